From an optimization exercise on the open Yosys and OpenROAD flow, aimed at small area and a short achievable clock period; shortcuts taken in it are not production practice.
Where RTL was checked, it was by simulation tests only, not by an equivalence proof against the original.
Runs are listed by start time; runs that overlapped did not see each other's results, and the first one shown may already differ from the original design.
Not every run is shown, and edits may drop behaviour that the tests do not exercise.
No functional check of the RTL was part of runs 2, 3, 5, 7, 9, 15, 17 to 21, 33, 34, 41, 43 and 45 to 47.
In runs 16 to 22 and 24 to 49 the design's own scripts or RTL, not TritonCTS, make the clock network.
The clock input has no modelled driver; a real chip could not lean on it and would need a root buffer or a full tree.
No activity file was given, so power comes from the tool's default toggle rates.

File: design/flow/config.mk
export PLATFORM = sky130hd
export DESIGN_NAME = adder_top
export DESIGN_NICKNAME = adder_top
export VERILOG_FILES = /design/flow/design.v
export SDC_FILE = /design/flow/constraint.sdc
export NUM_CORES = 4
export LEC_CHECK = 0
export ABC_CLOCK_PERIOD_IN_PS = 2500
export CAP_MARGIN = 20
export CORE_MARGIN = 2
export CORE_UTILIZATION = 40
export PLACE_DENSITY = 0.6
export SETUP_SLACK_MARGIN = 0.6
export SLEW_MARGIN = 20
File: design/flow/constraint.sdc
create_clock -name core_clock -period 3.1 [get_ports {clk}]
set_input_delay 0.6200 -clock core_clock [delete_from_list [all_inputs] [get_ports {clk}]]
set_output_delay 0.6200 -clock core_clock [all_outputs]
set_load 0.01 [all_outputs]
File: design/flow/design.v
module adder_top (
    input         clk,
    input  [63:0] a,
    input  [63:0] b,
    input         cin,
    output [63:0] sum,
    output        cout
);
    reg [63:0] a_q, b_q;
    reg        cin_q;
    reg [63:0] sum_q;
    reg        cout_q;
    wire [63:0] s;
    wire        c;
    Adder #(.WIDTH(64)) u_adder (
        .io_a   (a_q),
        .io_b   (b_q),
        .io_cin (cin_q),
        .io_sum (s),
        .io_cout(c)
    );
    always @(posedge clk) begin
        a_q    <= a;
        b_q    <= b;
        cin_q  <= cin;
        sum_q  <= s;
        cout_q <= c;
    end
    assign sum  = sum_q;
    assign cout = cout_q;
endmodule

module Adder #(
    parameter WIDTH = 64
) (
    input  [WIDTH-1:0] io_a,
    input  [WIDTH-1:0] io_b,
    input              io_cin,
    output [WIDTH-1:0] io_sum,
    output             io_cout
);
assign {io_cout, io_sum}  = io_a + io_b + io_cin;
endmodule
File: design/flow/run.sh
#!/bin/bash
# synth_recipe.tcl (not shown) runs the flow's synth.tcl, then flattens the netlist and writes it again
# the make line also repeats each setting of config.mk as NAME=value (left out here)
make -C /OpenROAD-flow-scripts/flow DESIGN_CONFIG=/design/flow/config.mk WORK_HOME=/design/flow/orfs CLKGATE_MAP_FILE= SYNTH_SCRIPT=/design/flow/synth_recipe.tcl finish
==> out/metrics.csv, run 1 <==
metric;value;unit
initial antenna violation count;1;
Post-Layout Cell Count;1281;
xor and xnor fraction of the mapped netlist area;6.43;%
GRT met1 Usage;28.4;%
row cnt;51;
critical-path cell list;fa_2 -> fa_2 -> a21oi_2 -> nand4b_1 -> a21oi_2 -> o211ai_2 -> a211oi_4 -> o41ai_4 -> buf_4 -> o41ai_4 -> buf_6 -> a21oi_4 -> xnor2_1;
compound-cell area share of the yosys netlist;18.5;%
DR iter-0 viols;384;
simple-gate portion of the synthesized area;13.2;%
Final Hold Fails;0;
sequential share of power;42.5;%
Post-layout nets;1197;
Critical Path RT;3.43;ns
largest cells by area after synthesis;dfxtp_1, ha_1, a21oi_1;
CTS root buf;clkbuf_16;
clk sinks;194;
ANT nets after route;0;
Die Ht;145;microns
clk_skew;0.0132;ns
WL per Instance;16.4;microns
met3 Resource Use GR;4.74;%
DP Area;0.0101;sq mm
gr ovfl total;0;
peak supply drop;369;uV
die area;0.0209;sq mm
vias per cell;4.96;
DR vias;6355;
Cell Pwr Density;593;mW/mm^2
post-synthesis cell type count;68;
critical path class;flip-flop to flip-flop;
adder-cell area share of the yosys netlist;10.5;%
Max-slew headroom;48.9;%
number of synthesized flops with an enable pin;0;
first-pass GRT wire length;32500;microns
power share of the combinational group;25.9;%
clock tree buffer depth;2;
multiplexer share of the synthesized area;0.253;%
RSZ-0062 raised after global routing;yes;
switching pwr;1.99;mW
Total Routing Usage GR;20.3;%
Pre-antenna DRT Iters;5;
cell total after placement;1222;
final period utilization;92.4;%
minimum clock period;2.86;ns
CP endpoint kind;flip-flop;
CP max FO;4;
max-cap viol count;0;
Slew Limit Fails;0;
Residual DRC;0;
area of the multi-input gates;0.00436;sq mm
PnR worst setup slack;0.235;ns
Worst path max stage delay;0.40;ns
WHS Path Cells;1;
H-tree depth;4;
Mean Syn Cell Area;10.1;sq um
GR peak layer;met2;
fill count;1708;
Synth-to-Final Area Change;44.6;%
total wire length;21000;microns
main combinational cell family by area after synthesis;compound AO/OA/AOI/OAI gates;
FF-to-FF path depth;13;
status;no timing/DRC/antenna violations;
syn nets;974;
commonest non-fill, non-tap cell in the layout;clkdlybuf4s50_1;
Gate Count Post-Synth;779;
slowest CP cell;fa_2;
#FFs+latches synth;194;
# port buffers;194;
internal cell power;4.78;mW
Seq/Total Area, Yosys;49.2;%
post-route cell area;0.0114;sq mm
highest clock rate;349;MHz
area leader, netlist;dfxtp_1;
FF/Latch Area;0.00389;sq mm
Core Area;0.0194;sq mm
Critical Path AT;3.19;ns
num ports;195;
clock power share;31.6;%
latest clock arrival within the worst-skew pair;0.44;ns
Critical R2R Launch;a_q[0];
Hold Startpoint;cin_q;
layout cells sized above 1;15.8;%
largest net degree at the start of global routing;20;
vias in the first global route;6246;
dpl ws;0.0733;ns
met2 Use GR;31.0;%
# setup viols final;0;
worst slew pin tran;0.759;ns
Initial Utilization;40.7;%
Final TNS setup;0;ns
area of the mapped netlist;0.00790;sq mm
die width;145;microns
P_leak;4.66;nW
Hold Crit Class;flip-flop to flip-flop;
Synth Flop Type;dfxtp_1;
Total Power;6.77;mW
Sw Share;29.4;%
Critical Path Start;a_q[0];
total of warnings raised by yosys;1;
hold_buf cts;0;
GP Congestion;0.823;
Reg clk slew, reported paths;0.08;ns
hpwl dp;16400;microns
most frequent cells in the layout;clkdlybuf4s50_1, dfxtp_1, a21oi_1;
CTS tree;done;
Critical Path Start Type;flip-flop;
Yosys top cell area share;49.2;%
asr flop ratio synth;0;%
CTS buffer count;17;
[kinds of logic (layout without fill, tap and decap cells)]
kind of cell               after synthesis  in the layout
and+or+nand+nor                        210            210
other                                    0              1
xor gates and xnor gates                58             58
muxes                                    2              2
AOI/OAI and AO/OA                      216            216
DFF                                    194            194
adders and majority gates               65             65
buffers and inverters                   34            270
[flip-flops by register name (all words and copies together) (netlist names)]
| name | cells |
|---|---|
| a_q | 64 |
| b_q | 64 |
| cin_q | 1 |
| cout_q | 1 |
| sum_q | 64 |
[cell usage after synthesis (3+ instances only)]
cell	instances
o21ai_0	30
xor2_1	23
o21bai_1	14
nor2b_1	6
a21o_1	33
nor3b_1	4
inv_1	11
clkbuf_1	13
nand2_1	61
nand2b_1	8
xnor2_1	35
nor4_1	5
nor3_1	14
or3_1	4
and2_1	7
dfxtp_1	194
o21ai_1	8
buf_2	6
nand4_1	18
nand4b_1	3
a21oi_2	7
a31oi_1	5
nor2_1	52
o31ai_1	4
a21oi_1	78
ha_1	63
a211oi_1	3
and3_1	6
o21a_1	5
nand3_1	13
[through the flow]
step                      utilization, %  hold WS [ns]
after global placement              52.2         0.523
final                               58.9         0.545
after global routing                58.9         0.554
after floorplan                        -         0.516
after detailed placement            52.2         0.544
after CTS                           57.3         0.548
[final timing paths]
kind / to / slack, ns
hold / removal: sum_q[0] / 0.54
hold reg to reg: sum_q[0] / 0.54
setup / recovery: sum_q[60] / 0.24
setup reg to reg: sum_q[60] / 0.24
[power groups by stage]
stage | registers, mW | clock network (mW) | logic (mW)
floorplan | 3.01 | 0 | 0.721
global placement | 2.93 | 0 | 1.59
detailed placement | 2.93 | 0 | 1.58
CTS | 2.88 | 2.19 | 1.68
global route | 2.90 | 2.28 | 1.89
finish | 2.88 | 2.14 | 1.75
[area by class of cell]
cell class                 count  area share [%]
inverter                      11           0.361
antenna                        1          0.0219
tap                          265            2.90
clock inverter                14            1.26
timing repair buffer         227            19.5
multi-input combinational    551            38.2
sequential                   194            34.0
clock buffer                  18            3.76
[critical path: cells and delay by family (launching register included)]
family          cells  cell delay (ns)
compound gates      7             1.06
xor+xnor            1             0.08
fa+ha+maj           2             0.76
buf+inv             2             0.35
flops               1             0.33
simple gates        1             0.16
[layer usage]
metal	wire, microns	vias to the layer above
li1	-	3222
met1	10200	2958
met2	9370	157
met3	1170	18
met4	289	0
met5	0	-
[what timing repair did]
| action | 4_1_cts | 5_1_grt |
|---|---|---|
| setup buffers | 17 | 9 |
| hold endpoints to repair | 0 | 0 |
| endpoints found under the setup margin | 35 | 46 |
| pin swaps | 41 | 27 |
| resized for setup | 63 | 46 |
==> run 2, diff against run 1 <==
--- a/design/flow/design.v
+++ b/design/flow/design.v
@@ -39,5 +39,187 @@
     output [WIDTH-1:0] io_sum,
     output             io_cout
 );
-assign {io_cout, io_sum}  = io_a + io_b + io_cin;
+wire [WIDTH-1:0] p0 = io_a ^ io_b;
+wire [WIDTH-1:0] g0 = io_a & io_b;
+wire gc0 = g0[0] | (p0[0] & io_cin);
+wire g1_1 = g0[1] | (p0[1] & gc0);
+wire g1_3 = g0[3] | (p0[3] & g0[2]);
+wire p1_3 = p0[3] & p0[2];
+wire g1_5 = g0[5] | (p0[5] & g0[4]);
+wire p1_5 = p0[5] & p0[4];
+wire g1_7 = g0[7] | (p0[7] & g0[6]);
+wire p1_7 = p0[7] & p0[6];
+wire g1_9 = g0[9] | (p0[9] & g0[8]);
+wire p1_9 = p0[9] & p0[8];
+wire g1_11 = g0[11] | (p0[11] & g0[10]);
+wire p1_11 = p0[11] & p0[10];
+wire g1_13 = g0[13] | (p0[13] & g0[12]);
+wire p1_13 = p0[13] & p0[12];
+wire g1_15 = g0[15] | (p0[15] & g0[14]);
+wire p1_15 = p0[15] & p0[14];
+wire g1_17 = g0[17] | (p0[17] & g0[16]);
+wire p1_17 = p0[17] & p0[16];
+wire g1_19 = g0[19] | (p0[19] & g0[18]);
+wire p1_19 = p0[19] & p0[18];
+wire g1_21 = g0[21] | (p0[21] & g0[20]);
+wire p1_21 = p0[21] & p0[20];
+wire g1_23 = g0[23] | (p0[23] & g0[22]);
+wire p1_23 = p0[23] & p0[22];
+wire g1_25 = g0[25] | (p0[25] & g0[24]);
+wire p1_25 = p0[25] & p0[24];
+wire g1_27 = g0[27] | (p0[27] & g0[26]);
+wire p1_27 = p0[27] & p0[26];
+wire g1_29 = g0[29] | (p0[29] & g0[28]);
+wire p1_29 = p0[29] & p0[28];
+wire g1_31 = g0[31] | (p0[31] & g0[30]);
+wire p1_31 = p0[31] & p0[30];
+wire g1_33 = g0[33] | (p0[33] & g0[32]);
+wire p1_33 = p0[33] & p0[32];
+wire g1_35 = g0[35] | (p0[35] & g0[34]);
+wire p1_35 = p0[35] & p0[34];
+wire g1_37 = g0[37] | (p0[37] & g0[36]);
+wire p1_37 = p0[37] & p0[36];
+wire g1_39 = g0[39] | (p0[39] & g0[38]);
+wire p1_39 = p0[39] & p0[38];
+wire g1_41 = g0[41] | (p0[41] & g0[40]);
+wire p1_41 = p0[41] & p0[40];
+wire g1_43 = g0[43] | (p0[43] & g0[42]);
+wire p1_43 = p0[43] & p0[42];
+wire g1_45 = g0[45] | (p0[45] & g0[44]);
+wire p1_45 = p0[45] & p0[44];
+wire g1_47 = g0[47] | (p0[47] & g0[46]);
+wire p1_47 = p0[47] & p0[46];
+wire g1_49 = g0[49] | (p0[49] & g0[48]);
+wire p1_49 = p0[49] & p0[48];
+wire g1_51 = g0[51] | (p0[51] & g0[50]);
+wire p1_51 = p0[51] & p0[50];
+wire g1_53 = g0[53] | (p0[53] & g0[52]);
+wire p1_53 = p0[53] & p0[52];
+wire g1_55 = g0[55] | (p0[55] & g0[54]);
+wire p1_55 = p0[55] & p0[54];
+wire g1_57 = g0[57] | (p0[57] & g0[56]);
+wire p1_57 = p0[57] & p0[56];
+wire g1_59 = g0[59] | (p0[59] & g0[58]);
+wire p1_59 = p0[59] & p0[58];
+wire g1_61 = g0[61] | (p0[61] & g0[60]);
+wire p1_61 = p0[61] & p0[60];
+wire g1_63 = g0[63] | (p0[63] & g0[62]);
+wire p1_63 = p0[63] & p0[62];
+wire g2_3 = g1_3 | (p1_3 & g1_1);
+wire g2_7 = g1_7 | (p1_7 & g1_5);
+wire p2_7 = p1_7 & p1_5;
+wire g2_11 = g1_11 | (p1_11 & g1_9);
+wire p2_11 = p1_11 & p1_9;
+wire g2_15 = g1_15 | (p1_15 & g1_13);
+wire p2_15 = p1_15 & p1_13;
+wire g2_19 = g1_19 | (p1_19 & g1_17);
+wire p2_19 = p1_19 & p1_17;
+wire g2_23 = g1_23 | (p1_23 & g1_21);
+wire p2_23 = p1_23 & p1_21;
+wire g2_27 = g1_27 | (p1_27 & g1_25);
+wire p2_27 = p1_27 & p1_25;
+wire g2_31 = g1_31 | (p1_31 & g1_29);
+wire p2_31 = p1_31 & p1_29;
+wire g2_35 = g1_35 | (p1_35 & g1_33);
+wire p2_35 = p1_35 & p1_33;
+wire g2_39 = g1_39 | (p1_39 & g1_37);
+wire p2_39 = p1_39 & p1_37;
+wire g2_43 = g1_43 | (p1_43 & g1_41);
+wire p2_43 = p1_43 & p1_41;
+wire g2_47 = g1_47 | (p1_47 & g1_45);
+wire p2_47 = p1_47 & p1_45;
+wire g2_51 = g1_51 | (p1_51 & g1_49);
+wire p2_51 = p1_51 & p1_49;
+wire g2_55 = g1_55 | (p1_55 & g1_53);
+wire p2_55 = p1_55 & p1_53;
+wire g2_59 = g1_59 | (p1_59 & g1_57);
+wire p2_59 = p1_59 & p1_57;
+wire g2_63 = g1_63 | (p1_63 & g1_61);
+wire p2_63 = p1_63 & p1_61;
+wire g3_7 = g2_7 | (p2_7 & g2_3);
+wire g3_15 = g2_15 | (p2_15 & g2_11);
+wire p3_15 = p2_15 & p2_11;
+wire g3_23 = g2_23 | (p2_23 & g2_19);
+wire p3_23 = p2_23 & p2_19;
+wire g3_31 = g2_31 | (p2_31 & g2_27);
+wire p3_31 = p2_31 & p2_27;
+wire g3_39 = g2_39 | (p2_39 & g2_35);
+wire p3_39 = p2_39 & p2_35;
+wire g3_47 = g2_47 | (p2_47 & g2_43);
+wire p3_47 = p2_47 & p2_43;
+wire g3_55 = g2_55 | (p2_55 & g2_51);
+wire p3_55 = p2_55 & p2_51;
+wire g3_63 = g2_63 | (p2_63 & g2_59);
+wire p3_63 = p2_63 & p2_59;
+wire g4_15 = g3_15 | (p3_15 & g3_7);
+wire g4_31 = g3_31 | (p3_31 & g3_23);
+wire p4_31 = p3_31 & p3_23;
+wire g4_47 = g3_47 | (p3_47 & g3_39);
+wire p4_47 = p3_47 & p3_39;
+wire g4_63 = g3_63 | (p3_63 & g3_55);
+wire p4_63 = p3_63 & p3_55;
+wire g5_31 = g4_31 | (p4_31 & g4_15);
+wire g5_63 = g4_63 | (p4_63 & g4_47);
+wire p5_63 = p4_63 & p4_47;
+wire g6_63 = g5_63 | (p5_63 & g5_31);
+wire g7_47 = g4_47 | (p4_47 & g5_31);
+wire g8_23 = g3_23 | (p3_23 & g4_15);
+wire g8_39 = g3_39 | (p3_39 & g5_31);
+wire g8_55 = g3_55 | (p3_55 & g7_47);
+wire g9_11 = g2_11 | (p2_11 & g3_7);
+wire g9_19 = g2_19 | (p2_19 & g4_15);
+wire g9_27 = g2_27 | (p2_27 & g8_23);
+wire g9_35 = g2_35 | (p2_35 & g5_31);
+wire g9_43 = g2_43 | (p2_43 & g8_39);
+wire g9_51 = g2_51 | (p2_51 & g7_47);
+wire g9_59 = g2_59 | (p2_59 & g8_55);
+wire g10_5 = g1_5 | (p1_5 & g2_3);
+wire g10_9 = g1_9 | (p1_9 & g3_7);
+wire g10_13 = g1_13 | (p1_13 & g9_11);
+wire g10_17 = g1_17 | (p1_17 & g4_15);
+wire g10_21 = g1_21 | (p1_21 & g9_19);
+wire g10_25 = g1_25 | (p1_25 & g8_23);
+wire g10_29 = g1_29 | (p1_29 & g9_27);
+wire g10_33 = g1_33 | (p1_33 & g5_31);
+wire g10_37 = g1_37 | (p1_37 & g9_35);
+wire g10_41 = g1_41 | (p1_41 & g8_39);
+wire g10_45 = g1_45 | (p1_45 & g9_43);
+wire g10_49 = g1_49 | (p1_49 & g7_47);
+wire g10_53 = g1_53 | (p1_53 & g9_51);
+wire g10_57 = g1_57 | (p1_57 & g8_55);
+wire g10_61 = g1_61 | (p1_61 & g9_59);
+wire g11_2 = g0[2] | (p0[2] & g1_1);
+wire g11_4 = g0[4] | (p0[4] & g2_3);
+wire g11_6 = g0[6] | (p0[6] & g10_5);
+wire g11_8 = g0[8] | (p0[8] & g3_7);
+wire g11_10 = g0[10] | (p0[10] & g10_9);
+wire g11_12 = g0[12] | (p0[12] & g9_11);
+wire g11_14 = g0[14] | (p0[14] & g10_13);
+wire g11_16 = g0[16] | (p0[16] & g4_15);
+wire g11_18 = g0[18] | (p0[18] & g10_17);
+wire g11_20 = g0[20] | (p0[20] & g9_19);
+wire g11_22 = g0[22] | (p0[22] & g10_21);
+wire g11_24 = g0[24] | (p0[24] & g8_23);
+wire g11_26 = g0[26] | (p0[26] & g10_25);
+wire g11_28 = g0[28] | (p0[28] & g9_27);
+wire g11_30 = g0[30] | (p0[30] & g10_29);
+wire g11_32 = g0[32] | (p0[32] & g5_31);
+wire g11_34 = g0[34] | (p0[34] & g10_33);
+wire g11_36 = g0[36] | (p0[36] & g9_35);
+wire g11_38 = g0[38] | (p0[38] & g10_37);
+wire g11_40 = g0[40] | (p0[40] & g8_39);
+wire g11_42 = g0[42] | (p0[42] & g10_41);
+wire g11_44 = g0[44] | (p0[44] & g9_43);
+wire g11_46 = g0[46] | (p0[46] & g10_45);
+wire g11_48 = g0[48] | (p0[48] & g7_47);
+wire g11_50 = g0[50] | (p0[50] & g10_49);
+wire g11_52 = g0[52] | (p0[52] & g9_51);
+wire g11_54 = g0[54] | (p0[54] & g10_53);
+wire g11_56 = g0[56] | (p0[56] & g8_55);
+wire g11_58 = g0[58] | (p0[58] & g10_57);
+wire g11_60 = g0[60] | (p0[60] & g9_59);
+wire g11_62 = g0[62] | (p0[62] & g10_61);
+wire [WIDTH:0] c = {g6_63, g11_62, g10_61, g11_60, g9_59, g11_58, g10_57, g11_56, g8_55, g11_54, g10_53, g11_52, g9_51, g11_50, g10_49, g11_48, g7_47, g11_46, g10_45, g11_44, g9_43, g11_42, g10_41, g11_40, g8_39, g11_38, g10_37, g11_36, g9_35, g11_34, g10_33, g11_32, g5_31, g11_30, g10_29, g11_28, g9_27, g11_26, g10_25, g11_24, g8_23, g11_22, g10_21, g11_20, g9_19, g11_18, g10_17, g11_16, g4_15, g11_14, g10_13, g11_12, g9_11, g11_10, g10_9, g11_8, g3_7, g11_6, g10_5, g11_4, g2_3, g11_2, g1_1, gc0, io_cin};
+assign io_sum = p0 ^ c[WIDTH-1:0];
+assign io_cout = c[WIDTH];
 endmodule
==> design/flow/config.mk (replaced) <==
export PLATFORM = sky130hd
export DESIGN_NAME = adder_top
export DESIGN_NICKNAME = adder_top
export VERILOG_FILES = /design/flow/design.v
export SDC_FILE = /design/flow/constraint.sdc
export NUM_CORES = 4
export LEC_CHECK = 0
export ABC_CLOCK_PERIOD_IN_PS = 1500
export CAP_MARGIN = 20
export CORE_MARGIN = 2
export CORE_UTILIZATION = 40
export PLACE_DENSITY = 0.6
export SETUP_SLACK_MARGIN = 1.0
export SLEW_MARGIN = 20
==> run 2 against run 1 <==
Against the previous run: now fails the layout checks on setup timing; first-iteration DRC count fell by 60%; flip-flop and latch count unchanged; cell area shrank 14%; clock power barely moved; setup slack worse by 0.34 ns; power fell by 7.5%.
==> out/metrics.csv, run 2 <==
metric;value;unit
status;complete, but fails checks;
SO Faults;setup timing;
peak supply drop;545;uV
commonest non-fill, non-tap cell in the layout;clkdlybuf4s50_1;
Final Hold Fails;0;
largest cells by area after synthesis;dfxtp_1, ha_1, fa_1;
Crit Reg-Reg Endpoint;sum_q[43];
Antenna Cells;0;
multiplexer share of the synthesized area;0;%
Hold EP;sum_q[44];
registers with the most flip-flops;a_q: 64 flops, b_q: 64 flops, sum_q: 64 flops;
Hold WS;0.552;ns
H-tree depth;4;
clk sinks;194;
Die Ht;133;microns
area of the mapped netlist;0.00663;sq mm
clock tree buffer depth;2;
Core Area;0.0164;sq mm
Cell Pwr Density;634;mW/mm^2
DR iter-0 viols;155;
Synth-to-Final Area Change;49.0;%
gr ovfl total;0;
Initial Utilization;40.4;%
Total Routing Usage GR;15.8;%
area leader, netlist;dfxtp_1;
Hold Crit Class;flip-flop to flip-flop;
initial antenna violation count;0;
Worst path max stage delay;0.37;ns
critical-path cell list;inv_2 -> fa_2 -> inv_2 -> fa_2 -> a211oi_2 -> o211ai_1 -> nand4b_1 -> a311oi_2 -> buf_4 -> o211ai_4 -> o21ai_1 -> buf_4 -> a21o_1 -> a21o_1 -> fa_1 -> xor2_1;
Slew Limit Fails;0;
Yosys top cell area share;58.6;%
Post-layout nets;967;
Gate Count Post-Synth;497;
first-pass GRT wire length;21900;microns
layout cells sized above 1;14.8;%
PnR worst setup slack;-0.108;ns
Reg2Reg Setup Slack;-0.11;ns
# setup viols final;10;
num ports;195;
largest net degree at the start of global routing;18;
total wire length;13400;microns
RSZ-0062 raised after global routing;yes;
Critical R2R Launch;a_q[0];
FF-to-FF path depth;16;
CP endpoint kind;flip-flop;
Critical Path AT;3.52;ns
Critical Path Start Type;flip-flop;
total of warnings raised by yosys;1;
latest clock arrival within the worst-skew pair;0.43;ns
main combinational cell family by area after synthesis;adder cells;
#FFs+latches synth;194;
Final Core Density;60.2;%
Pre-antenna DRT Iters;4;
Critical Path RT;3.42;ns
Mean Syn Cell Area;13.3;sq um
highest clock rate;312;MHz
Worst Path Buf+Inv;4;
# port buffers;194;
CP max FO;3;
Hold Startpoint;b_q[44];
ANT nets after route;0;
WL per Instance;13.7;microns
worst slew pin tran;0.580;ns
clk_skew;0.0121;ns
simple-gate portion of the synthesized area;4.29;%
P_leak;4.31;nW
die area;0.0176;sq mm
CTS root buf;clkbuf_16;
row cnt;47;
minimum clock period;3.21;ns
most frequent cells in the layout;clkdlybuf4s50_1, dfxtp_1, ha_1;
Reg clk slew, reported paths;0.07;ns
CTS buffer count;17;
compound-cell area share of the yosys netlist;9.06;%
DR vias;4356;
number of synthesized flops with an enable pin;0;
most common cell in the synthesized netlist;dfxtp_1;
vias per cell;4.47;
post-synthesis cell type count;40;
max-cap viol count;0;
die width;133;microns
critical path class;flip-flop to flip-flop;
Seq/Total Area, Yosys;58.6;%
final period utilization;103;%
hpwl dp;10400;microns
hold_buf cts;0;
GP Congestion;0.784;
vias in the first global route;4680;
Top Family by Delay on Critical Path;compound AO/OA/AOI/OAI gates;
Max-slew headroom;61.1;%
asr flop ratio synth;0;%
Synth Flop Type;dfxtp_1;
Residual DRC;0;
dpl ws;-0.235;ns
xor and xnor fraction of the mapped netlist area;4.10;%
Synth top cells by count;dfxtp_1, ha_1, inv_1, fa_1, a21o_1;
syn nets;722;
CTS tree;done;
slowest CP cell;fa_1;
WHS Path Cells;1;
adder-cell area share of the yosys netlist;21.7;%
==> run 2: area by class of cell <==
type	count	area (sq um)
clock buffer	18	429
tap	220	275
fill	1305	6540
inverter	40	150
multi-input combinational	263	2750
sequential	194	3880
timing repair buffer	226	2220
clock inverter	14	159
==> run 2: how the worst max path moves through the flow <==
stage	start	end	cells past startpoint	slack (ns)
finish	a_q[0]	sum_q[43]	16	-0.11
global route	a_q[0]	sum_q[39]	16	-0.30
CTS	a_q[0]	sum_q[43]	16	-0.12
detailed placement	a_q[0]	sum_q[62]	14	-0.23
global placement	a_q[0]	sum_q[62]	14	-0.16
floorplan	a_q[0]	sum_q[39]	15	0.11
==> run 2: cell families (layout without fill, tap and decap cells) <==
group / Yosys count / count (layout)
compound gates: 86 / 86
xor+xnor: 31 / 31
fa+ha+maj: 95 / 95
buf+inv: 40 / 298
flops: 194 / 194
simple gates: 51 / 51
==> run 2: repair_timing <==
action                     in CTS  in global routing
pin swaps                      23                 17
setup endpoints to repair      59                 60
setup buffers                   9                  5
resized for setup              28                 15
==> run 2: worst reg2reg max path: stages, from the launching register on <==
cell,delay [ns]
dfxtp_2,0.32
inv_2,0.05
fa_2,0.19
inv_2,0.04
fa_2,0.34
a211oi_2,0.21
o211ai_1,0.17
nand4b_1,0.15
a311oi_2,0.10
buf_4,0.17
o211ai_4,0.19
o21ai_1,0.12
buf_4,0.16
a21o_1,0.16
a21o_1,0.18
fa_1,0.37
xor2_1,0.17
==> run 2: through the flow <==
step | total power, mW | setup TNS (ns) | instances | instance area, sq um
floorplan | 3.40 | 0 | 497 | 6670
global placement | 4.08 | -0.955 | 929 | 9020
detailed placement | 4.10 | -2.52 | 929 | 9020
CTS | 6.32 | -0.889 | 970 | 9770
global route | 6.57 | -5.34 | 975 | 9870
finish | 6.26 | -0.485 | 975 | 9870
==> run 2: report_power, final <==
| group | total [mW] | internal, mW | switching, mW | leakage (nW) |
|---|---|---|---|---|
| logic | 1.23 | 0.745 | 0.488 | 2.40 |
| registers | 2.88 | 2.77 | 0.103 | 1.64 |
| clock network | 2.15 | 1.20 | 0.956 | 0.272 |
| total | 6.26 | 4.72 | 1.55 | 4.31 |
==> run 2: routing by layer <==
layer	vias to the layer above	GRT usage [%]	wire length, microns
li1	2175	-	-
met1	2042	18.3	5520
met2	120	26.3	6550
met3	19	6.36	1020
met4	0	6.39	287
met5	-	0	0
## Run 3: large edit since run 2, in outline
design/flow/design.v: 225 -> 369 lines; modules unchanged: 1
  Adder: edited, 193 -> 337 lines, not shown
==> run 3 against run 2 <==
Against the previous run: now clean on timing, DRC and antenna; largest power group unchanged; non-clock buffer count down 6; count of clock-buffer cells in the layout up 3; final cell count up 6.8%.
==> out/metrics.csv, run 3 <==
metric;value;unit
met2 Use GR;29.3;%
status;no timing/DRC/antenna violations;
worst slew pin tran;0.508;ns
Final Hold Fails;0;
max-cap viol count;0;
vias per cell;4.72;
Gate Count Post-Synth;575;
H-tree depth;4;
CP max FO;3;
num ports;195;
# port buffers;194;
Critical Path AT;3.07;ns
Pre-antenna DRT Iters;4;
Sw Share;24.9;%
critical path class;flip-flop to flip-flop;
DR vias;4913;
largest net degree at the start of global routing;17;
Total Routing Usage GR;17.4;%
CTS tree;done;
met1 wire length;7100;microns
Post-layout nets;1009;
registers with the most flip-flops;a_q: 64 flops, b_q: 64 flops, sum_q: 64 flops;
RSZ-0062 raised after global routing;yes;
post-synthesis cell type count;63;
final period utilization;88.8;%
Final Core Density;61.3;%
met3 Resource Use GR;4.35;%
Initial Utilization;41.0;%
die area;0.0181;sq mm
Crit Reg-Reg Endpoint;sum_q[35];
switching pwr;1.59;mW
hpwl dp;11700;microns
DR iter-0 viols;191;
Critical Path RT;3.41;ns
hold_buf cts;0;
total wire length;15800;microns
latest clock arrival within the worst-skew pair;0.43;ns
highest clock rate;363;MHz
CTS root buf;clkbuf_16;
Hold Crit Class;flip-flop to flip-flop;
most frequent cells in the layout;clkdlybuf4s50_1, dfxtp_1, ha_1;
largest cells by area after synthesis;dfxtp_1, ha_1, xnor2_1;
met2 routed WL;7700;microns
Core Area;0.0166;sq mm
Seq/Total Area, Yosys;57.1;%
Yosys top cell area share;57.1;%
met3 wire length;741;microns
Final TNS setup;0;ns
Hold Startpoint;b_q[63];
GR peak layer;met2;
Max-slew headroom;66.1;%
Cell Pwr Density;629;mW/mm^2
die width;134;microns
total of warnings raised by yosys;1;
first-pass GRT wire length;24400;microns
Die Ht;134;microns
Hold EP;cout_q;
internal cell power;4.80;mW
commonest non-fill, non-tap cell in the layout;clkdlybuf4s50_1;
WHS Path Cells;2;
layout cells sized above 1;15.8;%
CP endpoint kind;flip-flop;
Reg2Reg Setup Slack;0.35;ns
Slew Limit Fails;0;
clock power share;33.5;%
GRT met1 Usage;22.0;%
area leader, netlist;dfxtp_1;
Synth top cells by count;dfxtp_1, ha_1, a21oi_1, xnor2_1, nand2_1;
ANT nets after route;0;
P_leak;4.23;nW
peak supply drop;417;uV
sequential share of power;45.0;%
FF-to-FF path depth;15;
CTS buffer count;17;
initial antenna violation count;0;
Reg clk slew, reported paths;0.06;ns
Critical Path Start Type;flip-flop;
number of synthesized flops with an enable pin;0;
gr ovfl total;0;
area of the mapped netlist;0.00681;sq mm
vias in the first global route;4931;
Mean Syn Cell Area;11.8;sq um
clock tree buffer depth;2;
#FFs+latches synth;194;
row cnt;47;
most common cell in the synthesized netlist;dfxtp_1;
WL per Instance;15.1;microns
Synth Flop Type;dfxtp_1;
clk sinks;194;
Residual DRC;0;
asr flop ratio synth;0;%
# setup viols final;0;
Antenna Cells;0;
clk_skew;0.00693;ns
minimum clock period;2.75;ns
Critical R2R Launch;cin_q;
GP Congestion;0.763;
power share of the combinational group;21.5;%
Synth-to-Final Area Change;49.3;%
syn nets;774;
uppermost routed layer;met4;
run 3: cell count changes after synthesis, sizes merged, moves of 13 or more:
cell	previous run	this run
nand2	13	26
a21o	26	12
inv	40	24
a21oi	21	38
nor2	6	19
xnor2	9	29
fa	33	7
run 3: through the flow:
step / instance area [sq um] / hold WS (ns) / power [mW] / std cells / setup WS, ns
after floorplan: 6880 / 0.514 / 3.52 / 575 / 0.563
after global placement: 9080 / 0.526 / 4.19 / 986 / 0.190
after detailed placement: 9080 / 0.540 / 4.20 / 986 / 0.0792
after CTS: 9910 / 0.553 / 6.41 / 1031 / 0.312
after global routing: 10200 / 0.592 / 6.68 / 1041 / 0.205
final: 10200 / 0.553 / 6.39 / 1041 / 0.348
run 3: power groups by stage:
stage | Clock (mW) | Sequential [mW] | Combinational (mW)
4_1_cts | 2.20 | 2.88 | 1.33
3_3_place_gp | 0 | 2.93 | 1.26
5_1_grt | 2.29 | 2.90 | 1.49
2_1_floorplan | 0 | 3.00 | 0.517
6_report | 2.14 | 2.87 | 1.38
3_5_place_dp | 0 | 2.93 | 1.27
run 3: layout make-up:
cell class	instances	area (sq um)
Timing Repair Buffer	220	2190
Fill cell	1398	6420
Clock buffer	21	470
Multi-Input combinational cell	353	3150
Inverter	24	90.1
Clock inverter	9	108
Tap cell	220	275
Sequential cell	194	3890
run 3: kinds of logic after synthesis:
kind of cell / Yosys count / share of synthesized area, %
flip-flops: 194 / 57.1
AO/OA/AOI/OAI: 122 / 12.4
AND/OR/NAND/NOR: 112 / 9.03
buffers and inverters: 28 / 1.56
multiplexers: 1 / 0.147
adder cells (fa/ha/maj): 69 / 13.5
XOR/XNOR: 49 / 6.31
run 3: worst max-delay path by stage:
| stage | end | slack (ns) | cells past startpoint | from |
|---|---|---|---|---|
| 2_1_floorplan | sum_q[47] | 0.56 | 12 | a_q[0] |
| 3_3_place_gp | sum_q[51] | 0.19 | 12 | a_q[0] |
| 3_5_place_dp | sum_q[51] | 0.08 | 12 | a_q[0] |
| 4_1_cts | sum_q[58] | 0.31 | 9 | a_q[37] |
| 5_1_grt | sum_q[61] | 0.21 | 14 | cin_q |
| 6_report | sum_q[35] | 0.35 | 15 | cin_q |
run 3: critical path: stages (launching register included):
cell and delay, ns:
dfxtp_2 0.33, inv_2 0.04, fa_2 0.37, inv_2 0.06
fa_2 0.23, a211oi_4 0.07, o211ai_2 0.25, nand3_4 0.13
buf_4 0.16, buf_6 0.12, o21ai_4 0.16, o21bai_4 0.10
buf_6 0.12, o211ai_1 0.22, a31oi_1 0.15, xnor2_1 0.14
run 3: repair_timing:
item                       in CTS  in global routing
setup endpoints to repair      56                 58
resized for setup              34                 39
buffers inserted               15                 10
hold endpoints to repair        0                  0
pin swaps                      27                 33
==> run 4, diff against run 3 <==
==> design/flow/design.v (replaced) <==
module adder_top (
    input         clk,
    input  [63:0] a,
    input  [63:0] b,
    input         cin,
    output [63:0] sum,
    output        cout
);
    reg [63:0] a_q, b_q;
    reg        cin_q;
    reg [63:0] sum_q;
    reg        cout_q;
    wire [63:0] s;
    wire        c;
    Adder #(.WIDTH(64)) u_adder (
        .io_a   (a_q),
        .io_b   (b_q),
        .io_cin (cin_q),
        .io_sum (s),
        .io_cout(c)
    );
    always @(posedge clk) begin
        a_q    <= a;
        b_q    <= b;
        cin_q  <= cin;
        sum_q  <= s;
        cout_q <= c;
    end
    assign sum  = sum_q;
    assign cout = cout_q;
endmodule

module Adder #(
    parameter WIDTH = 64
) (
    input  [WIDTH-1:0] io_a,
    input  [WIDTH-1:0] io_b,
    input              io_cin,
    output [WIDTH-1:0] io_sum,
    output             io_cout
);
assign {io_cout, io_sum}  = io_a + io_b + io_cin;
endmodule
==> design/flow/config.mk (replaced) <==
export PLATFORM = sky130hd
export DESIGN_NAME = adder_top
export DESIGN_NICKNAME = adder_top
export VERILOG_FILES = /design/flow/design.v
export SDC_FILE = /design/flow/constraint.sdc
export NUM_CORES = 4
export LEC_CHECK = 0
export ABC_CLOCK_PERIOD_IN_PS = 1000
export CAP_MARGIN = 20
export CORE_MARGIN = 2
export CORE_UTILIZATION = 40
export PLACE_DENSITY = 0.6
export SETUP_SLACK_MARGIN = 1.1
export SLEW_MARGIN = 20
==> run 4 against run 3 <==
Against the previous run: synthesized area increased by 16%; clock skew is essentially flat; power rose by 7.8%; final cell count up 25%; synthesized cell count is 35% higher; combinational power rose by 32%; core utilization is 1.1 points lower; still clean; first-iteration DRC count is 140% higher.
==> out/metrics.csv, run 4 <==
metric;value;unit
num ports;195;
dpl ws;0.158;ns
Total Power;6.89;mW
total wire length;21600;microns
gr ovfl total;0;
CTS root buf;clkbuf_16;
Seq/Total Area, Yosys;49.2;%
latest clock arrival within the worst-skew pair;0.44;ns
worst slew pin tran;0.565;ns
most frequent cells in the layout;dfxtp_1, clkdlybuf4s50_1, a21oi_1;
DR iter-0 viols;457;
Initial Utilization;40.7;%
critical-path cell list;fa_2 -> fa_2 -> a21oi_2 -> nand4b_1 -> a21oi_2 -> o211ai_2 -> a211oi_4 -> o41ai_4 -> buf_4 -> o21ai_4 -> a21oi_2 -> xnor2_1;
minimum clock period;2.86;ns
clk sinks;194;
status;no timing/DRC/antenna violations;
Max-slew headroom;62.0;%
area of the multi-input gates;0.00442;sq mm
total of warnings raised by yosys;1;
# setup viols final;0;
PnR worst setup slack;0.243;ns
Pre-antenna DRT Iters;5;
clock tree buffer depth;2;
CTS tree;done;
critical path class;flip-flop to flip-flop;
Reg clk slew, reported paths;0.07;ns
FF/Latch Area;0.00388;sq mm
Antenna Cells;0;
# port buffers;194;
layout cells sized above 1;18.3;%
Crit Reg-Reg Endpoint;sum_q[44];
multiplexer share of the synthesized area;0.253;%
Critical R2R Launch;cin_q;
FF-to-FF path depth;12;
Critical Path Start Type;flip-flop;
hold_buf cts;0;
hpwl dp;16200;microns
final period utilization;92.2;%
compound-cell area share of the yosys netlist;18.5;%
area leader, netlist;dfxtp_1;
#FFs+latches synth;194;
Synth top cells by count;dfxtp_1, a21oi_1, ha_1, nand2_1, nor2_1;
largest net degree at the start of global routing;18;
asr flop ratio synth;0;%
Worst Path Buf+Inv;1;
Reg2Reg Setup Slack;0.24;ns
Final Hold Fails;0;
CTS buffer count;17;
Post-layout nets;1216;
CP max FO;3;
Critical Path AT;3.22;ns
fill count;1689;
registers with the most flip-flops;a_q: 64 flops, b_q: 64 flops, sum_q: 64 flops;
Hold Crit Class;flip-flop to flip-flop;
post-synthesis cell type count;68;
largest cells by area after synthesis;dfxtp_1, ha_1, a21oi_1;
simple-gate portion of the synthesized area;13.2;%
RSZ-0062 raised after global routing;yes;
Critical Path RT;3.47;ns
Residual DRC;0;
Final TNS setup;0;ns
first-pass GRT wire length;32600;microns
ANT nets after route;0;
Slew Limit Fails;0;
vias per cell;5.06;
die area;0.0209;sq mm
vias in the first global route;6318;
Top Family by Delay on Critical Path;compound AO/OA/AOI/OAI gates;
Critical Path Start;cin_q;
initial antenna violation count;0;
main combinational cell family by area after synthesis;compound AO/OA/AOI/OAI gates;
Worst path max stage delay;0.39;ns
GP Congestion;0.875;
area of the mapped netlist;0.00790;sq mm
die width;145;microns
Total Routing Usage GR;20.4;%
xor and xnor fraction of the mapped netlist area;6.43;%
Synth Flop Type;dfxtp_1;
Gate Count Post-Synth;779;
P_leak;4.81;nW
number of synthesized flops with an enable pin;0;
Mean Syn Cell Area;10.1;sq um
Crit. path cell count;12;
Cell Pwr Density;590;mW/mm^2
H-tree depth;4;
CP endpoint kind;flip-flop;
highest clock rate;350;MHz
Synth-to-Final Area Change;47.9;%
max-cap viol count;0;
most common cell in the synthesized netlist;dfxtp_1;
WL per Instance;16.6;microns
syn nets;974;
CP most frequent cell;a21oi_2;
DR vias;6574;
Die Ht;145;microns
CP Capture Point;sum_q[44];
peak supply drop;380;uV
row cnt;51;
clk_skew;0.00678;ns
slowest CP cell;fa_2;
adder-cell area share of the yosys netlist;10.5;%
Core Area;0.0194;sq mm
Yosys top cell area share;49.2;%
run 4: worst min path at each step:
stage	cells past startpoint	end	slack (ns)	from
final	1	sum_q[0]	0.54	a_q[0]
after global routing	1	sum_q[0]	0.56	cin_q
after CTS	1	sum_q[0]	0.54	a_q[0]
after detailed placement	1	sum_q[0]	0.53	cin_q
after global placement	1	sum_q[0]	0.52	cin_q
after floorplan	1	sum_q[0]	0.52	cin_q
run 4: layout make-up:
cell class | count | share of cell area (%)
timing repair buffer | 246 | 20.7
inverter | 11 | 0.354
multi-input combinational | 551 | 37.9
tap | 265 | 2.84
clock buffer | 17 | 3.64
clock inverter | 14 | 1.33
sequential | 194 | 33.3
run 4: routing by layer:
metal | GRT usage, % | routed length (microns) | up-vias
met5 | 0 | 0 | -
met4 | 6.90 | 342 | 0
met2 | 32.2 | 10200 | 190
li1 | - | - | 3273
met3 | 4.17 | 1150 | 26
met1 | 27.8 | 9920 | 3085
run 4: power breakdown:
part | total (mW) | internal, mW | switching, mW
logic | 1.82 | 0.975 | 0.848
registers | 2.88 | 2.78 | 0.102
clock network | 2.19 | 1.20 | 0.990
total | 6.89 | 4.95 | 1.94
run 4: cells by family after synthesis:
kind of cell,Yosys count
compound gates,216
xor+xnor,58
fa+ha+maj,65
buf+inv,34
flops,194
mux,2
simple gates,210
run 4: repair_timing:
action | CTS | global route
pin swaps | 28 | 35
endpoints found under the hold margin | 0 | 0
setup buffers | 26 | 17
resized for setup | 34 | 84
setup endpoints to repair | 53 | 61
run 4: through the flow:
stage / hold WS, ns / area, sq um / cells / utilization, %
finish: 0.540 / 11700 / 1298 / 60.2
global route: 0.564 / 11700 / 1298 / 60.2
detailed placement: 0.526 / 10200 / 1224 / 52.7
CTS: 0.540 / 11200 / 1281 / 57.5
floorplan: 0.516 / 8000 / 779 / -
global placement: 0.521 / 10200 / 1224 / 52.7
## Run 5: large edit since run 4, in outline
design/flow/design.v: 43 -> 1015 lines; modules unchanged: 1
  Adder: edited, 11 -> 956 lines, not shown
  AdderPgN: new, 4 lines, not shown
  AdderXor: new, 3 lines
  AdderXnor: new, 3 lines
  AdderBlackP: new, 4 lines, not shown
  AdderGreyP: new, 3 lines
  AdderBlackN: new, 4 lines, not shown
  AdderGreyN: new, 3 lines, not shown
  AdderInv: new, 3 lines
==> module AdderXor as of run 5 <==
module AdderXor (input a, input b, output y);
  assign y = a ^ b;
endmodule
==> module AdderXnor as of run 5 <==
module AdderXnor (input a, input b, output y);
  assign y = ~(a ^ b);
endmodule
==> module AdderGreyP as of run 5 <==
module AdderGreyP (input gi, input pi, input gj, output gn);
  assign gn = ~(gi | (pi & gj));
endmodule
==> module AdderInv as of run 5 <==
module AdderInv (input a, output y);
  assign y = ~a;
endmodule
--- a/design/flow/config.mk
+++ b/design/flow/config.mk
@@ -5,10 +5,11 @@
 export SDC_FILE = /design/flow/constraint.sdc
 export NUM_CORES = 4
 export LEC_CHECK = 0
-export ABC_CLOCK_PERIOD_IN_PS = 1000
+export ABC_CLOCK_PERIOD_IN_PS = 1500
 export CAP_MARGIN = 20
 export CORE_MARGIN = 2
 export CORE_UTILIZATION = 40
 export PLACE_DENSITY = 0.6
 export SETUP_SLACK_MARGIN = 1.1
 export SLEW_MARGIN = 20
+export SYNTH_HIERARCHICAL = 1
==> run 5 against run 4 <==
Against the previous run: setup slack improved by 0.89 ns; clock power barely moved; power rose by 5.0%; sequential power is 2% higher; die area is 18% higher; critical endpoint is now sum[15]; highest routed layer unchanged; synthesized cell count grew 36%; synthesized area up 18%; largest power group unchanged; maximum frequency increased by 45%.
==> out/metrics.csv, run 5 <==
metric;value;unit
area of the mapped netlist;0.00933;sq mm
Gate Count Post-Synth;1058;
most frequent cells in the layout;dfxtp_1, clkdlybuf4s50_1, nand2_1;
RSZ-0062 raised after global routing;yes;
peak supply drop;339;uV
Critical Path RT;2.48;ns
area leader, netlist;dfxtp_1;
compound-cell area share of the yosys netlist;29.9;%
# setup viols final;0;
first-pass GRT wire length;42500;microns
commonest non-fill, non-tap cell in the layout;dfxtp_1;
DP Area;0.0117;sq mm
Cell Pwr Density;570;mW/mm^2
initial antenna violation count;0;
Worst path max stage delay;0.60;ns
Top Family by Delay on Critical Path;buffers and inverters;
clock power share;30.1;%
highest clock rate;508;MHz
row cnt;55;
Antenna Cells;0;
FF-to-FF path depth;7;
H-tree depth;4;
Worst Path Buf+Inv;1;
switching pwr;2.41;mW
simple-gate portion of the synthesized area;15.8;%
#FFs+latches synth;194;
critical path class;flip-flop to primary output;
syn nets;1188;
number of synthesized flops with an enable pin;0;
multiplexer share of the synthesized area;0;%
Pre-antenna DRT Iters;5;
post-route cell area;0.0127;sq mm
Hold Startpoint;cin_q;
sequential share of power;40.8;%
hold_buf cts;0;
post-synthesis cell type count;9;
Hold Crit Class;flip-flop to flip-flop;
Synth-to-Final Area Change;36.2;%
Sw Share;33.4;%
Critical Path AT;1.35;ns
Max-slew headroom;64.5;%
CTS root buf;clkbuf_16;
Initial Utilization;40.9;%
Critical Path Start;sum_q[15];
clk_skew;0.0139;ns
hpwl dp;24800;microns
Slew Limit Fails;0;
power share of the combinational group;29.1;%
GP Congestion;0.967;
internal cell power;4.82;mW
Critical Path Start Type;flip-flop;
Reg2Reg Setup Slack;1.14;ns
CP Capture Point;sum[15];
Hold WS;0.547;ns
vias per cell;4.78;
Die Ht;157;microns
Synth top cells by count;nor2_1, dfxtp_1, nand2_1, a21oi_2, o21ai_2;
asr flop ratio synth;0;%
Reg clk slew, reported paths;0.08;ns
P_leak;4.64;nW
Crit. path cell count;1;
CTS tree;done;
Yosys top cell area share;41.6;%
Mean Syn Cell Area;8.82;sq um
latest clock arrival within the worst-skew pair;0.44;ns
Final TNS setup;0;ns
Core Area;0.0228;sq mm
layout cells sized above 1;34.8;%
# port buffers;194;
Critical R2R Launch;b_q[13];
most common cell in the synthesized netlist;nor2_1;
DR vias;7664;
Total Routing Usage GR;23.6;%
Seq/Total Area, Yosys;41.6;%
Residual DRC;0;
adder-cell area share of the yosys netlist;0;%
die area;0.0246;sq mm
Synth Flop Type;dfxtp_1;
CP max FO;1;
vias in the first global route;7691;
Crit Reg-Reg Endpoint;sum_q[20];
gr ovfl total;0;
Final Hold Fails;0;
clock tree buffer depth;2;
CP endpoint kind;primary output;
xor and xnor fraction of the mapped netlist area;12.0;%
DR iter-0 viols;271;
final period utilization;63.5;%
largest cells by area after synthesis;dfxtp_1, a21oi_2, o21ai_2;
critical-path cell list;clkdlybuf4s50_1;
minimum clock period;1.97;ns
die width;157;microns
PnR worst setup slack;1.13;ns
dpl ws;0.553;ns
num ports;195;
status;no timing/DRC/antenna violations;
Final Core Density;55.8;%
clk sinks;194;
WL per Instance;18.0;microns
fill count;2125;
registers with the most flip-flops;a_q: 64 flops, b_q: 64 flops, sum_q: 64 flops;
slowest CP cell;clkdlybuf4s50_1;
CTS buffer count;17;
total of warnings raised by yosys;7;
max-cap viol count;0;
Post-layout nets;1407;
total wire length;28900;microns
ANT nets after route;0;
largest net degree at the start of global routing;20;
main combinational cell family by area after synthesis;compound AO/OA/AOI/OAI gates;
worst slew pin tran;0.529;ns
## run 5: cell count changes in the layout (fill, tap and decap cells not counted), moves of 59 or more
cell     previous run  this run
nor2_1             48       138
nand2_1            56       169
o21ai_2             4       161
nor2_2              3        78
xor2_1             22        85
a21oi_1            59         0
a21oi_2            20       145
## run 5: repair_timing
action                                  CTS  global route
buffers inserted                          3             3
pin swaps                                 4             6
endpoints found under the setup margin   41            39
gates resized for setup                  35            92
cloned                                    0             0
## run 5: logic make-up (layout without fill, tap and decap cells)
| kind of cell | after synthesis | after routing |
|---|---|---|
| DFF | 194 | 194 |
| AOI/OAI and AO/OA | 328 | 328 |
| and+or+nand+nor | 392 | 392 |
| xor gates and xnor gates | 128 | 128 |
| buffers and inverters | 16 | 247 |
## run 5: per-layer routing
metal | GRT usage [%] | up-vias | share of wire (%) | wire length, microns
li1 | - | 3983 | - | -
met1 | 29.2 | 3436 | 45 | 12900
met2 | 41.5 | 198 | 48 | 13800
met3 | 3.54 | 47 | 4.0 | 1160
met4 | 8.87 | 0 | 3.6 | 1040
met5 | 0 | - | 0 | 0
## run 5: layout make-up
type | instances | area [sq um] | area share [%]
Multi-Input combinational cell | 848 | 5800 | 45.6
Sequential cell | 194 | 3890 | 30.6
Timing Repair Buffer | 200 | 1990 | 15.6
Clock buffer | 18 | 439 | 3.46
Tap cell | 313 | 392 | 3.08
Clock inverter | 13 | 144 | 1.13
Inverter | 16 | 60.1 | 0.473
## run 5: worst min-delay path by stage
| stage | cells after the start | to |
|---|---|---|
| after floorplan | 1 | sum_q[0] |
| after global placement | 2 | sum_q[29] |
| after detailed placement | 1 | sum_q[0] |
| after CTS | 1 | sum_q[0] |
| after global routing | 1 | sum_q[0] |
| final | 1 | sum_q[0] |
## run 5: power groups by stage
stage                     logic (mW)  clock network, mW  registers [mW]
after floorplan                0.997                  0            3.08
after global placement          2.04                  0            3.00
after detailed placement        2.02                  0            3.00
after CTS                       2.06               2.23            2.95
after global routing            2.25               2.33            2.98
final                           2.11               2.18            2.95
## run 5: stage by stage
step / power, mW / instances
floorplan: 4.07 / 1058
global placement: 5.03 / 1565
detailed placement: 5.02 / 1565
CTS: 7.24 / 1599
global route: 7.57 / 1602
finish: 7.24 / 1602
## run 5: Yosys stat by module (local to each module, per instance), a selection
module	times used	cells	cell area, sq um	flip-flops and latches
AdderXor	86	1	8.76	0
AdderGreyN	22	1	5.00	0
AdderBlackN	153	2	12.5	0
adder_top	1	194	3880	194
AdderInv	16	1	3.75	0
AdderXnor	42	1	8.76	0
AdderPgN	64	2	7.51	0
AdderGreyP	42	1	8.76	0
AdderBlackP	111	2	12.5	0
--- run 6: outline of the changes from run 5 ---
design/flow/design.v: 1015 -> 747 lines; modules unchanged: 9
  Adder: edited, 956 -> 688 lines, not shown
==> run 6 against run 5 <==
Against the previous run: core utilization increased by 3.2 points; register-to-register slack better by 0.04 ns; sequential power about the same; clock power shrank 4%; sequential share of layout area up 4.7 points; synthesized cell count decreased by 25%; critical endpoint is now sum[5]; largest cell class unchanged; highest routed layer unchanged.
==> out/metrics.csv, run 6 <==
metric;value;unit
asr flop ratio synth;0;%
most frequent cells in the layout;dfxtp_1, clkdlybuf4s50_1, nand2_1, xor2_1, o21ai_2;
ANT nets after route;0;
vias in the first global route;5685;
largest net degree at the start of global routing;17;
largest cells by area after synthesis;dfxtp_1, xor2_1, a21oi_2;
Critical Path RT;2.48;ns
Worst Path Buf+Inv;1;
GP Congestion;0.911;
CP max FO;1;
die area;0.0200;sq mm
most common cell in the synthesized netlist;dfxtp_1;
initial antenna violation count;0;
RSZ-0062 raised after global routing;yes;
Post-Layout Cell Count;1265;
post-synthesis cell type count;9;
Reg clk slew, reported paths;0.07;ns
total wire length;18700;microns
DR iter-0 viols;165;
# port buffers;194;
CP endpoint kind;primary output;
CTS tree;done;
num ports;195;
Initial Utilization;40.6;%
latest clock arrival within the worst-skew pair;0.43;ns
Hold WS;0.452;ns
Final TNS setup;0;ns
DR vias;5818;
status;no timing/DRC/antenna violations;
total of warnings raised by yosys;7;
clk sinks;194;
Final Hold Fails;0;
fill count;1668;
Synth top cells by count;dfxtp_1, nor2_1, nand2_1, xor2_1;
first-pass GRT wire length;28000;microns
clock tree buffer depth;2;
Synth-to-Final Area Change;45.4;%
gr ovfl total;0;
Critical Path AT;1.32;ns
Max-slew headroom;81.8;%
row cnt;50;
hpwl dp;14800;microns
die width;141;microns
Total Routing Usage GR;18.3;%
Critical Path Start Type;flip-flop;
Hold Crit Class;flip-flop to flip-flop;
area leader, netlist;dfxtp_1;
syn nets;919;
#FFs+latches synth;194;
area of the mapped netlist;0.00756;sq mm
P_leak;4.23;nW
Core Area;0.0186;sq mm
clk_skew;0.00939;ns
layout cells sized above 1;28.9;%
final period utilization;62.6;%
number of synthesized flops with an enable pin;0;
hold_buf cts;0;
peak supply drop;383;uV
Pre-antenna DRT Iters;4;
Top Family by Delay on Critical Path;buffers and inverters;
registers with the most flip-flops;a_q: 64 flops, b_q: 64 flops, sum_q: 64 flops;
Yosys top cell area share;51.4;%
Total Power;6.64;mW
cell total after placement;1217;
slowest CP cell;clkdlybuf4s50_1;
WL per Instance;14.8;microns
max-cap viol count;0;
highest clock rate;515;MHz
minimum clock period;1.94;ns
CTS root buf;clkbuf_16;
Residual DRC;0;
worst slew pin tran;0.272;ns
Slew Limit Fails;0;
Synth Flop Type;dfxtp_1;
CTS buffer count;17;
Final Core Density;59.0;%
Mean Syn Cell Area;9.58;sq um
Die Ht;141;microns
Antenna Cells;0;
Post-layout nets;1149;
critical-path cell list;clkdlybuf4s50_1;
Worst path max stage delay;0.54;ns
vias per cell;4.60;
# setup viols final;0;
Seq/Total Area, Yosys;51.4;%
H-tree depth;4;
critical path class;flip-flop to primary output;
Cell Pwr Density;604;mW/mm^2
Gate Count Post-Synth;789;
run 6: cell count changes after synthesis, moves of 57 or more:
cell | previous run | this run
a21oi_2 | 153 | 75
nor2_1 | 217 | 139
o21ai_2 | 153 | 75
nand2_1 | 175 | 118
run 6: worst paths after layout:
check | startpoint | end | slack, ns | cells after the start
max reg2reg | b_q[17] | sum_q[61] | 1.18 | 9
min reg2reg | cin_q | sum_q[0] | 0.45 | 1
min | cin_q | sum_q[0] | 0.45 | 1
max | sum_q[5] | sum[5] | 1.16 | 1
run 6: layout make-up:
class                      count  area [sq um]  area share, %
multi-input combinational    578          4130           37.5
sequential                   194          3880           35.3
timing repair buffer         211          2070           18.8
clock buffer                  23           478           4.35
tap                          234           293           2.66
clock inverter                 8          80.1          0.728
inverter                      17          63.8          0.580
run 6: kinds of logic (layout without fill, tap and decap cells):
kind of cell	after synthesis	count (layout)	share of synthesized area, %
AND/OR/NAND/NOR	257	257	12.8
buffers and inverters	17	259	0.844
XOR/XNOR	128	128	14.8
AO/OA/AOI/OAI	193	193	20.2
flip-flops	194	194	51.4
run 6: routing by layer:
layer / track usage (%) / vias up / wire length [microns]
met2: 32.8 / 137 / 9440
li1: - / 3051 / -
met3: 4.72 / 25 / 909
met5: 0 / - / 0
met1: 21.1 / 2605 / 8060
met4: 6.26 / 0 / 322
run 6: timing repair:
action | 4_1_cts | 5_1_grt
endpoints found under the setup margin | 36 | 37
resized for setup | 39 | 101
buffers inserted | 3 | 14
pin swaps | 4 | 24
run 6: per-stage QoR:
stage / cell area (sq um) / setup WS (ns)
finish: 11000 / 1.16
global route: 11000 / 1.06
CTS: 10600 / 1.08
detailed placement: 9800 / 0.625
global placement: 9800 / 0.643
floorplan: 7570 / 1.22
run 6: power breakdown:
group,internal [mW],switching [mW]
sequential,2.79,0.140
clock,1.17,0.928
combinational,0.830,0.791
total,4.79,1.86
run 6: Yosys stat by module, one instance, submodules excluded, a selection:
| module | flip-flops and latches | cell area [sq um] | cells | copies in the design |
|---|---|---|---|---|
| AdderBlackN | 0 | 12.5 | 2 | 75 |
| AdderBlackP | 0 | 12.5 | 2 | 54 |
| AdderGreyN | 0 | 5.00 | 1 | 43 |
| AdderGreyP | 0 | 8.76 | 1 | 21 |
| AdderInv | 0 | 3.75 | 1 | 17 |
| AdderPgN | 0 | 7.51 | 2 | 64 |
| AdderXnor | 0 | 8.76 | 1 | 21 |
| AdderXor | 0 | 8.76 | 1 | 107 |
| adder_top | 194 | 3880 | 194 | 1 |
==> run 7, diff against run 6 <==
==> design/flow/design.v: back to that of run 5 <==
==> design/flow/flow/run.sh (new file) <==
#!/bin/bash
# Layout: the standard ORFS flow, with the input and output ports buffered
# by a plain buffer (buf_2) instead of the cell buffer_ports picks on its own.
set -euo pipefail
bash standard.sh BUFFER_PORTS_ARGS="-buffer_cell sky130_fd_sc_hd__buf_2" finish > flow_make.log 2>&1
==> design/flow/standard.sh (new file) <==
#!/bin/bash
# synth_recipe.tcl (not shown) runs the flow's synth.tcl, then flattens the netlist and writes it again
# the make line also repeats each setting of config.mk as NAME=value (left out here)
make -C /OpenROAD-flow-scripts/flow DESIGN_CONFIG=/design/flow/config.mk WORK_HOME=/design/flow/orfs CLKGATE_MAP_FILE= SYNTH_SCRIPT=/design/flow/synth_recipe.tcl "${@:-finish}"
==> design/flow/config.mk (replaced) <==
export PLATFORM = sky130hd
export DESIGN_NAME = adder_top
export DESIGN_NICKNAME = adder_top
export VERILOG_FILES = /design/flow/design.v
export SDC_FILE = /design/flow/constraint.sdc
export NUM_CORES = 4
export LEC_CHECK = 0
export ABC_CLOCK_PERIOD_IN_PS = 1000
export CAP_MARGIN = 20
export CORE_MARGIN = 2
export CORE_UTILIZATION = 40
export PLACE_DENSITY = 0.6
export SETUP_SLACK_MARGIN = 1.6
export SLEW_MARGIN = 20
export SYNTH_HIERARCHICAL = 1
removed: design/flow/run.sh
==> run 7 against run 6 <==
Against the previous run: cell area grew 27%; first-iteration DRC count grew 90%; sequential power grew 3%; largest power group unchanged.
==> out/metrics.csv, run 7 <==
metric;value;unit
GP Congestion;0.920;
max-cap viol count;0;
WL per Instance;17.9;microns
layout cells sized above 1;71.1;%
minimum clock period;1.85;ns
Gate Count Post-Synth;1058;
vias per cell;4.93;
Yosys top cell area share;41.6;%
clk_skew;0.0143;ns
ANT nets after route;0;
simple-gate portion of the synthesized area;15.8;%
hpwl dp;23300;microns
xor and xnor fraction of the mapped netlist area;12.0;%
latest clock arrival within the worst-skew pair;0.44;ns
die area;0.0246;sq mm
Critical Path AT;2.22;ns
clk sinks;194;
hold_buf cts;0;
gr ovfl total;0;
area of the mapped netlist;0.00933;sq mm
Worst Path Buf+Inv;1;
Final TNS setup;0;ns
first-pass GRT wire length;43700;microns
number of synthesized flops with an enable pin;0;
fill count;1930;
Residual DRC;0;
Final Core Density;61.4;%
Synth-to-Final Area Change;49.9;%
commonest non-fill, non-tap cell in the layout;buf_2;
Critical Path RT;3.47;ns
#FFs+latches synth;194;
Mean Syn Cell Area;8.82;sq um
critical path class;flip-flop to flip-flop;
DP Area;0.0109;sq mm
registers with the most flip-flops;a_q: 64 flops, b_q: 64 flops, sum_q: 64 flops;
multiplexer share of the synthesized area;0;%
# setup viols final;0;
Reg clk slew, reported paths;0.08;ns
total wire length;29500;microns
Hold Crit Class;primary input to flip-flop;
CTS tree;done;
peak supply drop;422;uV
Die Ht;157;microns
RSZ-0062 raised after global routing;yes;
highest clock rate;541;MHz
total of warnings raised by yosys;7;
H-tree depth;4;
syn nets;1188;
post-route cell area;0.0140;sq mm
clock tree buffer depth;2;
Pre-antenna DRT Iters;4;
critical-path cell list;nor2_4 -> o21ai_4 -> a21oi_4 -> o21ai_4 -> a21oi_4 -> inv_1 -> a21oi_2 -> xor2_1;
Synth Flop Type;dfxtp_1;
P_leak;5.14;nW
largest cells by area after synthesis;dfxtp_1, a21oi_2, o21ai_2;
row cnt;55;
main combinational cell family by area after synthesis;compound AO/OA/AOI/OAI gates;
die width;157;microns
Slew Limit Fails;0;
Post-layout nets;1447;
Initial Utilization;40.9;%
most common cell in the synthesized netlist;nor2_1;
asr flop ratio synth;0;%
Max-slew headroom;62.9;%
CTS root buf;clkbuf_16;
post-synthesis cell type count;9;
largest net degree at the start of global routing;19;
Antenna Cells;0;
vias in the first global route;8279;
Total Power;7.59;mW
# port buffers;194;
CTS buffer count;17;
num ports;195;
adder-cell area share of the yosys netlist;0;%
slowest CP cell;dfxtp_4;
CP max FO;3;
Synth top cells by count;nor2_1, dfxtp_1, nand2_1, a21oi_2, o21ai_2;
Cell Pwr Density;543;mW/mm^2
dpl ws;0.989;ns
compound-cell area share of the yosys netlist;29.9;%
worst slew pin tran;0.553;ns
Seq/Total Area, Yosys;41.6;%
final period utilization;59.6;%
Core Area;0.0228;sq mm
Final Hold Fails;0;
PnR worst setup slack;1.25;ns
Worst path max stage delay;0.36;ns
Total Routing Usage GR;23.8;%
area leader, netlist;dfxtp_1;
DR iter-0 viols;313;
CP endpoint kind;flip-flop;
DR vias;8098;
most frequent cells in the layout;buf_2, o21ai_2, nand2_1;
Top Family by Delay on Critical Path;compound AO/OA/AOI/OAI gates;
status;no timing/DRC/antenna violations;
Critical Path Start Type;flip-flop;
initial antenna violation count;0;
## run 7: kinds of logic after synthesis
kind of cell,count (synthesis)
xor gates and xnor gates,128
DFF,194
AOI/OAI and AO/OA,328
and+or+nand+nor,392
buffers and inverters,16
## run 7: timing repair
action                                  4_1_cts  5_1_grt
buffers inserted                             36       10
endpoints found under the setup margin      106      118
pin swaps                                    90       47
gates resized for setup                     370      162
## run 7: per-module statistics from Yosys, one instance, submodules excluded, a selection
module | flip-flops and latches | area (sq um) | cells | times used
AdderBlackN | 0 | 12.5 | 2 | 153
AdderGreyN | 0 | 5.00 | 1 | 22
AdderGreyP | 0 | 8.76 | 1 | 42
AdderXor | 0 | 8.76 | 1 | 86
AdderInv | 0 | 3.75 | 1 | 16
AdderPgN | 0 | 7.51 | 2 | 64
adder_top | 194 | 3880 | 194 | 1
AdderXnor | 0 | 8.76 | 1 | 42
AdderBlackP | 0 | 12.5 | 2 | 111
## run 7: worst paths after layout
| kind | startpoint | endpoint | slack, ns | depth (start not counted) |
|---|---|---|---|---|
| worst max-delay path | a_q[6] | sum_q[41] | 1.25 | 8 |
| worst min-delay path | a[28] | a_q[28] | 0.27 | 1 |
| worst max register to register | a_q[6] | sum_q[41] | 1.25 | 8 |
| worst min register to register | a_q[25] | sum_q[25] | 0.59 | 2 |
## run 7: per-stage QoR
stage | cells | hold slack, ns
global placement | 1565 | 0.518
finish | 1643 | 0.269
detailed placement | 1565 | 0.515
global route | 1643 | 0.254
floorplan | 1058 | 0.488
CTS | 1633 | 0.254
## run 7: report_power, final
group	total [mW]	internal (mW)	switching [mW]
combinational	2.36	0.973	1.38
clock	2.22	1.18	1.03
sequential	3.02	2.82	0.195
## run 7: per-layer routing
metal  share of wire, %  routed length [microns]  global-route usage (%)
met1                 42                    12400                    28.2
met2                 50                    14700                    42.9
met3                4.0                     1170                    3.52
met4                4.0                     1170                    10.0
met5                  0                        0                       0
## run 7: cell type report
cell class | count | area, sq um | area share (%)
multi-input combinational | 848 | 7360 | 52.6
inverter | 16 | 65.1 | 0.465
sequential | 194 | 4030 | 28.8
clock inverter | 13 | 139 | 0.994
tap | 313 | 392 | 2.80
clock buffer | 19 | 454 | 3.25
timing repair buffer | 240 | 1540 | 11.0
==> run 8, diff against run 7 <==
==> design/flow/design.v: back to that of run 6 <==
==> run 8 against run 7 <==
Against the previous run: still clean on timing, DRC and antenna; power is 9.7% lower; setup slack better by 0.012 ns; final cell count is 21% lower; synthesized cell count is 25% lower; clock power is 4% lower; combinational power is 27% lower; register-to-register slack hardly changed; maximum frequency is 0.63% higher; non-clock buffer count stayed put; sequential share of layout area is 6.0 points higher.
==> out/metrics.csv, run 8 <==
metric;value;unit
registers with the most flip-flops;a_q: 64 flops, b_q: 64 flops, sum_q: 64 flops;
initial antenna violation count;0;
WL per Instance;14.7;microns
CP endpoint kind;flip-flop;
clk_skew;0.0139;ns
row cnt;50;
fill count;1559;
die area;0.0200;sq mm
Critical Path AT;2.15;ns
Synth Flop Type;dfxtp_1;
peak supply drop;434;uV
Hold Crit Class;primary input to flip-flop;
first-pass GRT wire length;29100;microns
Seq/Total Area, Yosys;51.4;%
critical-path cell list;nor2_4 -> nor2_4 -> a21oi_4 -> o21ai_4 -> a21oi_4 -> o21ai_4 -> a21oi_4 -> o21ai_2 -> xor2_1;
Yosys top cell area share;51.4;%
internal cell power;4.89;mW
CP max FO;4;
hpwl dp;14400;microns
Gate Count Post-Synth;789;
Final Hold Fails;0;
Worst path max stage delay;0.36;ns
largest cells by area after synthesis;dfxtp_1, xor2_1, a21oi_2;
post-synthesis cell type count;9;
GR peak layer;met2;
clock tree buffer depth;2;
clk sinks;194;
H-tree depth;4;
gr ovfl total;0;
GP Congestion;0.826;
CTS root buf;clkbuf_16;
clock power share;31.1;%
met3 Resource Use GR;4.79;%
#FFs+latches synth;194;
die width;141;microns
most common cell in the synthesized netlist;dfxtp_1;
Worst Path Buf+Inv;0;
highest clock rate;545;MHz
asr flop ratio synth;0;%
vias in the first global route;5985;
CP most frequent cell;a21oi_4;
area leader, netlist;dfxtp_1;
Residual DRC;0;
status;no timing/DRC/antenna violations;
total of warnings raised by yosys;7;
Post-layout nets;1178;
PnR worst setup slack;1.26;ns
worst slew pin tran;0.371;ns
max-cap viol count;0;
Hold WS;0.289;ns
slowest CP cell;dfxtp_4;
Critical Path Start Type;flip-flop;
largest net degree at the start of global routing;17;
Final TNS setup;0;ns
CTS buffer count;17;
Slew Limit Fails;0;
# setup viols final;0;
Max-slew headroom;75.2;%
Antenna Cells;0;
Sw Share;28.6;%
Total Routing Usage GR;18.8;%
most frequent cells in the layout;buf_2, xor2_1, dfxtp_2;
vias per cell;4.63;
DR vias;5981;
Cell Pwr Density;591;mW/mm^2
Synth top cells by count;dfxtp_1, nor2_1, nand2_1, xor2_1;
layout cells sized above 1;67.1;%
CTS tree;done;
P_leak;4.65;nW
area of the mapped netlist;0.00756;sq mm
latest clock arrival within the worst-skew pair;0.43;ns
Pre-antenna DRT Iters;4;
hold_buf cts;0;
Top Family by Delay on Critical Path;compound AO/OA/AOI/OAI gates;
minimum clock period;1.84;ns
commonest non-fill, non-tap cell in the layout;buf_2;
RSZ-0062 raised after global routing;yes;
Core Area;0.0186;sq mm
power share of the combinational group;25.1;%
switching pwr;1.96;mW
ANT nets after route;0;
GRT met1 Usage;22.3;%
number of synthesized flops with an enable pin;0;
syn nets;919;
DR iter-0 viols;151;
sequential share of power;43.9;%
Die Ht;141;microns
Initial Utilization;40.6;%
met2 Use GR;33.2;%
final period utilization;59.2;%
# port buffers;194;
Reg clk slew, reported paths;0.06;ns
Mean Syn Cell Area;9.58;sq um
Final Core Density;62.2;%
total wire length;19000;microns
Synth-to-Final Area Change;53.3;%
critical path class;flip-flop to flip-flop;
dpl ws;1.07;ns
Critical Path RT;3.41;ns
num ports;195;
[run 8: stage by stage]
step	cell area [sq um]	cells	power, mW
5_1_grt	11600	1292	7.17
3_5_place_dp	9240	1217	4.25
3_3_place_gp	9240	1217	4.26
4_1_cts	10800	1278	6.65
6_report	11600	1292	6.85
2_1_floorplan	7980	789	3.79
[run 8: worst paths after layout]
path	start	endpoint	slack (ns)	cells past startpoint
worst max register to register	b_q[4]	sum_q[62]	1.26	9
worst min register to register	b_q[63]	cout_q	0.48	2
worst max-delay path	b_q[4]	sum_q[62]	1.26	9
worst min-delay path	b[31]	b_q[31]	0.29	1
[run 8: area by class of cell]
type	instances	area (sq um)	area share, %
Tap cell	234	293	2.53
Clock buffer	24	492	4.24
Timing Repair Buffer	240	1590	13.8
Inverter	17	63.8	0.551
Multi-Input combinational cell	578	5040	43.5
Sequential cell	194	4030	34.8
Clock inverter	5	77.6	0.669
[run 8: per-layer routing]
layer	share of wire [%]	routed length, microns
met1	43	8120
met2	51	9690
met3	4.6	865
met4	1.5	285
met5	0	0
[run 8: timing repair]
action                     CTS  global route
gates cloned                 0             0
setup endpoints to repair   79           113
buffers inserted            32            14
pin swaps                   83            39
gates resized for setup    209           159
[run 8: power by group through the flow]
stage                     combinational (mW)  clock (mW)  sequential [mW]
final                                   1.72        2.13             3.01
after global placement                  1.27           0             2.99
after floorplan                        0.705           0             3.08
after global routing                    1.84        2.29             3.04
after CTS                               1.50        2.18             2.97
after detailed placement                1.26           0             2.99
[run 8: per-module statistics from Yosys, one instance, submodules excluded, excerpt]
| module | cell area (sq um) | flops+latches |
|---|---|---|
| AdderBlackN | 12.5 | 0 |
| AdderBlackP | 12.5 | 0 |
| AdderGreyN | 5.00 | 0 |
| AdderGreyP | 8.76 | 0 |
| AdderInv | 3.75 | 0 |
| AdderPgN | 7.51 | 0 |
| AdderXnor | 8.76 | 0 |
| AdderXor | 8.76 | 0 |
| adder_top | 3880 | 194 |
[run 8: logic make-up (layout without fill, tap and decap cells)]
logic type	after synthesis	in the layout	synth area share (%)
xor gates and xnor gates	128	128	14.8
and+or+nand+nor	257	257	12.8
buffers and inverters	17	286	0.844
DFF	194	194	51.4
AOI/OAI and AO/OA	193	193	20.2
==> run 9, diff against run 8 <==
==> design/flow/design.v: back to that of run 5 <==
--- a/design/flow/config.mk
+++ b/design/flow/config.mk
@@ -8,8 +8,8 @@
 export ABC_CLOCK_PERIOD_IN_PS = 1000
 export CAP_MARGIN = 20
 export CORE_MARGIN = 2
-export CORE_UTILIZATION = 40
-export PLACE_DENSITY = 0.6
-export SETUP_SLACK_MARGIN = 1.6
+export CORE_UTILIZATION = 65
+export PLACE_DENSITY = 0.85
+export SETUP_SLACK_MARGIN = 1.4
 export SLEW_MARGIN = 20
 export SYNTH_HIERARCHICAL = 1
==> run 9 against run 8 <==
Against the previous run: the run now fails in 5_1_grt; synthesized area is 23% higher; synthesized cell count increased by 34%.
==> out/metrics.csv, run 9 <==
metric;value;unit
Error;[ERROR GRT-0232] Routing congestion too high. Check the congestion heatmap in the GUI.;
CTS root buf;clkbuf_16;
H-tree depth;4;
clk sinks;194;
clock tree buffer depth;2;
Gate Count Post-Synth;1058;
# port buffers;194;
Synth top cells by count;nor2_1, dfxtp_1, nand2_1, a21oi_2, o21ai_2;
syn nets;1188;
worst_ep grt;sum_q[42]$_DFF_P_/D;
gr ovfl total;1644;
GP Congestion;1.04;
Yosys top cell area share;41.6;%
CTS buffer count;17;
stage reached;5_1_grt;
Seq/Total Area, Yosys;41.6;%
Die Ht;124;microns
#FFs+latches synth;194;
Mean Syn Cell Area;8.82;sq um
row cnt;43;
area leader, netlist;dfxtp_1;
Synth Flop Type;dfxtp_1;
largest net degree at the start of global routing;19;
hpwl dp;22400;microns
most common cell in the synthesized netlist;nor2_1;
die width;124;microns
asr flop ratio synth;0;%
post-synthesis cell type count;9;
DP Area;0.0106;sq mm
Total Routing Usage GR;97.4;%
total of warnings raised by yosys;7;
hold_buf cts;0;
worst endpoint type;register input;
number of synthesized flops with an enable pin;0;
Initial Utilization;66.9;%
num ports;195;
dpl ws;0.794;ns
status;stopped before the end;
area of the mapped netlist;0.00933;sq mm
largest cells by area after synthesis;dfxtp_1, a21oi_2, o21ai_2;
==> run 9: cell families after synthesis <==
| kind of cell | count (synthesis) | share of synthesized area, % |
|---|---|---|
| compound gates | 328 | 29.9 |
| xor+xnor | 128 | 12.0 |
| buf+inv | 16 | 0.644 |
| flops | 194 | 41.6 |
| simple gates | 392 | 15.8 |
==> run 9: stage by stage <==
step,util (%),cells
2_1_floorplan,-,1058
3_3_place_gp,75.7,1432
4_1_cts,90.4,1492
3_5_place_dp,75.7,1432
==> run 9: worst max-delay path by stage <==
stage,from,end,slack (ns)
after floorplan,a_q[0],sum_q[62],1.39
after global placement,b_q[1],sum_q[62],0.76
after detailed placement,b_q[1],sum_q[62],0.79
after CTS,a_q[3],sum_q[46],1.32
==> run 9: timing repair <==
action,in CTS
endpoints found under the hold margin,0
endpoints found under the setup margin,54
pin swaps,71
gates resized for setup,368
buffers inserted,28
==> run 9: Yosys stat by module, one instance, submodules excluded, a selection <==
module / cells / flops+latches
adder_top: 194 / 194
AdderBlackN: 2 / 0
AdderBlackP: 2 / 0
AdderGreyP: 1 / 0
AdderXnor: 1 / 0
AdderXor: 1 / 0
AdderPgN: 2 / 0
AdderGreyN: 1 / 0
AdderInv: 1 / 0
==> run 9: routing by layer <==
metal / GRT overflow / GRT usage, %
met2: 1330 / 143
met4: 291 / 114
met1: 15 / 81.9
met3: 8 / 61.6
met5: 0 / 10.1
==> run 9: power groups by stage <==
stage | clock network, mW | registers [mW] | logic [mW]
2_1_floorplan | 0 | 3.08 | 1.00
3_3_place_gp | 0 | 2.98 | 1.67
3_5_place_dp | 0 | 2.99 | 1.69
4_1_cts | 2.16 | 2.98 | 2.00
==> run 10, diff against run 9 <==
==> design/flow/design.v: back to that of run 6 <==
==> run 10 against run 9 <==
Against the previous run: the flow again stops in 5_1_grt; synthesized area down 19%; synthesized cell count down 25%.
==> out/metrics.csv, run 10 <==
metric;value;unit
hpwl dp;13500;microns
Synth top cells by count;dfxtp_1, nor2_1, nand2_1, xor2_1;
worst endpoint type;register input;
clock tree buffer depth;2;
asr flop ratio synth;0;%
post-synthesis cell type count;9;
largest cells by area after synthesis;dfxtp_1, xor2_1, a21oi_2;
syn nets;919;
worst_ep grt;sum_q[50]$_DFF_P_/D;
GP Congestion;0.924;
area of the mapped netlist;0.00756;sq mm
Mean Syn Cell Area;9.58;sq um
#FFs+latches synth;194;
area leader, netlist;dfxtp_1;
Gate Count Post-Synth;789;
CTS buffer count;17;
Initial Utilization;66.5;%
Die Ht;112;microns
largest net degree at the start of global routing;17;
most common cell in the synthesized netlist;dfxtp_1;
total of warnings raised by yosys;7;
number of synthesized flops with an enable pin;0;
initial antenna violation count;1;
hold_buf cts;0;
gr ovfl total;925;
num ports;195;
status;stopped before the end;
Synth Flop Type;dfxtp_1;
Total Routing Usage GR;91.7;%
Yosys top cell area share;51.4;%
stage reached;5_1_grt;
H-tree depth;4;
Seq/Total Area, Yosys;51.4;%
die width;112;microns
# port buffers;194;
DP Area;0.00876;sq mm
Error;[ERROR GRT-0232] Routing congestion too high. Check the congestion heatmap in the GUI.;
clk sinks;194;
row cnt;39;
CTS root buf;clkbuf_16;
run 10: changes by cell type after synthesis, sizes merged:
| cell | before | now |
|---|---|---|
| a21oi | 153 | 75 |
| inv | 16 | 17 |
| nand2 | 175 | 118 |
| nor2 | 217 | 139 |
| o21ai | 175 | 118 |
| xnor2 | 42 | 21 |
| xor2 | 86 | 107 |
run 10: through the flow:
| step | setup WS, ns | power (mW) | cells | hold WS (ns) |
|---|---|---|---|---|
| after floorplan | 1.38 | 3.72 | 789 | 0.431 |
| after global placement | 1.01 | 4.14 | 1126 | 0.440 |
| after detailed placement | 0.966 | 4.17 | 1126 | 0.444 |
| after CTS | 1.26 | 6.36 | 1175 | 0.265 |
run 10: worst min-delay path by stage:
stage / start / end / slack, ns / cells past startpoint
detailed placement: cin_q / sum_q[0] / 0.44 / 1
floorplan: cin_q / sum_q[0] / 0.43 / 1
global placement: cin_q / sum_q[0] / 0.44 / 1
CTS: b[33] / b_q[33] / 0.26 / 1
run 10: per-module statistics from Yosys (local to each module, per instance), a selection:
module / copies in the design / area [sq um] / cells
AdderBlackN: 75 / 12.5 / 2
AdderBlackP: 54 / 12.5 / 2
AdderGreyN: 43 / 5.00 / 1
AdderGreyP: 21 / 8.76 / 1
AdderInv: 17 / 3.75 / 1
AdderPgN: 64 / 7.51 / 2
AdderXnor: 21 / 8.76 / 1
AdderXor: 107 / 8.76 / 1
adder_top: 1 / 3880 / 194
run 10: what timing repair did:
item	CTS
endpoints found under the setup margin	52
pin swaps	59
gates resized for setup	168
setup buffers	18
run 10: logic make-up after synthesis:
kind of cell / synth area share (%)
buf+inv: 0.844
compound gates: 20.2
simple gates: 12.8
xor+xnor: 14.8
flops: 51.4
run 10: power groups by stage:
stage	Sequential [mW]	Clock [mW]	Combinational (mW)
detailed placement	2.97	0	1.19
floorplan	3.07	0	0.652
CTS	2.94	2.08	1.34
global placement	2.97	0	1.17
run 10: per-layer routing:
layer,track usage [%],overflow
met5,6.67,0
met2,126,727
met1,84.3,8
met3,59.2,11
met4,105,179
==> run 11, diff against run 10 <==
--- a/design/flow/config.mk
+++ b/design/flow/config.mk
@@ -8,8 +8,8 @@
 export ABC_CLOCK_PERIOD_IN_PS = 1000
 export CAP_MARGIN = 20
 export CORE_MARGIN = 2
-export CORE_UTILIZATION = 65
-export PLACE_DENSITY = 0.85
+export CORE_UTILIZATION = 50
+export PLACE_DENSITY = 0.7
 export SETUP_SLACK_MARGIN = 1.4
 export SLEW_MARGIN = 20
 export SYNTH_HIERARCHICAL = 1
==> run 11 against run 10 <==
Against the previous run: the run now finishes clean; synthesized cell count is the same; synthesized area is the same.
==> out/metrics.csv, run 11 <==
metric;value;unit
status;no timing/DRC/antenna violations;
Residual DRC;0;
Cell Pwr Density;594;mW/mm^2
Comb power;1.70;mW
peak supply drop;839;uV
Clock net power;2.19;mW
die area;0.0161;sq mm
num ports;195;
layout cells sized above 1;66.8;%
Sw Share;32.0;%
vias per cell;5.18;
clock tree buffer depth;2;
hpwl dp;13300;microns
largest cells by area after synthesis;dfxtp_1, xor2_1, a21oi_2;
DR iter-0 viols;327;
Final TNS setup;0;ns
Synth Flop Type;dfxtp_1;
power share of the combinational group;24.8;%
number of synthesized flops with an enable pin;0;
area of the mapped netlist;0.00756;sq mm
Final Hold Fails;0;
most common cell in the synthesized netlist;dfxtp_1;
#FFs+latches synth;194;
sequential share of power;43.2;%
Pre-antenna DRT Iters;4;
P_leak;4.68;nW
CTS tree;done;
PnR worst setup slack;1.09;ns
Synth top cells by count;dfxtp_1, nor2_1, nand2_1, xor2_1;
WL per Instance;17.9;microns
gr ovfl total;0;
CTS root buf;clkbuf_16;
die width;127;microns
post-synthesis cell type count;9;
syn nets;919;
CP endpoint kind;flip-flop;
Core Area;0.0146;sq mm
DR vias;6502;
Critical Path RT;3.42;ns
top power group;registers;
switching pwr;2.19;mW
critical path class;flip-flop to flip-flop;
internal cell power;4.65;mW
ANT nets after route;0;
CTS buffer count;17;
asr flop ratio synth;0;%
final period utilization;64.8;%
Synth-to-Final Area Change;52.4;%
Initial Utilization;51.6;%
clk_skew;0.00817;ns
Reg clk slew, reported paths;0.08;ns
Gate Count Post-Synth;789;
Critical Path Start Type;flip-flop;
Seq/Total Area, Yosys;51.4;%
Die Ht;127;microns
total wire length;22400;microns
first-pass GRT wire length;28500;microns
# setup viols final;0;
hold_buf cts;0;
# port buffers;194;
H-tree depth;4;
Hold Crit Class;primary input to flip-flop;
worst slew pin tran;0.291;ns
Critical Path AT;2.33;ns
area leader, netlist;dfxtp_1;
post-route cell area;0.0115;sq mm
Slew Limit Fails;0;
initial antenna violation count;0;
dpl ws;0.925;ns
Max-slew headroom;80.5;%
Total Routing Usage GR;22.8;%
clock power share;32.0;%
vias in the first global route;6066;
row cnt;44;
minimum clock period;2.01;ns
GP Congestion;0.906;
highest clock rate;498;MHz
RSZ-0062 raised after global routing;yes;
DP Area;0.00881;sq mm
Antenna Cells;0;
max-cap viol count;0;
clk sinks;194;
largest net degree at the start of global routing;20;
registers with the most flip-flops;a_q: 64 flops, b_q: 64 flops, sum_q: 64 flops;
CP max FO;3;
commonest non-fill, non-tap cell in the layout;buf_2;
most frequent cells in the layout;buf_2, dfxtp_1, xor2_1;
Post-layout nets;1189;
total of warnings raised by yosys;7;
Mean Syn Cell Area;9.58;sq um
Seq power;2.96;mW
latest clock arrival within the worst-skew pair;0.45;ns
Yosys top cell area share;51.4;%
[run 11: final cells by class]
type	instances	area (sq um)
clock buffers	17	425
clock inverters	15	165
fillers	888	3120
inverters	17	63.8
multi-input cells	578	5170
flip-flops and latches	194	4020
well taps	184	230
repair buffers	251	1450
[run 11: Yosys stat by module, one instance, submodules excluded, a selection]
| module | flip-flops and latches | copies in the design | cell area [sq um] | cells inside |
|---|---|---|---|---|
| AdderPgN | 0 | 64 | 7.51 | 2 |
| AdderBlackP | 0 | 54 | 12.5 | 2 |
| AdderGreyP | 0 | 21 | 8.76 | 1 |
| AdderXnor | 0 | 21 | 8.76 | 1 |
| AdderGreyN | 0 | 43 | 5.00 | 1 |
| AdderBlackN | 0 | 75 | 12.5 | 2 |
| adder_top | 194 | 1 | 3880 | 194 |
| AdderInv | 0 | 17 | 3.75 | 1 |
| AdderXor | 0 | 107 | 8.76 | 1 |
[run 11: worst paths after layout]
kind,from,end,slack (ns),cells after the start
setup / recovery,b_q[5],sum_q[60],1.09,9
hold / removal,b[3],b_q[3],0.27,1
setup reg to reg,b_q[5],sum_q[60],1.09,9
hold reg to reg,cin_q,sum_q[0],0.46,1
[run 11: stage by stage]
stage | util (%) | total power, mW | instances | hold slack, ns
floorplan | - | 3.72 | 789 | 0.431
global placement | 60.2 | 4.16 | 1167 | 0.438
detailed placement | 60.2 | 4.16 | 1167 | 0.453
CTS | 71.8 | 6.57 | 1229 | 0.256
global route | 78.7 | 7.13 | 1256 | 0.246
finish | 78.7 | 6.84 | 1256 | 0.267
[run 11: routing by layer]
| metal | vias to the layer above | global-route usage [%] | share of wire (%) |
|---|---|---|---|
| met1 | 3047 | 25.6 | 37 |
| met3 | 77 | 5.07 | 4.5 |
| met4 | 0 | 8.34 | 4.8 |
| met2 | 238 | 42.3 | 53 |
| li1 | 3140 | - | - |
| met5 | - | 0 | 0 |
[run 11: kinds of logic (layout without fill, tap and decap cells)]
kind of cell	Yosys count	in the layout	synth area share, %
buffers and inverters	17	300	0.844
AO/OA/AOI/OAI	193	193	20.2
AND/OR/NAND/NOR	257	257	12.8
flip-flops	194	194	51.4
XOR/XNOR	128	128	14.8
[run 11: what timing repair did]
action,in CTS,in global routing
setup endpoints to repair,54,55
buffers inserted,30,27
endpoints found under the hold margin,0,0
pin swaps,82,124
gates resized for setup,243,224
[run 11: worst max-delay path, cell delays in order (launching register included)]
cell and delay (ns):
dfxtp_4 0.37, nor2_2 0.23, nor2_4 0.12, a21oi_4 0.26
o21ai_4 0.13, a21oi_4 0.23, o21ai_4 0.11, a21oi_4 0.20
o21ai_2 0.07, xor2_1 0.16
==> run 12, diff against run 11 <==
==> design/flow/config.mk (replaced) <==
export PLATFORM = sky130hd
export DESIGN_NAME = adder_top
export DESIGN_NICKNAME = adder_top
export VERILOG_FILES = /design/flow/design.v
export SDC_FILE = /design/flow/constraint.sdc
export NUM_CORES = 4
export LEC_CHECK = 0
export ABC_CLOCK_PERIOD_IN_PS = 1500
export CAP_MARGIN = 20
export CORE_MARGIN = 2
export CORE_UTILIZATION = 40
export PLACE_DENSITY = 0.6
export SETUP_SLACK_MARGIN = 1.1
export SLEW_MARGIN = 20
export SYNTH_HIERARCHICAL = 1
==> run 12 against run 11 <==
Against the previous run: clock power is 2% higher; largest cell class unchanged; non-clock buffer count is 48 lower; sequential share of layout area is 3.7 points higher; still clean; flip-flop and latch count stayed put; register-to-register slack better by 0.07 ns; highest routed layer unchanged; via count is 11% lower; cell area is 13% lower; largest power group unchanged; maximum frequency is 3.4% higher.
==> out/metrics.csv, run 12 <==
metric;value;unit
status;no timing/DRC/antenna violations;
Antenna Cells;0;
clock tree buffer depth;2;
#FFs+latches synth;194;
syn nets;919;
DR vias;5816;
Cell Pwr Density;645;mW/mm^2
Critical Path RT;3.46;ns
uppermost routed layer;met4;
worst slew pin tran;0.302;ns
Worst Path Buf+Inv;1;
Hold EP;b_q[24];
Hold Crit Class;primary input to flip-flop;
Max-slew headroom;79.9;%
GP Congestion;0.922;
RSZ-0062 raised after global routing;yes;
initial antenna violation count;0;
Die Ht;141;microns
number of synthesized flops with an enable pin;0;
gr ovfl total;0;
vias in the first global route;5647;
commonest non-fill, non-tap cell in the layout;buf_2;
Initial Utilization;40.6;%
most frequent cells in the layout;buf_2, dfxtp_1, xor2_1;
Synth top cells by count;dfxtp_1, nor2_1, nand2_1, xor2_1;
met3 wire length;899;microns
Hold WS;0.279;ns
latest clock arrival within the worst-skew pair;0.44;ns
Seq/Total Area, Yosys;51.4;%
CTS tree;done;
vias per cell;4.62;
Final Core Density;54.0;%
Total Routing Usage GR;17.8;%
total of warnings raised by yosys;7;
met2 routed WL;9010;microns
Gate Count Post-Synth;789;
critical-path cell list;nor2_2 -> nor2_2 -> nand2_2 -> o21ai_4 -> inv_1 -> o21ai_4 -> a21oi_4 -> o21ai_1 -> xor2_1;
largest cells by area after synthesis;dfxtp_1, xor2_1, a21oi_2;
Worst path max stage delay;0.39;ns
Core Area;0.0186;sq mm
area of the mapped netlist;0.00756;sq mm
Yosys top cell area share;51.4;%
CTS buffer count;17;
clk sinks;194;
highest clock rate;515;MHz
largest net degree at the start of global routing;17;
H-tree depth;4;
WL per Instance;14.2;microns
Residual DRC;0;
CTS root buf;clkbuf_16;
row cnt;50;
CP endpoint kind;flip-flop;
FF-to-FF path depth;9;
# port buffers;194;
Slew Limit Fails;0;
die area;0.0200;sq mm
Reg2Reg Setup Slack;1.16;ns
peak supply drop;501;uV
Synth-to-Final Area Change;33.2;%
Critical Path Start Type;flip-flop;
post-synthesis cell type count;9;
first-pass GRT wire length;27000;microns
layout cells sized above 1;47.1;%
met1 wire length;7560;microns
final period utilization;62.7;%
Final Hold Fails;0;
slowest CP cell;dfxtp_1;
area of the multi-input gates;0.00419;sq mm
asr flop ratio synth;0;%
num ports;195;
FF/Latch Area;0.00389;sq mm
ANT nets after route;0;
minimum clock period;1.94;ns
fill count;1696;
clk_skew;0.00986;ns
Post-layout nets;1141;
Final TNS setup;0;ns
Critical R2R Launch;b_q[6];
Hold Startpoint;b[24];
total wire length;17900;microns
Top Family by Delay on Critical Path;compound AO/OA/AOI/OAI gates;
CP max FO;4;
hpwl dp;14200;microns
die width;141;microns
Reg clk slew, reported paths;0.07;ns
P_leak;4.23;nW
WHS Path Cells;1;
DR iter-0 viols;237;
Pre-antenna DRT Iters;5;
Mean Syn Cell Area;9.58;sq um
area leader, netlist;dfxtp_1;
most common cell in the synthesized netlist;dfxtp_1;
Crit Reg-Reg Endpoint;sum_q[56];
Synth Flop Type;dfxtp_1;
critical path class;flip-flop to flip-flop;
max-cap viol count;0;
# setup viols final;0;
Critical Path AT;2.30;ns
registers with the most flip-flops;a_q: 64 flops, b_q: 64 flops, sum_q: 64 flops;
## run 12: cell counts after synthesis
No cell type changed its count.
## run 12: how the worst max path moves through the flow
| stage | start | end | cells after the start |
|---|---|---|---|
| 6_report | b_q[6] | sum_q[56] | 9 |
| 2_1_floorplan | b_q[0] | sum_q[62] | 9 |
| 3_5_place_dp | b_q[0] | sum_q[56] | 9 |
| 4_1_cts | b_q[54] | sum_q[56] | 9 |
| 5_1_grt | b_q[20] | sum_q[54] | 9 |
| 3_3_place_gp | b_q[0] | sum_q[56] | 9 |
## run 12: timing repair
action | in CTS | in global routing
setup buffers | 4 | 5
setup endpoints to repair | 35 | 33
resized for setup | 35 | 111
hold buffers | 0 | 0
pin swaps | 4 | 16
## run 12: metal layers
metal | up-vias | GRT usage [%]
li1 | 3040 | -
met1 | 2592 | 20.1
met2 | 152 | 31.8
met3 | 32 | 5.20
met4 | 0 | 6.53
met5 | - | 0
## run 12: through the flow
step	total power [mW]	instances	instance area [sq um]	setup slack, ns
2_1_floorplan	3.71	789	7570	1.22
3_3_place_gp	4.17	1217	8830	0.715
3_5_place_dp	4.17	1217	8830	0.601
4_1_cts	6.46	1253	9610	1.08
5_1_grt	6.82	1258	10100	1.03
6_report	6.50	1258	10100	1.16
## run 12: cells by family (layout without fill, tap and decap cells)
family,after synthesis,in the layout,share of synthesized area (%)
XOR/XNOR,128,128,14.8
AND/OR/NAND/NOR,257,257,12.8
buffers and inverters,17,252,0.844
AO/OA/AOI/OAI,193,193,20.2
flip-flops,194,194,51.4
## run 12: area by class of cell
type,count,area share [%]
clock inverter,12,1.58
multi-input combinational,578,41.6
inverter,17,0.633
timing repair buffer,203,10.3
clock buffer,20,4.43
tap,234,2.91
sequential,194,38.6
## run 12: worst register-to-register path, stage by stage, from the launching register on
cell and delay, ns:
dfxtp_1 0.39, nor2_2 0.08, nor2_2 0.24, nand2_2 0.14, o21ai_4 0.24, inv_1 0.12
o21ai_4 0.24, a21oi_4 0.11, o21ai_1 0.16, xor2_1 0.17
## run 12: power breakdown
group	switching (mW)	internal (mW)	leakage (nW)	total, mW
logic	0.795	0.544	2.30	1.34
clock network	0.942	1.29	0.290	2.24
registers	0.134	2.79	1.64	2.92
total	1.87	4.63	4.23	6.50
## run 12: Yosys stat by module, one instance, submodules excluded, a selection
module       cells inside  times used  flip-flops and latches
adder_top             194           1                     194
AdderGreyN              1          43                       0
AdderGreyP              1          21                       0
AdderPgN                2          64                       0
AdderXnor               1          21                       0
AdderBlackP             2          54                       0
==> run 13, diff against run 12 <==
==> design/flow/flow/run.sh (replaced) <==
#!/bin/bash
# Layout: the standard ORFS flow, with the input and output ports buffered
# by a plain buffer (buf_1) instead of the cell buffer_ports picks on its own.
set -euo pipefail
bash standard.sh BUFFER_PORTS_ARGS="-buffer_cell sky130_fd_sc_hd__buf_1" finish > flow_make.log 2>&1
--- a/design/flow/config.mk
+++ b/design/flow/config.mk
@@ -9,6 +9,7 @@
 export CAP_MARGIN = 20
 export CORE_MARGIN = 2
 export CORE_UTILIZATION = 40
+export CTS_BUF_LIST = sky130_fd_sc_hd__clkbuf_8
 export PLACE_DENSITY = 0.6
 export SETUP_SLACK_MARGIN = 1.1
 export SLEW_MARGIN = 20
==> run 13 against run 12 <==
Against the previous run: final cell count is 0.56% higher; wire length shrank 0.79%; clock power shrank 23%; first-iteration DRC count down 23%; non-clock buffer count is 7 higher; critical path type unchanged; largest cell class unchanged.
==> out/metrics.csv, run 13 <==
metric;value;unit
largest net degree at the start of global routing;18;
DR vias;5774;
# port buffers;194;
RSZ-0062 raised after global routing;yes;
registers with the most flip-flops;a_q: 64 flops, b_q: 64 flops, sum_q: 64 flops;
sequential share of power;49.3;%
met3 wire length;832;microns
WL per Instance;14.1;microns
Reg2Reg Setup Slack;1.15;ns
total wire length;17800;microns
# setup viols final;0;
#FFs+latches synth;194;
Hold Crit Class;primary input to flip-flop;
most common cell in the synthesized netlist;dfxtp_1;
Critical Path AT;2.30;ns
post-route cell area;0.00966;sq mm
met1 wire length;7450;microns
die area;0.0200;sq mm
CP max FO;3;
uppermost routed layer;met4;
clk sinks;194;
Synth Flop Type;dfxtp_1;
Initial Utilization;40.6;%
clk_skew;0.0159;ns
ANT nets after route;0;
vias in the first global route;5667;
Residual DRC;0;
clock power share;29.2;%
num ports;195;
DR iter-0 viols;183;
row cnt;50;
area of the mapped netlist;0.00756;sq mm
post-synthesis cell type count;9;
initial antenna violation count;0;
most frequent cells in the layout;buf_1, dfxtp_1, xor2_1;
CTS buffer count;17;
status;no timing/DRC/antenna violations;
Synth-to-Final Area Change;27.7;%
GP Congestion;0.909;
met2 routed WL;9060;microns
area leader, netlist;dfxtp_1;
Seq/Total Area, Yosys;51.4;%
gr ovfl total;0;
Post-layout nets;1148;
power share of the combinational group;21.4;%
clock tree buffer depth;2;
hpwl dp;14000;microns
die width;141;microns
critical path class;flip-flop to flip-flop;
final period utilization;62.9;%
vias per cell;4.56;
Max-slew headroom;81.3;%
highest clock rate;513;MHz
CTS tree;done;
max-cap viol count;0;
FF/Latch Area;0.00389;sq mm
Mean Syn Cell Area;9.58;sq um
Pre-antenna DRT Iters;5;
total of warnings raised by yosys;7;
Die Ht;141;microns
Core Area;0.0186;sq mm
largest cells by area after synthesis;dfxtp_1, xor2_1, a21oi_2;
Total Routing Usage GR;17.7;%
Final TNS setup;0;ns
asr flop ratio synth;0;%
CTS root buf;clkbuf_8;
Final Hold Fails;0;
DP Area;0.00859;sq mm
peak supply drop;422;uV
Gate Count Post-Synth;789;
Critical Path Start Type;flip-flop;
internal cell power;4.09;mW
Critical Path RT;3.45;ns
Slew Limit Fails;0;
number of synthesized flops with an enable pin;0;
worst slew pin tran;0.279;ns
H-tree depth;4;
Antenna Cells;0;
Cell Pwr Density;614;mW/mm^2
minimum clock period;1.95;ns
Sw Share;31.0;%
Synth top cells by count;dfxtp_1, nor2_1, nand2_1, xor2_1;
layout cells sized above 1;29.3;%
P_leak;3.64;nW
syn nets;919;
CP endpoint kind;flip-flop;
fill count;1744;
switching pwr;1.84;mW
commonest non-fill, non-tap cell in the layout;buf_1;
Reg clk slew, reported paths;0.10;ns
latest clock arrival within the worst-skew pair;0.47;ns
Yosys top cell area share;51.4;%
first-pass GRT wire length;26900;microns
area of the multi-input gates;0.00414;sq mm
[run 13: per-stage QoR]
step	instances	worst slack, ns	hold slack, ns	util [%]	power [mW]
final	1265	1.15	0.231	51.8	5.93
after CTS	1253	1.06	0.187	49.2	5.88
after detailed placement	1217	0.682	0.450	46.1	4.10
after global routing	1265	1.04	0.193	51.8	6.24
after floorplan	789	1.22	0.431	-	3.71
after global placement	1217	0.746	0.440	46.1	4.09
[run 13: final timing paths]
check                           startpoint        end  depth (start not counted)
worst max-delay path                b_q[3]  sum_q[50]                          9
worst min-delay path                 a[31]    a_q[31]                          1
worst max register to register      b_q[3]  sum_q[50]                          9
worst min register to register       cin_q   sum_q[0]                          1
[run 13: final cells by class]
cell class	count	area share [%]
Inverter	17	0.661
Tap cell	234	3.03
Clock inverter	11	1.44
Clock buffer	21	2.99
Multi-Input combinational cell	578	42.9
Sequential cell	194	40.2
Timing Repair Buffer	210	8.78
[run 13: layer usage]
metal | GRT usage [%] | vias to the layer above
li1 | - | 3042
met5 | 0 | -
met3 | 4.42 | 27
met1 | 19.9 | 2563
met4 | 6.84 | 0
met2 | 32.1 | 142
[run 13: timing repair]
item / 4_1_cts / 5_1_grt
setup buffers: 4 / 12
hold buffers: 0 / 0
resized for setup: 28 / 114
cloned: 0 / 0
pin swaps: 4 / 18
endpoints found under the hold margin: 0 / 0
endpoints found under the setup margin: 34 / 41
[run 13: per-module statistics from Yosys, one instance, submodules excluded, excerpt]
| module | flip-flops and latches | area [sq um] |
|---|---|---|
| AdderBlackN | 0 | 12.5 |
| AdderXor | 0 | 8.76 |
| AdderPgN | 0 | 7.51 |
| AdderXnor | 0 | 8.76 |
| AdderGreyP | 0 | 8.76 |
| AdderGreyN | 0 | 5.00 |
| AdderBlackP | 0 | 12.5 |
| AdderInv | 0 | 3.75 |
| adder_top | 194 | 3880 |
[run 13: critical path: stages, from the launching register on]
cell     delay, ns
dfxtp_1       0.34
nor2_1        0.24
nor2_4        0.07
a21oi_2       0.22
o21ai_2       0.13
a21oi_2       0.25
o21ai_4       0.12
a21oi_4       0.21
o21ai_1       0.11
xor2_1        0.16
[run 13: cell families (layout without fill, tap and decap cells)]
group	count (synthesis)	after routing	synth area share, %
AOI/OAI and AO/OA	193	193	20.2
xor gates and xnor gates	128	128	14.8
and+or+nand+nor	257	257	12.8
DFF	194	194	51.4
buffers and inverters	17	259	0.844
[run 13: power groups by stage]
stage	clock [mW]	sequential, mW	combinational [mW]
after detailed placement	0	2.98	1.12
after global placement	0	2.98	1.12
final	1.73	2.93	1.27
after global routing	1.89	2.96	1.38
after CTS	1.79	2.92	1.17
after floorplan	0	3.07	0.640
==> run 14, diff against run 13 <==
==> design/flow/flow/run.sh (replaced) <==
#!/bin/bash
# Layout: the standard ORFS flow with two changes:
#  - the input and output ports are buffered by buf_1 (buffer_ports -buffer_cell)
#  - after clock tree synthesis, flow/skew.tcl gives the result registers a
#    later clock (useful skew on the register-to-register adder path); timing
#    repair then runs after global routing, with the skew in place.
set -euo pipefail
here=$(pwd)
bash standard.sh \
  BUFFER_PORTS_ARGS="-buffer_cell sky130_fd_sc_hd__buf_1" \
  SKIP_CTS_REPAIR_TIMING=1 \
  POST_CTS_TCL="$here/flow/skew.tcl" \
  finish > flow_make.log 2>&1
==> design/flow/flow/skew.tcl (new file) <==
# POST_CTS hook: give the result registers (sum_q, cout_q) a later clock than
# the operand registers, so the adder path between them gets more of the
# cycle.  Every result register's clock pin is moved from its leaf clock net
# onto a new net driven by a delay buffer hung on that same leaf net.
set skew_cell sky130_fd_sc_hd__clkbuf_4
set block [ord::get_db_block]
set master [[ord::get_db] findMaster $skew_cell]
if { $master == "NULL" } { error "no master $skew_cell" }
set groups [dict create]
foreach inst [$block getInsts] {
  set n [$inst getName]
  if { [string match "sum_q*" $n] || [string match "cout_q*" $n] } {
    set it [$inst findITerm CLK]
    set net [$it getNet]
    dict lappend groups [$net getName] $it
  }
}
set k 0
foreach netname [dict keys $groups] {
  set net [$block findNet $netname]
  set iterms [dict get $groups $netname]
  set newnet [odb::dbNet_create $block "clk_late_$k"]
  $newnet setSigType CLOCK
  set buf [odb::dbInst_create $block $master "clk_late_buf_$k"]
  set sx 0
  set sy 0
  foreach it $iterms {
    set b [[$it getInst] getBBox]
    set sx [expr { $sx + ([$b xMin] + [$b xMax]) / 2 }]
    set sy [expr { $sy + ([$b yMin] + [$b yMax]) / 2 }]
    $it disconnect
    $it connect $newnet
  }
  set n [llength $iterms]
  $buf setLocation [expr { $sx / $n }] [expr { $sy / $n }]
  $buf setPlacementStatus PLACED
  foreach it [$buf getITerms] {
    set mt [$it getMTerm]
    if { [$mt getSigType] == "POWER" || [$mt getSigType] == "GROUND" } { continue }
    if { [$mt getIoType] == "INPUT" } { $it connect $net }
    if { [$mt getIoType] == "OUTPUT" } { $it connect $newnet }
  }
  puts "skew: $netname -> clk_late_$k ($n result registers)"
  incr k
}
global_connect
detailed_placement
check_placement -verbose
estimate_parasitics -placement
report_clock_skew
report_checks -path_delay max -digits 3
report_checks -path_delay max -to [all_outputs] -digits 3
report_worst_slack -max
report_worst_slack -min
--- a/design/flow/config.mk
+++ b/design/flow/config.mk
@@ -11,6 +11,6 @@
 export CORE_UTILIZATION = 40
 export CTS_BUF_LIST = sky130_fd_sc_hd__clkbuf_8
 export PLACE_DENSITY = 0.6
-export SETUP_SLACK_MARGIN = 1.1
+export SETUP_SLACK_MARGIN = 1.3
 export SLEW_MARGIN = 20
 export SYNTH_HIERARCHICAL = 1
==> run 14 against run 13 <==
Against the previous run: still clean; sequential share of layout area shrank 1.2 points; maximum frequency grew 10%; register-to-register slack gained 0.18 ns; combinational power is essentially flat; power grew 7.4%; core utilization grew 1.7 points; global-route usage shrank 0.066 points; sequential power is essentially flat; critical path type unchanged; largest cell class unchanged.
==> out/metrics.csv, run 14 <==
metric;value;unit
Gate Count Post-Synth;789;
asr flop ratio synth;0;%
FF/Latch Area;0.00389;sq mm
highest clock rate;567;MHz
fill count;1746;
Final Hold Fails;0;
CP max FO;3;
Hold Crit Class;primary input to flip-flop;
latest clock arrival within the worst-skew pair;0.61;ns
first-pass GRT wire length;27000;microns
Final Core Density;53.6;%
commonest non-fill, non-tap cell in the layout;buf_1;
Max-slew headroom;81.6;%
gr ovfl total;0;
Hold WS;0.251;ns
area of the multi-input gates;0.00432;sq mm
Worst path max stage delay;0.36;ns
status;no timing/DRC/antenna violations;
Critical Path Start Type;flip-flop;
multiplexer share of the synthesized area;0;%
syn nets;919;
Die Ht;141;microns
# setup viols final;0;
CTS tree;done;
Total Routing Usage GR;17.6;%
Core Area;0.0186;sq mm
worst slew pin tran;0.277;ns
hpwl dp;14100;microns
Post-layout nets;1164;
largest net degree at the start of global routing;17;
layout cells sized above 1;32.0;%
adder-cell area share of the yosys netlist;0;%
clk sinks;194;
Mean Syn Cell Area;9.58;sq um
most common cell in the synthesized netlist;dfxtp_1;
slowest CP cell;dfxtp_1;
most frequent cells in the layout;buf_1, dfxtp_1, xor2_1;
Reg clk slew, reported paths;0.08;ns
xor and xnor fraction of the mapped netlist area;14.8;%
largest cells by area after synthesis;dfxtp_1, xor2_1, a21oi_2;
area leader, netlist;dfxtp_1;
total of warnings raised by yosys;7;
post-synthesis cell type count;9;
vias per cell;4.63;
vias in the first global route;5677;
Yosys top cell area share;51.4;%
area of the mapped netlist;0.00756;sq mm
# port buffers;194;
peak supply drop;291;uV
DR vias;5924;
minimum clock period;1.77;ns
Cell Pwr Density;638;mW/mm^2
Final TNS setup;0;ns
registers with the most flip-flops;a_q: 64 flops, b_q: 64 flops, sum_q: 64 flops;
row cnt;50;
die width;141;microns
max-cap viol count;0;
compound-cell area share of the yosys netlist;20.2;%
initial antenna violation count;0;
Seq/Total Area, Yosys;51.4;%
P_leak;3.75;nW
critical-path cell list;nor2_4 -> o21ai_4 -> a21oi_2 -> o21ai_2 -> a21oi_2 -> o21ai_2 -> a21oi_2 -> o21ai_1 -> xor2_1;
CP most frequent cell;a21oi_2;
critical path class;flip-flop to flip-flop;
die area;0.0200;sq mm
Critical Path RT;3.59;ns
#FFs+latches synth;194;
Pre-antenna DRT Iters;7;
Synth Flop Type;dfxtp_1;
simple-gate portion of the synthesized area;12.8;%
ANT nets after route;0;
number of synthesized flops with an enable pin;0;
RSZ-0062 raised after global routing;yes;
Critical Path AT;2.26;ns
CP endpoint kind;flip-flop;
Antenna Cells;0;
Initial Utilization;40.6;%
Synth top cells by count;dfxtp_1, nor2_1, nand2_1, xor2_1;
clk_skew;0.179;ns
WL per Instance;14.0;microns
Synth-to-Final Area Change;32.0;%
main combinational cell family by area after synthesis;compound AO/OA/AOI/OAI gates;
DR iter-0 viols;145;
num ports;195;
total wire length;18000;microns
final period utilization;56.9;%
Slew Limit Fails;0;
GP Congestion;0.871;
Residual DRC;0;
run 14: metal layers:
metal  GRT usage, %  routed length [microns]
met5              0                        0
met4           5.16                      304
met3           4.32                      827
met2           31.5                     8990
met1           20.9                     7850
run 14: path summary, 6_finish.rpt:
path                             start        end  slack [ns]  cells after the start
worst min-delay path              b[1]     b_q[1]        0.25                      1
worst max register to register  b_q[4]  sum_q[52]        1.33                      9
worst max-delay path            b_q[4]  sum_q[52]        1.33                      9
worst min register to register   cin_q   sum_q[0]        0.31                      1
run 14: area by class of cell, clock buffers not listed:
class	count	area share (%)
Timing Repair Buffer	210	8.51
Multi-Input combinational cell	578	43.3
Tap cell	234	2.93
Sequential cell	194	39.0
Clock inverter	9	1.55
Buffer	16	1.20
Inverter	17	0.639
run 14: per-stage QoR:
stage	worst slack, ns	power [mW]	instances	instance area (sq um)
after global placement	0.720	4.10	1217	8590
after floorplan	1.30	3.71	789	7570
after detailed placement	0.764	4.10	1217	8590
after global routing	1.25	6.69	1279	9980
final	1.33	6.37	1279	9980
run 14: critical path, delay by kind of cell (launching register included):
kind	cells	cell delay, ns
simple gates	1	0.18
compound gates	7	1.09
xor+xnor	1	0.17
flops	1	0.36
run 14: power by group:
group | total, mW | internal [mW] | switching (mW)
Clock | 2.14 | 1.19 | 0.949
Sequential | 2.94 | 2.79 | 0.148
Combinational | 1.29 | 0.494 | 0.800
Total | 6.37 | 4.47 | 1.90
run 14: logic make-up after synthesis:
logic type | count (synthesis)
AO/OA/AOI/OAI | 193
XOR/XNOR | 128
buffers and inverters | 17
flip-flops | 194
AND/OR/NAND/NOR | 257
run 14: per-module statistics from Yosys, one instance, submodules excluded, excerpt:
module	cell area, sq um	copies in the design	cells
AdderXnor	8.76	21	1
AdderBlackP	12.5	54	2
AdderPgN	7.51	64	2
AdderXor	8.76	107	1
AdderBlackN	12.5	75	2
AdderInv	3.75	17	1
AdderGreyP	8.76	21	1
AdderGreyN	5.00	43	1
--- run 15: outline of the changes from run 14 ---
design/flow/design.v: 747 -> 750 lines; modules unchanged: 8
  Adder: edited, 688 -> 688 lines, not shown
  AdderHalf: new, 3 lines
  AdderHalfN: new, 3 lines
  removed: AdderXnor
==> module AdderHalf as of run 15 <==
module AdderHalf (input gn, input pn, output x);
  assign x = gn & ~pn;
endmodule
==> module AdderHalfN as of run 15 <==
module AdderHalfN (input gn, input pn, output xn);
  assign xn = ~(gn & ~pn);
endmodule
new, not shown: design/flow/flow/clocktree.tcl
removed: design/flow/flow/skew.tcl
==> design/flow/flow/run.sh (replaced) <==
#!/bin/bash
# Layout: the standard ORFS flow (standard.sh) with two changes:
#  - the input and output ports are buffered by buf_1 (buffer_ports -buffer_cell);
#  - after clock tree synthesis, flow/clocktree.tcl replaces the clock tree with
#    a shallow one: the clock port drives four buffers; three drive the operand
#    registers, the fourth drives the leaf buffers of the result registers.
#    Timing repair then runs after global routing, on the new tree.
# make's full output goes to flow_make.log; each ORFS step logs to orfs/logs/.
set -euo pipefail
here=$(pwd)
bash standard.sh \
  BUFFER_PORTS_ARGS="-buffer_cell sky130_fd_sc_hd__buf_1" \
  SKIP_CTS_REPAIR_TIMING=1 \
  POST_CTS_TCL="$here/flow/clocktree.tcl" \
  finish > flow_make.log 2>&1
--- a/design/flow/config.mk
+++ b/design/flow/config.mk
@@ -9,8 +9,7 @@
 export CAP_MARGIN = 20
 export CORE_MARGIN = 2
 export CORE_UTILIZATION = 40
-export CTS_BUF_LIST = sky130_fd_sc_hd__clkbuf_8
 export PLACE_DENSITY = 0.6
-export SETUP_SLACK_MARGIN = 1.3
+export SETUP_SLACK_MARGIN = 1.5
 export SLEW_MARGIN = 20
 export SYNTH_HIERARCHICAL = 1
==> run 15 against run 14 <==
Against the previous run: the flow now stops in 4_1_cts; synthesized area is 2.2% higher; synthesized cell count unchanged.
==> out/metrics.csv, run 15 <==
metric;value;unit
clk sinks;194;
area of the mapped netlist;0.00772;sq mm
Seq/Total Area, Yosys;50.3;%
area leader, netlist;dfxtp_1;
Mean Syn Cell Area;9.79;sq um
status;stopped before the end;
DP Area;0.00904;sq mm
Error;"Error: cts.tcl, 90 can't read ""db"": no such variable";
Synth top cells by count;dfxtp_1, nor2_1, nand2_1, a21oi_2, o21ai_2;
asr flop ratio synth;0;%
post-synthesis cell type count;10;
Gate Count Post-Synth;789;
row cnt;50;
syn nets;919;
Die Ht;143;microns
stage reached;4_1_cts;
num ports;195;
Synth Flop Type;dfxtp_1;
dpl ws;0.919;ns
total of warnings raised by yosys;7;
hpwl dp;14100;microns
GP Congestion;0.843;
Initial Utilization;41.0;%
#FFs+latches synth;194;
number of synthesized flops with an enable pin;0;
cell total after placement;1243;
# port buffers;194;
Yosys top cell area share;50.3;%
most common cell in the synthesized netlist;dfxtp_1;
largest cells by area after synthesis;dfxtp_1, a21oi_2, o21ai_2;
die width;143;microns
run 15: cell types whose count changed after synthesis, sizes merged:
cell,previous run,this run
xnor2,21,0
xor2,107,64
nand2b,0,21
nor2b,0,43
run 15: power groups by stage:
stage / clock network (mW) / registers, mW / logic, mW
global placement: 0 / 2.94 / 1.15
floorplan: 0 / 3.01 / 0.710
detailed placement: 0 / 2.94 / 1.15
run 15: how the worst max path moves through the flow:
stage | start | end | slack, ns
3_5_place_dp | b_q[12] | sum_q[52] | 0.92
2_1_floorplan | b_q[6] | sum_q[52] | 1.41
3_3_place_gp | b_q[12] | sum_q[52] | 0.93
run 15: per-stage QoR:
stage	hold WS, ns	total power, mW
after detailed placement	0.441	4.09
after global placement	0.442	4.09
after floorplan	0.431	3.72
run 15: cells by family after synthesis:
kind of cell,Yosys count,share of synthesized area [%]
compound gates,193,19.8
xor+xnor,64,7.26
buf+inv,17,0.826
flops,194,50.3
simple gates,321,21.8
run 15: modules after synthesis (local to each module, per instance), excerpt:
module,times used,area [sq um],cells inside
AdderBlackP,54,12.5,2
AdderBlackN,75,12.5,2
AdderXor,64,8.76,1
AdderHalf,43,13.8,1
AdderHalfN,21,6.26,1
AdderGreyP,21,8.76,1
adder_top,1,3880,194
AdderInv,17,3.75,1
AdderGreyN,43,5.00,1
==> run 16, diff against run 15 <==
==> design/flow/design.v: back to that of run 6 <==
==> design/flow/flow/run.sh (replaced) <==
#!/bin/bash
# Layout: the standard ORFS flow (standard.sh) with two changes:
#  - the input and output ports are buffered by buf_1 (buffer_ports -buffer_cell);
#  - after clock tree synthesis, flow/clocktree.tcl replaces the clock tree with
#    a two-level one (see its header); timing repair then runs after global
#    routing, on the new tree.
# make's full output goes to flow_make.log; each ORFS step logs to orfs/logs/.
set -euo pipefail
here=$(pwd)
bash standard.sh \
  BUFFER_PORTS_ARGS="-buffer_cell sky130_fd_sc_hd__buf_1" \
  SKIP_CTS_REPAIR_TIMING=1 \
  POST_CTS_TCL="$here/flow/clocktree.tcl" \
  finish > flow_make.log 2>&1
--- a/design/flow/flow/clocktree.tcl
+++ b/design/flow/flow/clocktree.tcl
@@ -3,10 +3,22 @@
   return $default
 }
 set in_roots   [ct_env CT_IN_ROOTS 3]
+set in_leaves  [ct_env CT_IN_LEAVES 9]
 set in_cell    [ct_env CT_IN_CELL sky130_fd_sc_hd__clkbuf_16]
+set in_leaf_cell [ct_env CT_IN_LEAF_CELL sky130_fd_sc_hd__clkbuf_16]
 set mid_cell   [ct_env CT_MID_CELL sky130_fd_sc_hd__clkbuf_8]
-set out_leaves [ct_env CT_OUT_LEAVES 2]
+set out_leaves [ct_env CT_OUT_LEAVES 4]
 set out_cell   [ct_env CT_OUT_CELL sky130_fd_sc_hd__clkbuf_16]
+
+# signal (or clock) input and output pins, leaving out the supply pins
+proc ct_in { it } {
+  set mt [$it getMTerm]
+  return [expr { [$mt getSigType] in {SIGNAL CLOCK} && [$mt getIoType] eq "INPUT" }]
+}
+proc ct_out { it } {
+  set mt [$it getMTerm]
+  return [expr { [$mt getSigType] in {SIGNAL CLOCK} && [$mt getIoType] eq "OUTPUT" }]
+}
 
 set db [ord::get_db]
 set block [ord::get_db_block]
@@ -22,7 +34,7 @@
   set net [lindex $todo 0]
   set todo [lrange $todo 1 end]
   foreach it [$net getITerms] {
-    if { ![$it isInputSignal] } { continue }
+    if { ![ct_in $it] } { continue }
     set inst [$it getInst]
     set m [[$inst getMaster] getName]
     if { [string match "*df*" $m] } {
@@ -35,7 +47,7 @@
     if { [lsearch -exact $old_insts $inst] >= 0 } { continue }
     lappend old_insts $inst
     foreach ot [$inst getITerms] {
-      if { [$ot isOutputSignal] && [$ot getNet] ne "NULL" } {
+      if { [ct_out $ot] && [$ot getNet] ne "NULL" } {
         if { [string match "*inv*" $m] && [llength [[$ot getNet] getITerms]] > 1 } {
           error "inverter [$inst getName] drives a clock net"
         }
@@ -119,23 +131,25 @@
   return $groups
 }
 
-set ct_count 0
+set ::ct_count 0
 # a buffer of master cell driving a new net, placed at (x, y), input on net in_net
 proc ct_buffer { cell in_net x y } {
-  global db block ct_count
+  set db [ord::get_db]
+  set block [ord::get_db_block]
   set master [$db findMaster $cell]
   if { $master eq "NULL" } { error "no cell $cell" }
-  set inst [odb::dbInst_create $block $master "clktree_buf_$ct_count"]
-  set net [odb::dbNet_create $block "clktree_net_$ct_count"]
-  incr ct_count
+  set inst [odb::dbInst_create $block $master "clktree_buf_$::ct_count"]
+  set ::ct_last_inst $inst
+  set net [odb::dbNet_create $block "clktree_net_$::ct_count"]
+  incr ::ct_count
   $net setSigType CLOCK
   set w [$master getWidth]
   set h [$master getHeight]
   $inst setLocation [expr { int($x - $w / 2) }] [expr { int($y - $h / 2) }]
   $inst setPlacementStatus PLACED
   foreach it [$inst getITerms] {
-    if { [$it isInputSignal] } { $it connect $in_net }
-    if { [$it isOutputSignal] } { $it connect $net }
+    if { [ct_in $it] } { $it connect $in_net }
+    if { [ct_out $it] } { $it connect $net }
   }
   return $net
 }
@@ -161,22 +175,42 @@
   }
 }
 
-foreach g [ct_cluster $in_sinks $in_roots] {
-  lassign [ct_centroid $g] x y
-  set net [ct_buffer $in_cell $clk_net $x $y]
-  foreach it $g { $it connect $net }
-  puts "clocktree: $in_cell at ([expr {$x/1000.0}], [expr {$y/1000.0}]) drives [llength $g] operand registers"
-}
-set out_groups [ct_cluster $out_sinks $out_leaves]
-lassign [ct_centroid $out_sinks] x y
-set mid_net [ct_buffer $mid_cell $clk_net $x $y]
-puts "clocktree: $mid_cell at ([expr {$x/1000.0}], [expr {$y/1000.0}]) drives $out_leaves leaf buffers"
-foreach g $out_groups {
-  lassign [ct_centroid $g] x y
-  set net [ct_buffer $out_cell $mid_net $x $y]
-  foreach it $g { $it connect $net }
-  puts "clocktree: $out_cell at ([expr {$x/1000.0}], [expr {$y/1000.0}]) drives [llength $g] result registers"
-}
+# leaf buffers on clusters of registers; their input pins, clustered again, go
+# to the root buffers.  Returns the leaf buffers' input pins.
+proc ct_leaves { regs nleaves cell what } {
+  set pins {}
+  foreach g [ct_cluster $regs $nleaves] {
+    lassign [ct_centroid $g] x y
+    set net [odb::dbNet_create [ord::get_db_block] "clktree_tmp_$::ct_count"]
+    set leafnet [ct_buffer $cell $net $x $y]
+    foreach it $g { $it connect $leafnet }
+    set inst $::ct_last_inst
+    foreach it [$inst getITerms] {
+      if { [ct_in $it] } { lappend pins $it }
+    }
+    puts "clocktree: $cell at ([expr {$x/1000.0}], [expr {$y/1000.0}]) drives [llength $g] $what registers"
+  }
+  return $pins
+}
+proc ct_drive { pins cell in_net } {
+  lassign [ct_centroid $pins] x y
+  set net [ct_buffer $cell $in_net $x $y]
+  foreach it $pins {
+    set old [$it getNet]
+    $it disconnect
+    if { $old ne "NULL" && [llength [$old getITerms]] == 0 } { odb::dbNet_destroy $old }
+    $it connect $net
+  }
+  puts "clocktree: $cell at ([expr {$x/1000.0}], [expr {$y/1000.0}]) drives [llength $pins] buffers"
+  return $net
+}
+
+set in_leaf_pins [ct_leaves $in_sinks $in_leaves $in_leaf_cell operand]
+foreach g [ct_cluster $in_leaf_pins $in_roots] {
+  ct_drive $g $in_cell $clk_net
+}
+set out_leaf_pins [ct_leaves $out_sinks $out_leaves $out_cell result]
+ct_drive $out_leaf_pins $mid_cell $clk_net
 
 global_connect
 detailed_placement
==> run 16 against run 15 <==
Against the previous run: now clean on timing, DRC and antenna; synthesized area is 2.1% lower; synthesized cell count unchanged.
==> out/metrics.csv, run 16 <==
metric;value;unit
#FFs+latches synth;194;
Critical Path RT;3.34;ns
Initial Utilization;40.6;%
number of synthesized flops with an enable pin;0;
most common cell in the synthesized netlist;dfxtp_1;
clk_skew;0.102;ns
Synth-to-Final Area Change;44.6;%
gr ovfl total;0;
Antenna Cells;0;
Post-Layout Cell Count;1269;
critical path class;flip-flop to flip-flop;
vias per cell;4.69;
cell total after placement;1217;
GP Congestion;0.849;
Max-slew headroom;81.0;%
syn nets;919;
total wire length;19100;microns
post-route cell area;0.0109;sq mm
final period utilization;57.5;%
initial antenna violation count;0;
Total Routing Usage GR;17.3;%
Core Area;0.0186;sq mm
largest cells by area after synthesis;dfxtp_1, xor2_1, a21oi_2;
commonest non-fill, non-tap cell in the layout;buf_1;
num ports;195;
Residual DRC;0;
largest net degree at the start of global routing;18;
PnR worst setup slack;1.32;ns
highest clock rate;561;MHz
Final TNS setup;0;ns
Yosys top cell area share;51.4;%
asr flop ratio synth;0;%
DR vias;5947;
layout cells sized above 1;42.2;%
Cell Pwr Density;575;mW/mm^2
registers with the most flip-flops;a_q: 64 flops, b_q: 64 flops, sum_q: 64 flops;
Synth Flop Type;dfxtp_1;
minimum clock period;1.78;ns
Gate Count Post-Synth;789;
Critical Path Start Type;flip-flop;
Final Hold Fails;0;
die area;0.0200;sq mm
dpl ws;1.05;ns
Slew Limit Fails;0;
row cnt;50;
max-cap viol count;0;
area leader, netlist;dfxtp_1;
Reg clk slew, reported paths;0.09;ns
Critical Path AT;2.02;ns
first-pass GRT wire length;26900;microns
DR iter-0 viols;106;
RSZ-0062 raised after global routing;yes;
Seq/Total Area, Yosys;51.4;%
P_leak;3.96;nW
DP Area;0.00878;sq mm
Pre-antenna DRT Iters;4;
# setup viols final;0;
clk sinks;194;
worst slew pin tran;0.285;ns
Die Ht;141;microns
Mean Syn Cell Area;9.58;sq um
Synth top cells by count;dfxtp_1, nor2_1, nand2_1, xor2_1;
WL per Instance;15.1;microns
Hold Crit Class;flip-flop to flip-flop;
Hold WS;0.335;ns
latest clock arrival within the worst-skew pair;0.37;ns
post-synthesis cell type count;9;
most frequent cells in the layout;buf_1, dfxtp_1, xor2_1;
hpwl dp;13700;microns
total of warnings raised by yosys;7;
ANT nets after route;0;
CP max FO;3;
# port buffers;194;
CP endpoint kind;flip-flop;
peak supply drop;440;uV
die width;141;microns
vias in the first global route;5542;
status;no timing/DRC/antenna violations;
area of the mapped netlist;0.00756;sq mm
Post-layout nets;1167;
run 16: changes by cell type after synthesis, sizes merged:
cell,change
nor2b,-43
xnor2,+21
xor2,+43
nand2b,-21
run 16: layout make-up:
type,instances,area (sq um)
Tap cell,234,293
Buffer,17,414
Multi-Input combinational cell,578,5120
Timing Repair Buffer,229,1040
Inverter,17,68.8
Fill cell,1604,7710
Sequential cell,194,3990
run 16: cells by family after synthesis:
family          share of synthesized area (%)
simple gates                             12.8
xor+xnor                                 14.8
buf+inv                                 0.844
compound gates                           20.2
flops                                    51.4
run 16: path summary, 6_finish.rpt:
kind,startpoint,to,slack [ns],cells after the start
setup / recovery,a_q[14],sum_q[58],1.32,9
hold / removal,cin_q,sum_q[0],0.33,1
setup reg to reg,a_q[14],sum_q[58],1.32,9
hold reg to reg,cin_q,sum_q[0],0.33,1
run 16: modules after synthesis (local to each module, per instance), a selection:
module / copies in the design / cells inside / flip-flops and latches / cell area [sq um]
AdderGreyN: 43 / 1 / 0 / 5.00
AdderXnor: 21 / 1 / 0 / 8.76
AdderBlackP: 54 / 2 / 0 / 12.5
AdderBlackN: 75 / 2 / 0 / 12.5
adder_top: 1 / 194 / 194 / 3880
AdderXor: 107 / 1 / 0 / 8.76
AdderPgN: 64 / 2 / 0 / 7.51
AdderInv: 17 / 1 / 0 / 3.75
run 16: where the power goes:
group	switching, mW	internal, mW
clock	0.862	0.947
combinational	0.912	0.606
sequential	0.168	2.79
run 16: through the flow:
stage	power (mW)	utilization, %
final	6.29	58.7
after global routing	6.60	58.7
after detailed placement	4.14	47.1
after global placement	4.13	47.1
after floorplan	3.75	-
run 16: critical path, stage by stage (launching register included):
cell     delay [ns]
dfxtp_4        0.36
nor2_4         0.17
o21ai_4        0.11
a21oi_4        0.24
o21ai_4        0.12
a21oi_4        0.22
o21ai_4        0.11
a21oi_4        0.21
o21ai_2        0.08
xor2_1         0.14
run 16: metal layers:
layer	vias up	share of wire, %	wire (microns)	track usage [%]
met5	-	0	0	0
met4	0	3.1	587	6.21
met1	2698	40	7710	20.7
met3	38	4.8	915	3.34
met2	135	52	9890	30.8
li1	3076	-	-	-
==> run 17, diff against run 16 <==
==> design/flow/design.v: back to that of run 15 <==
==> run 17 against run 16 <==
Against the previous run: largest cell class unchanged; synthesized cell count did not move; power fell by 1.7%; sequential power fell by 2%; flip-flop and latch count did not move; final cell count rose by 2.6%; setup slack got worse by 0.00079 ns; highest routed layer unchanged; still clean; critical path depth did not move.
==> out/metrics.csv, run 17 <==
metric;value;unit
status;no timing/DRC/antenna violations;
layout cells sized above 1;43.5;%
P_leak;4.22;nW
largest cells by area after synthesis;dfxtp_1, a21oi_2, o21ai_2;
Gate Count Post-Synth;789;
Hold EP;sum_q[0];
critical path class;flip-flop to flip-flop;
FF-to-FF path depth;9;
CP endpoint kind;flip-flop;
highest clock rate;561;MHz
die width;143;microns
worst slew pin tran;0.375;ns
post-synthesis cell type count;10;
max-cap viol count;0;
WHS Path Cells;1;
# setup viols final;0;
latest clock arrival within the worst-skew pair;0.37;ns
area of the mapped netlist;0.00772;sq mm
area leader, netlist;dfxtp_1;
Final Core Density;58.1;%
clk_skew;0.102;ns
Core Area;0.0188;sq mm
Pre-antenna DRT Iters;4;
registers with the most flip-flops;a_q: 64 flops, b_q: 64 flops, sum_q: 64 flops;
Residual DRC;0;
slowest CP cell;dfxtp_2;
syn nets;919;
Synth top cells by count;dfxtp_1, nor2_1, nand2_1, a21oi_2, o21ai_2;
Critical Path RT;3.35;ns
num ports;195;
Crit Reg-Reg Endpoint;sum_q[50];
Die Ht;143;microns
met2 Use GR;29.5;%
largest net degree at the start of global routing;18;
Hold Startpoint;cin_q;
Hold Crit Class;flip-flop to flip-flop;
total wire length;19000;microns
Reg clk slew, reported paths;0.08;ns
gr ovfl total;0;
area of the multi-input gates;0.00515;sq mm
Initial Utilization;41.0;%
Critical Path Start Type;flip-flop;
met3 Resource Use GR;3.35;%
peak supply drop;440;uV
Reg2Reg Setup Slack;1.32;ns
DR vias;5968;
critical-path cell list;nor2_4 -> o21ai_4 -> a21oi_4 -> o21ai_4 -> a21oi_4 -> o21ai_4 -> a21oi_4 -> o21ai_2 -> xor2_1;
Mean Syn Cell Area;9.79;sq um
Max-slew headroom;74.9;%
die area;0.0204;sq mm
commonest non-fill, non-tap cell in the layout;buf_1;
ANT nets after route;0;
Antenna Cells;0;
WL per Instance;14.6;microns
fill count;1656;
Critical Path AT;2.03;ns
FF/Latch Area;0.00391;sq mm
asr flop ratio synth;0;%
row cnt;50;
initial antenna violation count;0;
DR iter-0 viols;186;
Worst path max stage delay;0.34;ns
# port buffers;194;
Worst Path Buf+Inv;0;
#FFs+latches synth;194;
Post-Layout Cell Count;1302;
GP Congestion;0.843;
GRT met1 Usage;20.8;%
Total Routing Usage GR;16.8;%
number of synthesized flops with an enable pin;0;
cell total after placement;1243;
Cell Pwr Density;564;mW/mm^2
Synth Flop Type;dfxtp_1;
minimum clock period;1.78;ns
most frequent cells in the layout;buf_1, dfxtp_1, nand2_1;
Seq/Total Area, Yosys;50.3;%
final period utilization;57.5;%
GR peak layer;met2;
Top Family by Delay on Critical Path;compound AO/OA/AOI/OAI gates;
vias per cell;4.58;
vias in the first global route;5529;
hpwl dp;14100;microns
Final Hold Fails;0;
Synth-to-Final Area Change;41.7;%
first-pass GRT wire length;26900;microns
Critical R2R Launch;a_q[14];
CP max FO;3;
total of warnings raised by yosys;7;
Post-layout nets;1174;
most common cell in the synthesized netlist;dfxtp_1;
Final TNS setup;0;ns
Slew Limit Fails;0;
clk sinks;194;
Yosys top cell area share;50.3;%
RSZ-0062 raised after global routing;yes;
run 17: cell types whose count changed after synthesis:
| cell | before | now |
|---|---|---|
| nand2b_1 | 0 | 21 |
| nor2b_4 | 0 | 43 |
| xnor2_1 | 21 | 0 |
| xor2_1 | 107 | 64 |
run 17: stage by stage:
| step | area, sq um | hold slack [ns] | total power [mW] | worst slack, ns |
|---|---|---|---|---|
| floorplan | 7990 | 0.431 | 3.72 | 1.41 |
| global placement | 9040 | 0.442 | 4.09 | 0.926 |
| detailed placement | 9040 | 0.441 | 4.09 | 0.919 |
| global route | 10900 | 0.363 | 6.48 | 1.23 |
| finish | 10900 | 0.355 | 6.18 | 1.32 |
run 17: worst max-delay path by stage:
stage | from | endpoint | slack [ns] | cells past startpoint
floorplan | b_q[6] | sum_q[52] | 1.41 | 9
global placement | b_q[12] | sum_q[52] | 0.93 | 9
detailed placement | b_q[12] | sum_q[52] | 0.92 | 9
global route | a_q[6] | sum_q[50] | 1.23 | 9
finish | a_q[14] | sum_q[50] | 1.32 | 9
run 17: per-layer routing:
| metal | part of all wire (%) | vias to the layer above |
|---|---|---|
| li1 | - | 3095 |
| met1 | 42 | 2710 |
| met2 | 51 | 134 |
| met3 | 5.0 | 29 |
| met4 | 2.1 | 0 |
| met5 | 0 | - |
run 17: modules after synthesis (local to each module, per instance), excerpt:
module / cells / flops+latches / area (sq um)
AdderHalf: 1 / 0 / 13.8
AdderBlackN: 2 / 0 / 12.5
adder_top: 194 / 194 / 3880
AdderBlackP: 2 / 0 / 12.5
AdderGreyP: 1 / 0 / 8.76
AdderGreyN: 1 / 0 / 5.00
AdderInv: 1 / 0 / 3.75
AdderXor: 1 / 0 / 8.76
AdderHalfN: 1 / 0 / 6.26
AdderPgN: 2 / 0 / 7.51
run 17: area by class of cell:
cell class / count / share of cell area, %
multi-input cells: 578 / 47.0
repair buffers: 236 / 9.89
inverters: 17 / 0.606
plain buffers: 17 / 3.78
flip-flops and latches: 194 / 35.7
well taps: 260 / 2.97
run 17: kinds of logic (layout without fill, tap and decap cells):
logic type	count (synthesis)	in the layout	synth area share, %
buffers and inverters	17	270	0.826
AND/OR/NAND/NOR	321	321	21.8
AO/OA/AOI/OAI	193	193	19.8
flip-flops	194	194	50.3
XOR/XNOR	64	64	7.26
run 17: power breakdown:
| group | internal (mW) | total, mW | switching (mW) |
|---|---|---|---|
| Clock | 0.946 | 1.80 | 0.854 |
| Combinational | 0.598 | 1.47 | 0.877 |
| Sequential | 2.77 | 2.91 | 0.135 |
| Total | 4.31 | 6.18 | 1.87 |
==> run 18, diff against run 17 <==
--- a/design/flow/config.mk
+++ b/design/flow/config.mk
@@ -8,8 +8,8 @@
 export ABC_CLOCK_PERIOD_IN_PS = 1500
 export CAP_MARGIN = 20
 export CORE_MARGIN = 2
-export CORE_UTILIZATION = 40
-export PLACE_DENSITY = 0.6
-export SETUP_SLACK_MARGIN = 1.5
+export CORE_UTILIZATION = 55
+export PLACE_DENSITY = 0.8
+export SETUP_SLACK_MARGIN = 1.4
 export SLEW_MARGIN = 20
 export SYNTH_HIERARCHICAL = 1
==> run 18 against run 17 <==
Against the previous run: register-to-register slack got worse by 0.09 ns; combinational power barely moved; global-route usage rose by 5.8 points; flip-flop and latch count did not move; maximum frequency fell by 4.9%; critical path depth did not move; synthesized area did not move; cell area fell by 2.5%; sequential share of layout area rose by 0.96 points; first-iteration DRC count rose by 19%; worst hold slack improved by 0.0080 ns; critical path type unchanged.
==> out/metrics.csv, run 18 <==
metric;value;unit
Residual DRC;0;
largest net degree at the start of global routing;18;
CP most frequent cell;nor2_4;
Cell Pwr Density;578;mW/mm^2
most frequent cells in the layout;buf_1, dfxtp_1, nand2_1;
die area;0.0150;sq mm
Total Routing Usage GR;22.6;%
Synth-to-Final Area Change;38.2;%
FF-to-FF path depth;9;
# setup viols final;0;
hpwl dp;13100;microns
P_leak;4.16;nW
Reg clk slew, reported paths;0.08;ns
RSZ-0062 raised after global routing;yes;
post-route cell area;0.0107;sq mm
Post-Layout Cell Count;1221;
Slew Limit Fails;0;
slowest CP cell;dfxtp_1;
Hold WS;0.363;ns
clk_skew;0.103;ns
dpl ws;0.931;ns
# port buffers;194;
total wire length;20500;microns
Synth Flop Type;dfxtp_1;
Top Family by Delay on Critical Path;simple AND/OR/NAND/NOR gates;
clk sinks;194;
Critical Path Start Type;flip-flop;
Post-layout nets;1173;
Final Hold Fails;0;
area leader, netlist;dfxtp_1;
max-cap viol count;0;
Final Core Density;77.5;%
highest clock rate;533;MHz
Hold Crit Class;flip-flop to flip-flop;
Critical Path Start;a_q[18];
Mean Syn Cell Area;9.79;sq um
Yosys top cell area share;50.3;%
vias in the first global route;5810;
Pre-antenna DRT Iters;5;
minimum clock period;1.88;ns
Seq/Total Area, Yosys;50.3;%
Gate Count Post-Synth;789;
layout cells sized above 1;43.0;%
die width;123;microns
registers with the most flip-flops;a_q: 64 flops, b_q: 64 flops, sum_q: 64 flops;
cell total after placement;1163;
initial antenna violation count;0;
first-pass GRT wire length;26400;microns
ANT nets after route;0;
worst slew pin tran;0.396;ns
vias per cell;5.18;
Worst Path Buf+Inv;1;
Crit. path cell count;9;
Antenna Cells;0;
syn nets;919;
peak supply drop;671;uV
num ports;195;
area of the mapped netlist;0.00772;sq mm
Max-slew headroom;73.5;%
Worst path max stage delay;0.39;ns
Critical Path AT;2.16;ns
Critical Path RT;3.38;ns
CP endpoint kind;flip-flop;
DR iter-0 viols;222;
Synth top cells by count;dfxtp_1, nor2_1, nand2_1, a21oi_2, o21ai_2;
critical-path cell list;nor2_4 -> nor2_4 -> nand2_2 -> nor2_4 -> nand2_1 -> o21ai_4 -> inv_1 -> o21ai_1 -> xor2_1;
row cnt;43;
critical path class;flip-flop to flip-flop;
WHS Path Cells;1;
latest clock arrival within the worst-skew pair;0.37;ns
#FFs+latches synth;194;
Die Ht;123;microns
CP max FO;3;
Critical R2R Launch;a_q[18];
Final TNS setup;0;ns
Core Area;0.0138;sq mm
post-synthesis cell type count;10;
GP Congestion;0.886;
PnR worst setup slack;1.22;ns
DR vias;6330;
Total Power;6.17;mW
status;no timing/DRC/antenna violations;
largest cells by area after synthesis;dfxtp_1, a21oi_2, o21ai_2;
Hold Startpoint;cin_q;
commonest non-fill, non-tap cell in the layout;buf_1;
total of warnings raised by yosys;7;
WL per Instance;16.8;microns
final period utilization;60.5;%
gr ovfl total;0;
most common cell in the synthesized netlist;dfxtp_1;
fill count;859;
number of synthesized flops with an enable pin;0;
asr flop ratio synth;0;%
DP Area;0.00881;sq mm
Initial Utilization;56.1;%
run 18: cell count changes in the layout (fill, tap and decap cells not counted), sizes merged:
cell	change
buf	-1
run 18: power by group:
part           internal [mW]  switching [mW]  total [mW]
logic                  0.579           0.883        1.46
clock network          0.946           0.850        1.80
registers               2.77           0.140        2.91
total                   4.30            1.87        6.17
run 18: final timing paths:
check	slack, ns	end
max	1.22	sum_q[20]
min	0.36	sum_q[0]
max reg2reg	1.22	sum_q[20]
min reg2reg	0.36	sum_q[0]
run 18: logic make-up after synthesis:
| group | share of synthesized area [%] |
|---|---|
| compound gates | 19.8 |
| xor+xnor | 7.26 |
| flops | 50.3 |
| buf+inv | 0.826 |
| simple gates | 21.8 |
run 18: cell type report:
| cell class | count | area [sq um] | share of cell area (%) |
|---|---|---|---|
| inverters | 17 | 63.8 | 0.598 |
| plain buffers | 17 | 414 | 3.88 |
| flip-flops and latches | 194 | 3920 | 36.7 |
| repair buffers | 235 | 1050 | 9.88 |
| multi-input cells | 578 | 5000 | 46.8 |
| well taps | 180 | 225 | 2.11 |
run 18: worst reg2reg max path: stages, from the launching register on:
cell and delay, ns:
dfxtp_1 0.39, nor2_4 0.08, nor2_4 0.22, nand2_2 0.15, nor2_4 0.14, nand2_1 0.14
o21ai_4 0.29, inv_1 0.10, o21ai_1 0.18, xor2_1 0.19
run 18: per-module statistics from Yosys (local to each module, per instance), a selection:
| module | times used | flops+latches | cell area (sq um) | cells inside |
|---|---|---|---|---|
| adder_top | 1 | 194 | 3880 | 194 |
| AdderHalf | 43 | 0 | 13.8 | 1 |
| AdderBlackN | 75 | 0 | 12.5 | 2 |
| AdderBlackP | 54 | 0 | 12.5 | 2 |
| AdderGreyP | 21 | 0 | 8.76 | 1 |
| AdderXor | 64 | 0 | 8.76 | 1 |
| AdderPgN | 64 | 0 | 7.51 | 2 |
| AdderHalfN | 21 | 0 | 6.26 | 1 |
| AdderGreyN | 43 | 0 | 5.00 | 1 |
| AdderInv | 17 | 0 | 3.75 | 1 |
run 18: routing by layer:
layer / part of all wire (%) / GRT usage [%] / routed length, microns
met5: 0 / 0 / 0
met2: 53 / 41.5 / 10800
met1: 37 / 25.7 / 7660
met4: 3.8 / 8.91 / 779
met3: 5.8 / 4.28 / 1180
==> run 19, diff against run 18 <==
--- a/design/flow/config.mk
+++ b/design/flow/config.mk
@@ -8,8 +8,8 @@
 export ABC_CLOCK_PERIOD_IN_PS = 1500
 export CAP_MARGIN = 20
 export CORE_MARGIN = 2
-export CORE_UTILIZATION = 55
-export PLACE_DENSITY = 0.8
+export CORE_UTILIZATION = 40
+export PLACE_DENSITY = 0.85
 export SETUP_SLACK_MARGIN = 1.4
 export SLEW_MARGIN = 20
 export SYNTH_HIERARCHICAL = 1
==> run 19 against run 18 <==
Against the previous run: power is 0.51% lower; critical path depth stayed put; global-route usage is 4.8 points lower; worst hold slack worse by 0.014 ns; die area is 36% higher; wire length is 0.95% lower; combinational power hardly changed; largest cell class unchanged.
==> out/metrics.csv, run 19 <==
metric;value;unit
status;no timing/DRC/antenna violations;
met1 wire length;8170;microns
met3 wire length;1100;microns
WHS Path Cells;1;
Slew Limit Fails;0;
Crit Reg-Reg Endpoint;sum_q[56];
GP Congestion;0.861;
Hold Startpoint;cin_q;
critical path class;flip-flop to flip-flop;
ANT nets after route;0;
area of the mapped netlist;0.00772;sq mm
critical-path cell list;nor2_4 -> o21ai_4 -> a21oi_2 -> o21ai_2 -> a21oi_2 -> o21ai_4 -> a21oi_4 -> o21ai_2 -> xor2_1;
largest net degree at the start of global routing;18;
syn nets;919;
Reg2Reg Setup Slack;1.29;ns
Residual DRC;0;
P_leak;4.15;nW
Synth-to-Final Area Change;38.7;%
Mean Syn Cell Area;9.79;sq um
Final Hold Fails;0;
DR vias;6150;
Post-layout nets;1170;
vias in the first global route;5760;
Synth top cells by count;dfxtp_1, nor2_1, nand2_1, a21oi_2, o21ai_2;
CP max FO;3;
largest cells by area after synthesis;dfxtp_1, a21oi_2, o21ai_2;
peak supply drop;539;uV
Critical Path RT;3.35;ns
FF-to-FF path depth;9;
die area;0.0204;sq mm
uppermost routed layer;met4;
slowest CP cell;dfxtp_2;
num ports;195;
clk_skew;0.0940;ns
Cell Pwr Density;573;mW/mm^2
Max-slew headroom;75.0;%
Hold Crit Class;flip-flop to flip-flop;
DR iter-0 viols;211;
total of warnings raised by yosys;7;
worst slew pin tran;0.373;ns
# port buffers;194;
#FFs+latches synth;194;
Seq/Total Area, Yosys;50.3;%
latest clock arrival within the worst-skew pair;0.36;ns
minimum clock period;1.81;ns
commonest non-fill, non-tap cell in the layout;buf_1;
vias per cell;4.74;
post-synthesis cell type count;10;
met2 routed WL;10400;microns
Worst path max stage delay;0.33;ns
Post-Layout Cell Count;1298;
clk sinks;194;
Gate Count Post-Synth;789;
Die Ht;143;microns
Critical Path AT;2.06;ns
RSZ-0062 raised after global routing;yes;
Critical Path Start Type;flip-flop;
asr flop ratio synth;0;%
Reg clk slew, reported paths;0.08;ns
total wire length;20300;microns
CP endpoint kind;flip-flop;
layout cells sized above 1;43.6;%
number of synthesized flops with an enable pin;0;
initial antenna violation count;0;
Initial Utilization;41.0;%
area leader, netlist;dfxtp_1;
highest clock rate;554;MHz
WL per Instance;15.6;microns
final period utilization;58.3;%
# setup viols final;0;
registers with the most flip-flops;a_q: 64 flops, b_q: 64 flops, sum_q: 64 flops;
Total Routing Usage GR;17.8;%
cell total after placement;1243;
Critical R2R Launch;a_q[12];
Core Area;0.0188;sq mm
most frequent cells in the layout;buf_1, dfxtp_1, nand2_1;
Antenna Cells;0;
Yosys top cell area share;50.3;%
gr ovfl total;0;
max-cap viol count;0;
row cnt;50;
fill count;1537;
die width;143;microns
hpwl dp;14700;microns
most common cell in the synthesized netlist;dfxtp_1;
first-pass GRT wire length;28000;microns
Synth Flop Type;dfxtp_1;
Hold EP;sum_q[0];
Pre-antenna DRT Iters;4;
Final TNS setup;0;ns
run 19: cell counts after synthesis:
Identical to the previous run, type by type.
run 19: report_power, final:
group / switching [mW] / total, mW / internal, mW / leakage (nW)
combinational: 0.873 / 1.44 / 0.568 / 2.31
clock: 0.846 / 1.79 / 0.946 / 0.204
sequential: 0.134 / 2.90 / 2.77 / 1.64
total: 1.85 / 6.14 / 4.28 / 4.15
run 19: critical path: cells and delay by family, from the launching register on:
kind | cells | cell delay, ns
AOI/OAI and AO/OA | 7 | 1.10
xor gates and xnor gates | 1 | 0.14
DFF | 1 | 0.33
and+or+nand+nor | 1 | 0.21
run 19: cell families after synthesis:
| kind of cell | share of synthesized area, % |
|---|---|
| xor gates and xnor gates | 7.26 |
| and+or+nand+nor | 21.8 |
| AOI/OAI and AO/OA | 19.8 |
| DFF | 50.3 |
| buffers and inverters | 0.826 |
run 19: worst max path at each step:
| stage | slack (ns) | start | end | cells after the start |
|---|---|---|---|---|
| 6_report | 1.29 | a_q[12] | sum_q[56] | 9 |
| 5_1_grt | 1.21 | a_q[18] | sum_q[61] | 9 |
| 3_5_place_dp | 0.85 | a_q[14] | sum_q[50] | 9 |
| 3_3_place_gp | 0.88 | b_q[14] | sum_q[50] | 9 |
| 2_1_floorplan | 1.37 | a_q[0] | sum_q[62] | 9 |
run 19: modules after synthesis, one instance, submodules excluded, a selection:
module	cells inside	area, sq um
AdderHalf	1	13.8
AdderGreyN	1	5.00
AdderBlackP	2	12.5
AdderInv	1	3.75
AdderHalfN	1	6.26
AdderGreyP	1	8.76
AdderPgN	2	7.51
adder_top	194	3880
AdderBlackN	2	12.5
AdderXor	1	8.76
run 19: per-stage QoR:
| step | hold WS, ns | power [mW] | worst slack, ns | util [%] | cell area [sq um] |
|---|---|---|---|---|---|
| floorplan | 0.431 | 3.70 | 1.37 | - | 7860 |
| global route | 0.355 | 6.42 | 1.21 | 56.9 | 10700 |
| global placement | 0.449 | 4.06 | 0.877 | 47.3 | 8910 |
| detailed placement | 0.452 | 4.08 | 0.849 | 47.3 | 8910 |
| finish | 0.349 | 6.14 | 1.29 | 56.9 | 10700 |
run 19: per-layer routing:
layer  up-vias  global-route usage, %
met5         -                      0
li1       3085                      -
met2       185                   32.5
met4         0                   5.16
met1      2836                   20.8
met3        44                   3.89
run 19: cell type report:
type	instances	area [sq um]	area share, %
multi-input combinational	578	4960	46.3
sequential	194	3920	36.6
timing repair buffer	232	1020	9.53
buffer	17	414	3.87
tap	260	325	3.04
inverter	17	66.3	0.619
==> run 20, diff against run 19 <==
==> design/flow/flow/run.sh (replaced) <==
#!/bin/bash
# Layout: the standard ORFS flow (standard.sh) with three changes:
#  - flow/pins.tcl places the ports as a bit-sliced datapath (operands on the
#    bottom edge, results on the top edge, both in bit order);
#  - the input and output ports are buffered by buf_1 (buffer_ports -buffer_cell);
#  - after clock tree synthesis, flow/clocktree.tcl replaces the clock tree with
#    a two-level one (see its header); timing repair then runs after global
#    routing, on the new tree.
# make's full output goes to flow_make.log; each ORFS step logs to orfs/logs/.
set -euo pipefail
here=$(pwd)
bash standard.sh \
  BUFFER_PORTS_ARGS="-buffer_cell sky130_fd_sc_hd__buf_1" \
  PRE_IO_PLACEMENT_TCL="$here/flow/pins.tcl" \
  SKIP_CTS_REPAIR_TIMING=1 \
  POST_CTS_TCL="$here/flow/clocktree.tcl" \
  finish > flow_make.log 2>&1
==> design/flow/flow/pins.tcl (new file) <==
# PRE_IO_PLACEMENT hook: lay the ports out as a bit-sliced datapath.  The die
# width is cut into 66 equal slots; slot 0 holds cin, slot i+1 holds a[i] and
# b[i] on the bottom edge and sum[i] on the top edge, slot 65 holds cout on
# the top edge.  The clock goes on the left edge.  place_pins then picks the
# exact legal positions inside each slot.
set die [[ord::get_db_block] getDieArea]
set x0 [expr { [$die xMin] / 1000.0 + 3.0 }]
set x1 [expr { [$die xMax] / 1000.0 - 3.0 }]
set step [expr { ($x1 - $x0) / 66.0 }]
proc pins_slot { x0 step k } {
  set a [expr { $x0 + $k * $step }]
  return [format "%.3f-%.3f" $a [expr { $a + $step }]]
}
set_io_pin_constraint -pin_names {cin} -region bottom:[pins_slot $x0 $step 0]
for { set i 0 } { $i < 64 } { incr i } {
  set r [pins_slot $x0 $step [expr { $i + 1 }]]
  set_io_pin_constraint -pin_names [list "a\[$i\]" "b\[$i\]"] -region bottom:$r
  set_io_pin_constraint -pin_names [list "sum\[$i\]"] -region top:$r
}
set_io_pin_constraint -pin_names {cout} -region top:[pins_slot $x0 $step 65]
set_io_pin_constraint -pin_names {clk} -region left:*
--- a/design/flow/config.mk
+++ b/design/flow/config.mk
@@ -9,7 +9,7 @@
 export CAP_MARGIN = 20
 export CORE_MARGIN = 2
 export CORE_UTILIZATION = 40
-export PLACE_DENSITY = 0.85
+export PLACE_DENSITY = 0.6
 export SETUP_SLACK_MARGIN = 1.4
 export SLEW_MARGIN = 20
 export SYNTH_HIERARCHICAL = 1
==> run 20 against run 19 <==
Against the previous run: power is 3.0% higher; flip-flop and latch count unchanged; wire length up 32%; synthesized cell count unchanged; sequential share of layout area shrank 1.6 points; via count increased by 2.4%; critical path type unchanged; largest power group unchanged.
==> out/metrics.csv, run 20 <==
metric;value;unit
Synth top cells by count;dfxtp_1, nor2_1, nand2_1, a21oi_2, o21ai_2;
most common cell in the synthesized netlist;dfxtp_1;
Crit Reg-Reg Endpoint;sum_q[28];
Initial Utilization;41.0;%
peak supply drop;473;uV
Critical Path AT;2.15;ns
post-route cell area;0.0113;sq mm
# port buffers;194;
Reg clk slew, reported paths;0.06;ns
largest net degree at the start of global routing;18;
Antenna Cells;0;
Die Ht;143;microns
num ports;195;
power share of the combinational group;26.4;%
latest clock arrival within the worst-skew pair;0.33;ns
WHS Path Cells;1;
#FFs+latches synth;194;
post-synthesis cell type count;10;
vias per cell;4.85;
Seq/Total Area, Yosys;50.3;%
CP max FO;3;
critical-path cell list;nor2_4 -> nor2_4 -> nand2_4 -> nor2_4 -> nand2_1 -> o21ai_4 -> inv_1 -> o21ai_2 -> xor2_2;
Critical Path Start Type;flip-flop;
largest cells by area after synthesis;dfxtp_1, a21oi_2, o21ai_2;
area of the mapped netlist;0.00772;sq mm
sequential share of power;46.2;%
most frequent cells in the layout;buf_1, dfxtp_1, nor2_4;
Sw Share;31.3;%
Pre-antenna DRT Iters;4;
Max-slew headroom;73.3;%
minimum clock period;1.91;ns
Final TNS setup;0;ns
Worst path max stage delay;0.35;ns
Mean Syn Cell Area;9.79;sq um
status;no timing/DRC/antenna violations;
first-pass GRT wire length;36000;microns
Synth Flop Type;dfxtp_1;
Reg2Reg Setup Slack;1.19;ns
clk sinks;194;
Total Routing Usage GR;25.2;%
die area;0.0204;sq mm
ANT nets after route;0;
hpwl dp;21900;microns
final period utilization;61.7;%
switching pwr;1.98;mW
Core Area;0.0188;sq mm
area leader, netlist;dfxtp_1;
# setup viols final;0;
number of synthesized flops with an enable pin;0;
total of warnings raised by yosys;7;
slowest CP cell;dfxtp_2;
die width;143;microns
max-cap viol count;0;
GP Congestion;0.942;
CP most frequent cell;nor2_4;
dpl ws;0.795;ns
DR vias;6299;
Hold Startpoint;b[38];
Residual DRC;0;
Synth-to-Final Area Change;46.1;%
asr flop ratio synth;0;%
RSZ-0062 raised after global routing;yes;
Hold Crit Class;primary input to flip-flop;
internal cell power;4.34;mW
CP endpoint kind;flip-flop;
PnR worst setup slack;1.19;ns
Final Hold Fails;0;
DP Area;0.00891;sq mm
Hold WS;0.424;ns
clk_skew;0.0662;ns
Yosys top cell area share;50.3;%
Gate Count Post-Synth;789;
Slew Limit Fails;0;
DR iter-0 viols;154;
syn nets;919;
Critical Path RT;3.33;ns
total wire length;26800;microns
gr ovfl total;0;
worst slew pin tran;0.399;ns
vias in the first global route;6526;
row cnt;50;
commonest non-fill, non-tap cell in the layout;buf_1;
FF-to-FF path depth;9;
initial antenna violation count;0;
Cell Pwr Density;560;mW/mm^2
registers with the most flip-flops;a_q: 64 flops, b_q: 64 flops, sum_q: 64 flops;
critical path class;flip-flop to flip-flop;
Hold EP;b_q[38];
highest clock rate;523;MHz
P_leak;4.30;nW
WL per Instance;20.7;microns
clock power share;27.4;%
layout cells sized above 1;49.9;%
Post-layout nets;1171;
Critical R2R Launch;b_q[17];
## run 20: layout make-up
type / instances / area, sq um
fillers: 1625 / 7540
multi-input cells: 578 / 5490
flip-flops and latches: 194 / 3950
repair buffers: 233 / 1040
plain buffers: 17 / 414
well taps: 260 / 325
inverters: 17 / 66.3
## run 20: logic make-up (layout without fill, tap and decap cells)
kind of cell,after synthesis,in the layout,synth area share [%]
AO/OA/AOI/OAI,193,193,19.8
XOR/XNOR,64,64,7.26
buffers and inverters,17,267,0.826
flip-flops,194,194,50.3
AND/OR/NAND/NOR,321,321,21.8
## run 20: stage by stage
stage | total power, mW | instances | utilization, %
2_1_floorplan | 3.70 | 789 | -
5_1_grt | 6.60 | 1299 | 59.9
3_3_place_gp | 4.22 | 1243 | 47.3
6_report | 6.32 | 1299 | 59.9
3_5_place_dp | 4.21 | 1243 | 47.3
## run 20: worst max path at each step
stage / depth (start not counted) / start / slack, ns / end
6_report: 9 / b_q[17] / 1.19 / sum_q[28]
5_1_grt: 9 / a_q[5] / 1.16 / sum_q[24]
3_5_place_dp: 9 / cin_q / 0.80 / sum_q[62]
3_3_place_gp: 9 / b_q[2] / 0.79 / sum_q[32]
2_1_floorplan: 9 / a_q[0] / 1.37 / sum_q[62]
## run 20: layer usage
metal / vias to the layer above / routed length [microns] / track usage [%]
met4: 0 / 1580 / 12.6
met5: - / 0 / 0
met1: 3044 / 7320 / 18.2
met2: 122 / 17200 / 58.2
met3: 74 / 770 / 3.89
li1: 3059 / - / -
## run 20: worst max-delay path, delay by kind of cell (launching register included)
kind                   cells  cell delay [ns]
AO/OA/AOI/OAI              2             0.42
AND/OR/NAND/NOR            5             0.74
XOR/XNOR                   1             0.22
buffers and inverters      1             0.12
flip-flops                 1             0.35
## run 20: power by group through the flow
stage	Sequential, mW	Clock, mW	Combinational (mW)
finish	2.92	1.73	1.67
global route	2.95	1.88	1.77
detailed placement	2.95	0	1.26
global placement	2.95	0	1.27
floorplan	3.01	0	0.694
## run 20: modules after synthesis, one instance, submodules excluded, excerpt
module	cell area [sq um]	flops+latches	cells inside	times used
adder_top	3880	194	194	1
AdderHalf	13.8	0	1	43
AdderXor	8.76	0	1	64
AdderPgN	7.51	0	2	64
AdderHalfN	6.26	0	1	21
AdderGreyN	5.00	0	1	43
AdderInv	3.75	0	1	17
==> run 21, diff against run 20 <==
--- a/design/flow/config.mk
+++ b/design/flow/config.mk
@@ -7,6 +7,7 @@
 export LEC_CHECK = 0
 export ABC_CLOCK_PERIOD_IN_PS = 1500
 export CAP_MARGIN = 20
+export CORE_ASPECT_RATIO = 0.5
 export CORE_MARGIN = 2
 export CORE_UTILIZATION = 40
 export PLACE_DENSITY = 0.6
==> run 21 against run 20 <==
Against the previous run: via count is 0.94% lower; critical path type unchanged; power is 1.3% lower; still clean on timing, DRC and antenna; largest power group unchanged; wire length is 12% lower.
==> out/metrics.csv, run 21 <==
metric;value;unit
Critical Path Start Type;flip-flop;
Mean Syn Cell Area;9.79;sq um
vias in the first global route;6212;
CP endpoint kind;flip-flop;
Critical Path RT;3.35;ns
Reg2Reg Setup Slack;1.17;ns
Hold Crit Class;primary input to flip-flop;
CP most frequent cell;o21ai_4;
total wire length;23600;microns
dpl ws;0.609;ns
Post-Layout Cell Count;1305;
P_leak;4.27;nW
hpwl dp;18900;microns
post-synthesis cell type count;10;
RSZ-0062 raised after global routing;yes;
slowest CP cell;dfxtp_2;
Core Area;0.0187;sq mm
latest clock arrival within the worst-skew pair;0.34;ns
area of the mapped netlist;0.00772;sq mm
cell total after placement;1242;
area leader, netlist;dfxtp_1;
commonest non-fill, non-tap cell in the layout;buf_1;
clk sinks;194;
Slew Limit Fails;0;
Worst path max stage delay;0.36;ns
Synth Flop Type;dfxtp_1;
Yosys top cell area share;50.3;%
CP max FO;5;
largest net degree at the start of global routing;18;
Critical Path AT;2.19;ns
max-cap viol count;0;
Final TNS setup;0;ns
#FFs+latches synth;194;
# port buffers;194;
Total Power;6.24;mW
DR iter-0 viols;197;
largest cells by area after synthesis;dfxtp_1, a21oi_2, o21ai_2;
Residual DRC;0;
Reg clk slew, reported paths;0.07;ns
Total Routing Usage GR;21.9;%
Die Ht;102;microns
PnR worst setup slack;1.17;ns
worst slew pin tran;0.396;ns
registers with the most flip-flops;a_q: 64 flops, b_q: 64 flops, sum_q: 64 flops;
initial antenna violation count;0;
WL per Instance;18.1;microns
most common cell in the synthesized netlist;dfxtp_1;
Seq/Total Area, Yosys;50.3;%
row cnt;35;
Cell Pwr Density;559;mW/mm^2
final period utilization;62.4;%
ANT nets after route;0;
syn nets;919;
Final Core Density;59.8;%
Final Hold Fails;0;
vias per cell;4.78;
GP Congestion;0.905;
die area;0.0205;sq mm
Post-layout nets;1178;
asr flop ratio synth;0;%
Synth-to-Final Area Change;44.4;%
critical-path cell list;nor2_4 -> o21ai_4 -> a21oi_4 -> o21ai_4 -> a21oi_4 -> o21ai_4 -> inv_1 -> o21ai_2 -> xor2_2;
Synth top cells by count;dfxtp_1, nor2_1, nand2_1, a21oi_2, o21ai_2;
minimum clock period;1.93;ns
# setup viols final;0;
Max-slew headroom;73.5;%
gr ovfl total;0;
total of warnings raised by yosys;7;
Gate Count Post-Synth;789;
highest clock rate;517;MHz
critical path class;flip-flop to flip-flop;
die width;201;microns
most frequent cells in the layout;buf_1, dfxtp_1, nand2_1;
fill count;1683;
Pre-antenna DRT Iters;4;
Initial Utilization;41.4;%
peak supply drop;370;uV
layout cells sized above 1;48.7;%
clk_skew;0.0756;ns
DR vias;6240;
number of synthesized flops with an enable pin;0;
Antenna Cells;0;
status;no timing/DRC/antenna violations;
first-pass GRT wire length;32800;microns
num ports;195;
==> run 21: cell counts after synthesis <==
Identical to the previous run, type by type.
==> run 21: final timing paths <==
| check | endpoint | startpoint | cells after the start |
|---|---|---|---|
| setup / recovery | sum_q[32] | a_q[0] | 9 |
| hold / removal | a_q[56] | a[56] | 1 |
| setup reg to reg | sum_q[32] | a_q[0] | 9 |
| hold reg to reg | sum_q[0] | cin_q | 1 |
==> run 21: logic make-up after synthesis <==
kind of cell | synth area share, %
xor gates and xnor gates | 7.26
buffers and inverters | 0.826
AOI/OAI and AO/OA | 19.8
DFF | 50.3
and+or+nand+nor | 21.8
==> run 21: Yosys stat by module (local to each module, per instance), excerpt <==
module / copies in the design / flops+latches
AdderPgN: 64 / 0
AdderXor: 64 / 0
AdderHalf: 43 / 0
AdderBlackN: 75 / 0
AdderBlackP: 54 / 0
AdderGreyN: 43 / 0
==> run 21: worst max-delay path, delay by kind of cell, from the launching register on <==
| kind | cells | cell delay, ns |
|---|---|---|
| AND/OR/NAND/NOR | 1 | 0.05 |
| flip-flops | 1 | 0.36 |
| XOR/XNOR | 1 | 0.21 |
| buffers and inverters | 1 | 0.10 |
| AO/OA/AOI/OAI | 6 | 1.17 |
==> run 21: routing by layer <==
layer / vias to the layer above / global-route usage [%] / wire length, microns
met5: - / 0 / 0
met4: 0 / 6.32 / 514
met3: 26 / 3.44 / 784
met2: 61 / 48.6 / 14100
met1: 3070 / 21.0 / 8210
li1: 3083 / - / -
==> run 21: layout make-up <==
type	instances	area [sq um]	share of cell area, %
buffer	17	414	3.71
inverter	17	71.3	0.639
multi-input combinational	578	5280	47.4
sequential	194	3940	35.3
tap	259	324	2.91
timing repair buffer	240	1120	10.1
==> run 21: per-stage QoR <==
step | hold slack (ns) | cell area [sq um]
after floorplan | 0.431 | 7860
after global placement | 0.508 | 8910
after detailed placement | 0.507 | 8910
after global routing | 0.409 | 11200
final | 0.420 | 11200
==> run 21: where the power goes <==
group / switching (mW) / internal (mW)
logic: 0.982 / 0.631
registers: 0.131 / 2.77
clock network: 0.777 / 0.944
## Run 22: large edit since run 21, in outline
design/flow/design.v: 750 -> 778 lines; modules unchanged: 10
  Adder: edited, 688 -> 716 lines, not shown
removed: design/flow/flow/pins.tcl
==> design/flow/flow/run.sh (replaced) <==
#!/bin/bash
# Layout: the standard ORFS flow (standard.sh) with two changes:
#  - the input and output ports are buffered by buf_1 (buffer_ports -buffer_cell);
#  - after clock tree synthesis, flow/clocktree.tcl replaces the clock tree with
#    a two-level one (see its header); timing repair then runs after global
#    routing, on the new tree.
# make's full output goes to flow_make.log; each ORFS step logs to orfs/logs/.
set -euo pipefail
here=$(pwd)
bash standard.sh \
  BUFFER_PORTS_ARGS="-buffer_cell sky130_fd_sc_hd__buf_1" \
  SKIP_CTS_REPAIR_TIMING=1 \
  POST_CTS_TCL="$here/flow/clocktree.tcl" \
  finish > flow_make.log 2>&1
==> design/flow/config.mk (replaced) <==
export PLATFORM = sky130hd
export DESIGN_NAME = adder_top
export DESIGN_NICKNAME = adder_top
export VERILOG_FILES = /design/flow/design.v
export SDC_FILE = /design/flow/constraint.sdc
export NUM_CORES = 4
export LEC_CHECK = 0
export ABC_AREA = 1
export ABC_CLOCK_PERIOD_IN_PS = 1500
export CAP_MARGIN = 20
export CORE_MARGIN = 2
export CORE_UTILIZATION = 40
export PLACE_DENSITY = 0.6
export SETUP_SLACK_MARGIN = 1.3
export SLEW_MARGIN = 20
export SYNTH_HIERARCHICAL = 1
==> run 22 against run 21 <==
Against the previous run: final cell count grew 25%; clock power grew 5%; critical path depth grew 1; still clean; power shrank 3.6%; global-route usage shrank 4.6 points; sequential power shrank 2%; sequential share of layout area grew 0.21 points; worst hold slack lost 0.048 ns; critical endpoint is now sum_q[48].
==> out/metrics.csv, run 22 <==
metric;value;unit
Die Ht;148;microns
# setup viols final;0;
Critical Path AT;2.07;ns
most common cell in the synthesized netlist;nand2_1;
worst slew pin tran;0.343;ns
Post-Layout Cell Count;1626;
Reg clk slew, reported paths;0.08;ns
final period utilization;58.0;%
clk sinks;194;
Hold Crit Class;flip-flop to flip-flop;
fill count;1924;
RSZ-0062 raised after global routing;yes;
Mean Syn Cell Area;7.39;sq um
vias per cell;4.41;
CP endpoint kind;flip-flop;
commonest non-fill, non-tap cell in the layout;nand2_1;
most frequent cells in the layout;nand2_1, inv_1, buf_1;
gr ovfl total;0;
total wire length;20300;microns
hpwl dp;15600;microns
registers with the most flip-flops;a_q: 64 flops, b_q: 64 flops, sum_q: 64 flops;
Antenna Cells;0;
largest net degree at the start of global routing;18;
Final Hold Fails;0;
WL per Instance;12.5;microns
Cell Pwr Density;549;mW/mm^2
Hold WS;0.372;ns
num ports;195;
Core Area;0.0203;sq mm
critical path class;flip-flop to flip-flop;
Final TNS setup;0;ns
#FFs+latches synth;194;
power share of the combinational group;23.1;%
total of warnings raised by yosys;7;
Initial Utilization;40.9;%
Pre-antenna DRT Iters;5;
clock power share;29.9;%
GP Congestion;0.860;
dpl ws;0.835;ns
CP max FO;7;
Synth top cells by count;nand2_1, inv_1, dfxtp_1, nor2_1, a21oi_2;
P_leak;5.10;nW
DR iter-0 viols;206;
vias in the first global route;6446;
highest clock rate;556;MHz
Synth-to-Final Area Change;32.0;%
Max-slew headroom;77.1;%
row cnt;52;
Synth Flop Type;dfxtp_1;
PnR worst setup slack;1.30;ns
latest clock arrival within the worst-skew pair;0.37;ns
largest cells by area after synthesis;dfxtp_1, nand2_1, inv_1;
layout cells sized above 1;29.4;%
Critical Path RT;3.37;ns
minimum clock period;1.80;ns
Residual DRC;0;
Yosys top cell area share;46.8;%
syn nets;1253;
peak supply drop;477;uV
die area;0.0219;sq mm
Slew Limit Fails;0;
DR vias;7174;
Critical Path Start Type;flip-flop;
area leader, netlist;dfxtp_1;
Sw Share;30.7;%
die width;148;microns
switching pwr;1.85;mW
number of synthesized flops with an enable pin;0;
internal cell power;4.17;mW
max-cap viol count;0;
Reg2Reg Setup Slack;1.30;ns
first-pass GRT wire length;30200;microns
asr flop ratio synth;0;%
area of the mapped netlist;0.00830;sq mm
cell total after placement;1587;
Post-layout nets;1488;
# port buffers;194;
initial antenna violation count;0;
clk_skew;0.0968;ns
sequential share of power;47.0;%
post-synthesis cell type count;8;
Seq/Total Area, Yosys;46.8;%
Total Routing Usage GR;17.3;%
ANT nets after route;0;
Gate Count Post-Synth;1123;
status;no timing/DRC/antenna violations;
## run 22: per-module statistics from Yosys, one instance, submodules excluded, excerpt
| module | cells | flip-flops and latches | copies in the design |
|---|---|---|---|
| AdderGreyP | 1 | 0 | 32 |
| AdderXor | 5 | 0 | 64 |
| AdderHalf | 2 | 0 | 32 |
| AdderPgN | 2 | 0 | 64 |
| AdderBlackN | 2 | 0 | 75 |
| AdderInv | 1 | 0 | 31 |
| AdderHalfN | 2 | 0 | 32 |
| AdderBlackP | 2 | 0 | 54 |
| adder_top | 194 | 194 | 1 |
| AdderGreyN | 1 | 0 | 32 |
## run 22: critical path, cell delays in order, from the launching register on
cell     delay, ns
dfxtp_2       0.34
nor2_4        0.13
o21ai_4       0.13
a21oi_4       0.30
o21ai_4       0.13
a21oi_4       0.27
inv_2         0.08
a21oi_4       0.22
o21ai_2       0.08
nand2_1       0.06
nand2_1       0.06
## run 22: worst paths after layout
path              depth (start not counted)  startpoint         to
setup reg to reg                         10      a_q[0]  sum_q[48]
hold reg to reg                           2       cin_q   sum_q[0]
hold / removal                            2       cin_q   sum_q[0]
setup / recovery                         10      a_q[0]  sum_q[48]
## run 22: power groups by stage
| stage | logic, mW | clock network [mW] | registers [mW] |
|---|---|---|---|
| final | 1.39 | 1.80 | 2.83 |
| after global placement | 1.13 | 0 | 2.87 |
| after floorplan | 0.735 | 0 | 2.92 |
| after global routing | 1.54 | 1.96 | 2.85 |
| after detailed placement | 1.15 | 0 | 2.87 |
## run 22: per-layer routing
metal	up-vias	wire length, microns	share of wire [%]	GRT usage [%]
met1	3161	8750	43	21.3
met3	24	891	4.4	2.90
met2	143	10200	50	31.5
met5	-	0	0	0
met4	0	395	2.0	4.52
li1	3846	-	-	-
## run 22: kinds of logic (layout without fill, tap and decap cells)
logic type	count (synthesis)	in the layout	synth area share, %
DFF	194	194	46.8
AOI/OAI and AO/OA	193	193	18.9
and+or+nand+nor	513	513	24.2
buffers and inverters	223	456	10.1
## run 22: layout make-up
class	count	area, sq um	area share [%]
timing repair buffer	216	897	8.19
inverter	223	837	7.64
sequential	194	3890	35.5
multi-input combinational	706	4570	41.8
tap	270	338	3.09
buffer	17	414	3.78
## run 22: metrics by stage
step	instance area [sq um]	util, %	power, mW
2_1_floorplan	8330	-	3.66
3_3_place_gp	9400	46.3	4.00
3_5_place_dp	9400	46.3	4.01
5_1_grt	10900	53.9	6.34
6_report	10900	53.9	6.01
==> run 23, diff against run 22 <==
==> design/flow/flow/run.sh (replaced) <==
#!/bin/bash
# Layout: the standard ORFS flow with two changes:
#  - the input and output ports are buffered by buf_1 (buffer_ports -buffer_cell)
#  - after clock tree synthesis, flow/skew.tcl gives the result registers a
#    later clock (useful skew on the register-to-register adder path); timing
#    repair then runs after global routing, with the skew in place.
set -euo pipefail
here=$(pwd)
bash standard.sh \
  BUFFER_PORTS_ARGS="-buffer_cell sky130_fd_sc_hd__buf_1" \
  SKIP_CTS_REPAIR_TIMING=1 \
  POST_CTS_TCL="$here/flow/skew.tcl" \
  finish > flow_make.log 2>&1
==> design/flow/flow/skew.tcl (new file) <==
# POST_CTS hook: give the result registers (sum_q, cout_q) a later clock than
# the operand registers, so the adder path between them gets more of the
# cycle.  Every result register's clock pin is moved from its leaf clock net
# onto a new net driven by a delay buffer hung on that same leaf net.
set skew_cell sky130_fd_sc_hd__clkbuf_4
set block [ord::get_db_block]
set master [[ord::get_db] findMaster $skew_cell]
if { $master == "NULL" } { error "no master $skew_cell" }
set groups [dict create]
foreach inst [$block getInsts] {
  set n [$inst getName]
  if { [string match "sum_q*" $n] || [string match "cout_q*" $n] } {
    set it [$inst findITerm CLK]
    set net [$it getNet]
    dict lappend groups [$net getName] $it
  }
}
set k 0
foreach netname [dict keys $groups] {
  set net [$block findNet $netname]
  set iterms [dict get $groups $netname]
  set newnet [odb::dbNet_create $block "clk_late_$k"]
  $newnet setSigType CLOCK
  set buf [odb::dbInst_create $block $master "clk_late_buf_$k"]
  set sx 0
  set sy 0
  foreach it $iterms {
    set b [[$it getInst] getBBox]
    set sx [expr { $sx + ([$b xMin] + [$b xMax]) / 2 }]
    set sy [expr { $sy + ([$b yMin] + [$b yMax]) / 2 }]
    $it disconnect
    $it connect $newnet
  }
  set n [llength $iterms]
  $buf setLocation [expr { $sx / $n }] [expr { $sy / $n }]
  $buf setPlacementStatus PLACED
  foreach it [$buf getITerms] {
    set mt [$it getMTerm]
    if { [$mt getSigType] == "POWER" || [$mt getSigType] == "GROUND" } { continue }
    if { [$mt getIoType] == "INPUT" } { $it connect $net }
    if { [$mt getIoType] == "OUTPUT" } { $it connect $newnet }
  }
  puts "skew: $netname -> clk_late_$k ($n result registers)"
  incr k
}
global_connect
detailed_placement
check_placement -verbose
estimate_parasitics -placement
report_clock_skew
report_checks -path_delay max -digits 3
report_checks -path_delay max -to [all_outputs] -digits 3
report_worst_slack -max
report_worst_slack -min
--- a/design/flow/config.mk
+++ b/design/flow/config.mk
@@ -10,6 +10,7 @@
 export CAP_MARGIN = 20
 export CORE_MARGIN = 2
 export CORE_UTILIZATION = 40
+export CTS_BUF_LIST = sky130_fd_sc_hd__clkbuf_8
 export PLACE_DENSITY = 0.6
 export SETUP_SLACK_MARGIN = 1.3
 export SLEW_MARGIN = 20
removed: design/flow/flow/clocktree.tcl
==> run 23 against run 22 <==
Against the previous run: still clean on timing, DRC and antenna; wire length decreased by 0.15%; worst hold slack got worse by 0.14 ns; core utilization about the same; critical path depth increased by 1; sequential share of layout area increased by 0.065 points; flip-flop and latch count unchanged; via count increased by 0.35%; synthesized cell count unchanged; sequential power about the same; final cell count increased by 1.8%; maximum frequency increased by 2.6%; highest routed layer unchanged.
==> out/metrics.csv, run 23 <==
metric;value;unit
registers with the most flip-flops;a_q: 64 flops, b_q: 64 flops, sum_q: 64 flops;
Seq/Total Area, Yosys;46.8;%
highest clock rate;570;MHz
Final Hold Fails;0;
number of synthesized flops with an enable pin;0;
max-cap viol count;0;
hpwl dp;15600;microns
largest cells by area after synthesis;dfxtp_1, nand2_1, inv_1;
CP max FO;3;
Pre-antenna DRT Iters;5;
Residual DRC;0;
Max-slew headroom;77.1;%
gr ovfl total;0;
post-synthesis cell type count;8;
vias per cell;4.35;
CP endpoint kind;flip-flop;
# port buffers;194;
layout cells sized above 1;30.8;%
die area;0.0219;sq mm
# setup viols final;0;
Reg clk slew, reported paths;0.09;ns
vias in the first global route;6510;
latest clock arrival within the worst-skew pair;0.63;ns
Synth top cells by count;nand2_1, inv_1, dfxtp_1, nor2_1, a21oi_2;
area leader, netlist;dfxtp_1;
Cell Pwr Density;578;mW/mm^2
area of the mapped netlist;0.00830;sq mm
commonest non-fill, non-tap cell in the layout;nand2_1;
ANT nets after route;0;
final period utilization;56.6;%
most frequent cells in the layout;nand2_1, inv_1, buf_1;
Yosys top cell area share;46.8;%
worst slew pin tran;0.343;ns
clock power share;33.8;%
GP Congestion;0.860;
DR vias;7199;
row cnt;52;
Gate Count Post-Synth;1123;
total of warnings raised by yosys;7;
clk_skew;0.186;ns
Synth Flop Type;dfxtp_1;
Post-layout nets;1503;
Antenna Cells;0;
internal cell power;4.34;mW
Critical Path AT;2.28;ns
Critical Path Start Type;flip-flop;
total wire length;20200;microns
DP Area;0.00940;sq mm
switching pwr;1.99;mW
dpl ws;0.835;ns
sequential share of power;44.7;%
Initial Utilization;40.9;%
Final TNS setup;0;ns
syn nets;1253;
post-route cell area;0.0110;sq mm
first-pass GRT wire length;30300;microns
#FFs+latches synth;194;
DR iter-0 viols;214;
Hold Crit Class;primary input to flip-flop;
largest net degree at the start of global routing;17;
CTS tree;done;
peak supply drop;309;uV
Mean Syn Cell Area;7.39;sq um
Slew Limit Fails;0;
clk sinks;194;
Core Area;0.0203;sq mm
power share of the combinational group;21.5;%
P_leak;5.19;nW
die width;148;microns
asr flop ratio synth;0;%
Hold WS;0.234;ns
WL per Instance;12.2;microns
num ports;195;
most common cell in the synthesized netlist;nand2_1;
initial antenna violation count;0;
minimum clock period;1.75;ns
Critical Path RT;3.63;ns
Total Routing Usage GR;17.8;%
critical path class;flip-flop to flip-flop;
Sw Share;31.4;%
Die Ht;148;microns
status;no timing/DRC/antenna violations;
RSZ-0062 raised after global routing;yes;
Synth-to-Final Area Change;32.0;%
PnR worst setup slack;1.35;ns
run 23: cell counts after synthesis:
No cell type changed its count.
run 23: logic make-up (layout without fill, tap and decap cells):
| group | Yosys count | after routing | share of synthesized area [%] |
|---|---|---|---|
| AOI/OAI and AO/OA | 193 | 193 | 18.9 |
| and+or+nand+nor | 513 | 513 | 24.2 |
| DFF | 194 | 194 | 46.8 |
| buffers and inverters | 223 | 486 | 10.1 |
run 23: power by group through the flow:
stage / Clock, mW / Combinational [mW] / Sequential [mW]
finish: 2.14 / 1.36 / 2.83
global route: 2.32 / 1.51 / 2.85
detailed placement: 0 / 1.15 / 2.87
global placement: 0 / 1.13 / 2.87
floorplan: 0 / 0.735 / 2.92
run 23: per-module statistics from Yosys (local to each module, per instance), a selection:
module / cells inside / flops+latches / copies in the design / area (sq um)
AdderPgN: 2 / 0 / 64 / 7.51
AdderBlackN: 2 / 0 / 75 / 12.5
AdderInv: 1 / 0 / 31 / 3.75
AdderGreyP: 1 / 0 / 32 / 8.76
AdderHalfN: 2 / 0 / 32 / 7.51
adder_top: 194 / 194 / 1 / 3880
AdderGreyN: 1 / 0 / 32 / 5.00
AdderHalf: 2 / 0 / 32 / 10.0
run 23: per-stage QoR:
stage                     util, %  total power [mW]  instances
after floorplan                 -              3.66       1123
after global routing         53.9              6.68       1656
final                        53.9              6.33       1656
after global placement       46.3              4.00       1587
after detailed placement     46.3              4.01       1587
run 23: cell type report, clock buffers not listed:
class / instances / area, sq um
Fill cell: 1957 / 9350
Multi-Input combinational cell: 706 / 4410
Sequential cell: 194 / 3900
Timing Repair Buffer: 215 / 907
Inverter: 223 / 837
Tap cell: 270 / 338
Clock inverter: 15 / 204
Buffer: 16 / 120
run 23: layer usage:
layer / vias up / share of wire [%] / global-route usage [%]
met1: 3178 / 44 / 21.5
met2: 117 / 51 / 31.9
met4: 0 / 0.81 / 4.76
met3: 10 / 3.4 / 3.92
met5: - / 0 / 0
li1: 3894 / - / -
run 23: path summary, 6_finish.rpt:
| check | start | to | slack [ns] | depth (start not counted) |
|---|---|---|---|---|
| hold / removal | b[32] | b_q[32] | 0.23 | 1 |
| setup reg to reg | b_q[6] | sum_q[18] | 1.35 | 11 |
| hold reg to reg | cin_q | sum_q[0] | 0.31 | 2 |
| setup / recovery | b_q[6] | sum_q[18] | 1.35 | 11 |
run 23: worst max-delay path: stages, from the launching register on:
cell and delay, ns:
dfxtp_1 0.34, nor2_4 0.19, o21ai_4 0.09, a21oi_2 0.25, o21ai_4 0.11, a21oi_2 0.26
o21ai_4 0.11, buf_4 0.17, a21oi_2 0.15, inv_1 0.05, nand2_1 0.05, nand2_1 0.05
==> run 24, diff against run 23 <==
==> design/flow/flow/run.sh (replaced) <==
#!/bin/bash
# Layout: the standard ORFS flow (standard.sh) with two changes:
#  - the input and output ports are buffered by buf_1 (buffer_ports -buffer_cell);
#  - after clock tree synthesis, flow/clocktree.tcl replaces the clock tree with
#    a two-level one (see its header); timing repair then runs after global
#    routing, on the new tree.
# make's full output goes to flow_make.log; each ORFS step logs to orfs/logs/.
set -euo pipefail
here=$(pwd)
# clock tree cells (read by flow/clocktree.tcl)
export CT_IN_ROOTS=3 CT_IN_LEAVES=9 CT_OUT_LEAVES=4
export CT_IN_CELL=sky130_fd_sc_hd__clkbuf_16
export CT_IN_LEAF_CELL=sky130_fd_sc_hd__clkbuf_8
export CT_MID_CELL=sky130_fd_sc_hd__clkbuf_2
export CT_OUT_CELL=sky130_fd_sc_hd__clkbuf_8
bash standard.sh \
  BUFFER_PORTS_ARGS="-buffer_cell sky130_fd_sc_hd__buf_1" \
  SKIP_CTS_REPAIR_TIMING=1 \
  POST_CTS_TCL="$here/flow/clocktree.tcl" \
  finish > flow_make.log 2>&1
==> design/flow/flow/clocktree.tcl: back to that of run 16 <==
--- a/design/flow/config.mk
+++ b/design/flow/config.mk
@@ -5,12 +5,10 @@
 export SDC_FILE = /design/flow/constraint.sdc
 export NUM_CORES = 4
 export LEC_CHECK = 0
-export ABC_AREA = 1
 export ABC_CLOCK_PERIOD_IN_PS = 1500
 export CAP_MARGIN = 20
 export CORE_MARGIN = 2
 export CORE_UTILIZATION = 40
-export CTS_BUF_LIST = sky130_fd_sc_hd__clkbuf_8
 export PLACE_DENSITY = 0.6
 export SETUP_SLACK_MARGIN = 1.3
 export SLEW_MARGIN = 20
removed: design/flow/flow/skew.tcl
==> run 24 against run 23 <==
Against the previous run: power fell by 14%; critical path depth fell by 10; synthesized area is 6.8% lower; worst hold slack got worse by 0.067 ns; sequential power up 1%; clock skew up 0.090 ns; sequential share of layout area is 5.4 points higher; core utilization decreased by 3.6 points; highest routed layer unchanged; cell area decreased by 13%; maximum frequency up 2.6%; final cell count decreased by 22%; flip-flop and latch count did not move.
==> out/metrics.csv, run 24 <==
metric;value;unit
layout cells sized above 1;29.2;%
CP endpoint kind;primary output;
registers with the most flip-flops;a_q: 64 flops, b_q: 64 flops, sum_q: 64 flops;
ANT nets after route;0;
Gate Count Post-Synth;803;
final period utilization;55.1;%
area of the multi-input gates;0.00410;sq mm
Top Family by Delay on Critical Path;flip-flops;
total wire length;17500;microns
Initial Utilization;41.1;%
GP Congestion;0.862;
simple-gate portion of the synthesized area;20.8;%
RSZ-0062 raised after global routing;yes;
Total Routing Usage GR;16.6;%
Critical Path Start Type;flip-flop;
minimum clock period;1.71;ns
post-synthesis cell type count;10;
Hold WS;0.167;ns
compound-cell area share of the yosys netlist;20.3;%
WHS Path Cells;1;
status;no timing/DRC/antenna violations;
initial antenna violation count;1;
critical path class;flip-flop to primary output;
Seq/Total Area, Yosys;50.2;%
DR vias;5760;
total of warnings raised by yosys;7;
vias in the first global route;5474;
FF-to-FF path depth;9;
Final Core Density;50.3;%
multiplexer share of the synthesized area;0;%
highest clock rate;585;MHz
fill count;1806;
Worst Path Buf+Inv;1;
num ports;195;
syn nets;933;
largest net degree at the start of global routing;18;
P_leak;3.81;nW
row cnt;50;
# port buffers;194;
Synth-to-Final Area Change;22.5;%
most frequent cells in the layout;dfxtp_1, buf_1, nand2_1;
most common cell in the synthesized netlist;dfxtp_1;
peak supply drop;418;uV
Slew Limit Fails;0;
clk_skew;0.276;ns
latest clock arrival within the worst-skew pair;0.55;ns
#FFs+latches synth;194;
Pre-antenna DRT Iters;4;
die width;143;microns
vias per cell;4.49;
Worst path max stage delay;0.37;ns
Final Hold Fails;0;
hpwl dp;13900;microns
Critical Path AT;1.09;ns
WL per Instance;13.7;microns
number of synthesized flops with an enable pin;0;
Yosys top cell area share;50.2;%
Reg clk slew, reported paths;0.12;ns
Residual DRC;0;
CP max FO;1;
xor and xnor fraction of the mapped netlist area;7.25;%
# setup viols final;0;
clk sinks;194;
Core Area;0.0188;sq mm
Final TNS setup;0;ns
first-pass GRT wire length;26200;microns
Cell Pwr Density;572;mW/mm^2
asr flop ratio synth;0;%
gr ovfl total;0;
Post-layout nets;1155;
Die Ht;143;microns
area leader, netlist;dfxtp_1;
Synth Flop Type;dfxtp_1;
Hold Crit Class;flip-flop to flip-flop;
Critical Path RT;2.48;ns
DR iter-0 viols;174;
critical-path cell list;buf_1;
main combinational cell family by area after synthesis;simple AND/OR/NAND/NOR gates;
worst slew pin tran;0.380;ns
die area;0.0205;sq mm
Max-slew headroom;74.6;%
max-cap viol count;0;
largest cells by area after synthesis;dfxtp_1, a21oi_2, o21ai_2;
adder-cell area share of the yosys netlist;0;%
FF/Latch Area;0.00388;sq mm
area of the mapped netlist;0.00774;sq mm
Synth top cells by count;dfxtp_1, nor2_1, nand2_1, a21oi_2, o21ai_2;
Mean Syn Cell Area;9.63;sq um
Crit. path cell count;1;
slowest CP cell;dfxtp_1;
==> run 24: changes by cell type in the layout (fill, tap and decap cells not counted), moves of 24 or more <==
cell / before / now
nor2b_4: 0 / 32
inv_1: 221 / 31
xor2_1: 0 / 64
nor2_4: 38 / 5
nand2b_1: 0 / 32
nand2_2: 24 / 0
nor2_2: 97 / 64
nand2_1: 317 / 118
nor2_1: 36 / 70
==> run 24: Yosys stat by module, one instance, submodules excluded, a selection <==
module | flops+latches | copies in the design | cell area, sq um | cells
adder_top | 194 | 1 | 3880 | 194
AdderHalf | 0 | 32 | 13.8 | 1
AdderInv | 0 | 31 | 3.75 | 1
AdderHalfN | 0 | 32 | 6.26 | 1
AdderBlackP | 0 | 54 | 12.5 | 2
AdderGreyN | 0 | 32 | 5.00 | 1
==> run 24: final timing paths <==
path                             endpoint  slack [ns]      start
worst max-delay path              sum[14]        1.39  sum_q[14]
worst min register to register   sum_q[0]        0.17      cin_q
worst min-delay path             sum_q[0]        0.17      cin_q
worst max register to register  sum_q[46]        1.39    b_q[34]
==> run 24: layer usage <==
metal  part of all wire, %  track usage, %  up-vias  routed length (microns)
met5                     0               0        -                        0
met4                   3.0            6.31        0                      526
met3                   5.0            3.35       36                      872
met2                    50            29.5      139                     8720
met1                    42            19.5     2535                     7420
li1                      -               -     3050                        -
==> run 24: kinds of logic after synthesis <==
group | count (synthesis)
simple gates | 321
buf+inv | 31
flops | 194
xor+xnor | 64
compound gates | 193
==> run 24: metrics by stage <==
step	cell area (sq um)	instances	power (mW)	worst slack (ns)
finish	9480	1284	5.42	1.39
detailed placement	8830	1257	4.05	0.833
global route	9480	1284	5.71	1.27
global placement	8830	1257	4.04	0.868
floorplan	7780	803	3.68	1.29
==> run 24: power breakdown <==
part           internal, mW  switching [mW]  leakage [nW]
logic                 0.454           0.745          2.04
clock network         0.559           0.794         0.135
registers              2.76           0.109          1.64
==> run 24: layout make-up <==
type / count / area share, %
multi-input cells: 578 / 43.2
diodes: 1 / 0.0264
well taps: 260 / 3.43
repair buffers: 203 / 8.40
flip-flops and latches: 194 / 41.0
plain buffers: 17 / 2.73
inverters: 31 / 1.23
==> run 25, diff against run 24 <==
==> design/flow/flow/run.sh (replaced) <==
#!/bin/bash
# Layout: the standard ORFS flow (standard.sh) with these changes:
#  - the input and output ports are buffered by buf_1 (buffer_ports -buffer_cell),
#    and after clock tree synthesis flow/outbuf.tcl makes the output ones stronger;
#  - after clock tree synthesis, flow/clocktree.tcl replaces the clock tree with
#    a two-level one (see its header); timing repair then runs after global
#    routing, on the new tree.
# make's full output goes to flow_make.log; each ORFS step logs to orfs/logs/.
set -euo pipefail
here=$(pwd)
# clock tree cells (read by flow/clocktree.tcl)
export CT_IN_ROOTS=3 CT_IN_LEAVES=9 CT_OUT_LEAVES=4
export CT_IN_CELL=sky130_fd_sc_hd__clkbuf_16
export CT_IN_LEAF_CELL=sky130_fd_sc_hd__clkbuf_8
export CT_MID_CELL=sky130_fd_sc_hd__clkbuf_2
export CT_OUT_CELL=sky130_fd_sc_hd__clkbuf_16
# output port buffer (read by flow/outbuf.tcl)
export OUT_PORT_BUF=sky130_fd_sc_hd__buf_2
bash standard.sh \
  BUFFER_PORTS_ARGS="-buffer_cell sky130_fd_sc_hd__buf_1" \
  SKIP_CTS_REPAIR_TIMING=1 \
  POST_CTS_TCL="$here/flow/post_cts.tcl" \
  finish > flow_make.log 2>&1
==> design/flow/flow/outbuf.tcl (new file) <==
# Give the output ports a stronger buffer than the one buffer_ports put on
# every port (OUT_PORT_BUF, default buf_2): the path from the result
# registers to the outputs is one of the critical ones.
set ob_cell [expr { [info exists ::env(OUT_PORT_BUF)] ? $::env(OUT_PORT_BUF) : "sky130_fd_sc_hd__buf_2" }]
set ob_master [[ord::get_db] findMaster $ob_cell]
if { $ob_master eq "NULL" } { error "no cell $ob_cell" }
set ob_count 0
foreach bt [[ord::get_db_block] getBTerms] {
  if { [$bt getIoType] ne "OUTPUT" } { continue }
  set net [$bt getNet]
  foreach it [$net getITerms] {
    if { [[$it getMTerm] getIoType] ne "OUTPUT" } { continue }
    set inst [$it getInst]
    if { [string match "sky130_fd_sc_hd__buf_*" [[$inst getMaster] getName]] } {
      $inst swapMaster $ob_master
      incr ob_count
    }
  }
}
puts "outbuf: $ob_count output port buffers are now $ob_cell"
==> design/flow/flow/post_cts.tcl (new file) <==
# POST_CTS hook: stronger output port buffers, then the clock tree.
set post_cts_dir [file dirname [info script]]
source [file join $post_cts_dir outbuf.tcl]
source [file join $post_cts_dir clocktree.tcl]
==> run 25 against run 24 <==
Against the previous run: wire length is 0.80% lower; setup slack gained 0.0040 ns; critical endpoint is now sum_q[54]; register-to-register slack is essentially flat; via count is 0.61% lower; final cell count about the same; clock power up 9%; still clean on timing, DRC and antenna; largest cell class unchanged; global-route usage shrank 0.057 points; sequential share of layout area is 0.41 points lower; first-iteration DRC count rose by 17%.
==> out/metrics.csv, run 25 <==
metric;value;unit
status;no timing/DRC/antenna violations;
Core Area;0.0188;sq mm
Critical Path RT;3.55;ns
Pre-antenna DRT Iters;4;
clk sinks;194;
clk_skew;0.296;ns
layout cells sized above 1;34.9;%
gr ovfl total;0;
Synth Flop Type;dfxtp_1;
initial antenna violation count;0;
Post-layout nets;1155;
most common cell in the synthesized netlist;dfxtp_1;
DR iter-0 viols;203;
Die Ht;143;microns
most frequent cells in the layout;dfxtp_1, buf_1, nand2_1;
hpwl dp;13900;microns
DP Area;0.00883;sq mm
Cell Pwr Density;582;mW/mm^2
die area;0.0205;sq mm
GRT met1 Usage;19.4;%
Gate Count Post-Synth;803;
WL per Instance;13.6;microns
largest net degree at the start of global routing;18;
Total Routing Usage GR;16.5;%
post-route cell area;0.00957;sq mm
#FFs+latches synth;194;
Crit Reg-Reg Endpoint;sum_q[54];
Mean Syn Cell Area;9.63;sq um
CP max FO;3;
post-synthesis cell type count;10;
number of synthesized flops with an enable pin;0;
Critical Path AT;2.15;ns
Post-Layout Cell Count;1283;
max-cap viol count;0;
cell total after placement;1257;
# port buffers;194;
registers with the most flip-flops;a_q: 64 flops, b_q: 64 flops, sum_q: 64 flops;
dpl ws;0.833;ns
final period utilization;55.0;%
die width;143;microns
ANT nets after route;0;
latest clock arrival within the worst-skew pair;0.56;ns
Synth top cells by count;dfxtp_1, nor2_1, nand2_1, a21oi_2, o21ai_2;
first-pass GRT wire length;26100;microns
# setup viols final;0;
Antenna Cells;0;
CP endpoint kind;flip-flop;
worst slew pin tran;0.382;ns
RSZ-0062 raised after global routing;yes;
minimum clock period;1.70;ns
Residual DRC;0;
Critical Path Start Type;flip-flop;
PnR worst setup slack;1.40;ns
vias in the first global route;5474;
peak supply drop;419;uV
Hold EP;sum_q[0];
Seq/Total Area, Yosys;50.2;%
Critical R2R Launch;b_q[12];
GR peak layer;met2;
Hold WS;0.157;ns
met2 Use GR;29.5;%
total of warnings raised by yosys;7;
WHS Path Cells;1;
commonest non-fill, non-tap cell in the layout;dfxtp_1;
Hold Crit Class;flip-flop to flip-flop;
Synth-to-Final Area Change;23.8;%
Hold Startpoint;cin_q;
Final TNS setup;0;ns
Reg clk slew, reported paths;0.08;ns
DR vias;5725;
Slew Limit Fails;0;
Final Hold Fails;0;
row cnt;50;
met3 Resource Use GR;3.32;%
Initial Utilization;41.1;%
P_leak;4.01;nW
largest cells by area after synthesis;dfxtp_1, a21oi_2, o21ai_2;
num ports;195;
syn nets;933;
asr flop ratio synth;0;%
Yosys top cell area share;50.2;%
highest clock rate;587;MHz
GP Congestion;0.862;
vias per cell;4.46;
critical path class;flip-flop to flip-flop;
area of the mapped netlist;0.00774;sq mm
FF-to-FF path depth;9;
Max-slew headroom;74.4;%
area leader, netlist;dfxtp_1;
total wire length;17400;microns
Reg2Reg Setup Slack;1.40;ns
run 25: cells by family after synthesis:
family | share of synthesized area (%)
AO/OA/AOI/OAI | 20.3
XOR/XNOR | 7.25
buffers and inverters | 1.50
flip-flops | 50.2
AND/OR/NAND/NOR | 20.8
run 25: modules after synthesis, one instance, submodules excluded, a selection:
module       cells inside  copies in the design  area (sq um)
adder_top             194                     1          3880
AdderBlackN             2                    75          12.5
AdderBlackP             2                    54          12.5
AdderGreyP              1                    32          8.76
AdderXor                1                    64          8.76
AdderPgN                2                    64          7.51
AdderHalfN              1                    32          6.26
AdderGreyN              1                    32          5.00
run 25: layout make-up:
cell class	count	area, sq um
plain buffers	17	304
fillers	1802	9260
inverters	31	116
multi-input cells	578	4070
flip-flops and latches	194	3880
well taps	260	325
repair buffers	203	877
run 25: worst max path at each step:
stage               startpoint   endpoint  slack (ns)  cells past startpoint
finish                 b_q[12]  sum_q[54]        1.40                      9
detailed placement       cin_q  sum_q[54]        0.83                      9
floorplan                cin_q  sum_q[54]        1.29                      9
global route           b_q[50]  sum_q[54]        1.27                      9
global placement         cin_q  sum_q[54]        0.87                      9
run 25: where the power goes:
| group | switching (mW) | leakage (nW) | internal [mW] |
|---|---|---|---|
| clock | 0.799 | 0.155 | 0.668 |
| sequential | 0.102 | 1.64 | 2.76 |
| combinational | 0.741 | 2.22 | 0.500 |
| total | 1.64 | 4.01 | 3.93 |
run 25: layer usage:
metal / routed length [microns] / part of all wire (%)
met1: 7360 / 42
met2: 8640 / 50
met3: 900 / 5.2
met4: 499 / 2.9
met5: 0 / 0
run 25: worst max-delay path, stage by stage (launching register included):
cell and delay (ns):
dfxtp_1 0.33, nor2_2 0.22, nor2_2 0.10, a21oi_2 0.21, o21ai_2 0.12, a21oi_2 0.23, o21ai_4 0.12, a21oi_2 0.26
o21ai_1 0.12, xor2_1 0.17
run 25: through the flow:
step	total power, mW	utilization, %
final	5.57	50.8
after global placement	4.04	46.9
after global routing	5.86	50.8
after detailed placement	4.05	46.9
after floorplan	3.68	-
==> run 26, diff against run 25 <==
--- a/design/flow/config.mk
+++ b/design/flow/config.mk
@@ -10,6 +10,6 @@
 export CORE_MARGIN = 2
 export CORE_UTILIZATION = 40
 export PLACE_DENSITY = 0.6
-export SETUP_SLACK_MARGIN = 1.3
+export SETUP_SLACK_MARGIN = 1.2
 export SLEW_MARGIN = 20
 export SYNTH_HIERARCHICAL = 1
==> run 26 against run 25 <==
Against the previous run: final cell count fell by 0.16%; cell area fell by 2.2%; maximum frequency fell by 7.1%; sequential power barely moved; sequential share of layout area rose by 0.92 points; synthesized area did not move; synthesized cell count did not move; clock skew rose by 0.0019 ns; global-route usage rose by 0.65 points; setup slack got worse by 0.13 ns; still clean; critical path type unchanged; register-to-register slack got worse by 0.13 ns; highest routed layer unchanged.
==> out/metrics.csv, run 26 <==
metric;value;unit
# port buffers;194;
Hold WS;0.170;ns
Total Routing Usage GR;17.1;%
first-pass GRT wire length;27100;microns
xor and xnor fraction of the mapped netlist area;7.25;%
Max-slew headroom;74.0;%
worst slew pin tran;0.388;ns
CP most frequent cell;a21oi_2;
ANT nets after route;0;
initial antenna violation count;1;
# setup viols final;0;
area of the mapped netlist;0.00774;sq mm
Initial Utilization;41.1;%
asr flop ratio synth;0;%
Post-layout nets;1152;
most common cell in the synthesized netlist;dfxtp_1;
latest clock arrival within the worst-skew pair;0.58;ns
Synth Flop Type;dfxtp_1;
simple-gate portion of the synthesized area;20.8;%
Worst path max stage delay;0.32;ns
Reg clk slew, reported paths;0.09;ns
clk_skew;0.298;ns
clk sinks;194;
total wire length;17800;microns
max-cap viol count;0;
CP Capture Point;sum_q[54];
Residual DRC;0;
final period utilization;59.2;%
largest cells by area after synthesis;dfxtp_1, a21oi_2, o21ai_2;
gr ovfl total;0;
Critical Path Start;b_q[12];
Die Ht;143;microns
DR iter-0 viols;188;
status;no timing/DRC/antenna violations;
highest clock rate;545;MHz
vias in the first global route;5601;
die width;143;microns
registers with the most flip-flops;a_q: 64 flops, b_q: 64 flops, sum_q: 64 flops;
Mean Syn Cell Area;9.63;sq um
FF-to-FF path depth;9;
critical-path cell list;nor2_1 -> nor2_1 -> a21oi_2 -> o21ai_2 -> a21oi_2 -> o21ai_2 -> a21oi_2 -> o21ai_1 -> xor2_1;
GP Congestion;0.837;
Core Area;0.0188;sq mm
Cell Pwr Density;592;mW/mm^2
Worst Path Buf+Inv;0;
WL per Instance;13.9;microns
number of synthesized flops with an enable pin;0;
peak supply drop;377;uV
critical path class;flip-flop to flip-flop;
Critical Path RT;3.57;ns
area leader, netlist;dfxtp_1;
minimum clock period;1.83;ns
vias per cell;4.47;
compound-cell area share of the yosys netlist;20.3;%
syn nets;933;
die area;0.0205;sq mm
Seq/Total Area, Yosys;50.2;%
Hold Crit Class;flip-flop to flip-flop;
DR vias;5726;
layout cells sized above 1;30.1;%
Slew Limit Fails;0;
Crit Reg-Reg Endpoint;sum_q[54];
total of warnings raised by yosys;7;
main combinational cell family by area after synthesis;simple AND/OR/NAND/NOR gates;
commonest non-fill, non-tap cell in the layout;dfxtp_1;
Pre-antenna DRT Iters;4;
Critical Path AT;2.30;ns
Reg2Reg Setup Slack;1.27;ns
CP endpoint kind;flip-flop;
CP max FO;3;
multiplexer share of the synthesized area;0;%
RSZ-0062 raised after global routing;yes;
hpwl dp;14300;microns
Final Hold Fails;0;
Critical Path Start Type;flip-flop;
slowest CP cell;dfxtp_1;
Top Family by Delay on Critical Path;compound AO/OA/AOI/OAI gates;
P_leak;3.98;nW
adder-cell area share of the yosys netlist;0;%
Critical R2R Launch;b_q[12];
Yosys top cell area share;50.2;%
most frequent cells in the layout;dfxtp_1, buf_1, nor2_1;
#FFs+latches synth;194;
Crit. path cell count;9;
Gate Count Post-Synth;803;
Synth top cells by count;dfxtp_1, nor2_1, nand2_1, a21oi_2, o21ai_2;
num ports;195;
post-synthesis cell type count;10;
Synth-to-Final Area Change;21.0;%
row cnt;50;
Final TNS setup;0;ns
largest net degree at the start of global routing;18;
run 26: metrics by stage:
stage | area (sq um) | utilization (%) | cells | power (mW) | worst slack, ns
after floorplan | 7750 | - | 803 | 3.67 | 1.20
after global placement | 8800 | 46.8 | 1257 | 4.04 | 0.673
after detailed placement | 8800 | 46.8 | 1257 | 4.04 | 0.623
after global routing | 9360 | 49.7 | 1281 | 5.85 | 1.16
final | 9360 | 49.7 | 1281 | 5.54 | 1.27
run 26: Yosys stat by module, one instance, submodules excluded, excerpt:
module	times used	cells inside
adder_top	1	194
AdderHalf	32	1
AdderBlackN	75	2
AdderBlackP	54	2
AdderGreyP	32	1
AdderXor	64	1
AdderPgN	64	2
AdderHalfN	32	1
AdderGreyN	32	1
AdderInv	31	1
run 26: logic make-up (layout without fill, tap and decap cells):
group / Yosys count / in the layout
buffers and inverters: 31 / 248
other: 0 / 1
xor gates and xnor gates: 64 / 64
and+or+nand+nor: 321 / 321
AOI/OAI and AO/OA: 193 / 193
DFF: 194 / 194
run 26: routing by layer:
layer | GRT usage (%) | wire length, microns | vias to the layer above
li1 | - | - | 3046
met1 | 20.4 | 7660 | 2530
met2 | 31.4 | 8950 | 128
met3 | 3.59 | 880 | 22
met4 | 4.38 | 319 | 0
met5 | 0 | 0 | -
run 26: cell type report:
class | count | area (sq um)
Fill cell | 1799 | 9470
Sequential cell | 194 | 3880
Multi-Input combinational cell | 578 | 3870
Timing Repair Buffer | 200 | 855
Tap cell | 260 | 325
Buffer | 17 | 304
Inverter | 31 | 116
Antenna cell | 1 | 2.50
run 26: worst min-delay path by stage:
| stage | from | end | slack, ns | cells after the start |
|---|---|---|---|---|
| 6_report | cin_q | sum_q[0] | 0.17 | 1 |
| 5_1_grt | cin_q | sum_q[0] | 0.18 | 1 |
| 3_5_place_dp | cin_q | sum_q[0] | 0.45 | 1 |
| 3_3_place_gp | cin_q | sum_q[0] | 0.44 | 1 |
| 2_1_floorplan | cin_q | sum_q[0] | 0.43 | 1 |
run 26: where the power goes:
group	switching (mW)	internal (mW)	leakage (nW)	total [mW]
combinational	0.727	0.478	2.19	1.21
clock	0.819	0.668	0.155	1.49
sequential	0.0895	2.76	1.64	2.85
total	1.64	3.91	3.98	5.54
==> run 27, diff against run 26 <==
==> design/flow/config.mk (replaced) <==
export PLATFORM = sky130hd
export DESIGN_NAME = adder_top
export DESIGN_NICKNAME = adder_top
export VERILOG_FILES = /design/flow/design.v
export SDC_FILE = /design/flow/constraint.sdc
export NUM_CORES = 4
export LEC_CHECK = 0
export ABC_CLOCK_PERIOD_IN_PS = 100000
export CAP_MARGIN = 20
export CORE_MARGIN = 2
export CORE_UTILIZATION = 40
export PLACE_DENSITY = 0.6
export SETUP_SLACK_MARGIN = 1.3
export SLEW_MARGIN = 20
export SYNTH_HIERARCHICAL = 1
==> run 27 against run 26 <==
Against the previous run: largest cell class is now multi-input gates; combinational power is essentially flat; cell area grew 2.3%; first-iteration DRC count grew 8.0%.
==> out/metrics.csv, run 27 <==
metric;value;unit
number of synthesized flops with an enable pin;0;
Worst path max stage delay;0.33;ns
Pre-antenna DRT Iters;4;
#FFs+latches synth;194;
area of the mapped netlist;0.00774;sq mm
final period utilization;55.0;%
commonest non-fill, non-tap cell in the layout;dfxtp_1;
post-route cell area;0.00957;sq mm
Initial Utilization;41.1;%
Slew Limit Fails;0;
max-cap viol count;0;
registers with the most flip-flops;a_q: 64 flops, b_q: 64 flops, sum_q: 64 flops;
Critical Path Start Type;flip-flop;
Yosys top cell area share;50.2;%
latest clock arrival within the worst-skew pair;0.56;ns
total wire length;17400;microns
worst slew pin tran;0.382;ns
# setup viols final;0;
num ports;195;
Critical Path Start;b_q[12];
most frequent cells in the layout;dfxtp_1, buf_1, nand2_1;
P_leak;4.01;nW
DR iter-0 viols;203;
die area;0.0205;sq mm
gr ovfl total;0;
Total Routing Usage GR;16.5;%
critical-path cell list;nor2_2 -> nor2_2 -> a21oi_2 -> o21ai_2 -> a21oi_2 -> o21ai_4 -> a21oi_2 -> o21ai_1 -> xor2_1;
slowest CP cell;dfxtp_1;
area leader, netlist;dfxtp_1;
DR vias;5725;
layout cells sized above 1;34.9;%
Residual DRC;0;
clk_skew;0.296;ns
total of warnings raised by yosys;7;
Post-Layout Cell Count;1283;
Core Area;0.0188;sq mm
die width;143;microns
largest net degree at the start of global routing;18;
CP max FO;3;
GP Congestion;0.862;
vias in the first global route;5474;
minimum clock period;1.70;ns
Post-layout nets;1155;
Reg clk slew, reported paths;0.08;ns
DP Area;0.00883;sq mm
CP endpoint kind;flip-flop;
largest cells by area after synthesis;dfxtp_1, a21oi_2, o21ai_2;
Final Hold Fails;0;
hpwl dp;13900;microns
initial antenna violation count;0;
WL per Instance;13.6;microns
Worst Path Buf+Inv;0;
Critical Path AT;2.15;ns
row cnt;50;
cell total after placement;1257;
Synth-to-Final Area Change;23.8;%
Top Family by Delay on Critical Path;compound AO/OA/AOI/OAI gates;
Critical Path RT;3.55;ns
CP most frequent cell;a21oi_2;
Total Power;5.57;mW
clk sinks;194;
first-pass GRT wire length;26100;microns
ANT nets after route;0;
asr flop ratio synth;0;%
Max-slew headroom;74.4;%
critical path class;flip-flop to flip-flop;
Die Ht;143;microns
Final Core Density;50.8;%
dpl ws;0.833;ns
Synth Flop Type;dfxtp_1;
Synth top cells by count;dfxtp_1, nor2_1, nand2_1, a21oi_2, o21ai_2;
RSZ-0062 raised after global routing;yes;
Cell Pwr Density;582;mW/mm^2
Hold Crit Class;flip-flop to flip-flop;
syn nets;933;
Critical R2R Launch;b_q[12];
fill count;1802;
peak supply drop;419;uV
Final TNS setup;0;ns
# port buffers;194;
Seq/Total Area, Yosys;50.2;%
status;no timing/DRC/antenna violations;
highest clock rate;587;MHz
post-synthesis cell type count;10;
Mean Syn Cell Area;9.63;sq um
vias per cell;4.46;
Hold WS;0.157;ns
Antenna Cells;0;
most common cell in the synthesized netlist;dfxtp_1;
PnR worst setup slack;1.40;ns
Hold Startpoint;cin_q;
Gate Count Post-Synth;803;
[run 27: changes by cell type in the layout (fill, tap and decap cells not counted), sizes merged]
cell	before	now
diode	1	0
buf	200	203
[run 27: cell families after synthesis]
group           synth area share [%]
simple gates                    20.8
xor+xnor                        7.25
buf+inv                         1.50
flops                           50.2
compound gates                  20.3
[run 27: worst reg2reg max path, stage by stage (launching register included)]
cell and delay, ns:
dfxtp_1 0.33, nor2_2 0.22, nor2_2 0.10, a21oi_2 0.21, o21ai_2 0.12, a21oi_2 0.23
o21ai_4 0.12, a21oi_2 0.26, o21ai_1 0.13, xor2_1 0.17
[run 27: cell type report]
type	count	area (sq um)	share of cell area, %
Buffer	17	304	3.18
Inverter	31	116	1.22
Multi-Input combinational cell	578	4070	42.5
Sequential cell	194	3880	40.6
Tap cell	260	325	3.40
Timing Repair Buffer	203	877	9.16
[run 27: path summary, 6_finish.rpt]
kind                    end  cells after the start  slack, ns
setup / recovery  sum_q[54]                      9       1.40
hold / removal     sum_q[0]                      1       0.16
setup reg to reg  sum_q[54]                      9       1.40
hold reg to reg    sum_q[0]                      1       0.16
[run 27: report_power, final]
group	internal, mW	switching, mW
clock network	0.668	0.799
logic	0.500	0.741
registers	2.76	0.102
total	3.93	1.64
[run 27: per-module statistics from Yosys, one instance, submodules excluded, a selection]
| module | cells | flops+latches |
|---|---|---|
| AdderBlackN | 2 | 0 |
| AdderBlackP | 2 | 0 |
| AdderPgN | 2 | 0 |
| AdderHalfN | 1 | 0 |
| AdderGreyN | 1 | 0 |
| AdderHalf | 1 | 0 |
| AdderGreyP | 1 | 0 |
| adder_top | 194 | 194 |
| AdderInv | 1 | 0 |
| AdderXor | 1 | 0 |
[run 27: metal layers]
layer / wire, microns / GRT usage, %
met4: 499 / 6.10
met5: 0 / 0
met3: 900 / 3.32
met1: 7360 / 19.4
met2: 8640 / 29.5
==> run 28, diff against run 27 <==
==> design/flow/config.mk (replaced) <==
export PLATFORM = sky130hd
export DESIGN_NAME = adder_top
export DESIGN_NICKNAME = adder_top
export VERILOG_FILES = /design/flow/design.v
export SDC_FILE = /design/flow/constraint.sdc
export NUM_CORES = 4
export LEC_CHECK = 0
export ABC_CLOCK_PERIOD_IN_PS = 1500
export CAP_MARGIN = 20
export CORE_MARGIN = 2
export CORE_UTILIZATION = 40
export PLACE_DENSITY = 0.6
export SETUP_SLACK_MARGIN = 1.4
export SLEW_MARGIN = 20
export SYNTH_HIERARCHICAL = 1
==> run 28 against run 27 <==
Against the previous run: still clean on timing, DRC and antenna; worst hold slack gained 0.038 ns; maximum frequency up 1.4%; final cell count up 0.47%; clock power barely moved; synthesized cell count unchanged; synthesized area unchanged; clock skew up 0.0013 ns; power increased by 2.3%; largest power group unchanged.
==> out/metrics.csv, run 28 <==
metric;value;unit
latest clock arrival within the worst-skew pair;0.56;ns
number of synthesized flops with an enable pin;0;
post-synthesis cell type count;10;
num ports;195;
WHS Path Cells;1;
Mean Syn Cell Area;9.63;sq um
Synth top cells by count;dfxtp_1, nor2_1, nand2_1, a21oi_2, o21ai_2;
clk sinks;194;
fill count;1779;
GP Congestion;0.898;
gr ovfl total;0;
CP endpoint kind;flip-flop;
FF-to-FF path depth;9;
row cnt;50;
area leader, netlist;dfxtp_1;
Reg2Reg Setup Slack;1.42;ns
area of the mapped netlist;0.00774;sq mm
Yosys top cell area share;50.2;%
Pre-antenna DRT Iters;4;
largest cells by area after synthesis;dfxtp_1, a21oi_2, o21ai_2;
# port buffers;194;
Post-layout nets;1161;
DR vias;5827;
syn nets;933;
Reg clk slew, reported paths;0.12;ns
Critical Path RT;3.54;ns
WL per Instance;14.2;microns
Hold Crit Class;flip-flop to flip-flop;
area of the multi-input gates;0.00439;sq mm
peak supply drop;376;uV
Critical Path AT;2.12;ns
# setup viols final;0;
FF/Latch Area;0.00390;sq mm
Residual DRC;0;
Final Hold Fails;0;
#FFs+latches synth;194;
max-cap viol count;0;
Antenna Cells;0;
status;no timing/DRC/antenna violations;
clk_skew;0.297;ns
most common cell in the synthesized netlist;dfxtp_1;
highest clock rate;595;MHz
total wire length;18300;microns
ANT nets after route;0;
DR iter-0 viols;163;
RSZ-0062 raised after global routing;yes;
die width;143;microns
Initial Utilization;41.1;%
Max-slew headroom;74.9;%
commonest non-fill, non-tap cell in the layout;dfxtp_1;
minimum clock period;1.68;ns
Critical Path Start Type;flip-flop;
Cell Pwr Density;573;mW/mm^2
die area;0.0205;sq mm
most frequent cells in the layout;dfxtp_1, buf_1, nand2_1;
initial antenna violation count;1;
Synth Flop Type;dfxtp_1;
Total Routing Usage GR;17.3;%
total of warnings raised by yosys;7;
Seq/Total Area, Yosys;50.2;%
hpwl dp;14100;microns
dpl ws;0.962;ns
worst slew pin tran;0.375;ns
final period utilization;54.2;%
Synth-to-Final Area Change;28.7;%
largest net degree at the start of global routing;18;
vias in the first global route;5661;
P_leak;4.08;nW
Die Ht;143;microns
PnR worst setup slack;1.42;ns
vias per cell;4.52;
Core Area;0.0188;sq mm
layout cells sized above 1;40.6;%
CP max FO;3;
Final TNS setup;0;ns
Slew Limit Fails;0;
registers with the most flip-flops;a_q: 64 flops, b_q: 64 flops, sum_q: 64 flops;
critical path class;flip-flop to flip-flop;
first-pass GRT wire length;27500;microns
asr flop ratio synth;0;%
Gate Count Post-Synth;803;
## run 28: cell count changes in the layout (fill, tap and decap cells not counted), sizes merged
cell / previous run / this run
buf: 203 / 209
## run 28: layout make-up
class / instances / area share (%)
plain buffers: 17 / 3.05
well taps: 260 / 3.27
flip-flops and latches: 194 / 39.2
multi-input cells: 578 / 44.1
inverters: 31 / 1.17
repair buffers: 209 / 9.26
## run 28: kinds of logic (layout without fill, tap and decap cells)
| kind of cell | count (synthesis) | after routing | share of synthesized area [%] |
|---|---|---|---|
| AND/OR/NAND/NOR | 321 | 321 | 20.8 |
| buffers and inverters | 31 | 257 | 1.50 |
| AO/OA/AOI/OAI | 193 | 193 | 20.3 |
| flip-flops | 194 | 194 | 50.2 |
| XOR/XNOR | 64 | 64 | 7.25 |
## run 28: metal layers
metal / routed length (microns) / track usage (%) / vias up
met5: 0 / 0 / -
met4: 318 / 4.38 / 0
met3: 980 / 3.42 / 23
met2: 9260 / 31.7 / 131
met1: 7780 / 20.6 / 2614
li1: - / - / 3059
## run 28: report_power, final
part | internal (mW) | switching (mW) | leakage, nW
clock network | 0.669 | 0.835 | 0.155
registers | 2.77 | 0.112 | 1.64
logic | 0.537 | 0.782 | 2.29
total | 3.98 | 1.73 | 4.08
## run 28: critical path: stages (launching register included)
cell and delay, ns:
dfxtp_1 0.34, nor2_2 0.19, o21ai_2 0.11, a21oi_2 0.22, o21ai_2 0.13, a21oi_2 0.25
o21ai_4 0.11, a21oi_4 0.20, o21ai_1 0.11, xor2_1 0.17
## run 28: stage by stage
step	power (mW)	cell area (sq um)	hold slack, ns	utilization (%)	instances
detailed placement	4.08	8920	0.452	47.4	1257
global route	6.01	9960	0.201	52.9	1289
global placement	4.08	8920	0.444	47.4	1257
finish	5.70	9960	0.195	52.9	1289
floorplan	3.70	7870	0.431	-	803
## run 28: worst paths after layout
| path | from | to |
|---|---|---|
| setup / recovery | b_q[8] | sum_q[52] |
| setup reg to reg | b_q[8] | sum_q[52] |
| hold reg to reg | cin_q | sum_q[0] |
| hold / removal | cin_q | sum_q[0] |
## run 28: modules after synthesis (local to each module, per instance), a selection
module       area [sq um]  copies in the design  flip-flops and latches  cells
AdderHalfN           6.26                    32                       0      1
AdderBlackP          12.5                    54                       0      2
AdderInv             3.75                    31                       0      1
AdderGreyN           5.00                    32                       0      1
AdderBlackN          12.5                    75                       0      2
AdderPgN             7.51                    64                       0      2
AdderGreyP           8.76                    32                       0      1
AdderXor             8.76                    64                       0      1
==> run 29: too many edits to list; what changed since run 28 <==
design/flow/design.v: 778 -> 814 lines; modules unchanged: 10
  Adder: edited, 716 -> 752 lines, not shown
--- a/design/flow/config.mk
+++ b/design/flow/config.mk
@@ -10,6 +10,6 @@
 export CORE_MARGIN = 2
 export CORE_UTILIZATION = 40
 export PLACE_DENSITY = 0.6
-export SETUP_SLACK_MARGIN = 1.4
+export SETUP_SLACK_MARGIN = 1.3
 export SLEW_MARGIN = 20
 export SYNTH_HIERARCHICAL = 1
==> run 29 against run 28 <==
Against the previous run: maximum frequency fell by 1.5%; die area fell by 1.8%; first-iteration DRC count fell by 45%; largest cell class is now registers.
==> out/metrics.csv, run 29 <==
metric;value;unit
Initial Utilization;40.7;%
multiplexer share of the synthesized area;0;%
area leader, netlist;dfxtp_1;
peak supply drop;457;uV
slowest CP cell;dfxtp_1;
Worst Path Buf+Inv;0;
Synth-to-Final Area Change;23.0;%
vias in the first global route;5313;
post-synthesis cell type count;10;
Mean Syn Cell Area;9.56;sq um
hpwl dp;12400;microns
clk sinks;194;
Final Hold Fails;0;
Hold Crit Class;flip-flop to flip-flop;
number of synthesized flops with an enable pin;0;
vias per cell;4.35;
met2 routed WL;7620;microns
simple-gate portion of the synthesized area;20.4;%
clk_skew;0.280;ns
Max-slew headroom;72.9;%
Critical Path RT;3.55;ns
die width;142;microns
met1 wire length;6920;microns
WL per Instance;12.7;microns
largest net degree at the start of global routing;18;
minimum clock period;1.71;ns
Core Area;0.0186;sq mm
row cnt;50;
worst slew pin tran;0.404;ns
Residual DRC;0;
layout cells sized above 1;30.0;%
Cell Pwr Density;586;mW/mm^2
Worst path max stage delay;0.33;ns
GP Congestion;0.773;
adder-cell area share of the yosys netlist;0;%
met3 wire length;886;microns
total wire length;15800;microns
num ports;195;
Total Routing Usage GR;15.7;%
RSZ-0062 raised after global routing;no;
Hold WS;0.327;ns
total of warnings raised by yosys;7;
area of the mapped netlist;0.00759;sq mm
CP endpoint kind;flip-flop;
first-pass GRT wire length;25000;microns
FF-to-FF path depth;9;
Post-Layout Cell Count;1248;
gr ovfl total;0;
P_leak;4.21;nW
Slew Limit Fails;0;
Post-layout nets;1145;
die area;0.0201;sq mm
asr flop ratio synth;0;%
Yosys top cell area share;51.2;%
main combinational cell family by area after synthesis;simple AND/OR/NAND/NOR gates;
Synth Flop Type;dfxtp_1;
highest clock rate;586;MHz
Top Family by Delay on Critical Path;compound AO/OA/AOI/OAI gates;
#FFs+latches synth;194;
Reg clk slew, reported paths;0.08;ns
initial antenna violation count;1;
most common cell in the synthesized netlist;dfxtp_1;
Pre-antenna DRT Iters;4;
final period utilization;55.0;%
latest clock arrival within the worst-skew pair;0.55;ns
Critical Path AT;2.15;ns
# setup viols final;0;
WHS Path Cells;3;
DR vias;5427;
critical-path cell list;nor2_1 -> o21ai_2 -> a21oi_2 -> o21ai_2 -> a21oi_2 -> o21ai_2 -> a21oi_2 -> o21ai_1 -> xor2_1;
commonest non-fill, non-tap cell in the layout;dfxtp_1;
# port buffers;194;
Gate Count Post-Synth;794;
DR iter-0 viols;90;
ANT nets after route;0;
Crit. path cell count;9;
critical path class;flip-flop to flip-flop;
largest cells by area after synthesis;dfxtp_1, a21oi_2, xor2_1;
Synth top cells by count;dfxtp_1, nor2_1, nand2_1, inv_1, a21oi_2;
Seq/Total Area, Yosys;51.2;%
syn nets;924;
Die Ht;142;microns
Final TNS setup;0;ns
Critical Path Start Type;flip-flop;
cell total after placement;1222;
max-cap viol count;0;
uppermost routed layer;met4;
Reg2Reg Setup Slack;1.39;ns
xor and xnor fraction of the mapped netlist area;7.39;%
registers with the most flip-flops;a_q: 64 flops, b_q: 64 flops, sum_q: 64 flops;
status;no timing/DRC/antenna violations;
CP max FO;4;
compound-cell area share of the yosys netlist;17.3;%
most frequent cells in the layout;dfxtp_1, buf_1, nand2_1;
## run 29: cell types whose count changed in the layout (fill, tap and decap cells not counted), moves of 13 or more
cell     change
nor2_1      +35
nor2_4      -22
o21ai_2     -18
o21ai_1     +13
inv_1       +47
nor2_2      -32
## run 29: path summary, 6_finish.rpt
path,from,endpoint
worst max-delay path,b_q[5],sum_q[35]
worst min-delay path,b_q[29],sum_q[29]
worst max register to register,b_q[5],sum_q[35]
worst min register to register,b_q[29],sum_q[29]
## run 29: layout make-up
type	count	area, sq um
Antenna cell	1	2.50
Buffer	17	304
Fill cell	1741	9310
Inverter	76	285
Multi-Input combinational cell	524	3700
Sequential cell	194	3880
Tap cell	234	293
Timing Repair Buffer	202	870
## run 29: per-module statistics from Yosys (local to each module, per instance), a selection
module	flip-flops and latches	cells inside	area (sq um)
AdderHalfN	0	1	6.26
AdderGreyN	0	1	5.00
AdderPgN	0	2	7.51
AdderHalf	0	1	13.8
AdderBlackN	0	2	12.5
AdderInv	0	1	3.75
AdderXor	0	1	8.76
## run 29: logic make-up after synthesis
logic type | after synthesis
xor+xnor | 64
compound gates | 166
buf+inv | 76
simple gates | 294
flops | 194
## run 29: worst min-delay path: cells and delay by family, from the launching register on
family,cells,cell delay (ns)
simple gates,2,0.17
xor+xnor,1,0.06
flops,1,0.33
## run 29: stage by stage
stage	util [%]	total power [mW]	instance area, sq um	setup WS [ns]
final	50.1	5.47	9340	1.39
after global routing	50.1	5.79	9340	1.30
after detailed placement	46.8	3.97	8730	0.925
after global placement	46.8	3.96	8730	0.946
after floorplan	-	3.63	7700	1.30
## run 29: per-layer routing
layer / GRT usage, % / vias up
met4: 5.32 / 0
met1: 18.7 / 2337
met3: 3.64 / 22
met2: 27.7 / 132
met5: 0 / -
li1: - / 2936
## run 29: power breakdown
group          internal (mW)  switching [mW]
combinational          0.476           0.655
clock                  0.668           0.810
sequential              2.76           0.100
==> run 30, diff against run 29 <==
==> design/flow/design.v: back to that of run 22 <==
--- a/design/flow/flow/run.sh
+++ b/design/flow/flow/run.sh
@@ -1,5 +1,7 @@
 #!/bin/bash
 # Layout: the standard ORFS flow (standard.sh) with these changes:
+#  - after floorplanning, flow/downsize.tcl sets every logic gate to its
+#    smallest drive strength (timing repair later upsizes what it needs);
 #  - the input and output ports are buffered by buf_1 (buffer_ports -buffer_cell),
 #    and after clock tree synthesis flow/outbuf.tcl makes the output ones stronger;
 #  - after clock tree synthesis, flow/clocktree.tcl replaces the clock tree with
@@ -18,6 +20,7 @@
 export OUT_PORT_BUF=sky130_fd_sc_hd__buf_2
 bash standard.sh \
   BUFFER_PORTS_ARGS="-buffer_cell sky130_fd_sc_hd__buf_1" \
+  POST_FLOORPLAN_TCL="$here/flow/downsize.tcl" \
   SKIP_CTS_REPAIR_TIMING=1 \
   POST_CTS_TCL="$here/flow/post_cts.tcl" \
   finish > flow_make.log 2>&1
==> design/flow/flow/downsize.tcl (new file) <==
# POST_FLOORPLAN hook: synthesis maps each small helper module of the adder
# once, at whatever drive strength ABC picks, and every instance inherits it.
# Start all logic gates from the smallest drive strength of their kind
# instead; timing repair after placement and routing upsizes the ones on
# critical paths.  Registers and tie cells are left alone.
set db [ord::get_db]
set ds_count 0
foreach inst [[ord::get_db_block] getInsts] {
  set m [[$inst getMaster] getName]
  if { ![regexp {^(sky130_fd_sc_hd__(?:a21oi|o21ai|nand2|nor2|nand2b|nor2b|xor2|xnor2|inv|and2|or2|a21o|o21a|a21boi|o21bai))_([0-9]+)$} $m -> base size] } { continue }
  if { $size == 1 } { continue }
  set small [$db findMaster "${base}_1"]
  if { $small eq "NULL" } { continue }
  $inst swapMaster $small
  incr ds_count
}
puts "downsize: $ds_count logic gates set to drive strength 1"
==> run 30 against run 29 <==
Against the previous run: combinational power down 4%; sequential share of layout area up 2.7 points; wire length grew 15%; cell area fell by 6.1%; synthesized area is 1.9% higher; setup slack lost 0.093 ns; synthesized cell count rose by 1.1%; maximum frequency decreased by 5.2%; first-iteration DRC count rose to 3.2 times the previous value; clock power about the same; flip-flop and latch count unchanged; die area grew 1.9%; critical endpoint is now sum_q[60].
==> out/metrics.csv, run 30 <==
metric;value;unit
# setup viols final;0;
Final Hold Fails;0;
Critical Path Start Type;flip-flop;
Critical Path Start;b_q[0];
Hold Crit Class;flip-flop to flip-flop;
Reg2Reg Setup Slack;1.30;ns
area leader, netlist;dfxtp_1;
critical path class;flip-flop to flip-flop;
post-route cell area;0.00877;sq mm
Synth-to-Final Area Change;13.3;%
final period utilization;58.1;%
syn nets;933;
post-synthesis cell type count;10;
Seq/Total Area, Yosys;50.2;%
vias per cell;4.55;
Critical Path RT;3.54;ns
num ports;195;
Critical R2R Launch;b_q[0];
layout cells sized above 1;17.6;%
# port buffers;194;
area of the mapped netlist;0.00774;sq mm
total wire length;18300;microns
Cell Pwr Density;618;mW/mm^2
initial antenna violation count;1;
most frequent cells in the layout;dfxtp_1, buf_1, nand2_1;
Final Core Density;46.6;%
ANT nets after route;0;
Reg clk slew, reported paths;0.09;ns
CP most frequent cell;a21oi_2;
CP max FO;6;
P_leak;3.64;nW
gr ovfl total;0;
highest clock rate;556;MHz
clk sinks;194;
max-cap viol count;0;
worst slew pin tran;0.359;ns
Synth Flop Type;dfxtp_1;
RSZ-0062 raised after global routing;yes;
Mean Syn Cell Area;9.63;sq um
slowest CP cell;dfxtp_1;
DP Area;0.00795;sq mm
status;no timing/DRC/antenna violations;
Total Routing Usage GR;16.9;%
hpwl dp;14100;microns
Crit Reg-Reg Endpoint;sum_q[60];
registers with the most flip-flops;a_q: 64 flops, b_q: 64 flops, sum_q: 64 flops;
WL per Instance;14.2;microns
die area;0.0205;sq mm
CP endpoint kind;flip-flop;
Die Ht;143;microns
peak supply drop;383;uV
cell total after placement;1258;
Slew Limit Fails;0;
critical-path cell list;nor2_1 -> o21ai_4 -> a21oi_4 -> inv_1 -> a21oi_2 -> o21ai_2 -> a21oi_2 -> o21ai_1 -> xor2_1;
commonest non-fill, non-tap cell in the layout;dfxtp_1;
most common cell in the synthesized netlist;dfxtp_1;
Total Power;5.41;mW
DR vias;5840;
largest cells by area after synthesis;dfxtp_1, a21oi_2, o21ai_2;
row cnt;50;
DR iter-0 viols;285;
Final TNS setup;0;ns
minimum clock period;1.80;ns
Critical Path AT;2.24;ns
vias in the first global route;5511;
dpl ws;0.510;ns
die width;143;microns
largest net degree at the start of global routing;18;
CP Capture Point;sum_q[60];
Hold WS;0.183;ns
Max-slew headroom;76.1;%
number of synthesized flops with an enable pin;0;
Post-layout nets;1154;
FF-to-FF path depth;9;
first-pass GRT wire length;26700;microns
Pre-antenna DRT Iters;4;
Worst path max stage delay;0.32;ns
Residual DRC;0;
Post-Layout Cell Count;1283;
#FFs+latches synth;194;
Gate Count Post-Synth;803;
Yosys top cell area share;50.2;%
latest clock arrival within the worst-skew pair;0.56;ns
PnR worst setup slack;1.30;ns
Synth top cells by count;dfxtp_1, nor2_1, nand2_1, a21oi_2, o21ai_2;
clk_skew;0.288;ns
asr flop ratio synth;0;%
total of warnings raised by yosys;7;
Initial Utilization;41.1;%
GP Congestion;0.946;
Core Area;0.0188;sq mm
[run 30: cell count changes after synthesis, sizes merged]
| cell | change |
|---|---|
| o21ai | +13 |
| nor2 | +19 |
| inv | -45 |
| nor2b | -6 |
| a21oi | +14 |
| nand2b | +6 |
| nand2 | +8 |
[run 30: logic make-up after synthesis]
logic type,after synthesis,share of synthesized area [%]
xor+xnor,64,7.25
compound gates,193,20.3
simple gates,321,20.8
flops,194,50.2
buf+inv,31,1.50
[run 30: power by group]
group / leakage, nW / switching, mW / internal, mW
clock: 0.155 / 0.799 / 0.668
sequential: 1.64 / 0.0972 / 2.76
combinational: 1.85 / 0.667 / 0.421
total: 3.64 / 1.56 / 3.85
[run 30: layer usage]
metal	share of wire, %	vias up	GRT usage [%]
met2	46	158	27.8
li1	-	3041	-
met5	0	-	0
met1	45	2611	21.9
met3	6.4	30	3.66
met4	2.2	0	5.52
[run 30: worst min path at each step]
| stage | start | slack, ns | end | depth (start not counted) |
|---|---|---|---|---|
| after global routing | cin_q | 0.20 | sum_q[0] | 1 |
| after detailed placement | cin_q | 0.45 | sum_q[0] | 1 |
| after floorplan | cin_q | 0.43 | sum_q[0] | 1 |
| final | cin_q | 0.18 | sum_q[0] | 1 |
| after global placement | cin_q | 0.44 | sum_q[0] | 1 |
[run 30: final cells by class]
class / count / area, sq um
fill: 1928 / 10100
sequential: 194 / 3880
multi-input combinational: 578 / 3270
timing repair buffer: 202 / 870
tap: 260 / 325
buffer: 17 / 304
inverter: 31 / 116
antenna: 1 / 2.50
[run 30: modules after synthesis (local to each module, per instance), excerpt]
module | cells inside | copies in the design
AdderBlackN | 2 | 75
AdderBlackP | 2 | 54
AdderGreyP | 1 | 32
AdderHalf | 1 | 32
AdderInv | 1 | 31
AdderXor | 1 | 64
adder_top | 194 | 1
[run 30: worst max-delay path: cells and delay by family (launching register included)]
| family | cells | cell delay [ns] |
|---|---|---|
| AO/OA/AOI/OAI | 6 | 1.12 |
| flip-flops | 1 | 0.32 |
| AND/OR/NAND/NOR | 1 | 0.25 |
| XOR/XNOR | 1 | 0.17 |
| buffers and inverters | 1 | 0.11 |
==> run 31, diff against run 30 <==
==> design/flow/design.v: back to that of run 29 <==
==> run 31 against run 30 <==
Against the previous run: critical path depth increased by 2; core utilization decreased by 0.48 points; combinational power is 9.6% lower; sequential share of layout area grew 0.94 points; setup slack better by 0.072 ns; register-to-register slack improved by 0.07 ns; critical endpoint is now sum_q[61]; highest routed layer unchanged.
==> out/metrics.csv, run 31 <==
metric;value;unit
largest net degree at the start of global routing;18;
Final Hold Fails;0;
asr flop ratio synth;0;%
registers with the most flip-flops;a_q: 64 flops, b_q: 64 flops, sum_q: 64 flops;
clk_skew;0.278;ns
multiplexer share of the synthesized area;0;%
clk sinks;194;
Synth Flop Type;dfxtp_1;
power share of the combinational group;18.4;%
Gate Count Post-Synth;794;
Post-layout nets;1149;
first-pass GRT wire length;23700;microns
xor and xnor fraction of the mapped netlist area;7.39;%
most frequent cells in the layout;dfxtp_1, buf_1, nand2_1;
CP endpoint kind;flip-flop;
minimum clock period;1.73;ns
largest cells by area after synthesis;dfxtp_1, a21oi_2, xor2_1;
Hold Startpoint;cin_q;
internal cell power;3.84;mW
vias per cell;4.43;
met3 Resource Use GR;3.71;%
Core Area;0.0186;sq mm
Yosys top cell area share;51.2;%
simple-gate portion of the synthesized area;20.4;%
Reg clk slew, reported paths;0.09;ns
ANT nets after route;0;
# setup viols final;0;
most common cell in the synthesized netlist;dfxtp_1;
final period utilization;55.7;%
initial antenna violation count;0;
total wire length;15900;microns
Mean Syn Cell Area;9.56;sq um
Cell Pwr Density;622;mW/mm^2
total of warnings raised by yosys;7;
DR iter-0 viols;154;
switching pwr;1.50;mW
Hold Crit Class;flip-flop to flip-flop;
#FFs+latches synth;194;
Synth top cells by count;dfxtp_1, nor2_1, nand2_1, inv_1, a21oi_2;
Critical Path Start Type;flip-flop;
WL per Instance;12.7;microns
commonest non-fill, non-tap cell in the layout;dfxtp_1;
Critical Path AT;2.17;ns
peak supply drop;320;uV
layout cells sized above 1;15.4;%
GRT met1 Usage;18.3;%
Critical R2R Launch;a_q[1];
number of synthesized flops with an enable pin;0;
latest clock arrival within the worst-skew pair;0.56;ns
Total Power;5.34;mW
compound-cell area share of the yosys netlist;17.3;%
main combinational cell family by area after synthesis;simple AND/OR/NAND/NOR gates;
Slew Limit Fails;0;
clock power share;28.1;%
GR peak layer;met2;
P_leak;3.83;nW
highest clock rate;579;MHz
FF-to-FF path depth;11;
CP max FO;5;
sequential share of power;53.5;%
worst slew pin tran;0.352;ns
Critical Path RT;3.55;ns
row cnt;50;
Antenna Cells;0;
PnR worst setup slack;1.37;ns
area leader, netlist;dfxtp_1;
RSZ-0062 raised after global routing;yes;
Final Core Density;46.1;%
vias in the first global route;5070;
Critical Path Start;a_q[1];
Seq/Total Area, Yosys;51.2;%
Crit Reg-Reg Endpoint;sum_q[61];
Pre-antenna DRT Iters;6;
gr ovfl total;0;
status;no timing/DRC/antenna violations;
DR vias;5536;
CP Capture Point;sum_q[61];
num ports;195;
hpwl dp;11900;microns
syn nets;924;
adder-cell area share of the yosys netlist;0;%
Residual DRC;0;
post-synthesis cell type count;10;
die area;0.0201;sq mm
max-cap viol count;0;
Hold WS;0.273;ns
Initial Utilization;40.7;%
Synth-to-Final Area Change;13.2;%
GP Congestion;0.801;
# port buffers;194;
Final TNS setup;0;ns
Total Routing Usage GR;15.1;%
Reg2Reg Setup Slack;1.37;ns
Max-slew headroom;76.6;%
area of the mapped netlist;0.00759;sq mm
met2 Use GR;25.4;%
dpl ws;0.598;ns
die width;142;microns
Die Ht;142;microns
critical path class;flip-flop to flip-flop;
Sw Share;28.1;%
-- run 31: kinds of logic (layout without fill, tap and decap cells) --
logic type      after synthesis  count (layout)
compound gates              166             166
buf+inv                      76             299
flops                       194             194
simple gates                294             294
xor+xnor                     64              64
-- run 31: cell type report --
type	instances	area, sq um
tap	234	293
buffer	17	304
inverter	76	285
multi-input combinational	524	2920
timing repair buffer	206	900
sequential	194	3890
fill	1866	10100
-- run 31: worst min path at each step --
| stage | depth (start not counted) | to | slack, ns |
|---|---|---|---|
| finish | 1 | sum_q[0] | 0.27 |
| global route | 1 | sum_q[0] | 0.26 |
| detailed placement | 3 | sum_q[21] | 0.56 |
| global placement | 1 | sum_q[0] | 0.55 |
| floorplan | 1 | sum_q[0] | 0.55 |
-- run 31: power groups by stage --
stage                     logic (mW)  clock network [mW]  registers, mW
after global placement         0.857                   0           2.91
after floorplan                0.631                   0           3.00
after global routing            1.09                1.66           2.88
final                          0.985                1.50           2.86
after detailed placement       0.860                   0           2.92
-- run 31: through the flow --
| stage | area [sq um] | instances |
|---|---|---|
| after floorplan | 7700 | 794 |
| after global placement | 7880 | 1226 |
| after detailed placement | 7880 | 1226 |
| after global routing | 8590 | 1251 |
| final | 8590 | 1251 |
-- run 31: Yosys stat by module (local to each module, per instance), excerpt --
| module | flops+latches | cells | copies in the design | cell area, sq um |
|---|---|---|---|---|
| AdderHalf | 0 | 1 | 38 | 13.8 |
| AdderHalfN | 0 | 1 | 26 | 6.26 |
| AdderPgN | 0 | 2 | 64 | 7.51 |
| AdderGreyP | 0 | 1 | 26 | 8.76 |
| AdderBlackN | 0 | 2 | 56 | 12.5 |
| AdderGreyN | 0 | 1 | 38 | 5.00 |
| AdderXor | 0 | 1 | 64 | 8.76 |
| AdderInv | 0 | 1 | 76 | 3.75 |
| adder_top | 194 | 194 | 1 | 3880 |
| AdderBlackP | 0 | 2 | 46 | 12.5 |
-- run 31: layer usage --
metal  vias up  part of all wire (%)
met2       149                    47
met4         0                   3.7
li1       2950                     -
met1      2404                    43
met5         -                     0
met3        33                   6.3
-- run 31: worst max-delay path, stage by stage (launching register included) --
cell and delay [ns]:
dfxtp_2 0.33, nor2_2 0.14, o21ai_1 0.12, a21oi_2 0.24, o21ai_4 0.12, a21oi_2 0.14
buf_4 0.13, o21ai_1 0.05, buf_4 0.16, a21oi_4 0.20, o21ai_1 0.10, xor2_1 0.17
==> run 32, diff against run 31 <==
--- a/design/flow/config.mk
+++ b/design/flow/config.mk
@@ -10,6 +10,6 @@
 export CORE_MARGIN = 2
 export CORE_UTILIZATION = 40
 export PLACE_DENSITY = 0.6
-export SETUP_SLACK_MARGIN = 1.3
+export SETUP_SLACK_MARGIN = 1.5
 export SLEW_MARGIN = 20
 export SYNTH_HIERARCHICAL = 1
==> run 32 against run 31 <==
Against the previous run: via count is 0.70% higher; synthesized cell count unchanged; die area stayed put; flip-flop and latch count stayed put; final cell count is 0.24% higher; maximum frequency rose by 6.3%; clock skew shrank 0.014 ns; cell area increased by 9.3%; clock power hardly changed; sequential share of layout area is 3.2 points lower; wire length grew 2.5%; highest routed layer unchanged.
==> out/metrics.csv, run 32 <==
metric;value;unit
status;no timing/DRC/antenna violations;
post-synthesis cell type count;10;
clk sinks;194;
critical path class;flip-flop to flip-flop;
latest clock arrival within the worst-skew pair;0.54;ns
highest clock rate;616;MHz
most frequent cells in the layout;dfxtp_1, buf_1, nand2_1;
number of synthesized flops with an enable pin;0;
Critical Path RT;3.52;ns
layout cells sized above 1;30.1;%
Critical Path Start Type;flip-flop;
registers with the most flip-flops;a_q: 64 flops, b_q: 64 flops, sum_q: 64 flops;
initial antenna violation count;1;
# port buffers;194;
Critical R2R Launch;b_q[5];
area of the mapped netlist;0.00759;sq mm
worst slew pin tran;0.332;ns
Synth top cells by count;dfxtp_1, nor2_1, nand2_1, inv_1, a21oi_2;
Total Routing Usage GR;15.3;%
row cnt;50;
die area;0.0201;sq mm
max-cap viol count;0;
die width;142;microns
CP max FO;4;
Final Hold Fails;0;
most common cell in the synthesized netlist;dfxtp_1;
area leader, netlist;dfxtp_1;
CP endpoint kind;flip-flop;
Hold Crit Class;flip-flop to flip-flop;
peak supply drop;367;uV
DP Area;0.00786;sq mm
vias in the first global route;5162;
Initial Utilization;40.7;%
Pre-antenna DRT Iters;5;
Slew Limit Fails;0;
Core Area;0.0186;sq mm
Synth-to-Final Area Change;23.7;%
Post-layout nets;1151;
P_leak;4.00;nW
RSZ-0062 raised after global routing;yes;
clk_skew;0.264;ns
GP Congestion;0.822;
WL per Instance;13.0;microns
Die Ht;142;microns
vias per cell;4.45;
Cell Pwr Density;598;mW/mm^2
Critical Path Start;b_q[5];
Mean Syn Cell Area;9.56;sq um
ANT nets after route;0;
gr ovfl total;0;
Hold Startpoint;cin_q;
num ports;195;
commonest non-fill, non-tap cell in the layout;dfxtp_1;
largest net degree at the start of global routing;18;
asr flop ratio synth;0;%
post-route cell area;0.00939;sq mm
syn nets;924;
Seq/Total Area, Yosys;51.2;%
total wire length;16300;microns
total of warnings raised by yosys;7;
#FFs+latches synth;194;
DR vias;5575;
Yosys top cell area share;51.2;%
Residual DRC;0;
hpwl dp;11900;microns
largest cells by area after synthesis;dfxtp_1, a21oi_2, xor2_1;
Reg clk slew, reported paths;0.09;ns
Critical Path AT;2.05;ns
Final TNS setup;0;ns
first-pass GRT wire length;24400;microns
final period utilization;52.4;%
# setup viols final;0;
minimum clock period;1.62;ns
Max-slew headroom;77.9;%
DR iter-0 viols;158;
Gate Count Post-Synth;794;
Synth Flop Type;dfxtp_1;
-- run 32: changes by cell type in the layout (fill, tap and decap cells not counted), sizes merged --
| cell | before | now |
|---|---|---|
| buf | 206 | 208 |
| diode | 0 | 1 |
-- run 32: stage by stage --
step                      total power [mW]  std cells  worst slack (ns)  util [%]  hold WS, ns
after global placement                3.76       1223             0.586      42.1        0.540
after floorplan                       3.64        794              1.30         -        0.548
after detailed placement              3.77       1223             0.508      42.1        0.544
after global routing                  5.91       1254              1.41      50.4        0.268
final                                 5.61       1254              1.48      50.4        0.271
-- run 32: layer usage --
| layer | GRT usage [%] | share of wire [%] | up-vias |
|---|---|---|---|
| met5 | 0 | 0 | - |
| met4 | 5.53 | 2.2 | 0 |
| met3 | 3.75 | 6.1 | 22 |
| met2 | 26.8 | 50 | 138 |
| met1 | 18.3 | 42 | 2466 |
| li1 | - | - | 2949 |
-- run 32: path summary, 6_finish.rpt --
check         endpoint  slack, ns  cells past startpoint
max          sum_q[19]       1.48                      9
min           sum_q[0]       0.27                      1
max reg2reg  sum_q[19]       1.48                      9
min reg2reg   sum_q[0]       0.27                      1
-- run 32: power breakdown --
| part | switching (mW) | internal, mW | leakage, nW |
|---|---|---|---|
| clock network | 0.811 | 0.668 | 0.155 |
| logic | 0.632 | 0.579 | 2.21 |
| registers | 0.133 | 2.79 | 1.64 |
| total | 1.58 | 4.04 | 4.00 |
-- run 32: Yosys stat by module (local to each module, per instance), a selection --
module	area, sq um	flip-flops and latches	copies in the design	cells inside
AdderBlackP	12.5	0	46	2
AdderHalf	13.8	0	38	1
AdderInv	3.75	0	76	1
AdderPgN	7.51	0	64	2
AdderGreyP	8.76	0	26	1
AdderBlackN	12.5	0	56	2
AdderGreyN	5.00	0	38	1
AdderHalfN	6.26	0	26	1
AdderXor	8.76	0	64	1
adder_top	3880	194	1	194
-- run 32: layout make-up --
class	count	area (sq um)
diodes	1	2.50
repair buffers	208	1190
multi-input cells	524	3360
fillers	1791	9250
inverters	76	285
well taps	234	293
flip-flops and latches	194	3950
plain buffers	17	304
-- run 32: critical path: stages, from the launching register on --
cell and delay (ns):
dfxtp_1 0.38, nor2_4 0.05, nor2_1 0.23, nand2_2 0.14
nor2_2 0.20, nand2_1 0.14, o21ai_4 0.21, buf_4 0.16
a21oi_1 0.08, xor2_1 0.16
-- run 32: logic make-up after synthesis --
kind of cell,after synthesis,share of synthesized area [%]
AND/OR/NAND/NOR,294,20.4
flip-flops,194,51.2
AO/OA/AOI/OAI,166,17.3
buffers and inverters,76,3.76
XOR/XNOR,64,7.39
--- run 33: outline of the changes from run 32 ---
design/flow/design.v: 814 -> 880 lines; modules unchanged: 10
  Adder: edited, 752 -> 818 lines, not shown
--- a/design/flow/config.mk
+++ b/design/flow/config.mk
@@ -10,6 +10,6 @@
 export CORE_MARGIN = 2
 export CORE_UTILIZATION = 40
 export PLACE_DENSITY = 0.6
-export SETUP_SLACK_MARGIN = 1.5
+export SETUP_SLACK_MARGIN = 1.4
 export SLEW_MARGIN = 20
 export SYNTH_HIERARCHICAL = 1
==> run 33 against run 32 <==
Against the previous run: still clean; final cell count increased by 6.1%; wire length is 3.9% lower; combinational power down 11%; flip-flop and latch count did not move; worst hold slack improved by 0.030 ns; register-to-register slack got worse by 0.02 ns; critical path depth grew 1; clock power about the same; critical path type unchanged; largest cell class unchanged; highest routed layer unchanged.
==> out/metrics.csv, run 33 <==
metric;value;unit
Initial Utilization;40.4;%
ANT nets after route;0;
final period utilization;53.0;%
power share of the combinational group;19.9;%
CP most frequent cell;o21ai_1;
most frequent cells in the layout;dfxtp_1, buf_1, inv_1;
CP endpoint kind;flip-flop;
layout cells sized above 1;21.5;%
internal cell power;3.90;mW
Core Area;0.0193;sq mm
Synth-to-Final Area Change;17.4;%
Pre-antenna DRT Iters;4;
Hold WS;0.301;ns
simple-gate portion of the synthesized area;20.5;%
WL per Instance;11.8;microns
minimum clock period;1.64;ns
number of synthesized flops with an enable pin;0;
adder-cell area share of the yosys netlist;0;%
Final Core Density;47.4;%
peak supply drop;407;uV
Post-layout nets;1197;
compound-cell area share of the yosys netlist;17.5;%
Synth top cells by count;dfxtp_1, nor2_1, nand2_1, inv_1, o21ai_2;
commonest non-fill, non-tap cell in the layout;dfxtp_1;
met1 wire length;6700;microns
clk_skew;0.274;ns
# port buffers;194;
row cnt;51;
Total Routing Usage GR;14.4;%
latest clock arrival within the worst-skew pair;0.55;ns
vias in the first global route;5214;
Yosys top cell area share;49.9;%
fill count;1899;
Residual DRC;0;
clock power share;27.6;%
first-pass GRT wire length;23700;microns
P_leak;4.06;nW
Antenna Cells;0;
multiplexer share of the synthesized area;0;%
CP max FO;8;
clk sinks;194;
max-cap viol count;0;
Final Hold Fails;0;
Die Ht;144;microns
Seq/Total Area, Yosys;49.9;%
#FFs+latches synth;194;
DR iter-0 viols;117;
met2 routed WL;7720;microns
die area;0.0206;sq mm
Final TNS setup;0;ns
xor and xnor fraction of the mapped netlist area;7.20;%
most common cell in the synthesized netlist;dfxtp_1;
Hold Crit Class;flip-flop to flip-flop;
Worst Path Buf+Inv;1;
slowest CP cell;dfxtp_1;
hpwl dp;11500;microns
Sw Share;28.5;%
total of warnings raised by yosys;7;
highest clock rate;609;MHz
# setup viols final;0;
Reg clk slew, reported paths;0.09;ns
Mean Syn Cell Area;9.34;sq um
die width;144;microns
syn nets;964;
met3 wire length;834;microns
total wire length;15700;microns
sequential share of power;52.6;%
critical-path cell list;nor2_2 -> o21ai_1 -> a21oi_1 -> o21ai_4 -> a21oi_4 -> o21ai_1 -> a21oi_2 -> buf_6 -> o21ai_2 -> xor2_1;
Critical Path Start Type;flip-flop;
Max-slew headroom;74.3;%
Critical Path AT;2.08;ns
area of the multi-input gates;0.00321;sq mm
RSZ-0062 raised after global routing;yes;
largest net degree at the start of global routing;18;
Synth Flop Type;dfxtp_1;
initial antenna violation count;0;
vias per cell;4.31;
Cell Pwr Density;597;mW/mm^2
num ports;195;
worst slew pin tran;0.386;ns
area leader, netlist;dfxtp_1;
registers with the most flip-flops;a_q: 64 flops, b_q: 64 flops, sum_q: 64 flops;
status;no timing/DRC/antenna violations;
Top Family by Delay on Critical Path;compound AO/OA/AOI/OAI gates;
DR vias;5737;
main combinational cell family by area after synthesis;simple AND/OR/NAND/NOR gates;
gr ovfl total;0;
largest cells by area after synthesis;dfxtp_1, o21ai_2, nor2b_4;
switching pwr;1.55;mW
Critical Path RT;3.53;ns
post-synthesis cell type count;10;
FF/Latch Area;0.00390;sq mm
GP Congestion;0.803;
area of the mapped netlist;0.00779;sq mm
uppermost routed layer;met4;
Gate Count Post-Synth;834;
Slew Limit Fails;0;
Worst path max stage delay;0.33;ns
critical path class;flip-flop to flip-flop;
asr flop ratio synth;0;%
==> run 33: cell count changes after synthesis <==
cell,change
o21ai_1,+3
nand2_1,-6
o21ai_2,+13
nor2_1,+13
inv_1,+26
a21oi_2,-9
nor2b_4,+3
nand2b_1,-3
==> run 33: cell families after synthesis <==
group / Yosys count
AND/OR/NAND/NOR: 301
flip-flops: 194
AO/OA/AOI/OAI: 173
buffers and inverters: 102
XOR/XNOR: 64
==> run 33: routing by layer <==
metal / GRT usage (%) / vias up
met1: 17.3 / 2527
met2: 25.2 / 123
met5: 0 / -
met3: 3.20 / 24
met4: 5.01 / 0
li1: - / 3063
==> run 33: layout make-up <==
type,count,share of cell area (%)
multi-input combinational,538,35.1
buffer,17,3.33
sequential,194,42.7
inverter,102,4.19
timing repair buffer,214,11.0
tap,265,3.63
==> run 33: path summary, 6_finish.rpt <==
check                           startpoint  cells after the start   endpoint  slack (ns)
worst min-delay path               b_q[21]                      3  sum_q[21]        0.30
worst max-delay path               b_q[37]                     10  sum_q[41]        1.46
worst min register to register     b_q[21]                      3  sum_q[21]        0.30
worst max register to register     b_q[37]                     10  sum_q[41]        1.46
==> run 33: metrics by stage <==
step | setup slack, ns | area (sq um) | std cells | power (mW)
6_report | 1.46 | 9140 | 1330 | 5.46
5_1_grt | 1.33 | 9140 | 1330 | 5.77
2_1_floorplan | 1.18 | 7940 | 834 | 3.67
3_5_place_dp | 0.553 | 8090 | 1299 | 3.80
3_3_place_gp | 0.629 | 8090 | 1299 | 3.79
==> run 33: worst reg2reg max path, delay by kind of cell, from the launching register on <==
| family | cells | cell delay [ns] |
|---|---|---|
| xor+xnor | 1 | 0.16 |
| simple gates | 1 | 0.16 |
| buf+inv | 1 | 0.17 |
| compound gates | 7 | 0.98 |
| flops | 1 | 0.33 |
==> run 33: power groups by stage <==
| stage | Clock [mW] | Sequential [mW] | Combinational [mW] |
|---|---|---|---|
| 2_1_floorplan | 0 | 3.00 | 0.670 |
| 5_1_grt | 1.66 | 2.90 | 1.20 |
| 6_report | 1.50 | 2.87 | 1.08 |
| 3_3_place_gp | 0 | 2.91 | 0.879 |
| 3_5_place_dp | 0 | 2.91 | 0.889 |
==> run 33: per-module statistics from Yosys (local to each module, per instance), a selection <==
| module | cells | copies in the design | flops+latches |
|---|---|---|---|
| adder_top | 194 | 1 | 194 |
| AdderHalf | 1 | 41 | 0 |
| AdderBlackN | 2 | 69 | 0 |
| AdderBlackP | 2 | 40 | 0 |
| AdderGreyP | 1 | 23 | 0 |
| AdderXor | 1 | 64 | 0 |
| AdderPgN | 2 | 64 | 0 |
| AdderHalfN | 1 | 23 | 0 |
| AdderGreyN | 1 | 41 | 0 |
| AdderInv | 1 | 102 | 0 |
--- run 34: outline of the changes from run 33 ---
design/flow/design.v: 880 -> 784 lines; modules unchanged: 10
  Adder: edited, 818 -> 722 lines, not shown
==> run 34 against run 33 <==
Against the previous run: register-to-register slack got worse by 0.03 ns; cell area rose by 1.2%; worst hold slack got worse by 0.012 ns; flip-flop and latch count stayed put; global-route usage increased by 2.4 points; sequential share of layout area fell by 0.54 points; clock skew is 0.046 ns higher; power grew 2.1%; highest routed layer unchanged.
==> out/metrics.csv, run 34 <==
metric;value;unit
CP endpoint kind;primary output;
Hold WS;0.289;ns
GP Congestion;0.952;
# port buffers;194;
WHS Path Cells;3;
area of the mapped netlist;0.00780;sq mm
RSZ-0062 raised after global routing;yes;
highest clock rate;598;MHz
simple-gate portion of the synthesized area;21.0;%
DR vias;5933;
most common cell in the synthesized netlist;dfxtp_1;
multiplexer share of the synthesized area;0;%
WL per Instance;14.1;microns
Post-layout nets;1175;
DR iter-0 viols;304;
Worst Path Buf+Inv;1;
Synth top cells by count;dfxtp_1, nor2_1, nand2_1, a21oi_2, o21ai_2;
vias per cell;4.53;
row cnt;51;
largest net degree at the start of global routing;18;
clk sinks;194;
number of synthesized flops with an enable pin;0;
Top Family by Delay on Critical Path;flip-flops;
initial antenna violation count;1;
Initial Utilization;40.5;%
P_leak;3.75;nW
worst slew pin tran;0.439;ns
compound-cell area share of the yosys netlist;20.7;%
most frequent cells in the layout;dfxtp_1, buf_1, nand2_1;
vias in the first global route;5459;
syn nets;942;
#FFs+latches synth;194;
Final Core Density;48.0;%
Cell Pwr Density;603;mW/mm^2
Synth-to-Final Area Change;18.4;%
area leader, netlist;dfxtp_1;
Mean Syn Cell Area;9.61;sq um
latest clock arrival within the worst-skew pair;0.59;ns
Die Ht;144;microns
final period utilization;54.0;%
Pre-antenna DRT Iters;4;
registers with the most flip-flops;a_q: 64 flops, b_q: 64 flops, sum_q: 64 flops;
max-cap viol count;0;
critical path class;flip-flop to primary output;
xor and xnor fraction of the mapped netlist area;7.18;%
Critical Path Start Type;flip-flop;
Final Hold Fails;0;
ANT nets after route;0;
FF-to-FF path depth;9;
Core Area;0.0193;sq mm
main combinational cell family by area after synthesis;simple AND/OR/NAND/NOR gates;
total of warnings raised by yosys;7;
largest cells by area after synthesis;dfxtp_1, a21oi_2, o21ai_2;
asr flop ratio synth;0;%
minimum clock period;1.67;ns
num ports;195;
layout cells sized above 1;25.2;%
Total Routing Usage GR;16.8;%
Critical Path RT;2.48;ns
slowest CP cell;dfxtp_1;
# setup viols final;0;
clk_skew;0.319;ns
Worst path max stage delay;0.34;ns
gr ovfl total;0;
die width;144;microns
peak supply drop;404;uV
Reg clk slew, reported paths;0.09;ns
total wire length;18500;microns
first-pass GRT wire length;26800;microns
Total Power;5.57;mW
hpwl dp;14000;microns
commonest non-fill, non-tap cell in the layout;dfxtp_1;
status;no timing/DRC/antenna violations;
Residual DRC;0;
adder-cell area share of the yosys netlist;0;%
Crit. path cell count;1;
Critical Path AT;1.05;ns
post-synthesis cell type count;10;
Yosys top cell area share;49.8;%
Slew Limit Fails;0;
Synth Flop Type;dfxtp_1;
Seq/Total Area, Yosys;49.8;%
Max-slew headroom;70.5;%
Final TNS setup;0;ns
critical-path cell list;buf_2;
die area;0.0206;sq mm
CP max FO;1;
Gate Count Post-Synth;812;
Hold Crit Class;flip-flop to flip-flop;
run 34: final timing paths:
path | from | to | slack [ns]
worst max-delay path | sum_q[30] | sum[30] | 1.43
worst min register to register | b_q[38] | sum_q[38] | 0.29
worst max register to register | b_q[13] | sum_q[45] | 1.43
worst min-delay path | b_q[38] | sum_q[38] | 0.29
run 34: modules after synthesis, one instance, submodules excluded, a selection:
| module | flip-flops and latches | cell area [sq um] |
|---|---|---|
| adder_top | 194 | 3880 |
| AdderHalf | 0 | 13.8 |
| AdderBlackN | 0 | 12.5 |
| AdderBlackP | 0 | 12.5 |
| AdderGreyP | 0 | 8.76 |
| AdderXor | 0 | 8.76 |
| AdderPgN | 0 | 7.51 |
| AdderHalfN | 0 | 6.26 |
| AdderGreyN | 0 | 5.00 |
| AdderInv | 0 | 3.75 |
run 34: kinds of logic after synthesis:
family,count (synthesis)
flip-flops,194
AO/OA/AOI/OAI,199
buffers and inverters,28
XOR/XNOR,64
AND/OR/NAND/NOR,327
run 34: layout make-up:
type	instances	area, sq um
fillers	1940	10000
plain buffers	17	304
well taps	265	332
diodes	1	2.50
repair buffers	214	1020
flip-flops and latches	194	3900
inverters	28	105
multi-input cells	590	3580
run 34: where the power goes:
| group | total [mW] | internal (mW) | switching (mW) |
|---|---|---|---|
| Clock | 1.50 | 0.668 | 0.827 |
| Combinational | 1.20 | 0.497 | 0.706 |
| Sequential | 2.88 | 2.77 | 0.106 |
| Total | 5.57 | 3.93 | 1.64 |
run 34: layer usage:
metal / share of wire (%) / global-route usage [%] / wire [microns] / up-vias
met1: 45 / 22.4 / 8250 / 2634
met4: 1.7 / 4.80 / 310 / 0
met5: 0 / 0 / 0 / -
met2: 47 / 27.3 / 8690 / 163
met3: 6.7 / 3.93 / 1230 / 18
li1: - / - / - / 3118
run 34: worst min-delay path, delay by kind of cell, from the launching register on:
kind,cells,cell delay [ns]
flops,1,0.33
simple gates,2,0.17
xor+xnor,1,0.06
run 34: metrics by stage:
stage               cell area (sq um)  std cells  setup slack [ns]
floorplan                        7900        812              1.36
global placement                 7990       1271             0.601
detailed placement               7990       1271             0.540
global route                     9240       1309              1.31
finish                           9240       1309              1.43
==> run 35, diff against run 34 <==
==> design/flow/design.v: back to that of run 29 <==
--- a/design/flow/config.mk
+++ b/design/flow/config.mk
@@ -8,8 +8,8 @@
 export ABC_CLOCK_PERIOD_IN_PS = 1500
 export CAP_MARGIN = 20
 export CORE_MARGIN = 2
-export CORE_UTILIZATION = 40
-export PLACE_DENSITY = 0.6
+export CORE_UTILIZATION = 50
+export PLACE_DENSITY = 0.7
 export SETUP_SLACK_MARGIN = 1.4
 export SLEW_MARGIN = 20
 export SYNTH_HIERARCHICAL = 1
==> run 35 against run 34 <==
Against the previous run: clock power about the same; die area down 22%; sequential power about the same; sequential share of layout area up 1.8 points; synthesized cell count down 2.2%; still clean; critical path type is now flip-flop to flip-flop; first-iteration DRC count down 24%; register-to-register slack worse by 0.07 ns; wire length down 14%; clock skew down 0.050 ns; flip-flop and latch count unchanged.
==> out/metrics.csv, run 35 <==
metric;value;unit
Synth top cells by count;dfxtp_1, nor2_1, nand2_1, inv_1, a21oi_2;
CP endpoint kind;flip-flop;
Critical Path AT;2.16;ns
fill count;1315;
status;no timing/DRC/antenna violations;
Total Routing Usage GR;18.2;%
area of the multi-input gates;0.00319;sq mm
worst slew pin tran;0.332;ns
final period utilization;56.2;%
highest clock rate;574;MHz
Cell Pwr Density;609;mW/mm^2
CP max FO;4;
Slew Limit Fails;0;
Initial Utilization;50.5;%
clk_skew;0.270;ns
hpwl dp;11300;microns
commonest non-fill, non-tap cell in the layout;dfxtp_1;
die area;0.0162;sq mm
largest cells by area after synthesis;dfxtp_1, a21oi_2, xor2_1;
Antenna Cells;0;
vias in the first global route;5161;
syn nets;924;
GP Congestion;0.794;
# setup viols final;0;
Yosys top cell area share;51.2;%
Critical Path Start Type;flip-flop;
critical path class;flip-flop to flip-flop;
Synth Flop Type;dfxtp_1;
first-pass GRT wire length;23500;microns
gr ovfl total;0;
area of the mapped netlist;0.00759;sq mm
Mean Syn Cell Area;9.56;sq um
Max-slew headroom;77.9;%
largest net degree at the start of global routing;18;
initial antenna violation count;0;
post-synthesis cell type count;10;
peak supply drop;398;uV
vias per cell;4.69;
Die Ht;127;microns
DR vias;5664;
P_leak;3.89;nW
Final TNS setup;0;ns
Reg clk slew, reported paths;0.09;ns
dpl ws;0.803;ns
Residual DRC;0;
asr flop ratio synth;0;%
Final Hold Fails;0;
Pre-antenna DRT Iters;4;
DR iter-0 viols;231;
#FFs+latches synth;194;
# port buffers;194;
area leader, netlist;dfxtp_1;
latest clock arrival within the worst-skew pair;0.54;ns
most frequent cells in the layout;dfxtp_1, buf_1, nand2_1;
num ports;195;
PnR worst setup slack;1.36;ns
Hold Crit Class;flip-flop to flip-flop;
Gate Count Post-Synth;794;
layout cells sized above 1;23.1;%
Seq/Total Area, Yosys;51.2;%
number of synthesized flops with an enable pin;0;
most common cell in the synthesized netlist;dfxtp_1;
minimum clock period;1.74;ns
Core Area;0.0150;sq mm
clk sinks;194;
max-cap viol count;0;
total of warnings raised by yosys;7;
WL per Instance;13.2;microns
ANT nets after route;0;
Synth-to-Final Area Change;16.6;%
die width;127;microns
total wire length;15900;microns
registers with the most flip-flops;a_q: 64 flops, b_q: 64 flops, sum_q: 64 flops;
row cnt;45;
RSZ-0062 raised after global routing;yes;
Critical Path RT;3.52;ns
Post-layout nets;1152;
FF/Latch Area;0.00389;sq mm
[run 35: where the power goes]
part           leakage [nW]  switching, mW  total (mW)  internal, mW
registers              1.64          0.102        2.86          2.76
logic                  2.10          0.618        1.06         0.437
clock network         0.155          0.799        1.47         0.668
total                  3.89           1.52        5.39          3.87
[run 35: metal layers]
metal  vias to the layer above  GRT usage (%)  part of all wire (%)
met5                         -              0                     0
met4                         0           7.95                   3.8
met3                        42           4.19                   5.8
met2                       156           32.3                    50
met1                      2509           21.0                    41
li1                       2957              -                     -
[run 35: cells by family (layout without fill, tap and decap cells)]
group           count (synthesis)  in the layout  share of synthesized area [%]
simple gates                  294            294                           20.4
compound gates                166            166                           17.3
buf+inv                        76            302                           3.76
flops                         194            194                           51.2
xor+xnor                       64             64                           7.39
[run 35: modules after synthesis, one instance, submodules excluded, excerpt]
module,flops+latches,times used,cells
adder_top,194,1,194
AdderBlackP,0,46,2
AdderXor,0,64,1
AdderHalfN,0,26,1
AdderGreyN,0,38,1
AdderInv,0,76,1
AdderPgN,0,64,2
AdderHalf,0,38,1
AdderGreyP,0,26,1
AdderBlackN,0,56,2
[run 35: per-stage QoR]
stage / hold WS, ns / cell area (sq um) / utilization (%) / instances / total power, mW
global placement: 0.526 / 7810 / 52.0 / 1179 / 3.76
finish: 0.278 / 8850 / 58.8 / 1208 / 5.39
floorplan: 0.548 / 7740 / - / 794 / 3.63
detailed placement: 0.546 / 7810 / 52.0 / 1179 / 3.76
global route: 0.279 / 8850 / 58.8 / 1208 / 5.66
[run 35: layout make-up]
cell class	instances	share of cell area, %
Sequential cell	194	44.0
Multi-Input combinational cell	524	36.1
Timing Repair Buffer	209	10.6
Buffer	17	3.44
Inverter	76	3.22
Tap cell	188	2.66
[run 35: path summary, 6_finish.rpt]
check | slack (ns) | end | depth (start not counted) | from
max | 1.36 | sum_q[50] | 9 | a_q[5]
min | 0.28 | sum_q[0] | 1 | cin_q
max reg2reg | 1.36 | sum_q[50] | 9 | a_q[5]
min reg2reg | 0.28 | sum_q[0] | 1 | cin_q
[run 35: critical path, stage by stage (launching register included)]
cell     delay, ns
dfxtp_1       0.32
nor2_2        0.17
o21ai_2       0.11
a21oi_2       0.25
o21ai_2       0.11
a21oi_2       0.25
o21ai_4       0.11
a21oi_4       0.28
o21ai_2       0.12
xor2_1        0.17
==> run 36, diff against run 35 <==
--- a/design/flow/config.mk
+++ b/design/flow/config.mk
@@ -8,8 +8,8 @@
 export ABC_CLOCK_PERIOD_IN_PS = 1500
 export CAP_MARGIN = 20
 export CORE_MARGIN = 2
-export CORE_UTILIZATION = 50
-export PLACE_DENSITY = 0.7
+export CORE_UTILIZATION = 40
+export PLACE_DENSITY = 0.6
 export SETUP_SLACK_MARGIN = 1.4
 export SLEW_MARGIN = 20
 export SYNTH_HIERARCHICAL = 1
==> run 36 against run 35 <==
Against the previous run: sequential share of layout area up 0.095 points; wire length increased by 2.6%; worst hold slack better by 0.036 ns; first-iteration DRC count shrank 25%; clock skew rose by 0.014 ns; largest power group unchanged.
==> out/metrics.csv, run 36 <==
metric;value;unit
status;no timing/DRC/antenna violations;
clock power share;28.0;%
highest clock rate;603;MHz
Final Hold Fails;0;
most frequent cells in the layout;dfxtp_1, buf_1, nand2_1;
Critical Path Start Type;flip-flop;
P_leak;3.87;nW
Critical Path AT;1.04;ns
Worst Path Buf+Inv;1;
Die Ht;142;microns
commonest non-fill, non-tap cell in the layout;dfxtp_1;
max-cap viol count;0;
Core Area;0.0186;sq mm
layout cells sized above 1;21.1;%
Total Routing Usage GR;15.5;%
Post-layout nets;1151;
Pre-antenna DRT Iters;5;
slowest CP cell;dfxtp_2;
CP max FO;1;
Gate Count Post-Synth;794;
area of the mapped netlist;0.00759;sq mm
latest clock arrival within the worst-skew pair;0.57;ns
critical path class;flip-flop to primary output;
Residual DRC;0;
hpwl dp;12100;microns
Seq/Total Area, Yosys;51.2;%
Synth Flop Type;dfxtp_1;
Top Family by Delay on Critical Path;flip-flops;
Final TNS setup;0;ns
CP endpoint kind;primary output;
ANT nets after route;0;
Mean Syn Cell Area;9.56;sq um
# setup viols final;0;
die width;142;microns
total of warnings raised by yosys;7;
GP Congestion;0.811;
Synth-to-Final Area Change;16.2;%
largest net degree at the start of global routing;18;
DR vias;5541;
first-pass GRT wire length;24400;microns
num ports;195;
clk_skew;0.284;ns
switching pwr;1.55;mW
Post-Layout Cell Count;1253;
Worst path max stage delay;0.34;ns
critical-path cell list;buf_2;
syn nets;924;
#FFs+latches synth;194;
Slew Limit Fails;0;
final period utilization;53.5;%
Synth top cells by count;dfxtp_1, nor2_1, nand2_1, inv_1, a21oi_2;
# port buffers;194;
internal cell power;3.86;mW
Yosys top cell area share;51.2;%
power share of the combinational group;19.3;%
gr ovfl total;0;
cell total after placement;1225;
RSZ-0062 raised after global routing;yes;
largest cells by area after synthesis;dfxtp_1, a21oi_2, xor2_1;
peak supply drop;353;uV
initial antenna violation count;0;
area leader, netlist;dfxtp_1;
WL per Instance;13.0;microns
Hold Crit Class;flip-flop to flip-flop;
number of synthesized flops with an enable pin;0;
post-synthesis cell type count;10;
registers with the most flip-flops;a_q: 64 flops, b_q: 64 flops, sum_q: 64 flops;
asr flop ratio synth;0;%
most common cell in the synthesized netlist;dfxtp_1;
DR iter-0 viols;174;
Max-slew headroom;76.1;%
Cell Pwr Density;614;mW/mm^2
worst slew pin tran;0.358;ns
vias per cell;4.42;
die area;0.0201;sq mm
minimum clock period;1.66;ns
Critical Path RT;2.48;ns
total wire length;16300;microns
Antenna Cells;0;
Sw Share;28.7;%
vias in the first global route;5079;
Reg clk slew, reported paths;0.09;ns
row cnt;50;
Initial Utilization;40.7;%
sequential share of power;52.7;%
clk sinks;194;
Final Core Density;47.3;%
run 36: cell counts after synthesis:
No cell type changed its count.
run 36: routing by layer:
layer | GRT usage [%] | part of all wire [%] | up-vias
met4 | 6.47 | 3.0 | 0
met2 | 26.2 | 48 | 148
met3 | 3.71 | 6.4 | 28
met1 | 19.1 | 42 | 2408
met5 | 0 | 0 | -
li1 | - | - | 2957
run 36: power by group through the flow:
stage               logic, mW  clock network [mW]  registers (mW)
finish                   1.05                1.51            2.85
global route             1.15                1.67            2.88
detailed placement      0.867                   0            2.91
global placement        0.861                   0            2.91
floorplan               0.633                   0            3.00
run 36: Yosys stat by module (local to each module, per instance), a selection:
module	flops+latches	area (sq um)
AdderHalf	0	13.8
AdderBlackP	0	12.5
AdderPgN	0	7.51
AdderBlackN	0	12.5
adder_top	194	3880
AdderInv	0	3.75
AdderXor	0	8.76
AdderGreyP	0	8.76
AdderGreyN	0	5.00
AdderHalfN	0	6.26
run 36: cell families after synthesis:
logic type	Yosys count	synth area share, %
XOR/XNOR	64	7.39
flip-flops	194	51.2
AO/OA/AOI/OAI	166	17.3
AND/OR/NAND/NOR	294	20.4
buffers and inverters	76	3.76
run 36: path summary, 6_finish.rpt:
path / slack [ns] / startpoint / depth (start not counted) / endpoint
hold / removal: 0.31 / b_q[27] / 3 / sum_q[27]
hold reg to reg: 0.31 / b_q[27] / 3 / sum_q[27]
setup reg to reg: 1.47 / b_q[17] / 10 / sum_q[61]
setup / recovery: 1.44 / cout_q / 1 / cout
run 36: layout make-up:
cell class                 instances  area [sq um]
buffer                            17           304
multi-input combinational        524          3130
fill                            1809          9820
timing repair buffer             208           918
sequential                       194          3890
tap                              234           293
inverter                          76           285
run 36: per-stage QoR:
step                hold WS, ns  power (mW)  instance area (sq um)  setup WS [ns]
floorplan                 0.548        3.63                   7740           1.30
global placement          0.529        3.77                   7870          0.693
detailed placement        0.559        3.77                   7870          0.679
global route              0.336        5.71                   8820           1.32
finish                    0.314        5.41                   8820           1.44
==> run 37, diff against run 36 <==
--- a/design/flow/flow/run.sh
+++ b/design/flow/flow/run.sh
@@ -11,11 +11,11 @@
 set -euo pipefail
 here=$(pwd)
 # clock tree cells (read by flow/clocktree.tcl)
-export CT_IN_ROOTS=3 CT_IN_LEAVES=9 CT_OUT_LEAVES=4
-export CT_IN_CELL=sky130_fd_sc_hd__clkbuf_16
+export CT_IN_ROOTS=3 CT_IN_LEAVES=9 CT_OUT_LEAVES=5
+export CT_IN_CELL=sky130_fd_sc_hd__clkbuf_8
 export CT_IN_LEAF_CELL=sky130_fd_sc_hd__clkbuf_8
 export CT_MID_CELL=sky130_fd_sc_hd__clkbuf_2
-export CT_OUT_CELL=sky130_fd_sc_hd__clkbuf_16
+export CT_OUT_CELL=sky130_fd_sc_hd__clkbuf_8
 # output port buffer (read by flow/outbuf.tcl)
 export OUT_PORT_BUF=sky130_fd_sc_hd__buf_2
 bash standard.sh \
==> run 37 against run 36 <==
Against the previous run: synthesized cell count unchanged; sequential power about the same; combinational power increased by 5%; core utilization increased by 0.70 points; flip-flop and latch count unchanged; wire length increased by 1.7%; critical path type unchanged; largest cell class unchanged; largest power group unchanged.
==> out/metrics.csv, run 37 <==
metric;value;unit
most common cell in the synthesized netlist;dfxtp_1;
DR iter-0 viols;157;
asr flop ratio synth;0;%
registers with the most flip-flops;a_q: 64 flops, b_q: 64 flops, sum_q: 64 flops;
commonest non-fill, non-tap cell in the layout;dfxtp_1;
Critical R2R Launch;b_q[3];
RSZ-0062 raised after global routing;yes;
Core Area;0.0186;sq mm
Post-layout nets;1155;
DP Area;0.00787;sq mm
Critical Path Start;sum_q[20];
peak supply drop;355;uV
status;no timing/DRC/antenna violations;
Seq/Total Area, Yosys;51.2;%
P_leak;3.90;nW
# setup viols final;0;
final period utilization;53.9;%
Synth Flop Type;dfxtp_1;
Max-slew headroom;77.4;%
GP Congestion;0.811;
Hold Startpoint;a_q[22];
Total Routing Usage GR;15.6;%
initial antenna violation count;1;
Residual DRC;0;
post-synthesis cell type count;10;
latest clock arrival within the worst-skew pair;0.58;ns
# port buffers;194;
clk_skew;0.283;ns
critical-path cell list;buf_6;
Total Power;5.32;mW
syn nets;924;
die width;142;microns
Worst path max stage delay;0.36;ns
row cnt;50;
layout cells sized above 1;24.7;%
Worst Path Buf+Inv;1;
slowest CP cell;dfxtp_1;
hpwl dp;12100;microns
Slew Limit Fails;0;
area of the multi-input gates;0.00322;sq mm
clk sinks;194;
area leader, netlist;dfxtp_1;
Final TNS setup;0;ns
Synth-to-Final Area Change;17.9;%
total wire length;16600;microns
vias per cell;4.45;
Pre-antenna DRT Iters;4;
fill count;1823;
CP endpoint kind;primary output;
Synth top cells by count;dfxtp_1, nor2_1, nand2_1, inv_1, a21oi_2;
CP max FO;1;
Mean Syn Cell Area;9.56;sq um
Reg clk slew, reported paths;0.12;ns
gr ovfl total;0;
ANT nets after route;0;
worst slew pin tran;0.340;ns
Gate Count Post-Synth;794;
number of synthesized flops with an enable pin;0;
die area;0.0201;sq mm
#FFs+latches synth;194;
WL per Instance;13.2;microns
largest cells by area after synthesis;dfxtp_1, a21oi_2, xor2_1;
minimum clock period;1.67;ns
Final Hold Fails;0;
num ports;195;
critical path class;flip-flop to primary output;
Critical Path AT;1.05;ns
Critical Path Start Type;flip-flop;
DR vias;5594;
Top Family by Delay on Critical Path;flip-flops;
FF/Latch Area;0.00390;sq mm
largest net degree at the start of global routing;16;
Hold Crit Class;flip-flop to flip-flop;
Initial Utilization;40.7;%
Die Ht;142;microns
max-cap viol count;0;
total of warnings raised by yosys;7;
vias in the first global route;5048;
Cell Pwr Density;595;mW/mm^2
most frequent cells in the layout;dfxtp_1, buf_1, nand2_1;
first-pass GRT wire length;24400;microns
Critical Path RT;2.48;ns
post-route cell area;0.00895;sq mm
area of the mapped netlist;0.00759;sq mm
Yosys top cell area share;51.2;%
highest clock rate;598;MHz
-- run 37: worst paths after layout --
path                                   to  slack (ns)  cells past startpoint
worst max-delay path              sum[20]        1.43                      1
worst min-delay path            sum_q[22]        0.32                      3
worst max register to register  sum_q[51]        1.45                      9
worst min register to register  sum_q[22]        0.32                      3
-- run 37: cells by family (layout without fill, tap and decap cells) --
logic type      Yosys count  in the layout  synth area share [%]
simple gates            294            294                  20.4
flops                   194            194                  51.2
compound gates          166            166                  17.3
buf+inv                  76            305                  3.76
xor+xnor                 64             64                  7.39
other cells               0              1                     0
-- run 37: metrics by stage --
step,hold WS [ns],utilization (%),cells,setup slack (ns)
2_1_floorplan,0.548,-,794,1.30
3_3_place_gp,0.529,42.2,1225,0.693
3_5_place_dp,0.559,42.2,1225,0.679
5_1_grt,0.345,48.0,1258,1.33
6_report,0.320,48.0,1258,1.43
-- run 37: layout make-up --
type	instances	area share, %
timing repair buffer	211	11.3
tap	234	3.27
buffer	18	2.67
inverter	76	3.19
antenna	1	0.0280
multi-input combinational	524	36.0
sequential	194	43.6
-- run 37: where the power goes --
part	internal [mW]	switching, mW
logic	0.472	0.629
clock network	0.503	0.851
registers	2.77	0.101
total	3.74	1.58
-- run 37: worst register-to-register path, delay by kind of cell, from the launching register on --
kind	cells	cell delay (ns)
flops	1	0.33
simple gates	2	0.24
xor+xnor	1	0.17
compound gates	6	1.05
-- run 37: per-module statistics from Yosys (local to each module, per instance), a selection --
module,area [sq um],cells inside,flops+latches,copies in the design
AdderGreyN,5.00,1,0,38
AdderHalf,13.8,1,0,38
AdderInv,3.75,1,0,76
AdderGreyP,8.76,1,0,26
AdderBlackN,12.5,2,0,56
adder_top,3880,194,194,1
AdderBlackP,12.5,2,0,46
AdderXor,8.76,1,0,64
AdderPgN,7.51,2,0,64
AdderHalfN,6.26,1,0,26
-- run 37: per-layer routing --
metal  vias to the layer above  GRT usage, %  wire (microns)
met5                         -             0               0
met4                         0          6.63             575
met3                        36          3.81            1050
met2                       144          26.0            7890
met1                      2443          19.3            7070
li1                       2971             -               -
==> run 38, diff against run 37 <==
--- a/design/flow/flow/run.sh
+++ b/design/flow/flow/run.sh
@@ -6,21 +6,23 @@
 #    and after clock tree synthesis flow/outbuf.tcl makes the output ones stronger;
 #  - after clock tree synthesis, flow/clocktree.tcl replaces the clock tree with
 #    a two-level one (see its header); timing repair then runs after global
-#    routing, on the new tree.
+#    routing, on the new tree, and is followed by power recovery (RECOVER_POWER),
+#    which downsizes gates off the critical paths.
 # make's full output goes to flow_make.log; each ORFS step logs to orfs/logs/.
 set -euo pipefail
 here=$(pwd)
 # clock tree cells (read by flow/clocktree.tcl)
-export CT_IN_ROOTS=3 CT_IN_LEAVES=9 CT_OUT_LEAVES=5
-export CT_IN_CELL=sky130_fd_sc_hd__clkbuf_8
+export CT_IN_ROOTS=3 CT_IN_LEAVES=9 CT_OUT_LEAVES=4
+export CT_IN_CELL=sky130_fd_sc_hd__clkbuf_16
 export CT_IN_LEAF_CELL=sky130_fd_sc_hd__clkbuf_8
 export CT_MID_CELL=sky130_fd_sc_hd__clkbuf_2
-export CT_OUT_CELL=sky130_fd_sc_hd__clkbuf_8
+export CT_OUT_CELL=sky130_fd_sc_hd__clkbuf_16
 # output port buffer (read by flow/outbuf.tcl)
 export OUT_PORT_BUF=sky130_fd_sc_hd__buf_2
 bash standard.sh \
   BUFFER_PORTS_ARGS="-buffer_cell sky130_fd_sc_hd__buf_1" \
   POST_FLOORPLAN_TCL="$here/flow/downsize.tcl" \
   SKIP_CTS_REPAIR_TIMING=1 \
+  RECOVER_POWER=100 \
   POST_CTS_TCL="$here/flow/post_cts.tcl" \
   finish > flow_make.log 2>&1
==> run 38 against run 37 <==
Against the previous run: still clean; sequential power about the same; final cell count down 0.40%; wire length down 1.6%; cell area down 3.9%; synthesized cell count unchanged; clock skew up 0.0018 ns; setup slack worse by 0.52 ns.
==> out/metrics.csv, run 38 <==
metric;value;unit
dpl ws;0.679;ns
Worst path max stage delay;0.69;ns
CP most frequent cell;a21oi_1;
registers with the most flip-flops;a_q: 64 flops, b_q: 64 flops, sum_q: 64 flops;
P_leak;3.65;nW
critical-path cell list;nor2_4 -> nor2_2 -> nand2_2 -> o21ai_2 -> a21oi_1 -> clkbuf_1 -> o21ai_0 -> clkbuf_4 -> a21oi_1 -> xor2_1;
CP Capture Point;sum_q[25];
die area;0.0201;sq mm
slowest CP cell;o21ai_0;
Gate Count Post-Synth;794;
compound-cell area share of the yosys netlist;17.3;%
Synth-to-Final Area Change;13.3;%
vias in the first global route;5079;
Total Power;5.32;mW
Max-slew headroom;45.4;%
Critical Path Start Type;flip-flop;
total of warnings raised by yosys;7;
num ports;195;
asr flop ratio synth;0;%
#FFs+latches synth;194;
Critical R2R Launch;b_q[5];
RSZ-0062 raised after global routing;yes;
Seq/Total Area, Yosys;51.2;%
area of the multi-input gates;0.00301;sq mm
Yosys top cell area share;51.2;%
Hold WS;0.281;ns
WL per Instance;13.0;microns
Synth top cells by count;dfxtp_1, nor2_1, nand2_1, inv_1, a21oi_2;
gr ovfl total;0;
ANT nets after route;0;
adder-cell area share of the yosys netlist;0;%
multiplexer share of the synthesized area;0;%
Synth Flop Type;dfxtp_1;
vias per cell;4.43;
fill count;1879;
FF/Latch Area;0.00389;sq mm
Core Area;0.0186;sq mm
layout cells sized above 1;12.6;%
Final TNS setup;0;ns
most frequent cells in the layout;dfxtp_1, buf_1, nand2_1;
# port buffers;194;
peak supply drop;346;uV
post-synthesis cell type count;10;
CP max FO;6;
row cnt;50;
worst slew pin tran;0.811;ns
Reg clk slew, reported paths;0.09;ns
Hold Crit Class;flip-flop to flip-flop;
DP Area;0.00787;sq mm
minimum clock period;2.19;ns
Critical Path AT;2.65;ns
Final Hold Fails;0;
number of synthesized flops with an enable pin;0;
Critical Path Start;b_q[5];
Reg2Reg Setup Slack;0.91;ns
clk sinks;194;
PnR worst setup slack;0.908;ns
Cell Pwr Density;619;mW/mm^2
status;no timing/DRC/antenna violations;
initial antenna violation count;0;
first-pass GRT wire length;24400;microns
critical path class;flip-flop to flip-flop;
largest net degree at the start of global routing;18;
FF-to-FF path depth;10;
CP endpoint kind;flip-flop;
area of the mapped netlist;0.00759;sq mm
max-cap viol count;0;
Die Ht;142;microns
Initial Utilization;40.7;%
most common cell in the synthesized netlist;dfxtp_1;
post-route cell area;0.00860;sq mm
highest clock rate;456;MHz
Antenna Cells;0;
Residual DRC;0;
Post-layout nets;1151;
DR iter-0 viols;175;
clk_skew;0.285;ns
final period utilization;70.7;%
DR vias;5548;
GP Congestion;0.811;
latest clock arrival within the worst-skew pair;0.57;ns
xor and xnor fraction of the mapped netlist area;7.39;%
simple-gate portion of the synthesized area;20.4;%
area leader, netlist;dfxtp_1;
Critical Path RT;3.56;ns
commonest non-fill, non-tap cell in the layout;dfxtp_1;
Crit Reg-Reg Endpoint;sum_q[25];
die width;142;microns
Slew Limit Fails;0;
Total Routing Usage GR;15.5;%
total wire length;16300;microns
Pre-antenna DRT Iters;6;
# setup viols final;0;
Mean Syn Cell Area;9.56;sq um
main combinational cell family by area after synthesis;simple AND/OR/NAND/NOR gates;
largest cells by area after synthesis;dfxtp_1, a21oi_2, xor2_1;
syn nets;924;
hpwl dp;12100;microns
[run 38: cell count changes in the layout (fill, tap and decap cells not counted), sizes merged]
cell	change
clkdlybuf4s25	+1
clkbuf	+68
buf	-73
diode	-1
[run 38: worst min-delay path by stage]
stage / startpoint / to / depth (start not counted)
after floorplan: cin_q / sum_q[0] / 1
after global placement: cin_q / sum_q[0] / 1
after detailed placement: cin_q / sum_q[0] / 1
after global routing: cin_q / sum_q[0] / 1
final: cin_q / sum_q[0] / 1
[run 38: kinds of logic after synthesis]
family | Yosys count
AOI/OAI and AO/OA | 166
xor gates and xnor gates | 64
buffers and inverters | 76
DFF | 194
and+or+nand+nor | 294
[run 38: modules after synthesis, one instance, submodules excluded, a selection]
| module | cells inside | area, sq um | flip-flops and latches | times used |
|---|---|---|---|---|
| AdderBlackN | 2 | 12.5 | 0 | 56 |
| adder_top | 194 | 3880 | 194 | 1 |
| AdderGreyP | 1 | 8.76 | 0 | 26 |
| AdderInv | 1 | 3.75 | 0 | 76 |
| AdderHalfN | 1 | 6.26 | 0 | 26 |
| AdderGreyN | 1 | 5.00 | 0 | 38 |
| AdderBlackP | 2 | 12.5 | 0 | 46 |
| AdderPgN | 2 | 7.51 | 0 | 64 |
| AdderHalf | 1 | 13.8 | 0 | 38 |
| AdderXor | 1 | 8.76 | 0 | 64 |
[run 38: stage by stage]
step / cells / util, %
finish: 1253 / 46.1
floorplan: 794 / -
global placement: 1225 / 42.2
detailed placement: 1225 / 42.2
global route: 1253 / 46.1
[run 38: per-layer routing]
metal | global-route usage, % | wire, microns | up-vias
met4 | 6.47 | 509 | 0
li1 | - | - | 2952
met2 | 26.2 | 7820 | 147
met5 | 0 | 0 | -
met1 | 19.1 | 6920 | 2421
met3 | 3.71 | 1080 | 28
[run 38: power by group]
part,total (mW),switching (mW),internal [mW]
Clock,1.51,0.842,0.669
Combinational,0.952,0.595,0.357
Sequential,2.86,0.0960,2.76
[run 38: worst max-delay path, delay by kind of cell (launching register included)]
family / cells / cell delay (ns)
AO/OA/AOI/OAI: 4 / 1.01
flip-flops: 1 / 0.38
buffers and inverters: 2 / 0.48
XOR/XNOR: 1 / 0.17
AND/OR/NAND/NOR: 3 / 0.33
[run 38: cell type report]
class / instances / share of cell area (%)
Buffer: 17 / 3.54
Inverter: 76 / 3.32
Multi-Input combinational cell: 524 / 35.0
Sequential cell: 194 / 45.2
Tap cell: 234 / 3.41
Timing Repair Buffer: 208 / 9.56
==> run 39, diff against run 38 <==
--- a/design/flow/flow/run.sh
+++ b/design/flow/flow/run.sh
@@ -6,8 +6,7 @@
 #    and after clock tree synthesis flow/outbuf.tcl makes the output ones stronger;
 #  - after clock tree synthesis, flow/clocktree.tcl replaces the clock tree with
 #    a two-level one (see its header); timing repair then runs after global
-#    routing, on the new tree, and is followed by power recovery (RECOVER_POWER),
-#    which downsizes gates off the critical paths.
+#    routing, on the new tree.
 # make's full output goes to flow_make.log; each ORFS step logs to orfs/logs/.
 set -euo pipefail
 here=$(pwd)
@@ -23,6 +22,5 @@
   BUFFER_PORTS_ARGS="-buffer_cell sky130_fd_sc_hd__buf_1" \
   POST_FLOORPLAN_TCL="$here/flow/downsize.tcl" \
   SKIP_CTS_REPAIR_TIMING=1 \
-  RECOVER_POWER=100 \
   POST_CTS_TCL="$here/flow/post_cts.tcl" \
   finish > flow_make.log 2>&1
--- a/design/flow/config.mk
+++ b/design/flow/config.mk
@@ -10,6 +10,6 @@
 export CORE_MARGIN = 2
 export CORE_UTILIZATION = 40
 export PLACE_DENSITY = 0.6
-export SETUP_SLACK_MARGIN = 1.4
+export SETUP_SLACK_MARGIN = 1.35
 export SLEW_MARGIN = 20
 export SYNTH_HIERARCHICAL = 1
==> run 39 against run 38 <==
Against the previous run: highest routed layer unchanged; largest power group unchanged; global-route usage shrank 0.39 points; clock power is 3% lower; flip-flop and latch count did not move; critical path depth unchanged; power grew 0.48%; critical endpoint is now sum_q[62].
==> out/metrics.csv, run 39 <==
metric;value;unit
most frequent cells in the layout;dfxtp_1, buf_1, nand2_1;
critical path class;flip-flop to flip-flop;
fill count;1813;
Critical Path AT;2.12;ns
Seq/Total Area, Yosys;51.2;%
Mean Syn Cell Area;9.56;sq um
gr ovfl total;0;
die width;142;microns
Yosys top cell area share;51.2;%
Post-layout nets;1153;
post-synthesis cell type count;10;
GP Congestion;0.788;
Cell Pwr Density;614;mW/mm^2
# setup viols final;0;
CP max FO;6;
# port buffers;194;
RSZ-0062 raised after global routing;yes;
vias per cell;4.42;
Critical Path RT;3.53;ns
Total Routing Usage GR;15.1;%
Synth top cells by count;dfxtp_1, nor2_1, nand2_1, inv_1, a21oi_2;
vias in the first global route;5074;
post-route cell area;0.00870;sq mm
CP endpoint kind;flip-flop;
largest net degree at the start of global routing;18;
largest cells by area after synthesis;dfxtp_1, a21oi_2, xor2_1;
clk_skew;0.279;ns
Initial Utilization;40.7;%
Synth-to-Final Area Change;14.7;%
#FFs+latches synth;194;
max-cap viol count;0;
Die Ht;142;microns
most common cell in the synthesized netlist;dfxtp_1;
Pre-antenna DRT Iters;4;
Reg clk slew, reported paths;0.09;ns
syn nets;924;
highest clock rate;594;MHz
asr flop ratio synth;0;%
total of warnings raised by yosys;7;
Total Power;5.35;mW
P_leak;3.87;nW
Gate Count Post-Synth;794;
latest clock arrival within the worst-skew pair;0.54;ns
DR vias;5550;
registers with the most flip-flops;a_q: 64 flops, b_q: 64 flops, sum_q: 64 flops;
Max-slew headroom;77.1;%
Slew Limit Fails;0;
area of the mapped netlist;0.00759;sq mm
layout cells sized above 1;17.8;%
total wire length;15900;microns
worst slew pin tran;0.344;ns
num ports;195;
dpl ws;0.516;ns
PnR worst setup slack;1.42;ns
initial antenna violation count;0;
area leader, netlist;dfxtp_1;
Core Area;0.0186;sq mm
Final TNS setup;0;ns
WL per Instance;12.7;microns
Synth Flop Type;dfxtp_1;
DP Area;0.00786;sq mm
clk sinks;194;
status;no timing/DRC/antenna violations;
first-pass GRT wire length;24000;microns
Antenna Cells;0;
final period utilization;54.3;%
Hold WS;0.317;ns
Post-Layout Cell Count;1255;
Critical Path Start Type;flip-flop;
Final Hold Fails;0;
number of synthesized flops with an enable pin;0;
DR iter-0 viols;168;
Hold Crit Class;flip-flop to flip-flop;
commonest non-fill, non-tap cell in the layout;dfxtp_1;
ANT nets after route;0;
Residual DRC;0;
minimum clock period;1.68;ns
cell total after placement;1224;
Final Core Density;46.7;%
die area;0.0201;sq mm
hpwl dp;12000;microns
row cnt;50;
peak supply drop;359;uV
==> run 39: final timing paths <==
| path | start | to | slack (ns) | cells past startpoint |
|---|---|---|---|---|
| worst max register to register | a_q[1] | sum_q[62] | 1.42 | 10 |
| worst min-delay path | a_q[36] | sum_q[36] | 0.32 | 3 |
| worst max-delay path | a_q[1] | sum_q[62] | 1.42 | 10 |
| worst min register to register | a_q[36] | sum_q[36] | 0.32 | 3 |
==> run 39: cell type report <==
| type | count | area [sq um] | share of cell area (%) |
|---|---|---|---|
| flip-flops and latches | 194 | 3880 | 44.6 |
| multi-input cells | 524 | 3000 | 34.5 |
| repair buffers | 210 | 933 | 10.7 |
| plain buffers | 17 | 304 | 3.49 |
| well taps | 234 | 293 | 3.36 |
| inverters | 76 | 285 | 3.28 |
==> run 39: routing by layer <==
metal | share of wire, % | GRT usage [%] | vias up
li1 | - | - | 2953
met1 | 44 | 18.8 | 2420
met2 | 48 | 26.2 | 152
met3 | 5.8 | 3.58 | 25
met4 | 2.0 | 4.63 | 0
met5 | 0 | 0 | -
==> run 39: logic make-up (layout without fill, tap and decap cells) <==
kind of cell,count (synthesis),after routing,share of synthesized area [%]
xor gates and xnor gates,64,64,7.39
buffers and inverters,76,303,3.76
and+or+nand+nor,294,294,20.4
AOI/OAI and AO/OA,166,166,17.3
DFF,194,194,51.2
==> run 39: worst max-delay path, cell delays in order, from the launching register on <==
cell and delay (ns):
dfxtp_2 0.33, nor2_2 0.15, o21ai_2 0.10, a21oi_2 0.23
o21ai_4 0.10, a21oi_1 0.17, buf_4 0.19, o21ai_4 0.09
a21oi_4 0.23, o21ai_1 0.10, xor2_1 0.14
==> run 39: Yosys stat by module (local to each module, per instance), excerpt <==
module	cells	copies in the design	flops+latches
AdderInv	1	76	0
AdderGreyP	1	26	0
AdderHalfN	1	26	0
AdderBlackN	2	56	0
adder_top	194	1	194
AdderHalf	1	38	0
==> run 39: where the power goes <==
| part | total (mW) | switching, mW | internal, mW |
|---|---|---|---|
| registers | 2.85 | 0.0930 | 2.76 |
| clock network | 1.47 | 0.806 | 0.668 |
| logic | 1.02 | 0.595 | 0.424 |
| total | 5.35 | 1.49 | 3.85 |
==> run 40, diff against run 39 <==
--- a/design/flow/config.mk
+++ b/design/flow/config.mk
@@ -10,6 +10,6 @@
 export CORE_MARGIN = 2
 export CORE_UTILIZATION = 40
 export PLACE_DENSITY = 0.6
-export SETUP_SLACK_MARGIN = 1.35
+export SETUP_SLACK_MARGIN = 1.45
 export SLEW_MARGIN = 20
 export SYNTH_HIERARCHICAL = 1
==> run 40 against run 39 <==
Against the previous run: clock power hardly changed; final cell count is 0.80% higher; combinational power rose by 14%; cell area up 6.8%; core utilization up 3.2 points; die area stayed put; synthesized cell count unchanged; worst hold slack got worse by 0.0092 ns; synthesized area unchanged; wire length is 4.8% higher; flip-flop and latch count did not move; critical path type unchanged; largest power group unchanged.
==> out/metrics.csv, run 40 <==
metric;value;unit
main combinational cell family by area after synthesis;simple AND/OR/NAND/NOR gates;
Max-slew headroom;77.7;%
asr flop ratio synth;0;%
initial antenna violation count;1;
CP max FO;4;
Initial Utilization;40.7;%
compound-cell area share of the yosys netlist;17.3;%
total wire length;16700;microns
Pre-antenna DRT Iters;4;
status;no timing/DRC/antenna violations;
Top Family by Delay on Critical Path;compound AO/OA/AOI/OAI gates;
Post-Layout Cell Count;1265;
Mean Syn Cell Area;9.56;sq um
GP Congestion;0.819;
max-cap viol count;0;
Core Area;0.0186;sq mm
Total Power;5.52;mW
Post-layout nets;1162;
DR vias;5588;
clk_skew;0.271;ns
final period utilization;53.3;%
most common cell in the synthesized netlist;dfxtp_1;
multiplexer share of the synthesized area;0;%
area of the mapped netlist;0.00759;sq mm
RSZ-0062 raised after global routing;yes;
Reg2Reg Setup Slack;1.45;ns
CP endpoint kind;flip-flop;
Synth-to-Final Area Change;22.5;%
largest net degree at the start of global routing;18;
Hold Crit Class;flip-flop to flip-flop;
registers with the most flip-flops;a_q: 64 flops, b_q: 64 flops, sum_q: 64 flops;
Slew Limit Fails;0;
commonest non-fill, non-tap cell in the layout;dfxtp_1;
#FFs+latches synth;194;
# port buffers;194;
clk sinks;194;
FF/Latch Area;0.00391;sq mm
adder-cell area share of the yosys netlist;0;%
Final Hold Fails;0;
critical-path cell list;nor2_4 -> o21ai_4 -> a21oi_4 -> o21ai_4 -> a21oi_2 -> buf_4 -> o21ai_4 -> a21oi_4 -> o21ai_2 -> xor2_1;
slowest CP cell;dfxtp_2;
num ports;195;
Synth Flop Type;dfxtp_1;
Worst Path Buf+Inv;1;
xor and xnor fraction of the mapped netlist area;7.39;%
# setup viols final;0;
layout cells sized above 1;27.9;%
number of synthesized flops with an enable pin;0;
first-pass GRT wire length;24400;microns
area leader, netlist;dfxtp_1;
critical path class;flip-flop to flip-flop;
dpl ws;0.701;ns
vias in the first global route;5099;
ANT nets after route;0;
row cnt;50;
latest clock arrival within the worst-skew pair;0.55;ns
Seq/Total Area, Yosys;51.2;%
Worst path max stage delay;0.34;ns
Critical Path AT;2.08;ns
Reg clk slew, reported paths;0.09;ns
worst slew pin tran;0.334;ns
Final TNS setup;0;ns
cell total after placement;1225;
most frequent cells in the layout;dfxtp_1, buf_1, nand2_1;
hpwl dp;12100;microns
die width;142;microns
Gate Count Post-Synth;794;
simple-gate portion of the synthesized area;20.4;%
Total Routing Usage GR;15.4;%
gr ovfl total;0;
total of warnings raised by yosys;7;
vias per cell;4.42;
Critical Path Start Type;flip-flop;
P_leak;4.00;nW
fill count;1836;
area of the multi-input gates;0.00343;sq mm
Synth top cells by count;dfxtp_1, nor2_1, nand2_1, inv_1, a21oi_2;
largest cells by area after synthesis;dfxtp_1, a21oi_2, xor2_1;
Critical Path RT;3.53;ns
peak supply drop;341;uV
PnR worst setup slack;1.45;ns
Yosys top cell area share;51.2;%
post-synthesis cell type count;10;
highest clock rate;605;MHz
CP most frequent cell;o21ai_4;
WL per Instance;13.2;microns
minimum clock period;1.65;ns
syn nets;924;
DR iter-0 viols;174;
Die Ht;142;microns
Cell Pwr Density;594;mW/mm^2
Residual DRC;0;
die area;0.0201;sq mm
==> run 40: changes by cell type in the layout (fill, tap and decap cells not counted), moves of 5 or more <==
cell / before / now
nor2_1: 89 / 53
nor2_4: 1 / 30
dfxtp_1: 193 / 170
dfxtp_2: 1 / 24
o21ai_1: 73 / 53
o21ai_2: 16 / 33
buf_2: 65 / 55
buf_6: 1 / 11
buf_4: 15 / 24
nand2_1: 106 / 98
a21oi_1: 45 / 38
nor2_2: 30 / 37
nand2_2: 4 / 10
a21oi_4: 5 / 10
==> run 40: power by group <==
part           internal [mW]  switching [mW]  total, mW
Sequential              2.77           0.107       2.88
Combinational          0.499           0.656       1.16
Clock                  0.669           0.818       1.49
Total                   3.94            1.58       5.52
==> run 40: layer usage <==
metal	global-route usage [%]	share of wire [%]
met2	27.8	51
met3	3.10	5.4
met1	18.1	41
met5	0	0
met4	5.79	2.7
==> run 40: cell families after synthesis <==
kind of cell	Yosys count
and+or+nand+nor	294
DFF	194
AOI/OAI and AO/OA	166
xor gates and xnor gates	64
buffers and inverters	76
==> run 40: final timing paths <==
kind | from | endpoint | cells past startpoint
worst max-delay path | a_q[5] | sum_q[58] | 10
worst min-delay path | cin_q | sum_q[0] | 1
worst max register to register | a_q[5] | sum_q[58] | 10
worst min register to register | cin_q | sum_q[0] | 1
==> run 40: Yosys stat by module, one instance, submodules excluded, a selection <==
module / flip-flops and latches / times used / cells / area, sq um
AdderPgN: 0 / 64 / 2 / 7.51
AdderXor: 0 / 64 / 1 / 8.76
AdderGreyP: 0 / 26 / 1 / 8.76
AdderBlackN: 0 / 56 / 2 / 12.5
AdderGreyN: 0 / 38 / 1 / 5.00
AdderBlackP: 0 / 46 / 2 / 12.5
AdderHalf: 0 / 38 / 1 / 13.8
AdderHalfN: 0 / 26 / 1 / 6.26
AdderInv: 0 / 76 / 1 / 3.75
==> run 40: cell type report <==
| class | count | area share [%] |
|---|---|---|
| diodes | 1 | 0.0269 |
| plain buffers | 17 | 3.27 |
| inverters | 76 | 3.10 |
| multi-input cells | 524 | 36.9 |
| flip-flops and latches | 194 | 42.1 |
| well taps | 234 | 3.15 |
| repair buffers | 219 | 11.4 |
==> run 40: metrics by stage <==
step / hold slack, ns / area [sq um] / util, %
finish: 0.307 / 9290 / 49.9
global route: 0.329 / 9290 / 49.9
detailed placement: 0.565 / 7870 / 42.2
global placement: 0.557 / 7870 / 42.2
floorplan: 0.548 / 7750 / -
--- run 41: outline of the changes from run 40 ---
design/flow/design.v: 814 -> 1018 lines; modules unchanged: 10
  Adder: edited, 752 -> 956 lines, not shown
--- a/design/flow/config.mk
+++ b/design/flow/config.mk
@@ -10,6 +10,6 @@
 export CORE_MARGIN = 2
 export CORE_UTILIZATION = 40
 export PLACE_DENSITY = 0.6
-export SETUP_SLACK_MARGIN = 1.45
+export SETUP_SLACK_MARGIN = 1.4
 export SLEW_MARGIN = 20
 export SYNTH_HIERARCHICAL = 1
==> run 41 against run 40 <==
Against the previous run: still clean on timing, DRC and antenna; setup slack got worse by 0.047 ns; critical path depth is 9 lower; register-to-register slack worse by 0.03 ns; synthesized area increased by 23%; critical path type is now flip-flop to primary output; largest cell class is now multi-input gates.
==> out/metrics.csv, run 41 <==
metric;value;unit
status;no timing/DRC/antenna violations;
Crit Reg-Reg Endpoint;sum_q[53];
met2 routed WL;12400;microns
internal cell power;3.98;mW
Critical Path AT;1.08;ns
hpwl dp;22600;microns
#FFs+latches synth;194;
most frequent cells in the layout;dfxtp_1, nand2_1, nor2_1;
FF-to-FF path depth;8;
slowest CP cell;dfxtp_2;
P_leak;4.06;nW
CP max FO;1;
gr ovfl total;0;
Synth-to-Final Area Change;10.4;%
Core Area;0.0228;sq mm
post-route cell area;0.0103;sq mm
num ports;195;
first-pass GRT wire length;40500;microns
CP endpoint kind;primary output;
asr flop ratio synth;0;%
cell total after placement;1565;
Total Power;5.93;mW
CP Capture Point;sum[63];
total wire length;27900;microns
Pre-antenna DRT Iters;5;
final period utilization;54.9;%
Critical Path Start;sum_q[63];
Top Family by Delay on Critical Path;flip-flops;
minimum clock period;1.70;ns
critical-path cell list;buf_6;
Yosys top cell area share;41.6;%
Final Hold Fails;0;
GP Congestion;1.03;
post-synthesis cell type count;10;
WL per Instance;17.5;microns
Sw Share;32.8;%
Residual DRC;0;
Max-slew headroom;71.2;%
Hold Crit Class;flip-flop to flip-flop;
Critical Path RT;2.48;ns
largest cells by area after synthesis;dfxtp_1, a21oi_2, o21ai_2;
row cnt;55;
max-cap viol count;0;
highest clock rate;588;MHz
ANT nets after route;0;
Post-layout nets;1418;
Post-Layout Cell Count;1600;
area of the mapped netlist;0.00933;sq mm
syn nets;1188;
layout cells sized above 1;20.1;%
clock power share;25.5;%
vias in the first global route;7640;
Slew Limit Fails;0;
Mean Syn Cell Area;8.82;sq um
RSZ-0062 raised after global routing;yes;
peak supply drop;331;uV
Crit. path cell count;1;
total of warnings raised by yosys;7;
DP Area;0.00914;sq mm
Worst Path Buf+Inv;1;
clk sinks;194;
die width;157;microns
Synth Flop Type;dfxtp_1;
Critical R2R Launch;cin_q;
commonest non-fill, non-tap cell in the layout;dfxtp_1;
clk_skew;0.321;ns
Critical Path Start Type;flip-flop;
most common cell in the synthesized netlist;nor2_1;
# port buffers;194;
Synth top cells by count;nor2_1, dfxtp_1, nand2_1, a21oi_2, o21ai_2;
# setup viols final;0;
die area;0.0246;sq mm
DR vias;7977;
power share of the combinational group;25.9;%
area leader, netlist;dfxtp_1;
Total Routing Usage GR;21.9;%
initial antenna violation count;1;
Reg clk slew, reported paths;0.10;ns
Cell Pwr Density;575;mW/mm^2
sequential share of power;48.6;%
Gate Count Post-Synth;1058;
switching pwr;1.95;mW
number of synthesized flops with an enable pin;0;
met1 wire length;12400;microns
Initial Utilization;41.0;%
vias per cell;4.99;
Worst path max stage delay;0.38;ns
largest net degree at the start of global routing;18;
Die Ht;157;microns
worst slew pin tran;0.431;ns
registers with the most flip-flops;a_q: 64 flops, b_q: 64 flops, sum_q: 64 flops;
Reg2Reg Setup Slack;1.42;ns
DR iter-0 viols;499;
latest clock arrival within the worst-skew pair;0.59;ns
Final TNS setup;0;ns
Seq/Total Area, Yosys;41.6;%
met3 wire length;2290;microns
critical path class;flip-flop to primary output;
uppermost routed layer;met4;
[run 41: cell count changes after synthesis]
cell,change
inv_1,-60
nor2_1,+97
nand2b_1,+16
o21ai_2,+97
a21oi_2,+81
nand2_1,+65
nor2b_4,-16
o21ai_1,-16
[run 41: routing by layer]
layer  track usage (%)  vias up
met2              35.1      279
met3              5.32       48
li1                  -     3991
met1              29.3     3659
met5                 0        -
met4              6.25        0
[run 41: power groups by stage]
stage	sequential (mW)	clock (mW)	combinational [mW]
after floorplan	3.01	0	1.01
after detailed placement	2.93	0	1.27
final	2.88	1.51	1.54
after global routing	2.91	1.65	1.67
after global placement	2.93	0	1.28
[run 41: worst min path at each step]
stage | startpoint | end | slack (ns) | depth (start not counted)
floorplan | cin_q | sum_q[0] | 0.48 | 1
global placement | cin_q | sum_q[0] | 0.48 | 1
detailed placement | cin_q | sum_q[0] | 0.50 | 1
global route | cin_q | sum_q[0] | 0.34 | 1
finish | b_q[39] | sum_q[39] | 0.28 | 3
[run 41: stage by stage]
step	util (%)	worst slack [ns]	hold WS, ns
global placement	40.1	0.462	0.480
global route	45.2	1.35	0.336
floorplan	-	1.45	0.483
finish	45.2	1.40	0.281
detailed placement	40.1	0.400	0.496
[run 41: final cells by class]
cell class | instances | area, sq um
buffer | 17 | 304
inverter | 16 | 60.1
multi-input combinational | 848 | 4700
sequential | 194 | 3890
fill | 2408 | 12500
timing repair buffer | 211 | 955
antenna | 1 | 2.50
tap | 313 | 392
[run 41: modules after synthesis (local to each module, per instance), excerpt]
module       cell area (sq um)  flops+latches
AdderPgN                  7.51              0
AdderGreyP                8.76              0
AdderBlackN               12.5              0
AdderInv                  3.75              0
AdderHalf                 13.8              0
AdderBlackP               12.5              0
AdderHalfN                6.26              0
AdderXor                  8.76              0
AdderGreyN                5.00              0
adder_top                 3880            194
[run 41: kinds of logic after synthesis]
family                    count (synthesis)  synth area share, %
AOI/OAI and AO/OA                       328                 29.9
xor gates and xnor gates                 64                 6.01
buffers and inverters                    16                0.644
DFF                                     194                 41.6
and+or+nand+nor                         456                 21.8
==> run 42, diff against run 41 <==
==> design/flow/design.v: back to that of run 29 <==
--- a/design/flow/flow/run.sh
+++ b/design/flow/flow/run.sh
@@ -17,7 +17,7 @@
 export CT_MID_CELL=sky130_fd_sc_hd__clkbuf_2
 export CT_OUT_CELL=sky130_fd_sc_hd__clkbuf_16
 # output port buffer (read by flow/outbuf.tcl)
-export OUT_PORT_BUF=sky130_fd_sc_hd__buf_2
+export OUT_PORT_BUF=sky130_fd_sc_hd__buf_1
 bash standard.sh \
   BUFFER_PORTS_ARGS="-buffer_cell sky130_fd_sc_hd__buf_1" \
   POST_FLOORPLAN_TCL="$here/flow/downsize.tcl" \
==> run 42 against run 41 <==
Against the previous run: first-iteration DRC count decreased by 63%; power is 8.7% lower; global-route usage down 6.4 points; core utilization rose by 2.3 points; synthesized area shrank 19%; critical path depth is the same; flip-flop and latch count did not move; synthesized cell count fell by 25%; combinational power fell by 32%; worst hold slack improved by 0.047 ns; die area is 18% lower; critical path type unchanged; largest power group unchanged.
==> out/metrics.csv, run 42 <==
metric;value;unit
Synth-to-Final Area Change;16.7;%
Residual DRC;0;
critical path class;flip-flop to primary output;
P_leak;3.82;nW
Hold WS;0.328;ns
clk sinks;194;
first-pass GRT wire length;24400;microns
Hold Crit Class;flip-flop to flip-flop;
commonest non-fill, non-tap cell in the layout;dfxtp_1;
Gate Count Post-Synth;794;
Post-layout nets;1153;
critical-path cell list;buf_1;
Final TNS setup;0;ns
area of the mapped netlist;0.00759;sq mm
gr ovfl total;0;
Core Area;0.0186;sq mm
peak supply drop;353;uV
number of synthesized flops with an enable pin;0;
#FFs+latches synth;194;
initial antenna violation count;0;
met3 wire length;1020;microns
DP Area;0.00787;sq mm
Final Core Density;47.5;%
most common cell in the synthesized netlist;dfxtp_1;
cell total after placement;1225;
minimum clock period;1.66;ns
largest cells by area after synthesis;dfxtp_1, a21oi_2, xor2_1;
Critical Path Start Type;flip-flop;
Reg clk slew, reported paths;0.09;ns
uppermost routed layer;met4;
Initial Utilization;40.7;%
Die Ht;142;microns
die area;0.0201;sq mm
RSZ-0062 raised after global routing;yes;
Total Power;5.41;mW
final period utilization;53.6;%
Pre-antenna DRT Iters;5;
Slew Limit Fails;0;
Worst path max stage delay;0.33;ns
most frequent cells in the layout;dfxtp_1, buf_1, nand2_1;
CP endpoint kind;primary output;
WL per Instance;13.1;microns
post-route cell area;0.00886;sq mm
die width;142;microns
Synth top cells by count;dfxtp_1, nor2_1, nand2_1, inv_1, a21oi_2;
# port buffers;194;
slowest CP cell;dfxtp_1;
# setup viols final;0;
GP Congestion;0.811;
vias in the first global route;5072;
Worst Path Buf+Inv;1;
post-synthesis cell type count;10;
max-cap viol count;0;
highest clock rate;602;MHz
met1 wire length;6910;microns
Max-slew headroom;76.1;%
Mean Syn Cell Area;9.56;sq um
Yosys top cell area share;51.2;%
Seq/Total Area, Yosys;51.2;%
clk_skew;0.285;ns
num ports;195;
dpl ws;0.679;ns
Critical Path AT;1.04;ns
registers with the most flip-flops;a_q: 64 flops, b_q: 64 flops, sum_q: 64 flops;
row cnt;50;
worst slew pin tran;0.359;ns
Post-Layout Cell Count;1255;
total of warnings raised by yosys;7;
syn nets;924;
area leader, netlist;dfxtp_1;
Synth Flop Type;dfxtp_1;
layout cells sized above 1;19.7;%
hpwl dp;12100;microns
latest clock arrival within the worst-skew pair;0.57;ns
PnR worst setup slack;1.44;ns
largest net degree at the start of global routing;18;
Total Routing Usage GR;15.5;%
met2 routed WL;7980;microns
Critical Path RT;2.48;ns
vias per cell;4.42;
asr flop ratio synth;0;%
Top Family by Delay on Critical Path;flip-flops;
ANT nets after route;0;
Antenna Cells;0;
total wire length;16400;microns
CP max FO;1;
status;no timing/DRC/antenna violations;
DR vias;5549;
DR iter-0 viols;184;
Final Hold Fails;0;
Cell Pwr Density;611;mW/mm^2
run 42: cell count changes after synthesis:
cell      before  now
nor2b_4       22   38
o21ai_2      153   56
nand2_1      175  110
o21ai_1       22   38
inv_1         16   76
a21oi_2      153   72
nand2b_1      42   26
nor2_1       217  120
run 42: worst paths after layout:
check	slack, ns	startpoint	depth (start not counted)	to
min	0.33	b_q[36]	3	sum_q[37]
max reg2reg	1.47	a_q[7]	10	sum_q[59]
min reg2reg	0.33	b_q[36]	3	sum_q[37]
max	1.44	sum_q[1]	1	sum[1]
run 42: final cells by class:
| class | instances | area, sq um |
|---|---|---|
| fill | 1817 | 9790 |
| sequential | 194 | 3890 |
| multi-input combinational | 524 | 3170 |
| timing repair buffer | 210 | 911 |
| buffer | 17 | 304 |
| tap | 234 | 293 |
| inverter | 76 | 285 |
run 42: kinds of logic after synthesis:
logic type      count (synthesis)  synth area share [%]
simple gates                  294                  20.4
buf+inv                        76                  3.76
xor+xnor                       64                  7.39
compound gates                166                  17.3
flops                         194                  51.2
run 42: layer usage:
metal / GRT usage (%) / up-vias
met5: 0 / -
met4: 6.47 / 0
met3: 3.68 / 28
met2: 26.1 / 148
met1: 19.1 / 2413
li1: - / 2960
run 42: power by group:
part           switching, mW  total, mW  internal [mW]
sequential            0.0990       2.86           2.76
clock                  0.843       1.51          0.669
combinational          0.623       1.04          0.416
total                   1.57       5.41           3.85
run 42: per-module statistics from Yosys, one instance, submodules excluded, excerpt:
module,times used,cells
adder_top,1,194
AdderPgN,64,2
AdderHalf,38,1
AdderInv,76,1
AdderGreyN,38,1
AdderBlackP,46,2
AdderGreyP,26,1
AdderBlackN,56,2
AdderXor,64,1
AdderHalfN,26,1
--- run 43: outline of the changes from run 42 ---
design/flow/design.v: 814 -> 802 lines; modules unchanged: 10
  Adder: edited, 752 -> 740 lines, not shown
--- a/design/flow/flow/run.sh
+++ b/design/flow/flow/run.sh
@@ -17,7 +17,7 @@
 export CT_MID_CELL=sky130_fd_sc_hd__clkbuf_2
 export CT_OUT_CELL=sky130_fd_sc_hd__clkbuf_16
 # output port buffer (read by flow/outbuf.tcl)
-export OUT_PORT_BUF=sky130_fd_sc_hd__buf_1
+export OUT_PORT_BUF=sky130_fd_sc_hd__buf_2
 bash standard.sh \
   BUFFER_PORTS_ARGS="-buffer_cell sky130_fd_sc_hd__buf_1" \
   POST_FLOORPLAN_TCL="$here/flow/downsize.tcl" \
==> run 43 against run 42 <==
Against the previous run: power fell by 0.92%; setup slack worse by 0.13 ns; global-route usage is 1.2 points lower; sequential share of layout area increased by 1.4 points; clock power about the same; wire length decreased by 11%; core utilization up 0.28 points; critical path depth up 10; synthesized cell count is 3.4% lower; register-to-register slack worse by 0.16 ns; worst hold slack worse by 0.090 ns; die area down 2.6%; critical path type is now flip-flop to flip-flop.
==> out/metrics.csv, run 43 <==
metric;value;unit
main combinational cell family by area after synthesis;simple AND/OR/NAND/NOR gates;
vias per cell;4.37;
max-cap viol count;0;
cell total after placement;1192;
GP Congestion;0.780;
Mean Syn Cell Area;9.63;sq um
Yosys top cell area share;52.6;%
critical-path cell list;nor2_4 -> o21ai_4 -> a21oi_2 -> o21ai_4 -> a21oi_2 -> buf_6 -> o21ai_4 -> buf_12 -> a21oi_4 -> o21ai_2 -> xor2_1;
gr ovfl total;0;
DR vias;5334;
Critical Path Start Type;flip-flop;
post-synthesis cell type count;10;
Pre-antenna DRT Iters;4;
Post-layout nets;1123;
Hold WS;0.238;ns
DR iter-0 viols;136;
area of the mapped netlist;0.00738;sq mm
total of warnings raised by yosys;7;
Slew Limit Fails;0;
area leader, netlist;dfxtp_1;
layout cells sized above 1;18.5;%
Seq/Total Area, Yosys;52.6;%
ANT nets after route;0;
worst slew pin tran;0.379;ns
minimum clock period;1.79;ns
Synth top cells by count;dfxtp_1, nor2_1, nand2_1, inv_1;
FF/Latch Area;0.00391;sq mm
Synth Flop Type;dfxtp_1;
Post-Layout Cell Count;1221;
clk sinks;194;
compound-cell area share of the yosys netlist;15.3;%
first-pass GRT wire length;22800;microns
CP max FO;7;
highest clock rate;560;MHz
post-route cell area;0.00861;sq mm
Total Routing Usage GR;14.3;%
most frequent cells in the layout;dfxtp_1, buf_1, nand2_1;
registers with the most flip-flops;a_q: 64 flops, b_q: 64 flops, sum_q: 64 flops;
clk_skew;0.273;ns
initial antenna violation count;1;
Cell Pwr Density;623;mW/mm^2
# port buffers;194;
Critical Path AT;2.21;ns
largest net degree at the start of global routing;18;
Residual DRC;0;
xor and xnor fraction of the mapped netlist area;7.59;%
CP most frequent cell;o21ai_4;
Hold Crit Class;flip-flop to flip-flop;
slowest CP cell;dfxtp_2;
fill count;1714;
number of synthesized flops with an enable pin;0;
die area;0.0196;sq mm
commonest non-fill, non-tap cell in the layout;dfxtp_1;
area of the multi-input gates;0.00282;sq mm
row cnt;49;
simple-gate portion of the synthesized area;19.9;%
critical path class;flip-flop to flip-flop;
status;no timing/DRC/antenna violations;
largest cells by area after synthesis;dfxtp_1, a21oi_2, xor2_1;
Reg2Reg Setup Slack;1.31;ns
total wire length;14700;microns
#FFs+latches synth;194;
most common cell in the synthesized netlist;dfxtp_1;
P_leak;3.93;nW
Core Area;0.0180;sq mm
peak supply drop;382;uV
vias in the first global route;5012;
Gate Count Post-Synth;767;
Final Hold Fails;0;
RSZ-0062 raised after global routing;yes;
latest clock arrival within the worst-skew pair;0.55;ns
Reg clk slew, reported paths;0.10;ns
Worst path max stage delay;0.34;ns
Die Ht;140;microns
Critical Path RT;3.53;ns
multiplexer share of the synthesized area;0;%
Final Core Density;47.8;%
Synth-to-Final Area Change;16.7;%
Initial Utilization;41.0;%
final period utilization;57.6;%
adder-cell area share of the yosys netlist;0;%
Final TNS setup;0;ns
num ports;195;
CP endpoint kind;flip-flop;
# setup viols final;0;
WL per Instance;12.0;microns
syn nets;897;
hpwl dp;10400;microns
Max-slew headroom;74.6;%
die width;140;microns
DP Area;0.00774;sq mm
asr flop ratio synth;0;%
## run 43: report_power, final
| group | internal [mW] | leakage (nW) | switching, mW |
|---|---|---|---|
| registers | 2.77 | 1.64 | 0.0910 |
| logic | 0.427 | 2.14 | 0.558 |
| clock network | 0.670 | 0.155 | 0.853 |
## run 43: per-layer routing
layer / share of wire, % / global-route usage (%)
met4: 2.9 / 5.16
met2: 46 / 23.7
met1: 42 / 17.0
met5: 0 / 0
met3: 9.3 / 5.40
## run 43: modules after synthesis, one instance, submodules excluded, excerpt
| module | times used | cells |
|---|---|---|
| AdderBlackN | 43 | 2 |
| AdderBlackP | 38 | 2 |
| AdderGreyN | 38 | 1 |
| AdderGreyP | 26 | 1 |
| AdderHalf | 38 | 1 |
| AdderHalfN | 26 | 1 |
| AdderInv | 91 | 1 |
| AdderPgN | 64 | 2 |
| AdderXor | 64 | 1 |
| adder_top | 1 | 194 |
## run 43: path summary, 6_finish.rpt
path	depth (start not counted)	end	start
setup / recovery	11	sum_q[61]	b_q[1]
hold / removal	1	sum_q[0]	cin_q
setup reg to reg	11	sum_q[61]	b_q[1]
hold reg to reg	1	sum_q[0]	cin_q
## run 43: kinds of logic after synthesis
group	Yosys count
AO/OA/AOI/OAI	145
XOR/XNOR	64
buffers and inverters	91
flip-flops	194
AND/OR/NAND/NOR	273
## run 43: through the flow
stage               setup slack (ns)  power (mW)
floorplan                       1.19        3.57
global placement               0.666        3.71
detailed placement             0.626        3.72
global route                    1.21        5.67
finish                          1.31        5.36
## run 43: area by class of cell
class / count / share of cell area (%)
inverters: 91 / 3.97
multi-input cells: 482 / 32.7
well taps: 229 / 3.33
plain buffers: 17 / 3.53
flip-flops and latches: 194 / 45.4
repair buffers: 207 / 11.1
diodes: 1 / 0.0291
## run 43: worst max-delay path: cells and delay by family, from the launching register on
kind | cells | cell delay (ns)
AO/OA/AOI/OAI | 7 | 0.94
flip-flops | 1 | 0.34
buffers and inverters | 2 | 0.31
AND/OR/NAND/NOR | 1 | 0.17
XOR/XNOR | 1 | 0.15
==> run 44, diff against run 43 <==
==> design/flow/design.v: back to that of run 29 <==
--- a/design/flow/flow/run.sh
+++ b/design/flow/flow/run.sh
@@ -13,7 +13,7 @@
 # clock tree cells (read by flow/clocktree.tcl)
 export CT_IN_ROOTS=3 CT_IN_LEAVES=9 CT_OUT_LEAVES=4
 export CT_IN_CELL=sky130_fd_sc_hd__clkbuf_16
-export CT_IN_LEAF_CELL=sky130_fd_sc_hd__clkbuf_8
+export CT_IN_LEAF_CELL=sky130_fd_sc_hd__clkbuf_16
 export CT_MID_CELL=sky130_fd_sc_hd__clkbuf_2
 export CT_OUT_CELL=sky130_fd_sc_hd__clkbuf_16
 # output port buffer (read by flow/outbuf.tcl)
==> run 44 against run 43 <==
Against the previous run: synthesized area up 2.8%; core utilization down 0.094 points; final cell count rose by 2.4%; largest power group unchanged.
==> out/metrics.csv, run 44 <==
metric;value;unit
vias per cell;4.43;
Post-layout nets;1148;
P_leak;3.90;nW
Worst path max stage delay;0.34;ns
most frequent cells in the layout;dfxtp_1, buf_1, nand2_1;
ANT nets after route;0;
asr flop ratio synth;0;%
first-pass GRT wire length;24500;microns
area of the mapped netlist;0.00759;sq mm
Total Routing Usage GR;15.5;%
Mean Syn Cell Area;9.56;sq um
Hold WS;0.298;ns
GP Congestion;0.811;
DR iter-0 viols;182;
critical-path cell list;buf_2;
Max-slew headroom;76.5;%
worst slew pin tran;0.353;ns
gr ovfl total;0;
vias in the first global route;5086;
registers with the most flip-flops;a_q: 64 flops, b_q: 64 flops, sum_q: 64 flops;
Residual DRC;0;
WL per Instance;13.1;microns
most common cell in the synthesized netlist;dfxtp_1;
# port buffers;194;
die width;142;microns
Initial Utilization;40.7;%
Reg2Reg Setup Slack;1.48;ns
RSZ-0062 raised after global routing;yes;
# setup viols final;0;
Hold Crit Class;flip-flop to flip-flop;
Post-Layout Cell Count;1250;
FF/Latch Area;0.00389;sq mm
Synth top cells by count;dfxtp_1, nor2_1, nand2_1, inv_1, a21oi_2;
Final Hold Fails;0;
area of the multi-input gates;0.00312;sq mm
peak supply drop;461;uV
Slew Limit Fails;0;
Reg clk slew, reported paths;0.09;ns
highest clock rate;606;MHz
status;no timing/DRC/antenna violations;
Final TNS setup;0;ns
Synth-to-Final Area Change;17.1;%
minimum clock period;1.65;ns
Top Family by Delay on Critical Path;flip-flops;
post-synthesis cell type count;10;
Pre-antenna DRT Iters;7;
DP Area;0.00787;sq mm
final period utilization;53.2;%
Die Ht;142;microns
commonest non-fill, non-tap cell in the layout;dfxtp_1;
Critical Path RT;2.48;ns
layout cells sized above 1;20.9;%
cell total after placement;1225;
clk_skew;0.284;ns
latest clock arrival within the worst-skew pair;0.56;ns
Seq/Total Area, Yosys;51.2;%
syn nets;924;
fill count;1796;
slowest CP cell;dfxtp_2;
Antenna Cells;0;
uppermost routed layer;met4;
critical path class;flip-flop to primary output;
met1 wire length;6900;microns
met2 routed WL;7830;microns
Yosys top cell area share;51.2;%
total wire length;16300;microns
largest cells by area after synthesis;dfxtp_1, a21oi_2, xor2_1;
Critical Path AT;1.03;ns
area leader, netlist;dfxtp_1;
met3 wire length;1040;microns
CP max FO;1;
initial antenna violation count;0;
PnR worst setup slack;1.45;ns
Gate Count Post-Synth;794;
Synth Flop Type;dfxtp_1;
die area;0.0201;sq mm
CP endpoint kind;primary output;
total of warnings raised by yosys;7;
max-cap viol count;0;
dpl ws;0.679;ns
#FFs+latches synth;194;
Worst Path Buf+Inv;1;
Cell Pwr Density;639;mW/mm^2
DR vias;5540;
post-route cell area;0.00889;sq mm
Critical Path Start Type;flip-flop;
row cnt;50;
number of synthesized flops with an enable pin;0;
Core Area;0.0186;sq mm
Total Power;5.68;mW
Final Core Density;47.7;%
largest net degree at the start of global routing;18;
hpwl dp;12100;microns
clk sinks;194;
num ports;195;
## run 44: cell count changes after synthesis
| cell | before | now |
|---|---|---|
| nand2_1 | 102 | 110 |
| inv_1 | 91 | 76 |
| a21oi_2 | 64 | 72 |
| o21ai_2 | 43 | 56 |
| nor2_1 | 107 | 120 |
## run 44: cell type report
cell class	instances	share of cell area, %
inverters	76	3.21
repair buffers	205	10.1
flip-flops and latches	194	43.8
plain buffers	17	4.56
multi-input cells	524	35.1
well taps	234	3.29
## run 44: kinds of logic after synthesis
family          share of synthesized area, %
simple gates                            20.4
xor+xnor                                7.39
compound gates                          17.3
flops                                   51.2
buf+inv                                 3.76
## run 44: power by group
part	internal [mW]	total (mW)	switching, mW
clock network	0.920	1.79	0.870
logic	0.422	1.04	0.617
registers	2.76	2.85	0.0900
total	4.11	5.68	1.58
## run 44: modules after synthesis (local to each module, per instance), a selection
module / flops+latches / cells
AdderBlackN: 0 / 2
AdderBlackP: 0 / 2
AdderGreyN: 0 / 1
AdderGreyP: 0 / 1
AdderHalf: 0 / 1
AdderHalfN: 0 / 1
AdderInv: 0 / 1
AdderPgN: 0 / 2
AdderXor: 0 / 1
adder_top: 194 / 194
## run 44: routing by layer
metal	GRT usage, %	up-vias
met1	18.9	2404
met3	3.71	28
li1	-	2957
met2	26.3	151
met5	0	-
met4	6.53	0
## run 44: worst paths after layout
| path | startpoint | end | cells after the start |
|---|---|---|---|
| worst min-delay path | cin_q | sum_q[0] | 1 |
| worst max-delay path | cout_q | cout | 1 |
| worst max register to register | a_q[0] | sum_q[59] | 10 |
| worst min register to register | cin_q | sum_q[0] | 1 |
## Run 45: large edit since run 44, in outline
design/flow/design.v: 814 -> 784 lines; modules unchanged: 10
  Adder: edited, 752 -> 722 lines, not shown
==> run 45 against run 44 <==
Against the previous run: wire length shrank 2.2%; die area shrank 0.72%; sequential power is essentially flat; global-route usage shrank 0.62 points; worst hold slack gained 0.010 ns; final cell count shrank 0.72%; synthesized cell count shrank 1.9%; maximum frequency grew 0.19%; flip-flop and latch count is the same; clock power is essentially flat; combinational power is essentially flat; setup slack gained 0.0032 ns.
==> out/metrics.csv, run 45 <==
metric;value;unit
status;no timing/DRC/antenna violations;
DR iter-0 viols;139;
first-pass GRT wire length;23600;microns
multiplexer share of the synthesized area;0;%
area of the mapped netlist;0.00753;sq mm
Synth Flop Type;dfxtp_1;
compound-cell area share of the yosys netlist;17.4;%
Post-layout nets;1138;
Worst Path Buf+Inv;1;
clk_skew;0.292;ns
Post-Layout Cell Count;1241;
Reg clk slew, reported paths;0.08;ns
syn nets;909;
Crit Reg-Reg Endpoint;sum_q[61];
Mean Syn Cell Area;9.67;sq um
# port buffers;194;
clk sinks;194;
Gate Count Post-Synth;779;
area of the multi-input gates;0.00320;sq mm
most common cell in the synthesized netlist;dfxtp_1;
Synth top cells by count;dfxtp_1, nor2_1, nand2_1, a21oi_2, xor2_1;
Initial Utilization;40.5;%
largest cells by area after synthesis;dfxtp_1, a21oi_2, xor2_1;
#FFs+latches synth;194;
asr flop ratio synth;0;%
DR vias;5502;
P_leak;3.90;nW
latest clock arrival within the worst-skew pair;0.56;ns
initial antenna violation count;2;
total wire length;16000;microns
WL per Instance;12.9;microns
slowest CP cell;dfxtp_1;
most frequent cells in the layout;dfxtp_1, buf_1, nand2_1;
final period utilization;53.1;%
max-cap viol count;0;
die area;0.0199;sq mm
Worst path max stage delay;0.34;ns
peak supply drop;351;uV
Final TNS setup;0;ns
number of synthesized flops with an enable pin;0;
total of warnings raised by yosys;7;
Max-slew headroom;75.9;%
simple-gate portion of the synthesized area;20.6;%
CP Capture Point;sum[13];
Yosys top cell area share;51.6;%
GP Congestion;0.796;
Critical R2R Launch;a_q[1];
main combinational cell family by area after synthesis;simple AND/OR/NAND/NOR gates;
adder-cell area share of the yosys netlist;0;%
row cnt;50;
Hold Crit Class;flip-flop to flip-flop;
Critical Path RT;2.48;ns
Critical Path Start;sum_q[13];
Synth-to-Final Area Change;19.1;%
Top Family by Delay on Critical Path;flip-flops;
cell total after placement;1210;
vias per cell;4.43;
critical-path cell list;buf_2;
CP max FO;1;
Final Hold Fails;0;
RSZ-0062 raised after global routing;yes;
Die Ht;141;microns
die width;141;microns
ANT nets after route;0;
Total Routing Usage GR;14.9;%
critical path class;flip-flop to primary output;
FF/Latch Area;0.00389;sq mm
vias in the first global route;5024;
hpwl dp;11700;microns
minimum clock period;1.65;ns
# setup viols final;0;
Critical Path AT;1.03;ns
FF-to-FF path depth;11;
Crit. path cell count;1;
post-synthesis cell type count;10;
Slew Limit Fails;0;
CP endpoint kind;primary output;
Residual DRC;0;
registers with the most flip-flops;a_q: 64 flops, b_q: 64 flops, sum_q: 64 flops;
gr ovfl total;0;
largest net degree at the start of global routing;18;
Critical Path Start Type;flip-flop;
Seq/Total Area, Yosys;51.6;%
Pre-antenna DRT Iters;4;
area leader, netlist;dfxtp_1;
Cell Pwr Density;636;mW/mm^2
highest clock rate;607;MHz
Hold WS;0.308;ns
xor and xnor fraction of the mapped netlist area;7.44;%
fill count;1796;
num ports;195;
Core Area;0.0186;sq mm
commonest non-fill, non-tap cell in the layout;dfxtp_1;
worst slew pin tran;0.362;ns
layout cells sized above 1;22.0;%
Reg2Reg Setup Slack;1.47;ns
-- run 45: cell count changes in the layout (fill, tap and decap cells not counted), moves of 3 or more --
| cell | before | now |
|---|---|---|
| o21ai_4 | 4 | 7 |
| a21oi_2 | 26 | 23 |
| nor2_1 | 72 | 67 |
| o21ai_2 | 25 | 22 |
| inv_1 | 76 | 61 |
| buf_4 | 10 | 15 |
| nor2_4 | 6 | 11 |
| a21oi_4 | 6 | 9 |
-- run 45: worst min path at each step --
stage	from	to	slack (ns)	cells after the start
floorplan	cin_q	sum_q[0]	0.55	1
global placement	cin_q	sum_q[0]	0.53	1
detailed placement	cin_q	sum_q[0]	0.55	1
global route	a_q[6]	sum_q[6]	0.33	3
finish	cin_q	sum_q[0]	0.31	1
-- run 45: layout make-up --
class	instances	share of cell area (%)
well taps	234	3.26
plain buffers	17	4.52
flip-flops and latches	194	43.3
multi-input cells	524	35.7
inverters	61	2.55
repair buffers	210	10.6
diodes	1	0.0279
-- run 45: layer usage --
metal  GRT usage (%)  routed length, microns
met1            18.0                    6580
met5               0                       0
met4            6.11                     488
met3            4.31                    1210
met2            24.9                    7690
-- run 45: modules after synthesis (local to each module, per instance), excerpt --
module / cell area, sq um / cells / flops+latches / times used
AdderPgN: 7.51 / 2 / 0 / 64
adder_top: 3880 / 194 / 194 / 1
AdderInv: 3.75 / 1 / 0 / 61
AdderBlackP: 12.5 / 2 / 0 / 46
AdderXor: 8.76 / 1 / 0 / 64
AdderHalf: 13.8 / 1 / 0 / 38
AdderGreyN: 5.00 / 1 / 0 / 38
-- run 45: stage by stage --
stage	power, mW	instance area [sq um]	setup slack [ns]	utilization [%]
6_report	5.71	8970	1.45	48.3
3_3_place_gp	3.77	7810	0.633	42.0
2_1_floorplan	3.63	7680	1.30	-
5_1_grt	5.99	8970	1.33	48.3
3_5_place_dp	3.77	7810	0.646	42.0
-- run 45: logic make-up after synthesis --
kind of cell | Yosys count
simple gates | 294
flops | 194
compound gates | 166
xor+xnor | 64
buf+inv | 61
-- run 45: power breakdown --
part	switching [mW]	internal, mW
registers	0.0980	2.76
clock network	0.865	0.920
logic	0.615	0.443
-- run 45: worst reg2reg max path: cells and delay by family, from the launching register on --
family                 cells  cell delay, ns
buffers and inverters      2            0.29
AND/OR/NAND/NOR            1            0.13
AO/OA/AOI/OAI              7            0.92
flip-flops                 1            0.33
XOR/XNOR                   1            0.14
--- run 46: outline of the changes from run 45 ---
design/flow/design.v: 784 -> 816 lines; modules unchanged: 10
  Adder: edited, 722 -> 754 lines, not shown
==> run 46 against run 45 <==
Against the previous run: power grew 0.30%; core utilization decreased by 0.40 points; combinational power grew 4%; die area rose by 1.5%; flip-flop and latch count is the same; worst hold slack got worse by 0.019 ns; sequential share of layout area hardly changed; global-route usage up 0.84 points; sequential power hardly changed; still clean; wire length up 6.1%; synthesized area rose by 1.6%.
==> out/metrics.csv, run 46 <==
metric;value;unit
largest net degree at the start of global routing;18;
Antenna Cells;0;
Synth-to-Final Area Change;17.4;%
registers with the most flip-flops;a_q: 64 flops, b_q: 64 flops, sum_q: 64 flops;
Synth Flop Type;dfxtp_1;
Mean Syn Cell Area;9.62;sq um
Gate Count Post-Synth;795;
asr flop ratio synth;0;%
status;no timing/DRC/antenna violations;
gr ovfl total;0;
syn nets;925;
Post-Layout Cell Count;1249;
slowest CP cell;dfxtp_1;
P_leak;3.88;nW
Yosys top cell area share;50.8;%
hpwl dp;12700;microns
clk_skew;0.283;ns
Seq/Total Area, Yosys;50.8;%
Core Area;0.0188;sq mm
max-cap viol count;0;
Hold Crit Class;flip-flop to flip-flop;
ANT nets after route;0;
area of the mapped netlist;0.00765;sq mm
most frequent cells in the layout;dfxtp_1, buf_1, nand2_1;
Slew Limit Fails;0;
Post-layout nets;1147;
final period utilization;53.9;%
vias per cell;4.53;
total of warnings raised by yosys;7;
Worst path max stage delay;0.36;ns
Synth top cells by count;dfxtp_1, nor2_1, nand2_1, a21oi_2, xor2_1;
Final Hold Fails;0;
DR iter-0 viols;183;
total wire length;16900;microns
Initial Utilization;40.8;%
largest cells by area after synthesis;dfxtp_1, a21oi_2, xor2_1;
Cell Pwr Density;637;mW/mm^2
RSZ-0062 raised after global routing;yes;
# setup viols final;0;
vias in the first global route;5209;
latest clock arrival within the worst-skew pair;0.55;ns
DP Area;0.00788;sq mm
dpl ws;0.565;ns
worst slew pin tran;0.425;ns
first-pass GRT wire length;24900;microns
CP most frequent cell;nor2_2;
Reg clk slew, reported paths;0.08;ns
# port buffers;194;
Final TNS setup;0;ns
number of synthesized flops with an enable pin;0;
critical path class;flip-flop to flip-flop;
area leader, netlist;dfxtp_1;
Pre-antenna DRT Iters;4;
highest clock rate;599;MHz
initial antenna violation count;0;
row cnt;50;
Final Core Density;47.9;%
die area;0.0203;sq mm
cell total after placement;1224;
CP endpoint kind;flip-flop;
layout cells sized above 1;20.3;%
PnR worst setup slack;1.43;ns
WL per Instance;13.6;microns
Total Power;5.72;mW
minimum clock period;1.67;ns
post-synthesis cell type count;10;
commonest non-fill, non-tap cell in the layout;dfxtp_1;
Max-slew headroom;71.7;%
peak supply drop;469;uV
Total Routing Usage GR;15.8;%
Critical Path RT;3.58;ns
CP max FO;3;
critical-path cell list;nor2_2 -> nor2_1 -> nand2_2 -> nor2_4 -> nand2_1 -> nor2_2 -> a21oi_4 -> o21ai_1 -> xor2_1;
#FFs+latches synth;194;
clk sinks;194;
most common cell in the synthesized netlist;dfxtp_1;
GP Congestion;0.800;
num ports;195;
DR vias;5664;
Critical Path Start Type;flip-flop;
Hold WS;0.289;ns
post-route cell area;0.00899;sq mm
Residual DRC;0;
Die Ht;142;microns
die width;142;microns
Critical Path AT;2.15;ns
## run 46: cell types whose count changed in the layout (fill, tap and decap cells not counted), moves of 3 or more
cell,before,now
a21oi_1,40,51
a21oi_2,23,18
a21oi_4,9,13
buf_4,15,11
nand2_1,105,101
nand2_2,5,9
nor2_1,67,81
nor2_2,42,31
nor2_4,11,8
o21ai_1,65,71
## run 46: critical path, delay by kind of cell, from the launching register on
kind             cells  cell delay [ns]
AO/OA/AOI/OAI        2             0.28
XOR/XNOR             1             0.18
flip-flops           1             0.36
AND/OR/NAND/NOR      6             1.04
## run 46: layout make-up
| class | instances | area, sq um |
|---|---|---|
| Inverter | 61 | 229 |
| Timing Repair Buffer | 203 | 882 |
| Sequential cell | 194 | 3890 |
| Buffer | 17 | 405 |
| Fill cell | 1815 | 9780 |
| Multi-Input combinational cell | 540 | 3290 |
| Tap cell | 234 | 293 |
## run 46: logic make-up after synthesis
logic type      count (synthesis)  synth area share, %
simple gates                  294                 20.2
flops                         194                 50.8
compound gates                182                 18.7
xor+xnor                       64                 7.33
buf+inv                        61                 2.99
## run 46: report_power, final
group / switching, mW / internal (mW) / leakage, nW
clock network: 0.849 / 0.919 / 0.201
registers: 0.0926 / 2.77 / 1.64
logic: 0.661 / 0.435 / 2.05
## run 46: final timing paths
check | endpoint | slack [ns] | depth (start not counted) | start
setup reg to reg | sum_q[33] | 1.43 | 9 | a_q[13]
setup / recovery | sum_q[33] | 1.43 | 9 | a_q[13]
hold reg to reg | sum_q[27] | 0.29 | 3 | b_q[27]
hold / removal | sum_q[27] | 0.29 | 3 | b_q[27]
## run 46: per-layer routing
| layer | global-route usage, % | routed length [microns] |
|---|---|---|
| met4 | 6.04 | 474 |
| met2 | 25.9 | 7930 |
| met1 | 19.6 | 7370 |
| met3 | 4.58 | 1160 |
| met5 | 0 | 0 |
## run 46: Yosys stat by module, one instance, submodules excluded, a selection
module | cells | flip-flops and latches | area [sq um]
AdderPgN | 2 | 0 | 7.51
AdderHalf | 1 | 0 | 13.8
AdderInv | 1 | 0 | 3.75
adder_top | 194 | 194 | 3880
AdderGreyP | 1 | 0 | 8.76
AdderGreyN | 1 | 0 | 5.00
AdderHalfN | 1 | 0 | 6.26
AdderXor | 1 | 0 | 8.76
AdderBlackN | 2 | 0 | 12.5
AdderBlackP | 2 | 0 | 12.5
==> run 47, diff against run 46 <==
--- a/design/flow/design.v
+++ b/design/flow/design.v
@@ -346,8 +346,6 @@
 AdderGreyN gn152 (.gin(g2_4), .pin(p2_4), .gjn(inv_io_cin), .g(g3_4));
 wire g3_4_d1;
 AdderGreyN gn152_d1 (.gin(g2_4), .pin(p2_4), .gjn(inv_io_cin), .g(g3_4_d1));
-wire g3_4_d2;
-AdderGreyN gn152_d2 (.gin(g2_4), .pin(p2_4), .gjn(inv_io_cin), .g(g3_4_d2));
 wire g3_8, p3_8;
 AdderBlackN bn153 (.gin(g2_8), .pin(p2_8), .gjn(g2_4), .pjn(p2_4), .g(g3_8), .p(p3_8));
 wire g3_12, p3_12;
@@ -450,40 +448,24 @@
 AdderBlackN bn196 (.gin(g4_64), .pin(p4_64), .gjn(g4_48), .pjn(p4_48), .g(g5_64), .p(p5_64));
 wire g6_32;
 AdderGreyP gp197 (.gi(g5_32), .pi(p5_32), .gj(io_cin), .gn(g6_32));
-wire g6_32_d1;
-AdderGreyP gp197_d1 (.gi(g5_32), .pi(p5_32), .gj(io_cin), .gn(g6_32_d1));
 wire g6_36;
 AdderGreyP gp198 (.gi(g5_36), .pi(p5_36), .gj(g3_4), .gn(g6_36));
-wire g6_36_d1;
-AdderGreyP gp198_d1 (.gi(g5_36), .pi(p5_36), .gj(g3_4), .gn(g6_36_d1));
 wire inv_g4_8;
 AdderInv iv199 (.a(g4_8), .y(inv_g4_8));
 wire g6_40;
 AdderGreyP gp200 (.gi(g5_40), .pi(p5_40), .gj(inv_g4_8), .gn(g6_40));
-wire g6_40_d1;
-AdderGreyP gp200_d1 (.gi(g5_40), .pi(p5_40), .gj(inv_g4_8), .gn(g6_40_d1));
 wire inv_g4_12;
 AdderInv iv201 (.a(g4_12), .y(inv_g4_12));
 wire g6_44;
 AdderGreyP gp202 (.gi(g5_44), .pi(p5_44), .gj(inv_g4_12), .gn(g6_44));
-wire g6_44_d1;
-AdderGreyP gp202_d1 (.gi(g5_44), .pi(p5_44), .gj(inv_g4_12), .gn(g6_44_d1));
 wire g6_48;
 AdderGreyP gp203 (.gi(g5_48), .pi(p5_48), .gj(g5_16), .gn(g6_48));
-wire g6_48_d1;
-AdderGreyP gp203_d1 (.gi(g5_48), .pi(p5_48), .gj(g5_16), .gn(g6_48_d1));
 wire g6_52;
 AdderGreyP gp204 (.gi(g5_52), .pi(p5_52), .gj(g5_20), .gn(g6_52));
-wire g6_52_d1;
-AdderGreyP gp204_d1 (.gi(g5_52), .pi(p5_52), .gj(g5_20), .gn(g6_52_d1));
 wire g6_56;
 AdderGreyP gp205 (.gi(g5_56), .pi(p5_56), .gj(g5_24), .gn(g6_56));
-wire g6_56_d1;
-AdderGreyP gp205_d1 (.gi(g5_56), .pi(p5_56), .gj(g5_24), .gn(g6_56_d1));
 wire g6_60;
 AdderGreyP gp206 (.gi(g5_60), .pi(p5_60), .gj(g5_28), .gn(g6_60));
-wire g6_60_d1;
-AdderGreyP gp206_d1 (.gi(g5_60), .pi(p5_60), .gj(g5_28), .gn(g6_60_d1));
 wire g6_64, p6_64;
 AdderBlackP bp207 (.gi(g5_64), .pi(p5_64), .gj(g5_32), .pj(p5_32), .gn(g6_64), .pn(p6_64));
 wire g7_64;
@@ -497,7 +479,7 @@
 wire inv_gn0_4;
 AdderInv iv212 (.a(gn0_4), .y(inv_gn0_4));
 wire g8_5;
-AdderGreyP gp213 (.gi(inv_gn0_4), .pi(x[4]), .gj(g3_4_d1), .gn(g8_5));
+AdderGreyP gp213 (.gi(inv_gn0_4), .pi(x[4]), .gj(g3_4), .gn(g8_5));
 wire g8_6;
 AdderGreyP gp214 (.gi(g1_6), .pi(p1_6), .gj(g3_4_d1), .gn(g8_6));
 wire inv_g2_7;
@@ -513,7 +495,7 @@
 wire inv_p1_10;
 AdderInv iv220 (.a(p1_10), .y(inv_p1_10));
 wire g8_10;
-AdderGreyN gn221 (.gin(inv_g1_10), .pin(inv_p1_10), .gjn(g4_8_d1), .g(g8_10));
+AdderGreyN gn221 (.gin(inv_g1_10), .pin(inv_p1_10), .gjn(g4_8), .g(g8_10));
 wire g8_11;
 AdderGreyN gn222 (.gin(g2_11), .pin(p2_11), .gjn(g4_8_d1), .g(g8_11));
 wire g8_13;
@@ -523,7 +505,7 @@
 wire inv_p1_14;
 AdderInv iv225 (.a(p1_14), .y(inv_p1_14));
 wire g8_14;
-AdderGreyN gn226 (.gin(inv_g1_14), .pin(inv_p1_14), .gjn(g4_12_d1), .g(g8_14));
+AdderGreyN gn226 (.gin(inv_g1_14), .pin(inv_p1_14), .gjn(g4_12), .g(g8_14));
 wire g8_15;
 AdderGreyN gn227 (.gin(g2_15), .pin(p2_15), .gjn(g4_12_d1), .g(g8_15));
 wire inv_gn0_16;
@@ -537,7 +519,7 @@
 wire inv_p2_19;
 AdderInv iv232 (.a(p2_19), .y(inv_p2_19));
 wire g8_19;
-AdderGreyP gp233 (.gi(inv_g2_19), .pi(inv_p2_19), .gj(g5_16_d1), .gn(g8_19));
+AdderGreyP gp233 (.gi(inv_g2_19), .pi(inv_p2_19), .gj(g5_16), .gn(g8_19));
 wire inv_gn0_20;
 AdderInv iv234 (.a(gn0_20), .y(inv_gn0_20));
 wire g8_21;
@@ -549,7 +531,7 @@
 wire inv_p2_23;
 AdderInv iv238 (.a(p2_23), .y(inv_p2_23));
 wire g8_23;
-AdderGreyP gp239 (.gi(inv_g2_23), .pi(inv_p2_23), .gj(g5_20_d1), .gn(g8_23));
+AdderGreyP gp239 (.gi(inv_g2_23), .pi(inv_p2_23), .gj(g5_20), .gn(g8_23));
 wire inv_gn0_24;
 AdderInv iv240 (.a(gn0_24), .y(inv_gn0_24));
 wire g8_25;
@@ -561,7 +543,7 @@
 wire inv_p2_27;
 AdderInv iv244 (.a(p2_27), .y(inv_p2_27));
 wire g8_27;
-AdderGreyP gp245 (.gi(inv_g2_27), .pi(inv_p2_27), .gj(g5_24_d1), .gn(g8_27));
+AdderGreyP gp245 (.gi(inv_g2_27), .pi(inv_p2_27), .gj(g5_24), .gn(g8_27));
 wire inv_gn0_28;
 AdderInv iv246 (.a(gn0_28), .y(inv_gn0_28));
 wire g8_29;
@@ -573,7 +555,7 @@
 wire inv_p2_31;
 AdderInv iv250 (.a(p2_31), .y(inv_p2_31));
 wire g8_31;
-AdderGreyP gp251 (.gi(inv_g2_31), .pi(inv_p2_31), .gj(g5_28_d1), .gn(g8_31));
+AdderGreyP gp251 (.gi(inv_g2_31), .pi(inv_p2_31), .gj(g5_28), .gn(g8_31));
 wire g8_33;
 AdderGreyN gn252 (.gin(gn0_32), .pin(pn0_32), .gjn(g6_32), .g(g8_33));
 wire inv_g1_34;
@@ -663,7 +645,7 @@
 AdderHalf hx298 (.gn(gn0_3), .pn(pn0_3), .x(x[3]));
 AdderXor sx299 (.a(x[3]), .b(g8_3), .y(io_sum[3]));
 AdderHalf hx300 (.gn(gn0_4), .pn(pn0_4), .x(x[4]));
-AdderXor sx301 (.a(x[4]), .b(g3_4_d2), .y(io_sum[4]));
+AdderXor sx301 (.a(x[4]), .b(g3_4_d1), .y(io_sum[4]));
 AdderHalfN hx302 (.gn(gn0_5), .pn(pn0_5), .xn(x[5]));
 AdderXor sx303 (.a(x[5]), .b(g8_5), .y(io_sum[5]));
 AdderHalfN hx304 (.gn(gn0_6), .pn(pn0_6), .xn(x[6]));
@@ -719,7 +701,7 @@
 AdderHalfN hx354 (.gn(gn0_31), .pn(pn0_31), .xn(x[31]));
 AdderXor sx355 (.a(x[31]), .b(g8_31), .y(io_sum[31]));
 AdderHalfN hx356 (.gn(gn0_32), .pn(pn0_32), .xn(x[32]));
-AdderXor sx357 (.a(x[32]), .b(g6_32_d1), .y(io_sum[32]));
+AdderXor sx357 (.a(x[32]), .b(g6_32), .y(io_sum[32]));
 AdderHalf hx358 (.gn(gn0_33), .pn(pn0_33), .x(x[33]));
 AdderXor sx359 (.a(x[33]), .b(g8_33), .y(io_sum[33]));
 AdderHalf hx360 (.gn(gn0_34), .pn(pn0_34), .x(x[34]));
@@ -727,7 +709,7 @@
 AdderHalf hx362 (.gn(gn0_35), .pn(pn0_35), .x(x[35]));
 AdderXor sx363 (.a(x[35]), .b(g8_35), .y(io_sum[35]));
 AdderHalfN hx364 (.gn(gn0_36), .pn(pn0_36), .xn(x[36]));
-AdderXor sx365 (.a(x[36]), .b(g6_36_d1), .y(io_sum[36]));
+AdderXor sx365 (.a(x[36]), .b(g6_36), .y(io_sum[36]));
 AdderHalf hx366 (.gn(gn0_37), .pn(pn0_37), .x(x[37]));
 AdderXor sx367 (.a(x[37]), .b(g8_37), .y(io_sum[37]));
 AdderHalf hx368 (.gn(gn0_38), .pn(pn0_38), .x(x[38]));
@@ -735,7 +717,7 @@
 AdderHalf hx370 (.gn(gn0_39), .pn(pn0_39), .x(x[39]));
 AdderXor sx371 (.a(x[39]), .b(g8_39), .y(io_sum[39]));
 AdderHalfN hx372 (.gn(gn0_40), .pn(pn0_40), .xn(x[40]));
-AdderXor sx373 (.a(x[40]), .b(g6_40_d1), .y(io_sum[40]));
+AdderXor sx373 (.a(x[40]), .b(g6_40), .y(io_sum[40]));
 AdderHalf hx374 (.gn(gn0_41), .pn(pn0_41), .x(x[41]));
 AdderXor sx375 (.a(x[41]), .b(g8_41), .y(io_sum[41]));
 AdderHalf hx376 (.gn(gn0_42), .pn(pn0_42), .x(x[42]));
@@ -743,7 +725,7 @@
 AdderHalf hx378 (.gn(gn0_43), .pn(pn0_43), .x(x[43]));
 AdderXor sx379 (.a(x[43]), .b(g8_43), .y(io_sum[43]));
 AdderHalfN hx380 (.gn(gn0_44), .pn(pn0_44), .xn(x[44]));
-AdderXor sx381 (.a(x[44]), .b(g6_44_d1), .y(io_sum[44]));
+AdderXor sx381 (.a(x[44]), .b(g6_44), .y(io_sum[44]));
 AdderHalf hx382 (.gn(gn0_45), .pn(pn0_45), .x(x[45]));
 AdderXor sx383 (.a(x[45]), .b(g8_45), .y(io_sum[45]));
 AdderHalf hx384 (.gn(gn0_46), .pn(pn0_46), .x(x[46]));
@@ -751,7 +733,7 @@
 AdderHalf hx386 (.gn(gn0_47), .pn(pn0_47), .x(x[47]));
 AdderXor sx387 (.a(x[47]), .b(g8_47), .y(io_sum[47]));
 AdderHalfN hx388 (.gn(gn0_48), .pn(pn0_48), .xn(x[48]));
-AdderXor sx389 (.a(x[48]), .b(g6_48_d1), .y(io_sum[48]));
+AdderXor sx389 (.a(x[48]), .b(g6_48), .y(io_sum[48]));
 AdderHalf hx390 (.gn(gn0_49), .pn(pn0_49), .x(x[49]));
 AdderXor sx391 (.a(x[49]), .b(g8_49), .y(io_sum[49]));
 AdderHalf hx392 (.gn(gn0_50), .pn(pn0_50), .x(x[50]));
@@ -759,7 +741,7 @@
 AdderHalf hx394 (.gn(gn0_51), .pn(pn0_51), .x(x[51]));
 AdderXor sx395 (.a(x[51]), .b(g8_51), .y(io_sum[51]));
 AdderHalfN hx396 (.gn(gn0_52), .pn(pn0_52), .xn(x[52]));
-AdderXor sx397 (.a(x[52]), .b(g6_52_d1), .y(io_sum[52]));
+AdderXor sx397 (.a(x[52]), .b(g6_52), .y(io_sum[52]));
 AdderHalf hx398 (.gn(gn0_53), .pn(pn0_53), .x(x[53]));
 AdderXor sx399 (.a(x[53]), .b(g8_53), .y(io_sum[53]));
 AdderHalf hx400 (.gn(gn0_54), .pn(pn0_54), .x(x[54]));
@@ -767,7 +749,7 @@
 AdderHalf hx402 (.gn(gn0_55), .pn(pn0_55), .x(x[55]));
 AdderXor sx403 (.a(x[55]), .b(g8_55), .y(io_sum[55]));
 AdderHalfN hx404 (.gn(gn0_56), .pn(pn0_56), .xn(x[56]));
-AdderXor sx405 (.a(x[56]), .b(g6_56_d1), .y(io_sum[56]));
+AdderXor sx405 (.a(x[56]), .b(g6_56), .y(io_sum[56]));
 AdderHalf hx406 (.gn(gn0_57), .pn(pn0_57), .x(x[57]));
 AdderXor sx407 (.a(x[57]), .b(g8_57), .y(io_sum[57]));
 AdderHalf hx408 (.gn(gn0_58), .pn(pn0_58), .x(x[58]));
@@ -775,7 +757,7 @@
 AdderHalf hx410 (.gn(gn0_59), .pn(pn0_59), .x(x[59]));
 AdderXor sx411 (.a(x[59]), .b(g8_59), .y(io_sum[59]));
 AdderHalfN hx412 (.gn(gn0_60), .pn(pn0_60), .xn(x[60]));
-AdderXor sx413 (.a(x[60]), .b(g6_60_d1), .y(io_sum[60]));
+AdderXor sx413 (.a(x[60]), .b(g6_60), .y(io_sum[60]));
 AdderHalf hx414 (.gn(gn0_61), .pn(pn0_61), .x(x[61]));
 AdderXor sx415 (.a(x[61]), .b(g8_61), .y(io_sum[61]));
 AdderHalf hx416 (.gn(gn0_62), .pn(pn0_62), .x(x[62]));
==> run 47 against run 46 <==
Against the previous run: first-iteration DRC count increased by 6.0%; critical path depth decreased by 8; still clean; clock skew decreased by 0.0025 ns; synthesized area decreased by 0.98%; die area decreased by 0.96%; combinational power about the same; wire length decreased by 1.0%; core utilization increased by 0.84 points; register-to-register slack about the same; worst hold slack improved by 0.0094 ns.
==> out/metrics.csv, run 47 <==
metric;value;unit
first-pass GRT wire length;25000;microns
status;no timing/DRC/antenna violations;
registers with the most flip-flops;a_q: 64 flops, b_q: 64 flops, sum_q: 64 flops;
vias in the first global route;5279;
Crit Reg-Reg Endpoint;sum_q[55];
Post-Layout Cell Count;1247;
initial antenna violation count;0;
Seq/Total Area, Yosys;51.3;%
CP max FO;1;
Core Area;0.0186;sq mm
area leader, netlist;dfxtp_1;
Top Family by Delay on Critical Path;flip-flops;
DP Area;0.00783;sq mm
ANT nets after route;0;
layout cells sized above 1;22.2;%
Reg clk slew, reported paths;0.09;ns
critical path class;flip-flop to primary output;
Yosys top cell area share;51.3;%
P_leak;3.92;nW
final period utilization;54.1;%
most frequent cells in the layout;dfxtp_1, buf_1, nand2_1;
#FFs+latches synth;194;
most common cell in the synthesized netlist;dfxtp_1;
post-route cell area;0.00908;sq mm
Synth-to-Final Area Change;19.9;%
Post-layout nets;1145;
WHS Path Cells;3;
Residual DRC;0;
Reg2Reg Setup Slack;1.43;ns
latest clock arrival within the worst-skew pair;0.56;ns
Worst Path Buf+Inv;1;
compound-cell area share of the yosys netlist;17.9;%
Critical Path AT;1.06;ns
GP Congestion;0.764;
main combinational cell family by area after synthesis;simple AND/OR/NAND/NOR gates;
highest clock rate;596;MHz
Die Ht;142;microns
DR vias;5597;
die width;142;microns
Critical Path Start;sum_q[19];
gr ovfl total;0;
Hold EP;sum_q[23];
Max-slew headroom;77.2;%
Total Routing Usage GR;15.9;%
Final TNS setup;0;ns
Synth top cells by count;dfxtp_1, nor2_1, nand2_1, a21oi_2, xor2_1;
number of synthesized flops with an enable pin;0;
Cell Pwr Density;632;mW/mm^2
asr flop ratio synth;0;%
slowest CP cell;dfxtp_1;
Hold Startpoint;b_q[23];
# setup viols final;0;
area of the mapped netlist;0.00758;sq mm
Synth Flop Type;dfxtp_1;
# port buffers;194;
worst slew pin tran;0.342;ns
cell total after placement;1215;
vias per cell;4.49;
hpwl dp;12200;microns
peak supply drop;386;uV
num ports;195;
Final Hold Fails;0;
xor and xnor fraction of the mapped netlist area;7.40;%
multiplexer share of the synthesized area;0;%
critical-path cell list;buf_2;
Critical Path RT;2.48;ns
clk sinks;194;
largest cells by area after synthesis;dfxtp_1, a21oi_2, xor2_1;
largest net degree at the start of global routing;18;
DR iter-0 viols;194;
Gate Count Post-Synth;786;
Critical Path Start Type;flip-flop;
CP endpoint kind;primary output;
Slew Limit Fails;0;
Critical R2R Launch;a_q[3];
simple-gate portion of the synthesized area;20.4;%
RSZ-0062 raised after global routing;yes;
post-synthesis cell type count;10;
Pre-antenna DRT Iters;4;
clk_skew;0.280;ns
total of warnings raised by yosys;7;
Mean Syn Cell Area;9.64;sq um
commonest non-fill, non-tap cell in the layout;dfxtp_1;
adder-cell area share of the yosys netlist;0;%
Hold Crit Class;flip-flop to flip-flop;
row cnt;50;
Antenna Cells;0;
Initial Utilization;40.6;%
FF-to-FF path depth;9;
WL per Instance;13.4;microns
minimum clock period;1.68;ns
max-cap viol count;0;
die area;0.0201;sq mm
total wire length;16800;microns
Worst path max stage delay;0.36;ns
syn nets;916;
run 47: cell types whose count changed in the layout (fill, tap and decap cells not counted), moves of 3 or more:
cell / previous run / this run
a21oi_1: 51 / 43
a21oi_2: 18 / 15
a21oi_4: 13 / 16
buf_4: 11 / 14
nor2_1: 81 / 68
nor2_2: 31 / 40
nor2_4: 8 / 12
o21ai_1: 71 / 74
o21ai_2: 20 / 15
run 47: power by group:
part / internal, mW / leakage [nW] / switching (mW)
Clock: 0.920 / 0.201 / 0.850
Sequential: 2.77 / 1.64 / 0.107
Combinational: 0.450 / 2.08 / 0.645
run 47: per-stage QoR:
stage / util (%) / total power [mW] / setup WS (ns) / hold slack [ns]
2_1_floorplan: - / 3.64 / 1.34 / 0.550
3_3_place_gp: 42.0 / 3.78 / 0.574 / 0.556
3_5_place_dp: 42.0 / 3.78 / 0.445 / 0.560
5_1_grt: 48.7 / 6.05 / 1.34 / 0.328
6_report: 48.7 / 5.74 / 1.42 / 0.299
run 47: logic make-up after synthesis:
family / count (synthesis)
buffers and inverters: 61
AND/OR/NAND/NOR: 294
AO/OA/AOI/OAI: 173
flip-flops: 194
XOR/XNOR: 64
run 47: worst max path at each step:
| stage | end | depth (start not counted) |
|---|---|---|
| finish | sum[19] | 1 |
| global route | sum_q[62] | 9 |
| detailed placement | sum_q[62] | 9 |
| global placement | sum_q[62] | 9 |
| floorplan | sum_q[53] | 9 |
run 47: cell type report:
cell class	count	area (sq um)
plain buffers	17	405
fillers	1781	9560
inverters	61	229
multi-input cells	531	3320
flip-flops and latches	194	3890
well taps	234	293
repair buffers	210	946
run 47: metal layers:
metal	global-route usage (%)	routed length [microns]	vias to the layer above	share of wire [%]
met1	19.6	7300	2465	44
met5	0	0	-	0
met2	26.8	7960	140	47
met4	6.37	461	0	2.7
li1	-	-	2963	-
met3	3.64	1050	29	6.2
run 47: modules after synthesis, one instance, submodules excluded, excerpt:
module	cell area, sq um	times used	flip-flops and latches	cells inside
AdderHalf	13.8	38	0	1
adder_top	3880	1	194	194
AdderXor	8.76	64	0	1
AdderInv	3.75	61	0	1
AdderPgN	7.51	64	0	2
AdderGreyP	8.76	28	0	1
AdderHalfN	6.26	26	0	1
AdderBlackN	12.5	56	0	2
AdderBlackP	12.5	46	0	2
AdderGreyN	5.00	43	0	1
==> run 48, diff against run 47 <==
==> design/flow/design.v: back to that of run 29 <==
--- a/design/flow/config.mk
+++ b/design/flow/config.mk
@@ -10,6 +10,6 @@
 export CORE_MARGIN = 2
 export CORE_UTILIZATION = 40
 export PLACE_DENSITY = 0.6
-export SETUP_SLACK_MARGIN = 1.4
+export SETUP_SLACK_MARGIN = 1.42
 export SLEW_MARGIN = 20
 export SYNTH_HIERARCHICAL = 1
==> run 48 against run 47 <==
Against the previous run: via count grew 0.32%; combinational power barely moved; flip-flop and latch count did not move; maximum frequency increased by 0.10%; clock skew decreased by 0.0099 ns; highest routed layer unchanged; register-to-register slack about the same; cell area fell by 0.59%; global-route usage down 0.59 points; critical path type is now flip-flop to flip-flop; first-iteration DRC count shrank 34%; synthesized cell count is 1.0% higher; largest power group unchanged; clock power about the same; critical endpoint is now sum_q[34]; sequential share of layout area is 0.46 points higher.
==> out/metrics.csv, run 48 <==
metric;value;unit
DR vias;5615;
# port buffers;194;
Synth Flop Type;dfxtp_1;
Yosys top cell area share;51.2;%
Reg2Reg Setup Slack;1.42;ns
Pre-antenna DRT Iters;4;
Hold EP;sum_q[29];
most frequent cells in the layout;dfxtp_1, buf_1, nand2_1;
fill count;1801;
vias in the first global route;5184;
number of synthesized flops with an enable pin;0;
total wire length;16100;microns
final period utilization;54.1;%
max-cap viol count;0;
row cnt;50;
ANT nets after route;0;
Top Family by Delay on Critical Path;compound AO/OA/AOI/OAI gates;
Final TNS setup;0;ns
highest clock rate;596;MHz
first-pass GRT wire length;24400;microns
minimum clock period;1.68;ns
latest clock arrival within the worst-skew pair;0.54;ns
simple-gate portion of the synthesized area;20.4;%
gr ovfl total;0;
Die Ht;142;microns
CP max FO;4;
main combinational cell family by area after synthesis;simple AND/OR/NAND/NOR gates;
Worst path max stage delay;0.31;ns
Hold Crit Class;flip-flop to flip-flop;
Gate Count Post-Synth;794;
Synth-to-Final Area Change;19.0;%
die width;142;microns
# setup viols final;0;
Critical R2R Launch;b_q[21];
adder-cell area share of the yosys netlist;0;%
commonest non-fill, non-tap cell in the layout;dfxtp_1;
Seq/Total Area, Yosys;51.2;%
Critical Path Start Type;flip-flop;
compound-cell area share of the yosys netlist;17.3;%
Critical Path RT;3.53;ns
die area;0.0201;sq mm
clk sinks;194;
Critical Path AT;2.10;ns
multiplexer share of the synthesized area;0;%
largest net degree at the start of global routing;18;
clk_skew;0.271;ns
WHS Path Cells;3;
Worst Path Buf+Inv;0;
syn nets;924;
FF-to-FF path depth;9;
FF/Latch Area;0.00391;sq mm
GP Congestion;0.742;
hpwl dp;11900;microns
Post-Layout Cell Count;1257;
Synth top cells by count;dfxtp_1, nor2_1, nand2_1, inv_1, a21oi_2;
post-synthesis cell type count;10;
Total Routing Usage GR;15.3;%
Antenna Cells;0;
most common cell in the synthesized netlist;dfxtp_1;
area of the multi-input gates;0.00305;sq mm
Residual DRC;0;
P_leak;3.97;nW
DR iter-0 viols;128;
cell total after placement;1224;
Max-slew headroom;78.4;%
DP Area;0.00786;sq mm
critical-path cell list;nor2_1 -> o21ai_1 -> a21oi_2 -> o21ai_1 -> a21oi_1 -> o21ai_1 -> a21oi_2 -> o21ai_1 -> xor2_1;
WL per Instance;12.8;microns
Initial Utilization;40.7;%
Cell Pwr Density;636;mW/mm^2
layout cells sized above 1;20.9;%
RSZ-0062 raised after global routing;yes;
initial antenna violation count;0;
xor and xnor fraction of the mapped netlist area;7.39;%
slowest CP cell;dfxtp_1;
Hold Startpoint;b_q[29];
Mean Syn Cell Area;9.56;sq um
asr flop ratio synth;0;%
critical path class;flip-flop to flip-flop;
Slew Limit Fails;0;
status;no timing/DRC/antenna violations;
Reg clk slew, reported paths;0.08;ns
registers with the most flip-flops;a_q: 64 flops, b_q: 64 flops, sum_q: 64 flops;
num ports;195;
worst slew pin tran;0.322;ns
CP endpoint kind;flip-flop;
Core Area;0.0186;sq mm
area leader, netlist;dfxtp_1;
#FFs+latches synth;194;
area of the mapped netlist;0.00759;sq mm
vias per cell;4.47;
total of warnings raised by yosys;7;
Crit Reg-Reg Endpoint;sum_q[34];
Post-layout nets;1155;
CP most frequent cell;o21ai_1;
peak supply drop;446;uV
post-route cell area;0.00903;sq mm
Final Hold Fails;0;
largest cells by area after synthesis;dfxtp_1, a21oi_2, xor2_1;
==> run 48: changes by cell type after synthesis, sizes merged <==
cell | before | now
inv | 61 | 76
o21ai | 99 | 94
a21oi | 74 | 72
==> run 48: how the worst max path moves through the flow <==
stage	startpoint	to	slack (ns)	depth (start not counted)
2_1_floorplan	a_q[1]	sum_q[61]	1.30	9
6_report	b_q[21]	sum_q[34]	1.42	9
3_5_place_dp	b_q[1]	sum_q[62]	0.63	10
5_1_grt	a_q[5]	sum_q[33]	1.37	9
3_3_place_gp	b_q[1]	sum_q[61]	0.71	10
==> run 48: logic make-up after synthesis <==
kind of cell	count (synthesis)
xor gates and xnor gates	64
DFF	194
and+or+nand+nor	294
AOI/OAI and AO/OA	166
buffers and inverters	76
==> run 48: worst register-to-register path, delay by kind of cell (launching register included) <==
kind                      cells  cell delay (ns)
DFF                           1             0.31
and+or+nand+nor               1             0.17
AOI/OAI and AO/OA             7             1.18
xor gates and xnor gates      1             0.16
==> run 48: report_power, final <==
part           leakage [nW]  switching, mW  internal [mW]
clock network         0.201          0.842          0.920
logic                  2.13          0.606          0.494
registers              1.64          0.105           2.78
total                  3.97           1.55           4.19
==> run 48: final cells by class <==
cell class                      count  area share (%)
Inverter                           76            3.16
Timing Repair Buffer              212            12.0
Buffer                             17            4.49
Tap cell                          234            3.24
Sequential cell                   194            43.3
Multi-Input combinational cell    524            33.8
==> run 48: modules after synthesis, one instance, submodules excluded, excerpt <==
module       copies in the design  flip-flops and latches  area [sq um]  cells
AdderGreyP                     26                       0          8.76      1
AdderGreyN                     38                       0          5.00      1
AdderXor                       64                       0          8.76      1
AdderBlackN                    56                       0          12.5      2
AdderPgN                       64                       0          7.51      2
AdderInv                       76                       0          3.75      1
AdderBlackP                    46                       0          12.5      2
adder_top                       1                     194          3880    194
AdderHalfN                     26                       0          6.26      1
AdderHalf                      38                       0          13.8      1
==> run 48: stage by stage <==
stage | util (%) | worst slack, ns | hold WS, ns | total power, mW
2_1_floorplan | - | 1.30 | 0.548 | 3.63
3_3_place_gp | 42.2 | 0.715 | 0.528 | 3.76
3_5_place_dp | 42.2 | 0.626 | 0.536 | 3.77
5_1_grt | 48.4 | 1.37 | 0.290 | 6.06
6_report | 48.4 | 1.42 | 0.299 | 5.74
==> run 48: layer usage <==
metal	global-route usage, %	wire [microns]	vias up
met5	0	0	-
met4	4.95	413	0
met3	3.61	955	26
met2	27.0	7840	141
met1	18.3	6860	2480
li1	-	-	2968
==> run 49, diff against run 48 <==
--- a/design/flow/flow/run.sh
+++ b/design/flow/flow/run.sh
@@ -11,7 +11,7 @@
 set -euo pipefail
 here=$(pwd)
 # clock tree cells (read by flow/clocktree.tcl)
-export CT_IN_ROOTS=3 CT_IN_LEAVES=9 CT_OUT_LEAVES=4
+export CT_IN_ROOTS=3 CT_IN_LEAVES=7 CT_OUT_LEAVES=4
 export CT_IN_CELL=sky130_fd_sc_hd__clkbuf_16
 export CT_IN_LEAF_CELL=sky130_fd_sc_hd__clkbuf_16
 export CT_MID_CELL=sky130_fd_sc_hd__clkbuf_2
--- a/design/flow/config.mk
+++ b/design/flow/config.mk
@@ -10,6 +10,6 @@
 export CORE_MARGIN = 2
 export CORE_UTILIZATION = 40
 export PLACE_DENSITY = 0.6
-export SETUP_SLACK_MARGIN = 1.42
+export SETUP_SLACK_MARGIN = 1.4
 export SLEW_MARGIN = 20
 export SYNTH_HIERARCHICAL = 1
==> run 49 against run 48 <==
Against the previous run: still clean on timing, DRC and antenna; sequential power hardly changed; clock skew is 0.018 ns higher; worst hold slack better by 0.0061 ns; synthesized cell count stayed put; critical path depth is 8 lower; final cell count is 0.64% lower; register-to-register slack better by 0.03 ns; flip-flop and latch count stayed put; core utilization is 1.0 points lower; critical endpoint is now sum[0]; largest power group unchanged; highest routed layer unchanged.
==> out/metrics.csv, run 49 <==
metric;value;unit
row cnt;50;
vias in the first global route;5068;
most frequent cells in the layout;dfxtp_1, buf_1, nand2_1;
first-pass GRT wire length;24100;microns
Final Hold Fails;0;
Residual DRC;0;
area of the mapped netlist;0.00759;sq mm
met3 Resource Use GR;3.88;%
Seq/Total Area, Yosys;51.2;%
critical path class;flip-flop to primary output;
adder-cell area share of the yosys netlist;0;%
GP Congestion;0.811;
post-synthesis cell type count;10;
asr flop ratio synth;0;%
worst slew pin tran;0.352;ns
peak supply drop;496;uV
met2 Use GR;25.9;%
Total Power;5.52;mW
Synth-to-Final Area Change;16.5;%
WHS Path Cells;3;
slowest CP cell;dfxtp_1;
Post-layout nets;1147;
total of warnings raised by yosys;7;
cell total after placement;1225;
Critical Path AT;1.03;ns
Synth Flop Type;dfxtp_1;
area leader, netlist;dfxtp_1;
CP endpoint kind;primary output;
total wire length;16100;microns
Initial Utilization;40.7;%
multiplexer share of the synthesized area;0;%
GRT met1 Usage;18.8;%
Hold Crit Class;flip-flop to flip-flop;
Critical Path RT;2.48;ns
clock power share;29.5;%
critical-path cell list;buf_2;
FF-to-FF path depth;10;
Worst path max stage delay;0.34;ns
# setup viols final;0;
Critical Path Start Type;flip-flop;
syn nets;924;
Post-Layout Cell Count;1249;
Max-slew headroom;76.6;%
registers with the most flip-flops;a_q: 64 flops, b_q: 64 flops, sum_q: 64 flops;
Yosys top cell area share;51.2;%
WL per Instance;12.9;microns
P_leak;3.88;nW
die width;142;microns
xor and xnor fraction of the mapped netlist area;7.39;%
Reg clk slew, reported paths;0.09;ns
Sw Share;27.6;%
num ports;195;
fill count;1791;
# port buffers;194;
switching pwr;1.53;mW
Final TNS setup;0;ns
simple-gate portion of the synthesized area;20.4;%
Synth top cells by count;dfxtp_1, nor2_1, nand2_1, inv_1, a21oi_2;
gr ovfl total;0;
Critical Path Start;sum_q[0];
compound-cell area share of the yosys netlist;17.3;%
Hold Startpoint;b_q[21];
internal cell power;3.99;mW
minimum clock period;1.65;ns
clk sinks;194;
vias per cell;4.43;
DR iter-0 viols;192;
Total Routing Usage GR;15.3;%
DP Area;0.00787;sq mm
layout cells sized above 1;20.7;%
RSZ-0062 raised after global routing;yes;
Critical R2R Launch;b_q[19];
die area;0.0201;sq mm
Slew Limit Fails;0;
highest clock rate;606;MHz
initial antenna violation count;0;
Worst Path Buf+Inv;1;
commonest non-fill, non-tap cell in the layout;dfxtp_1;
clk_skew;0.289;ns
Pre-antenna DRT Iters;4;
sequential share of power;51.7;%
post-route cell area;0.00884;sq mm
main combinational cell family by area after synthesis;simple AND/OR/NAND/NOR gates;
hpwl dp;12100;microns
largest cells by area after synthesis;dfxtp_1, a21oi_2, xor2_1;
Gate Count Post-Synth;794;
#FFs+latches synth;194;
GR peak layer;met2;
Mean Syn Cell Area;9.56;sq um
CP max FO;1;
latest clock arrival within the worst-skew pair;0.56;ns
max-cap viol count;0;
final period utilization;53.3;%
status;no timing/DRC/antenna violations;
Die Ht;142;microns
Top Family by Delay on Critical Path;flip-flops;
DR vias;5532;
power share of the combinational group;18.9;%
ANT nets after route;0;
Crit. path cell count;1;
Antenna Cells;0;
largest net degree at the start of global routing;20;
Cell Pwr Density;624;mW/mm^2
most common cell in the synthesized netlist;dfxtp_1;
number of synthesized flops with an enable pin;0;
Core Area;0.0186;sq mm
-- run 49: cell types whose count changed in the layout (fill, tap and decap cells not counted), moves of 5 or more --
cell     previous run  this run
buf_2              44        65
buf_4              19        11
buf_6              19         1
dfxtp_1           171       190
dfxtp_2            23         4
nor2_1             82        70
nor2_2             33        44
o21ai_1            74        69
o21ai_2            15        21
-- run 49: stage by stage --
step                worst slack (ns)  hold slack (ns)  util (%)
floorplan                       1.30            0.548         -
global placement               0.693            0.529      42.2
detailed placement             0.679            0.559      42.2
global route                    1.35            0.336      47.4
finish                          1.45            0.305      47.4
-- run 49: cell type report --
cell class | count | area [sq um] | area share [%]
sequential | 194 | 3890 | 44.0
tap | 234 | 293 | 3.31
timing repair buffer | 206 | 903 | 10.2
buffer | 15 | 355 | 4.02
inverter | 76 | 285 | 3.23
multi-input combinational | 524 | 3120 | 35.2
-- run 49: final timing paths --
path / end / slack, ns
setup / recovery: sum[0] / 1.45
hold / removal: sum_q[21] / 0.30
setup reg to reg: sum_q[62] / 1.45
hold reg to reg: sum_q[21] / 0.30
-- run 49: per-module statistics from Yosys, one instance, submodules excluded, a selection --
| module | cell area (sq um) | cells |
|---|---|---|
| AdderHalf | 13.8 | 1 |
| AdderGreyN | 5.00 | 1 |
| AdderBlackP | 12.5 | 2 |
| AdderXor | 8.76 | 1 |
| AdderInv | 3.75 | 1 |
| adder_top | 3880 | 194 |
| AdderGreyP | 8.76 | 1 |
-- run 49: logic make-up after synthesis --
group	count (synthesis)
xor+xnor	64
simple gates	294
buf+inv	76
flops	194
compound gates	166
-- run 49: routing by layer --
layer | part of all wire [%] | vias to the layer above
met2 | 48 | 153
met4 | 2.9 | 0
met5 | 0 | -
li1 | - | 2947
met3 | 6.5 | 28
met1 | 43 | 2404
-- run 49: power by group through the flow --
stage,Clock (mW),Sequential (mW),Combinational [mW]
floorplan,0,3.00,0.633
global route,1.79,2.88,1.15
finish,1.63,2.85,1.04
detailed placement,0,2.91,0.867
global placement,0,2.91,0.861

afterwards: timing with drivers on the ports:
No port has a modelled driver above. Below, the same layouts with a new extraction and two added sets of constraints.
Step 1, drivers: a clkbuf_16 drives clk and a buf_2 each remaining input, both assumed.
Step 2, shift: input delay + t, output delay - t, t = (earliest + latest rising clock arrival at the registers) / 2. This alone moves slack from input paths to output paths.
a / b / c = ideal ports / drivers / drivers and shift; a / b = the first two.
run | t, ns | setup slack, ns | worst setup path at the end | latest minus earliest clock arrival (ns) | worst data-port slew with drivers (ns)
run 1 | 0.483 | 0.235 / 0.235 / 0.235 | register to register | 0.013 / 0.013 | 0.08
run 2 | 0.467 | -0.108 / -0.108 / -0.108 | register to register | 0.012 / 0.013 | 0.06
run 3 | 0.466 | 0.348 / 0.348 / 0.348 | register to register | 0.007 / 0.007 | 0.07
run 4 | 0.483 | 0.243 / 0.243 / 0.243 | register to register | 0.008 / 0.008 | 0.07
run 5 | 0.478 | 1.131 / 1.086 / 1.136 | register to register | 0.013 / 0.014 | 0.05
run 6 | 0.475 | 1.159 / 1.114 / 1.177 | register to register | 0.009 / 0.009 | 0.05
run 7 | 0.485 | 1.253 / 1.253 / 1.253 | register to register | 0.014 / 0.015 | 0.03
run 8 | 0.467 | 1.265 / 1.265 / 1.265 | register to register | 0.014 / 0.014 | 0.05
run 11 | 0.484 | 1.092 / 1.092 / 1.092 | register to register | 0.009 / 0.009 | 0.05
run 12 | 0.476 | 1.157 / 1.157 / 1.157 | register to register | 0.010 / 0.010 | 0.05
run 13 | 0.505 | 1.151 / 1.151 / 1.151 | register to register | 0.016 / 0.016 | 0.06
run 14 | 0.563 | 1.335 / 1.302 / 1.335 | register to register | 0.181 / 0.182 | 0.05
run 16 | 0.408 | 1.317 / 1.318 / 1.318 | register to register | 0.102 / 0.102 | 0.05
run 17 | 0.397 | 1.317 / 1.317 / 1.317 | register to register | 0.102 / 0.103 | 0.05
run 18 | 0.402 | 1.225 / 1.225 / 1.225 | register to register | 0.103 / 0.103 | 0.06
run 19 | 0.404 | 1.293 / 1.294 / 1.294 | register to register | 0.094 / 0.094 | 0.06
run 20 | 0.388 | 1.187 / 1.188 / 1.188 | register to register | 0.067 / 0.066 | 0.04
run 21 | 0.398 | 1.167 / 1.167 / 1.167 | register to register | 0.076 / 0.075 | 0.04
run 22 | 0.406 | 1.301 / 1.302 / 1.302 | register to register | 0.098 / 0.098 | 0.04
run 23 | 0.580 | 1.346 / 1.321 / 1.346 | register to register | 0.187 / 0.187 | 0.04
run 24 | 0.491 | 1.391 / 1.309 / 1.391 | register to register | 0.276 / 0.276 | 0.05
run 25 | 0.498 | 1.395 / 1.332 / 1.395 | register to register | 0.296 / 0.296 | 0.06
run 26 | 0.510 | 1.265 / 1.265 / 1.265 | register to register | 0.298 / 0.297 | 0.05
run 27 | 0.498 | 1.395 / 1.332 / 1.395 | register to register | 0.296 / 0.296 | 0.06
run 28 | 0.490 | 1.419 / 1.364 / 1.419 | register to register | 0.298 / 0.298 | 0.04
run 29 | 0.493 | 1.394 / 1.332 / 1.393 | register to register | 0.281 / 0.281 | 0.06
run 30 | 0.497 | 1.300 / 1.300 / 1.300 | register to register | 0.288 / 0.288 | 0.05
run 31 | 0.500 | 1.372 / 1.367 / 1.372 | register to register | 0.278 / 0.278 | 0.06
run 32 | 0.488 | 1.475 / 1.407 / 1.475 | register to register | 0.264 / 0.264 | 0.06
run 33 | 0.486 | 1.457 / 1.399 / 1.457 | register to register | 0.274 / 0.274 | 0.05
run 34 | 0.510 | 1.427 / 1.345 / 1.427 | register to register | 0.319 / 0.319 | 0.05
run 35 | 0.479 | 1.358 / 1.357 / 1.357 | register to register | 0.270 / 0.269 | 0.06
run 36 | 0.505 | 1.443 / 1.364 / 1.466 | register to register | 0.284 / 0.284 | 0.06
run 37 | 0.508 | 1.428 / 1.355 / 1.445 | register to register | 0.285 / 0.284 | 0.07
run 38 | 0.506 | 0.908 / 0.907 / 0.907 | register to register | 0.285 / 0.284 | 0.06
run 39 | 0.485 | 1.418 / 1.352 / 1.417 | register to register | 0.283 / 0.283 | 0.07
run 40 | 0.489 | 1.446 / 1.404 / 1.446 | register to register | 0.271 / 0.271 | 0.06
run 41 | 0.520 | 1.399 / 1.309 / 1.421 | register to register | 0.323 / 0.323 | 0.04
run 42 | 0.506 | 1.440 / 1.357 / 1.469 | register to register | 0.285 / 0.284 | 0.07
run 43 | 0.487 | 1.313 / 1.313 / 1.313 | register to register | 0.273 / 0.273 | 0.07
run 44 | 0.500 | 1.450 / 1.370 / 1.476 | register to register | 0.283 / 0.284 | 0.07
run 45 | 0.494 | 1.453 / 1.376 / 1.467 | register to register | 0.292 / 0.293 | 0.06
run 46 | 0.487 | 1.431 / 1.386 / 1.430 | register to register | 0.283 / 0.283 | 0.05
run 47 | 0.497 | 1.422 / 1.340 / 1.425 | register to register | 0.281 / 0.281 | 0.05
run 48 | 0.489 | 1.423 / 1.392 / 1.423 | register to register | 0.271 / 0.271 | 0.07
run 49 | 0.494 | 1.449 / 1.369 / 1.452 | register to register | 0.290 / 0.289 | 0.07
In run 34 and run 41 the clock reaches the registers at very different times; t lies between them, and the last value is a rough guide only.
